Source: an optimization exercise on an open RTL-to-GDS flow (aim: small area and a short achievable clock period). Production flows keep margins and buffers that such runs may drop.
Where RTL was checked, it was by simulation tests only, not by an equivalence proof against the original.
Order is by start time. A run may have started before the one above it ended, and the first run may already hold edits.
The series may have gaps, and a smaller design here may also do less where the tests do not look.
For runs 2 to 4, 7, 9, 10, 27 to 29, 34 and 35, only the layout was checked, not whether the RTL still works.
Power figures rest on the tool's default switching activity, not on a simulated workload.

==> design/flow/run.sh <==
#!/bin/bash
# synth_recipe.tcl (not shown) runs the flow's synth.tcl, then flattens the netlist and writes it again
# the make line also repeats each setting of config.mk as NAME=value (left out here)
make -C /OpenROAD-flow-scripts/flow DESIGN_CONFIG=/design/flow/config.mk WORK_HOME=/design/flow/orfs CLKGATE_MAP_FILE= SYNTH_SCRIPT=/design/flow/synth_recipe.tcl finish
==> design/flow/constraint.sdc <==
create_clock -name core_clock -period 6.0 [get_ports {clk}]
set_input_delay 1.2000 -clock core_clock [delete_from_list [all_inputs] [get_ports {clk}]]
set_output_delay 1.2000 -clock core_clock [all_outputs]
set_load 0.01 [all_outputs]
==> design/flow/design.v <==
module top(clk,reset,a1,a2,a3,b1,b2,b3,c1,c2,c3,c4,c5,c6,c7,c8,c9);
 parameter data_size=8;
 input wire clk,reset;
 input wire [data_size-1:0] a1,a2,a3,b1,b2,b3;
 output wire [2*data_size:0] c1,c2,c3,c4,c5,c6,c7,c8,c9;
 wire [data_size-1:0] a12,a23,a45,a56,a78,a89,b14,b25,b36,b47,b58,b69;
 pe pe1 (.clk(clk), .reset(reset), .in_a(a1), .in_b(b1), .out_a(a12), .out_b(b14), .out_c(c1));
 pe pe2 (.clk(clk), .reset(reset), .in_a(a12), .in_b(b2), .out_a(a23), .out_b(b25), .out_c(c2));
 pe pe3 (.clk(clk), .reset(reset), .in_a(a23), .in_b(b3), .out_a(), .out_b(b36), .out_c(c3));
 pe pe4 (.clk(clk), .reset(reset), .in_a(a2), .in_b(b14), .out_a(a45), .out_b(b47), .out_c(c4));
 pe pe5 (.clk(clk), .reset(reset), .in_a(a45), .in_b(b25), .out_a(a56), .out_b(b58), .out_c(c5));
 pe pe6 (.clk(clk), .reset(reset), .in_a(a56), .in_b(b36), .out_a(), .out_b(b69), .out_c(c6));
 pe pe7 (.clk(clk), .reset(reset), .in_a(a3), .in_b(b47), .out_a(a78), .out_b(), .out_c(c7));
 pe pe8 (.clk(clk), .reset(reset), .in_a(a78), .in_b(b58), .out_a(a89), .out_b(), .out_c(c8));
 pe pe9 (.clk(clk), .reset(reset), .in_a(a89), .in_b(b69), .out_a(), .out_b(), .out_c(c9));
endmodule
module pe(clk,reset,in_a,in_b,out_a,out_b,out_c);
 parameter data_size=8;
 input wire reset,clk;
 input wire [data_size-1:0] in_a,in_b;
 output reg [2*data_size:0] out_c;
 output reg [data_size-1:0] out_a,out_b;
 always @(posedge clk)begin
    if(reset) begin
      out_a<=0;
      out_b<=0;
      out_c<=0;
    end
    else begin  
      out_c<=out_c+in_a*in_b;
      out_a<=in_a;
      out_b<=in_b;
    end
 end
endmodule
==> design/flow/config.mk <==
export PLATFORM = sky130hd
export DESIGN_NAME = top
export DESIGN_NICKNAME = top
export VERILOG_FILES = /design/flow/design.v
export SDC_FILE = /design/flow/constraint.sdc
export NUM_CORES = 4
export LEC_CHECK = 0
export CAP_MARGIN = 20
export CORE_MARGIN = 2
export CORE_UTILIZATION = 40
export SLEW_MARGIN = 20
==> run_results.csv, run 1 <==
group,metric,value,unit
worst_setup_path,cpMaxStageDelayCell,"fa_1",
placement,port_buffers,202,
logic_synthesis,async_flop_share,0,%
outcome,status,"timing/DRC/antenna clean",
detailed_routing,drc,0,
logic_synthesis,ys_seq_elements,249,
timing,fmax,171.8,MHz
detailed_routing,drt_pass1_iterations,5,
cts,clkTransAtPathRegs,0.05,ns
logic_synthesis,seq_area_frac_synth,15.54,%
placement,post-place-cells,5172,
global_routing,antenna_found_initial,3,
cts,clock-sinks,249,
global_routing,grt_usage,19.72,%
timing,period_share,96.99,%
pwr,p_per_area,280.1,nW/um^2
pwr,ir_worst_vdd,0.0003538,V
detailed_routing,drt.antenna.violating_nets,0,
worst_setup_path,cp_num_buf_inv,4,
finish,drive_above_1_share,12.62,%
min_path,hold_path_class,"flip-flop to flip-flop",
flow_run,cap_violations,0,
timing,final_critical_path_setup_slack,0.1808,ns
finish,fin_cells,5244,
placement,hpwl,66.18,mm
logic_synthesis,synth_edf_count,0,
pwr,p_leak,19.92,nW
global_routing,grt.overflow.total,0,
global_routing,grt_pass1_vias,26888,
worst_setup_path,crit_family,"adder cells",
floorplan,core.rowCount,103,
floorplan,core,79260,sq um
global_routing,grt_max_degree,119,
pwr,power,11.00,mW
worst_setup_path,critPathCaptureType,"flip-flop",
logic_synthesis,ys_types,72,
logic_synthesis,syn_nets,4498,
timing,setup_viol,0,
timing,min_period,5.819,ns
placement,dpl_cell_area,37770,sq um
floorplan,boundaryPins,203,
cts,cts_tree,"built",
worst_setup_path,cp_cell_sequence,"clkdlybuf4s15_1 -> buf_4 -> and2_1 -> fa_1 -> fa_1 -> fa_1 -> inv_1 -> fa_1 -> inv_1 -> ha_2 -> or2_2 -> o311ai_0 -> o21bai_1 -> a21oi_1 -> xnor2_1 -> ha_1 -> a21oi_2 -> o21ai_1 -> a21o_1 -> a221oi_2 -> mux2_1",
logic_synthesis,synth_ff_type,"dfxtp_1",
timing,fin_worst_skew,0.03172,ns
detailed_routing,avgRoutedWirePerCell,15.36,um
worst_setup_path,required,6.45,ns
timing,hold_viol,0,
cts,cts_htree_levels,2,
worst_setup_path,critPathKind,"input port to flip-flop",
worst_setup_path,max_stage_delay,0.49,ns
finish,nFillCells,7661,
cts,cts_buffers,35,
timing,setup_tns,0,ns
timing,hold_ws,0.5139,ns
detailed_routing,drt_first_iter_violations,1070,
worst_setup_path,cp-start-kind,"input port",
finish,syn2layout_area_growth,22.39,%
logic_synthesis,syn_area_per_cell,8.819,sq um
worst_setup_path,critical_path_arrival,6.27,ns
logic_synthesis,synth_area,32080,sq um
global_routing,grt_pass1_wl,133.5,mm
floorplan,initial_utilization,40.48,%
detailed_routing,via_per_inst,5.019,
cts,clock-root-buffer,"clkbuf_16",
logic_synthesis,ys_warn_count,1,
worst_setup_path,path_common_cell,"fa_1",
timing,worstMarginPinSlew,0.9148,ns
logic_synthesis,syn_inst,3638,
finish,design_area,39270,sq um
timing,rsz0062_at_grt,"true",
floorplan,die_area,82490,sq um
cts,clock_path_buffers,3,
finish,nets,5028,
placement,pre_cts_slack,-0.9629,ns
floorplan,die_h,287.2,um
cts,clk_latency,0.57,ns
worst_setup_path,cp_max_fo,4,
timing,finalMaxSlewViolations,0,
finish,fin_util,49.54,%
placement,place.gp.congestion,0.8980,
timing,slew_headroom,39.01,%
detailed_routing,vias,26319,
detailed_routing,wirelength,80.54,mm
floorplan,fp.dieW,287.2,um
## Yosys cell counts (all sizes together), types with 13 or more instances
library cell    n  area (sq um)
o31ai          23         187.7
nor2b         137         857.1
a21o           62         465.5
o21a           37         277.8
nand4          23         143.9
buf            22         97.60
nand2         176         660.6
a31o           15         131.4
o211ai         15         112.6
mux2           13         146.4
xnor2         141          1235
xor2           55         481.7
dfxtp         249          4985
a221oi         15         156.4
a31oi          14         93.84
and2          490          3065
nand2b         27         168.9
clkbuf         30         113.9
nor2          244         915.9
nand3          32         170.2
nor3           49         245.2
a211oi         58         455.4
o21ai         129         649.4
a21oi         145         737.0
o21bai         29         217.7
inv           498          1869
fa            333          6666
ha            477          5968
## per-layer routing
| metal | part of all wire [%] | track usage, % | vias up |
|---|---|---|---|
| li1 | - | - | 13088 |
| met1 | 44 | 24.63 | 12798 |
| met2 | 51 | 36.34 | 347 |
| met3 | 3.0 | 2.230 | 82 |
| met4 | 1.7 | 4.089 | 4 |
| met5 | 0.037 | 0 | - |
## final cells by class
type / instances / area [sq um] / area share (%)
Antenna cell: 1 / 2.502 / 0.006373
Tap cell: 1050 / 1314 / 3.346
Timing Repair Buffer: 545 / 4559 / 11.61
Sequential cell: 249 / 5002 / 12.74
Clock inverter: 13 / 165.2 / 0.4206
Clock buffer: 49 / 998.5 / 2.543
Multi-Input combinational cell: 2839 / 25360 / 64.57
Inverter: 498 / 1869 / 4.760
## final timing paths
| path | slack [ns] | endpoint | cells past startpoint | startpoint |
|---|---|---|---|---|
| worst max-delay path | 0.18 | pe4.out_c[15]$_SDFF_PP0_ | 21 | a2[5] |
| worst min-delay path | 0.51 | pe1.out_c[16]$_SDFF_PP0_ | 2 | pe1.out_c[16]$_SDFF_PP0_ |
| worst max register to register | 0.30 | pe6.out_c[14]$_SDFF_PP0_ | 20 | pe5.out_a[4]$_SDFF_PP0_ |
| worst min register to register | 0.51 | pe1.out_c[16]$_SDFF_PP0_ | 2 | pe1.out_c[16]$_SDFF_PP0_ |
## where the power goes
part           internal (mW)  switching (mW)
sequential              1.94           0.296
clock                   1.29           0.863
combinational           3.34            3.27
total                   6.57            4.43
## what timing repair did
item | CTS | global route
endpoints found under the hold margin | 0 | 0
setup buffers | 2 | 7
pin swaps | 12 | 60
endpoints found under the setup margin | 18 | 29
hold buffers | 0 | 0
resized for setup | 46 | 129
## kinds of logic after synthesis
| family | after synthesis | share of synthesized area, % |
|---|---|---|
| and+or+nand+nor | 1216 | 20.22 |
| adders and majority gates | 810 | 39.38 |
| AOI/OAI and AO/OA | 604 | 12.57 |
| buffers and inverters | 550 | 6.485 |
| DFF | 249 | 15.54 |
| xor gates and xnor gates | 196 | 5.351 |
| muxes | 13 | 0.4563 |
## registers in the layout, indices dropped and copies added (netlist names)
name,count
pe5.out_a,8
pe7.out_c,17
pe8.out_a,8
pe5.out_b,8
pe7.out_a,8
pe2.out_b,8
pe3.out_c,17
pe1.out_a,8
pe9.out_c,17
pe1.out_b,8
pe4.out_b,8
pe2.out_c,17
pe5.out_c,17
pe2.out_a,8
pe6.out_b,8
pe1.out_c,17
pe4.out_c,17
pe4.out_a,8
pe6.out_c,17
pe8.out_c,17
pe3.out_b,8
## tightest hold or removal path, stage by stage, from the launching register on
cell and delay, ns:
dfxtp_1 0.34, xnor2_1 0.07, nor2_1 0.07
## cell usage in the layout, fill, tap and decap left out, drive strengths merged, types with 141 or more instances in the layout
cell type	Yosys	layout
inv	498	501
and2	490	490
ha	477	477
buf	22	345
fa	333	333
dfxtp	249	249
nor2	244	244
nand2	176	176
clkdlybuf4s50	0	158
a21oi	145	145
xnor2	141	141
==> run 2, diff against run 1 <==
==> design/flow/design.v (replaced) <==
module top(clk,reset,a1,a2,a3,b1,b2,b3,c1,c2,c3,c4,c5,c6,c7,c8,c9);
 input wire clk,reset;
 input wire [7:0] a1,a2,a3,b1,b2,b3;
 output wire [16:0] c1,c2,c3,c4,c5,c6,c7,c8,c9;
 reg [7:0] a01,a02,a11,a12,a21,a22,b10,b11,b12,b20,b21,b22;
 reg [16:0] acc1,acc2,acc3,acc4,acc5,acc6,acc7,acc8,acc9;
 wire [16:0] s1,s2,s3,s4,s5,s6,s7,s8,s9;
 mac m1 (.a(a1),  .b(b1),  .acc(acc1), .s(s1));
 mac m2 (.a(a01), .b(b2),  .acc(acc2), .s(s2));
 mac m3 (.a(a02), .b(b3),  .acc(acc3), .s(s3));
 mac m4 (.a(a2),  .b(b10), .acc(acc4), .s(s4));
 mac m5 (.a(a11), .b(b11), .acc(acc5), .s(s5));
 mac m6 (.a(a12), .b(b12), .acc(acc6), .s(s6));
 mac m7 (.a(a3),  .b(b20), .acc(acc7), .s(s7));
 mac m8 (.a(a21), .b(b21), .acc(acc8), .s(s8));
 mac m9 (.a(a22), .b(b22), .acc(acc9), .s(s9));
 always @(posedge clk) begin
    if (reset) begin
      a01 <= 0; a02 <= 0; a11 <= 0; a12 <= 0; a21 <= 0; a22 <= 0;
      b10 <= 0; b11 <= 0; b12 <= 0; b20 <= 0; b21 <= 0; b22 <= 0;
      acc1 <= 0; acc2 <= 0; acc3 <= 0; acc4 <= 0; acc5 <= 0;
      acc6 <= 0; acc7 <= 0; acc8 <= 0; acc9 <= 0;
    end
    else begin
      a01 <= a1; a02 <= a01; a11 <= a2; a12 <= a11; a21 <= a3; a22 <= a21;
      b10 <= b1; b20 <= b10; b11 <= b2; b21 <= b11; b12 <= b3; b22 <= b12;
      acc1 <= s1; acc2 <= s2; acc3 <= s3; acc4 <= s4; acc5 <= s5;
      acc6 <= s6; acc7 <= s7; acc8 <= s8; acc9 <= s9;
    end
 end
 assign c1 = acc1; assign c2 = acc2; assign c3 = acc3;
 assign c4 = acc4; assign c5 = acc5; assign c6 = acc6;
 assign c7 = acc7; assign c8 = acc8; assign c9 = acc9;
endmodule
module mac(input wire [7:0] a, input wire [7:0] b, input wire [16:0] acc, output wire [16:0] s);
  wire pp0_0 = a[0] & b[0];
  wire pp0_1 = a[0] & b[1];
  wire pp0_2 = a[0] & b[2];
  wire pp0_3 = a[0] & b[3];
  wire pp0_4 = a[0] & b[4];
  wire pp0_5 = a[0] & b[5];
  wire pp0_6 = a[0] & b[6];
  wire pp0_7 = a[0] & b[7];
  wire pp1_0 = a[1] & b[0];
  wire pp1_1 = a[1] & b[1];
  wire pp1_2 = a[1] & b[2];
  wire pp1_3 = a[1] & b[3];
  wire pp1_4 = a[1] & b[4];
  wire pp1_5 = a[1] & b[5];
  wire pp1_6 = a[1] & b[6];
  wire pp1_7 = a[1] & b[7];
  wire pp2_0 = a[2] & b[0];
  wire pp2_1 = a[2] & b[1];
  wire pp2_2 = a[2] & b[2];
  wire pp2_3 = a[2] & b[3];
  wire pp2_4 = a[2] & b[4];
  wire pp2_5 = a[2] & b[5];
  wire pp2_6 = a[2] & b[6];
  wire pp2_7 = a[2] & b[7];
  wire pp3_0 = a[3] & b[0];
  wire pp3_1 = a[3] & b[1];
  wire pp3_2 = a[3] & b[2];
  wire pp3_3 = a[3] & b[3];
  wire pp3_4 = a[3] & b[4];
  wire pp3_5 = a[3] & b[5];
  wire pp3_6 = a[3] & b[6];
  wire pp3_7 = a[3] & b[7];
  wire pp4_0 = a[4] & b[0];
  wire pp4_1 = a[4] & b[1];
  wire pp4_2 = a[4] & b[2];
  wire pp4_3 = a[4] & b[3];
  wire pp4_4 = a[4] & b[4];
  wire pp4_5 = a[4] & b[5];
  wire pp4_6 = a[4] & b[6];
  wire pp4_7 = a[4] & b[7];
  wire pp5_0 = a[5] & b[0];
  wire pp5_1 = a[5] & b[1];
  wire pp5_2 = a[5] & b[2];
  wire pp5_3 = a[5] & b[3];
  wire pp5_4 = a[5] & b[4];
  wire pp5_5 = a[5] & b[5];
  wire pp5_6 = a[5] & b[6];
  wire pp5_7 = a[5] & b[7];
  wire pp6_0 = a[6] & b[0];
  wire pp6_1 = a[6] & b[1];
  wire pp6_2 = a[6] & b[2];
  wire pp6_3 = a[6] & b[3];
  wire pp6_4 = a[6] & b[4];
  wire pp6_5 = a[6] & b[5];
  wire pp6_6 = a[6] & b[6];
  wire pp6_7 = a[6] & b[7];
  wire pp7_0 = a[7] & b[0];
  wire pp7_1 = a[7] & b[1];
  wire pp7_2 = a[7] & b[2];
  wire pp7_3 = a[7] & b[3];
  wire pp7_4 = a[7] & b[4];
  wire pp7_5 = a[7] & b[5];
  wire pp7_6 = a[7] & b[6];
  wire pp7_7 = a[7] & b[7];
  wire s1, c2;
  ha us1 (acc[5], pp0_5, s1, c2);
  wire s3, c4;
  fa us3 (acc[6], pp0_6, pp1_5, s3, c4);
  wire s5, c6;
  ha us5 (pp2_4, pp3_3, s5, c6);
  wire s7, c8;
  fa us7 (acc[7], pp0_7, pp1_6, s7, c8);
  wire s9, c10;
  fa us9 (pp2_5, pp3_4, pp4_3, s9, c10);
  wire s11, c12;
  ha us11 (pp5_2, pp6_1, s11, c12);
  wire s13, c14;
  fa us13 (acc[8], pp1_7, pp2_6, s13, c14);
  wire s15, c16;
  fa us15 (pp3_5, pp4_4, pp5_3, s15, c16);
  wire s17, c18;
  ha us17 (pp6_2, pp7_1, s17, c18);
  wire s19, c20;
  fa us19 (acc[9], pp2_7, pp3_6, s19, c20);
  wire s21, c22;
  fa us21 (pp4_5, pp5_4, pp6_3, s21, c22);
  wire s23, c24;
  fa us23 (acc[10], pp3_7, pp4_6, s23, c24);
  wire s25, c26;
  ha us25 (acc[3], pp0_3, s25, c26);
  wire s27, c28;
  fa us27 (acc[4], pp0_4, pp1_3, s27, c28);
  wire s29, c30;
  ha us29 (pp2_2, pp3_1, s29, c30);
  wire s31, c32;
  fa us31 (pp1_4, pp2_3, pp3_2, s31, c32);
  wire s33, c34;
  fa us33 (pp4_1, pp5_0, s1, s33, c34);
  wire s35, c36;
  fa us35 (pp4_2, pp5_1, pp6_0, s35, c36);
  wire s37, c38;
  fa us37 (s3, s5, c2, s37, c38);
  wire s39, c40;
  fa us39 (pp7_0, s7, s9, s39, c40);
  wire s41, c42;
  fa us41 (s11, c4, c6, s41, c42);
  wire s43, c44;
  fa us43 (s13, s15, s17, s43, c44);
  wire s45, c46;
  fa us45 (c8, c10, c12, s45, c46);
  wire s47, c48;
  fa us47 (pp7_2, s19, s21, s47, c48);
  wire s49, c50;
  fa us49 (c14, c16, c18, s49, c50);
  wire s51, c52;
  fa us51 (pp5_5, pp6_4, pp7_3, s51, c52);
  wire s53, c54;
  fa us53 (s23, c20, c22, s53, c54);
  wire s55, c56;
  fa us55 (acc[11], pp4_7, pp5_6, s55, c56);
  wire s57, c58;
  fa us57 (pp6_5, pp7_4, c24, s57, c58);
  wire s59, c60;
  fa us59 (acc[12], pp5_7, pp6_6, s59, c60);
  wire s61, c62;
  ha us61 (acc[2], pp0_2, s61, c62);
  wire s63, c64;
  fa us63 (pp1_2, pp2_1, pp3_0, s63, c64);
  wire s65, c66;
  fa us65 (pp4_0, s27, s29, s65, c66);
  wire s67, c68;
  fa us67 (s31, s33, c28, s67, c68);
  wire s69, c70;
  fa us69 (s35, s37, c32, s69, c70);
  wire s71, c72;
  fa us71 (s39, s41, c36, s71, c72);
  wire s73, c74;
  fa us73 (s43, s45, c40, s73, c74);
  wire s75, c76;
  fa us75 (s47, s49, c44, s75, c76);
  wire s77, c78;
  fa us77 (s51, s53, c48, s77, c78);
  wire s79, c80;
  fa us79 (s55, s57, c52, s79, c80);
  wire s81, c82;
  fa us81 (pp7_5, s59, c56, s81, c82);
  wire s83, c84;
  fa us83 (acc[13], pp6_7, pp7_6, s83, c84);
  wire s85, c86;
  ha us85 (acc[1], pp0_1, s85, c86);
  wire s87, c88;
  fa us87 (pp1_1, pp2_0, s61, s87, c88);
  wire s89, c90;
  fa us89 (s25, s63, c62, s89, c90);
  wire s91, c92;
  fa us91 (c26, s65, c64, s91, c92);
  wire s93, c94;
  fa us93 (c30, s67, c66, s93, c94);
  wire s95, c96;
  fa us95 (c34, s69, c68, s95, c96);
  wire s97, c98;
  fa us97 (c38, s71, c70, s97, c98);
  wire s99, c100;
  fa us99 (c42, s73, c72, s99, c100);
  wire s101, c102;
  fa us101 (c46, s75, c74, s101, c102);
  wire s103, c104;
  fa us103 (c50, s77, c76, s103, c104);
  wire s105, c106;
  fa us105 (c54, s79, c78, s105, c106);
  wire s107, c108;
  fa us107 (c58, s81, c80, s107, c108);
  wire s109, c110;
  fa us109 (c60, s83, c82, s109, c110);
  wire s111, c112;
  fa us111 (acc[14], pp7_7, c84, s111, c112);
  wire [16:0] x = {acc[16], acc[15], s111, s109, s107, s105, s103, s101, s99, s97, s95, s93, s91, s89, s87, pp1_0, acc[0]};
  wire [16:0] y = {1'b0, c112, c110, c108, c106, c104, c102, c100, c98, c96, c94, c92, c90, c88, c86, s85, pp0_0};
  assign s = x + y;
endmodule
module fa(input wire x, input wire y, input wire z, output wire s, output wire c);
  assign s = x ^ y ^ z;
  assign c = (x & y) | (z & (x ^ y));
endmodule
module ha(input wire x, input wire y, output wire s, output wire c);
  assign s = x ^ y;
  assign c = x & y;
endmodule
--- a/design/flow/config.mk
+++ b/design/flow/config.mk
@@ -10,2 +10,3 @@
 export CORE_UTILIZATION = 40
 export SLEW_MARGIN = 20
+export SYNTH_HIERARCHICAL = 1
==> run 2 against run 1 <==
Power down 6.9%; register-to-register slack gained 1.1 ns; global-route usage rose by 0.084 points; sequential power barely moved; worst hold slack gained 0.061 ns; clock power is essentially flat; cell area fell by 22%; largest cell class unchanged; count of clock-buffer cells in the layout shrank 1; routed wire length shrank 20%; critical path depth shrank 7; synthesized cell count fell by 34%; final cell count decreased by 33%.
==> run_results.csv, run 2 <==
group,metric,value,unit
outcome,status,"timing/DRC/antenna clean",
floorplan,core,65750,sq um
cts,cts_tree,"built",
logic_synthesis,synth.top_cell.area_share,33.28,%
logic_synthesis,synth_edf_count,0,
worst_setup_path,critPathKind,"input port to flip-flop",
finish,diodes,0,
detailed_routing,drc,0,
timing,setup_viol,0,
timing,period_share,87.28,%
detailed_routing,wirelength,64.48,mm
logic_synthesis,ys_seq_elements,249,
cts,clk_latency,0.56,ns
placement,port_buffers,202,
placement,hpwl,51.38,mm
finish,fin_util,46.86,%
cts,postCtsSetupBuffers,0,
logic_synthesis,async_flop_share,0,%
worst_setup_path,required,6.41,ns
timing,hold_viol,0,
finish,syn2layout_area_growth,16.13,%
floorplan,core.rowCount,94,
detailed_routing,drt_first_iter_violations,748,
detailed_routing,vias,17926,
global_routing,antenna_found_initial,0,
cts,cts_buffers,36,
detailed_routing,via_per_inst,5.098,
pwr,p_per_area,332.5,nW/um^2
timing,rsz0062_at_grt,"false",
logic_synthesis,yosys.cell_count.top_type,"and2_1",
global_routing,grt_max_degree,106,
worst_setup_path,cp-startpoint,"b3[5]",
floorplan,fp.dieW,261.5,um
logic_synthesis,synth_area,26530,sq um
detailed_routing,drt_pass1_iterations,5,
finish,nFillCells,6110,
placement,dpl_cell_area,29620,sq um
timing,worstMarginPinSlew,0.7773,ns
worst_setup_path,cp-start-kind,"input port",
pwr,p_leak,14.67,nW
min_path,hold_path_class,"flip-flop to flip-flop",
floorplan,boundaryPins,203,
logic_synthesis,ys_warn_count,7,
worst_setup_path,reg2regPathDepth,13,
detailed_routing,drt.antenna.violating_nets,0,
timing,setup_tns,0,ns
flow_run,cap_violations,0,
timing,hold_ws,0.5750,ns
global_routing,grt_pass1_wl,108.3,mm
finish,design_area,30810,sq um
cts,cts_resized,0,
logic_synthesis,syn_area_per_cell,11.07,sq um
cts,clock-sinks,249,
floorplan,die_h,261.5,um
worst_setup_path,critical_path_arrival,5.65,ns
timing,fin_worst_skew,0.01817,ns
logic_synthesis,seq_area_frac_synth,18.79,%
worst_setup_path,cp_max_fo,9,
finish,nets,3333,
cts,clkTransAtPathRegs,0.05,ns
timing,min_period,5.237,ns
floorplan,initial_utilization,40.35,%
global_routing,grt.overflow.total,0,
cts,clock_path_buffers,3,
timing,finalMaxSlewViolations,0,
cts,holdBufCountCts,0,
finish,drive_above_1_share,6.863,%
global_routing,grt_usage,19.81,%
worst_setup_path,worstSetupEndpoint,"acc3[13]$_SDFF_PP0_",
global_routing,grt_pass1_vias,20432,
finish,final_cell_mix,"585 x and2_1, 441 x fa_1, 267 x nor2b_1",
finish,final_common_cell,"and2_1",
timing,fmax,191.0,MHz
logic_synthesis,syn_nets,3104,
logic_synthesis,syn_inst,2397,
cts,cts_htree_levels,2,
logic_synthesis,ys_top_cells_by_area,"fa_1 33%, dfxtp_1 19%, and2_1 14%, ha_1 10%, nor2b_1 6.3%",
worst_setup_path,reg2reg_from,"b22[6]$_SDFF_PP0_",
floorplan,die_area,68390,sq um
logic_synthesis,ys_types,33,
pwr,ir_worst_vdd,0.0003585,V
worst_setup_path,critPathCaptureType,"flip-flop",
placement,place.gp.congestion,0.8612,
cts,clock-root-buffer,"clkbuf_16",
detailed_routing,avgRoutedWirePerCell,18.34,um
timing,slew_headroom,48.18,%
logic_synthesis,yosys.area.top_type,"fa_1",
logic_synthesis,synthTopCellsByCount,"585 x and2_1, 441 x fa_1, 267 x nor2b_1",
worst_setup_path,r2r_slack,1.40,ns
worst_setup_path,r2r-end,"acc9[13]$_SDFF_PP0_",
logic_synthesis,synth_ff_type,"dfxtp_1",
run 2: modules after synthesis, one instance, submodules excluded:
module	times used	cells	flops+latches	cell area [sq um]
mac	9	152	0	1145
fa	432	1	0	20.02
ha	72	1	0	12.51
top	1	525	249	6674
run 2: worst min-delay path by stage:
| stage | end | slack, ns | cells after the start | from |
|---|---|---|---|---|
| after floorplan | a02[0]$_SDFF_PP0_ | 0.50 | 1 | a01[0]$_SDFF_PP0_ |
| after global placement | acc4[16]$_SDFF_PP0_ | 0.56 | 2 | acc4[16]$_SDFF_PP0_ |
| after detailed placement | acc5[16]$_SDFF_PP0_ | 0.56 | 2 | acc5[16]$_SDFF_PP0_ |
| after CTS | acc9[16]$_SDFF_PP0_ | 0.58 | 2 | acc9[16]$_SDFF_PP0_ |
| after global routing | acc9[16]$_SDFF_PP0_ | 0.60 | 2 | acc9[16]$_SDFF_PP0_ |
| final | acc6[16]$_SDFF_PP0_ | 0.58 | 2 | acc6[16]$_SDFF_PP0_ |
run 2: where the power goes:
part           internal (mW)  total [mW]  switching (mW)
registers               1.95        2.27           0.315
clock network           1.31        2.15           0.843
logic                   2.86        5.82            2.96
total                   6.12        10.2            4.12
run 2: kinds of logic after synthesis:
logic type | share of synthesized area (%)
flip-flops | 18.79
XOR/XNOR | 4.457
buffers and inverters | 0.6226
AND/OR/NAND/NOR | 22.26
adder cells (fa/ha/maj) | 43.47
AO/OA/AOI/OAI | 10.40
run 2: metrics by stage:
stage / total power [mW] / std cells / setup WS (ns)
after floorplan: 6.462 / 2397 / 1.220
after global placement: 8.032 / 3452 / 0.3589
after detailed placement: 8.123 / 3452 / 0.2388
after CTS: 10.40 / 3516 / 0.8296
after global routing: 11.18 / 3516 / 0.6268
final: 10.24 / 3516 / 0.7632
run 2: per-layer routing:
| layer | part of all wire [%] | GRT usage (%) | vias to the layer above | wire [um] |
|---|---|---|---|---|
| li1 | - | - | 8404 | - |
| met1 | 43 | 25.37 | 9055 | 27850 |
| met2 | 49 | 33.64 | 349 | 31560 |
| met3 | 5.0 | 3.968 | 118 | 3246 |
| met4 | 2.8 | 6.234 | 0 | 1827 |
| met5 | 0 | 0 | - | 0 |
run 2: layout make-up:
type,count,area [sq um],area share [%]
inverters,9,33.78,0.1097
well taps,864,1081,3.509
clock inverters,16,176.4,0.5727
clock buffers,48,1007,3.270
flip-flops and latches,249,4985,16.18
multi-input cells,2112,21380,69.39
repair buffers,218,2146,6.966
run 2: worst max-delay path: stages:
cell and delay [ns]:
clkdlybuf4s50_1 0.59, and2_1 0.27, fa_1 0.54, fa_1 0.44, fa_1 0.53, fa_1 0.49, ha_1 0.36, a21o_1 0.24
o21ai_0 0.31, nor4_2 0.09, o21ai_2 0.22, a21oi_2 0.09, xor2_1 0.14, nor2b_1 0.13
==> run 3, diff against run 2 <==
==> design/flow/flow/run.sh (new file) <==
#!/bin/bash
# Standard ORFS layout with small port buffers and no CTS dummy loads.
set -euo pipefail
export BUFFER_PORTS_ARGS="-buffer_cell sky130_fd_sc_hd__buf_2"
export CTS_ARGS="-sink_clustering_enable -repair_clock_nets -dont_use_dummy_load -buf_list sky130_fd_sc_hd__clkbuf_8"
bash standard.sh > standard_flow.log 2>&1
==> design/flow/standard.sh (new file) <==
#!/bin/bash
# synth_recipe.tcl (not shown) runs the flow's synth.tcl, then flattens the netlist and writes it again
# the make line also repeats each setting of config.mk as NAME=value (left out here)
make -C /OpenROAD-flow-scripts/flow DESIGN_CONFIG=/design/flow/config.mk WORK_HOME=/design/flow/orfs CLKGATE_MAP_FILE= SYNTH_SCRIPT=/design/flow/synth_recipe.tcl "${@:-finish}"
removed: design/flow/run.sh
==> run 3 against run 2 <==
Highest routed layer unchanged; count of clock-buffer cells in the layout grew 4; still clean on timing, DRC and antenna; utilization shrank 2.4 points; routed wire length shrank 2.2%; worst hold slack lost 0.010 ns; critical endpoint is now acc4[15]$_SDFF_PP0_; cell area shrank 5.1%; via count shrank 1.3%; critical path type unchanged.
==> run_results.csv, run 3 <==
group,metric,value,unit
outcome,status,"timing/DRC/antenna clean",
timing,fin_worst_skew,0.06841,ns
floorplan,die_h,261.5,um
worst_setup_path,critPathKind,"input port to flip-flop",
cts,cts_tree,"built",
timing,slew_headroom,40.21,%
worst_setup_path,required,6.47,ns
pwr,power,9.297,mW
worst_setup_path,cp_max_fo,9,
timing,fmax,219.4,MHz
pwr,ir_worst_vdd,0.0004623,V
logic_synthesis,async_flop_share,0,%
timing,hold_viol,0,
cts,postCtsSetupBuffers,0,
cts,cts_htree_levels,2,
logic_synthesis,ys_top_cells_by_area,"fa_1 33%, dfxtp_1 19%, and2_1 14%, ha_1 10%, nor2b_1 6.3%",
worst_setup_path,cp-start-kind,"input port",
placement,place.gp.congestion,0.8918,
timing,setup_tns,0,ns
detailed_routing,drt_first_iter_violations,592,
detailed_routing,via_per_inst,5.071,
floorplan,die_area,68390,sq um
global_routing,grt_pass1_vias,19769,
logic_synthesis,synth_edf_count,0,
worst_setup_path,crit_family,"adder cells",
global_routing,grt.overflow.total,0,
logic_synthesis,syn_nets,3104,
global_routing,grt_usage,19.01,%
pwr,p_leak,14.65,nW
floorplan,core.rowCount,94,
placement,port_buffers,202,
pwr,p_per_area,318.0,nW/um^2
placement,pre_cts_slack,0.7667,ns
cts,clkTransAtPathRegs,0.05,ns
logic_synthesis,syn_area_per_cell,11.07,sq um
logic_synthesis,ys_types,33,
detailed_routing,vias,17699,
logic_synthesis,synthTopCellsByCount,"585 x and2_1, 441 x fa_1, 267 x nor2b_1",
worst_setup_path,cpMaxStageDelayCell,"fa_1",
logic_synthesis,synth_ff_type,"dfxtp_1",
flow_run,cap_violations,0,
min_path,hold_path_class,"flip-flop to flip-flop",
global_routing,grt_pass1_wl,104.3,mm
finish,final_common_cell,"and2_1",
logic_synthesis,seq_area_frac_synth,18.79,%
logic_synthesis,ys_warn_count,7,
worst_setup_path,path_common_cell,"fa_1",
timing,setup_viol,0,
detailed_routing,drt.antenna.violating_nets,0,
cts,clk_latency,0.67,ns
timing,rsz0062_at_grt,"false",
cts,clock-sinks,249,
timing,min_period,4.558,ns
worst_setup_path,critPathCaptureType,"flip-flop",
cts,cts_resized,0,
detailed_routing,drc,0,
logic_synthesis,yosys.area.top_type,"fa_1",
finish,syn2layout_area_growth,10.21,%
finish,drive_above_1_share,13.83,%
timing,final_critical_path_setup_slack,1.442,ns
logic_synthesis,synth_area,26530,sq um
global_routing,antenna_found_initial,1,
detailed_routing,wirelength,63.04,mm
timing,finalMaxSlewViolations,0,
floorplan,fp.dieW,261.5,um
logic_synthesis,yosys.cell_count.top_type,"and2_1",
logic_synthesis,synth.top_cell.area_share,33.28,%
cts,cts_buffers,52,
timing,period_share,75.97,%
placement,hpwl,49.87,mm
worst_setup_path,cp_num_buf_inv,1,
worst_setup_path,max_stage_delay,0.55,ns
logic_synthesis,ys_seq_elements,249,
floorplan,boundaryPins,203,
detailed_routing,avgRoutedWirePerCell,18.06,um
worst_setup_path,critical_path_arrival,5.03,ns
worst_setup_path,cp_cell_sequence,"buf_2 -> and2_1 -> fa_1 -> fa_1 -> fa_1 -> fa_1 -> ha_1 -> a21o_1 -> o21ai_0 -> nor4_2 -> o21ai_2 -> o21ai_2 -> xor2_1 -> nor2b_1",
finish,nFillCells,6181,
finish,nets,3334,
floorplan,core,65750,sq um
global_routing,grt_max_degree,133,
cts,clock_path_buffers,3,
logic_synthesis,syn_inst,2397,
detailed_routing,drt_pass1_iterations,4,
floorplan,initial_utilization,40.35,%
cts,holdBufCountCts,0,
cts,clock-root-buffer,"clkbuf_8",
finish,final_cell_mix,"585 x and2_1, 441 x fa_1, 267 x nor2b_1",
timing,worstMarginPinSlew,0.8968,ns
[run 3: area by class of cell]
cell class              instances  area [sq um]  share of cell area [%]
multi-input cells            2112         21380                   73.12
inverters                       9         33.78                  0.1156
well taps                     864          1081                   3.698
flip-flops and latches        249          4985                   17.05
diodes                          1         2.502                0.008560
clock buffers                  52         715.7                   2.448
repair buffers                203          1040                   3.557
[run 3: final timing paths]
path         slack, ns  depth (start not counted)                   to           startpoint
max               1.44                         14  acc4[15]$_SDFF_PP0_                a2[0]
min reg2reg       0.56                          2  acc7[16]$_SDFF_PP0_  acc7[16]$_SDFF_PP0_
max reg2reg       1.52                         13  acc5[15]$_SDFF_PP0_    b11[5]$_SDFF_PP0_
min               0.56                          2  acc7[16]$_SDFF_PP0_  acc7[16]$_SDFF_PP0_
[run 3: power by group]
group	switching (mW)	internal (mW)	leakage (nW)
clock network	0.732	0.753	0.374
logic	2.94	2.61	12.2
registers	0.305	1.96	2.05
[run 3: Yosys stat by module, one instance, submodules excluded]
module  cells  flops+latches
top       525            249
mac       152              0
fa          1              0
ha          1              0
[run 3: per-stage QoR]
stage               hold WS [ns]  cells  utilization [%]  cell area (sq um)
floorplan                 0.5000   2397                -              26530
global placement          0.5526   3437            43.37              28520
detailed placement        0.5498   3437            43.37              28520
CTS                       0.5658   3489            44.46              29230
global route              0.5924   3490            44.47              29230
finish                    0.5650   3490            44.47              29230
[run 3: kinds of logic (layout without fill, tap and decap cells)]
logic type                 count (synthesis)  in the layout  share of synthesized area, %
other                                      0              1                             0
adders and majority gates                657            657                         43.47
DFF                                      249            249                         18.79
buffers and inverters                     36            264                        0.6226
xor gates and xnor gates                 135            135                         4.457
and+or+nand+nor                          969            969                         22.26
AOI/OAI and AO/OA                        351            351                         10.40
[run 3: routing by layer]
metal	track usage (%)	routed length, um	vias up	share of wire, %
met5	0	0	-	0
met2	32.22	30820	285	49
met1	24.96	28150	8958	45
met4	4.893	1443	0	2.3
met3	3.630	2633	89	4.2
li1	-	-	8367	-
[run 3: worst min-delay path: stages (launching register included)]
cell,delay (ns)
dfxtp_1,0.33
xnor2_1,0.07
nor2b_1,0.12
==> run 4, diff against run 3 <==
--- a/design/flow/design.v
+++ b/design/flow/design.v
@@ -3,28 +3,28 @@
  input wire [7:0] a1,a2,a3,b1,b2,b3;
  output wire [16:0] c1,c2,c3,c4,c5,c6,c7,c8,c9;
- reg [7:0] a01,a02,a11,a12,a21,a22,b10,b11,b12,b20,b21,b22;
+ reg [7:0] a01n,a02n,a11n,a12n,a21n,a22n,b10n,b11n,b12n,b20n,b21n,b22n;
  reg [16:0] acc1,acc2,acc3,acc4,acc5,acc6,acc7,acc8,acc9;
- wire [16:0] s1,s2,s3,s4,s5,s6,s7,s8,s9;
- mac m1 (.a(a1),  .b(b1),  .acc(acc1), .s(s1));
- mac m2 (.a(a01), .b(b2),  .acc(acc2), .s(s2));
- mac m3 (.a(a02), .b(b3),  .acc(acc3), .s(s3));
- mac m4 (.a(a2),  .b(b10), .acc(acc4), .s(s4));
- mac m5 (.a(a11), .b(b11), .acc(acc5), .s(s5));
- mac m6 (.a(a12), .b(b12), .acc(acc6), .s(s6));
- mac m7 (.a(a3),  .b(b20), .acc(acc7), .s(s7));
- mac m8 (.a(a21), .b(b21), .acc(acc8), .s(s8));
- mac m9 (.a(a22), .b(b22), .acc(acc9), .s(s9));
+ wire [16:0] s1n,s2n,s3n,s4n,s5n,s6n,s7n,s8n,s9n;
+ mac m1 (.an(~a1),  .bn(~b1),  .acc(acc1), .sn(s1n));
+ mac m2 (.an(a01n), .bn(~b2),  .acc(acc2), .sn(s2n));
+ mac m3 (.an(a02n), .bn(~b3),  .acc(acc3), .sn(s3n));
+ mac m4 (.an(~a2),  .bn(b10n), .acc(acc4), .sn(s4n));
+ mac m5 (.an(a11n), .bn(b11n), .acc(acc5), .sn(s5n));
+ mac m6 (.an(a12n), .bn(b12n), .acc(acc6), .sn(s6n));
+ mac m7 (.an(~a3),  .bn(b20n), .acc(acc7), .sn(s7n));
+ mac m8 (.an(a21n), .bn(b21n), .acc(acc8), .sn(s8n));
+ mac m9 (.an(a22n), .bn(b22n), .acc(acc9), .sn(s9n));
  always @(posedge clk) begin
     if (reset) begin
-      a01 <= 0; a02 <= 0; a11 <= 0; a12 <= 0; a21 <= 0; a22 <= 0;
-      b10 <= 0; b11 <= 0; b12 <= 0; b20 <= 0; b21 <= 0; b22 <= 0;
+      a01n <= 8'hff; a02n <= 8'hff; a11n <= 8'hff; a12n <= 8'hff; a21n <= 8'hff; a22n <= 8'hff;
+      b10n <= 8'hff; b11n <= 8'hff; b12n <= 8'hff; b20n <= 8'hff; b21n <= 8'hff; b22n <= 8'hff;
       acc1 <= 0; acc2 <= 0; acc3 <= 0; acc4 <= 0; acc5 <= 0;
       acc6 <= 0; acc7 <= 0; acc8 <= 0; acc9 <= 0;
     end
     else begin
-      a01 <= a1; a02 <= a01; a11 <= a2; a12 <= a11; a21 <= a3; a22 <= a21;
-      b10 <= b1; b20 <= b10; b11 <= b2; b21 <= b11; b12 <= b3; b22 <= b12;
-      acc1 <= s1; acc2 <= s2; acc3 <= s3; acc4 <= s4; acc5 <= s5;
-      acc6 <= s6; acc7 <= s7; acc8 <= s8; acc9 <= s9;
+      a01n <= ~a1; a02n <= a01n; a11n <= ~a2; a12n <= a11n; a21n <= ~a3; a22n <= a21n;
+      b10n <= ~b1; b20n <= b10n; b11n <= ~b2; b21n <= b11n; b12n <= ~b3; b22n <= b12n;
+      acc1 <= ~s1n; acc2 <= ~s2n; acc3 <= ~s3n; acc4 <= ~s4n; acc5 <= ~s5n;
+      acc6 <= ~s6n; acc7 <= ~s7n; acc8 <= ~s8n; acc9 <= ~s9n;
     end
  end
@@ -33,69 +33,69 @@
  assign c7 = acc7; assign c8 = acc8; assign c9 = acc9;
 endmodule
-module mac(input wire [7:0] a, input wire [7:0] b, input wire [16:0] acc, output wire [16:0] s);
-  wire pp0_0 = a[0] & b[0];
-  wire pp0_1 = a[0] & b[1];
-  wire pp0_2 = a[0] & b[2];
-  wire pp0_3 = a[0] & b[3];
-  wire pp0_4 = a[0] & b[4];
-  wire pp0_5 = a[0] & b[5];
-  wire pp0_6 = a[0] & b[6];
-  wire pp0_7 = a[0] & b[7];
-  wire pp1_0 = a[1] & b[0];
-  wire pp1_1 = a[1] & b[1];
-  wire pp1_2 = a[1] & b[2];
-  wire pp1_3 = a[1] & b[3];
-  wire pp1_4 = a[1] & b[4];
-  wire pp1_5 = a[1] & b[5];
-  wire pp1_6 = a[1] & b[6];
-  wire pp1_7 = a[1] & b[7];
-  wire pp2_0 = a[2] & b[0];
-  wire pp2_1 = a[2] & b[1];
-  wire pp2_2 = a[2] & b[2];
-  wire pp2_3 = a[2] & b[3];
-  wire pp2_4 = a[2] & b[4];
-  wire pp2_5 = a[2] & b[5];
-  wire pp2_6 = a[2] & b[6];
-  wire pp2_7 = a[2] & b[7];
-  wire pp3_0 = a[3] & b[0];
-  wire pp3_1 = a[3] & b[1];
-  wire pp3_2 = a[3] & b[2];
-  wire pp3_3 = a[3] & b[3];
-  wire pp3_4 = a[3] & b[4];
-  wire pp3_5 = a[3] & b[5];
-  wire pp3_6 = a[3] & b[6];
-  wire pp3_7 = a[3] & b[7];
-  wire pp4_0 = a[4] & b[0];
-  wire pp4_1 = a[4] & b[1];
-  wire pp4_2 = a[4] & b[2];
-  wire pp4_3 = a[4] & b[3];
-  wire pp4_4 = a[4] & b[4];
-  wire pp4_5 = a[4] & b[5];
-  wire pp4_6 = a[4] & b[6];
-  wire pp4_7 = a[4] & b[7];
-  wire pp5_0 = a[5] & b[0];
-  wire pp5_1 = a[5] & b[1];
-  wire pp5_2 = a[5] & b[2];
-  wire pp5_3 = a[5] & b[3];
-  wire pp5_4 = a[5] & b[4];
-  wire pp5_5 = a[5] & b[5];
-  wire pp5_6 = a[5] & b[6];
-  wire pp5_7 = a[5] & b[7];
-  wire pp6_0 = a[6] & b[0];
-  wire pp6_1 = a[6] & b[1];
-  wire pp6_2 = a[6] & b[2];
-  wire pp6_3 = a[6] & b[3];
-  wire pp6_4 = a[6] & b[4];
-  wire pp6_5 = a[6] & b[5];
-  wire pp6_6 = a[6] & b[6];
-  wire pp6_7 = a[6] & b[7];
-  wire pp7_0 = a[7] & b[0];
-  wire pp7_1 = a[7] & b[1];
-  wire pp7_2 = a[7] & b[2];
-  wire pp7_3 = a[7] & b[3];
-  wire pp7_4 = a[7] & b[4];
-  wire pp7_5 = a[7] & b[5];
-  wire pp7_6 = a[7] & b[6];
-  wire pp7_7 = a[7] & b[7];
+module mac(input wire [7:0] an, input wire [7:0] bn, input wire [16:0] acc, output wire [16:0] sn);
+  wire pp0_0 = ~(an[0] | bn[0]);
+  wire pp0_1 = ~(an[0] | bn[1]);
+  wire pp0_2 = ~(an[0] | bn[2]);
+  wire pp0_3 = ~(an[0] | bn[3]);
+  wire pp0_4 = ~(an[0] | bn[4]);
+  wire pp0_5 = ~(an[0] | bn[5]);
+  wire pp0_6 = ~(an[0] | bn[6]);
+  wire pp0_7 = ~(an[0] | bn[7]);
+  wire pp1_0 = ~(an[1] | bn[0]);
+  wire pp1_1 = ~(an[1] | bn[1]);
+  wire pp1_2 = ~(an[1] | bn[2]);
+  wire pp1_3 = ~(an[1] | bn[3]);
+  wire pp1_4 = ~(an[1] | bn[4]);
+  wire pp1_5 = ~(an[1] | bn[5]);
+  wire pp1_6 = ~(an[1] | bn[6]);
+  wire pp1_7 = ~(an[1] | bn[7]);
+  wire pp2_0 = ~(an[2] | bn[0]);
+  wire pp2_1 = ~(an[2] | bn[1]);
+  wire pp2_2 = ~(an[2] | bn[2]);
+  wire pp2_3 = ~(an[2] | bn[3]);
+  wire pp2_4 = ~(an[2] | bn[4]);
+  wire pp2_5 = ~(an[2] | bn[5]);
+  wire pp2_6 = ~(an[2] | bn[6]);
+  wire pp2_7 = ~(an[2] | bn[7]);
+  wire pp3_0 = ~(an[3] | bn[0]);
+  wire pp3_1 = ~(an[3] | bn[1]);
+  wire pp3_2 = ~(an[3] | bn[2]);
+  wire pp3_3 = ~(an[3] | bn[3]);
+  wire pp3_4 = ~(an[3] | bn[4]);
+  wire pp3_5 = ~(an[3] | bn[5]);
+  wire pp3_6 = ~(an[3] | bn[6]);
+  wire pp3_7 = ~(an[3] | bn[7]);
+  wire pp4_0 = ~(an[4] | bn[0]);
+  wire pp4_1 = ~(an[4] | bn[1]);
+  wire pp4_2 = ~(an[4] | bn[2]);
+  wire pp4_3 = ~(an[4] | bn[3]);
+  wire pp4_4 = ~(an[4] | bn[4]);
+  wire pp4_5 = ~(an[4] | bn[5]);
+  wire pp4_6 = ~(an[4] | bn[6]);
+  wire pp4_7 = ~(an[4] | bn[7]);
+  wire pp5_0 = ~(an[5] | bn[0]);
+  wire pp5_1 = ~(an[5] | bn[1]);
+  wire pp5_2 = ~(an[5] | bn[2]);
+  wire pp5_3 = ~(an[5] | bn[3]);
+  wire pp5_4 = ~(an[5] | bn[4]);
+  wire pp5_5 = ~(an[5] | bn[5]);
+  wire pp5_6 = ~(an[5] | bn[6]);
+  wire pp5_7 = ~(an[5] | bn[7]);
+  wire pp6_0 = ~(an[6] | bn[0]);
+  wire pp6_1 = ~(an[6] | bn[1]);
+  wire pp6_2 = ~(an[6] | bn[2]);
+  wire pp6_3 = ~(an[6] | bn[3]);
+  wire pp6_4 = ~(an[6] | bn[4]);
+  wire pp6_5 = ~(an[6] | bn[5]);
+  wire pp6_6 = ~(an[6] | bn[6]);
+  wire pp6_7 = ~(an[6] | bn[7]);
+  wire pp7_0 = ~(an[7] | bn[0]);
+  wire pp7_1 = ~(an[7] | bn[1]);
+  wire pp7_2 = ~(an[7] | bn[2]);
+  wire pp7_3 = ~(an[7] | bn[3]);
+  wire pp7_4 = ~(an[7] | bn[4]);
+  wire pp7_5 = ~(an[7] | bn[5]);
+  wire pp7_6 = ~(an[7] | bn[6]);
+  wire pp7_7 = ~(an[7] | bn[7]);
   wire s1, c2;
   ha us1 (acc[5], pp0_5, s1, c2);
@@ -212,5 +212,5 @@
   wire [16:0] x = {acc[16], acc[15], s111, s109, s107, s105, s103, s101, s99, s97, s95, s93, s91, s89, s87, pp1_0, acc[0]};
   wire [16:0] y = {1'b0, c112, c110, c108, c106, c104, c102, c100, c98, c96, c94, c92, c90, c88, c86, s85, pp0_0};
-  assign s = x + y;
+  assign sn = ~(x + y);
 endmodule
 module fa(input wire x, input wire y, input wire z, output wire s, output wire c);
==> run 4 against run 3 <==
Highest routed layer is now met5; register-to-register slack got worse by 0.18 ns; clock power about the same; critical endpoint is now acc3[15]$_SDFF_PP0_; area after synthesis decreased by 3.2%; still clean.
==> run_results.csv, run 4 <==
group,metric,value,unit
logic_synthesis,synthTopCellsByCount,"756 x nor2_1, 441 x fa_1, 249 x dfxtp_1",
cts,clk_latency,0.63,ns
logic_synthesis,synth_area,25680,sq um
min_path,hold_path_class,"flip-flop to flip-flop",
logic_synthesis,synth.top_cell.area_share,34.38,%
cts,postCtsSetupBuffers,0,
global_routing,antenna_found_initial,4,
timing,slew_headroom,38.75,%
placement,post-place-cells,3568,
pwr,p_per_area,349.3,nW/um^2
logic_synthesis,seq_area_frac_synth,19.41,%
logic_synthesis,yosys.area.top_type,"fa_1",
cts,cts_tree,"built",
placement,port_buffers,202,
detailed_routing,via_per_inst,5.209,
finish,nets,3482,
detailed_routing,dr_wl_met2,32.87,mm
worst_setup_path,reg2regPathDepth,13,
worst_setup_path,reg2reg_from,"b10n[7]$_SDFF_PP1_",
global_routing,grt_max_degree,102,
cts,holdBufCountCts,0,
timing,finalMaxSlewViolations,0,
min_path,worstHoldStart,"acc3[16]$_SDFF_PP0_",
cts,cts_resized,0,
logic_synthesis,yosys.cell_count.top_type,"nor2_1",
timing,period_share,82.76,%
detailed_routing,drc,0,
global_routing,grt.overflow.total,0,
floorplan,die_h,257.4,um
logic_synthesis,synth_edf_count,0,
floorplan,die_area,66230,sq um
floorplan,boundaryPins,203,
floorplan,core,63310,sq um
logic_synthesis,synth_ff_type,"dfxtp_1",
placement,hpwl,54.33,mm
detailed_routing,dr_wl_met3,4.477,mm
logic_synthesis,syn_area_per_cell,9.520,sq um
logic_synthesis,syn_nets,3404,
min_path,hold_end,"acc3[16]$_SDFF_PP0_",
logic_synthesis,ys_seq_elements,249,
timing,min_period,4.966,ns
timing,setup_tns,0,ns
finish,drive_above_1_share,14.21,%
worst_setup_path,cp_max_fo,8,
finish,final_cell_mix,"756 x nor2_1, 441 x fa_1, 249 x dfxtp_1",
flow_run,cap_violations,0,
timing,hold_viol,0,
floorplan,fp.dieW,257.4,um
detailed_routing,drt.antenna.violating_nets,0,
detailed_routing,avgRoutedWirePerCell,18.50,um
timing,rsz0062_at_grt,"false",
cts,clock-sinks,249,
detailed_routing,met1_length,27.80,mm
logic_synthesis,ys_types,40,
detailed_routing,top_layer,"met5",
global_routing,grt_pass1_wl,109.4,mm
finish,final_common_cell,"nor2_1",
floorplan,core.rowCount,92,
cts,clock_path_buffers,3,
worst_setup_path,required,6.49,ns
cts,clkTransAtPathRegs,0.05,ns
detailed_routing,wirelength,66.96,mm
pwr,ir_worst_vdd,0.0005064,V
finish,syn2layout_area_growth,8.026,%
placement,place.gp.congestion,0.9301,
timing,setup_viol,0,
floorplan,initial_utilization,40.56,%
min_path,hold_depth,2,
timing,fin_worst_skew,0.04647,ns
logic_synthesis,ys_warn_count,7,
worst_setup_path,cp-start-kind,"input port",
logic_synthesis,syn_inst,2697,
timing,fmax,201.4,MHz
global_routing,grt_usage,20.63,%
timing,worstMarginPinSlew,0.9187,ns
worst_setup_path,critPathCaptureType,"flip-flop",
detailed_routing,drt_pass1_iterations,5,
logic_synthesis,ys_top_cells_by_area,"fa_1 34%, dfxtp_1 19%, nor2_1 11%, ha_1 11%, xor2_1 2.5%",
worst_setup_path,critPathKind,"input port to flip-flop",
detailed_routing,vias,18856,
pwr,p_leak,13.95,nW
cts,cts_htree_levels,2,
detailed_routing,drt_first_iter_violations,1117,
worst_setup_path,critical_path_arrival,5.46,ns
logic_synthesis,async_flop_share,0,%
global_routing,grt_pass1_vias,20533,
worst_setup_path,r2r_slack,1.34,ns
cts,clock-root-buffer,"clkbuf_8",
cts,cts_buffers,51,
outcome,status,"timing/DRC/antenna clean",
pwr,power,9.687,mW
worst_setup_path,r2r-end,"acc4[14]$_SDFF_PP0_",
finish,fin_cells,3620,
run 4: routing by layer:
layer | up-vias | track usage [%]
li1 | 8760 | -
met1 | 9432 | 25.81
met2 | 541 | 35.50
met3 | 117 | 4.502
met4 | 6 | 6.471
met5 | - | 0
run 4: stage by stage:
step | hold slack (ns) | area (sq um) | utilization (%) | setup slack (ns)
final | 0.5231 | 27740 | 43.81 | 1.034
after global routing | 0.5521 | 27740 | 43.81 | 0.8310
after CTS | 0.5314 | 27730 | 43.81 | 1.104
after detailed placement | 0.5149 | 27030 | 42.70 | 0.4039
after global placement | 0.5068 | 27030 | 42.70 | 0.5073
after floorplan | 0.4122 | 25680 | - | 0.9210
run 4: report_power, final:
part / switching, mW / internal [mW] / leakage (nW)
clock: 0.724 / 0.740 / 0.367
sequential: 0.368 / 1.97 / 2.06
combinational: 3.35 / 2.54 / 11.5
total: 4.44 / 5.25 / 13.9
run 4: cell families (layout without fill, tap and decap cells):
group | after synthesis | count (layout) | share of synthesized area (%)
fa+ha+maj | 657 | 657 | 44.91
flops | 249 | 249 | 19.41
simple gates | 1113 | 1113 | 18.96
xor+xnor | 117 | 117 | 3.991
other cells | 0 | 1 | 0
buf+inv | 291 | 367 | 4.522
compound gates | 270 | 270 | 8.201
run 4: worst max-delay path, cell delays in order:
cell and delay, ns:
buf_2 0.16, inv_1 0.27, nor2_1 0.12, fa_1 0.51, fa_1 0.59, fa_1 0.46, fa_1 0.49, ha_1 0.36
a21oi_1 0.28, nand2_1 0.12, a21oi_1 0.20, o21bai_1 0.12, a221oi_2 0.33, xor2_1 0.18, nor2_1 0.06
run 4: layout make-up:
| type | instances | area [sq um] |
|---|---|---|
| Antenna cell | 1 | 2.502 |
| Clock buffer | 51 | 701.9 |
| Fill cell | 6187 | 35570 |
| Inverter | 111 | 416.7 |
| Multi-Input combinational cell | 2157 | 19530 |
| Sequential cell | 249 | 4985 |
| Tap cell | 846 | 1059 |
| Timing Repair Buffer | 205 | 1042 |
run 4: how the worst max path moves through the flow:
stage           from                   to  cells past startpoint
2_1_floorplan  a2[0]  acc4[11]$_SDFF_PP0_                     14
3_3_place_gp   b3[7]  acc3[15]$_SDFF_PP0_                     15
3_5_place_dp   b3[7]  acc3[15]$_SDFF_PP0_                     15
4_1_cts        b3[7]  acc3[15]$_SDFF_PP0_                     15
5_1_grt        b3[7]  acc3[15]$_SDFF_PP0_                     15
6_report       b3[7]  acc3[15]$_SDFF_PP0_                     15
run 4: per-module statistics from Yosys, one instance, submodules excluded:
module  copies in the design  flops+latches
mac                        9              0
ha                        72              0
top                        1            249
fa                       432              0
==> run 5, diff against run 4 <==
==> design/flow/design.v (replaced) <==
module top(clk,reset,a1,a2,a3,b1,b2,b3,c1,c2,c3,c4,c5,c6,c7,c8,c9);
 input wire clk,reset;
 input wire [7:0] a1,a2,a3,b1,b2,b3;
 output wire [16:0] c1,c2,c3,c4,c5,c6,c7,c8,c9;
 reg [7:0] a01n,a02n,a11n,a12n,a21n,a22n,b10n,b11n,b12n,b20n,b21n,b22n;
 reg [16:0] acc1,acc2,acc3,acc4,acc5,acc6,acc7,acc8,acc9;
 wire [16:0] s1n,s2n,s3n,s4n,s5n,s6n,s7n,s8n,s9n;
 mac_pp m1 (.a(a1),    .b(b1),    .acc(acc1), .sn(s1n));
 mac_np m2 (.an(a01n), .b(b2),    .acc(acc2), .sn(s2n));
 mac_np m3 (.an(a02n), .b(b3),    .acc(acc3), .sn(s3n));
 mac_pn m4 (.a(a2),    .bn(b10n), .acc(acc4), .sn(s4n));
 mac_nn m5 (.an(a11n), .bn(b11n), .acc(acc5), .sn(s5n));
 mac_nn m6 (.an(a12n), .bn(b12n), .acc(acc6), .sn(s6n));
 mac_pn m7 (.a(a3),    .bn(b20n), .acc(acc7), .sn(s7n));
 mac_nn m8 (.an(a21n), .bn(b21n), .acc(acc8), .sn(s8n));
 mac_nn m9 (.an(a22n), .bn(b22n), .acc(acc9), .sn(s9n));
 always @(posedge clk) begin
    if (reset) begin
      a01n <= 8'hff; a02n <= 8'hff; a11n <= 8'hff; a12n <= 8'hff; a21n <= 8'hff; a22n <= 8'hff;
      b10n <= 8'hff; b11n <= 8'hff; b12n <= 8'hff; b20n <= 8'hff; b21n <= 8'hff; b22n <= 8'hff;
      acc1 <= 0; acc2 <= 0; acc3 <= 0; acc4 <= 0; acc5 <= 0;
      acc6 <= 0; acc7 <= 0; acc8 <= 0; acc9 <= 0;
    end
    else begin
      a01n <= ~a1; a02n <= a01n; a11n <= ~a2; a12n <= a11n; a21n <= ~a3; a22n <= a21n;
      b10n <= ~b1; b20n <= b10n; b11n <= ~b2; b21n <= b11n; b12n <= ~b3; b22n <= b12n;
      acc1 <= ~s1n; acc2 <= ~s2n; acc3 <= ~s3n; acc4 <= ~s4n; acc5 <= ~s5n;
      acc6 <= ~s6n; acc7 <= ~s7n; acc8 <= ~s8n; acc9 <= ~s9n;
    end
 end
 assign c1 = acc1; assign c2 = acc2; assign c3 = acc3;
 assign c4 = acc4; assign c5 = acc5; assign c6 = acc6;
 assign c7 = acc7; assign c8 = acc8; assign c9 = acc9;
endmodule
module mac_pp(input wire [7:0] a, input wire [7:0] b, input wire [16:0] acc, output wire [16:0] sn);
  wire pp0_0 = a[0] & b[0];
  wire pp0_1 = a[0] & b[1];
  wire pp0_2 = a[0] & b[2];
  wire pp0_3 = a[0] & b[3];
  wire pp0_4 = a[0] & b[4];
  wire pp0_5 = a[0] & b[5];
  wire pp0_6 = a[0] & b[6];
  wire pp0_7 = a[0] & b[7];
  wire pp1_0 = a[1] & b[0];
  wire pp1_1 = a[1] & b[1];
  wire pp1_2 = a[1] & b[2];
  wire pp1_3 = a[1] & b[3];
  wire pp1_4 = a[1] & b[4];
  wire pp1_5 = a[1] & b[5];
  wire pp1_6 = a[1] & b[6];
  wire pp1_7 = a[1] & b[7];
  wire pp2_0 = a[2] & b[0];
  wire pp2_1 = a[2] & b[1];
  wire pp2_2 = a[2] & b[2];
  wire pp2_3 = a[2] & b[3];
  wire pp2_4 = a[2] & b[4];
  wire pp2_5 = a[2] & b[5];
  wire pp2_6 = a[2] & b[6];
  wire pp2_7 = a[2] & b[7];
  wire pp3_0 = a[3] & b[0];
  wire pp3_1 = a[3] & b[1];
  wire pp3_2 = a[3] & b[2];
  wire pp3_3 = a[3] & b[3];
  wire pp3_4 = a[3] & b[4];
  wire pp3_5 = a[3] & b[5];
  wire pp3_6 = a[3] & b[6];
  wire pp3_7 = a[3] & b[7];
  wire pp4_0 = a[4] & b[0];
  wire pp4_1 = a[4] & b[1];
  wire pp4_2 = a[4] & b[2];
  wire pp4_3 = a[4] & b[3];
  wire pp4_4 = a[4] & b[4];
  wire pp4_5 = a[4] & b[5];
  wire pp4_6 = a[4] & b[6];
  wire pp4_7 = a[4] & b[7];
  wire pp5_0 = a[5] & b[0];
  wire pp5_1 = a[5] & b[1];
  wire pp5_2 = a[5] & b[2];
  wire pp5_3 = a[5] & b[3];
  wire pp5_4 = a[5] & b[4];
  wire pp5_5 = a[5] & b[5];
  wire pp5_6 = a[5] & b[6];
  wire pp5_7 = a[5] & b[7];
  wire pp6_0 = a[6] & b[0];
  wire pp6_1 = a[6] & b[1];
  wire pp6_2 = a[6] & b[2];
  wire pp6_3 = a[6] & b[3];
  wire pp6_4 = a[6] & b[4];
  wire pp6_5 = a[6] & b[5];
  wire pp6_6 = a[6] & b[6];
  wire pp6_7 = a[6] & b[7];
  wire pp7_0 = a[7] & b[0];
  wire pp7_1 = a[7] & b[1];
  wire pp7_2 = a[7] & b[2];
  wire pp7_3 = a[7] & b[3];
  wire pp7_4 = a[7] & b[4];
  wire pp7_5 = a[7] & b[5];
  wire pp7_6 = a[7] & b[6];
  wire pp7_7 = a[7] & b[7];
  wire s1, c1;
  ha us1 (acc[5], pp0_5, s1, c1);
  wire s2, c2;
  fax us2 (acc[6], pp0_6, pp1_5, s2, c2);
  wire s3, c3;
  hax us3 (pp2_4, pp3_3, s3, c3);
  wire s4, c4;
  fax us4 (acc[7], pp0_7, pp1_6, s4, c4);
  wire s5, c5;
  fax us5 (pp2_5, pp3_4, pp4_3, s5, c5);
  wire s6, c6;
  ha us6 (pp5_2, pp6_1, s6, c6);
  wire s7, c7;
  fax us7 (acc[8], pp1_7, pp2_6, s7, c7);
  wire s8, c8;
  fa us8 (pp3_5, pp4_4, pp5_3, s8, c8);
  wire s9, c9;
  hax us9 (pp6_2, pp7_1, s9, c9);
  wire s10, c10;
  fax us10 (acc[9], pp2_7, pp3_6, s10, c10);
  wire s11, c11;
  fax us11 (pp4_5, pp5_4, pp6_3, s11, c11);
  wire s12, c12;
  fax us12 (acc[10], pp3_7, pp4_6, s12, c12);
  wire s13, c13;
  ha us13 (acc[3], pp0_3, s13, c13);
  wire s14, c14;
  fa us14 (acc[4], pp0_4, pp1_3, s14, c14);
  wire s15, c15;
  ha us15 (pp2_2, pp3_1, s15, c15);
  wire s16, c16;
  fax us16 (pp1_4, pp2_3, pp3_2, s16, c16);
  wire s17, c17;
  fax us17 (pp4_1, pp5_0, s1, s17, c17);
  wire s18, c18;
  fa us18 (pp4_2, pp5_1, pp6_0, s18, c18);
  wire s19, c19;
  fax us19 (c1, s3, s2, s19, c19);
  wire s20, c20;
  fax us20 (pp7_0, c3, s6, s20, c20);
  wire s21, c21;
  fa us21 (c2, s4, s5, s21, c21);
  wire s22, c22;
  fax us22 (c6, s9, c4, s22, c22);
  wire s23, c23;
  fax us23 (c5, s7, s8, s23, c23);
  wire s24, c24;
  fax us24 (pp7_2, c9, c7, s24, c24);
  wire s25, c25;
  fa us25 (c8, s10, s11, s25, c25);
  wire s26, c26;
  fa us26 (pp5_5, pp6_4, pp7_3, s26, c26);
  wire s27, c27;
  fa us27 (c10, c11, s12, s27, c27);
  wire s28, c28;
  fa us28 (acc[11], pp4_7, pp5_6, s28, c28);
  wire s29, c29;
  fax us29 (pp6_5, pp7_4, c12, s29, c29);
  wire s30, c30;
  fa us30 (acc[12], pp5_7, pp6_6, s30, c30);
  wire s31, c31;
  ha us31 (acc[2], pp0_2, s31, c31);
  wire s32, c32;
  fa us32 (pp1_2, pp2_1, pp3_0, s32, c32);
  wire s33, c33;
  fa us33 (pp4_0, c13, s15, s33, c33);
  wire s34, c34;
  fa us34 (c15, c14, s16, s34, c34);
  wire s35, c35;
  fax us35 (c16, c17, s18, s35, c35);
  wire s36, c36;
  fa us36 (c18, s20, c19, s36, c36);
  wire s37, c37;
  fax us37 (c20, s22, c21, s37, c37);
  wire s38, c38;
  fax us38 (s24, c22, c23, s38, c38);
  wire s39, c39;
  fax us39 (s26, c24, s27, s39, c39);
  wire s40, c40;
  fax us40 (c26, s28, s29, s40, c40);
  wire s41, c41;
  fax us41 (pp7_5, c28, s30, s41, c41);
  wire s42, c42;
  fa us42 (acc[13], pp6_7, pp7_6, s42, c42);
  wire s43, c43;
  ha us43 (acc[1], pp0_1, s43, c43);
  wire s44, c44;
  fa us44 (pp1_1, pp2_0, s31, s44, c44);
  wire s45, c45;
  fa us45 (c31, s13, s32, s45, c45);
  wire s46, c46;
  fa us46 (c32, s14, s33, s46, c46);
  wire s47, c47;
  fa us47 (s17, c33, s34, s47, c47);
  wire s48, c48;
  fa us48 (s19, c34, s35, s48, c48);
  wire s49, c49;
  fax us49 (c35, s21, s36, s49, c49);
  wire s50, c50;
  fax us50 (s23, c36, s37, s50, c50);
  wire s51, c51;
  fax us51 (s25, s38, c37, s51, c51);
  wire s52, c52;
  fax us52 (c25, c38, s39, s52, c52);
  wire s53, c53;
  fax us53 (c27, s40, c39, s53, c53);
  wire s54, c54;
  fa us54 (c29, s41, c40, s54, c54);
  wire s55, c55;
  fa us55 (c30, s42, c41, s55, c55);
  wire s56, c56;
  fa us56 (acc[14], pp7_7, c42, s56, c56);
  wire p0_0, g0_0;
  x2 px0 (acc[0], pp0_0, p0_0);
  assign g0_0 = acc[0] & pp0_0;
  wire p1_1, g1_1;
  x2 px1 (pp1_0, s43, p1_1);
  assign g1_1 = pp1_0 & s43;
  wire p2_2, g2_2;
  x2 px2 (s44, c43, p2_2);
  assign g2_2 = s44 & c43;
  wire p3_3, g3_3;
  x2 px3 (s45, c44, p3_3);
  assign g3_3 = s45 & c44;
  wire p4_4, g4_4;
  x2 px4 (s46, c45, p4_4);
  assign g4_4 = s46 & c45;
  wire p5_5, g5_5;
  x2 px5 (s47, c46, p5_5);
  assign g5_5 = s47 & c46;
  wire p6_6, g6_6;
  x2 px6 (s48, c47, p6_6);
  assign g6_6 = s48 & c47;
  wire p7_7, g7_7;
  x2 px7 (s49, c48, p7_7);
  assign g7_7 = s49 & c48;
  wire p8_8, g8_8;
  x2 px8 (s50, c49, p8_8);
  assign g8_8 = s50 & c49;
  wire p9_9, g9_9;
  x2 px9 (s51, c50, p9_9);
  assign g9_9 = s51 & c50;
  wire p10_10, g10_10;
  x2 px10 (s52, c51, p10_10);
  assign g10_10 = s52 & c51;
  wire p11_11, g11_11;
  x2 px11 (s53, c52, p11_11);
  assign g11_11 = s53 & c52;
  wire p12_12, g12_12;
  x2 px12 (s54, c53, p12_12);
  assign g12_12 = s54 & c53;
  wire p13_13, g13_13;
  x2 px13 (s55, c54, p13_13);
  assign g13_13 = s55 & c54;
  wire p14_14, g14_14;
  x2 px14 (s56, c55, p14_14);
  assign g14_14 = s56 & c55;
  wire p15_15, g15_15;
  x2 px15 (acc[15], c56, p15_15);
  assign g15_15 = acc[15] & c56;
  wire g1_0 = g1_1 | (p1_1 & g0_0);
  wire g2_1 = g2_2 | (p2_2 & g1_1);
  wire p2_1 = p2_2 & p1_1;
  wire g3_2 = g3_3 | (p3_3 & g2_2);
  wire p3_2 = p3_3 & p2_2;
  wire g4_3 = g4_4 | (p4_4 & g3_3);
  wire p4_3 = p4_4 & p3_3;
  wire g5_4 = g5_5 | (p5_5 & g4_4);
  wire p5_4 = p5_5 & p4_4;
  wire g6_5 = g6_6 | (p6_6 & g5_5);
  wire p6_5 = p6_6 & p5_5;
  wire g7_6 = g7_7 | (p7_7 & g6_6);
  wire p7_6 = p7_7 & p6_6;
  wire g8_7 = g8_8 | (p8_8 & g7_7);
  wire p8_7 = p8_8 & p7_7;
  wire g9_8 = g9_9 | (p9_9 & g8_8);
  wire p9_8 = p9_9 & p8_8;
  wire g10_9 = g10_10 | (p10_10 & g9_9);
  wire p10_9 = p10_10 & p9_9;
  wire g11_10 = g11_11 | (p11_11 & g10_10);
  wire p11_10 = p11_11 & p10_10;
  wire g12_11 = g12_12 | (p12_12 & g11_11);
  wire p12_11 = p12_12 & p11_11;
  wire g13_12 = g13_13 | (p13_13 & g12_12);
  wire p13_12 = p13_13 & p12_12;
  wire g14_13 = g14_14 | (p14_14 & g13_13);
  wire p14_13 = p14_14 & p13_13;
  wire g15_14 = g15_15 | (p15_15 & g14_14);
  wire p15_14 = p15_15 & p14_14;
  wire g2_0 = g2_1 | (p2_1 & g0_0);
  wire g3_0 = g3_2 | (p3_2 & g1_0);
  wire g4_1 = g4_3 | (p4_3 & g2_1);
  wire p4_1 = p4_3 & p2_1;
  wire g5_2 = g5_4 | (p5_4 & g3_2);
  wire p5_2 = p5_4 & p3_2;
  wire g6_3 = g6_5 | (p6_5 & g4_3);
  wire p6_3 = p6_5 & p4_3;
  wire g7_4 = g7_6 | (p7_6 & g5_4);
  wire p7_4 = p7_6 & p5_4;
  wire g8_5 = g8_7 | (p8_7 & g6_5);
  wire p8_5 = p8_7 & p6_5;
  wire g9_6 = g9_8 | (p9_8 & g7_6);
  wire p9_6 = p9_8 & p7_6;
  wire g10_7 = g10_9 | (p10_9 & g8_7);
  wire p10_7 = p10_9 & p8_7;
  wire g11_8 = g11_10 | (p11_10 & g9_8);
  wire p11_8 = p11_10 & p9_8;
  wire g12_9 = g12_11 | (p12_11 & g10_9);
  wire p12_9 = p12_11 & p10_9;
  wire g13_10 = g13_12 | (p13_12 & g11_10);
  wire p13_10 = p13_12 & p11_10;
  wire g14_11 = g14_13 | (p14_13 & g12_11);
  wire p14_11 = p14_13 & p12_11;
  wire g15_12 = g15_14 | (p15_14 & g13_12);
  wire p15_12 = p15_14 & p13_12;
  wire g4_0 = g4_1 | (p4_1 & g0_0);
  wire g5_0 = g5_2 | (p5_2 & g1_0);
  wire g6_0 = g6_3 | (p6_3 & g2_0);
  wire g7_0 = g7_4 | (p7_4 & g3_0);
  wire g8_1 = g8_5 | (p8_5 & g4_1);
  wire p8_1 = p8_5 & p4_1;
  wire g9_2 = g9_6 | (p9_6 & g5_2);
  wire p9_2 = p9_6 & p5_2;
  wire g10_3 = g10_7 | (p10_7 & g6_3);
  wire p10_3 = p10_7 & p6_3;
  wire g11_4 = g11_8 | (p11_8 & g7_4);
  wire p11_4 = p11_8 & p7_4;
  wire g12_5 = g12_9 | (p12_9 & g8_5);
  wire p12_5 = p12_9 & p8_5;
  wire g13_6 = g13_10 | (p13_10 & g9_6);
  wire p13_6 = p13_10 & p9_6;
  wire g14_7 = g14_11 | (p14_11 & g10_7);
  wire p14_7 = p14_11 & p10_7;
  wire g15_8 = g15_12 | (p15_12 & g11_8);
  wire p15_8 = p15_12 & p11_8;
  wire g8_0 = g8_1 | (p8_1 & g0_0);
  wire g9_0 = g9_2 | (p9_2 & g1_0);
  wire g10_0 = g10_3 | (p10_3 & g2_0);
  wire g11_0 = g11_4 | (p11_4 & g3_0);
  wire g12_0 = g12_5 | (p12_5 & g4_0);
  wire g13_0 = g13_6 | (p13_6 & g5_0);
  wire g14_0 = g14_7 | (p14_7 & g6_0);
  wire g15_0 = g15_8 | (p15_8 & g7_0);
  assign sn[0] = ~p0_0;
  xn2 sx1 (p1_1, g0_0, sn[1]);
  xn2 sx2 (p2_2, g1_0, sn[2]);
  xn2 sx3 (p3_3, g2_0, sn[3]);
  xn2 sx4 (p4_4, g3_0, sn[4]);
  xn2 sx5 (p5_5, g4_0, sn[5]);
  xn2 sx6 (p6_6, g5_0, sn[6]);
  xn2 sx7 (p7_7, g6_0, sn[7]);
  xn2 sx8 (p8_8, g7_0, sn[8]);
  xn2 sx9 (p9_9, g8_0, sn[9]);
  xn2 sx10 (p10_10, g9_0, sn[10]);
  xn2 sx11 (p11_11, g10_0, sn[11]);
  xn2 sx12 (p12_12, g11_0, sn[12]);
  xn2 sx13 (p13_13, g12_0, sn[13]);
  xn2 sx14 (p14_14, g13_0, sn[14]);
  xn2 sx15 (p15_15, g14_0, sn[15]);
  xn2 sx16 (acc[16], g15_0, sn[16]);
endmodule
module mac_np(input wire [7:0] an, input wire [7:0] b, input wire [16:0] acc, output wire [16:0] sn);
  wire pp0_0 = ~an[0] & b[0];
  wire pp0_1 = ~an[0] & b[1];
  wire pp0_2 = ~an[0] & b[2];
  wire pp0_3 = ~an[0] & b[3];
  wire pp0_4 = ~an[0] & b[4];
  wire pp0_5 = ~an[0] & b[5];
  wire pp0_6 = ~an[0] & b[6];
  wire pp0_7 = ~an[0] & b[7];
  wire pp1_0 = ~an[1] & b[0];
  wire pp1_1 = ~an[1] & b[1];
  wire pp1_2 = ~an[1] & b[2];
  wire pp1_3 = ~an[1] & b[3];
  wire pp1_4 = ~an[1] & b[4];
  wire pp1_5 = ~an[1] & b[5];
  wire pp1_6 = ~an[1] & b[6];
  wire pp1_7 = ~an[1] & b[7];
  wire pp2_0 = ~an[2] & b[0];
  wire pp2_1 = ~an[2] & b[1];
  wire pp2_2 = ~an[2] & b[2];
  wire pp2_3 = ~an[2] & b[3];
  wire pp2_4 = ~an[2] & b[4];
  wire pp2_5 = ~an[2] & b[5];
  wire pp2_6 = ~an[2] & b[6];
  wire pp2_7 = ~an[2] & b[7];
  wire pp3_0 = ~an[3] & b[0];
  wire pp3_1 = ~an[3] & b[1];
  wire pp3_2 = ~an[3] & b[2];
  wire pp3_3 = ~an[3] & b[3];
  wire pp3_4 = ~an[3] & b[4];
  wire pp3_5 = ~an[3] & b[5];
  wire pp3_6 = ~an[3] & b[6];
  wire pp3_7 = ~an[3] & b[7];
  wire pp4_0 = ~an[4] & b[0];
  wire pp4_1 = ~an[4] & b[1];
  wire pp4_2 = ~an[4] & b[2];
  wire pp4_3 = ~an[4] & b[3];
  wire pp4_4 = ~an[4] & b[4];
  wire pp4_5 = ~an[4] & b[5];
  wire pp4_6 = ~an[4] & b[6];
  wire pp4_7 = ~an[4] & b[7];
  wire pp5_0 = ~an[5] & b[0];
  wire pp5_1 = ~an[5] & b[1];
  wire pp5_2 = ~an[5] & b[2];
  wire pp5_3 = ~an[5] & b[3];
  wire pp5_4 = ~an[5] & b[4];
  wire pp5_5 = ~an[5] & b[5];
  wire pp5_6 = ~an[5] & b[6];
  wire pp5_7 = ~an[5] & b[7];
  wire pp6_0 = ~an[6] & b[0];
  wire pp6_1 = ~an[6] & b[1];
  wire pp6_2 = ~an[6] & b[2];
  wire pp6_3 = ~an[6] & b[3];
  wire pp6_4 = ~an[6] & b[4];
  wire pp6_5 = ~an[6] & b[5];
  wire pp6_6 = ~an[6] & b[6];
  wire pp6_7 = ~an[6] & b[7];
  wire pp7_0 = ~an[7] & b[0];
  wire pp7_1 = ~an[7] & b[1];
  wire pp7_2 = ~an[7] & b[2];
  wire pp7_3 = ~an[7] & b[3];
  wire pp7_4 = ~an[7] & b[4];
  wire pp7_5 = ~an[7] & b[5];
  wire pp7_6 = ~an[7] & b[6];
  wire pp7_7 = ~an[7] & b[7];
  wire s1, c1;
  ha us1 (acc[5], pp0_5, s1, c1);
  wire s2, c2;
  fax us2 (acc[6], pp0_6, pp1_5, s2, c2);
  wire s3, c3;
  hax us3 (pp2_4, pp3_3, s3, c3);
  wire s4, c4;
  fax us4 (acc[7], pp0_7, pp1_6, s4, c4);
  wire s5, c5;
  fax us5 (pp2_5, pp3_4, pp4_3, s5, c5);
  wire s6, c6;
  ha us6 (pp5_2, pp6_1, s6, c6);
  wire s7, c7;
  fax us7 (acc[8], pp1_7, pp2_6, s7, c7);
  wire s8, c8;
  fa us8 (pp3_5, pp4_4, pp5_3, s8, c8);
  wire s9, c9;
  hax us9 (pp6_2, pp7_1, s9, c9);
  wire s10, c10;
  fax us10 (acc[9], pp2_7, pp3_6, s10, c10);
  wire s11, c11;
  fax us11 (pp4_5, pp5_4, pp6_3, s11, c11);
  wire s12, c12;
  fax us12 (acc[10], pp3_7, pp4_6, s12, c12);
  wire s13, c13;
  ha us13 (acc[3], pp0_3, s13, c13);
  wire s14, c14;
  fa us14 (acc[4], pp0_4, pp1_3, s14, c14);
  wire s15, c15;
  ha us15 (pp2_2, pp3_1, s15, c15);
  wire s16, c16;
  fax us16 (pp1_4, pp2_3, pp3_2, s16, c16);
  wire s17, c17;
  fax us17 (pp4_1, pp5_0, s1, s17, c17);
  wire s18, c18;
  fa us18 (pp4_2, pp5_1, pp6_0, s18, c18);
  wire s19, c19;
  fax us19 (c1, s3, s2, s19, c19);
  wire s20, c20;
  fax us20 (pp7_0, c3, s6, s20, c20);
  wire s21, c21;
  fa us21 (c2, s4, s5, s21, c21);
  wire s22, c22;
  fax us22 (c6, s9, c4, s22, c22);
  wire s23, c23;
  fax us23 (c5, s7, s8, s23, c23);
  wire s24, c24;
  fax us24 (pp7_2, c9, c7, s24, c24);
  wire s25, c25;
  fa us25 (c8, s10, s11, s25, c25);
  wire s26, c26;
  fa us26 (pp5_5, pp6_4, pp7_3, s26, c26);
  wire s27, c27;
  fa us27 (c10, c11, s12, s27, c27);
  wire s28, c28;
  fa us28 (acc[11], pp4_7, pp5_6, s28, c28);
  wire s29, c29;
  fax us29 (pp6_5, pp7_4, c12, s29, c29);
  wire s30, c30;
  fa us30 (acc[12], pp5_7, pp6_6, s30, c30);
  wire s31, c31;
  ha us31 (acc[2], pp0_2, s31, c31);
  wire s32, c32;
  fa us32 (pp1_2, pp2_1, pp3_0, s32, c32);
  wire s33, c33;
  fa us33 (pp4_0, c13, s15, s33, c33);
  wire s34, c34;
  fa us34 (c15, c14, s16, s34, c34);
  wire s35, c35;
  fax us35 (c16, c17, s18, s35, c35);
  wire s36, c36;
  fa us36 (c18, s20, c19, s36, c36);
  wire s37, c37;
  fax us37 (c20, s22, c21, s37, c37);
  wire s38, c38;
  fax us38 (s24, c22, c23, s38, c38);
  wire s39, c39;
  fax us39 (s26, c24, s27, s39, c39);
  wire s40, c40;
  fax us40 (c26, s28, s29, s40, c40);
  wire s41, c41;
  fax us41 (pp7_5, c28, s30, s41, c41);
  wire s42, c42;
  fa us42 (acc[13], pp6_7, pp7_6, s42, c42);
  wire s43, c43;
  ha us43 (acc[1], pp0_1, s43, c43);
  wire s44, c44;
  fa us44 (pp1_1, pp2_0, s31, s44, c44);
  wire s45, c45;
  fa us45 (c31, s13, s32, s45, c45);
  wire s46, c46;
  fa us46 (c32, s14, s33, s46, c46);
  wire s47, c47;
  fa us47 (s17, c33, s34, s47, c47);
  wire s48, c48;
  fa us48 (s19, c34, s35, s48, c48);
  wire s49, c49;
  fax us49 (c35, s21, s36, s49, c49);
  wire s50, c50;
  fax us50 (s23, c36, s37, s50, c50);
  wire s51, c51;
  fax us51 (s25, s38, c37, s51, c51);
  wire s52, c52;
  fax us52 (c25, c38, s39, s52, c52);
  wire s53, c53;
  fax us53 (c27, s40, c39, s53, c53);
  wire s54, c54;
  fa us54 (c29, s41, c40, s54, c54);
  wire s55, c55;
  fa us55 (c30, s42, c41, s55, c55);
  wire s56, c56;
  fa us56 (acc[14], pp7_7, c42, s56, c56);
  wire p0_0, g0_0;
  x2 px0 (acc[0], pp0_0, p0_0);
  assign g0_0 = acc[0] & pp0_0;
  wire p1_1, g1_1;
  x2 px1 (pp1_0, s43, p1_1);
  assign g1_1 = pp1_0 & s43;
  wire p2_2, g2_2;
  x2 px2 (s44, c43, p2_2);
  assign g2_2 = s44 & c43;
  wire p3_3, g3_3;
  x2 px3 (s45, c44, p3_3);
  assign g3_3 = s45 & c44;
  wire p4_4, g4_4;
  x2 px4 (s46, c45, p4_4);
  assign g4_4 = s46 & c45;
  wire p5_5, g5_5;
  x2 px5 (s47, c46, p5_5);
  assign g5_5 = s47 & c46;
  wire p6_6, g6_6;
  x2 px6 (s48, c47, p6_6);
  assign g6_6 = s48 & c47;
  wire p7_7, g7_7;
  x2 px7 (s49, c48, p7_7);
  assign g7_7 = s49 & c48;
  wire p8_8, g8_8;
  x2 px8 (s50, c49, p8_8);
  assign g8_8 = s50 & c49;
  wire p9_9, g9_9;
  x2 px9 (s51, c50, p9_9);
  assign g9_9 = s51 & c50;
  wire p10_10, g10_10;
  x2 px10 (s52, c51, p10_10);
  assign g10_10 = s52 & c51;
  wire p11_11, g11_11;
  x2 px11 (s53, c52, p11_11);
  assign g11_11 = s53 & c52;
  wire p12_12, g12_12;
  x2 px12 (s54, c53, p12_12);
  assign g12_12 = s54 & c53;
  wire p13_13, g13_13;
  x2 px13 (s55, c54, p13_13);
  assign g13_13 = s55 & c54;
  wire p14_14, g14_14;
  x2 px14 (s56, c55, p14_14);
  assign g14_14 = s56 & c55;
  wire p15_15, g15_15;
  x2 px15 (acc[15], c56, p15_15);
  assign g15_15 = acc[15] & c56;
  wire g1_0 = g1_1 | (p1_1 & g0_0);
  wire g2_1 = g2_2 | (p2_2 & g1_1);
  wire p2_1 = p2_2 & p1_1;
  wire g3_2 = g3_3 | (p3_3 & g2_2);
  wire p3_2 = p3_3 & p2_2;
  wire g4_3 = g4_4 | (p4_4 & g3_3);
  wire p4_3 = p4_4 & p3_3;
  wire g5_4 = g5_5 | (p5_5 & g4_4);
  wire p5_4 = p5_5 & p4_4;
  wire g6_5 = g6_6 | (p6_6 & g5_5);
  wire p6_5 = p6_6 & p5_5;
  wire g7_6 = g7_7 | (p7_7 & g6_6);
  wire p7_6 = p7_7 & p6_6;
  wire g8_7 = g8_8 | (p8_8 & g7_7);
  wire p8_7 = p8_8 & p7_7;
  wire g9_8 = g9_9 | (p9_9 & g8_8);
  wire p9_8 = p9_9 & p8_8;
  wire g10_9 = g10_10 | (p10_10 & g9_9);
  wire p10_9 = p10_10 & p9_9;
  wire g11_10 = g11_11 | (p11_11 & g10_10);
  wire p11_10 = p11_11 & p10_10;
  wire g12_11 = g12_12 | (p12_12 & g11_11);
  wire p12_11 = p12_12 & p11_11;
  wire g13_12 = g13_13 | (p13_13 & g12_12);
  wire p13_12 = p13_13 & p12_12;
  wire g14_13 = g14_14 | (p14_14 & g13_13);
  wire p14_13 = p14_14 & p13_13;
  wire g15_14 = g15_15 | (p15_15 & g14_14);
  wire p15_14 = p15_15 & p14_14;
  wire g2_0 = g2_1 | (p2_1 & g0_0);
  wire g3_0 = g3_2 | (p3_2 & g1_0);
  wire g4_1 = g4_3 | (p4_3 & g2_1);
  wire p4_1 = p4_3 & p2_1;
  wire g5_2 = g5_4 | (p5_4 & g3_2);
  wire p5_2 = p5_4 & p3_2;
  wire g6_3 = g6_5 | (p6_5 & g4_3);
  wire p6_3 = p6_5 & p4_3;
  wire g7_4 = g7_6 | (p7_6 & g5_4);
  wire p7_4 = p7_6 & p5_4;
  wire g8_5 = g8_7 | (p8_7 & g6_5);
  wire p8_5 = p8_7 & p6_5;
  wire g9_6 = g9_8 | (p9_8 & g7_6);
  wire p9_6 = p9_8 & p7_6;
  wire g10_7 = g10_9 | (p10_9 & g8_7);
  wire p10_7 = p10_9 & p8_7;
  wire g11_8 = g11_10 | (p11_10 & g9_8);
  wire p11_8 = p11_10 & p9_8;
  wire g12_9 = g12_11 | (p12_11 & g10_9);
  wire p12_9 = p12_11 & p10_9;
  wire g13_10 = g13_12 | (p13_12 & g11_10);
  wire p13_10 = p13_12 & p11_10;
  wire g14_11 = g14_13 | (p14_13 & g12_11);
  wire p14_11 = p14_13 & p12_11;
  wire g15_12 = g15_14 | (p15_14 & g13_12);
  wire p15_12 = p15_14 & p13_12;
  wire g4_0 = g4_1 | (p4_1 & g0_0);
  wire g5_0 = g5_2 | (p5_2 & g1_0);
  wire g6_0 = g6_3 | (p6_3 & g2_0);
  wire g7_0 = g7_4 | (p7_4 & g3_0);
  wire g8_1 = g8_5 | (p8_5 & g4_1);
  wire p8_1 = p8_5 & p4_1;
  wire g9_2 = g9_6 | (p9_6 & g5_2);
  wire p9_2 = p9_6 & p5_2;
  wire g10_3 = g10_7 | (p10_7 & g6_3);
  wire p10_3 = p10_7 & p6_3;
  wire g11_4 = g11_8 | (p11_8 & g7_4);
  wire p11_4 = p11_8 & p7_4;
  wire g12_5 = g12_9 | (p12_9 & g8_5);
  wire p12_5 = p12_9 & p8_5;
  wire g13_6 = g13_10 | (p13_10 & g9_6);
  wire p13_6 = p13_10 & p9_6;
  wire g14_7 = g14_11 | (p14_11 & g10_7);
  wire p14_7 = p14_11 & p10_7;
  wire g15_8 = g15_12 | (p15_12 & g11_8);
  wire p15_8 = p15_12 & p11_8;
  wire g8_0 = g8_1 | (p8_1 & g0_0);
  wire g9_0 = g9_2 | (p9_2 & g1_0);
  wire g10_0 = g10_3 | (p10_3 & g2_0);
  wire g11_0 = g11_4 | (p11_4 & g3_0);
  wire g12_0 = g12_5 | (p12_5 & g4_0);
  wire g13_0 = g13_6 | (p13_6 & g5_0);
  wire g14_0 = g14_7 | (p14_7 & g6_0);
  wire g15_0 = g15_8 | (p15_8 & g7_0);
  assign sn[0] = ~p0_0;
  xn2 sx1 (p1_1, g0_0, sn[1]);
  xn2 sx2 (p2_2, g1_0, sn[2]);
  xn2 sx3 (p3_3, g2_0, sn[3]);
  xn2 sx4 (p4_4, g3_0, sn[4]);
  xn2 sx5 (p5_5, g4_0, sn[5]);
  xn2 sx6 (p6_6, g5_0, sn[6]);
  xn2 sx7 (p7_7, g6_0, sn[7]);
  xn2 sx8 (p8_8, g7_0, sn[8]);
  xn2 sx9 (p9_9, g8_0, sn[9]);
  xn2 sx10 (p10_10, g9_0, sn[10]);
  xn2 sx11 (p11_11, g10_0, sn[11]);
  xn2 sx12 (p12_12, g11_0, sn[12]);
  xn2 sx13 (p13_13, g12_0, sn[13]);
  xn2 sx14 (p14_14, g13_0, sn[14]);
  xn2 sx15 (p15_15, g14_0, sn[15]);
  xn2 sx16 (acc[16], g15_0, sn[16]);
endmodule
module mac_pn(input wire [7:0] a, input wire [7:0] bn, input wire [16:0] acc, output wire [16:0] sn);
  wire pp0_0 = a[0] & ~bn[0];
  wire pp0_1 = a[0] & ~bn[1];
  wire pp0_2 = a[0] & ~bn[2];
  wire pp0_3 = a[0] & ~bn[3];
  wire pp0_4 = a[0] & ~bn[4];
  wire pp0_5 = a[0] & ~bn[5];
  wire pp0_6 = a[0] & ~bn[6];
  wire pp0_7 = a[0] & ~bn[7];
  wire pp1_0 = a[1] & ~bn[0];
  wire pp1_1 = a[1] & ~bn[1];
  wire pp1_2 = a[1] & ~bn[2];
  wire pp1_3 = a[1] & ~bn[3];
  wire pp1_4 = a[1] & ~bn[4];
  wire pp1_5 = a[1] & ~bn[5];
  wire pp1_6 = a[1] & ~bn[6];
  wire pp1_7 = a[1] & ~bn[7];
  wire pp2_0 = a[2] & ~bn[0];
  wire pp2_1 = a[2] & ~bn[1];
  wire pp2_2 = a[2] & ~bn[2];
  wire pp2_3 = a[2] & ~bn[3];
  wire pp2_4 = a[2] & ~bn[4];
  wire pp2_5 = a[2] & ~bn[5];
  wire pp2_6 = a[2] & ~bn[6];
  wire pp2_7 = a[2] & ~bn[7];
  wire pp3_0 = a[3] & ~bn[0];
  wire pp3_1 = a[3] & ~bn[1];
  wire pp3_2 = a[3] & ~bn[2];
  wire pp3_3 = a[3] & ~bn[3];
  wire pp3_4 = a[3] & ~bn[4];
  wire pp3_5 = a[3] & ~bn[5];
  wire pp3_6 = a[3] & ~bn[6];
  wire pp3_7 = a[3] & ~bn[7];
  wire pp4_0 = a[4] & ~bn[0];
  wire pp4_1 = a[4] & ~bn[1];
  wire pp4_2 = a[4] & ~bn[2];
  wire pp4_3 = a[4] & ~bn[3];
  wire pp4_4 = a[4] & ~bn[4];
  wire pp4_5 = a[4] & ~bn[5];
  wire pp4_6 = a[4] & ~bn[6];
  wire pp4_7 = a[4] & ~bn[7];
  wire pp5_0 = a[5] & ~bn[0];
  wire pp5_1 = a[5] & ~bn[1];
  wire pp5_2 = a[5] & ~bn[2];
  wire pp5_3 = a[5] & ~bn[3];
  wire pp5_4 = a[5] & ~bn[4];
  wire pp5_5 = a[5] & ~bn[5];
  wire pp5_6 = a[5] & ~bn[6];
  wire pp5_7 = a[5] & ~bn[7];
  wire pp6_0 = a[6] & ~bn[0];
  wire pp6_1 = a[6] & ~bn[1];
  wire pp6_2 = a[6] & ~bn[2];
  wire pp6_3 = a[6] & ~bn[3];
  wire pp6_4 = a[6] & ~bn[4];
  wire pp6_5 = a[6] & ~bn[5];
  wire pp6_6 = a[6] & ~bn[6];
  wire pp6_7 = a[6] & ~bn[7];
  wire pp7_0 = a[7] & ~bn[0];
  wire pp7_1 = a[7] & ~bn[1];
  wire pp7_2 = a[7] & ~bn[2];
  wire pp7_3 = a[7] & ~bn[3];
  wire pp7_4 = a[7] & ~bn[4];
  wire pp7_5 = a[7] & ~bn[5];
  wire pp7_6 = a[7] & ~bn[6];
  wire pp7_7 = a[7] & ~bn[7];
  wire s1, c1;
  ha us1 (acc[5], pp0_5, s1, c1);
  wire s2, c2;
  fax us2 (acc[6], pp0_6, pp1_5, s2, c2);
  wire s3, c3;
  hax us3 (pp2_4, pp3_3, s3, c3);
  wire s4, c4;
  fax us4 (acc[7], pp0_7, pp1_6, s4, c4);
  wire s5, c5;
  fax us5 (pp2_5, pp3_4, pp4_3, s5, c5);
  wire s6, c6;
  ha us6 (pp5_2, pp6_1, s6, c6);
  wire s7, c7;
  fax us7 (acc[8], pp1_7, pp2_6, s7, c7);
  wire s8, c8;
  fa us8 (pp3_5, pp4_4, pp5_3, s8, c8);
  wire s9, c9;
  hax us9 (pp6_2, pp7_1, s9, c9);
  wire s10, c10;
  fax us10 (acc[9], pp2_7, pp3_6, s10, c10);
  wire s11, c11;
  fax us11 (pp4_5, pp5_4, pp6_3, s11, c11);
  wire s12, c12;
  fax us12 (acc[10], pp3_7, pp4_6, s12, c12);
  wire s13, c13;
  ha us13 (acc[3], pp0_3, s13, c13);
  wire s14, c14;
  fa us14 (acc[4], pp0_4, pp1_3, s14, c14);
  wire s15, c15;
  ha us15 (pp2_2, pp3_1, s15, c15);
  wire s16, c16;
  fax us16 (pp1_4, pp2_3, pp3_2, s16, c16);
  wire s17, c17;
  fax us17 (pp4_1, pp5_0, s1, s17, c17);
  wire s18, c18;
  fa us18 (pp4_2, pp5_1, pp6_0, s18, c18);
  wire s19, c19;
  fax us19 (c1, s3, s2, s19, c19);
  wire s20, c20;
  fax us20 (pp7_0, c3, s6, s20, c20);
  wire s21, c21;
  fa us21 (c2, s4, s5, s21, c21);
  wire s22, c22;
  fax us22 (c6, s9, c4, s22, c22);
  wire s23, c23;
  fax us23 (c5, s7, s8, s23, c23);
  wire s24, c24;
  fax us24 (pp7_2, c9, c7, s24, c24);
  wire s25, c25;
  fa us25 (c8, s10, s11, s25, c25);
  wire s26, c26;
  fa us26 (pp5_5, pp6_4, pp7_3, s26, c26);
  wire s27, c27;
  fa us27 (c10, c11, s12, s27, c27);
  wire s28, c28;
  fa us28 (acc[11], pp4_7, pp5_6, s28, c28);
  wire s29, c29;
  fax us29 (pp6_5, pp7_4, c12, s29, c29);
  wire s30, c30;
  fa us30 (acc[12], pp5_7, pp6_6, s30, c30);
  wire s31, c31;
  ha us31 (acc[2], pp0_2, s31, c31);
  wire s32, c32;
  fa us32 (pp1_2, pp2_1, pp3_0, s32, c32);
  wire s33, c33;
  fa us33 (pp4_0, c13, s15, s33, c33);
  wire s34, c34;
  fa us34 (c15, c14, s16, s34, c34);
  wire s35, c35;
  fax us35 (c16, c17, s18, s35, c35);
  wire s36, c36;
  fa us36 (c18, s20, c19, s36, c36);
  wire s37, c37;
  fax us37 (c20, s22, c21, s37, c37);
  wire s38, c38;
  fax us38 (s24, c22, c23, s38, c38);
  wire s39, c39;
  fax us39 (s26, c24, s27, s39, c39);
  wire s40, c40;
  fax us40 (c26, s28, s29, s40, c40);
  wire s41, c41;
  fax us41 (pp7_5, c28, s30, s41, c41);
  wire s42, c42;
  fa us42 (acc[13], pp6_7, pp7_6, s42, c42);
  wire s43, c43;
  ha us43 (acc[1], pp0_1, s43, c43);
  wire s44, c44;
  fa us44 (pp1_1, pp2_0, s31, s44, c44);
  wire s45, c45;
  fa us45 (c31, s13, s32, s45, c45);
  wire s46, c46;
  fa us46 (c32, s14, s33, s46, c46);
  wire s47, c47;
  fa us47 (s17, c33, s34, s47, c47);
  wire s48, c48;
  fa us48 (s19, c34, s35, s48, c48);
  wire s49, c49;
  fax us49 (c35, s21, s36, s49, c49);
  wire s50, c50;
  fax us50 (s23, c36, s37, s50, c50);
  wire s51, c51;
  fax us51 (s25, s38, c37, s51, c51);
  wire s52, c52;
  fax us52 (c25, c38, s39, s52, c52);
  wire s53, c53;
  fax us53 (c27, s40, c39, s53, c53);
  wire s54, c54;
  fa us54 (c29, s41, c40, s54, c54);
  wire s55, c55;
  fa us55 (c30, s42, c41, s55, c55);
  wire s56, c56;
  fa us56 (acc[14], pp7_7, c42, s56, c56);
  wire p0_0, g0_0;
  x2 px0 (acc[0], pp0_0, p0_0);
  assign g0_0 = acc[0] & pp0_0;
  wire p1_1, g1_1;
  x2 px1 (pp1_0, s43, p1_1);
  assign g1_1 = pp1_0 & s43;
  wire p2_2, g2_2;
  x2 px2 (s44, c43, p2_2);
  assign g2_2 = s44 & c43;
  wire p3_3, g3_3;
  x2 px3 (s45, c44, p3_3);
  assign g3_3 = s45 & c44;
  wire p4_4, g4_4;
  x2 px4 (s46, c45, p4_4);
  assign g4_4 = s46 & c45;
  wire p5_5, g5_5;
  x2 px5 (s47, c46, p5_5);
  assign g5_5 = s47 & c46;
  wire p6_6, g6_6;
  x2 px6 (s48, c47, p6_6);
  assign g6_6 = s48 & c47;
  wire p7_7, g7_7;
  x2 px7 (s49, c48, p7_7);
  assign g7_7 = s49 & c48;
  wire p8_8, g8_8;
  x2 px8 (s50, c49, p8_8);
  assign g8_8 = s50 & c49;
  wire p9_9, g9_9;
  x2 px9 (s51, c50, p9_9);
  assign g9_9 = s51 & c50;
  wire p10_10, g10_10;
  x2 px10 (s52, c51, p10_10);
  assign g10_10 = s52 & c51;
  wire p11_11, g11_11;
  x2 px11 (s53, c52, p11_11);
  assign g11_11 = s53 & c52;
  wire p12_12, g12_12;
  x2 px12 (s54, c53, p12_12);
  assign g12_12 = s54 & c53;
  wire p13_13, g13_13;
  x2 px13 (s55, c54, p13_13);
  assign g13_13 = s55 & c54;
  wire p14_14, g14_14;
  x2 px14 (s56, c55, p14_14);
  assign g14_14 = s56 & c55;
  wire p15_15, g15_15;
  x2 px15 (acc[15], c56, p15_15);
  assign g15_15 = acc[15] & c56;
  wire g1_0 = g1_1 | (p1_1 & g0_0);
  wire g2_1 = g2_2 | (p2_2 & g1_1);
  wire p2_1 = p2_2 & p1_1;
  wire g3_2 = g3_3 | (p3_3 & g2_2);
  wire p3_2 = p3_3 & p2_2;
  wire g4_3 = g4_4 | (p4_4 & g3_3);
  wire p4_3 = p4_4 & p3_3;
  wire g5_4 = g5_5 | (p5_5 & g4_4);
  wire p5_4 = p5_5 & p4_4;
  wire g6_5 = g6_6 | (p6_6 & g5_5);
  wire p6_5 = p6_6 & p5_5;
  wire g7_6 = g7_7 | (p7_7 & g6_6);
  wire p7_6 = p7_7 & p6_6;
  wire g8_7 = g8_8 | (p8_8 & g7_7);
  wire p8_7 = p8_8 & p7_7;
  wire g9_8 = g9_9 | (p9_9 & g8_8);
  wire p9_8 = p9_9 & p8_8;
  wire g10_9 = g10_10 | (p10_10 & g9_9);
  wire p10_9 = p10_10 & p9_9;
  wire g11_10 = g11_11 | (p11_11 & g10_10);
  wire p11_10 = p11_11 & p10_10;
  wire g12_11 = g12_12 | (p12_12 & g11_11);
  wire p12_11 = p12_12 & p11_11;
  wire g13_12 = g13_13 | (p13_13 & g12_12);
  wire p13_12 = p13_13 & p12_12;
  wire g14_13 = g14_14 | (p14_14 & g13_13);
  wire p14_13 = p14_14 & p13_13;
  wire g15_14 = g15_15 | (p15_15 & g14_14);
  wire p15_14 = p15_15 & p14_14;
  wire g2_0 = g2_1 | (p2_1 & g0_0);
  wire g3_0 = g3_2 | (p3_2 & g1_0);
  wire g4_1 = g4_3 | (p4_3 & g2_1);
  wire p4_1 = p4_3 & p2_1;
  wire g5_2 = g5_4 | (p5_4 & g3_2);
  wire p5_2 = p5_4 & p3_2;
  wire g6_3 = g6_5 | (p6_5 & g4_3);
  wire p6_3 = p6_5 & p4_3;
  wire g7_4 = g7_6 | (p7_6 & g5_4);
  wire p7_4 = p7_6 & p5_4;
  wire g8_5 = g8_7 | (p8_7 & g6_5);
  wire p8_5 = p8_7 & p6_5;
  wire g9_6 = g9_8 | (p9_8 & g7_6);
  wire p9_6 = p9_8 & p7_6;
  wire g10_7 = g10_9 | (p10_9 & g8_7);
  wire p10_7 = p10_9 & p8_7;
  wire g11_8 = g11_10 | (p11_10 & g9_8);
  wire p11_8 = p11_10 & p9_8;
  wire g12_9 = g12_11 | (p12_11 & g10_9);
  wire p12_9 = p12_11 & p10_9;
  wire g13_10 = g13_12 | (p13_12 & g11_10);
  wire p13_10 = p13_12 & p11_10;
  wire g14_11 = g14_13 | (p14_13 & g12_11);
  wire p14_11 = p14_13 & p12_11;
  wire g15_12 = g15_14 | (p15_14 & g13_12);
  wire p15_12 = p15_14 & p13_12;
  wire g4_0 = g4_1 | (p4_1 & g0_0);
  wire g5_0 = g5_2 | (p5_2 & g1_0);
  wire g6_0 = g6_3 | (p6_3 & g2_0);
  wire g7_0 = g7_4 | (p7_4 & g3_0);
  wire g8_1 = g8_5 | (p8_5 & g4_1);
  wire p8_1 = p8_5 & p4_1;
  wire g9_2 = g9_6 | (p9_6 & g5_2);
  wire p9_2 = p9_6 & p5_2;
  wire g10_3 = g10_7 | (p10_7 & g6_3);
  wire p10_3 = p10_7 & p6_3;
  wire g11_4 = g11_8 | (p11_8 & g7_4);
  wire p11_4 = p11_8 & p7_4;
  wire g12_5 = g12_9 | (p12_9 & g8_5);
  wire p12_5 = p12_9 & p8_5;
  wire g13_6 = g13_10 | (p13_10 & g9_6);
  wire p13_6 = p13_10 & p9_6;
  wire g14_7 = g14_11 | (p14_11 & g10_7);
  wire p14_7 = p14_11 & p10_7;
  wire g15_8 = g15_12 | (p15_12 & g11_8);
  wire p15_8 = p15_12 & p11_8;
  wire g8_0 = g8_1 | (p8_1 & g0_0);
  wire g9_0 = g9_2 | (p9_2 & g1_0);
  wire g10_0 = g10_3 | (p10_3 & g2_0);
  wire g11_0 = g11_4 | (p11_4 & g3_0);
  wire g12_0 = g12_5 | (p12_5 & g4_0);
  wire g13_0 = g13_6 | (p13_6 & g5_0);
  wire g14_0 = g14_7 | (p14_7 & g6_0);
  wire g15_0 = g15_8 | (p15_8 & g7_0);
  assign sn[0] = ~p0_0;
  xn2 sx1 (p1_1, g0_0, sn[1]);
  xn2 sx2 (p2_2, g1_0, sn[2]);
  xn2 sx3 (p3_3, g2_0, sn[3]);
  xn2 sx4 (p4_4, g3_0, sn[4]);
  xn2 sx5 (p5_5, g4_0, sn[5]);
  xn2 sx6 (p6_6, g5_0, sn[6]);
  xn2 sx7 (p7_7, g6_0, sn[7]);
  xn2 sx8 (p8_8, g7_0, sn[8]);
  xn2 sx9 (p9_9, g8_0, sn[9]);
  xn2 sx10 (p10_10, g9_0, sn[10]);
  xn2 sx11 (p11_11, g10_0, sn[11]);
  xn2 sx12 (p12_12, g11_0, sn[12]);
  xn2 sx13 (p13_13, g12_0, sn[13]);
  xn2 sx14 (p14_14, g13_0, sn[14]);
  xn2 sx15 (p15_15, g14_0, sn[15]);
  xn2 sx16 (acc[16], g15_0, sn[16]);
endmodule
module mac_nn(input wire [7:0] an, input wire [7:0] bn, input wire [16:0] acc, output wire [16:0] sn);
  wire pp0_0 = ~an[0] & ~bn[0];
  wire pp0_1 = ~an[0] & ~bn[1];
  wire pp0_2 = ~an[0] & ~bn[2];
  wire pp0_3 = ~an[0] & ~bn[3];
  wire pp0_4 = ~an[0] & ~bn[4];
  wire pp0_5 = ~an[0] & ~bn[5];
  wire pp0_6 = ~an[0] & ~bn[6];
  wire pp0_7 = ~an[0] & ~bn[7];
  wire pp1_0 = ~an[1] & ~bn[0];
  wire pp1_1 = ~an[1] & ~bn[1];
  wire pp1_2 = ~an[1] & ~bn[2];
  wire pp1_3 = ~an[1] & ~bn[3];
  wire pp1_4 = ~an[1] & ~bn[4];
  wire pp1_5 = ~an[1] & ~bn[5];
  wire pp1_6 = ~an[1] & ~bn[6];
  wire pp1_7 = ~an[1] & ~bn[7];
  wire pp2_0 = ~an[2] & ~bn[0];
  wire pp2_1 = ~an[2] & ~bn[1];
  wire pp2_2 = ~an[2] & ~bn[2];
  wire pp2_3 = ~an[2] & ~bn[3];
  wire pp2_4 = ~an[2] & ~bn[4];
  wire pp2_5 = ~an[2] & ~bn[5];
  wire pp2_6 = ~an[2] & ~bn[6];
  wire pp2_7 = ~an[2] & ~bn[7];
  wire pp3_0 = ~an[3] & ~bn[0];
  wire pp3_1 = ~an[3] & ~bn[1];
  wire pp3_2 = ~an[3] & ~bn[2];
  wire pp3_3 = ~an[3] & ~bn[3];
  wire pp3_4 = ~an[3] & ~bn[4];
  wire pp3_5 = ~an[3] & ~bn[5];
  wire pp3_6 = ~an[3] & ~bn[6];
  wire pp3_7 = ~an[3] & ~bn[7];
  wire pp4_0 = ~an[4] & ~bn[0];
  wire pp4_1 = ~an[4] & ~bn[1];
  wire pp4_2 = ~an[4] & ~bn[2];
  wire pp4_3 = ~an[4] & ~bn[3];
  wire pp4_4 = ~an[4] & ~bn[4];
  wire pp4_5 = ~an[4] & ~bn[5];
  wire pp4_6 = ~an[4] & ~bn[6];
  wire pp4_7 = ~an[4] & ~bn[7];
  wire pp5_0 = ~an[5] & ~bn[0];
  wire pp5_1 = ~an[5] & ~bn[1];
  wire pp5_2 = ~an[5] & ~bn[2];
  wire pp5_3 = ~an[5] & ~bn[3];
  wire pp5_4 = ~an[5] & ~bn[4];
  wire pp5_5 = ~an[5] & ~bn[5];
  wire pp5_6 = ~an[5] & ~bn[6];
  wire pp5_7 = ~an[5] & ~bn[7];
  wire pp6_0 = ~an[6] & ~bn[0];
  wire pp6_1 = ~an[6] & ~bn[1];
  wire pp6_2 = ~an[6] & ~bn[2];
  wire pp6_3 = ~an[6] & ~bn[3];
  wire pp6_4 = ~an[6] & ~bn[4];
  wire pp6_5 = ~an[6] & ~bn[5];
  wire pp6_6 = ~an[6] & ~bn[6];
  wire pp6_7 = ~an[6] & ~bn[7];
  wire pp7_0 = ~an[7] & ~bn[0];
  wire pp7_1 = ~an[7] & ~bn[1];
  wire pp7_2 = ~an[7] & ~bn[2];
  wire pp7_3 = ~an[7] & ~bn[3];
  wire pp7_4 = ~an[7] & ~bn[4];
  wire pp7_5 = ~an[7] & ~bn[5];
  wire pp7_6 = ~an[7] & ~bn[6];
  wire pp7_7 = ~an[7] & ~bn[7];
  wire s1, c1;
  ha us1 (acc[5], pp0_5, s1, c1);
  wire s2, c2;
  fax us2 (acc[6], pp0_6, pp1_5, s2, c2);
  wire s3, c3;
  ha us3 (pp2_4, pp3_3, s3, c3);
  wire s4, c4;
  fax us4 (acc[7], pp0_7, pp1_6, s4, c4);
  wire s5, c5;
  fax us5 (pp2_5, pp3_4, pp4_3, s5, c5);
  wire s6, c6;
  ha us6 (pp5_2, pp6_1, s6, c6);
  wire s7, c7;
  fax us7 (acc[8], pp1_7, pp2_6, s7, c7);
  wire s8, c8;
  fa us8 (pp3_5, pp4_4, pp5_3, s8, c8);
  wire s9, c9;
  ha us9 (pp6_2, pp7_1, s9, c9);
  wire s10, c10;
  fa us10 (acc[9], pp2_7, pp3_6, s10, c10);
  wire s11, c11;
  fax us11 (pp4_5, pp5_4, pp6_3, s11, c11);
  wire s12, c12;
  fa us12 (acc[10], pp3_7, pp4_6, s12, c12);
  wire s13, c13;
  ha us13 (acc[3], pp0_3, s13, c13);
  wire s14, c14;
  fa us14 (acc[4], pp0_4, pp1_3, s14, c14);
  wire s15, c15;
  ha us15 (pp2_2, pp3_1, s15, c15);
  wire s16, c16;
  fa us16 (pp1_4, pp2_3, pp3_2, s16, c16);
  wire s17, c17;
  fa us17 (pp4_1, pp5_0, s1, s17, c17);
  wire s18, c18;
  fa us18 (pp4_2, pp5_1, pp6_0, s18, c18);
  wire s19, c19;
  fa us19 (c1, s3, s2, s19, c19);
  wire s20, c20;
  fa us20 (pp7_0, c3, s6, s20, c20);
  wire s21, c21;
  fa us21 (c2, s4, s5, s21, c21);
  wire s22, c22;
  fax us22 (c6, s9, c4, s22, c22);
  wire s23, c23;
  fax us23 (c5, s7, s8, s23, c23);
  wire s24, c24;
  fax us24 (pp7_2, c9, c7, s24, c24);
  wire s25, c25;
  fa us25 (c8, s10, s11, s25, c25);
  wire s26, c26;
  fa us26 (pp5_5, pp6_4, pp7_3, s26, c26);
  wire s27, c27;
  fax us27 (c11, c10, s12, s27, c27);
  wire s28, c28;
  fa us28 (acc[11], pp4_7, pp5_6, s28, c28);
  wire s29, c29;
  fax us29 (pp6_5, pp7_4, c12, s29, c29);
  wire s30, c30;
  fa us30 (acc[12], pp5_7, pp6_6, s30, c30);
  wire s31, c31;
  ha us31 (acc[2], pp0_2, s31, c31);
  wire s32, c32;
  fa us32 (pp1_2, pp2_1, pp3_0, s32, c32);
  wire s33, c33;
  fa us33 (pp4_0, c13, s15, s33, c33);
  wire s34, c34;
  fa us34 (c15, c14, s16, s34, c34);
  wire s35, c35;
  fa us35 (c16, c17, s18, s35, c35);
  wire s36, c36;
  fa us36 (c18, s20, c19, s36, c36);
  wire s37, c37;
  fa us37 (c20, s22, c21, s37, c37);
  wire s38, c38;
  fa us38 (s24, c22, c23, s38, c38);
  wire s39, c39;
  fa us39 (s26, c24, s27, s39, c39);
  wire s40, c40;
  fa us40 (c26, s28, s29, s40, c40);
  wire s41, c41;
  fa us41 (pp7_5, c28, s30, s41, c41);
  wire s42, c42;
  fa us42 (acc[13], pp6_7, pp7_6, s42, c42);
  wire s43, c43;
  ha us43 (acc[1], pp0_1, s43, c43);
  wire s44, c44;
  fa us44 (pp1_1, pp2_0, s31, s44, c44);
  wire s45, c45;
  fa us45 (c31, s13, s32, s45, c45);
  wire s46, c46;
  fa us46 (c32, s14, s33, s46, c46);
  wire s47, c47;
  fa us47 (s17, c33, s34, s47, c47);
  wire s48, c48;
  fa us48 (s19, c34, s35, s48, c48);
  wire s49, c49;
  fa us49 (c35, s21, s36, s49, c49);
  wire s50, c50;
  fa us50 (s23, c36, s37, s50, c50);
  wire s51, c51;
  fa us51 (s25, s38, c37, s51, c51);
  wire s52, c52;
  fa us52 (c25, c38, s39, s52, c52);
  wire s53, c53;
  fa us53 (c27, s40, c39, s53, c53);
  wire s54, c54;
  fa us54 (c29, s41, c40, s54, c54);
  wire s55, c55;
  fa us55 (c30, s42, c41, s55, c55);
  wire s56, c56;
  fa us56 (acc[14], pp7_7, c42, s56, c56);
  wire p0_0, g0_0;
  x2 px0 (acc[0], pp0_0, p0_0);
  assign g0_0 = acc[0] & pp0_0;
  wire p1_1, g1_1;
  x2 px1 (pp1_0, s43, p1_1);
  assign g1_1 = pp1_0 & s43;
  wire p2_2, g2_2;
  x2 px2 (s44, c43, p2_2);
  assign g2_2 = s44 & c43;
  wire p3_3, g3_3;
  x2 px3 (s45, c44, p3_3);
  assign g3_3 = s45 & c44;
  wire p4_4, g4_4;
  x2 px4 (s46, c45, p4_4);
  assign g4_4 = s46 & c45;
  wire p5_5, g5_5;
  x2 px5 (s47, c46, p5_5);
  assign g5_5 = s47 & c46;
  wire p6_6, g6_6;
  x2 px6 (s48, c47, p6_6);
  assign g6_6 = s48 & c47;
  wire p7_7, g7_7;
  x2 px7 (s49, c48, p7_7);
  assign g7_7 = s49 & c48;
  wire p8_8, g8_8;
  x2 px8 (s50, c49, p8_8);
  assign g8_8 = s50 & c49;
  wire p9_9, g9_9;
  x2 px9 (s51, c50, p9_9);
  assign g9_9 = s51 & c50;
  wire p10_10, g10_10;
  x2 px10 (s52, c51, p10_10);
  assign g10_10 = s52 & c51;
  wire p11_11, g11_11;
  x2 px11 (s53, c52, p11_11);
  assign g11_11 = s53 & c52;
  wire p12_12, g12_12;
  x2 px12 (s54, c53, p12_12);
  assign g12_12 = s54 & c53;
  wire p13_13, g13_13;
  x2 px13 (s55, c54, p13_13);
  assign g13_13 = s55 & c54;
  wire p14_14, g14_14;
  x2 px14 (s56, c55, p14_14);
  assign g14_14 = s56 & c55;
  wire p15_15, g15_15;
  x2 px15 (acc[15], c56, p15_15);
  assign g15_15 = acc[15] & c56;
  wire g1_0 = g1_1 | (p1_1 & g0_0);
  wire g2_1 = g2_2 | (p2_2 & g1_1);
  wire p2_1 = p2_2 & p1_1;
  wire g3_2 = g3_3 | (p3_3 & g2_2);
  wire p3_2 = p3_3 & p2_2;
  wire g4_3 = g4_4 | (p4_4 & g3_3);
  wire p4_3 = p4_4 & p3_3;
  wire g5_4 = g5_5 | (p5_5 & g4_4);
  wire p5_4 = p5_5 & p4_4;
  wire g6_5 = g6_6 | (p6_6 & g5_5);
  wire p6_5 = p6_6 & p5_5;
  wire g7_6 = g7_7 | (p7_7 & g6_6);
  wire p7_6 = p7_7 & p6_6;
  wire g8_7 = g8_8 | (p8_8 & g7_7);
  wire p8_7 = p8_8 & p7_7;
  wire g9_8 = g9_9 | (p9_9 & g8_8);
  wire p9_8 = p9_9 & p8_8;
  wire g10_9 = g10_10 | (p10_10 & g9_9);
  wire p10_9 = p10_10 & p9_9;
  wire g11_10 = g11_11 | (p11_11 & g10_10);
  wire p11_10 = p11_11 & p10_10;
  wire g12_11 = g12_12 | (p12_12 & g11_11);
  wire p12_11 = p12_12 & p11_11;
  wire g13_12 = g13_13 | (p13_13 & g12_12);
  wire p13_12 = p13_13 & p12_12;
  wire g14_13 = g14_14 | (p14_14 & g13_13);
  wire p14_13 = p14_14 & p13_13;
  wire g15_14 = g15_15 | (p15_15 & g14_14);
  wire p15_14 = p15_15 & p14_14;
  wire g2_0 = g2_1 | (p2_1 & g0_0);
  wire g3_0 = g3_2 | (p3_2 & g1_0);
  wire g4_1 = g4_3 | (p4_3 & g2_1);
  wire p4_1 = p4_3 & p2_1;
  wire g5_2 = g5_4 | (p5_4 & g3_2);
  wire p5_2 = p5_4 & p3_2;
  wire g6_3 = g6_5 | (p6_5 & g4_3);
  wire p6_3 = p6_5 & p4_3;
  wire g7_4 = g7_6 | (p7_6 & g5_4);
  wire p7_4 = p7_6 & p5_4;
  wire g8_5 = g8_7 | (p8_7 & g6_5);
  wire p8_5 = p8_7 & p6_5;
  wire g9_6 = g9_8 | (p9_8 & g7_6);
  wire p9_6 = p9_8 & p7_6;
  wire g10_7 = g10_9 | (p10_9 & g8_7);
  wire p10_7 = p10_9 & p8_7;
  wire g11_8 = g11_10 | (p11_10 & g9_8);
  wire p11_8 = p11_10 & p9_8;
  wire g12_9 = g12_11 | (p12_11 & g10_9);
  wire p12_9 = p12_11 & p10_9;
  wire g13_10 = g13_12 | (p13_12 & g11_10);
  wire p13_10 = p13_12 & p11_10;
  wire g14_11 = g14_13 | (p14_13 & g12_11);
  wire p14_11 = p14_13 & p12_11;
  wire g15_12 = g15_14 | (p15_14 & g13_12);
  wire p15_12 = p15_14 & p13_12;
  wire g4_0 = g4_1 | (p4_1 & g0_0);
  wire g5_0 = g5_2 | (p5_2 & g1_0);
  wire g6_0 = g6_3 | (p6_3 & g2_0);
  wire g7_0 = g7_4 | (p7_4 & g3_0);
  wire g8_1 = g8_5 | (p8_5 & g4_1);
  wire p8_1 = p8_5 & p4_1;
  wire g9_2 = g9_6 | (p9_6 & g5_2);
  wire p9_2 = p9_6 & p5_2;
  wire g10_3 = g10_7 | (p10_7 & g6_3);
  wire p10_3 = p10_7 & p6_3;
  wire g11_4 = g11_8 | (p11_8 & g7_4);
  wire p11_4 = p11_8 & p7_4;
  wire g12_5 = g12_9 | (p12_9 & g8_5);
  wire p12_5 = p12_9 & p8_5;
  wire g13_6 = g13_10 | (p13_10 & g9_6);
  wire p13_6 = p13_10 & p9_6;
  wire g14_7 = g14_11 | (p14_11 & g10_7);
  wire p14_7 = p14_11 & p10_7;
  wire g15_8 = g15_12 | (p15_12 & g11_8);
  wire p15_8 = p15_12 & p11_8;
  wire g8_0 = g8_1 | (p8_1 & g0_0);
  wire g9_0 = g9_2 | (p9_2 & g1_0);
  wire g10_0 = g10_3 | (p10_3 & g2_0);
  wire g11_0 = g11_4 | (p11_4 & g3_0);
  wire g12_0 = g12_5 | (p12_5 & g4_0);
  wire g13_0 = g13_6 | (p13_6 & g5_0);
  wire g14_0 = g14_7 | (p14_7 & g6_0);
  wire g15_0 = g15_8 | (p15_8 & g7_0);
  assign sn[0] = ~p0_0;
  xn2 sx1 (p1_1, g0_0, sn[1]);
  xn2 sx2 (p2_2, g1_0, sn[2]);
  xn2 sx3 (p3_3, g2_0, sn[3]);
  xn2 sx4 (p4_4, g3_0, sn[4]);
  xn2 sx5 (p5_5, g4_0, sn[5]);
  xn2 sx6 (p6_6, g5_0, sn[6]);
  xn2 sx7 (p7_7, g6_0, sn[7]);
  xn2 sx8 (p8_8, g7_0, sn[8]);
  xn2 sx9 (p9_9, g8_0, sn[9]);
  xn2 sx10 (p10_10, g9_0, sn[10]);
  xn2 sx11 (p11_11, g10_0, sn[11]);
  xn2 sx12 (p12_12, g11_0, sn[12]);
  xn2 sx13 (p13_13, g12_0, sn[13]);
  xn2 sx14 (p14_14, g13_0, sn[14]);
  xn2 sx15 (p15_15, g14_0, sn[15]);
  xn2 sx16 (acc[16], g15_0, sn[16]);
endmodule
module fa(input wire x, input wire y, input wire z, output wire s, output wire c);
  assign s = x ^ y ^ z;
  assign c = (x & y) | (z & (x ^ y));
endmodule
module fax(input wire x, input wire y, input wire z, output wire s, output wire c);
  wire t;
  x2 u0 (x, y, t);
  x2 u1 (t, z, s);
  assign c = (x & y) | (z & t);
endmodule
module ha(input wire x, input wire y, output wire s, output wire c);
  assign s = x ^ y;
  assign c = x & y;
endmodule
module hax(input wire x, input wire y, output wire s, output wire c);
  x2 u0 (x, y, s);
  assign c = x & y;
endmodule
module x2(input wire x, input wire y, output wire s);
  assign s = x ^ y;
endmodule
module xn2(input wire x, input wire y, output wire s);
  assign s = ~(x ^ y);
endmodule
--- a/design/flow/config.mk
+++ b/design/flow/config.mk
@@ -9,4 +9,5 @@
 export CORE_MARGIN = 2
 export CORE_UTILIZATION = 40
+export SETUP_SLACK_MARGIN = 1.0
 export SLEW_MARGIN = 20
 export SYNTH_HIERARCHICAL = 1
==> run 5 against run 4 <==
Still clean on timing, DRC and antenna; count of clock-buffer cells in the layout is 1 higher; critical path depth is 2 lower; cell area is 0.56% higher; non-clock buffer count is 2 lower; utilization is 0.41 points higher; global-route usage is 0.12 points lower; area after synthesis is 0.57% lower; register-to-register slack better by 0.12 ns; clock power hardly changed; largest power group unchanged.
==> run_results.csv, run 5 <==
group,metric,value,unit
outcome,status,"timing/DRC/antenna clean",
pwr,p_per_area,331.6,nW/um^2
cts,clkTransAtPathRegs,0.05,ns
logic_synthesis,syn_nets,3098,
worst_setup_path,critPathKind,"flip-flop to flip-flop",
floorplan,initial_utilization,40.47,%
detailed_routing,drt.antenna.violating_nets,0,
floorplan,boundaryPins,203,
timing,min_period,4.542,ns
worst_setup_path,cp_max_fo,9,
global_routing,grt_pass1_wl,110.0,mm
logic_synthesis,ys_types,52,
min_path,hold_depth,2,
flow_run,cap_violations,0,
placement,pre_cts_slack,1.091,ns
logic_synthesis,ys_warn_count,7,
placement,dpl_cell_area,27170,sq um
placement,place.gp.congestion,0.8715,
logic_synthesis,syn_area_per_cell,9.373,sq um
min_path,hold_path_class,"flip-flop to flip-flop",
logic_synthesis,synth.top_cell.area_share,20.54,%
cts,holdBufCountCts,0,
logic_synthesis,synth_area,25530,sq um
floorplan,fp.dieW,256.6,um
floorplan,core.rowCount,92,
detailed_routing,drc,0,
finish,nFillCells,6266,
logic_synthesis,ys_seq_elements,249,
worst_setup_path,critical_path_arrival,5.00,ns
floorplan,core,63080,sq um
timing,final_critical_path_setup_slack,1.458,ns
worst_setup_path,required,6.46,ns
placement,port_buffers,202,
worst_setup_path,reg2regPathDepth,13,
global_routing,grt_max_degree,142,
global_routing,grt.overflow.total,0,
detailed_routing,drt_pass1_iterations,5,
logic_synthesis,ys_top_cells_by_area,"fa_1 21%, dfxtp_1 20%, xor2_1 17%, a22o_1 7.0%, nor2b_1 6.2%",
logic_synthesis,seq_area_frac_synth,19.52,%
timing,fin_worst_skew,0.05241,ns
floorplan,die_h,256.6,um
cts,cts_tree,"built",
detailed_routing,drt_first_iter_violations,869,
global_routing,grt_pass1_vias,20982,
logic_synthesis,yosys.area.top_type,"fa_1",
timing,setup_tns,0,ns
cts,clock-root-buffer,"clkbuf_8",
logic_synthesis,synth_edf_count,0,
global_routing,grt_usage,20.51,%
finish,final_common_cell,"xor2_1",
detailed_routing,via_per_inst,5.293,
logic_synthesis,yosys.cell_count.top_type,"xor2_1",
timing,hold_viol,0,
placement,hpwl,52.16,mm
finish,syn2layout_area_growth,9.248,%
cts,cts_htree_levels,2,
worst_setup_path,critPathCaptureType,"flip-flop",
logic_synthesis,synth_ff_type,"dfxtp_1",
timing,slew_headroom,41.63,%
worst_setup_path,cp-start-kind,"flip-flop",
pwr,ir_worst_vdd,0.0003176,V
cts,clock-sinks,249,
cts,clk_latency,0.65,ns
timing,rsz0062_at_grt,"false",
timing,worstMarginPinSlew,0.8756,ns
timing,period_share,75.70,%
logic_synthesis,async_flop_share,0,%
cts,cts_buffers,52,
detailed_routing,vias,19764,
global_routing,antenna_found_initial,8,
timing,setup_viol,0,
cts,clock_path_buffers,3,
detailed_routing,avgRoutedWirePerCell,18.20,um
detailed_routing,wirelength,67.94,mm
cts,postCtsSetupBuffers,0,
floorplan,die_area,65860,sq um
logic_synthesis,synthTopCellsByCount,"494 x xor2_1, 416 x nor2_1, 262 x fa_1",
cts,cts_resized,0,
timing,finalMaxSlewViolations,0,
finish,final_cell_mix,"494 x xor2_1, 416 x nor2_1, 262 x fa_1",
finish,design_area,27890,sq um
timing,fmax,220.2,MHz
finish,drive_above_1_share,12.02,%
finish,nets,3263,
logic_synthesis,syn_inst,2724,
pwr,p_leak,14.03,nW
-- run 5: logic make-up after synthesis --
family	Yosys count	synth area share (%)
xor+xnor	638	21.89
compound gates	393	13.01
fa+ha+maj	324	23.58
simple gates	989	19.65
flops	249	19.52
buf+inv	131	2.347
-- run 5: path summary, 6_finish.rpt --
kind                            slack, ns                start                  end
worst max-delay path                 1.46   a11n[5]$_SDFF_PP1_  acc5[16]$_SDFF_PP0_
worst min-delay path                 0.52  acc5[16]$_SDFF_PP0_  acc5[16]$_SDFF_PP0_
worst max register to register       1.46   a11n[5]$_SDFF_PP1_  acc5[16]$_SDFF_PP0_
worst min register to register       0.52  acc5[16]$_SDFF_PP0_  acc5[16]$_SDFF_PP0_
-- run 5: layout make-up --
cell class	count	area (sq um)	share of cell area, %
inverters	39	146.4	0.5248
diodes	1	2.502	0.008972
repair buffers	203	1037	3.719
flip-flops and latches	249	4985	17.87
well taps	846	1059	3.795
multi-input cells	2344	19950	71.51
clock buffers	52	715.7	2.566
-- run 5: modules after synthesis (local to each module, per instance) --
module	cells	flip-flops and latches	times used
x2	1	0	494
fax	1	0	170
top	525	249	1
mac_pp	111	0	1
fa	1	0	262
mac_pn	111	0	2
xn2	1	0	144
mac_nn	126	0	4
mac_np	110	0	2
hax	1	0	10
ha	1	0	62
-- run 5: layer usage --
layer	wire [um]	GRT usage, %
met5	74	0
met4	2286	7.590
met3	3241	3.440
met2	32630	35.03
met1	29700	25.96
-- run 5: worst max-delay path: stages (launching register included) --
cell and delay (ns):
dfxtp_1 0.74, nor2_1 0.10, ha_1 0.32, fa_1 0.49, fa_1 0.58, fa_1 0.45
xor2_1 0.19, and3_1 0.23, a32oi_1 0.31, nand3_1 0.16, o21ai_1 0.37, o221ai_1 0.19
xnor2_1 0.19, nor2_1 0.06
-- run 5: power by group --
part	leakage [nW]	switching, mW	total [mW]	internal, mW
logic	11.6	3.13	5.45	2.33
clock network	0.374	0.735	1.49	0.753
registers	2.06	0.343	2.31	1.96
total	14.0	4.21	9.25	5.04
-- run 5: through the flow --
stage	std cells	util (%)	hold slack [ns]	total power, mW
6_report	3734	44.22	0.5170	9.249
5_1_grt	3734	44.22	0.5606	10.04
4_1_cts	3733	44.21	0.5269	9.338
3_5_place_dp	3681	43.08	0.5097	7.733
3_3_place_gp	3681	43.08	0.4995	7.631
2_1_floorplan	2724	-	0.4084	6.518
==> run 6, diff against run 5 <==
--- a/design/flow/config.mk
+++ b/design/flow/config.mk
@@ -9,5 +9,5 @@
 export CORE_MARGIN = 2
 export CORE_UTILIZATION = 40
-export SETUP_SLACK_MARGIN = 1.0
+export SETUP_SLACK_MARGIN = 2.0
 export SLEW_MARGIN = 20
 export SYNTH_HIERARCHICAL = 1
==> run 6 against run 5 <==
Routed wire length grew 8.9%; final cell count grew 4.6%; register-to-register slack gained 0.58 ns; cell area grew 16%; worst setup slack gained 0.55 ns; worst hold slack lost 0.0031 ns; flip-flop and latch count is the same; highest routed layer is now met4.
==> run_results.csv, run 6 <==
group,metric,value,unit
logic_synthesis,syn_area_per_cell,9.373,sq um
logic_synthesis,synth-compound-area-share,13.01,%
worst_setup_path,critPathKind,"input port to flip-flop",
finish,drive_above_1_share,32.81,%
global_routing,grt_max_degree,125,
logic_synthesis,synth_mux_area_share,0,%
logic_synthesis,synth_area,25530,sq um
logic_synthesis,synth-xor-area-share,21.89,%
logic_synthesis,ys_top_cells_by_area,"fa_1 21%, dfxtp_1 20%, xor2_1 17%, a22o_1 7.0%, nor2b_1 6.2%",
floorplan,boundaryPins,203,
floorplan,core,63080,sq um
outcome,status,"timing/DRC/antenna clean",
pwr,seqPwrFrac,21.1,%
logic_synthesis,synthAdderAreaFrac,23.58,%
timing,finalMaxSlewViolations,0,
worst_setup_path,cpMaxStageDelayCell,"fa_2",
worst_setup_path,cp_cell_sequence,"buf_4 -> and2b_1 -> fa_2 -> fa_2 -> fa_2 -> xor2_4 -> and3_4 -> and4_4 -> a21o_4 -> or2_4 -> a22o_1 -> xnor2_1 -> nor2_1",
worst_setup_path,required,6.49,ns
floorplan,fp.dieW,256.6,um
timing,min_period,3.991,ns
min_path,hold_depth,1,
detailed_routing,avgRoutedWirePerCell,18.94,um
worst_setup_path,cp-startpoint,"b3[4]",
logic_synthesis,syn_nets,3098,
floorplan,die_h,256.6,um
floorplan,core.rowCount,92,
logic_synthesis,synthTopCellsByCount,"494 x xor2_1, 416 x nor2_1, 262 x fa_1",
finish,nets,3436,
placement,place.gp.congestion,0.8739,
timing,fin_worst_skew,0.05877,ns
logic_synthesis,async_flop_share,0,%
detailed_routing,drt_first_iter_violations,1111,
floorplan,die_area,65860,sq um
placement,hpwl,53.50,mm
pwr,p_clk_share,13.7,%
cts,clock_path_buffers,3,
finish,fin_util,51.10,%
logic_synthesis,syn_inst,2724,
logic_synthesis,synth.top_cell.area_share,20.54,%
finish,final_common_cell,"nor2_1",
floorplan,initial_utilization,40.47,%
placement,port_buffers,202,
global_routing,grt_pass1_wl,112.2,mm
cts,cts_htree_levels,2,
timing,hold_viol,0,
logic_synthesis,ys_warn_count,7,
finish,syn2layout_area_growth,26.26,%
timing,hold_ws,0.5138,ns
timing,slew_headroom,38.89,%
detailed_routing,drt_pass1_iterations,5,
worst_setup_path,cp_max_fo,9,
cts,clkTransAtPathRegs,0.05,ns
timing,period_share,66.52,%
min_path,hold_end,"b21n[5]$_SDFF_PP1_",
global_routing,antenna_found_initial,0,
cts,cts_tree,"built",
min_path,worstHoldStart,"b11n[5]$_SDFF_PP1_",
placement,post-place-cells,3682,
pwr,ir_worst_vdd,0.0002971,V
global_routing,grt_pass1_vias,20921,
pwr,switching_share,45.43,%
cts,clock-root-buffer,"clkbuf_8",
detailed_routing,drc,0,
worst_setup_path,r2r-end,"acc9[11]$_SDFF_PP0_",
min_path,hold_path_class,"flip-flop to flip-flop",
cts,cts_buffers,54,
timing,fmax,250.6,MHz
flow_run,cap_violations,0,
logic_synthesis,synthSimpleGateAreaFrac,19.65,%
global_routing,grt_usage,20.99,%
detailed_routing,drt.antenna.violating_nets,0,
worst_setup_path,cp-start-kind,"input port",
pwr,power.share.combinational,65.2,%
pwr,power,11.10,mW
global_routing,grt.overflow.total,0,
timing,worstMarginPinSlew,0.9167,ns
detailed_routing,via_per_inst,5.302,
logic_synthesis,ys_types,52,
worst_setup_path,max_stage_delay,0.57,ns
pwr,p_per_area,344.5,nW/um^2
cts,holdBufCountCts,0,
timing,setup_tns,0,ns
logic_synthesis,yosys.area.top_type,"fa_1",
pwr,switchingPower,5.044,mW
timing,rsz0062_at_grt,"true",
logic_synthesis,ys_seq_elements,249,
finish,fin_cells,3906,
worst_setup_path,critical_path_arrival,4.48,ns
detailed_routing,wirelength,73.98,mm
logic_synthesis,yosys.cell_count.top_type,"xor2_1",
cts,clk_latency,0.66,ns
logic_synthesis,synth_edf_count,0,
cts,clock-sinks,249,
logic_synthesis,synth_top_family_by_area,"adder cells",
pwr,internal_power,6.060,mW
detailed_routing,vias,20708,
finish,final_cell_mix,"390 x nor2_1, 322 x xor2_1, 222 x fa_1",
worst_setup_path,reg2regPathDepth,13,
logic_synthesis,seq_area_frac_synth,19.52,%
logic_synthesis,synth_ff_type,"dfxtp_1",
worst_setup_path,path_common_cell,"fa_2",
finish,diodes,0,
pwr,p_leak,15.40,nW
worst_setup_path,reg2reg_from,"a22n[6]$_SDFF_PP1_",
worst_setup_path,critPathCaptureType,"flip-flop",
timing,setup_viol,0,
worst_setup_path,r2r_slack,2.04,ns
==> run 6: cell counts after synthesis <==
Identical to the previous run, type by type.
==> run 6: power groups by stage <==
| stage | combinational (mW) | sequential [mW] | clock [mW] |
|---|---|---|---|
| 2_1_floorplan | 4.38 | 2.31 | 0 |
| 3_3_place_gp | 5.51 | 2.37 | 0 |
| 3_5_place_dp | 5.62 | 2.36 | 0 |
| 4_1_cts | 5.95 | 2.32 | 1.60 |
| 5_1_grt | 7.84 | 2.38 | 1.66 |
| 6_report | 7.24 | 2.34 | 1.52 |
==> run 6: final cells by class <==
class,count,area [sq um]
inverter,39,146.4
fill,5855,30840
sequential,249,5187
multi-input combinational,2344,22660
tap,846,1059
timing repair buffer,374,2445
clock buffer,54,743.2
==> run 6: worst max-delay path: cells and delay by family <==
kind,cells,cell delay (ns)
xor+xnor,2,0.36
simple gates,5,0.89
compound gates,2,0.43
buf+inv,1,0.15
fa+ha+maj,3,1.44
==> run 6: timing repair <==
item,in CTS,in global routing
pin swaps,46,355
endpoints found under the setup margin,53,73
resized for setup,138,465
setup buffers,34,136
hold endpoints to repair,0,0
gates cloned,0,0
==> run 6: cell families after synthesis <==
family / Yosys count
xor gates and xnor gates: 638
and+or+nand+nor: 989
buffers and inverters: 131
adders and majority gates: 324
AOI/OAI and AO/OA: 393
DFF: 249
==> run 6: Yosys stat by module (local to each module, per instance), excerpt <==
module,cell area [sq um],flip-flops and latches,times used
ha,12.51,0,62
hax,6.256,0,10
mac_nn,615.6,0,4
mac_pn,705.7,0,2
top,6319,249,1
xn2,8.758,0,144
==> run 6: worst max path at each step <==
stage | end | slack [ns] | cells past startpoint
final | acc3[9]$_SDFF_PP0_ | 2.01 | 13
after global routing | acc9[11]$_SDFF_PP0_ | 1.85 | 14
after CTS | acc9[16]$_SDFF_PP0_ | 1.97 | 15
after detailed placement | acc3[16]$_SDFF_PP0_ | 1.19 | 15
after global placement | acc1[13]$_SDFF_PP0_ | 1.28 | 14
after floorplan | acc3[9]$_SDFF_PP0_ | 1.81 | 14
==> run 6: metrics by stage <==
| step | area [sq um] | worst slack, ns |
|---|---|---|
| after floorplan | 25870 | 1.807 |
| after global placement | 27500 | 1.281 |
| after detailed placement | 27500 | 1.186 |
| after CTS | 28940 | 1.967 |
| after global routing | 32240 | 1.851 |
| final | 32240 | 2.009 |
==> run 6: per-layer routing <==
| layer | routed length (um) | track usage (%) |
|---|---|---|
| met5 | 0 | 0 |
| met2 | 36750 | 35.60 |
| met3 | 3747 | 3.667 |
| met1 | 31310 | 27.33 |
| met4 | 2170 | 6.137 |
--- run 7: outline of the changes from run 6 ---
design/flow/design.v: 1362 -> 1364 lines; modules unchanged: 6
  top: edited, 34 -> 32 lines
  mac_pp: edited, 326 -> 327 lines
  mac_np: edited, 326 -> 327 lines
  mac_pn: edited, 326 -> 327 lines, not shown
  mac_nn: edited, 326 -> 327 lines, shown in part
==> module top as of run 7 <==
module top(clk,reset,a1,a2,a3,b1,b2,b3,c1,c2,c3,c4,c5,c6,c7,c8,c9);
 input wire clk,reset;
 input wire [7:0] a1,a2,a3,b1,b2,b3;
 output wire [16:0] c1,c2,c3,c4,c5,c6,c7,c8,c9;
 reg [7:0] a01n,a02n,a11n,a12n,a21n,a22n,b10n,b11n,b12n,b20n,b21n,b22n;
 reg [16:0] acc1,acc2,acc3,acc4,acc5,acc6,acc7,acc8,acc9;
 wire [16:0] n1,n2,n3,n4,n5,n6,n7,n8,n9;
 mac_pp m1 (.a(a1),    .b(b1),    .acc(acc1), .reset(reset), .nxt(n1));
 mac_np m2 (.an(a01n), .b(b2),    .acc(acc2), .reset(reset), .nxt(n2));
 mac_np m3 (.an(a02n), .b(b3),    .acc(acc3), .reset(reset), .nxt(n3));
 mac_pn m4 (.a(a2),    .bn(b10n), .acc(acc4), .reset(reset), .nxt(n4));
 mac_nn m5 (.an(a11n), .bn(b11n), .acc(acc5), .reset(reset), .nxt(n5));
 mac_nn m6 (.an(a12n), .bn(b12n), .acc(acc6), .reset(reset), .nxt(n6));
 mac_pn m7 (.a(a3),    .bn(b20n), .acc(acc7), .reset(reset), .nxt(n7));
 mac_nn m8 (.an(a21n), .bn(b21n), .acc(acc8), .reset(reset), .nxt(n8));
 mac_nn m9 (.an(a22n), .bn(b22n), .acc(acc9), .reset(reset), .nxt(n9));
 always @(posedge clk) begin
    if (reset) begin
      a01n <= 8'hff; a02n <= 8'hff; a11n <= 8'hff; a12n <= 8'hff; a21n <= 8'hff; a22n <= 8'hff;
      b10n <= 8'hff; b11n <= 8'hff; b12n <= 8'hff; b20n <= 8'hff; b21n <= 8'hff; b22n <= 8'hff;
    end
    else begin
      a01n <= ~a1; a02n <= a01n; a11n <= ~a2; a12n <= a11n; a21n <= ~a3; a22n <= a21n;
      b10n <= ~b1; b20n <= b10n; b11n <= ~b2; b21n <= b11n; b12n <= ~b3; b22n <= b12n;
    end
    acc1 <= n1; acc2 <= n2; acc3 <= n3; acc4 <= n4; acc5 <= n5;
    acc6 <= n6; acc7 <= n7; acc8 <= n8; acc9 <= n9;
 end
 assign c1 = acc1; assign c2 = acc2; assign c3 = acc3;
 assign c4 = acc4; assign c5 = acc5; assign c6 = acc6;
 assign c7 = acc7; assign c8 = acc8; assign c9 = acc9;
endmodule
==> module mac_pp, changes in run 7 <==
@@ -1,3 +1,3 @@
-module mac_pp(input wire [7:0] a, input wire [7:0] b, input wire [16:0] acc, output wire [16:0] sn);
+module mac_pp(input wire [7:0] a, input wire [7:0] b, input wire [16:0] acc, input wire reset, output wire [16:0] nxt);
   wire pp0_0 = a[0] & b[0];
   wire pp0_1 = a[0] & b[1];
@@ -176,16 +176,16 @@
   wire s56, c56;
   fa us56 (acc[14], pp7_7, c42, s56, c56);
-  wire p0_0, g0_0;
-  x2 px0 (acc[0], pp0_0, p0_0);
-  assign g0_0 = acc[0] & pp0_0;
-  wire p1_1, g1_1;
-  x2 px1 (pp1_0, s43, p1_1);
-  assign g1_1 = pp1_0 & s43;
-  wire p2_2, g2_2;
-  x2 px2 (s44, c43, p2_2);
-  assign g2_2 = s44 & c43;
-  wire p3_3, g3_3;
-  x2 px3 (s45, c44, p3_3);
-  assign g3_3 = s45 & c44;
+  wire rs0, rc1;
+  ha r0 (acc[0], pp0_0, rs0, rc1);
+  assign nxt[0] = rs0 & ~reset;
+  wire rs1, rc2;
+  fa r1 (pp1_0, s43, rc1, rs1, rc2);
+  assign nxt[1] = rs1 & ~reset;
+  wire rs2, rc3;
+  fa r2 (s44, c43, rc2, rs2, rc3);
+  assign nxt[2] = rs2 & ~reset;
+  wire rs3, rc4;
+  fa r3 (s45, c44, rc3, rs3, rc4);
+  assign nxt[3] = rs3 & ~reset;
   wire p4_4, g4_4;
   x2 px4 (s46, c45, p4_4);
@@ -224,11 +224,5 @@
   x2 px15 (acc[15], c56, p15_15);
   assign g15_15 = acc[15] & c56;
-  wire g1_0 = g1_1 | (p1_1 & g0_0);
-  wire g2_1 = g2_2 | (p2_2 & g1_1);
-  wire p2_1 = p2_2 & p1_1;
-  wire g3_2 = g3_3 | (p3_3 & g2_2);
-  wire p3_2 = p3_3 & p2_2;
-  wire g4_3 = g4_4 | (p4_4 & g3_3);
-  wire p4_3 = p4_4 & p3_3;
+  wire g4_3 = g4_4 | (p4_4 & rc4);
   wire g5_4 = g5_5 | (p5_5 & g4_4);
   wire p5_4 = p5_5 & p4_4;
@@ -253,12 +247,6 @@
   wire g15_14 = g15_15 | (p15_15 & g14_14);
   wire p15_14 = p15_15 & p14_14;
-  wire g2_0 = g2_1 | (p2_1 & g0_0);
-  wire g3_0 = g3_2 | (p3_2 & g1_0);
-  wire g4_1 = g4_3 | (p4_3 & g2_1);
-  wire p4_1 = p4_3 & p2_1;
-  wire g5_2 = g5_4 | (p5_4 & g3_2);
-  wire p5_2 = p5_4 & p3_2;
+  wire g5_3 = g5_4 | (p5_4 & rc4);
   wire g6_3 = g6_5 | (p6_5 & g4_3);
-  wire p6_3 = p6_5 & p4_3;
   wire g7_4 = g7_6 | (p7_6 & g5_4);
   wire p7_4 = p7_6 & p5_4;
@@ -279,14 +267,8 @@
   wire g15_12 = g15_14 | (p15_14 & g13_12);
   wire p15_12 = p15_14 & p13_12;
-  wire g4_0 = g4_1 | (p4_1 & g0_0);
-  wire g5_0 = g5_2 | (p5_2 & g1_0);
-  wire g6_0 = g6_3 | (p6_3 & g2_0);
-  wire g7_0 = g7_4 | (p7_4 & g3_0);
-  wire g8_1 = g8_5 | (p8_5 & g4_1);
-  wire p8_1 = p8_5 & p4_1;
-  wire g9_2 = g9_6 | (p9_6 & g5_2);
-  wire p9_2 = p9_6 & p5_2;
+  wire g7_3 = g7_4 | (p7_4 & rc4);
+  wire g8_3 = g8_5 | (p8_5 & g4_3);
+  wire g9_3 = g9_6 | (p9_6 & g5_3);
   wire g10_3 = g10_7 | (p10_7 & g6_3);
-  wire p10_3 = p10_7 & p6_3;
   wire g11_4 = g11_8 | (p11_8 & g7_4);
   wire p11_4 = p11_8 & p7_4;
@@ -299,28 +281,47 @@
   wire g15_8 = g15_12 | (p15_12 & g11_8);
   wire p15_8 = p15_12 & p11_8;
-  wire g8_0 = g8_1 | (p8_1 & g0_0);
-  wire g9_0 = g9_2 | (p9_2 & g1_0);
-  wire g10_0 = g10_3 | (p10_3 & g2_0);
-  wire g11_0 = g11_4 | (p11_4 & g3_0);
-  wire g12_0 = g12_5 | (p12_5 & g4_0);
-  wire g13_0 = g13_6 | (p13_6 & g5_0);
-  wire g14_0 = g14_7 | (p14_7 & g6_0);
-  wire g15_0 = g15_8 | (p15_8 & g7_0);
-  assign sn[0] = ~p0_0;
-  xn2 sx1 (p1_1, g0_0, sn[1]);
-  xn2 sx2 (p2_2, g1_0, sn[2]);
-  xn2 sx3 (p3_3, g2_0, sn[3]);
-  xn2 sx4 (p4_4, g3_0, sn[4]);
-  xn2 sx5 (p5_5, g4_0, sn[5]);
-  xn2 sx6 (p6_6, g5_0, sn[6]);
-  xn2 sx7 (p7_7, g6_0, sn[7]);
-  xn2 sx8 (p8_8, g7_0, sn[8]);
-  xn2 sx9 (p9_9, g8_0, sn[9]);
-  xn2 sx10 (p10_10, g9_0, sn[10]);
-  xn2 sx11 (p11_11, g10_0, sn[11]);
-  xn2 sx12 (p12_12, g11_0, sn[12]);
-  xn2 sx13 (p13_13, g12_0, sn[13]);
-  xn2 sx14 (p14_14, g13_0, sn[14]);
-  xn2 sx15 (p15_15, g14_0, sn[15]);
-  xn2 sx16 (acc[16], g15_0, sn[16]);
+  wire g11_3 = g11_4 | (p11_4 & rc4);
+  wire g12_3 = g12_5 | (p12_5 & g4_3);
+  wire g13_3 = g13_6 | (p13_6 & g5_3);
+  wire g14_3 = g14_7 | (p14_7 & g6_3);
+  wire g15_3 = g15_8 | (p15_8 & g7_3);
+  wire sn4;
+  xn2 sx4 (p4_4, rc4, sn4);
+  assign nxt[4] = ~(sn4 | reset);
+  wire sn5;
+  xn2 sx5 (p5_5, g4_3, sn5);
+  assign nxt[5] = ~(sn5 | reset);
+  wire sn6;
+  xn2 sx6 (p6_6, g5_3, sn6);
+  assign nxt[6] = ~(sn6 | reset);
+  wire sn7;
+  xn2 sx7 (p7_7, g6_3, sn7);
+  assign nxt[7] = ~(sn7 | reset);
+  wire sn8;
+  xn2 sx8 (p8_8, g7_3, sn8);
+  assign nxt[8] = ~(sn8 | reset);
+  wire sn9;
+  xn2 sx9 (p9_9, g8_3, sn9);
+  assign nxt[9] = ~(sn9 | reset);
+  wire sn10;
+  xn2 sx10 (p10_10, g9_3, sn10);
+  assign nxt[10] = ~(sn10 | reset);
+  wire sn11;
+  xn2 sx11 (p11_11, g10_3, sn11);
+  assign nxt[11] = ~(sn11 | reset);
+  wire sn12;
+  xn2 sx12 (p12_12, g11_3, sn12);
+  assign nxt[12] = ~(sn12 | reset);
+  wire sn13;
+  xn2 sx13 (p13_13, g12_3, sn13);
+  assign nxt[13] = ~(sn13 | reset);
+  wire sn14;
+  xn2 sx14 (p14_14, g13_3, sn14);
+  assign nxt[14] = ~(sn14 | reset);
+  wire sn15;
+  xn2 sx15 (p15_15, g14_3, sn15);
+  assign nxt[15] = ~(sn15 | reset);
+  wire sn16;
+  xn2 sx16 (acc[16], g15_3, sn16);
+  assign nxt[16] = ~(sn16 | reset);
 endmodule
==> module mac_np, changes in run 7 <==
@@ -1,3 +1,3 @@
-module mac_np(input wire [7:0] an, input wire [7:0] b, input wire [16:0] acc, output wire [16:0] sn);
+module mac_np(input wire [7:0] an, input wire [7:0] b, input wire [16:0] acc, input wire reset, output wire [16:0] nxt);
   wire pp0_0 = ~an[0] & b[0];
   wire pp0_1 = ~an[0] & b[1];
@@ -176,16 +176,16 @@
   wire s56, c56;
   fa us56 (acc[14], pp7_7, c42, s56, c56);
-  wire p0_0, g0_0;
-  x2 px0 (acc[0], pp0_0, p0_0);
-  assign g0_0 = acc[0] & pp0_0;
-  wire p1_1, g1_1;
-  x2 px1 (pp1_0, s43, p1_1);
-  assign g1_1 = pp1_0 & s43;
-  wire p2_2, g2_2;
-  x2 px2 (s44, c43, p2_2);
-  assign g2_2 = s44 & c43;
-  wire p3_3, g3_3;
-  x2 px3 (s45, c44, p3_3);
-  assign g3_3 = s45 & c44;
+  wire rs0, rc1;
+  ha r0 (acc[0], pp0_0, rs0, rc1);
+  assign nxt[0] = rs0 & ~reset;
+  wire rs1, rc2;
+  fa r1 (pp1_0, s43, rc1, rs1, rc2);
+  assign nxt[1] = rs1 & ~reset;
+  wire rs2, rc3;
+  fa r2 (s44, c43, rc2, rs2, rc3);
+  assign nxt[2] = rs2 & ~reset;
+  wire rs3, rc4;
+  fa r3 (s45, c44, rc3, rs3, rc4);
+  assign nxt[3] = rs3 & ~reset;
   wire p4_4, g4_4;
   x2 px4 (s46, c45, p4_4);
@@ -224,11 +224,5 @@
   x2 px15 (acc[15], c56, p15_15);
   assign g15_15 = acc[15] & c56;
-  wire g1_0 = g1_1 | (p1_1 & g0_0);
-  wire g2_1 = g2_2 | (p2_2 & g1_1);
-  wire p2_1 = p2_2 & p1_1;
-  wire g3_2 = g3_3 | (p3_3 & g2_2);
-  wire p3_2 = p3_3 & p2_2;
-  wire g4_3 = g4_4 | (p4_4 & g3_3);
-  wire p4_3 = p4_4 & p3_3;
+  wire g4_3 = g4_4 | (p4_4 & rc4);
   wire g5_4 = g5_5 | (p5_5 & g4_4);
   wire p5_4 = p5_5 & p4_4;
@@ -253,12 +247,6 @@
   wire g15_14 = g15_15 | (p15_15 & g14_14);
   wire p15_14 = p15_15 & p14_14;
-  wire g2_0 = g2_1 | (p2_1 & g0_0);
-  wire g3_0 = g3_2 | (p3_2 & g1_0);
-  wire g4_1 = g4_3 | (p4_3 & g2_1);
-  wire p4_1 = p4_3 & p2_1;
-  wire g5_2 = g5_4 | (p5_4 & g3_2);
-  wire p5_2 = p5_4 & p3_2;
+  wire g5_3 = g5_4 | (p5_4 & rc4);
   wire g6_3 = g6_5 | (p6_5 & g4_3);
-  wire p6_3 = p6_5 & p4_3;
   wire g7_4 = g7_6 | (p7_6 & g5_4);
   wire p7_4 = p7_6 & p5_4;
@@ -279,14 +267,8 @@
   wire g15_12 = g15_14 | (p15_14 & g13_12);
   wire p15_12 = p15_14 & p13_12;
-  wire g4_0 = g4_1 | (p4_1 & g0_0);
-  wire g5_0 = g5_2 | (p5_2 & g1_0);
-  wire g6_0 = g6_3 | (p6_3 & g2_0);
-  wire g7_0 = g7_4 | (p7_4 & g3_0);
-  wire g8_1 = g8_5 | (p8_5 & g4_1);
-  wire p8_1 = p8_5 & p4_1;
-  wire g9_2 = g9_6 | (p9_6 & g5_2);
-  wire p9_2 = p9_6 & p5_2;
+  wire g7_3 = g7_4 | (p7_4 & rc4);
+  wire g8_3 = g8_5 | (p8_5 & g4_3);
+  wire g9_3 = g9_6 | (p9_6 & g5_3);
   wire g10_3 = g10_7 | (p10_7 & g6_3);
-  wire p10_3 = p10_7 & p6_3;
   wire g11_4 = g11_8 | (p11_8 & g7_4);
   wire p11_4 = p11_8 & p7_4;
@@ -299,28 +281,47 @@
   wire g15_8 = g15_12 | (p15_12 & g11_8);
   wire p15_8 = p15_12 & p11_8;
-  wire g8_0 = g8_1 | (p8_1 & g0_0);
-  wire g9_0 = g9_2 | (p9_2 & g1_0);
-  wire g10_0 = g10_3 | (p10_3 & g2_0);
-  wire g11_0 = g11_4 | (p11_4 & g3_0);
-  wire g12_0 = g12_5 | (p12_5 & g4_0);
-  wire g13_0 = g13_6 | (p13_6 & g5_0);
-  wire g14_0 = g14_7 | (p14_7 & g6_0);
-  wire g15_0 = g15_8 | (p15_8 & g7_0);
-  assign sn[0] = ~p0_0;
-  xn2 sx1 (p1_1, g0_0, sn[1]);
-  xn2 sx2 (p2_2, g1_0, sn[2]);
-  xn2 sx3 (p3_3, g2_0, sn[3]);
-  xn2 sx4 (p4_4, g3_0, sn[4]);
-  xn2 sx5 (p5_5, g4_0, sn[5]);
-  xn2 sx6 (p6_6, g5_0, sn[6]);
-  xn2 sx7 (p7_7, g6_0, sn[7]);
-  xn2 sx8 (p8_8, g7_0, sn[8]);
-  xn2 sx9 (p9_9, g8_0, sn[9]);
-  xn2 sx10 (p10_10, g9_0, sn[10]);
-  xn2 sx11 (p11_11, g10_0, sn[11]);
-  xn2 sx12 (p12_12, g11_0, sn[12]);
-  xn2 sx13 (p13_13, g12_0, sn[13]);
-  xn2 sx14 (p14_14, g13_0, sn[14]);
-  xn2 sx15 (p15_15, g14_0, sn[15]);
-  xn2 sx16 (acc[16], g15_0, sn[16]);
+  wire g11_3 = g11_4 | (p11_4 & rc4);
+  wire g12_3 = g12_5 | (p12_5 & g4_3);
+  wire g13_3 = g13_6 | (p13_6 & g5_3);
+  wire g14_3 = g14_7 | (p14_7 & g6_3);
+  wire g15_3 = g15_8 | (p15_8 & g7_3);
+  wire sn4;
+  xn2 sx4 (p4_4, rc4, sn4);
+  assign nxt[4] = ~(sn4 | reset);
+  wire sn5;
+  xn2 sx5 (p5_5, g4_3, sn5);
+  assign nxt[5] = ~(sn5 | reset);
+  wire sn6;
+  xn2 sx6 (p6_6, g5_3, sn6);
+  assign nxt[6] = ~(sn6 | reset);
+  wire sn7;
+  xn2 sx7 (p7_7, g6_3, sn7);
+  assign nxt[7] = ~(sn7 | reset);
+  wire sn8;
+  xn2 sx8 (p8_8, g7_3, sn8);
+  assign nxt[8] = ~(sn8 | reset);
+  wire sn9;
+  xn2 sx9 (p9_9, g8_3, sn9);
+  assign nxt[9] = ~(sn9 | reset);
+  wire sn10;
+  xn2 sx10 (p10_10, g9_3, sn10);
+  assign nxt[10] = ~(sn10 | reset);
+  wire sn11;
+  xn2 sx11 (p11_11, g10_3, sn11);
+  assign nxt[11] = ~(sn11 | reset);
+  wire sn12;
+  xn2 sx12 (p12_12, g11_3, sn12);
+  assign nxt[12] = ~(sn12 | reset);
+  wire sn13;
+  xn2 sx13 (p13_13, g12_3, sn13);
+  assign nxt[13] = ~(sn13 | reset);
+  wire sn14;
+  xn2 sx14 (p14_14, g13_3, sn14);
+  assign nxt[14] = ~(sn14 | reset);
+  wire sn15;
+  xn2 sx15 (p15_15, g14_3, sn15);
+  assign nxt[15] = ~(sn15 | reset);
+  wire sn16;
+  xn2 sx16 (acc[16], g15_3, sn16);
+  assign nxt[16] = ~(sn16 | reset);
 endmodule
==> module mac_nn, changes in run 7, first 53 of 250 lines <==
@@ -1,3 +1,3 @@
-module mac_nn(input wire [7:0] an, input wire [7:0] bn, input wire [16:0] acc, output wire [16:0] sn);
+module mac_nn(input wire [7:0] an, input wire [7:0] bn, input wire [16:0] acc, input wire reset, output wire [16:0] nxt);
   wire pp0_0 = ~an[0] & ~bn[0];
   wire pp0_1 = ~an[0] & ~bn[1];
@@ -65,9 +65,9 @@
   wire pp7_7 = ~an[7] & ~bn[7];
   wire s1, c1;
-  ha us1 (acc[5], pp0_5, s1, c1);
+  hax us1 (acc[5], pp0_5, s1, c1);
   wire s2, c2;
-  fax us2 (acc[6], pp0_6, pp1_5, s2, c2);
+  fa us2 (acc[6], pp0_6, pp1_5, s2, c2);
   wire s3, c3;
-  ha us3 (pp2_4, pp3_3, s3, c3);
+  hax us3 (pp2_4, pp3_3, s3, c3);
   wire s4, c4;
   fax us4 (acc[7], pp0_7, pp1_6, s4, c4);
@@ -79,9 +79,9 @@
   fax us7 (acc[8], pp1_7, pp2_6, s7, c7);
   wire s8, c8;
-  fa us8 (pp3_5, pp4_4, pp5_3, s8, c8);
+  fax us8 (pp3_5, pp4_4, pp5_3, s8, c8);
   wire s9, c9;
-  ha us9 (pp6_2, pp7_1, s9, c9);
+  hax us9 (pp6_2, pp7_1, s9, c9);
   wire s10, c10;
-  fa us10 (acc[9], pp2_7, pp3_6, s10, c10);
+  fax us10 (acc[9], pp2_7, pp3_6, s10, c10);
   wire s11, c11;
   fax us11 (pp4_5, pp5_4, pp6_3, s11, c11);
@@ -95,13 +95,13 @@
   ha us15 (pp2_2, pp3_1, s15, c15);
   wire s16, c16;
-  fa us16 (pp1_4, pp2_3, pp3_2, s16, c16);
+  fax us16 (pp1_4, pp2_3, pp3_2, s16, c16);
   wire s17, c17;
-  fa us17 (pp4_1, pp5_0, s1, s17, c17);
+  fax us17 (pp4_1, pp5_0, s1, s17, c17);
   wire s18, c18;
-  fa us18 (pp4_2, pp5_1, pp6_0, s18, c18);
+  fax us18 (pp4_2, pp5_1, pp6_0, s18, c18);
   wire s19, c19;
-  fa us19 (c1, s3, s2, s19, c19);
+  fax us19 (c1, s3, s2, s19, c19);
   wire s20, c20;
-  fa us20 (pp7_0, c3, s6, s20, c20);
+  fax us20 (pp7_0, c3, s6, s20, c20);
   wire s21, c21;
   fa us21 (c2, s4, s5, s21, c21);
@@ -109,5 +109,5 @@
   fax us22 (c6, s9, c4, s22, c22);
   wire s23, c23;
--- a/design/flow/config.mk
+++ b/design/flow/config.mk
@@ -9,5 +9,4 @@
 export CORE_MARGIN = 2
 export CORE_UTILIZATION = 40
-export SETUP_SLACK_MARGIN = 2.0
 export SLEW_MARGIN = 20
 export SYNTH_HIERARCHICAL = 1
==> run 7 against run 6 <==
Non-clock buffer count is 170 lower; sequential share of layout area is 1.7 points higher; sequential power fell by 2%; flip-flop and latch count unchanged; combinational power decreased by 25%; utilization decreased by 6.7 points.
==> run_results.csv, run 7 <==
group,metric,value,unit
logic_synthesis,ys_warn_count,7,
worst_setup_path,cp_num_buf_inv,1,
cts,clock_path_buffers,3,
worst_setup_path,cp-start-kind,"input port",
timing,final_critical_path_setup_slack,1.713,ns
logic_synthesis,syn_nets,3116,
cts,cts_buffers,53,
logic_synthesis,synth_mux_area_share,0,%
finish,nFillCells,6213,
worst_setup_path,max_stage_delay,0.48,ns
timing,finalMaxSlewViolations,0,
logic_synthesis,synthAdderAreaFrac,21.15,%
floorplan,core,63080,sq um
timing,fin_worst_skew,0.03839,ns
worst_setup_path,crit_family,"XOR/XNOR gates",
timing,setup_viol,0,
timing,fmax,233.2,MHz
detailed_routing,vias,20115,
global_routing,grt_pass1_vias,21126,
logic_synthesis,ys_types,31,
logic_synthesis,synth_ff_type,"dfxtp_1",
cts,cts_resized,0,
pwr,switchingPower,4.256,mW
worst_setup_path,critPathKind,"input port to flip-flop",
placement,hpwl,51.51,mm
floorplan,core.rowCount,92,
cts,postCtsSetupBuffers,0,
detailed_routing,drt_first_iter_violations,916,
pwr,internal_power,4.943,mW
worst_setup_path,critPathCaptureType,"flip-flop",
worst_setup_path,required,6.48,ns
detailed_routing,wirelength,66.46,mm
cts,clock-sinks,249,
timing,rsz0062_at_grt,"false",
pwr,ir_worst_vdd,0.0003763,V
logic_synthesis,syn_area_per_cell,9.209,sq um
worst_setup_path,cp_max_fo,9,
worst_setup_path,path_common_cell,"xor2_1",
global_routing,grt_max_degree,116,
logic_synthesis,synthTopCellsByCount,"582 x xor2_1, 391 x nor2_1, 310 x nor2b_1",
finish,multiInputGateArea,20140,sq um
logic_synthesis,synth_top_family_by_area,"XOR/XNOR gates",
pwr,p_leak,14.28,nW
pwr,switching_share,46.27,%
logic_synthesis,ys_seq_elements,249,
logic_synthesis,synth-xor-area-share,23.97,%
finish,nets,3292,
cts,cts_tree,"built",
logic_synthesis,syn_inst,2774,
logic_synthesis,ys_top_cells_by_area,"xor2_1 20%, dfxtp_1 20%, fa_1 18%, a22o_1 8.7%, nor2b_1 7.6%",
floorplan,die_h,256.7,um
finish,syn2layout_area_growth,9.693,%
pwr,p_per_area,328.3,nW/um^2
finish,drive_above_1_share,9.600,%
pwr,p_clk_share,16.1,%
cts,clk_latency,0.64,ns
worst_setup_path,cpMaxStageDelayCell,"fa_1",
pwr,seqPwrFrac,25.0,%
placement,place.gp.congestion,0.8727,
worst_setup_path,critical_path_arrival,4.77,ns
cts,cts_htree_levels,2,
finish,seq_area,4985,sq um
timing,setup_tns,0,ns
cts,holdBufCountCts,0,
global_routing,antenna_found_initial,1,
detailed_routing,via_per_inst,5.300,
detailed_routing,drt.antenna.violating_nets,0,
logic_synthesis,yosys.area.top_type,"xor2_1",
timing,min_period,4.287,ns
logic_synthesis,synth_area,25550,sq um
floorplan,die_area,65900,sq um
detailed_routing,drc,0,
pwr,power.share.combinational,58.9,%
timing,slew_headroom,46.56,%
placement,port_buffers,202,
worst_setup_path,cp_cell_sequence,"buf_2 -> nor2b_1 -> xor2_1 -> xor2_1 -> fa_1 -> xor2_1 -> xor2_1 -> xor2_1 -> and4_1 -> a41o_1 -> o21ai_2 -> o31ai_1 -> xnor2_1 -> nor2_1",
finish,final_common_cell,"xor2_1",
outcome,status,"timing/DRC/antenna clean",
placement,pre_cts_slack,1.219,ns
min_path,hold_path_class,"flip-flop to flip-flop",
logic_synthesis,async_flop_share,0,%
global_routing,grt.overflow.total,0,
timing,worstMarginPinSlew,0.8016,ns
floorplan,initial_utilization,40.50,%
cts,clock-root-buffer,"clkbuf_8",
logic_synthesis,synthSimpleGateAreaFrac,20.09,%
detailed_routing,drt_pass1_iterations,5,
floorplan,boundaryPins,203,
logic_synthesis,seq_area_frac_synth,19.51,%
logic_synthesis,synth-compound-area-share,13.66,%
detailed_routing,avgRoutedWirePerCell,17.51,um
flow_run,cap_violations,0,
cts,clkTransAtPathRegs,0.04,ns
timing,hold_viol,0,
logic_synthesis,synth.top_cell.area_share,19.95,%
timing,period_share,71.46,%
global_routing,grt_pass1_wl,108.6,mm
finish,final_cell_mix,"582 x xor2_1, 391 x nor2_1, 310 x nor2b_1",
floorplan,fp.dieW,256.7,um
logic_synthesis,synth_edf_count,0,
logic_synthesis,yosys.cell_count.top_type,"xor2_1",
global_routing,grt_usage,20.08,%
## run 7: changes by cell type after synthesis, moves of 29 or more
cell and delta:
fa_1 -29, inv_1 -30, or2_1 +34, or2_2 -40, xor2_1 +88, a22o_1 +49, nor2b_1 +57
## run 7: layer usage
metal	share of wire (%)	up-vias	track usage, %	wire [um]
met3	4.5	113	3.183	2978
met2	48	428	34.97	32230
met5	0	-	0	0
met1	44	9975	25.40	29430
met4	2.7	0	6.234	1823
li1	-	9599	-	-
## run 7: metrics by stage
| stage | utilization (%) | power (mW) | instance area (sq um) | cells | hold WS (ns) |
|---|---|---|---|---|---|
| 3_5_place_dp | 43.26 | 7.680 | 27290 | 3741 | 0.4925 |
| 6_report | 44.42 | 9.199 | 28020 | 3795 | 0.4981 |
| 4_1_cts | 44.42 | 9.292 | 28020 | 3794 | 0.5050 |
| 2_1_floorplan | - | 6.452 | 25550 | 2774 | 0.4059 |
| 3_3_place_gp | 43.26 | 7.593 | 27290 | 3741 | 0.4874 |
| 5_1_grt | 44.42 | 9.989 | 28020 | 3795 | 0.5447 |
## run 7: Yosys stat by module (local to each module, per instance)
module  flip-flops and latches  times used  cells  area (sq um)
fa                           0         233      1         20.02
fax                          0         226      1         8.758
ha                           0          59      1         12.51
hax                          0          22      1         6.256
mac_nn                       0           4    140         638.1
mac_np                       0           2    124         738.2
mac_pn                       0           2    124         738.2
mac_pp                       0           1    124         738.2
top                        249           1    355          5660
x2                           0         582      1         8.758
xn2                          0         117      1         8.758
## run 7: power by group through the flow
stage / clock [mW] / sequential, mW / combinational (mW)
after floorplan: 0 / 2.30 / 4.16
after global placement: 0 / 2.33 / 5.26
after detailed placement: 0 / 2.33 / 5.35
after CTS: 1.58 / 2.31 / 5.41
after global routing: 1.64 / 2.34 / 6.01
final: 1.48 / 2.30 / 5.41
## run 7: tightest hold or removal path, delay by kind of cell (launching register included)
family	cells	cell delay (ns)
flops	1	0.33
simple gates	1	0.07
xor+xnor	1	0.06
## run 7: area by class of cell
| type | instances | area share (%) |
|---|---|---|
| Antenna cell | 1 | 0.008930 |
| Sequential cell | 249 | 17.79 |
| Tap cell | 846 | 3.777 |
| Inverter | 18 | 0.2411 |
| Multi-Input combinational cell | 2424 | 71.89 |
| Clock buffer | 53 | 2.603 |
| Timing Repair Buffer | 204 | 3.693 |
## run 7: cell families after synthesis
logic type	Yosys count
adder cells (fa/ha/maj)	292
buffers and inverters	101
AO/OA/AOI/OAI	424
XOR/XNOR	699
flip-flops	249
AND/OR/NAND/NOR	1009
## run 7: worst paths after layout
path,from,endpoint,slack [ns],cells after the start
setup / recovery,b2[4],acc2[14]$_DFF_P_,1.71,14
setup reg to reg,b11n[3]$_SDFF_PP1_,acc5[12]$_DFF_P_,2.00,14
hold reg to reg,acc8[16]$_DFF_P_,acc8[16]$_DFF_P_,0.50,2
hold / removal,acc8[16]$_DFF_P_,acc8[16]$_DFF_P_,0.50,2
==> run 8, diff against run 7 <==
==> design/flow/design.v: back to that of run 5 <==
==> run 8 against run 7 <==
Still clean; utilization down 0.21 points; count of clock-buffer cells in the layout down 1; cell area down 0.46%; critical path type is now flip-flop to flip-flop; largest power group unchanged.
==> run_results.csv, run 8 <==
group,metric,value,unit
floorplan,core.rowCount,92,
timing,worstMarginPinSlew,0.8756,ns
global_routing,antenna_found_initial,8,
worst_setup_path,critical_path_arrival,5.00,ns
timing,fin_worst_skew,0.05241,ns
finish,fin_cells,3734,
logic_synthesis,ys_top_cells_by_area,"fa_1 21%, dfxtp_1 20%, xor2_1 17%, a22o_1 7.0%, nor2b_1 6.2%",
outcome,status,"timing/DRC/antenna clean",
detailed_routing,drt_first_iter_violations,869,
logic_synthesis,synthTopCellsByCount,"494 x xor2_1, 416 x nor2_1, 262 x fa_1",
placement,hpwl,52.16,mm
logic_synthesis,syn_nets,3098,
cts,cts_tree,"built",
pwr,p_per_area,331.6,nW/um^2
detailed_routing,drt.antenna.violating_nets,0,
logic_synthesis,syn_area_per_cell,9.373,sq um
timing,period_share,75.70,%
timing,final_critical_path_setup_slack,1.458,ns
detailed_routing,avgRoutedWirePerCell,18.20,um
logic_synthesis,synth_edf_count,0,
cts,clock-sinks,249,
placement,place.gp.congestion,0.8715,
finish,final_common_cell,"xor2_1",
worst_setup_path,cp_max_fo,9,
cts,holdBufCountCts,0,
worst_setup_path,required,6.46,ns
finish,drive_above_1_share,12.02,%
global_routing,grt_pass1_vias,20982,
floorplan,die_area,65860,sq um
logic_synthesis,synth_ff_type,"dfxtp_1",
cts,clk_latency,0.65,ns
logic_synthesis,ys_seq_elements,249,
cts,clock_path_buffers,3,
finish,final_cell_mix,"494 x xor2_1, 416 x nor2_1, 262 x fa_1",
finish,fin_util,44.22,%
logic_synthesis,yosys.area.top_type,"fa_1",
timing,rsz0062_at_grt,"false",
floorplan,initial_utilization,40.47,%
global_routing,grt_usage,20.51,%
timing,setup_tns,0,ns
timing,min_period,4.542,ns
cts,clkTransAtPathRegs,0.05,ns
flow_run,cap_violations,0,
floorplan,fp.dieW,256.6,um
logic_synthesis,synth_area,25530,sq um
min_path,hold_path_class,"flip-flop to flip-flop",
floorplan,core,63080,sq um
cts,clock-root-buffer,"clkbuf_8",
logic_synthesis,async_flop_share,0,%
timing,hold_viol,0,
worst_setup_path,critPathCaptureType,"flip-flop",
finish,multiInputGateArea,19950,sq um
floorplan,boundaryPins,203,
logic_synthesis,yosys.cell_count.top_type,"xor2_1",
min_path,hold_depth,2,
placement,port_buffers,202,
timing,slew_headroom,41.63,%
logic_synthesis,ys_warn_count,7,
logic_synthesis,seq_area_frac_synth,19.52,%
finish,seq_area,4985,sq um
cts,cts_resized,0,
finish,syn2layout_area_growth,9.248,%
pwr,p_leak,14.03,nW
detailed_routing,drt_pass1_iterations,5,
detailed_routing,wirelength,67.94,mm
timing,fmax,220.2,MHz
placement,post-place-cells,3681,
pwr,ir_worst_vdd,0.0003176,V
global_routing,grt_max_degree,142,
worst_setup_path,reg2regPathDepth,13,
cts,cts_buffers,52,
cts,postCtsSetupBuffers,0,
logic_synthesis,synth.top_cell.area_share,20.54,%
detailed_routing,via_per_inst,5.293,
detailed_routing,drc,0,
logic_synthesis,ys_types,52,
global_routing,grt_pass1_wl,110.0,mm
timing,finalMaxSlewViolations,0,
logic_synthesis,syn_inst,2724,
worst_setup_path,cp-start-kind,"flip-flop",
finish,nets,3263,
finish,nFillCells,6266,
global_routing,grt.overflow.total,0,
detailed_routing,vias,19764,
floorplan,die_h,256.6,um
cts,cts_htree_levels,2,
worst_setup_path,critPathKind,"flip-flop to flip-flop",
placement,pre_cts_slack,1.091,ns
timing,setup_viol,0,
-- run 8: per-stage QoR --
| stage | hold WS (ns) | power (mW) | cell area, sq um |
|---|---|---|---|
| 6_report | 0.5170 | 9.249 | 27890 |
| 2_1_floorplan | 0.4084 | 6.518 | 25530 |
| 3_3_place_gp | 0.4995 | 7.631 | 27170 |
| 3_5_place_dp | 0.5097 | 7.733 | 27170 |
| 5_1_grt | 0.5606 | 10.04 | 27890 |
| 4_1_cts | 0.5269 | 9.338 | 27890 |
-- run 8: final timing paths --
check / start / endpoint / slack, ns
hold / removal: acc5[16]$_SDFF_PP0_ / acc5[16]$_SDFF_PP0_ / 0.52
setup / recovery: a11n[5]$_SDFF_PP1_ / acc5[16]$_SDFF_PP0_ / 1.46
hold reg to reg: acc5[16]$_SDFF_PP0_ / acc5[16]$_SDFF_PP0_ / 0.52
setup reg to reg: a11n[5]$_SDFF_PP1_ / acc5[16]$_SDFF_PP0_ / 1.46
-- run 8: critical path, stage by stage, from the launching register on --
cell,delay (ns)
dfxtp_1,0.74
nor2_1,0.10
ha_1,0.32
fa_1,0.49
fa_1,0.58
fa_1,0.45
xor2_1,0.19
and3_1,0.23
a32oi_1,0.31
nand3_1,0.16
o21ai_1,0.37
o221ai_1,0.19
xnor2_1,0.19
nor2_1,0.06
-- run 8: report_power, final --
| part | switching (mW) | internal (mW) | total (mW) |
|---|---|---|---|
| registers | 0.343 | 1.96 | 2.31 |
| clock network | 0.735 | 0.753 | 1.49 |
| logic | 3.13 | 2.33 | 5.45 |
| total | 4.21 | 5.04 | 9.25 |
-- run 8: area by class of cell --
| cell class | instances | area share [%] |
|---|---|---|
| inverters | 39 | 0.5248 |
| well taps | 846 | 3.795 |
| clock buffers | 52 | 2.566 |
| repair buffers | 203 | 3.719 |
| diodes | 1 | 0.008972 |
| multi-input cells | 2344 | 71.51 |
| flip-flops and latches | 249 | 17.87 |
-- run 8: metal layers --
| metal | GRT usage, % | vias up | part of all wire (%) |
|---|---|---|---|
| met1 | 25.96 | 9831 | 44 |
| met5 | 0 | - | 0.11 |
| li1 | - | 9366 | - |
| met3 | 3.440 | 132 | 4.8 |
| met4 | 7.590 | 12 | 3.4 |
| met2 | 35.03 | 423 | 48 |
-- run 8: Yosys stat by module, one instance, submodules excluded --
module	area, sq um	flip-flops and latches	times used
top	6319	249	1
fa	20.02	0	262
ha	12.51	0	62
fax	8.758	0	170
x2	8.758	0	494
mac_nn	615.6	0	4
mac_pn	705.7	0	2
mac_np	726.9	0	2
hax	6.256	0	10
mac_pp	724.4	0	1
xn2	8.758	0	144
-- run 8: cell families after synthesis --
group                      after synthesis  synth area share (%)
DFF                                    249                 19.52
AOI/OAI and AO/OA                      393                 13.01
adders and majority gates              324                 23.58
buffers and inverters                  131                 2.347
xor gates and xnor gates               638                 21.89
and+or+nand+nor                        989                 19.65
==> run 9, diff against run 8 <==
==> design/flow/design.v: back to that of run 7 <==
--- a/design/flow/config.mk
+++ b/design/flow/config.mk
@@ -9,4 +9,5 @@
 export CORE_MARGIN = 2
 export CORE_UTILIZATION = 40
+export SETUP_SLACK_MARGIN = 1.9
 export SLEW_MARGIN = 20
 export SYNTH_HIERARCHICAL = 1
==> run 9 against run 8 <==
Critical endpoint is now acc1[16]$_DFF_P_; first-iteration DRC count up 9.2%; count of clock-buffer cells in the layout unchanged; non-clock buffer count up 54; flip-flop and latch count unchanged; highest routed layer is now met4; worst hold slack worse by 0.018 ns; utilization up 2.3 points; die area about the same; still clean on timing, DRC and antenna; cell area up 5.3%; critical path depth up 3; sequential power about the same; largest cell class unchanged; global-route usage down 0.18 points.
==> run_results.csv, run 9 <==
group,metric,value,unit
floorplan,core,63080,sq um
placement,dpl_cell_area,27340,sq um
cts,clock_path_buffers,3,
global_routing,grt.overflow.total,0,
timing,slew_headroom,42.91,%
flow_run,cap_violations,0,
logic_synthesis,synth_edf_count,0,
floorplan,die_area,65900,sq um
detailed_routing,vias,20292,
worst_setup_path,cp_max_fo,9,
floorplan,core.rowCount,92,
finish,nFillCells,6106,
timing,fmax,249.1,MHz
cts,clkTransAtPathRegs,0.05,ns
worst_setup_path,cp-start-kind,"input port",
logic_synthesis,synthTopCellsByCount,"582 x xor2_1, 391 x nor2_1, 310 x nor2b_1",
finish,multiInputGateArea,21060,sq um
finish,seq_area,5025,sq um
detailed_routing,drc,0,
global_routing,grt_pass1_vias,21606,
detailed_routing,drt_first_iter_violations,949,
floorplan,boundaryPins,203,
worst_setup_path,cp_num_buf_inv,2,
logic_synthesis,ys_top_cells_by_area,"xor2_1 20%, dfxtp_1 20%, fa_1 18%, a22o_1 8.7%, nor2b_1 7.6%",
floorplan,fp.dieW,256.7,um
cts,cts_buffers,52,
finish,syn2layout_area_growth,14.95,%
floorplan,die_h,256.7,um
logic_synthesis,async_flop_share,0,%
global_routing,grt_max_degree,88,
cts,clock-root-buffer,"clkbuf_8",
cts,clk_latency,0.63,ns
detailed_routing,drt.antenna.violating_nets,0,
worst_setup_path,crit_family,"compound AO/OA/AOI/OAI gates",
timing,fin_worst_skew,0.03888,ns
logic_synthesis,syn_inst,2774,
logic_synthesis,yosys.area.top_type,"xor2_1",
logic_synthesis,synth.top_cell.area_share,19.95,%
cts,holdBufCountCts,0,
timing,period_share,66.92,%
worst_setup_path,critPathKind,"input port to flip-flop",
pwr,p_per_area,344.7,nW/um^2
detailed_routing,via_per_inst,5.275,
pwr,ir_worst_vdd,0.0004307,V
logic_synthesis,synth_ff_type,"dfxtp_1",
cts,cts_tree,"built",
pwr,p_leak,14.62,nW
logic_synthesis,syn_nets,3116,
finish,nets,3344,
worst_setup_path,cp_cell_sequence,"buf_2 -> and2_1 -> xor2_2 -> a22o_1 -> buf_4 -> a22o_1 -> xor2_1 -> xor2_1 -> a22o_1 -> xor2_2 -> a32oi_2 -> a21oi_2 -> nor3_1 -> a211oi_2 -> xnor2_1 -> nor2_1",
placement,place.gp.congestion,0.8695,
finish,final_common_cell,"xor2_1",
floorplan,initial_utilization,40.50,%
placement,hpwl,52.03,mm
detailed_routing,avgRoutedWirePerCell,17.75,um
logic_synthesis,syn_area_per_cell,9.209,sq um
cts,cts_htree_levels,2,
timing,setup_tns,0,ns
finish,drive_above_1_share,16.83,%
placement,port_buffers,202,
logic_synthesis,ys_warn_count,7,
logic_synthesis,ys_seq_elements,249,
timing,min_period,4.015,ns
worst_setup_path,max_stage_delay,0.38,ns
timing,setup_viol,0,
global_routing,antenna_found_initial,1,
logic_synthesis,synth_area,25550,sq um
finish,final_cell_mix,"492 x xor2_1, 391 x nor2_1, 283 x nor2b_1",
worst_setup_path,cpMaxStageDelayCell,"xor2_1",
detailed_routing,wirelength,68.28,mm
timing,hold_viol,0,
finish,design_area,29370,sq um
outcome,status,"timing/DRC/antenna clean",
min_path,hold_path_class,"flip-flop to flip-flop",
timing,rsz0062_at_grt,"true",
timing,finalMaxSlewViolations,0,
timing,worstMarginPinSlew,0.8564,ns
logic_synthesis,yosys.cell_count.top_type,"xor2_1",
worst_setup_path,critPathCaptureType,"flip-flop",
global_routing,grt_usage,20.33,%
detailed_routing,drt_pass1_iterations,5,
worst_setup_path,critical_path_arrival,4.50,ns
worst_setup_path,required,6.48,ns
logic_synthesis,ys_types,31,
global_routing,grt_pass1_wl,110.4,mm
logic_synthesis,seq_area_frac_synth,19.51,%
worst_setup_path,path_common_cell,"a22o_1",
cts,clock-sinks,249,
## run 9: Yosys stat by module, one instance, submodules excluded
module,flip-flops and latches,cells
mac_pp,0,124
mac_nn,0,140
xn2,0,1
mac_np,0,124
ha,0,1
hax,0,1
fa,0,1
x2,0,1
top,249,355
mac_pn,0,124
fax,0,1
## run 9: metal layers
| layer | up-vias | part of all wire (%) | routed length (um) | track usage, % |
|---|---|---|---|---|
| met2 | 419 | 49 | 33670 | 35.93 |
| li1 | 9619 | - | - | - |
| met3 | 127 | 4.3 | 2949 | 3.351 |
| met4 | 0 | 2.9 | 1968 | 6.379 |
| met5 | - | 0 | 0 | 0 |
| met1 | 10127 | 43 | 29690 | 25.18 |
## run 9: cell families after synthesis
logic type / count (synthesis) / share of synthesized area, %
xor gates and xnor gates: 699 / 23.97
buffers and inverters: 101 / 1.631
DFF: 249 / 19.51
AOI/OAI and AO/OA: 424 / 13.66
and+or+nand+nor: 1009 / 20.09
adders and majority gates: 292 / 21.15
## run 9: final timing paths
path                            from          endpoint  slack, ns  depth (start not counted)
setup reg to reg  a22n[4]$_SDFF_PP1_  acc9[15]$_DFF_P_       2.12                         14
hold reg to reg     acc8[16]$_DFF_P_  acc8[16]$_DFF_P_       0.50                          2
hold / removal      acc8[16]$_DFF_P_  acc8[16]$_DFF_P_       0.50                          2
setup / recovery               a1[1]  acc1[16]$_DFF_P_       1.99                         16
## run 9: tightest hold or removal path, stage by stage (launching register included)
cell	delay (ns)
dfxtp_1	0.33
xnor2_1	0.06
nor2_1	0.07
## run 9: what timing repair did
item                       4_1_cts  5_1_grt
resized for setup                7      169
pin swaps                        0       85
setup endpoints to repair        4       52
setup buffers                    0       53
## run 9: cell type report
type	count	share of cell area, %
well taps	846	3.605
clock buffers	52	2.437
flip-flops and latches	249	17.11
multi-input cells	2424	71.70
diodes	1	0.008522
repair buffers	257	4.904
inverters	18	0.2301
## run 9: stage by stage
stage / total power [mW] / hold WS [ns] / cells / worst slack (ns) / util, %
2_1_floorplan: 6.481 / 0.4059 / 2774 / 1.907 / -
3_3_place_gp: 7.593 / 0.4898 / 3741 / 1.246 / 43.33
4_1_cts: 9.310 / 0.5064 / 3793 / 1.896 / 44.55
6_report: 10.12 / 0.4992 / 3847 / 1.985 / 46.55
5_1_grt: 10.94 / 0.5472 / 3847 / 1.782 / 46.55
3_5_place_dp: 7.698 / 0.4951 / 3741 / 1.110 / 43.33
## run 9: report_power, final
| group | internal (mW) | switching [mW] |
|---|---|---|
| combinational | 2.76 | 3.58 |
| sequential | 1.96 | 0.349 |
| clock | 0.752 | 0.716 |
==> run 10, diff against run 9 <==
--- a/design/flow/config.mk
+++ b/design/flow/config.mk
@@ -9,5 +9,5 @@
 export CORE_MARGIN = 2
 export CORE_UTILIZATION = 40
-export SETUP_SLACK_MARGIN = 1.9
+export SETUP_SLACK_MARGIN = 2.15
 export SLEW_MARGIN = 20
 export SYNTH_HIERARCHICAL = 1
==> run 10 against run 9 <==
Critical path depth grew 1; largest cell class unchanged; still clean; register-to-register slack gained 0.10 ns; global-route usage grew 0.41 points; critical path type unchanged; highest routed layer unchanged; die area is the same; area after synthesis is the same.
==> run_results.csv, run 10 <==
group,metric,value,unit
outcome,status,"timing/DRC/antenna clean",
global_routing,grt_pass1_wl,111.2,mm
global_routing,top_usage_layer,"met2",
logic_synthesis,ys_types,31,
global_routing,grt_usage,20.74,%
cts,holdBufCountCts,0,
floorplan,initial_utilization,40.50,%
global_routing,grt_use_met2,35.81,%
timing,setup_viol,0,
detailed_routing,via_per_inst,5.343,
detailed_routing,wirelength,72.43,mm
placement,hpwl,52.20,mm
finish,drive_above_1_share,29.12,%
worst_setup_path,critPathCaptureType,"flip-flop",
global_routing,gr-usage-met3,3.302,%
pwr,p_leak,15.47,nW
pwr,ir_worst_vdd,0.0004857,V
timing,rsz0062_at_grt,"true",
logic_synthesis,ys_top_cells_by_area,"xor2_1 20%, dfxtp_1 20%, fa_1 18%, a22o_1 8.7%, nor2b_1 7.6%",
timing,finalMaxSlewViolations,0,
logic_synthesis,seq_area_frac_synth,19.51,%
worst_setup_path,reg2regPathDepth,15,
detailed_routing,drc,0,
min_path,hold_end,"acc6[16]$_DFF_P_",
worst_setup_path,reg2reg_from,"b10n[7]$_SDFF_PP1_",
floorplan,fp.dieW,256.7,um
global_routing,grt.overflow.total,0,
worst_setup_path,cp-start-kind,"input port",
global_routing,grt_max_degree,115,
logic_synthesis,async_flop_share,0,%
cts,clkTransAtPathRegs,0.06,ns
cts,clock_path_buffers,3,
logic_synthesis,synth_ff_type,"dfxtp_1",
timing,fin_worst_skew,0.05287,ns
cts,cts_buffers,52,
min_path,worstHoldStart,"acc6[16]$_DFF_P_",
worst_setup_path,r2r_slack,2.22,ns
placement,place.gp.congestion,0.8601,
detailed_routing,drt_pass1_iterations,6,
pwr,p_per_area,354.8,nW/um^2
logic_synthesis,yosys.cell_count.top_type,"xor2_1",
global_routing,grt_pass1_vias,21395,
flow_run,cap_violations,0,
logic_synthesis,yosys.area.top_type,"xor2_1",
logic_synthesis,synthTopCellsByCount,"582 x xor2_1, 391 x nor2_1, 310 x nor2b_1",
floorplan,die_h,256.7,um
cts,clk_latency,0.65,ns
timing,hold_viol,0,
floorplan,boundaryPins,203,
finish,nets,3428,
logic_synthesis,synth.top_cell.area_share,19.95,%
min_path,hold_path_class,"flip-flop to flip-flop",
detailed_routing,drt.antenna.violating_nets,0,
worst_setup_path,critPathKind,"input port to flip-flop",
floorplan,core,63080,sq um
placement,post-place-cells,3741,
worst_setup_path,r2r-end,"acc4[16]$_DFF_P_",
detailed_routing,avgRoutedWirePerCell,18.42,um
timing,setup_tns,0,ns
global_routing,antenna_found_initial,1,
floorplan,die_area,65900,sq um
logic_synthesis,ys_seq_elements,249,
logic_synthesis,synth_area,25550,sq um
finish,final_cell_mix,"390 x xor2_1, 385 x nor2_1, 246 x a22o_1",
logic_synthesis,syn_nets,3116,
cts,clock-root-buffer,"clkbuf_8",
cts,cts_htree_levels,2,
finish,fin_cells,3932,
placement,port_buffers,202,
worst_setup_path,critical_path_arrival,4.38,ns
timing,slew_headroom,46.20,%
global_routing,use_met1,26.12,%
cts,clock-sinks,249,
timing,worstMarginPinSlew,0.8071,ns
worst_setup_path,cp_max_fo,9,
logic_synthesis,ys_warn_count,7,
detailed_routing,vias,21009,
timing,min_period,3.874,ns
min_path,hold_depth,2,
logic_synthesis,syn_area_per_cell,9.209,sq um
worst_setup_path,required,6.51,ns
timing,fmax,258.1,MHz
finish,syn2layout_area_growth,25.86,%
timing,period_share,64.57,%
detailed_routing,drt_first_iter_violations,974,
logic_synthesis,syn_inst,2774,
cts,cts_tree,"built",
logic_synthesis,synth_edf_count,0,
finish,final_common_cell,"xor2_1",
floorplan,core.rowCount,92,
run 10: cell counts after synthesis:
No cell type changed its count.
run 10: power breakdown:
part	internal, mW	switching [mW]
registers	1.97	0.377
clock network	0.752	0.723
logic	3.49	4.11
total	6.20	5.21
run 10: repair_timing:
action / CTS / global route
endpoints found under the setup margin: 41 / 72
cloned: 0 / 2
setup buffers: 23 / 112
pin swaps: 41 / 279
resized for setup: 63 / 535
run 10: cell type report:
cell class | instances | area [sq um]
timing repair buffer | 341 | 2377
multi-input combinational | 2424 | 22850
clock buffer | 52 | 715.7
fill | 5784 | 30930
inverter | 18 | 67.56
tap | 846 | 1059
antenna | 2 | 5.005
sequential | 249 | 5081
run 10: per-module statistics from Yosys (local to each module, per instance):
module | cell area (sq um) | times used | flops+latches
mac_pp | 738.2 | 1 | 0
mac_pn | 738.2 | 2 | 0
fax | 8.758 | 226 | 0
xn2 | 8.758 | 117 | 0
fa | 20.02 | 233 | 0
mac_np | 738.2 | 2 | 0
top | 5660 | 1 | 249
mac_nn | 638.1 | 4 | 0
ha | 12.51 | 59 | 0
x2 | 8.758 | 582 | 0
hax | 6.256 | 22 | 0
run 10: logic make-up (layout without fill, tap and decap cells):
logic type | after synthesis | in the layout | share of synthesized area (%)
compound gates | 424 | 424 | 13.66
xor+xnor | 699 | 699 | 23.97
fa+ha+maj | 292 | 292 | 21.15
buf+inv | 101 | 411 | 1.631
flops | 249 | 249 | 19.51
other cells | 0 | 2 | 0
simple gates | 1009 | 1009 | 20.09
run 10: per-layer routing:
metal,up-vias,wire length (um),part of all wire [%]
li1,9696,-,-
met1,10590,30670,42
met2,563,35520,49
met3,160,3815,5.3
met4,0,2435,3.4
met5,-,0,0
run 10: worst max-delay path by stage:
stage,end,start,slack [ns],cells after the start
finish,acc1[14]$_DFF_P_,a1[7],2.13,17
global route,acc3[13]$_DFF_P_,b3[7],1.96,17
floorplan,acc1[16]$_DFF_P_,a1[5],2.00,13
global placement,acc2[14]$_DFF_P_,b2[5],1.34,14
CTS,acc2[14]$_DFF_P_,b2[2],2.14,16
detailed placement,acc2[14]$_DFF_P_,b2[5],1.28,14
run 10: per-stage QoR:
stage	hold WS, ns	setup slack (ns)	instance area [sq um]	power, mW	utilization [%]
floorplan	0.4059	2.002	25910	6.689	-
global placement	0.4855	1.340	27650	7.832	43.84
detailed placement	0.4983	1.279	27650	7.932	43.84
CTS	0.5142	2.142	28770	9.788	45.61
global route	0.5299	1.958	32150	12.24	50.97
finish	0.5048	2.126	32150	11.41	50.97
run 10: critical path, cell delays in order:
cell      delay [ns]
clkbuf_4        0.17
and2_4          0.18
xor2_2          0.22
xor2_2          0.20
a22o_1          0.23
xor2_2          0.24
xor2_2          0.20
xor2_1          0.24
xor2_1          0.33
xor2_2          0.15
a32oi_2         0.24
nand2_2         0.11
o21ai_4         0.20
buf_4           0.16
o31ai_4         0.06
xnor2_1         0.17
nor2_1          0.06
==> run 11, diff against run 10 <==
--- a/design/flow/design.v
+++ b/design/flow/design.v
@@ -1078,5 +1078,5 @@
   wire pp7_7 = ~an[7] & ~bn[7];
   wire s1, c1;
-  hax us1 (acc[5], pp0_5, s1, c1);
+  ha us1 (acc[5], pp0_5, s1, c1);
   wire s2, c2;
   fa us2 (acc[6], pp0_6, pp1_5, s2, c2);
@@ -1084,19 +1084,19 @@
   hax us3 (pp2_4, pp3_3, s3, c3);
   wire s4, c4;
-  fax us4 (acc[7], pp0_7, pp1_6, s4, c4);
+  fa us4 (acc[7], pp0_7, pp1_6, s4, c4);
   wire s5, c5;
-  fax us5 (pp2_5, pp3_4, pp4_3, s5, c5);
+  fa us5 (pp2_5, pp3_4, pp4_3, s5, c5);
   wire s6, c6;
-  ha us6 (pp5_2, pp6_1, s6, c6);
+  hax us6 (pp5_2, pp6_1, s6, c6);
   wire s7, c7;
-  fax us7 (acc[8], pp1_7, pp2_6, s7, c7);
+  fa us7 (acc[8], pp1_7, pp2_6, s7, c7);
   wire s8, c8;
-  fax us8 (pp3_5, pp4_4, pp5_3, s8, c8);
+  fa us8 (pp3_5, pp4_4, pp5_3, s8, c8);
   wire s9, c9;
-  hax us9 (pp6_2, pp7_1, s9, c9);
+  ha us9 (pp6_2, pp7_1, s9, c9);
   wire s10, c10;
-  fax us10 (acc[9], pp2_7, pp3_6, s10, c10);
+  fa us10 (acc[9], pp2_7, pp3_6, s10, c10);
   wire s11, c11;
-  fax us11 (pp4_5, pp5_4, pp6_3, s11, c11);
+  fa us11 (pp4_5, pp5_4, pp6_3, s11, c11);
   wire s12, c12;
   fa us12 (acc[10], pp3_7, pp4_6, s12, c12);
@@ -1108,13 +1108,13 @@
   ha us15 (pp2_2, pp3_1, s15, c15);
   wire s16, c16;
-  fax us16 (pp1_4, pp2_3, pp3_2, s16, c16);
+  fa us16 (pp1_4, pp2_3, pp3_2, s16, c16);
   wire s17, c17;
-  fax us17 (pp4_1, pp5_0, s1, s17, c17);
+  fa us17 (pp4_1, pp5_0, s1, s17, c17);
   wire s18, c18;
-  fax us18 (pp4_2, pp5_1, pp6_0, s18, c18);
+  fa us18 (pp4_2, pp5_1, pp6_0, s18, c18);
   wire s19, c19;
   fax us19 (c1, s3, s2, s19, c19);
   wire s20, c20;
-  fax us20 (pp7_0, c3, s6, s20, c20);
+  fa us20 (pp7_0, c3, s6, s20, c20);
   wire s21, c21;
   fa us21 (c2, s4, s5, s21, c21);
@@ -1130,5 +1130,5 @@
   fa us26 (pp5_5, pp6_4, pp7_3, s26, c26);
   wire s27, c27;
-  fax us27 (c10, c11, s12, s27, c27);
+  fa us27 (c10, c11, s12, s27, c27);
   wire s28, c28;
   fa us28 (acc[11], pp4_7, pp5_6, s28, c28);
@@ -1136,5 +1136,5 @@
   fax us29 (pp6_5, pp7_4, c12, s29, c29);
   wire s30, c30;
-  fax us30 (acc[12], pp5_7, pp6_6, s30, c30);
+  fa us30 (acc[12], pp5_7, pp6_6, s30, c30);
   wire s31, c31;
   ha us31 (acc[2], pp0_2, s31, c31);
@@ -1148,5 +1148,5 @@
   fa us35 (c16, c17, s18, s35, c35);
   wire s36, c36;
-  fax us36 (c18, s20, c19, s36, c36);
+  fa us36 (c18, s20, c19, s36, c36);
   wire s37, c37;
   fax us37 (c20, s22, c21, s37, c37);
@@ -1156,5 +1156,5 @@
   fax us39 (s26, c24, s27, s39, c39);
   wire s40, c40;
-  fax us40 (c26, s28, s29, s40, c40);
+  fa us40 (c26, s28, s29, s40, c40);
   wire s41, c41;
   fa us41 (pp7_5, c28, s30, s41, c41);
@@ -1176,9 +1176,9 @@
   fa us49 (c35, s21, s36, s49, c49);
   wire s50, c50;
-  fax us50 (s23, c36, s37, s50, c50);
+  fa us50 (s23, c36, s37, s50, c50);
   wire s51, c51;
-  fax us51 (s25, c37, s38, s51, c51);
+  fa us51 (s25, s38, c37, s51, c51);
   wire s52, c52;
-  fax us52 (c25, c38, s39, s52, c52);
+  fa us52 (c25, c38, s39, s52, c52);
   wire s53, c53;
   fa us53 (c27, s40, c39, s53, c53);
@@ -1201,7 +1201,7 @@
   fa r3 (s45, c44, rc3, rs3, rc4);
   assign nxt[3] = rs3 & ~reset;
-  wire p4_4, g4_4;
-  x2 px4 (s46, c45, p4_4);
-  assign g4_4 = s46 & c45;
+  wire rs4, rc5;
+  fa r4 (s46, c45, rc4, rs4, rc5);
+  assign nxt[4] = rs4 & ~reset;
   wire p5_5, g5_5;
   x2 px5 (s47, c46, p5_5);
@@ -1237,7 +1237,5 @@
   x2 px15 (acc[15], c56, p15_15);
   assign g15_15 = acc[15] & c56;
-  wire g4_3 = g4_4 | (p4_4 & rc4);
-  wire g5_4 = g5_5 | (p5_5 & g4_4);
-  wire p5_4 = p5_5 & p4_4;
+  wire g5_4 = g5_5 | (p5_5 & rc5);
   wire g6_5 = g6_6 | (p6_6 & g5_5);
   wire p6_5 = p6_6 & p5_5;
@@ -1260,8 +1258,6 @@
   wire g15_14 = g15_15 | (p15_15 & g14_14);
   wire p15_14 = p15_15 & p14_14;
-  wire g5_3 = g5_4 | (p5_4 & rc4);
-  wire g6_3 = g6_5 | (p6_5 & g4_3);
+  wire g6_4 = g6_5 | (p6_5 & rc5);
   wire g7_4 = g7_6 | (p7_6 & g5_4);
-  wire p7_4 = p7_6 & p5_4;
   wire g8_5 = g8_7 | (p8_7 & g6_5);
   wire p8_5 = p8_7 & p6_5;
@@ -1280,10 +1276,8 @@
   wire g15_12 = g15_14 | (p15_14 & g13_12);
   wire p15_12 = p15_14 & p13_12;
-  wire g7_3 = g7_4 | (p7_4 & rc4);
-  wire g8_3 = g8_5 | (p8_5 & g4_3);
-  wire g9_3 = g9_6 | (p9_6 & g5_3);
-  wire g10_3 = g10_7 | (p10_7 & g6_3);
+  wire g8_4 = g8_5 | (p8_5 & rc5);
+  wire g9_4 = g9_6 | (p9_6 & g5_4);
+  wire g10_4 = g10_7 | (p10_7 & g6_4);
   wire g11_4 = g11_8 | (p11_8 & g7_4);
-  wire p11_4 = p11_8 & p7_4;
   wire g12_5 = g12_9 | (p12_9 & g8_5);
   wire p12_5 = p12_9 & p8_5;
@@ -1294,47 +1288,43 @@
   wire g15_8 = g15_12 | (p15_12 & g11_8);
   wire p15_8 = p15_12 & p11_8;
-  wire g11_3 = g11_4 | (p11_4 & rc4);
-  wire g12_3 = g12_5 | (p12_5 & g4_3);
-  wire g13_3 = g13_6 | (p13_6 & g5_3);
-  wire g14_3 = g14_7 | (p14_7 & g6_3);
-  wire g15_3 = g15_8 | (p15_8 & g7_3);
-  wire sn4;
-  xn2 sx4 (p4_4, rc4, sn4);
-  assign nxt[4] = ~(sn4 | reset);
+  wire g12_4 = g12_5 | (p12_5 & rc5);
+  wire g13_4 = g13_6 | (p13_6 & g5_4);
+  wire g14_4 = g14_7 | (p14_7 & g6_4);
+  wire g15_4 = g15_8 | (p15_8 & g7_4);
   wire sn5;
-  xn2 sx5 (p5_5, g4_3, sn5);
+  xn2 sx5 (p5_5, rc5, sn5);
   assign nxt[5] = ~(sn5 | reset);
   wire sn6;
-  xn2 sx6 (p6_6, g5_3, sn6);
+  xn2 sx6 (p6_6, g5_4, sn6);
   assign nxt[6] = ~(sn6 | reset);
   wire sn7;
-  xn2 sx7 (p7_7, g6_3, sn7);
+  xn2 sx7 (p7_7, g6_4, sn7);
   assign nxt[7] = ~(sn7 | reset);
   wire sn8;
-  xn2 sx8 (p8_8, g7_3, sn8);
+  xn2 sx8 (p8_8, g7_4, sn8);
   assign nxt[8] = ~(sn8 | reset);
   wire sn9;
-  xn2 sx9 (p9_9, g8_3, sn9);
+  xn2 sx9 (p9_9, g8_4, sn9);
   assign nxt[9] = ~(sn9 | reset);
   wire sn10;
-  xn2 sx10 (p10_10, g9_3, sn10);
+  xn2 sx10 (p10_10, g9_4, sn10);
   assign nxt[10] = ~(sn10 | reset);
   wire sn11;
-  xn2 sx11 (p11_11, g10_3, sn11);
+  xn2 sx11 (p11_11, g10_4, sn11);
   assign nxt[11] = ~(sn11 | reset);
   wire sn12;
-  xn2 sx12 (p12_12, g11_3, sn12);
+  xn2 sx12 (p12_12, g11_4, sn12);
   assign nxt[12] = ~(sn12 | reset);
   wire sn13;
-  xn2 sx13 (p13_13, g12_3, sn13);
+  xn2 sx13 (p13_13, g12_4, sn13);
   assign nxt[13] = ~(sn13 | reset);
   wire sn14;
-  xn2 sx14 (p14_14, g13_3, sn14);
+  xn2 sx14 (p14_14, g13_4, sn14);
   assign nxt[14] = ~(sn14 | reset);
   wire sn15;
-  xn2 sx15 (p15_15, g14_3, sn15);
+  xn2 sx15 (p15_15, g14_4, sn15);
   assign nxt[15] = ~(sn15 | reset);
   wire sn16;
-  xn2 sx16 (acc[16], g15_3, sn16);
+  xn2 sx16 (acc[16], g15_4, sn16);
   assign nxt[16] = ~(sn16 | reset);
 endmodule
--- a/design/flow/config.mk
+++ b/design/flow/config.mk
@@ -9,5 +9,5 @@
 export CORE_MARGIN = 2
 export CORE_UTILIZATION = 40
-export SETUP_SLACK_MARGIN = 2.15
+export SETUP_SLACK_MARGIN = 1.9
 export SLEW_MARGIN = 20
 export SYNTH_HIERARCHICAL = 1
==> run 11 against run 10 <==
Area after synthesis fell by 1.3%; synthesized cell count decreased by 5.0%; clock skew shrank 0.0088 ns; final cell count decreased by 6.1%; critical path type unchanged; flip-flop and latch count did not move; still clean; routed wire length is 9.1% lower; critical path depth rose by 1; largest power group unchanged; maximum frequency is 4.4% lower; non-clock buffer count shrank 98.
==> run_results.csv, run 11 <==
group,metric,value,unit
pwr,ir_worst_vdd,0.0003398,V
timing,slew_headroom,40.33,%
finish,final_common_cell,"nor2_1",
logic_synthesis,ys_top_cells_by_area,"fa_1 24%, dfxtp_1 20%, xor2_1 15%, nor2b_1 7.6%, a22o_1 6.1%",
logic_synthesis,synth_mux_area_share,0,%
timing,final_critical_path_setup_slack,1.948,ns
logic_synthesis,synth_edf_count,0,
cts,clock_path_buffers,3,
logic_synthesis,syn_inst,2634,
worst_setup_path,critPathCaptureType,"flip-flop",
pwr,p_leak,13.97,nW
cts,cts_buffers,52,
logic_synthesis,ys_seq_elements,249,
global_routing,grt_pass1_wl,105.4,mm
detailed_routing,vias,19338,
global_routing,grt_pass1_vias,20324,
detailed_routing,avgRoutedWirePerCell,17.83,um
detailed_routing,drt_first_iter_violations,867,
finish,nets,3266,
logic_synthesis,synthTopCellsByCount,"438 x xor2_1, 383 x nor2_1, 306 x nor2b_1",
detailed_routing,wirelength,65.84,mm
floorplan,die_h,255.1,um
placement,place.gp.congestion,0.8792,
timing,hold_ws,0.5004,ns
logic_synthesis,synthAdderAreaFrac,27.34,%
logic_synthesis,async_flop_share,0,%
detailed_routing,drt.antenna.violating_nets,0,
logic_synthesis,ys_warn_count,7,
finish,nFillCells,5978,
min_path,hold_path_class,"flip-flop to flip-flop",
floorplan,fp.dieW,255.1,um
logic_synthesis,synth-xor-area-share,19.14,%
finish,syn2layout_area_growth,15.35,%
worst_setup_path,critical_path_arrival,4.55,ns
timing,fin_worst_skew,0.04411,ns
logic_synthesis,synth_ff_type,"dfxtp_1",
logic_synthesis,synth_top_family_by_area,"adder cells",
floorplan,core,62740,sq um
logic_synthesis,synth-compound-area-share,12.03,%
timing,rsz0062_at_grt,"true",
logic_synthesis,synth.top_cell.area_share,24.21,%
detailed_routing,drt_pass1_iterations,5,
finish,final_cell_mix,"383 x nor2_1, 340 x xor2_1, 296 x fa_1",
placement,pre_cts_slack,1.153,ns
logic_synthesis,synth_area,25220,sq um
logic_synthesis,synthSimpleGateAreaFrac,20.01,%
cts,clock-root-buffer,"clkbuf_8",
timing,finalMaxSlewViolations,0,
logic_synthesis,seq_area_frac_synth,19.77,%
global_routing,antenna_found_initial,2,
timing,period_share,67.54,%
timing,worstMarginPinSlew,0.8950,ns
timing,setup_tns,0,ns
floorplan,core.rowCount,92,
worst_setup_path,critPathKind,"input port to flip-flop",
global_routing,grt.overflow.total,0,
cts,cts_htree_levels,2,
placement,hpwl,50.17,mm
floorplan,boundaryPins,203,
worst_setup_path,cp-start-kind,"input port",
global_routing,grt_usage,20.13,%
logic_synthesis,ys_types,39,
logic_synthesis,yosys.cell_count.top_type,"xor2_1",
pwr,power,10.03,mW
cts,clkTransAtPathRegs,0.06,ns
cts,clock-sinks,249,
timing,fmax,246.8,MHz
flow_run,cap_violations,0,
timing,setup_viol,0,
timing,hold_viol,0,
detailed_routing,drc,0,
worst_setup_path,required,6.50,ns
logic_synthesis,yosys.area.top_type,"fa_1",
cts,cts_tree,"built",
global_routing,grt_max_degree,92,
cts,holdBufCountCts,0,
outcome,status,"timing/DRC/antenna clean",
pwr,p_per_area,345.0,nW/um^2
detailed_routing,via_per_inst,5.236,
cts,clk_latency,0.64,ns
floorplan,initial_utilization,40.19,%
logic_synthesis,syn_nets,3052,
placement,port_buffers,202,
logic_synthesis,syn_area_per_cell,9.573,sq um
timing,min_period,4.052,ns
floorplan,die_area,65060,sq um
placement,dpl_cell_area,27000,sq um
finish,design_area,29090,sq um
finish,drive_above_1_share,18.87,%
worst_setup_path,cp_max_fo,9,
run 11: worst paths after layout:
check | cells past startpoint | start | to | slack, ns
max | 18 | b3[2] | acc3[14]$_DFF_P_ | 1.95
min | 2 | acc6[16]$_DFF_P_ | acc6[16]$_DFF_P_ | 0.50
min reg2reg | 2 | acc6[16]$_DFF_P_ | acc6[16]$_DFF_P_ | 0.50
max reg2reg | 12 | b22n[6]$_SDFF_PP1_ | acc9[13]$_DFF_P_ | 2.08
run 11: final cells by class:
| class | count | area [sq um] | share of cell area, % |
|---|---|---|---|
| sequential | 249 | 5044 | 17.34 |
| tap | 846 | 1059 | 3.639 |
| timing repair buffer | 243 | 1335 | 4.590 |
| inverter | 22 | 82.58 | 0.2839 |
| clock buffer | 52 | 715.7 | 2.461 |
| antenna | 1 | 2.502 | 0.008604 |
| multi-input combinational | 2280 | 20850 | 71.68 |
run 11: kinds of logic (layout without fill, tap and decap cells):
logic type,after synthesis,in the layout
AO/OA/AOI/OAI,368,368
XOR/XNOR,551,551
adder cells (fa/ha/maj),368,368
buffers and inverters,105,317
flip-flops,249,249
other,0,1
AND/OR/NAND/NOR,993,993
run 11: timing repair:
action,CTS,global route
buffers inserted,1,38
endpoints found under the setup margin,8,60
gates resized for setup,9,202
pin swaps,1,83
run 11: critical path, stage by stage:
cell     delay, ns
buf_2         0.18
nor2b_2       0.20
xor2_1        0.24
xor2_1        0.26
a22o_1        0.23
xor2_1        0.22
buf_4         0.16
xor2_2        0.21
xor2_2        0.22
xor2_2        0.21
xor2_1        0.24
buf_4         0.16
nand2_1       0.05
nand2_1       0.16
o21ai_4       0.12
o31ai_2       0.30
xnor2_1       0.15
nor2_1        0.05
run 11: routing by layer:
layer	GRT usage, %	wire length, um	part of all wire [%]
met1	25.55	28650	44
met3	3.997	3501	5.3
met4	6.099	1637	2.5
met2	34.50	32040	49
met5	0	7	0.011
run 11: power by group:
group | total, mW | leakage (nW) | switching (mW) | internal (mW)
clock | 1.47 | 0.374 | 0.716 | 0.753
sequential | 2.30 | 2.04 | 0.335 | 1.96
combinational | 6.27 | 11.6 | 3.55 | 2.72
total | 10.0 | 14.0 | 4.60 | 5.44
run 11: modules after synthesis (local to each module, per instance), excerpt:
| module | cell area, sq um | cells inside | flip-flops and latches |
|---|---|---|---|
| fa | 20.02 | 1 | 0 |
| top | 5660 | 355 | 249 |
| mac_pp | 738.2 | 124 | 0 |
| mac_np | 738.2 | 124 | 0 |
| mac_pn | 738.2 | 124 | 0 |
| xn2 | 8.758 | 1 | 0 |
| fax | 8.758 | 1 | 0 |
| x2 | 8.758 | 1 | 0 |
run 11: per-stage QoR:
step / util [%] / instances
2_1_floorplan: - / 2634
3_3_place_gp: 43.05 / 3601
3_5_place_dp: 43.05 / 3601
4_1_cts: 44.25 / 3654
5_1_grt: 46.36 / 3693
6_report: 46.36 / 3693
==> run 12, diff against run 11 <==
--- a/design/flow/config.mk
+++ b/design/flow/config.mk
@@ -9,5 +9,4 @@
 export CORE_MARGIN = 2
 export CORE_UTILIZATION = 40
-export SETUP_SLACK_MARGIN = 1.9
 export SLEW_MARGIN = 20
 export SYNTH_HIERARCHICAL = 1
==> run 12 against run 11 <==
Worst setup slack worse by 0.20 ns; clock power about the same; critical path depth decreased by 4; global-route usage about the same; critical endpoint is now acc7[14]$_DFF_P_.
==> run_results.csv, run 12 <==
group,metric,value,unit
outcome,status,"timing/DRC/antenna clean",
pwr,switching_share,46.15,%
global_routing,grt_usage,20.14,%
pwr,p_leak,13.67,nW
cts,cts_buffers,51,
finish,syn2layout_area_growth,9.720,%
finish,drive_above_1_share,10.58,%
floorplan,die_h,255.1,um
timing,fin_worst_skew,0.02542,ns
timing,rsz0062_at_grt,"false",
logic_synthesis,syn_nets,3052,
worst_setup_path,critical_path_arrival,4.72,ns
pwr,internal_power,4.901,mW
min_path,worstHoldStart,"acc8[16]$_DFF_P_",
logic_synthesis,syn_area_per_cell,9.573,sq um
logic_synthesis,yosys.cell_count.top_type,"xor2_1",
detailed_routing,drt.antenna.violating_nets,0,
logic_synthesis,yosys.area.top_type,"fa_1",
finish,fin_cells,3654,
floorplan,core.rowCount,92,
placement,post-place-cells,3601,
detailed_routing,wirelength,64.43,mm
logic_synthesis,ys_warn_count,7,
cts,clkTransAtPathRegs,0.05,ns
timing,period_share,70.95,%
global_routing,grt_pass1_vias,20434,
detailed_routing,drt_first_iter_violations,875,
pwr,p_clk_share,16.0,%
worst_setup_path,required,6.46,ns
worst_setup_path,cp-start-kind,"input port",
global_routing,grt.overflow.total,0,
global_routing,antenna_found_initial,3,
timing,final_critical_path_setup_slack,1.743,ns
placement,place.gp.congestion,0.8785,
cts,cts_tree,"built",
flow_run,cap_violations,0,
placement,pre_cts_slack,1.207,ns
floorplan,die_area,65060,sq um
finish,final_common_cell,"xor2_1",
floorplan,boundaryPins,203,
logic_synthesis,ys_seq_elements,249,
detailed_routing,vias,19172,
worst_setup_path,cp_max_fo,9,
timing,worstMarginPinSlew,0.8931,ns
pwr,power.share.combinational,58.9,%
timing,min_period,4.257,ns
logic_synthesis,seq_area_frac_synth,19.77,%
logic_synthesis,synth_edf_count,0,
logic_synthesis,synthTopCellsByCount,"438 x xor2_1, 383 x nor2_1, 306 x nor2b_1",
worst_setup_path,critPathCaptureType,"flip-flop",
cts,cts_resized,0,
logic_synthesis,ys_top_cells_by_area,"fa_1 24%, dfxtp_1 20%, xor2_1 15%, nor2b_1 7.6%, a22o_1 6.1%",
cts,cts_htree_levels,2,
detailed_routing,via_per_inst,5.247,
pwr,p_per_area,328.9,nW/um^2
cts,clk_latency,0.62,ns
detailed_routing,drt_pass1_iterations,5,
floorplan,core,62740,sq um
worst_setup_path,cp-startpoint,"a3[0]",
logic_synthesis,ys_types,39,
worst_setup_path,reg2reg_from,"b11n[6]$_SDFF_PP1_",
global_routing,grt_max_degree,123,
logic_synthesis,synth.top_cell.area_share,24.21,%
worst_setup_path,critPathKind,"input port to flip-flop",
timing,slew_headroom,40.46,%
logic_synthesis,synth_area,25220,sq um
placement,port_buffers,202,
timing,finalMaxSlewViolations,0,
cts,holdBufCountCts,0,
pwr,seqPwrFrac,25.1,%
cts,postCtsSetupBuffers,0,
floorplan,fp.dieW,255.1,um
logic_synthesis,async_flop_share,0,%
detailed_routing,drc,0,
cts,clock_path_buffers,3,
floorplan,initial_utilization,40.19,%
cts,clock-root-buffer,"clkbuf_8",
finish,final_cell_mix,"438 x xor2_1, 383 x nor2_1, 306 x nor2b_1",
cts,clock-sinks,249,
timing,fmax,234.9,MHz
min_path,hold_path_class,"flip-flop to flip-flop",
timing,hold_viol,0,
placement,hpwl,50.03,mm
logic_synthesis,syn_inst,2634,
pwr,switchingPower,4.199,mW
finish,nets,3226,
timing,setup_viol,0,
logic_synthesis,synth_ff_type,"dfxtp_1",
timing,hold_ws,0.5081,ns
pwr,ir_worst_vdd,0.0003470,V
detailed_routing,avgRoutedWirePerCell,17.63,um
global_routing,grt_pass1_wl,105.7,mm
timing,setup_tns,0,ns
==> run 12: final cells by class <==
| cell class | instances | area, sq um |
|---|---|---|
| timing repair buffer | 204 | 1035 |
| fill | 6100 | 35070 |
| tap | 846 | 1059 |
| clock buffer | 51 | 701.9 |
| inverter | 22 | 82.58 |
| sequential | 249 | 4985 |
| antenna | 2 | 5.005 |
| multi-input combinational | 2280 | 19800 |
==> run 12: critical path, cell delays in order <==
cell and delay [ns]:
buf_2 0.18, nor2b_1 0.26, xor2_1 0.30, xor2_1 0.15, fa_1 0.61, xor2_1 0.28, xor2_1 0.31, xor2_1 0.37
and4_1 0.25, a41o_1 0.16, o21ai_2 0.13, o31ai_1 0.30, xnor2_1 0.15, nor2_1 0.05
==> run 12: power groups by stage <==
| stage | Sequential [mW] | Clock, mW | Combinational (mW) |
|---|---|---|---|
| 4_1_cts | 2.29 | 1.55 | 5.36 |
| 3_3_place_gp | 2.31 | 0 | 5.22 |
| 3_5_place_dp | 2.32 | 0 | 5.30 |
| 5_1_grt | 2.32 | 1.60 | 6.01 |
| 6_report | 2.28 | 1.46 | 5.36 |
| 2_1_floorplan | 2.29 | 0 | 4.11 |
==> run 12: cell families (layout without fill, tap and decap cells) <==
| logic type | count (synthesis) | count (layout) | share of synthesized area [%] |
|---|---|---|---|
| AO/OA/AOI/OAI | 368 | 368 | 12.03 |
| adder cells (fa/ha/maj) | 368 | 368 | 27.34 |
| other | 0 | 2 | 0 |
| AND/OR/NAND/NOR | 993 | 993 | 20.01 |
| buffers and inverters | 105 | 277 | 1.712 |
| XOR/XNOR | 551 | 551 | 19.14 |
| flip-flops | 249 | 249 | 19.77 |
==> run 12: routing by layer <==
metal | vias to the layer above | share of wire (%) | GRT usage [%]
met4 | 2 | 2.3 | 6.015
met2 | 432 | 48 | 34.22
met3 | 93 | 6.1 | 4.505
met5 | - | 0.011 | 0
li1 | 9075 | - | -
met1 | 9570 | 44 | 25.54
==> run 12: worst paths after layout <==
path	to	slack (ns)	cells after the start
max reg2reg	acc5[13]$_DFF_P_	1.78	12
min reg2reg	acc8[16]$_DFF_P_	0.51	2
min	acc8[16]$_DFF_P_	0.51	2
max	acc7[14]$_DFF_P_	1.74	14
==> run 12: modules after synthesis (local to each module, per instance), a selection <==
| module | cells inside | cell area, sq um | times used |
|---|---|---|---|
| ha | 1 | 12.51 | 63 |
| xn2 | 1 | 8.758 | 113 |
| fax | 1 | 8.758 | 158 |
| mac_pp | 124 | 738.2 | 1 |
| mac_pn | 124 | 738.2 | 2 |
| fa | 1 | 20.02 | 305 |
| top | 355 | 5660 | 1 |
| mac_nn | 141 | 661.9 | 4 |
| hax | 1 | 6.256 | 18 |
| mac_np | 124 | 738.2 | 2 |
==> run 12: per-stage QoR <==
| step | power, mW | util (%) | instance area [sq um] |
|---|---|---|---|
| after floorplan | 6.398 | - | 25220 |
| after global placement | 7.531 | 42.97 | 26960 |
| after detailed placement | 7.619 | 42.97 | 26960 |
| after CTS | 9.195 | 44.09 | 27660 |
| after global routing | 9.931 | 44.10 | 27670 |
| final | 9.100 | 44.10 | 27670 |
==> run 13, diff against run 12 <==
==> design/flow/flow/run.sh (replaced) <==
#!/bin/bash
# Standard ORFS layout, with buf_2 input buffers, buf_1 output buffers and no
# CTS dummy loads.
set -euo pipefail
export BUFFER_PORTS_ARGS="-inputs -buffer_cell sky130_fd_sc_hd__buf_2"
export PRE_GLOBAL_PLACE_TCL="$(pwd)/flow/pre_gpl.tcl"
export CTS_ARGS="-sink_clustering_enable -repair_clock_nets -dont_use_dummy_load -buf_list sky130_fd_sc_hd__clkbuf_8"
bash standard.sh > standard_flow.log 2>&1
==> design/flow/flow/pre_gpl.tcl (new file) <==
# Output ports get the smallest buffer: they drive only the fixed output load
# and have most of the cycle to spare.
buffer_ports -outputs -buffer_cell sky130_fd_sc_hd__buf_1
==> run 13 against run 12 <==
Highest routed layer unchanged; still clean; sequential share of layout area up 0.50 points; area after synthesis stayed put; combinational power is 6.9% lower; critical endpoint is now acc5[13]$_DFF_P_; first-iteration DRC count decreased by 7.8%; largest power group unchanged; sequential power is 8.8% higher; synthesized cell count unchanged.
==> run_results.csv, run 13 <==
group,metric,value,unit
logic_synthesis,seq_area_frac_synth,19.77,%
pwr,switching_share,46.77,%
global_routing,grt.overflow.total,0,
pwr,p_clk_share,16.4,%
timing,rsz0062_at_grt,"false",
logic_synthesis,synth.top_cell.area_share,24.21,%
logic_synthesis,ys_top_cells_by_area,"fa_1 24%, dfxtp_1 20%, xor2_1 15%, nor2b_1 7.6%, a22o_1 6.1%",
cts,clkTransAtPathRegs,0.05,ns
logic_synthesis,yosys.area.top_type,"fa_1",
logic_synthesis,ys_warn_count,7,
global_routing,antenna_found_initial,2,
detailed_routing,drt.antenna.violating_nets,0,
cts,postCtsSetupBuffers,0,
finish,nets,3073,
timing,slew_headroom,52.38,%
cts,cts_htree_levels,2,
placement,dpl_cell_area,26200,sq um
detailed_routing,vias,18639,
timing,hold_viol,0,
timing,setup_tns,0,ns
cts,cts_buffers,52,
finish,final_cell_mix,"438 x xor2_1, 383 x nor2_1, 306 x nor2b_1",
timing,hold_ws,0.5664,ns
logic_synthesis,synth_top_family_by_area,"adder cells",
flow_run,cap_violations,0,
cts,clock-root-buffer,"clkbuf_8",
global_routing,grt_pass1_vias,19729,
cts,clock-sinks,249,
logic_synthesis,synth_mux_area_share,0,%
placement,hpwl,49.72,mm
floorplan,die_h,255.1,um
timing,finalMaxSlewViolations,0,
pwr,power,8.939,mW
logic_synthesis,syn_nets,3052,
finish,drive_above_1_share,5.428,%
detailed_routing,wirelength,64.27,mm
finish,final_common_cell,"xor2_1",
logic_synthesis,synthTopCellsByCount,"438 x xor2_1, 383 x nor2_1, 306 x nor2b_1",
logic_synthesis,synth_edf_count,0,
detailed_routing,avgRoutedWirePerCell,18.36,um
logic_synthesis,yosys.cell_count.top_type,"xor2_1",
finish,syn2layout_area_growth,6.749,%
worst_setup_path,cpMaxStageDelayCell,"dfxtp_1",
floorplan,core.rowCount,92,
placement,port_buffers,202,
cts,cts_tree,"built",
logic_synthesis,synthAdderAreaFrac,27.34,%
floorplan,die_area,65060,sq um
logic_synthesis,ys_seq_elements,249,
cts,holdBufCountCts,0,
finish,fin_util,42.91,%
min_path,hold_path_class,"flip-flop to flip-flop",
logic_synthesis,synth-compound-area-share,12.03,%
logic_synthesis,synthSimpleGateAreaFrac,20.01,%
timing,fin_worst_skew,0.04545,ns
timing,fmax,230.8,MHz
floorplan,boundaryPins,203,
floorplan,core,62740,sq um
logic_synthesis,synth_ff_type,"dfxtp_1",
worst_setup_path,cp-start-kind,"flip-flop",
detailed_routing,drc,0,
global_routing,grt_usage,19.95,%
outcome,status,"timing/DRC/antenna clean",
pwr,power.share.combinational,55.8,%
timing,worstMarginPinSlew,0.7143,ns
detailed_routing,drt_pass1_iterations,5,
cts,clock_path_buffers,3,
logic_synthesis,ys_types,39,
logic_synthesis,syn_area_per_cell,9.573,sq um
pwr,p_leak,12.89,nW
cts,clk_latency,0.63,ns
worst_setup_path,critPathKind,"flip-flop to flip-flop",
logic_synthesis,synth_area,25220,sq um
logic_synthesis,syn_inst,2634,
logic_synthesis,synth-xor-area-share,19.14,%
pwr,p_per_area,332.1,nW/um^2
detailed_routing,via_per_inst,5.325,
timing,min_period,4.333,ns
cts,cts_resized,0,
pwr,switchingPower,4.181,mW
global_routing,grt_max_degree,151,
placement,place.gp.congestion,0.8701,
worst_setup_path,required,6.44,ns
pwr,ir_worst_vdd,0.0003363,V
floorplan,initial_utilization,40.19,%
floorplan,fp.dieW,255.1,um
finish,nFillCells,6063,
worst_setup_path,cp_cell_sequence,"nor2_1 -> fa_1 -> a22o_1 -> fa_1 -> fa_1 -> xor2_1 -> nand3_1 -> o22ai_1 -> o211ai_1 -> a31oi_1 -> xnor2_1 -> nor2_1",
pwr,internal_power,4.758,mW
worst_setup_path,critPathCaptureType,"flip-flop",
worst_setup_path,critical_path_arrival,4.77,ns
worst_setup_path,max_stage_delay,0.65,ns
worst_setup_path,cp_max_fo,9,
detailed_routing,drt_first_iter_violations,807,
timing,setup_viol,0,
worst_setup_path,path_common_cell,"fa_1",
global_routing,grt_pass1_wl,103.7,mm
logic_synthesis,async_flop_share,0,%
pwr,seqPwrFrac,27.8,%
timing,period_share,72.22,%
finish,design_area,26920,sq um
-- run 13: cell counts after synthesis --
No cell type changed its count.
-- run 13: stage by stage --
stage	setup WS (ns)	instances
floorplan	1.857	2634
global placement	1.237	3447
detailed placement	1.191	3447
CTS	1.729	3499
global route	1.410	3500
finish	1.667	3500
-- run 13: layer usage --
metal  GRT usage (%)  routed length [um]  vias to the layer above
met5               0                  14                        -
met4           6.282                1668                        2
met3           5.899                4558                      109
met2           33.94               30890                      408
met1           24.23               27140                     9360
li1                -                   -                     8760
-- run 13: worst paths after layout --
| check | from | endpoint | slack [ns] | depth (start not counted) |
|---|---|---|---|---|
| worst max-delay path | b11n[5]$_SDFF_PP1_ | acc5[13]$_DFF_P_ | 1.67 | 12 |
| worst min register to register | acc4[16]$_DFF_P_ | acc4[16]$_DFF_P_ | 0.57 | 2 |
| worst max register to register | b11n[5]$_SDFF_PP1_ | acc5[13]$_DFF_P_ | 1.67 | 12 |
| worst min-delay path | acc4[16]$_DFF_P_ | acc4[16]$_DFF_P_ | 0.57 | 2 |
-- run 13: power groups by stage --
stage	clock [mW]	sequential [mW]	combinational (mW)
5_1_grt	1.62	2.54	5.56
3_3_place_gp	0	2.53	4.82
4_1_cts	1.57	2.50	4.96
2_1_floorplan	0	2.29	4.11
6_report	1.46	2.48	4.99
3_5_place_dp	0	2.53	4.90
-- run 13: cell type report --
class | instances | area, sq um | area share, %
Multi-Input combinational cell | 2280 | 19800 | 73.56
Antenna cell | 1 | 2.502 | 0.009297
Timing Repair Buffer | 50 | 274.0 | 1.018
Inverter | 22 | 82.58 | 0.3068
Sequential cell | 249 | 4985 | 18.52
Tap cell | 846 | 1059 | 3.933
Clock buffer | 52 | 715.7 | 2.659
-- run 13: cells by family after synthesis --
group	after synthesis
XOR/XNOR	551
AO/OA/AOI/OAI	368
AND/OR/NAND/NOR	993
flip-flops	249
buffers and inverters	105
adder cells (fa/ha/maj)	368
-- run 13: worst max-delay path, delay by kind of cell, from the launching register on --
kind	cells	cell delay, ns
AO/OA/AOI/OAI	4	0.96
XOR/XNOR	2	0.63
adder cells (fa/ha/maj)	3	1.56
flip-flops	1	0.65
AND/OR/NAND/NOR	3	0.36
-- run 13: modules after synthesis (local to each module, per instance), excerpt --
module	cell area [sq um]	cells	flip-flops and latches
mac_np	738.2	124	0
mac_pp	738.2	124	0
x2	8.758	1	0
ha	12.51	1	0
mac_pn	738.2	124	0
fax	8.758	1	0
xn2	8.758	1	0
hax	6.256	1	0
top	5660	355	249
fa	20.02	1	0
==> run 14, diff against run 13 <==
==> design/flow/flow/run.sh (replaced) <==
#!/bin/bash
# Standard ORFS layout with buf_1 port buffers (input ones then upsized) and
# no CTS dummy loads.
set -euo pipefail
export BUFFER_PORTS_ARGS="-buffer_cell sky130_fd_sc_hd__buf_1"
export POST_GLOBAL_PLACE_TCL="$(pwd)/flow/post_gpl.tcl"
export CTS_ARGS="-sink_clustering_enable -repair_clock_nets -dont_use_dummy_load -buf_list sky130_fd_sc_hd__clkbuf_8"
bash standard.sh > standard_flow.log 2>&1
==> design/flow/flow/post_gpl.tcl (new file) <==
# Port buffers are inserted as buf_1; the input ones each drive a PE's partial
# products, so they get a stronger buffer.
foreach inst [get_cells input*] {
  replace_cell $inst sky130_fd_sc_hd__buf_2
}
removed: design/flow/flow/pre_gpl.tcl
==> run 14 against run 13 <==
Flip-flop and latch count is the same; maximum frequency is 0.33% higher; die area unchanged; sequential share of layout area fell by 0.39 points; critical path type is now input port to flip-flop; global-route usage increased by 0.091 points; first-iteration DRC count grew 4.1%; critical path depth up 2; cell area increased by 2.2%; combinational power increased by 6.2%; area after synthesis stayed put; still clean; sequential power fell by 8%.
==> run_results.csv, run 14 <==
group,metric,value,unit
cts,clock-root-buffer,"clkbuf_8",
logic_synthesis,async_flop_share,0,%
timing,min_period,4.319,ns
floorplan,initial_utilization,40.19,%
global_routing,grt_use_met2,34.37,%
timing,hold_viol,0,
logic_synthesis,syn_nets,3052,
min_path,worstHoldStart,"acc6[16]$_DFF_P_",
global_routing,grt_pass1_vias,20173,
logic_synthesis,ys_types,39,
min_path,hold_depth,2,
cts,cts_resized,0,
detailed_routing,vias,19167,
worst_setup_path,cp_num_buf_inv,1,
detailed_routing,drt_pass1_iterations,5,
finish,nets,3229,
finish,nFillCells,6095,
cts,clock_path_buffers,3,
logic_synthesis,synth_edf_count,0,
min_path,hold_path_class,"flip-flop to flip-flop",
global_routing,grt_max_degree,82,
cts,clk_latency,0.63,ns
logic_synthesis,synth_ff_type,"dfxtp_1",
timing,slew_headroom,39.19,%
worst_setup_path,cpMaxStageDelayCell,"fa_1",
logic_synthesis,synthTopCellsByCount,"438 x xor2_1, 383 x nor2_1, 306 x nor2b_1",
finish,final_common_cell,"xor2_1",
worst_setup_path,crit_family,"XOR/XNOR gates",
global_routing,grt.overflow.total,0,
detailed_routing,drt_first_iter_violations,840,
floorplan,core.rowCount,92,
worst_setup_path,max_stage_delay,0.49,ns
timing,setup_viol,0,
global_routing,grt_pass1_wl,104.7,mm
cts,postCtsSetupBuffers,0,
timing,worstMarginPinSlew,0.9122,ns
timing,hold_ws,0.5066,ns
global_routing,top_usage_layer,"met2",
cts,clock-sinks,249,
placement,port_buffers,202,
logic_synthesis,ys_seq_elements,249,
worst_setup_path,cp_cell_sequence,"buf_2 -> nor2b_1 -> xor2_1 -> xor2_1 -> fa_1 -> xor2_1 -> xor2_1 -> xor2_1 -> and4_1 -> a41o_1 -> o21ai_2 -> a211oi_1 -> xnor2_1 -> nor2_1",
timing,setup_tns,0,ns
worst_setup_path,reg2regPathDepth,12,
timing,finalMaxSlewViolations,0,
pwr,p_leak,13.08,nW
timing,period_share,71.98,%
worst_setup_path,critPathCaptureType,"flip-flop",
cts,holdBufCountCts,0,
detailed_routing,avgRoutedWirePerCell,17.60,um
cts,cts_tree,"built",
finish,fin_cells,3656,
worst_setup_path,reg2reg_from,"b11n[5]$_SDFF_PP1_",
logic_synthesis,yosys.cell_count.top_type,"xor2_1",
placement,post-place-cells,3602,
worst_setup_path,r2r-end,"acc5[16]$_DFF_P_",
timing,rsz0062_at_grt,"false",
logic_synthesis,synth_area,25220,sq um
pwr,power,9.070,mW
outcome,status,"timing/DRC/antenna clean",
logic_synthesis,synth.top_cell.area_share,24.21,%
pwr,p_per_area,329.8,nW/um^2
floorplan,die_area,65060,sq um
floorplan,die_h,255.1,um
finish,fin_util,43.84,%
floorplan,core,62740,sq um
worst_setup_path,required,6.47,ns
worst_setup_path,cp-start-kind,"input port",
global_routing,antenna_found_initial,2,
finish,syn2layout_area_growth,9.066,%
logic_synthesis,yosys.area.top_type,"fa_1",
flow_run,cap_violations,0,
logic_synthesis,syn_inst,2634,
logic_synthesis,seq_area_frac_synth,19.77,%
global_routing,grt_usage,20.04,%
detailed_routing,drc,0,
timing,fin_worst_skew,0.03069,ns
floorplan,fp.dieW,255.1,um
worst_setup_path,cp_max_fo,9,
worst_setup_path,r2r_slack,1.81,ns
worst_setup_path,path_common_cell,"xor2_1",
finish,drive_above_1_share,5.233,%
detailed_routing,via_per_inst,5.243,
logic_synthesis,ys_top_cells_by_area,"fa_1 24%, dfxtp_1 20%, xor2_1 15%, nor2b_1 7.6%, a22o_1 6.1%",
finish,final_cell_mix,"438 x xor2_1, 383 x nor2_1, 306 x nor2b_1",
logic_synthesis,syn_area_per_cell,9.573,sq um
global_routing,gr-usage-met3,4.800,%
detailed_routing,drt.antenna.violating_nets,0,
detailed_routing,wirelength,64.35,mm
cts,cts_htree_levels,2,
worst_setup_path,critical_path_arrival,4.79,ns
timing,fmax,231.5,MHz
cts,cts_buffers,53,
global_routing,use_met1,24.98,%
logic_synthesis,ys_warn_count,7,
pwr,ir_worst_vdd,0.0002488,V
cts,clkTransAtPathRegs,0.05,ns
worst_setup_path,critPathKind,"input port to flip-flop",
min_path,hold_end,"acc6[16]$_DFF_P_",
floorplan,boundaryPins,203,
placement,hpwl,50.41,mm
==> run 14: cell counts after synthesis <==
No cell type changed its count.
==> run 14: worst max path at each step <==
stage	start	slack [ns]	endpoint	cells after the start
finish	b2[5]	1.68	acc2[16]$_DFF_P_	14
global route	b2[1]	1.43	acc2[16]$_DFF_P_	16
CTS	b2[5]	1.77	acc2[16]$_DFF_P_	14
detailed placement	b2[5]	1.11	acc2[16]$_DFF_P_	14
global placement	b2[5]	0.90	acc2[16]$_DFF_P_	14
floorplan	b1[4]	1.86	acc1[14]$_DFF_P_	11
==> run 14: power breakdown <==
| group | total, mW | switching, mW | internal [mW] |
|---|---|---|---|
| registers | 2.29 | 0.328 | 1.96 |
| clock network | 1.48 | 0.717 | 0.766 |
| logic | 5.30 | 3.16 | 2.14 |
| total | 9.07 | 4.20 | 4.87 |
==> run 14: cells by family after synthesis <==
group / count (synthesis) / share of synthesized area, %
simple gates: 993 / 20.01
flops: 249 / 19.77
compound gates: 368 / 12.03
buf+inv: 105 / 1.712
fa+ha+maj: 368 / 27.34
xor+xnor: 551 / 19.14
==> run 14: per-stage QoR <==
stage | area [sq um] | setup slack [ns]
2_1_floorplan | 25220 | 1.857
3_3_place_gp | 26710 | 0.9009
3_5_place_dp | 26770 | 1.110
4_1_cts | 27500 | 1.773
5_1_grt | 27500 | 1.430
6_report | 27500 | 1.681
==> run 14: worst reg2reg max path: stages (launching register included) <==
cell and delay, ns:
dfxtp_1 0.64, nor2_1 0.14, fa_1 0.52, a22o_1 0.25, fa_1 0.49, fa_1 0.59, xor2_1 0.36, nand2_1 0.12
o21ai_2 0.19, a31oi_2 0.20, o31ai_1 0.38, xnor2_1 0.16, nor2_1 0.05
==> run 14: layout make-up <==
cell class                 count  area [sq um]  area share (%)
timing repair buffer         205         844.6           3.071
multi-input combinational   2280         19800           71.99
antenna                        1         2.502        0.009099
tap                          846          1059           3.849
inverter                      22         82.58          0.3003
clock buffer                  53         729.5           2.652
sequential                   249          4985           18.13
==> run 14: routing by layer <==
layer | up-vias | share of wire (%)
li1 | 9077 | -
met1 | 9563 | 43
met2 | 420 | 48
met3 | 105 | 6.3
met4 | 2 | 2.4
met5 | - | 0.020
==> run 14: per-module statistics from Yosys, one instance, submodules excluded <==
module	area [sq um]	flip-flops and latches
fax	8.758	0
xn2	8.758	0
hax	6.256	0
mac_np	738.2	0
mac_nn	661.9	0
mac_pn	738.2	0
mac_pp	738.2	0
fa	20.02	0
ha	12.51	0
x2	8.758	0
top	5660	249
==> run 15, diff against run 14 <==
--- a/design/flow/config.mk
+++ b/design/flow/config.mk
@@ -8,5 +8,6 @@
 export CAP_MARGIN = 20
 export CORE_MARGIN = 2
-export CORE_UTILIZATION = 40
+export CORE_UTILIZATION = 60
+export PLACE_DENSITY = 0.8
 export SLEW_MARGIN = 20
 export SYNTH_HIERARCHICAL = 1
==> run 15 against run 14 <==
Synthesized cell count is the same; utilization rose by 21 points; power is 0.29% lower; clock skew shrank 0.013 ns; die area fell by 33%; flip-flop and latch count is the same; worst setup slack worse by 0.16 ns; combinational power increased by 2%; register-to-register slack about the same; sequential power is essentially flat; non-clock buffer count stayed put; critical path type unchanged; critical endpoint is now acc4[14]$_DFF_P_; highest routed layer is now met4.
==> run_results.csv, run 15 <==
group,metric,value,unit
outcome,status,"timing/DRC/antenna clean",
logic_synthesis,seq_area_frac_synth,19.77,%
finish,nets,3221,
placement,hpwl,48.71,mm
worst_setup_path,critical_path_arrival,4.94,ns
cts,cts_tree,"built",
logic_synthesis,ys_types,39,
worst_setup_path,crit_family,"XOR/XNOR gates",
cts,clk_latency,0.61,ns
floorplan,initial_utilization,60.38,%
worst_setup_path,reg2reg_from,"a22n[6]$_SDFF_PP1_",
floorplan,die_area,43680,sq um
logic_synthesis,ys_seq_elements,249,
floorplan,core.rowCount,75,
global_routing,antenna_found_initial,0,
flow_run,cap_violations,0,
cts,cts_htree_levels,2,
worst_setup_path,cpMaxStageDelayCell,"fa_1",
timing,fin_worst_skew,0.01744,ns
detailed_routing,drt_first_iter_violations,1164,
detailed_routing,avgRoutedWirePerCell,18.87,um
cts,holdBufCountCts,0,
finish,diodes,0,
finish,final_cell_mix,"438 x xor2_1, 383 x nor2_1, 306 x nor2b_1",
global_routing,grt_pass1_vias,21151,
placement,pre_cts_slack,1.140,ns
logic_synthesis,synth.top_cell.area_share,24.21,%
timing,finalMaxSlewViolations,0,
logic_synthesis,ys_top_cells_by_area,"fa_1 24%, dfxtp_1 20%, xor2_1 15%, nor2b_1 7.6%, a22o_1 6.1%",
logic_synthesis,ys_warn_count,7,
pwr,p_per_area,334.8,nW/um^2
finish,syn2layout_area_growth,7.145,%
detailed_routing,via_per_inst,5.913,
finish,drive_above_1_share,4.963,%
timing,period_share,74.68,%
placement,port_buffers,202,
global_routing,grt_pass1_wl,103.8,mm
timing,rsz0062_at_grt,"false",
cts,cts_resized,0,
finish,final_common_cell,"xor2_1",
worst_setup_path,required,6.46,ns
global_routing,grt_usage,29.13,%
timing,min_period,4.481,ns
floorplan,core,41760,sq um
worst_setup_path,reg2regPathDepth,12,
worst_setup_path,cp_max_fo,9,
global_routing,grt_max_degree,115,
timing,slew_headroom,50.86,%
worst_setup_path,r2r-end,"acc9[16]$_DFF_P_",
floorplan,fp.dieW,209,um
detailed_routing,drt.antenna.violating_nets,0,
logic_synthesis,syn_area_per_cell,9.573,sq um
timing,setup_viol,0,
worst_setup_path,critPathKind,"input port to flip-flop",
logic_synthesis,yosys.area.top_type,"fa_1",
cts,clock_path_buffers,3,
worst_setup_path,cp_num_buf_inv,1,
global_routing,grt.overflow.total,0,
timing,hold_viol,0,
detailed_routing,drt_pass1_iterations,6,
logic_synthesis,async_flop_share,0,%
floorplan,boundaryPins,203,
logic_synthesis,synth_ff_type,"dfxtp_1",
worst_setup_path,cp_cell_sequence,"buf_2 -> nor2b_1 -> xor2_1 -> xor2_1 -> fa_1 -> xor2_1 -> xor2_1 -> xor2_1 -> and4_1 -> a41o_1 -> o21ai_2 -> o31ai_1 -> xnor2_1 -> nor2_1",
min_path,hold_depth,2,
detailed_routing,vias,19749,
cts,clock-root-buffer,"clkbuf_8",
detailed_routing,drc,0,
cts,clock-sinks,249,
logic_synthesis,syn_inst,2634,
cts,cts_buffers,45,
cts,postCtsSetupBuffers,0,
timing,final_critical_path_setup_slack,1.519,ns
pwr,ir_worst_vdd,0.0003520,V
worst_setup_path,cp-start-kind,"input port",
cts,clkTransAtPathRegs,0.05,ns
min_path,hold_end,"acc4[16]$_DFF_P_",
logic_synthesis,synth_edf_count,0,
min_path,worstHoldStart,"acc4[16]$_DFF_P_",
timing,fmax,223.2,MHz
timing,setup_tns,0,ns
detailed_routing,wirelength,63.01,mm
timing,hold_ws,0.5178,ns
worst_setup_path,critPathCaptureType,"flip-flop",
worst_setup_path,max_stage_delay,0.50,ns
worst_setup_path,path_common_cell,"xor2_1",
timing,worstMarginPinSlew,0.7371,ns
floorplan,die_h,209,um
worst_setup_path,r2r_slack,1.80,ns
logic_synthesis,synth_area,25220,sq um
pwr,p_leak,13.03,nW
logic_synthesis,yosys.cell_count.top_type,"xor2_1",
logic_synthesis,synthTopCellsByCount,"438 x xor2_1, 383 x nor2_1, 306 x nor2b_1",
min_path,hold_path_class,"flip-flop to flip-flop",
logic_synthesis,syn_nets,3052,
[run 15: cell counts after synthesis]
Identical to the previous run, type by type.
[run 15: how the worst max path moves through the flow]
| stage | from | end | cells past startpoint |
|---|---|---|---|
| 5_1_grt | a2[1] | acc4[14]$_DFF_P_ | 16 |
| 2_1_floorplan | b1[4] | acc1[14]$_DFF_P_ | 11 |
| 3_5_place_dp | a2[3] | acc4[14]$_DFF_P_ | 14 |
| 4_1_cts | a2[3] | acc4[14]$_DFF_P_ | 14 |
| 3_3_place_gp | b2[1] | acc2[16]$_DFF_P_ | 16 |
| 6_report | a2[3] | acc4[14]$_DFF_P_ | 14 |
[run 15: final cells by class]
type / count / area, sq um
clock buffers: 45 / 619.3
well taps: 539 / 674.4
inverters: 22 / 82.58
multi-input cells: 2280 / 19800
flip-flops and latches: 249 / 4985
repair buffers: 205 / 857.1
fillers: 3372 / 14740
[run 15: worst register-to-register path: stages (launching register included)]
cell,delay [ns]
dfxtp_1,0.55
nor2_1,0.12
xor2_1,0.29
fa_1,0.49
fa_1,0.51
fa_1,0.60
xor2_1,0.37
nand2_1,0.12
o21ai_2,0.19
a31oi_2,0.17
o31ai_1,0.43
xnor2_1,0.16
nor2_1,0.06
[run 15: kinds of logic after synthesis]
kind of cell,after synthesis,synth area share (%)
compound gates,368,12.03
xor+xnor,551,19.14
fa+ha+maj,368,27.34
buf+inv,105,1.712
flops,249,19.77
simple gates,993,20.01
[run 15: routing by layer]
| metal | routed length, um | up-vias | global-route usage, % | part of all wire (%) |
|---|---|---|---|---|
| met2 | 31070 | 643 | 49.66 | 49 |
| li1 | - | 9046 | - | - |
| met4 | 1782 | 0 | 10.62 | 2.8 |
| met3 | 4191 | 152 | 6.237 | 6.7 |
| met5 | 0 | - | 0 | 0 |
| met1 | 25960 | 9908 | 36.53 | 41 |
[run 15: modules after synthesis, one instance, submodules excluded]
module | area (sq um) | flip-flops and latches
mac_pn | 738.2 | 0
mac_pp | 738.2 | 0
fa | 20.02 | 0
xn2 | 8.758 | 0
mac_nn | 661.9 | 0
x2 | 8.758 | 0
top | 5660 | 249
ha | 12.51 | 0
mac_np | 738.2 | 0
hax | 6.256 | 0
fax | 8.758 | 0
[run 15: per-stage QoR]
| step | instance area, sq um | cells | total power [mW] | utilization, % |
|---|---|---|---|---|
| after global routing | 27020 | 3340 | 9.739 | 64.70 |
| after CTS | 27020 | 3340 | 9.029 | 64.70 |
| after floorplan | 25220 | 2634 | 6.398 | - |
| final | 27020 | 3340 | 9.044 | 64.70 |
| after detailed placement | 26400 | 3295 | 7.609 | 63.21 |
| after global placement | 26340 | 3295 | 7.401 | 63.07 |
[run 15: report_power, final]
part	total (mW)	switching (mW)	internal (mW)	leakage (nW)
combinational	5.42	3.28	2.14	10.6
sequential	2.29	0.330	1.96	2.06
clock	1.33	0.675	0.658	0.324
total	9.04	4.28	4.76	13.0
==> run 16, diff against run 15 <==
==> design/flow/flow/post_gpl.tcl (replaced) <==
# Port buffers are inserted as buf_1; the input ones each drive a PE's partial
# products, so they get a stronger buffer.
foreach inst [get_cells input*] {
  replace_cell $inst sky130_fd_sc_hd__buf_4
}
--- a/design/flow/config.mk
+++ b/design/flow/config.mk
@@ -8,6 +8,5 @@
 export CAP_MARGIN = 20
 export CORE_MARGIN = 2
-export CORE_UTILIZATION = 60
-export PLACE_DENSITY = 0.8
+export CORE_UTILIZATION = 40
 export SLEW_MARGIN = 20
 export SYNTH_HIERARCHICAL = 1
==> run 16 against run 15 <==
Clock skew increased by 0.017 ns; via count decreased by 3.5%; clock power increased by 9.8%; routed wire length increased by 2.4%; power increased by 0.18%; final cell count increased by 9.4%; largest power group unchanged.
==> run_results.csv, run 16 <==
group,metric,value,unit
global_routing,antenna_found_initial,1,
placement,hpwl,50.43,mm
timing,fmax,237.9,MHz
worst_setup_path,critPathCaptureType,"flip-flop",
worst_setup_path,cp_max_fo,9,
logic_synthesis,ys_types,39,
detailed_routing,vias,19066,
timing,rsz0062_at_grt,"false",
worst_setup_path,critical_path_arrival,4.68,ns
logic_synthesis,synthTopCellsByCount,"438 x xor2_1, 383 x nor2_1, 306 x nor2b_1",
cts,cts_resized,0,
global_routing,grt.overflow.total,0,
global_routing,grt_max_degree,82,
cts,cts_buffers,51,
timing,period_share,70.05,%
cts,clock_path_buffers,3,
finish,syn2layout_area_growth,9.433,%
floorplan,core.rowCount,92,
global_routing,grt_pass1_vias,20026,
detailed_routing,avgRoutedWirePerCell,17.65,um
timing,finalMaxSlewViolations,0,
floorplan,die_h,255.1,um
detailed_routing,wirelength,64.51,mm
logic_synthesis,async_flop_share,0,%
flow_run,cap_violations,0,
cts,cts_tree,"built",
logic_synthesis,syn_nets,3052,
finish,nFillCells,6200,
logic_synthesis,synth_area,25220,sq um
cts,clock-root-buffer,"clkbuf_8",
cts,clkTransAtPathRegs,0.06,ns
timing,min_period,4.203,ns
outcome,status,"timing/DRC/antenna clean",
finish,final_common_cell,"xor2_1",
detailed_routing,drt.antenna.violating_nets,0,
finish,design_area,27590,sq um
logic_synthesis,yosys.cell_count.top_type,"xor2_1",
worst_setup_path,critPathKind,"input port to flip-flop",
logic_synthesis,ys_warn_count,7,
logic_synthesis,ys_seq_elements,249,
detailed_routing,drt_first_iter_violations,827,
placement,dpl_cell_area,26890,sq um
logic_synthesis,yosys.area.top_type,"fa_1",
min_path,hold_path_class,"flip-flop to flip-flop",
logic_synthesis,synth_ff_type,"dfxtp_1",
logic_synthesis,syn_inst,2634,
cts,holdBufCountCts,0,
cts,clk_latency,0.63,ns
pwr,p_per_area,328.3,nW/um^2
detailed_routing,via_per_inst,5.218,
cts,clock-sinks,249,
placement,post-place-cells,3602,
detailed_routing,drc,0,
finish,drive_above_1_share,5.166,%
timing,fin_worst_skew,0.03444,ns
finish,fin_cells,3654,
logic_synthesis,synth.top_cell.area_share,24.21,%
logic_synthesis,ys_top_cells_by_area,"fa_1 24%, dfxtp_1 20%, xor2_1 15%, nor2b_1 7.6%, a22o_1 6.1%",
logic_synthesis,synth_edf_count,0,
detailed_routing,drt_pass1_iterations,5,
timing,slew_headroom,39.57,%
logic_synthesis,seq_area_frac_synth,19.77,%
pwr,ir_worst_vdd,0.0002497,V
floorplan,initial_utilization,40.19,%
pwr,p_leak,13.11,nW
timing,setup_tns,0,ns
finish,nets,3227,
global_routing,grt_usage,20.04,%
worst_setup_path,cp-start-kind,"input port",
floorplan,die_area,65060,sq um
placement,port_buffers,202,
timing,worstMarginPinSlew,0.9064,ns
global_routing,grt_pass1_wl,104.6,mm
worst_setup_path,required,6.48,ns
floorplan,fp.dieW,255.1,um
cts,postCtsSetupBuffers,0,
floorplan,boundaryPins,203,
timing,hold_viol,0,
cts,cts_htree_levels,2,
finish,final_cell_mix,"438 x xor2_1, 383 x nor2_1, 306 x nor2b_1",
floorplan,core,62740,sq um
logic_synthesis,syn_area_per_cell,9.573,sq um
timing,setup_viol,0,
## run 16: worst max-delay path, cell delays in order
cell and delay (ns):
buf_4 0.17, nor2b_1 0.22, xor2_1 0.25, xor2_1 0.26, fa_1 0.49, xor2_1 0.24, xor2_1 0.31, xor2_1 0.40
and4_1 0.24, a41o_1 0.16, o21ai_2 0.13, a211oi_1 0.37, xnor2_1 0.17, nor2_1 0.05
## run 16: metrics by stage
stage / power, mW / utilization, % / hold slack, ns / setup slack [ns]
finish: 9.060 / 43.98 / 0.5105 / 1.797
global route: 9.854 / 43.98 / 0.5342 / 1.520
CTS: 9.144 / 43.98 / 0.5155 / 1.850
detailed placement: 7.580 / 42.86 / 0.5018 / 1.204
global placement: 7.462 / 42.57 / 0.4910 / 0.9009
floorplan: 6.398 / - / 0.4059 / 1.857
## run 16: final cells by class
type | count | area (sq um) | area share, %
timing repair buffer | 205 | 964.7 | 3.496
inverter | 22 | 82.58 | 0.2993
antenna | 1 | 2.502 | 0.009069
clock buffer | 51 | 701.9 | 2.544
tap | 846 | 1059 | 3.836
sequential | 249 | 4985 | 18.06
multi-input combinational | 2280 | 19800 | 71.75
## run 16: routing by layer
metal / vias up / GRT usage, % / part of all wire, %
met5: - / 0 / 0
met4: 0 / 5.380 / 2.2
met3: 98 / 4.475 / 5.3
met2: 391 / 34.36 / 48
met1: 9508 / 25.37 / 44
li1: 9069 / - / -
## run 16: per-module statistics from Yosys (local to each module, per instance)
module / copies in the design / cell area, sq um
fa: 305 / 20.02
fax: 158 / 8.758
ha: 63 / 12.51
hax: 18 / 6.256
mac_nn: 4 / 661.9
mac_np: 2 / 738.2
mac_pn: 2 / 738.2
mac_pp: 1 / 738.2
top: 1 / 5660
x2: 438 / 8.758
xn2: 113 / 8.758
## run 16: cell families after synthesis
group | count (synthesis) | synth area share, %
and+or+nand+nor | 993 | 20.01
xor gates and xnor gates | 551 | 19.14
AOI/OAI and AO/OA | 368 | 12.03
adders and majority gates | 368 | 27.34
DFF | 249 | 19.77
buffers and inverters | 105 | 1.712
## run 16: path summary, 6_finish.rpt
check	from	to	slack (ns)	cells past startpoint
worst max-delay path	b2[5]	acc2[16]$_DFF_P_	1.80	14
worst min-delay path	acc6[16]$_DFF_P_	acc6[16]$_DFF_P_	0.51	2
worst max register to register	b11n[5]$_SDFF_PP1_	acc5[13]$_DFF_P_	1.85	12
worst min register to register	acc6[16]$_DFF_P_	acc6[16]$_DFF_P_	0.51	2
## run 16: where the power goes
| part | total [mW] | leakage (nW) | internal, mW | switching, mW |
|---|---|---|---|---|
| Sequential | 2.29 | 2.06 | 1.96 | 0.328 |
| Combinational | 5.31 | 10.7 | 2.15 | 3.16 |
| Clock | 1.46 | 0.367 | 0.740 | 0.719 |
| Total | 9.06 | 13.1 | 4.85 | 4.21 |
==> run 17, diff against run 16 <==
==> design/flow/design.v (replaced) <==
module top(clk,reset,a1,a2,a3,b1,b2,b3,c1,c2,c3,c4,c5,c6,c7,c8,c9);
 input wire clk,reset;
 input wire [7:0] a1,a2,a3,b1,b2,b3;
 output wire [16:0] c1,c2,c3,c4,c5,c6,c7,c8,c9;
 reg [7:0] a01n,a02n,a11n,a12n,a21n,a22n,b10n,b11n,b12n,b20n,b21n,b22n;
 reg [16:0] acc1,acc2,acc3,acc4,acc5,acc6,acc7,acc8,acc9;
 wire [16:0] n1,n2,n3,n4,n5,n6,n7,n8,n9;
 wire [7:0] a1n = ~a1, a2n = ~a2, a3n = ~a3, b1n = ~b1, b2n = ~b2, b3n = ~b3;
 mac_in  m1 (.an(a1n),  .bn(b1n),  .acc(acc1), .reset(reset), .nxt(n1));
 mac_in  m2 (.an(a01n), .bn(b2n),  .acc(acc2), .reset(reset), .nxt(n2));
 mac_in  m3 (.an(a02n), .bn(b3n),  .acc(acc3), .reset(reset), .nxt(n3));
 mac_in  m4 (.an(a2n),  .bn(b10n), .acc(acc4), .reset(reset), .nxt(n4));
 mac_reg m5 (.an(a11n), .bn(b11n), .acc(acc5), .reset(reset), .nxt(n5));
 mac_reg m6 (.an(a12n), .bn(b12n), .acc(acc6), .reset(reset), .nxt(n6));
 mac_in  m7 (.an(a3n),  .bn(b20n), .acc(acc7), .reset(reset), .nxt(n7));
 mac_reg m8 (.an(a21n), .bn(b21n), .acc(acc8), .reset(reset), .nxt(n8));
 mac_reg m9 (.an(a22n), .bn(b22n), .acc(acc9), .reset(reset), .nxt(n9));
 always @(posedge clk) begin
    if (reset) begin
      a01n <= 8'hff; a02n <= 8'hff; a11n <= 8'hff; a12n <= 8'hff; a21n <= 8'hff; a22n <= 8'hff;
      b10n <= 8'hff; b11n <= 8'hff; b12n <= 8'hff; b20n <= 8'hff; b21n <= 8'hff; b22n <= 8'hff;
    end
    else begin
      a01n <= ~a1; a02n <= a01n; a11n <= ~a2; a12n <= a11n; a21n <= ~a3; a22n <= a21n;
      b10n <= ~b1; b20n <= b10n; b11n <= ~b2; b21n <= b11n; b12n <= ~b3; b22n <= b12n;
    end
    acc1 <= n1; acc2 <= n2; acc3 <= n3; acc4 <= n4; acc5 <= n5;
    acc6 <= n6; acc7 <= n7; acc8 <= n8; acc9 <= n9;
 end
 assign c1 = acc1; assign c2 = acc2; assign c3 = acc3;
 assign c4 = acc4; assign c5 = acc5; assign c6 = acc6;
 assign c7 = acc7; assign c8 = acc8; assign c9 = acc9;
endmodule
module mac_in(input wire [7:0] an, input wire [7:0] bn, input wire [16:0] acc, input wire reset, output wire [16:0] nxt);
  wire pp0_0 = ~an[0] & ~bn[0];
  wire pp0_1 = ~an[0] & ~bn[1];
  wire pp0_2 = ~an[0] & ~bn[2];
  wire pp0_3 = ~an[0] & ~bn[3];
  wire pp0_4 = ~an[0] & ~bn[4];
  wire pp0_5 = ~an[0] & ~bn[5];
  wire pp0_6 = ~an[0] & ~bn[6];
  wire pp0_7 = ~an[0] & ~bn[7];
  wire pp1_0 = ~an[1] & ~bn[0];
  wire pp1_1 = ~an[1] & ~bn[1];
  wire pp1_2 = ~an[1] & ~bn[2];
  wire pp1_3 = ~an[1] & ~bn[3];
  wire pp1_4 = ~an[1] & ~bn[4];
  wire pp1_5 = ~an[1] & ~bn[5];
  wire pp1_6 = ~an[1] & ~bn[6];
  wire pp1_7 = ~an[1] & ~bn[7];
  wire pp2_0 = ~an[2] & ~bn[0];
  wire pp2_1 = ~an[2] & ~bn[1];
  wire pp2_2 = ~an[2] & ~bn[2];
  wire pp2_3 = ~an[2] & ~bn[3];
  wire pp2_4 = ~an[2] & ~bn[4];
  wire pp2_5 = ~an[2] & ~bn[5];
  wire pp2_6 = ~an[2] & ~bn[6];
  wire pp2_7 = ~an[2] & ~bn[7];
  wire pp3_0 = ~an[3] & ~bn[0];
  wire pp3_1 = ~an[3] & ~bn[1];
  wire pp3_2 = ~an[3] & ~bn[2];
  wire pp3_3 = ~an[3] & ~bn[3];
  wire pp3_4 = ~an[3] & ~bn[4];
  wire pp3_5 = ~an[3] & ~bn[5];
  wire pp3_6 = ~an[3] & ~bn[6];
  wire pp3_7 = ~an[3] & ~bn[7];
  wire pp4_0 = ~an[4] & ~bn[0];
  wire pp4_1 = ~an[4] & ~bn[1];
  wire pp4_2 = ~an[4] & ~bn[2];
  wire pp4_3 = ~an[4] & ~bn[3];
  wire pp4_4 = ~an[4] & ~bn[4];
  wire pp4_5 = ~an[4] & ~bn[5];
  wire pp4_6 = ~an[4] & ~bn[6];
  wire pp4_7 = ~an[4] & ~bn[7];
  wire pp5_0 = ~an[5] & ~bn[0];
  wire pp5_1 = ~an[5] & ~bn[1];
  wire pp5_2 = ~an[5] & ~bn[2];
  wire pp5_3 = ~an[5] & ~bn[3];
  wire pp5_4 = ~an[5] & ~bn[4];
  wire pp5_5 = ~an[5] & ~bn[5];
  wire pp5_6 = ~an[5] & ~bn[6];
  wire pp5_7 = ~an[5] & ~bn[7];
  wire pp6_0 = ~an[6] & ~bn[0];
  wire pp6_1 = ~an[6] & ~bn[1];
  wire pp6_2 = ~an[6] & ~bn[2];
  wire pp6_3 = ~an[6] & ~bn[3];
  wire pp6_4 = ~an[6] & ~bn[4];
  wire pp6_5 = ~an[6] & ~bn[5];
  wire pp6_6 = ~an[6] & ~bn[6];
  wire pp6_7 = ~an[6] & ~bn[7];
  wire pp7_0 = ~an[7] & ~bn[0];
  wire pp7_1 = ~an[7] & ~bn[1];
  wire pp7_2 = ~an[7] & ~bn[2];
  wire pp7_3 = ~an[7] & ~bn[3];
  wire pp7_4 = ~an[7] & ~bn[4];
  wire pp7_5 = ~an[7] & ~bn[5];
  wire pp7_6 = ~an[7] & ~bn[6];
  wire pp7_7 = ~an[7] & ~bn[7];
  wire s1, c1;
  ha us1 (acc[5], pp0_5, s1, c1);
  wire s2, c2;
  fax us2 (acc[6], pp0_6, pp1_5, s2, c2);
  wire s3, c3;
  hax us3 (pp2_4, pp3_3, s3, c3);
  wire s4, c4;
  fax us4 (acc[7], pp0_7, pp1_6, s4, c4);
  wire s5, c5;
  fax us5 (pp2_5, pp3_4, pp4_3, s5, c5);
  wire s6, c6;
  ha us6 (pp5_2, pp6_1, s6, c6);
  wire s7, c7;
  fax us7 (acc[8], pp1_7, pp2_6, s7, c7);
  wire s8, c8;
  fa us8 (pp3_5, pp4_4, pp5_3, s8, c8);
  wire s9, c9;
  hax us9 (pp6_2, pp7_1, s9, c9);
  wire s10, c10;
  fax us10 (acc[9], pp2_7, pp3_6, s10, c10);
  wire s11, c11;
  fax us11 (pp4_5, pp5_4, pp6_3, s11, c11);
  wire s12, c12;
  fax us12 (acc[10], pp3_7, pp4_6, s12, c12);
  wire s13, c13;
  ha us13 (acc[3], pp0_3, s13, c13);
  wire s14, c14;
  fa us14 (acc[4], pp0_4, pp1_3, s14, c14);
  wire s15, c15;
  ha us15 (pp2_2, pp3_1, s15, c15);
  wire s16, c16;
  fax us16 (pp1_4, pp2_3, pp3_2, s16, c16);
  wire s17, c17;
  fax us17 (pp4_1, pp5_0, s1, s17, c17);
  wire s18, c18;
  fa us18 (pp4_2, pp5_1, pp6_0, s18, c18);
  wire s19, c19;
  fax us19 (c1, s3, s2, s19, c19);
  wire s20, c20;
  fax us20 (pp7_0, c3, s6, s20, c20);
  wire s21, c21;
  fa us21 (c2, s4, s5, s21, c21);
  wire s22, c22;
  fax us22 (c6, s9, c4, s22, c22);
  wire s23, c23;
  fax us23 (c5, s7, s8, s23, c23);
  wire s24, c24;
  fax us24 (pp7_2, c9, c7, s24, c24);
  wire s25, c25;
  fa us25 (c8, s10, s11, s25, c25);
  wire s26, c26;
  fa us26 (pp5_5, pp6_4, pp7_3, s26, c26);
  wire s27, c27;
  fa us27 (c10, c11, s12, s27, c27);
  wire s28, c28;
  fa us28 (acc[11], pp4_7, pp5_6, s28, c28);
  wire s29, c29;
  fax us29 (pp6_5, pp7_4, c12, s29, c29);
  wire s30, c30;
  fa us30 (acc[12], pp5_7, pp6_6, s30, c30);
  wire s31, c31;
  ha us31 (acc[2], pp0_2, s31, c31);
  wire s32, c32;
  fa us32 (pp1_2, pp2_1, pp3_0, s32, c32);
  wire s33, c33;
  fa us33 (pp4_0, c13, s15, s33, c33);
  wire s34, c34;
  fa us34 (c15, c14, s16, s34, c34);
  wire s35, c35;
  fax us35 (c16, c17, s18, s35, c35);
  wire s36, c36;
  fa us36 (c18, s20, c19, s36, c36);
  wire s37, c37;
  fax us37 (c20, s22, c21, s37, c37);
  wire s38, c38;
  fax us38 (s24, c22, c23, s38, c38);
  wire s39, c39;
  fax us39 (s26, c24, s27, s39, c39);
  wire s40, c40;
  fax us40 (c26, s28, s29, s40, c40);
  wire s41, c41;
  fax us41 (pp7_5, c28, s30, s41, c41);
  wire s42, c42;
  fa us42 (acc[13], pp6_7, pp7_6, s42, c42);
  wire s43, c43;
  ha us43 (acc[1], pp0_1, s43, c43);
  wire s44, c44;
  fa us44 (pp1_1, pp2_0, s31, s44, c44);
  wire s45, c45;
  fa us45 (c31, s13, s32, s45, c45);
  wire s46, c46;
  fa us46 (c32, s14, s33, s46, c46);
  wire s47, c47;
  fa us47 (s17, c33, s34, s47, c47);
  wire s48, c48;
  fa us48 (s19, c34, s35, s48, c48);
  wire s49, c49;
  fax us49 (c35, s21, s36, s49, c49);
  wire s50, c50;
  fax us50 (s23, c36, s37, s50, c50);
  wire s51, c51;
  fax us51 (s25, s38, c37, s51, c51);
  wire s52, c52;
  fax us52 (c25, c38, s39, s52, c52);
  wire s53, c53;
  fax us53 (c27, s40, c39, s53, c53);
  wire s54, c54;
  fa us54 (c29, s41, c40, s54, c54);
  wire s55, c55;
  fa us55 (c30, s42, c41, s55, c55);
  wire s56, c56;
  fa us56 (acc[14], pp7_7, c42, s56, c56);
  wire rs0, rc1;
  ha r0 (acc[0], pp0_0, rs0, rc1);
  assign nxt[0] = rs0 & ~reset;
  wire rs1, rc2;
  fa r1 (pp1_0, s43, rc1, rs1, rc2);
  assign nxt[1] = rs1 & ~reset;
  wire rs2, rc3;
  fa r2 (s44, c43, rc2, rs2, rc3);
  assign nxt[2] = rs2 & ~reset;
  wire rs3, rc4;
  fa r3 (s45, c44, rc3, rs3, rc4);
  assign nxt[3] = rs3 & ~reset;
  wire p4_4, g4_4;
  x2 px4 (s46, c45, p4_4);
  assign g4_4 = s46 & c45;
  wire p5_5, g5_5;
  x2 px5 (s47, c46, p5_5);
  assign g5_5 = s47 & c46;
  wire p6_6, g6_6;
  x2 px6 (s48, c47, p6_6);
  assign g6_6 = s48 & c47;
  wire p7_7, g7_7;
  x2 px7 (s49, c48, p7_7);
  assign g7_7 = s49 & c48;
  wire p8_8, g8_8;
  x2 px8 (s50, c49, p8_8);
  assign g8_8 = s50 & c49;
  wire p9_9, g9_9;
  x2 px9 (s51, c50, p9_9);
  assign g9_9 = s51 & c50;
  wire p10_10, g10_10;
  x2 px10 (s52, c51, p10_10);
  assign g10_10 = s52 & c51;
  wire p11_11, g11_11;
  x2 px11 (s53, c52, p11_11);
  assign g11_11 = s53 & c52;
  wire p12_12, g12_12;
  x2 px12 (s54, c53, p12_12);
  assign g12_12 = s54 & c53;
  wire p13_13, g13_13;
  x2 px13 (s55, c54, p13_13);
  assign g13_13 = s55 & c54;
  wire p14_14, g14_14;
  x2 px14 (s56, c55, p14_14);
  assign g14_14 = s56 & c55;
  wire p15_15, g15_15;
  x2 px15 (acc[15], c56, p15_15);
  assign g15_15 = acc[15] & c56;
  wire g4_3 = g4_4 | (p4_4 & rc4);
  wire g5_4 = g5_5 | (p5_5 & g4_4);
  wire p5_4 = p5_5 & p4_4;
  wire g6_5 = g6_6 | (p6_6 & g5_5);
  wire p6_5 = p6_6 & p5_5;
  wire g7_6 = g7_7 | (p7_7 & g6_6);
  wire p7_6 = p7_7 & p6_6;
  wire g8_7 = g8_8 | (p8_8 & g7_7);
  wire p8_7 = p8_8 & p7_7;
  wire g9_8 = g9_9 | (p9_9 & g8_8);
  wire p9_8 = p9_9 & p8_8;
  wire g10_9 = g10_10 | (p10_10 & g9_9);
  wire p10_9 = p10_10 & p9_9;
  wire g11_10 = g11_11 | (p11_11 & g10_10);
  wire p11_10 = p11_11 & p10_10;
  wire g12_11 = g12_12 | (p12_12 & g11_11);
  wire p12_11 = p12_12 & p11_11;
  wire g13_12 = g13_13 | (p13_13 & g12_12);
  wire p13_12 = p13_13 & p12_12;
  wire g14_13 = g14_14 | (p14_14 & g13_13);
  wire p14_13 = p14_14 & p13_13;
  wire g15_14 = g15_15 | (p15_15 & g14_14);
  wire p15_14 = p15_15 & p14_14;
  wire g5_3 = g5_4 | (p5_4 & rc4);
  wire g6_3 = g6_5 | (p6_5 & g4_3);
  wire g7_4 = g7_6 | (p7_6 & g5_4);
  wire p7_4 = p7_6 & p5_4;
  wire g8_5 = g8_7 | (p8_7 & g6_5);
  wire p8_5 = p8_7 & p6_5;
  wire g9_6 = g9_8 | (p9_8 & g7_6);
  wire p9_6 = p9_8 & p7_6;
  wire g10_7 = g10_9 | (p10_9 & g8_7);
  wire p10_7 = p10_9 & p8_7;
  wire g11_8 = g11_10 | (p11_10 & g9_8);
  wire p11_8 = p11_10 & p9_8;
  wire g12_9 = g12_11 | (p12_11 & g10_9);
  wire p12_9 = p12_11 & p10_9;
  wire g13_10 = g13_12 | (p13_12 & g11_10);
  wire p13_10 = p13_12 & p11_10;
  wire g14_11 = g14_13 | (p14_13 & g12_11);
  wire p14_11 = p14_13 & p12_11;
  wire g15_12 = g15_14 | (p15_14 & g13_12);
  wire p15_12 = p15_14 & p13_12;
  wire g7_3 = g7_4 | (p7_4 & rc4);
  wire g8_3 = g8_5 | (p8_5 & g4_3);
  wire g9_3 = g9_6 | (p9_6 & g5_3);
  wire g10_3 = g10_7 | (p10_7 & g6_3);
  wire g11_4 = g11_8 | (p11_8 & g7_4);
  wire p11_4 = p11_8 & p7_4;
  wire g12_5 = g12_9 | (p12_9 & g8_5);
  wire p12_5 = p12_9 & p8_5;
  wire g13_6 = g13_10 | (p13_10 & g9_6);
  wire p13_6 = p13_10 & p9_6;
  wire g14_7 = g14_11 | (p14_11 & g10_7);
  wire p14_7 = p14_11 & p10_7;
  wire g15_8 = g15_12 | (p15_12 & g11_8);
  wire p15_8 = p15_12 & p11_8;
  wire g11_3 = g11_4 | (p11_4 & rc4);
  wire g12_3 = g12_5 | (p12_5 & g4_3);
  wire g13_3 = g13_6 | (p13_6 & g5_3);
  wire g14_3 = g14_7 | (p14_7 & g6_3);
  wire g15_3 = g15_8 | (p15_8 & g7_3);
  wire sn4;
  xn2 sx4 (p4_4, rc4, sn4);
  assign nxt[4] = ~(sn4 | reset);
  wire sn5;
  xn2 sx5 (p5_5, g4_3, sn5);
  assign nxt[5] = ~(sn5 | reset);
  wire sn6;
  xn2 sx6 (p6_6, g5_3, sn6);
  assign nxt[6] = ~(sn6 | reset);
  wire sn7;
  xn2 sx7 (p7_7, g6_3, sn7);
  assign nxt[7] = ~(sn7 | reset);
  wire sn8;
  xn2 sx8 (p8_8, g7_3, sn8);
  assign nxt[8] = ~(sn8 | reset);
  wire sn9;
  xn2 sx9 (p9_9, g8_3, sn9);
  assign nxt[9] = ~(sn9 | reset);
  wire sn10;
  xn2 sx10 (p10_10, g9_3, sn10);
  assign nxt[10] = ~(sn10 | reset);
  wire sn11;
  xn2 sx11 (p11_11, g10_3, sn11);
  assign nxt[11] = ~(sn11 | reset);
  wire sn12;
  xn2 sx12 (p12_12, g11_3, sn12);
  assign nxt[12] = ~(sn12 | reset);
  wire sn13;
  xn2 sx13 (p13_13, g12_3, sn13);
  assign nxt[13] = ~(sn13 | reset);
  wire sn14;
  xn2 sx14 (p14_14, g13_3, sn14);
  assign nxt[14] = ~(sn14 | reset);
  wire sn15;
  xn2 sx15 (p15_15, g14_3, sn15);
  assign nxt[15] = ~(sn15 | reset);
  wire sn16;
  xn2 sx16 (acc[16], g15_3, sn16);
  assign nxt[16] = ~(sn16 | reset);
endmodule
module mac_reg(input wire [7:0] an, input wire [7:0] bn, input wire [16:0] acc, input wire reset, output wire [16:0] nxt);
  wire pp0_0 = ~an[0] & ~bn[0];
  wire pp0_1 = ~an[0] & ~bn[1];
  wire pp0_2 = ~an[0] & ~bn[2];
  wire pp0_3 = ~an[0] & ~bn[3];
  wire pp0_4 = ~an[0] & ~bn[4];
  wire pp0_5 = ~an[0] & ~bn[5];
  wire pp0_6 = ~an[0] & ~bn[6];
  wire pp0_7 = ~an[0] & ~bn[7];
  wire pp1_0 = ~an[1] & ~bn[0];
  wire pp1_1 = ~an[1] & ~bn[1];
  wire pp1_2 = ~an[1] & ~bn[2];
  wire pp1_3 = ~an[1] & ~bn[3];
  wire pp1_4 = ~an[1] & ~bn[4];
  wire pp1_5 = ~an[1] & ~bn[5];
  wire pp1_6 = ~an[1] & ~bn[6];
  wire pp1_7 = ~an[1] & ~bn[7];
  wire pp2_0 = ~an[2] & ~bn[0];
  wire pp2_1 = ~an[2] & ~bn[1];
  wire pp2_2 = ~an[2] & ~bn[2];
  wire pp2_3 = ~an[2] & ~bn[3];
  wire pp2_4 = ~an[2] & ~bn[4];
  wire pp2_5 = ~an[2] & ~bn[5];
  wire pp2_6 = ~an[2] & ~bn[6];
  wire pp2_7 = ~an[2] & ~bn[7];
  wire pp3_0 = ~an[3] & ~bn[0];
  wire pp3_1 = ~an[3] & ~bn[1];
  wire pp3_2 = ~an[3] & ~bn[2];
  wire pp3_3 = ~an[3] & ~bn[3];
  wire pp3_4 = ~an[3] & ~bn[4];
  wire pp3_5 = ~an[3] & ~bn[5];
  wire pp3_6 = ~an[3] & ~bn[6];
  wire pp3_7 = ~an[3] & ~bn[7];
  wire pp4_0 = ~an[4] & ~bn[0];
  wire pp4_1 = ~an[4] & ~bn[1];
  wire pp4_2 = ~an[4] & ~bn[2];
  wire pp4_3 = ~an[4] & ~bn[3];
  wire pp4_4 = ~an[4] & ~bn[4];
  wire pp4_5 = ~an[4] & ~bn[5];
  wire pp4_6 = ~an[4] & ~bn[6];
  wire pp4_7 = ~an[4] & ~bn[7];
  wire pp5_0 = ~an[5] & ~bn[0];
  wire pp5_1 = ~an[5] & ~bn[1];
  wire pp5_2 = ~an[5] & ~bn[2];
  wire pp5_3 = ~an[5] & ~bn[3];
  wire pp5_4 = ~an[5] & ~bn[4];
  wire pp5_5 = ~an[5] & ~bn[5];
  wire pp5_6 = ~an[5] & ~bn[6];
  wire pp5_7 = ~an[5] & ~bn[7];
  wire pp6_0 = ~an[6] & ~bn[0];
  wire pp6_1 = ~an[6] & ~bn[1];
  wire pp6_2 = ~an[6] & ~bn[2];
  wire pp6_3 = ~an[6] & ~bn[3];
  wire pp6_4 = ~an[6] & ~bn[4];
  wire pp6_5 = ~an[6] & ~bn[5];
  wire pp6_6 = ~an[6] & ~bn[6];
  wire pp6_7 = ~an[6] & ~bn[7];
  wire pp7_0 = ~an[7] & ~bn[0];
  wire pp7_1 = ~an[7] & ~bn[1];
  wire pp7_2 = ~an[7] & ~bn[2];
  wire pp7_3 = ~an[7] & ~bn[3];
  wire pp7_4 = ~an[7] & ~bn[4];
  wire pp7_5 = ~an[7] & ~bn[5];
  wire pp7_6 = ~an[7] & ~bn[6];
  wire pp7_7 = ~an[7] & ~bn[7];
  wire s1, c1;
  ha us1 (acc[5], pp0_5, s1, c1);
  wire s2, c2;
  fa us2 (acc[6], pp0_6, pp1_5, s2, c2);
  wire s3, c3;
  hax us3 (pp2_4, pp3_3, s3, c3);
  wire s4, c4;
  fa us4 (acc[7], pp0_7, pp1_6, s4, c4);
  wire s5, c5;
  fa us5 (pp2_5, pp3_4, pp4_3, s5, c5);
  wire s6, c6;
  hax us6 (pp5_2, pp6_1, s6, c6);
  wire s7, c7;
  fa us7 (acc[8], pp1_7, pp2_6, s7, c7);
  wire s8, c8;
  fa us8 (pp3_5, pp4_4, pp5_3, s8, c8);
  wire s9, c9;
  ha us9 (pp6_2, pp7_1, s9, c9);
  wire s10, c10;
  fa us10 (acc[9], pp2_7, pp3_6, s10, c10);
  wire s11, c11;
  fa us11 (pp4_5, pp5_4, pp6_3, s11, c11);
  wire s12, c12;
  fa us12 (acc[10], pp3_7, pp4_6, s12, c12);
  wire s13, c13;
  ha us13 (acc[3], pp0_3, s13, c13);
  wire s14, c14;
  fa us14 (acc[4], pp0_4, pp1_3, s14, c14);
  wire s15, c15;
  ha us15 (pp2_2, pp3_1, s15, c15);
  wire s16, c16;
  fa us16 (pp1_4, pp2_3, pp3_2, s16, c16);
  wire s17, c17;
  fa us17 (pp4_1, pp5_0, s1, s17, c17);
  wire s18, c18;
  fa us18 (pp4_2, pp5_1, pp6_0, s18, c18);
  wire s19, c19;
  fax us19 (c1, s3, s2, s19, c19);
  wire s20, c20;
  fa us20 (pp7_0, c3, s6, s20, c20);
  wire s21, c21;
  fa us21 (c2, s4, s5, s21, c21);
  wire s22, c22;
  fax us22 (c6, s9, c4, s22, c22);
  wire s23, c23;
  fa us23 (c5, s7, s8, s23, c23);
  wire s24, c24;
  fax us24 (pp7_2, c9, c7, s24, c24);
  wire s25, c25;
  fa us25 (c8, s10, s11, s25, c25);
  wire s26, c26;
  fa us26 (pp5_5, pp6_4, pp7_3, s26, c26);
  wire s27, c27;
  fa us27 (c10, c11, s12, s27, c27);
  wire s28, c28;
  fa us28 (acc[11], pp4_7, pp5_6, s28, c28);
  wire s29, c29;
  fax us29 (pp6_5, pp7_4, c12, s29, c29);
  wire s30, c30;
  fa us30 (acc[12], pp5_7, pp6_6, s30, c30);
  wire s31, c31;
  ha us31 (acc[2], pp0_2, s31, c31);
  wire s32, c32;
  fa us32 (pp1_2, pp2_1, pp3_0, s32, c32);
  wire s33, c33;
  fa us33 (pp4_0, c13, s15, s33, c33);
  wire s34, c34;
  fa us34 (c15, c14, s16, s34, c34);
  wire s35, c35;
  fa us35 (c16, c17, s18, s35, c35);
  wire s36, c36;
  fa us36 (c18, s20, c19, s36, c36);
  wire s37, c37;
  fax us37 (c20, s22, c21, s37, c37);
  wire s38, c38;
  fax us38 (s24, c22, c23, s38, c38);
  wire s39, c39;
  fax us39 (s26, c24, s27, s39, c39);
  wire s40, c40;
  fa us40 (c26, s28, s29, s40, c40);
  wire s41, c41;
  fa us41 (pp7_5, c28, s30, s41, c41);
  wire s42, c42;
  fa us42 (acc[13], pp6_7, pp7_6, s42, c42);
  wire s43, c43;
  ha us43 (acc[1], pp0_1, s43, c43);
  wire s44, c44;
  fa us44 (pp1_1, pp2_0, s31, s44, c44);
  wire s45, c45;
  fa us45 (c31, s13, s32, s45, c45);
  wire s46, c46;
  fa us46 (c32, s14, s33, s46, c46);
  wire s47, c47;
  fa us47 (s17, c33, s34, s47, c47);
  wire s48, c48;
  fa us48 (s19, c34, s35, s48, c48);
  wire s49, c49;
  fa us49 (c35, s21, s36, s49, c49);
  wire s50, c50;
  fa us50 (s23, c36, s37, s50, c50);
  wire s51, c51;
  fa us51 (s25, s38, c37, s51, c51);
  wire s52, c52;
  fa us52 (c25, c38, s39, s52, c52);
  wire s53, c53;
  fa us53 (c27, s40, c39, s53, c53);
  wire s54, c54;
  fa us54 (c29, s41, c40, s54, c54);
  wire s55, c55;
  fa us55 (c30, s42, c41, s55, c55);
  wire s56, c56;
  fa us56 (acc[14], pp7_7, c42, s56, c56);
  wire rs0, rc1;
  ha r0 (acc[0], pp0_0, rs0, rc1);
  assign nxt[0] = rs0 & ~reset;
  wire rs1, rc2;
  fa r1 (pp1_0, s43, rc1, rs1, rc2);
  assign nxt[1] = rs1 & ~reset;
  wire rs2, rc3;
  fa r2 (s44, c43, rc2, rs2, rc3);
  assign nxt[2] = rs2 & ~reset;
  wire rs3, rc4;
  fa r3 (s45, c44, rc3, rs3, rc4);
  assign nxt[3] = rs3 & ~reset;
  wire rs4, rc5;
  fa r4 (s46, c45, rc4, rs4, rc5);
  assign nxt[4] = rs4 & ~reset;
  wire p5_5, g5_5;
  x2 px5 (s47, c46, p5_5);
  assign g5_5 = s47 & c46;
  wire p6_6, g6_6;
  x2 px6 (s48, c47, p6_6);
  assign g6_6 = s48 & c47;
  wire p7_7, g7_7;
  x2 px7 (s49, c48, p7_7);
  assign g7_7 = s49 & c48;
  wire p8_8, g8_8;
  x2 px8 (s50, c49, p8_8);
  assign g8_8 = s50 & c49;
  wire p9_9, g9_9;
  x2 px9 (s51, c50, p9_9);
  assign g9_9 = s51 & c50;
  wire p10_10, g10_10;
  x2 px10 (s52, c51, p10_10);
  assign g10_10 = s52 & c51;
  wire p11_11, g11_11;
  x2 px11 (s53, c52, p11_11);
  assign g11_11 = s53 & c52;
  wire p12_12, g12_12;
  x2 px12 (s54, c53, p12_12);
  assign g12_12 = s54 & c53;
  wire p13_13, g13_13;
  x2 px13 (s55, c54, p13_13);
  assign g13_13 = s55 & c54;
  wire p14_14, g14_14;
  x2 px14 (s56, c55, p14_14);
  assign g14_14 = s56 & c55;
  wire p15_15, g15_15;
  x2 px15 (acc[15], c56, p15_15);
  assign g15_15 = acc[15] & c56;
  wire g5_4 = g5_5 | (p5_5 & rc5);
  wire g6_5 = g6_6 | (p6_6 & g5_5);
  wire p6_5 = p6_6 & p5_5;
  wire g7_6 = g7_7 | (p7_7 & g6_6);
  wire p7_6 = p7_7 & p6_6;
  wire g8_7 = g8_8 | (p8_8 & g7_7);
  wire p8_7 = p8_8 & p7_7;
  wire g9_8 = g9_9 | (p9_9 & g8_8);
  wire p9_8 = p9_9 & p8_8;
  wire g10_9 = g10_10 | (p10_10 & g9_9);
  wire p10_9 = p10_10 & p9_9;
  wire g11_10 = g11_11 | (p11_11 & g10_10);
  wire p11_10 = p11_11 & p10_10;
  wire g12_11 = g12_12 | (p12_12 & g11_11);
  wire p12_11 = p12_12 & p11_11;
  wire g13_12 = g13_13 | (p13_13 & g12_12);
  wire p13_12 = p13_13 & p12_12;
  wire g14_13 = g14_14 | (p14_14 & g13_13);
  wire p14_13 = p14_14 & p13_13;
  wire g15_14 = g15_15 | (p15_15 & g14_14);
  wire p15_14 = p15_15 & p14_14;
  wire g6_4 = g6_5 | (p6_5 & rc5);
  wire g7_4 = g7_6 | (p7_6 & g5_4);
  wire g8_5 = g8_7 | (p8_7 & g6_5);
  wire p8_5 = p8_7 & p6_5;
  wire g9_6 = g9_8 | (p9_8 & g7_6);
  wire p9_6 = p9_8 & p7_6;
  wire g10_7 = g10_9 | (p10_9 & g8_7);
  wire p10_7 = p10_9 & p8_7;
  wire g11_8 = g11_10 | (p11_10 & g9_8);
  wire p11_8 = p11_10 & p9_8;
  wire g12_9 = g12_11 | (p12_11 & g10_9);
  wire p12_9 = p12_11 & p10_9;
  wire g13_10 = g13_12 | (p13_12 & g11_10);
  wire p13_10 = p13_12 & p11_10;
  wire g14_11 = g14_13 | (p14_13 & g12_11);
  wire p14_11 = p14_13 & p12_11;
  wire g15_12 = g15_14 | (p15_14 & g13_12);
  wire p15_12 = p15_14 & p13_12;
  wire g8_4 = g8_5 | (p8_5 & rc5);
  wire g9_4 = g9_6 | (p9_6 & g5_4);
  wire g10_4 = g10_7 | (p10_7 & g6_4);
  wire g11_4 = g11_8 | (p11_8 & g7_4);
  wire g12_5 = g12_9 | (p12_9 & g8_5);
  wire p12_5 = p12_9 & p8_5;
  wire g13_6 = g13_10 | (p13_10 & g9_6);
  wire p13_6 = p13_10 & p9_6;
  wire g14_7 = g14_11 | (p14_11 & g10_7);
  wire p14_7 = p14_11 & p10_7;
  wire g15_8 = g15_12 | (p15_12 & g11_8);
  wire p15_8 = p15_12 & p11_8;
  wire g12_4 = g12_5 | (p12_5 & rc5);
  wire g13_4 = g13_6 | (p13_6 & g5_4);
  wire g14_4 = g14_7 | (p14_7 & g6_4);
  wire g15_4 = g15_8 | (p15_8 & g7_4);
  wire sn5;
  xn2 sx5 (p5_5, rc5, sn5);
  assign nxt[5] = ~(sn5 | reset);
  wire sn6;
  xn2 sx6 (p6_6, g5_4, sn6);
  assign nxt[6] = ~(sn6 | reset);
  wire sn7;
  xn2 sx7 (p7_7, g6_4, sn7);
  assign nxt[7] = ~(sn7 | reset);
  wire sn8;
  xn2 sx8 (p8_8, g7_4, sn8);
  assign nxt[8] = ~(sn8 | reset);
  wire sn9;
  xn2 sx9 (p9_9, g8_4, sn9);
  assign nxt[9] = ~(sn9 | reset);
  wire sn10;
  xn2 sx10 (p10_10, g9_4, sn10);
  assign nxt[10] = ~(sn10 | reset);
  wire sn11;
  xn2 sx11 (p11_11, g10_4, sn11);
  assign nxt[11] = ~(sn11 | reset);
  wire sn12;
  xn2 sx12 (p12_12, g11_4, sn12);
  assign nxt[12] = ~(sn12 | reset);
  wire sn13;
  xn2 sx13 (p13_13, g12_4, sn13);
  assign nxt[13] = ~(sn13 | reset);
  wire sn14;
  xn2 sx14 (p14_14, g13_4, sn14);
  assign nxt[14] = ~(sn14 | reset);
  wire sn15;
  xn2 sx15 (p15_15, g14_4, sn15);
  assign nxt[15] = ~(sn15 | reset);
  wire sn16;
  xn2 sx16 (acc[16], g15_4, sn16);
  assign nxt[16] = ~(sn16 | reset);
endmodule
module fa(input wire x, input wire y, input wire z, output wire s, output wire c);
  assign s = x ^ y ^ z;
  assign c = (x & y) | (z & (x ^ y));
endmodule
module fax(input wire x, input wire y, input wire z, output wire s, output wire c);
  wire t;
  x2 u0 (x, y, t);
  x2 u1 (t, z, s);
  assign c = (x & y) | (z & t);
endmodule
module ha(input wire x, input wire y, output wire s, output wire c);
  assign s = x ^ y;
  assign c = x & y;
endmodule
module hax(input wire x, input wire y, output wire s, output wire c);
  x2 u0 (x, y, s);
  assign c = x & y;
endmodule
module x2(input wire x, input wire y, output wire s);
  assign s = x ^ y;
endmodule
module xn2(input wire x, input wire y, output wire s);
  assign s = ~(x ^ y);
endmodule
==> run 17 against run 16 <==
Routed wire length increased by 2.4%; largest power group unchanged; register-to-register slack lost 0.06 ns; sequential power about the same.
==> run_results.csv, run 17 <==
group,metric,value,unit
worst_setup_path,cp_max_fo,8,
logic_synthesis,syn_area_per_cell,9.013,sq um
placement,post-place-cells,3640,
timing,worstMarginPinSlew,0.7942,ns
placement,pre_cts_slack,1.097,ns
global_routing,use_met1,25.45,%
worst_setup_path,cp_num_buf_inv,2,
timing,period_share,71.86,%
timing,rsz0062_at_grt,"false",
finish,nFillCells,5977,
cts,postCtsSetupBuffers,0,
detailed_routing,drt_first_iter_violations,1007,
flow_run,cap_violations,0,
detailed_routing,drt_pass1_iterations,5,
placement,hpwl,52.55,mm
timing,hold_viol,0,
finish,fin_cells,3698,
detailed_routing,avgRoutedWirePerCell,17.86,um
cts,clock-sinks,249,
global_routing,antenna_found_initial,3,
floorplan,initial_utilization,40.42,%
finish,nets,3277,
cts,holdBufCountCts,0,
cts,clk_latency,0.65,ns
timing,setup_tns,0,ns
worst_setup_path,max_stage_delay,0.60,ns
logic_synthesis,synth_edf_count,0,
logic_synthesis,seq_area_frac_synth,20.02,%
finish,final_common_cell,"nor2_1",
global_routing,grt_usage,20.76,%
pwr,power,9.143,mW
cts,cts_htree_levels,2,
global_routing,grt_pass1_wl,106.7,mm
floorplan,core,61600,sq um
cts,cts_buffers,54,
min_path,hold_path_class,"flip-flop to flip-flop",
logic_synthesis,synth.top_cell.area_share,24.53,%
logic_synthesis,synthTopCellsByCount,"703 x nor2_1, 438 x xor2_1, 305 x fa_1",
cts,cts_tree,"built",
cts,cts_resized,0,
logic_synthesis,syn_nets,3180,
timing,min_period,4.312,ns
detailed_routing,wirelength,66.04,mm
global_routing,grt_use_met2,35.30,%
global_routing,grt_pass1_vias,20701,
timing,fmax,231.9,MHz
worst_setup_path,required,6.48,ns
worst_setup_path,path_common_cell,"xor2_1",
logic_synthesis,async_flop_share,0,%
floorplan,die_area,64250,sq um
floorplan,die_h,253.5,um
floorplan,boundaryPins,203,
logic_synthesis,ys_seq_elements,249,
timing,setup_viol,0,
finish,syn2layout_area_growth,8.519,%
worst_setup_path,crit_family,"XOR/XNOR gates",
timing,final_critical_path_setup_slack,1.688,ns
pwr,p_per_area,338.4,nW/um^2
global_routing,grt.overflow.total,0,
logic_synthesis,yosys.cell_count.top_type,"nor2_1",
detailed_routing,via_per_inst,5.307,
logic_synthesis,synth_area,24900,sq um
timing,slew_headroom,47.05,%
global_routing,grt_max_degree,150,
worst_setup_path,cpMaxStageDelayCell,"fa_1",
detailed_routing,drt.antenna.violating_nets,0,
global_routing,gr-usage-met3,5.162,%
logic_synthesis,syn_inst,2762,
worst_setup_path,critPathCaptureType,"flip-flop",
floorplan,core.rowCount,91,
cts,clock-root-buffer,"clkbuf_8",
worst_setup_path,cp-start-kind,"input port",
placement,port_buffers,202,
worst_setup_path,critPathKind,"input port to flip-flop",
logic_synthesis,ys_top_cells_by_area,"fa_1 25%, dfxtp_1 20%, xor2_1 15%, nor2_1 11%, a22o_1 6.2%",
detailed_routing,vias,19626,
finish,final_cell_mix,"703 x nor2_1, 438 x xor2_1, 305 x fa_1",
worst_setup_path,critical_path_arrival,4.80,ns
global_routing,top_usage_layer,"met2",
worst_setup_path,cp_cell_sequence,"buf_4 -> inv_1 -> nor2_1 -> fa_1 -> xor2_1 -> xor2_1 -> xor2_1 -> xor2_1 -> xor2_1 -> a32oi_1 -> a21oi_1 -> nor3_1 -> a211oi_1 -> xnor2_1 -> nor2_1",
pwr,ir_worst_vdd,0.0002224,V
logic_synthesis,yosys.area.top_type,"fa_1",
timing,fin_worst_skew,0.04102,ns
finish,drive_above_1_share,5.145,%
detailed_routing,drc,0,
cts,clock_path_buffers,3,
outcome,status,"timing/DRC/antenna clean",
logic_synthesis,ys_types,40,
logic_synthesis,ys_warn_count,7,
timing,finalMaxSlewViolations,0,
logic_synthesis,synth_ff_type,"dfxtp_1",
floorplan,fp.dieW,253.5,um
pwr,p_leak,13.37,nW
cts,clkTransAtPathRegs,0.05,ns
run 17: cell types whose count changed in the layout (fill, tap and decap cells not counted):
| cell | previous run | this run |
|---|---|---|
| and2_1 | 82 | 18 |
| buf_12 | 0 | 1 |
| buf_4 | 52 | 50 |
| clkbuf_8 | 51 | 54 |
| diode_2 | 1 | 4 |
| inv_1 | 17 | 65 |
| nor2_1 | 383 | 703 |
| nor2b_1 | 306 | 50 |
run 17: area by class of cell:
cell class / count / area (sq um) / area share (%)
diodes: 4 / 10.01 / 0.03705
clock buffers: 54 / 743.2 / 2.751
inverters: 70 / 262.8 / 0.9726
repair buffers: 204 / 969.7 / 3.589
multi-input cells: 2280 / 19000 / 70.32
well taps: 837 / 1047 / 3.876
flip-flops and latches: 249 / 4985 / 18.45
run 17: path summary, 6_finish.rpt:
check / from / cells after the start / to / slack, ns
worst max-delay path: a3[4] / 15 / acc7[16]$_DFF_P_ / 1.69
worst min-delay path: acc8[16]$_DFF_P_ / 2 / acc8[16]$_DFF_P_ / 0.50
worst max register to register: b12n[6]$_SDFF_PP1_ / 12 / acc6[13]$_DFF_P_ / 1.79
worst min register to register: acc8[16]$_DFF_P_ / 2 / acc8[16]$_DFF_P_ / 0.50
run 17: metal layers:
layer | part of all wire (%) | routed length, um
met4 | 3.3 | 2148
met1 | 42 | 27840
met3 | 6.5 | 4296
met5 | 0.21 | 139
met2 | 48 | 31610
run 17: through the flow:
| step | util (%) | hold slack (ns) | cell area (sq um) |
|---|---|---|---|
| global route | 43.85 | 0.5517 | 27010 |
| global placement | 42.34 | 0.4886 | 26080 |
| CTS | 43.84 | 0.5152 | 27010 |
| detailed placement | 42.64 | 0.5025 | 26260 |
| floorplan | - | 0.4059 | 24900 |
| finish | 43.86 | 0.5019 | 27020 |
run 17: cell families (layout without fill, tap and decap cells):
kind of cell | Yosys count | in the layout | share of synthesized area (%)
and+or+nand+nor | 993 | 993 | 17.05
xor gates and xnor gates | 551 | 551 | 19.38
adders and majority gates | 368 | 368 | 27.69
AOI/OAI and AO/OA | 368 | 368 | 12.18
DFF | 249 | 249 | 20.02
buffers and inverters | 233 | 328 | 3.664
other | 0 | 4 | 0
run 17: Yosys stat by module (local to each module, per instance):
module / cells / area [sq um]
mac_in: 140 / 638.1
mac_reg: 141 / 661.9
fax: 1 / 8.758
ha: 1 / 12.51
xn2: 1 / 8.758
fa: 1 / 20.02
hax: 1 / 6.256
x2: 1 / 8.758
top: 403 / 5841
run 17: tightest hold or removal path, delay by kind of cell, from the launching register on:
kind	cells	cell delay, ns
xor gates and xnor gates	1	0.06
DFF	1	0.34
and+or+nand+nor	1	0.07
run 17: where the power goes:
| group | switching (mW) | internal [mW] | leakage [nW] |
|---|---|---|---|
| clock | 0.737 | 0.779 | 0.388 |
| sequential | 0.339 | 1.96 | 2.06 |
| combinational | 3.20 | 2.13 | 10.9 |
| total | 4.28 | 4.87 | 13.4 |
==> run 18, diff against run 17 <==
==> design/flow/flow/post_gpl.tcl (replaced) <==
# Port buffers are inserted as buf_1; the input ones each drive a PE's partial
# products, so they get a stronger buffer, and so do the inverters they drive.
foreach inst [get_cells input*] {
  replace_cell $inst sky130_fd_sc_hd__buf_4
  foreach pin [get_pins -of_objects [get_nets -of_objects [get_pins $inst/X]] -filter "direction == input"] {
    set c [get_cells -of_objects $pin]
    if {[get_property $c ref_name] == "sky130_fd_sc_hd__inv_1"} {
      replace_cell $c sky130_fd_sc_hd__inv_4
    }
  }
}
==> run 18 against run 17 <==
Area after synthesis unchanged; global-route usage unchanged; utilization stayed put; power stayed put; routed wire length did not move; highest routed layer unchanged.
==> run_results.csv, run 18 <==
group,metric,value,unit
finish,design_area,27020,sq um
timing,worstMarginPinSlew,0.7942,ns
logic_synthesis,ys_top_cells_by_area,"fa_1 25%, dfxtp_1 20%, xor2_1 15%, nor2_1 11%, a22o_1 6.2%",
logic_synthesis,syn_nets,3180,
cts,cts_htree_levels,2,
timing,fin_worst_skew,0.04102,ns
floorplan,core,61600,sq um
cts,clock-sinks,249,
placement,dpl_cell_area,26260,sq um
worst_setup_path,path_common_cell,"xor2_1",
timing,final_critical_path_setup_slack,1.688,ns
cts,cts_buffers,54,
pwr,p_leak,13.37,nW
detailed_routing,drt_pass1_iterations,5,
flow_run,cap_violations,0,
finish,multiInputGateArea,19000,sq um
timing,setup_tns,0,ns
floorplan,boundaryPins,203,
logic_synthesis,yosys.area.top_type,"fa_1",
timing,setup_viol,0,
placement,port_buffers,202,
cts,clk_latency,0.65,ns
logic_synthesis,ys_types,40,
logic_synthesis,synthTopCellsByCount,"703 x nor2_1, 438 x xor2_1, 305 x fa_1",
finish,final_cell_mix,"703 x nor2_1, 438 x xor2_1, 305 x fa_1",
worst_setup_path,critical_path_arrival,4.80,ns
detailed_routing,avgRoutedWirePerCell,17.86,um
floorplan,die_h,253.5,um
timing,hold_ws,0.5019,ns
logic_synthesis,synth_area,24900,sq um
placement,post-place-cells,3640,
cts,clock_path_buffers,3,
detailed_routing,wirelength,66.04,mm
worst_setup_path,r2r_slack,1.79,ns
cts,holdBufCountCts,0,
logic_synthesis,synth_ff_type,"dfxtp_1",
detailed_routing,drt_first_iter_violations,1007,
logic_synthesis,syn_area_per_cell,9.013,sq um
timing,finalMaxSlewViolations,0,
floorplan,core.rowCount,91,
worst_setup_path,critPathKind,"input port to flip-flop",
global_routing,grt_pass1_vias,20701,
global_routing,grt_pass1_wl,106.7,mm
finish,nFillCells,5977,
cts,clock-root-buffer,"clkbuf_8",
cts,cts_resized,0,
placement,hpwl,52.55,mm
timing,slew_headroom,47.05,%
logic_synthesis,seq_area_frac_synth,20.02,%
worst_setup_path,cp_max_fo,8,
finish,final_common_cell,"nor2_1",
worst_setup_path,reg2reg_from,"b12n[6]$_SDFF_PP1_",
finish,nets,3277,
detailed_routing,via_per_inst,5.307,
logic_synthesis,ys_warn_count,7,
pwr,p_per_area,338.4,nW/um^2
logic_synthesis,synth_edf_count,0,
min_path,worstHoldStart,"acc8[16]$_DFF_P_",
outcome,status,"timing/DRC/antenna clean",
global_routing,grt_usage,20.76,%
worst_setup_path,cp-startpoint,"a3[4]",
global_routing,grt_max_degree,150,
detailed_routing,vias,19626,
detailed_routing,drt.antenna.violating_nets,0,
logic_synthesis,syn_inst,2762,
timing,period_share,71.86,%
finish,fin_cells,3698,
logic_synthesis,synth.top_cell.area_share,24.53,%
timing,fmax,231.9,MHz
logic_synthesis,yosys.cell_count.top_type,"nor2_1",
worst_setup_path,cpMaxStageDelayCell,"fa_1",
timing,min_period,4.312,ns
cts,postCtsSetupBuffers,0,
placement,pre_cts_slack,1.097,ns
finish,syn2layout_area_growth,8.519,%
worst_setup_path,required,6.48,ns
cts,clkTransAtPathRegs,0.05,ns
min_path,hold_path_class,"flip-flop to flip-flop",
worst_setup_path,cp-start-kind,"input port",
timing,rsz0062_at_grt,"false",
worst_setup_path,critPathCaptureType,"flip-flop",
worst_setup_path,cp_cell_sequence,"buf_4 -> inv_1 -> nor2_1 -> fa_1 -> xor2_1 -> xor2_1 -> xor2_1 -> xor2_1 -> xor2_1 -> a32oi_1 -> a21oi_1 -> nor3_1 -> a211oi_1 -> xnor2_1 -> nor2_1",
floorplan,fp.dieW,253.5,um
pwr,ir_worst_vdd,0.0002224,V
global_routing,grt.overflow.total,0,
worst_setup_path,max_stage_delay,0.60,ns
global_routing,antenna_found_initial,3,
floorplan,die_area,64250,sq um
detailed_routing,drc,0,
logic_synthesis,ys_seq_elements,249,
finish,drive_above_1_share,5.145,%
finish,seq_area,4985,sq um
timing,hold_viol,0,
logic_synthesis,async_flop_share,0,%
cts,cts_tree,"built",
floorplan,initial_utilization,40.42,%
run 18: cell counts after synthesis:
No cell type changed its count.
run 18: logic make-up (layout without fill, tap and decap cells):
family | count (synthesis) | after routing | synth area share, %
fa+ha+maj | 368 | 368 | 27.69
flops | 249 | 249 | 20.02
buf+inv | 233 | 328 | 3.664
xor+xnor | 551 | 551 | 19.38
other cells | 0 | 4 | 0
compound gates | 368 | 368 | 12.18
simple gates | 993 | 993 | 17.05
run 18: per-module statistics from Yosys (local to each module, per instance):
module / flops+latches / cells inside
top: 249 / 403
fax: 0 / 1
xn2: 0 / 1
mac_reg: 0 / 141
hax: 0 / 1
mac_in: 0 / 140
x2: 0 / 1
fa: 0 / 1
ha: 0 / 1
run 18: area by class of cell:
class | count | area share [%]
Tap cell | 837 | 3.876
Timing Repair Buffer | 204 | 3.589
Multi-Input combinational cell | 2280 | 70.32
Inverter | 70 | 0.9726
Antenna cell | 4 | 0.03705
Clock buffer | 54 | 2.751
Sequential cell | 249 | 18.45
run 18: power by group:
part	switching, mW	leakage [nW]	internal, mW	total [mW]
clock network	0.737	0.388	0.779	1.52
logic	3.20	10.9	2.13	5.33
registers	0.339	2.06	1.96	2.30
run 18: through the flow:
step / power (mW) / util [%]
5_1_grt: 9.939 / 43.85
3_5_place_dp: 7.606 / 42.64
2_1_floorplan: 6.411 / -
4_1_cts: 9.229 / 43.84
6_report: 9.143 / 43.86
3_3_place_gp: 7.488 / 42.34
run 18: layer usage:
metal / up-vias / GRT usage [%] / part of all wire (%)
li1: 9186 / - / -
met1: 9778 / 25.45 / 42
met2: 536 / 35.30 / 48
met3: 122 / 5.162 / 6.5
met4: 4 / 7.456 / 3.3
met5: - / 0 / 0.21
run 18: worst paths after layout:
kind | depth (start not counted) | end
min reg2reg | 2 | acc8[16]$_DFF_P_
min | 2 | acc8[16]$_DFF_P_
max | 15 | acc7[16]$_DFF_P_
max reg2reg | 12 | acc6[13]$_DFF_P_
run 18: critical path: cells and delay by family:
kind,cells,cell delay (ns)
compound gates,3,0.83
xor+xnor,6,1.52
fa+ha+maj,1,0.60
buf+inv,2,0.40
simple gates,3,0.25
==> run 19, diff against run 18 <==
==> design/flow/design.v: back to that of run 11 <==
==> design/flow/flow/run.sh (replaced) <==
#!/bin/bash
# Standard ORFS layout with buf_1 port buffers (input ones then upsized) and
# no CTS dummy loads.
set -euo pipefail
export BUFFER_PORTS_ARGS="-buffer_cell sky130_fd_sc_hd__buf_1"
export POST_GLOBAL_PLACE_TCL="$(pwd)/flow/post_gpl.tcl"
export CTS_ARGS="-sink_clustering_enable -repair_clock_nets -dont_use_dummy_load -buf_list {sky130_fd_sc_hd__clkbuf_4 sky130_fd_sc_hd__clkbuf_8}"
bash standard.sh > standard_flow.log 2>&1
==> design/flow/flow/post_gpl.tcl (replaced) <==
# Port buffers are inserted as buf_1; the input ones each drive a PE's partial
# products, so they get a stronger buffer.
foreach inst [get_cells input*] {
  replace_cell $inst sky130_fd_sc_hd__buf_4
}
==> run 19 against run 18 <==
Flip-flop and latch count is the same; non-clock buffer count increased by 1; utilization up 0.13 points; worst setup slack improved by 0.11 ns; critical endpoint is now acc2[16]$_DFF_P_.
==> run_results.csv, run 19 <==
group,metric,value,unit
worst_setup_path,r2r_slack,1.85,ns
worst_setup_path,reg2reg_from,"b11n[5]$_SDFF_PP1_",
global_routing,grt.overflow.total,0,
floorplan,die_h,255.1,um
global_routing,grt_pass1_vias,20026,
logic_synthesis,synthAdderAreaFrac,27.34,%
outcome,status,"timing/DRC/antenna clean",
logic_synthesis,synth_area,25220,sq um
cts,cts_htree_levels,2,
detailed_routing,drt_pass1_iterations,5,
logic_synthesis,ys_seq_elements,249,
detailed_routing,avgRoutedWirePerCell,17.65,um
detailed_routing,drc,0,
global_routing,grt_usage,20.04,%
cts,clk_latency,0.63,ns
worst_setup_path,required,6.48,ns
finish,fin_util,43.98,%
worst_setup_path,max_stage_delay,0.49,ns
timing,finalMaxSlewViolations,0,
timing,period_share,70.05,%
logic_synthesis,yosys.cell_count.top_type,"xor2_1",
timing,setup_tns,0,ns
logic_synthesis,synth-xor-area-share,19.14,%
floorplan,boundaryPins,203,
global_routing,antenna_found_initial,1,
worst_setup_path,r2r-end,"acc5[13]$_DFF_P_",
cts,cts_tree,"built",
placement,dpl_cell_area,26890,sq um
detailed_routing,wirelength,64.51,mm
timing,fmax,237.9,MHz
worst_setup_path,cp-start-kind,"input port",
detailed_routing,drt_first_iter_violations,827,
placement,hpwl,50.43,mm
logic_synthesis,ys_top_cells_by_area,"fa_1 24%, dfxtp_1 20%, xor2_1 15%, nor2b_1 7.6%, a22o_1 6.1%",
logic_synthesis,synthSimpleGateAreaFrac,20.01,%
worst_setup_path,critPathCaptureType,"flip-flop",
finish,final_common_cell,"xor2_1",
logic_synthesis,ys_warn_count,7,
detailed_routing,drt.antenna.violating_nets,0,
cts,clock_path_buffers,3,
logic_synthesis,syn_inst,2634,
min_path,hold_path_class,"flip-flop to flip-flop",
logic_synthesis,synth_ff_type,"dfxtp_1",
logic_synthesis,syn_nets,3052,
logic_synthesis,synth_edf_count,0,
logic_synthesis,yosys.area.top_type,"fa_1",
timing,setup_viol,0,
logic_synthesis,seq_area_frac_synth,19.77,%
global_routing,grt_max_degree,82,
worst_setup_path,cp-startpoint,"b2[5]",
floorplan,core,62740,sq um
logic_synthesis,synth_top_family_by_area,"adder cells",
pwr,ir_worst_vdd,0.0002497,V
floorplan,die_area,65060,sq um
logic_synthesis,synthTopCellsByCount,"438 x xor2_1, 383 x nor2_1, 306 x nor2b_1",
worst_setup_path,cp_max_fo,9,
logic_synthesis,async_flop_share,0,%
finish,final_cell_mix,"438 x xor2_1, 383 x nor2_1, 306 x nor2b_1",
finish,nets,3227,
logic_synthesis,syn_area_per_cell,9.573,sq um
finish,design_area,27590,sq um
floorplan,fp.dieW,255.1,um
detailed_routing,via_per_inst,5.218,
worst_setup_path,reg2regPathDepth,12,
logic_synthesis,synth_mux_area_share,0,%
pwr,p_leak,13.11,nW
pwr,p_per_area,328.3,nW/um^2
logic_synthesis,synth.top_cell.area_share,24.21,%
cts,clkTransAtPathRegs,0.06,ns
timing,hold_viol,0,
cts,clock-sinks,249,
floorplan,initial_utilization,40.19,%
timing,worstMarginPinSlew,0.9064,ns
finish,drive_above_1_share,5.166,%
flow_run,cap_violations,0,
logic_synthesis,ys_types,39,
worst_setup_path,path_common_cell,"xor2_1",
timing,min_period,4.203,ns
cts,clock-root-buffer,"clkbuf_8",
detailed_routing,vias,19066,
worst_setup_path,critPathKind,"input port to flip-flop",
timing,rsz0062_at_grt,"false",
timing,fin_worst_skew,0.03444,ns
logic_synthesis,synth-compound-area-share,12.03,%
cts,cts_buffers,51,
cts,postCtsSetupBuffers,0,
timing,slew_headroom,39.57,%
worst_setup_path,cp_cell_sequence,"buf_4 -> nor2b_1 -> xor2_1 -> xor2_1 -> fa_1 -> xor2_1 -> xor2_1 -> xor2_1 -> and4_1 -> a41o_1 -> o21ai_2 -> a211oi_1 -> xnor2_1 -> nor2_1",
cts,cts_resized,0,
cts,holdBufCountCts,0,
finish,syn2layout_area_growth,9.433,%
global_routing,grt_pass1_wl,104.6,mm
placement,port_buffers,202,
worst_setup_path,critical_path_arrival,4.68,ns
worst_setup_path,cpMaxStageDelayCell,"fa_1",
pwr,power,9.060,mW
floorplan,core.rowCount,92,
worst_setup_path,worstSetupEndpoint,"acc2[16]$_DFF_P_",
[run 19: cell count changes after synthesis, sizes merged]
cell | previous run | this run
nor2 | 703 | 383
inv | 70 | 22
buf | 40 | 5
clkbuf | 123 | 78
and2 | 18 | 82
nor2b | 50 | 306
[run 19: logic make-up (layout without fill, tap and decap cells)]
group,after synthesis,after routing
and+or+nand+nor,993,993
adders and majority gates,368,368
xor gates and xnor gates,551,551
other,0,1
AOI/OAI and AO/OA,368,368
DFF,249,249
buffers and inverters,105,278
[run 19: per-module statistics from Yosys, one instance, submodules excluded, a selection]
module / cells / times used / cell area [sq um]
fa: 1 / 305 / 20.02
top: 355 / 1 / 5660
mac_pn: 124 / 2 / 738.2
xn2: 1 / 113 / 8.758
mac_np: 124 / 2 / 738.2
ha: 1 / 63 / 12.51
x2: 1 / 438 / 8.758
mac_nn: 141 / 4 / 661.9
[run 19: cell type report]
class	instances	area [sq um]
sequential	249	4985
fill	6200	35140
clock buffer	51	701.9
tap	846	1059
inverter	22	82.58
antenna	1	2.502
multi-input combinational	2280	19800
timing repair buffer	205	964.7
[run 19: worst min path at each step]
stage | startpoint | end | slack [ns] | cells after the start
3_3_place_gp | acc4[16]$_DFF_P_ | acc4[16]$_DFF_P_ | 0.49 | 2
4_1_cts | acc6[16]$_DFF_P_ | acc6[16]$_DFF_P_ | 0.52 | 2
3_5_place_dp | acc6[16]$_DFF_P_ | acc6[16]$_DFF_P_ | 0.50 | 2
6_report | acc6[16]$_DFF_P_ | acc6[16]$_DFF_P_ | 0.51 | 2
2_1_floorplan | a11n[0]$_SDFF_PP1_ | a12n[0]$_SDFF_PP1_ | 0.41 | 1
5_1_grt | acc3[16]$_DFF_P_ | acc3[16]$_DFF_P_ | 0.53 | 2
[run 19: worst max-delay path, delay by kind of cell]
kind | cells | cell delay, ns
xor gates and xnor gates | 6 | 1.63
adders and majority gates | 1 | 0.49
buffers and inverters | 1 | 0.17
and+or+nand+nor | 3 | 0.51
AOI/OAI and AO/OA | 3 | 0.66
[run 19: routing by layer]
layer / track usage [%] / routed length (um) / vias up
li1: - / - / 9069
met1: 25.37 / 28440 / 9508
met2: 34.36 / 31250 / 391
met3: 4.475 / 3394 / 98
met4: 5.380 / 1423 / 0
met5: 0 / 0 / -
[run 19: metrics by stage]
step | hold slack (ns) | cells | worst slack, ns
after detailed placement | 0.5018 | 3602 | 1.204
after floorplan | 0.4059 | 2634 | 1.857
after global placement | 0.4910 | 3602 | 0.9009
after global routing | 0.5342 | 3654 | 1.520
after CTS | 0.5155 | 3653 | 1.850
final | 0.5105 | 3654 | 1.797
[run 19: power breakdown]
group	switching (mW)	internal [mW]	leakage, nW	total, mW
sequential	0.328	1.96	2.06	2.29
combinational	3.16	2.15	10.7	5.31
clock	0.719	0.740	0.367	1.46
==> run 20, diff against run 19 <==
==> design/flow/design.v: back to that of run 17 <==
==> design/flow/flow/run.sh (replaced) <==
#!/bin/bash
# Standard ORFS layout with buf_1 port buffers (input ones then upsized) and
# no CTS dummy loads.
set -euo pipefail
export BUFFER_PORTS_ARGS="-buffer_cell sky130_fd_sc_hd__buf_1"
export POST_GLOBAL_PLACE_TCL="$(pwd)/flow/post_gpl.tcl"
export CTS_ARGS="-sink_clustering_enable -repair_clock_nets -dont_use_dummy_load -buf_list sky130_fd_sc_hd__clkbuf_8"
bash standard.sh > standard_flow.log 2>&1
==> design/flow/flow/post_gpl.tcl (replaced) <==
# Port buffers are inserted as buf_1; the input ones each drive a PE's partial
# products, so they get a stronger buffer, and so do the inverters they drive.
foreach inst [get_cells input*] {
  replace_cell $inst sky130_fd_sc_hd__buf_4
  foreach pin [get_pins -of_objects [get_nets -of_objects [get_pins [get_full_name $inst]/X]] -filter "direction == input"] {
    set c [get_cells -of_objects $pin]
    if {[get_property $c ref_name] == "sky130_fd_sc_hd__inv_1"} {
      replace_cell $c sky130_fd_sc_hd__inv_4
    }
  }
}
==> run 20 against run 19 <==
Largest power group unchanged; sequential share of layout area up 0.32 points; maximum frequency down 0.43%; worst setup slack worse by 0.018 ns.
==> run_results.csv, run 20 <==
group,metric,value,unit
outcome,status,"timing/DRC/antenna clean",
worst_setup_path,reg2regPathDepth,12,
global_routing,grt_usage,20.78,%
timing,slew_headroom,44.76,%
cts,holdBufCountCts,0,
logic_synthesis,synth_mux_area_share,0,%
cts,clock-root-buffer,"clkbuf_8",
detailed_routing,drt_pass1_iterations,5,
cts,cts_tree,"built",
logic_synthesis,synth-compound-area-share,12.18,%
worst_setup_path,critPathCaptureType,"flip-flop",
cts,cts_buffers,52,
timing,worstMarginPinSlew,0.8286,ns
timing,fin_worst_skew,0.04015,ns
detailed_routing,avgRoutedWirePerCell,17.80,um
min_path,worstHoldStart,"acc8[16]$_DFF_P_",
cts,cts_htree_levels,2,
finish,seq_area,4985,sq um
min_path,hold_end,"acc8[16]$_DFF_P_",
global_routing,grt.overflow.total,0,
logic_synthesis,synth_edf_count,0,
logic_synthesis,syn_area_per_cell,9.013,sq um
cts,clock_path_buffers,3,
detailed_routing,wirelength,65.81,mm
logic_synthesis,synth_area,24900,sq um
detailed_routing,drt.antenna.violating_nets,0,
logic_synthesis,syn_inst,2762,
global_routing,grt_pass1_wl,107.2,mm
logic_synthesis,async_flop_share,0,%
logic_synthesis,synth.top_cell.area_share,24.53,%
cts,cts_resized,0,
logic_synthesis,yosys.cell_count.top_type,"nor2_1",
worst_setup_path,required,6.49,ns
detailed_routing,drc,0,
cts,clock-sinks,249,
floorplan,fp.dieW,253.5,um
cts,postCtsSetupBuffers,0,
timing,setup_viol,0,
worst_setup_path,cp-start-kind,"flip-flop",
detailed_routing,via_per_inst,5.291,
pwr,p_leak,13.31,nW
worst_setup_path,critPathKind,"flip-flop to flip-flop",
worst_setup_path,cp_cell_sequence,"nor2_1 -> fa_1 -> a22o_1 -> fa_1 -> fa_1 -> xor2_1 -> nand3_1 -> o22ai_1 -> o211ai_1 -> a31oi_1 -> xnor2_1 -> nor2_1",
finish,final_cell_mix,"703 x nor2_1, 438 x xor2_1, 305 x fa_1",
worst_setup_path,cpMaxStageDelayCell,"dfxtp_1",
logic_synthesis,yosys.area.top_type,"fa_1",
timing,min_period,4.221,ns
pwr,p_per_area,336.2,nW/um^2
min_path,hold_path_class,"flip-flop to flip-flop",
global_routing,grt_max_degree,150,
detailed_routing,drt_first_iter_violations,967,
logic_synthesis,seq_area_frac_synth,20.02,%
global_routing,grt_pass1_vias,20859,
worst_setup_path,cp_max_fo,9,
floorplan,die_area,64250,sq um
cts,clk_latency,0.65,ns
logic_synthesis,ys_top_cells_by_area,"fa_1 25%, dfxtp_1 20%, xor2_1 15%, nor2_1 11%, a22o_1 6.2%",
finish,final_common_cell,"nor2_1",
timing,fmax,236.9,MHz
floorplan,core,61600,sq um
worst_setup_path,reg2reg_from,"b12n[6]$_SDFF_PP1_",
floorplan,initial_utilization,40.42,%
flow_run,cap_violations,0,
worst_setup_path,max_stage_delay,0.66,ns
min_path,hold_depth,2,
timing,period_share,70.35,%
finish,multiInputGateArea,19000,sq um
timing,finalMaxSlewViolations,0,
placement,port_buffers,202,
floorplan,core.rowCount,91,
timing,setup_tns,0,ns
timing,hold_viol,0,
finish,fin_cells,3697,
logic_synthesis,synth_ff_type,"dfxtp_1",
floorplan,boundaryPins,203,
worst_setup_path,r2r-end,"acc6[13]$_DFF_P_",
logic_synthesis,synth_top_family_by_area,"adder cells",
logic_synthesis,ys_types,40,
logic_synthesis,synthSimpleGateAreaFrac,17.05,%
pwr,ir_worst_vdd,0.0002016,V
worst_setup_path,path_common_cell,"fa_1",
logic_synthesis,synth-xor-area-share,19.38,%
floorplan,die_h,253.5,um
placement,post-place-cells,3640,
worst_setup_path,r2r_slack,1.78,ns
logic_synthesis,ys_warn_count,7,
finish,syn2layout_area_growth,8.901,%
logic_synthesis,syn_nets,3180,
logic_synthesis,synthTopCellsByCount,"703 x nor2_1, 438 x xor2_1, 305 x fa_1",
placement,hpwl,52.64,mm
logic_synthesis,synthAdderAreaFrac,27.69,%
global_routing,antenna_found_initial,5,
cts,clkTransAtPathRegs,0.05,ns
worst_setup_path,critical_path_arrival,4.71,ns
finish,nFillCells,6003,
timing,rsz0062_at_grt,"false",
finish,nets,3275,
logic_synthesis,ys_seq_elements,249,
detailed_routing,vias,19562,
finish,drive_above_1_share,6.760,%
-- run 20: cell count changes after synthesis, sizes merged --
cell	previous run	this run
nor2	383	703
nor2b	306	50
and2	82	18
inv	22	70
clkbuf	78	123
buf	5	40
-- run 20: power by group --
part,switching (mW),internal (mW)
logic,3.21,2.13
registers,0.341,1.96
clock network,0.722,0.752
-- run 20: routing by layer --
metal	routed length, um	vias to the layer above	global-route usage [%]
met1	27970	9725	25.55
met2	31290	523	35.18
li1	-	9179	-
met4	2519	4	8.740
met5	23	-	0
met3	4007	131	4.497
-- run 20: logic make-up (layout without fill, tap and decap cells) --
group,after synthesis,in the layout
flops,249,249
compound gates,368,368
xor+xnor,551,551
fa+ha+maj,368,368
simple gates,993,993
other cells,0,5
buf+inv,233,326
-- run 20: cell type report --
| cell class | count | area share, % |
|---|---|---|
| diodes | 5 | 0.04615 |
| clock buffers | 52 | 2.640 |
| inverters | 70 | 1.412 |
| multi-input cells | 2280 | 70.08 |
| flip-flops and latches | 249 | 18.39 |
| well taps | 837 | 3.863 |
| repair buffers | 204 | 3.577 |
-- run 20: metrics by stage --
step	setup WS (ns)	cell area [sq um]	power [mW]	hold WS, ns	util (%)
floorplan	1.659	24900	6.411	0.4059	-
global placement	1.043	26080	7.488	0.4886	42.34
detailed placement	1.232	26380	7.627	0.4967	42.83
CTS	1.804	27100	9.203	0.5145	43.99
global route	1.511	27100	9.917	0.5331	44.00
finish	1.779	27110	9.114	0.5020	44.01
-- run 20: worst max-delay path, delay by kind of cell, from the launching register on --
family / cells / cell delay [ns]
adders and majority gates: 3 / 1.61
AOI/OAI and AO/OA: 4 / 0.97
DFF: 1 / 0.66
xor gates and xnor gates: 2 / 0.53
and+or+nand+nor: 3 / 0.33
-- run 20: worst max path at each step --
| stage | to | startpoint | depth (start not counted) |
|---|---|---|---|
| 5_1_grt | acc6[13]$_DFF_P_ | b12n[6]$_SDFF_PP1_ | 12 |
| 2_1_floorplan | acc1[14]$_DFF_P_ | a1[0] | 13 |
| 6_report | acc6[13]$_DFF_P_ | b12n[6]$_SDFF_PP1_ | 12 |
| 3_3_place_gp | acc2[14]$_DFF_P_ | b2[7] | 15 |
| 3_5_place_dp | acc7[16]$_DFF_P_ | a3[2] | 15 |
| 4_1_cts | acc6[13]$_DFF_P_ | b12n[6]$_SDFF_PP1_ | 12 |
-- run 20: per-module statistics from Yosys, one instance, submodules excluded --
module | cells inside | times used
mac_in | 140 | 5
ha | 1 | 63
x2 | 1 | 438
fax | 1 | 158
hax | 1 | 18
xn2 | 1 | 113
mac_reg | 141 | 4
top | 403 | 1
fa | 1 | 305
==> run 21, diff against run 20 <==
==> design/flow/design.v: back to that of run 11 <==
--- a/design/flow/flow/run.sh
+++ b/design/flow/flow/run.sh
@@ -6,3 +6,4 @@
 export POST_GLOBAL_PLACE_TCL="$(pwd)/flow/post_gpl.tcl"
 export CTS_ARGS="-sink_clustering_enable -repair_clock_nets -dont_use_dummy_load -buf_list sky130_fd_sc_hd__clkbuf_8"
+export SETUP_MOVE_SEQUENCE="sizeup,swap"
 bash standard.sh > standard_flow.log 2>&1
==> design/flow/flow/post_gpl.tcl (replaced) <==
# Port buffers are inserted as buf_1; the input ones each drive a PE's partial
# products, so they get a stronger buffer.
foreach inst [get_cells input*] {
  replace_cell $inst sky130_fd_sc_hd__buf_4
}
--- a/design/flow/config.mk
+++ b/design/flow/config.mk
@@ -9,4 +9,5 @@
 export CORE_MARGIN = 2
 export CORE_UTILIZATION = 40
+export SETUP_SLACK_MARGIN = 1.95
 export SLEW_MARGIN = 20
 export SYNTH_HIERARCHICAL = 1
==> run 21 against run 20 <==
Highest routed layer is now met4; worst setup slack better by 0.27 ns; cell area increased by 6.9%; area after synthesis rose by 1.3%; synthesized cell count fell by 4.6%; first-iteration DRC count decreased by 19%; register-to-register slack better by 0.33 ns; worst hold slack improved by 0.0070 ns; via count decreased by 1.4%; global-route usage down 0.45 points.
==> run_results.csv, run 21 <==
group,metric,value,unit
global_routing,grt_max_degree,201,
logic_synthesis,seq_area_frac_synth,19.77,%
timing,min_period,3.950,ns
logic_synthesis,synthAdderAreaFrac,27.34,%
logic_synthesis,ys_top_cells_by_area,"fa_1 24%, dfxtp_1 20%, xor2_1 15%, nor2b_1 7.6%, a22o_1 6.1%",
placement,hpwl,50.51,mm
finish,syn2layout_area_growth,14.91,%
pwr,ir_worst_vdd,0.0002892,V
logic_synthesis,syn_area_per_cell,9.573,sq um
logic_synthesis,syn_inst,2634,
flow_run,cap_violations,0,
cts,clock-sinks,249,
logic_synthesis,yosys.cell_count.top_type,"xor2_1",
timing,fin_worst_skew,0.02838,ns
timing,worstMarginPinSlew,0.8828,ns
cts,postCtsSetupBuffers,0,
finish,nFillCells,6020,
timing,slew_headroom,41.15,%
worst_setup_path,critical_path_arrival,4.44,ns
cts,cts_buffers,52,
floorplan,core,62740,sq um
worst_setup_path,crit_family,"XOR/XNOR gates",
logic_synthesis,async_flop_share,0,%
worst_setup_path,required,6.49,ns
placement,pre_cts_slack,1.238,ns
cts,clkTransAtPathRegs,0.05,ns
timing,fmax,253.2,MHz
pwr,internal_power,5.122,mW
finish,nets,3227,
logic_synthesis,synth-compound-area-share,12.03,%
worst_setup_path,cp-startpoint,"a2[2]",
cts,clk_latency,0.65,ns
pwr,p_clk_share,15.3,%
logic_synthesis,synth_ff_type,"dfxtp_1",
worst_setup_path,reg2reg_from,"b11n[7]$_SDFF_PP1_",
worst_setup_path,path_depth,14,
logic_synthesis,synth_edf_count,0,
global_routing,antenna_found_initial,1,
cts,holdBufCountCts,0,
finish,design_area,28970,sq um
min_path,hold_path_class,"flip-flop to flip-flop",
worst_setup_path,cp_max_fo,9,
timing,final_critical_path_setup_slack,2.050,ns
finish,multiInputGateArea,21030,sq um
placement,port_buffers,202,
global_routing,grt_usage,20.33,%
logic_synthesis,synth.top_cell.area_share,24.21,%
pwr,p_per_area,334.6,nW/um^2
detailed_routing,avgRoutedWirePerCell,18.19,um
placement,dpl_cell_area,27000,sq um
pwr,power.share.combinational,60.9,%
min_path,hold_depth,2,
finish,drive_above_1_share,13.86,%
worst_setup_path,reg2regPathDepth,11,
detailed_routing,drt_first_iter_violations,779,
pwr,switching_share,47.17,%
cts,clock_path_buffers,3,
worst_setup_path,path_common_cell,"xor2_1",
worst_setup_path,critPathCaptureType,"flip-flop",
cts,cts_tree,"built",
global_routing,grt.overflow.total,0,
timing,setup_viol,0,
outcome,status,"timing/DRC/antenna clean",
logic_synthesis,synth-xor-area-share,19.14,%
logic_synthesis,synth_top_family_by_area,"adder cells",
logic_synthesis,synth_area,25220,sq um
pwr,power,9.696,mW
finish,final_cell_mix,"383 x nor2_1, 322 x xor2_1, 293 x fa_1",
detailed_routing,drt.antenna.violating_nets,0,
detailed_routing,via_per_inst,5.276,
floorplan,boundaryPins,203,
worst_setup_path,cp_cell_sequence,"buf_4 -> nor2b_1 -> xor2_1 -> xor2_1 -> fa_1 -> xor2_1 -> xor2_1 -> xor2_2 -> and4_1 -> a41o_1 -> o21ai_4 -> o21ai_1 -> xnor2_1 -> nor2_1",
finish,fin_util,46.18,%
timing,setup_tns,0,ns
worst_setup_path,cp_num_buf_inv,1,
worst_setup_path,critPathKind,"input port to flip-flop",
worst_setup_path,r2r_slack,2.11,ns
finish,fin_cells,3654,
cts,cts_htree_levels,2,
cts,clock-root-buffer,"clkbuf_8",
timing,period_share,65.84,%
logic_synthesis,yosys.area.top_type,"fa_1",
floorplan,core.rowCount,92,
logic_synthesis,ys_warn_count,7,
worst_setup_path,worstSetupEndpoint,"acc4[11]$_DFF_P_",
worst_setup_path,cpMaxStageDelayCell,"fa_1",
worst_setup_path,cp-start-kind,"input port",
logic_synthesis,synthSimpleGateAreaFrac,20.01,%
timing,finalMaxSlewViolations,0,
floorplan,die_h,255.1,um
logic_synthesis,synth_mux_area_share,0,%
timing,hold_viol,0,
pwr,seqPwrFrac,23.8,%
logic_synthesis,ys_seq_elements,249,
finish,final_common_cell,"nor2_1",
placement,post-place-cells,3601,
logic_synthesis,ys_types,39,
detailed_routing,wirelength,66.45,mm
pwr,switchingPower,4.574,mW
worst_setup_path,max_stage_delay,0.48,ns
floorplan,initial_utilization,40.19,%
pwr,p_leak,13.22,nW
detailed_routing,vias,19280,
global_routing,grt_pass1_wl,106.3,mm
logic_synthesis,syn_nets,3052,
finish,seq_area,5095,sq um
worst_setup_path,r2r-end,"acc5[16]$_DFF_P_",
floorplan,die_area,65060,sq um
timing,rsz0062_at_grt,"true",
floorplan,fp.dieW,255.1,um
global_routing,grt_pass1_vias,20708,
detailed_routing,drt_pass1_iterations,5,
logic_synthesis,synthTopCellsByCount,"438 x xor2_1, 383 x nor2_1, 306 x nor2b_1",
timing,hold_ws,0.5091,ns
detailed_routing,drc,0,
==> run 21: cells by family (layout without fill, tap and decap cells) <==
group	after synthesis	in the layout
and+or+nand+nor	993	993
DFF	249	249
xor gates and xnor gates	551	551
AOI/OAI and AO/OA	368	368
adders and majority gates	368	368
buffers and inverters	105	278
other	0	1
==> run 21: worst min path at each step <==
| stage | slack, ns | start | end |
|---|---|---|---|
| 6_report | 0.51 | acc8[16]$_DFF_P_ | acc8[16]$_DFF_P_ |
| 4_1_cts | 0.52 | acc8[16]$_DFF_P_ | acc8[16]$_DFF_P_ |
| 3_3_place_gp | 0.49 | acc6[16]$_DFF_P_ | acc6[16]$_DFF_P_ |
| 2_1_floorplan | 0.41 | a11n[0]$_SDFF_PP1_ | a12n[0]$_SDFF_PP1_ |
| 5_1_grt | 0.53 | acc9[16]$_DFF_P_ | acc9[16]$_DFF_P_ |
| 3_5_place_dp | 0.50 | acc1[16]$_DFF_P_ | acc1[16]$_DFF_P_ |
==> run 21: power groups by stage <==
stage / combinational, mW / sequential [mW] / clock [mW]
after floorplan: 4.22 / 2.29 / 0
after global placement: 5.24 / 2.33 / 0
after detailed placement: 5.34 / 2.33 / 0
after CTS: 5.41 / 2.30 / 1.58
after global routing: 6.57 / 2.34 / 1.63
final: 5.90 / 2.31 / 1.48
==> run 21: repair_timing <==
action / 4_1_cts / 5_1_grt
endpoints found under the setup margin: 10 / 60
pin swaps: 3 / 128
gates resized for setup: 18 / 244
==> run 21: area by class of cell <==
class | instances | area share, %
multi-input combinational | 2280 | 72.57
sequential | 249 | 17.58
tap | 846 | 3.653
timing repair buffer | 204 | 3.424
clock buffer | 52 | 2.470
inverter | 22 | 0.2850
antenna | 1 | 0.008637
==> run 21: worst reg2reg max path: stages (launching register included) <==
cell and delay (ns):
dfxtp_2 0.46, nor2_1 0.10, fa_1 0.52, fa_1 0.48, a22o_1 0.26, fa_1 0.59
xor2_1 0.41, a32o_1 0.30, a31oi_4 0.07, o31ai_1 0.34, xnor2_1 0.16, nor2_1 0.05
==> run 21: metal layers <==
metal	share of wire, %	up-vias	track usage (%)	wire length [um]
li1	-	8957	-	-
met1	43	9772	25.43	28480
met2	49	415	35.04	32740
met3	5.0	136	4.149	3329
met4	2.9	0	6.533	1903
met5	0	-	0	0
==> run 21: Yosys stat by module, one instance, submodules excluded <==
| module | copies in the design | cells | cell area (sq um) | flops+latches |
|---|---|---|---|---|
| top | 1 | 355 | 5660 | 249 |
| mac_pp | 1 | 124 | 738.2 | 0 |
| fax | 158 | 1 | 8.758 | 0 |
| mac_nn | 4 | 141 | 661.9 | 0 |
| mac_np | 2 | 124 | 738.2 | 0 |
| fa | 305 | 1 | 20.02 | 0 |
| xn2 | 113 | 1 | 8.758 | 0 |
| hax | 18 | 1 | 6.256 | 0 |
| x2 | 438 | 1 | 8.758 | 0 |
| ha | 63 | 1 | 12.51 | 0 |
| mac_pn | 2 | 124 | 738.2 | 0 |
==> run 22, diff against run 21 <==
==> design/flow/design.v: back to that of run 17 <==
==> design/flow/flow/post_gpl.tcl (replaced) <==
# Port buffers are inserted as buf_1; the input ones each drive a PE's partial
# products, so they get a stronger buffer, and so do the inverters they drive.
foreach inst [get_cells input*] {
  replace_cell $inst sky130_fd_sc_hd__buf_4
  foreach pin [get_pins -of_objects [get_nets -of_objects [get_pins [get_full_name $inst]/X]] -filter "direction == input"] {
    set c [get_cells -of_objects $pin]
    if {[get_property $c ref_name] == "sky130_fd_sc_hd__inv_1"} {
      replace_cell $c sky130_fd_sc_hd__inv_4
    }
  }
}
--- a/design/flow/config.mk
+++ b/design/flow/config.mk
@@ -9,5 +9,5 @@
 export CORE_MARGIN = 2
 export CORE_UTILIZATION = 40
-export SETUP_SLACK_MARGIN = 1.95
+export SETUP_SLACK_MARGIN = 2.1
 export SLEW_MARGIN = 20
 export SYNTH_HIERARCHICAL = 1
==> run 22 against run 21 <==
Still clean on timing, DRC and antenna; die area is 1.3% lower; flip-flop and latch count is the same; area after synthesis shrank 1.3%; routed wire length up 2.2%; cell area increased by 4.6%; combinational power rose by about 10%; first-iteration DRC count is 24% higher; critical path depth up 3; non-clock buffer count unchanged; clock skew grew 0.046 ns.
==> run_results.csv, run 22 <==
group,metric,value,unit
outcome,status,"timing/DRC/antenna clean",
detailed_routing,avgRoutedWirePerCell,18.39,um
floorplan,boundaryPins,203,
logic_synthesis,ys_seq_elements,249,
flow_run,cap_violations,0,
floorplan,core.rowCount,91,
cts,clock-sinks,249,
worst_setup_path,cpMaxStageDelayCell,"a22o_1",
finish,nets,3275,
finish,syn2layout_area_growth,21.74,%
timing,fmax,250.7,MHz
timing,slew_headroom,55.85,%
cts,clkTransAtPathRegs,0.05,ns
cts,cts_tree,"built",
global_routing,antenna_found_initial,2,
worst_setup_path,cp_max_fo,8,
worst_setup_path,path_common_cell,"xor2_2",
cts,clk_latency,0.64,ns
logic_synthesis,yosys.area.top_type,"fa_1",
pwr,ir_worst_vdd,0.0006155,V
finish,nFillCells,5648,
logic_synthesis,synthTopCellsByCount,"703 x nor2_1, 438 x xor2_1, 305 x fa_1",
cts,postCtsSetupBuffers,0,
logic_synthesis,seq_area_frac_synth,20.02,%
detailed_routing,drt_pass1_iterations,5,
cts,cts_buffers,52,
worst_setup_path,cp-start-kind,"input port",
cts,cts_htree_levels,2,
worst_setup_path,critPathKind,"input port to flip-flop",
cts,holdBufCountCts,0,
cts,clock-root-buffer,"clkbuf_8",
global_routing,grt.overflow.total,0,
placement,port_buffers,202,
logic_synthesis,synth.top_cell.area_share,24.53,%
timing,setup_viol,0,
global_routing,grt_usage,21.09,%
worst_setup_path,cp_cell_sequence,"buf_4 -> inv_8 -> nor2_4 -> xor2_4 -> xor2_2 -> a22o_1 -> xor2_2 -> xor2_2 -> xor2_2 -> xor2_2 -> xor2_2 -> a32oi_2 -> nand2_1 -> o21ai_4 -> o31ai_2 -> xnor2_1 -> nor2_1",
timing,hold_viol,0,
logic_synthesis,ys_top_cells_by_area,"fa_1 25%, dfxtp_1 20%, xor2_1 15%, nor2_1 11%, a22o_1 6.2%",
timing,rsz0062_at_grt,"true",
floorplan,core,61600,sq um
detailed_routing,wirelength,67.90,mm
worst_setup_path,crit_family,"XOR/XNOR gates",
finish,fin_cells,3693,
logic_synthesis,synth_ff_type,"dfxtp_1",
worst_setup_path,critical_path_arrival,4.46,ns
worst_setup_path,cp_num_buf_inv,2,
logic_synthesis,ys_types,40,
worst_setup_path,critPathCaptureType,"flip-flop",
placement,hpwl,52.72,mm
finish,drive_above_1_share,24.24,%
placement,post-place-cells,3640,
worst_setup_path,required,6.48,ns
floorplan,die_area,64250,sq um
logic_synthesis,synth_area,24900,sq um
logic_synthesis,syn_nets,3180,
global_routing,grt_pass1_vias,20585,
min_path,hold_path_class,"flip-flop to flip-flop",
timing,finalMaxSlewViolations,0,
timing,fin_worst_skew,0.07413,ns
logic_synthesis,syn_area_per_cell,9.013,sq um
logic_synthesis,syn_inst,2762,
detailed_routing,via_per_inst,5.236,
floorplan,initial_utilization,40.42,%
floorplan,fp.dieW,253.5,um
detailed_routing,vias,19336,
worst_setup_path,max_stage_delay,0.29,ns
finish,final_common_cell,"nor2_1",
global_routing,grt_max_degree,144,
logic_synthesis,async_flop_share,0,%
detailed_routing,drt.antenna.violating_nets,0,
pwr,p_leak,13.47,nW
floorplan,die_h,253.5,um
cts,clock_path_buffers,3,
detailed_routing,drt_first_iter_violations,964,
finish,final_cell_mix,"613 x nor2_1, 256 x xor2_1, 247 x fa_1",
timing,worstMarginPinSlew,0.6623,ns
global_routing,grt_pass1_wl,108.3,mm
logic_synthesis,yosys.cell_count.top_type,"nor2_1",
pwr,p_per_area,339.9,nW/um^2
logic_synthesis,synth_edf_count,0,
detailed_routing,drc,0,
timing,setup_tns,0,ns
timing,period_share,66.47,%
logic_synthesis,ys_warn_count,7,
timing,min_period,3.988,ns
## run 22: changes by cell type in the layout (fill, tap and decap cells not counted), sizes merged
cell,previous run,this run
and2,82,18
nor2b,306,50
clkinv,0,1
inv,22,69
nor2,383,703
## run 22: routing by layer
metal | GRT usage, % | vias to the layer above | part of all wire [%]
met2 | 35.73 | 433 | 49
met3 | 4.118 | 125 | 5.1
met4 | 8.318 | 2 | 3.7
met5 | 0 | - | 0.024
met1 | 26.41 | 9753 | 42
li1 | - | 9023 | -
## run 22: metrics by stage
step / setup slack [ns] / util, % / instance area [sq um] / power, mW / hold slack (ns)
CTS: 2.077 / 46.14 / 28420 / 9.679 / 0.5109
floorplan: 1.943 / - / 26460 / 6.879 / 0.4059
finish: 2.012 / 49.20 / 30310 / 10.30 / 0.5141
global route: 1.807 / 49.20 / 30310 / 11.16 / 0.5388
global placement: 1.352 / 44.24 / 27250 / 7.886 / 0.4934
detailed placement: 1.422 / 44.64 / 27500 / 8.044 / 0.4920
## run 22: timing repair
item | CTS | global route
pin swaps | 20 | 254
gates resized for setup | 75 | 359
endpoints found under the setup margin | 35 | 61
## run 22: final timing paths
path	startpoint	end	slack, ns	cells past startpoint
max	a2[7]	acc4[14]$_DFF_P_	2.01	17
min	a11n[6]$_SDFF_PP1_	a12n[6]$_SDFF_PP1_	0.51	1
max reg2reg	b10n[1]$_SDFF_PP1_	acc4[14]$_DFF_P_	2.11	15
min reg2reg	a11n[6]$_SDFF_PP1_	a12n[6]$_SDFF_PP1_	0.51	1
## run 22: kinds of logic (layout without fill, tap and decap cells)
kind of cell,count (synthesis),count (layout),share of synthesized area (%)
other,0,1,0
buffers and inverters,233,326,3.664
xor gates and xnor gates,551,551,19.38
and+or+nand+nor,993,993,17.05
DFF,249,249,20.02
adders and majority gates,368,368,27.69
AOI/OAI and AO/OA,368,368,12.18
## run 22: Yosys stat by module (local to each module, per instance), a selection
module   flip-flops and latches  cell area (sq um)
x2                            0              8.758
mac_reg                       0              661.9
fa                            0              20.02
ha                            0              12.51
hax                           0              6.256
xn2                           0              8.758
mac_in                        0              638.1
top                         249               5841
## run 22: power breakdown
| part | total (mW) | leakage [nW] | switching, mW | internal, mW |
|---|---|---|---|---|
| clock | 1.47 | 0.374 | 0.717 | 0.754 |
| combinational | 6.51 | 11.1 | 3.85 | 2.66 |
| sequential | 2.32 | 2.05 | 0.363 | 1.96 |
## run 22: layout make-up
type	count	area [sq um]	share of cell area, %
Tap cell	837	1047	3.456
Sequential cell	249	5139	16.96
Clock buffer	52	715.7	2.361
Inverter	70	545.5	1.800
Multi-Input combinational cell	2280	21830	72.03
Antenna cell	1	2.502	0.008257
Timing Repair Buffer	204	1027	3.389
==> run 23, diff against run 22 <==
--- a/design/flow/config.mk
+++ b/design/flow/config.mk
@@ -9,5 +9,5 @@
 export CORE_MARGIN = 2
 export CORE_UTILIZATION = 40
-export SETUP_SLACK_MARGIN = 2.1
+export SETUP_SLACK_MARGIN = 1.95
 export SLEW_MARGIN = 20
 export SYNTH_HIERARCHICAL = 1
==> run 23 against run 22 <==
Area after synthesis did not move; flip-flop and latch count did not move; clock skew fell by 0.016 ns.
==> run_results.csv, run 23 <==
group,metric,value,unit
pwr,power,9.793,mW
finish,syn2layout_area_growth,15.27,%
logic_synthesis,synthTopCellsByCount,"703 x nor2_1, 438 x xor2_1, 305 x fa_1",
timing,worstMarginPinSlew,0.7086,ns
worst_setup_path,critical_path_arrival,4.43,ns
placement,hpwl,51.93,mm
detailed_routing,avgRoutedWirePerCell,17.96,um
global_routing,gr-usage-met3,3.595,%
timing,slew_headroom,52.76,%
worst_setup_path,required,6.48,ns
logic_synthesis,synth_mux_area_share,0,%
logic_synthesis,ys_top_cells_by_area,"fa_1 25%, dfxtp_1 20%, xor2_1 15%, nor2_1 11%, a22o_1 6.2%",
pwr,switching_share,47.61,%
timing,finalMaxSlewViolations,0,
worst_setup_path,critPathCaptureType,"flip-flop",
cts,clk_latency,0.64,ns
pwr,internal_power,5.131,mW
timing,setup_viol,0,
timing,fmax,253.0,MHz
floorplan,initial_utilization,40.42,%
floorplan,fp.dieW,253.5,um
logic_synthesis,syn_nets,3180,
logic_synthesis,synthAdderAreaFrac,27.69,%
global_routing,grt.overflow.total,0,
min_path,hold_depth,2,
worst_setup_path,cp_cell_sequence,"buf_4 -> inv_4 -> nor2_1 -> ha_1 -> xor2_2 -> a22o_1 -> xor2_2 -> a22o_1 -> xor2_1 -> a22o_2 -> xor2_2 -> a32oi_4 -> nand2_1 -> nor2_1 -> a211oi_2 -> xnor2_1 -> nor2_1",
timing,min_period,3.953,ns
cts,cts_tree,"built",
finish,nets,3277,
logic_synthesis,synth-xor-area-share,19.38,%
min_path,hold_path_class,"flip-flop to flip-flop",
global_routing,antenna_found_initial,1,
detailed_routing,drt_first_iter_violations,926,
cts,clock-root-buffer,"clkbuf_8",
cts,clock_path_buffers,3,
timing,period_share,65.88,%
outcome,status,"timing/DRC/antenna clean",
pwr,p_leak,13.37,nW
worst_setup_path,cp_max_fo,8,
finish,final_common_cell,"nor2_1",
logic_synthesis,synth_edf_count,0,
pwr,p_per_area,341.3,nW/um^2
finish,final_cell_mix,"644 x nor2_1, 340 x xor2_1, 275 x fa_1",
logic_synthesis,synth_ff_type,"dfxtp_1",
logic_synthesis,yosys.cell_count.top_type,"nor2_1",
placement,post-place-cells,3640,
cts,cts_buffers,54,
cts,clock-sinks,249,
pwr,seqPwrFrac,23.6,%
logic_synthesis,yosys.area.top_type,"fa_1",
finish,fin_util,46.59,%
worst_setup_path,cp-start-kind,"input port",
worst_setup_path,path_depth,17,
finish,design_area,28700,sq um
detailed_routing,via_per_inst,5.248,
global_routing,grt_pass1_vias,20378,
worst_setup_path,reg2regPathDepth,12,
global_routing,grt_max_degree,122,
detailed_routing,wirelength,66.36,mm
floorplan,die_h,253.5,um
cts,clkTransAtPathRegs,0.06,ns
cts,postCtsSetupBuffers,0,
placement,port_buffers,202,
timing,rsz0062_at_grt,"true",
finish,fin_cells,3695,
logic_synthesis,synth-compound-area-share,12.18,%
timing,setup_tns,0,ns
logic_synthesis,synth_area,24900,sq um
timing,fin_worst_skew,0.05796,ns
floorplan,core,61600,sq um
floorplan,boundaryPins,203,
logic_synthesis,synthSimpleGateAreaFrac,17.05,%
cts,cts_htree_levels,2,
global_routing,use_met1,25.17,%
worst_setup_path,critPathKind,"input port to flip-flop",
finish,drive_above_1_share,17.36,%
global_routing,grt_pass1_wl,106.3,mm
worst_setup_path,cpMaxStageDelayCell,"xor2_1",
logic_synthesis,synth_top_family_by_area,"adder cells",
global_routing,grt_usage,20.58,%
global_routing,top_usage_layer,"met2",
finish,nFillCells,5904,
detailed_routing,drc,0,
worst_setup_path,crit_family,"compound AO/OA/AOI/OAI gates",
logic_synthesis,syn_inst,2762,
logic_synthesis,ys_types,40,
floorplan,die_area,64250,sq um
logic_synthesis,async_flop_share,0,%
timing,hold_viol,0,
pwr,power.share.combinational,60.7,%
logic_synthesis,seq_area_frac_synth,20.02,%
logic_synthesis,synth.top_cell.area_share,24.53,%
global_routing,grt_use_met2,35.72,%
logic_synthesis,syn_area_per_cell,9.013,sq um
flow_run,cap_violations,0,
pwr,switchingPower,4.662,mW
floorplan,core.rowCount,91,
logic_synthesis,ys_seq_elements,249,
pwr,ir_worst_vdd,0.0004451,V
pwr,p_clk_share,15.6,%
logic_synthesis,ys_warn_count,7,
detailed_routing,drt.antenna.violating_nets,0,
worst_setup_path,max_stage_delay,0.31,ns
detailed_routing,drt_pass1_iterations,5,
worst_setup_path,cp_num_buf_inv,2,
detailed_routing,vias,19393,
placement,dpl_cell_area,27220,sq um
[run 23: cell count changes in the layout (fill, tap and decap cells not counted), sizes merged]
cell,previous run,this run
clkbuf,52,54
[run 23: per-layer routing]
layer	up-vias	part of all wire, %
met5	-	0
met4	0	3.7
met3	138	4.9
met2	446	50
met1	9727	41
li1	9082	-
[run 23: what timing repair did]
item                                    4_1_cts  5_1_grt
hold buffers                                  0        0
resized for setup                            10      164
endpoints found under the setup margin        7       58
pin swaps                                     0       84
endpoints found under the hold margin         0        0
[run 23: path summary, 6_finish.rpt]
kind / startpoint / to / slack (ns)
worst min-delay path: acc9[16]$_DFF_P_ / acc9[16]$_DFF_P_ / 0.51
worst min register to register: acc9[16]$_DFF_P_ / acc9[16]$_DFF_P_ / 0.51
worst max-delay path: a1[6] / acc1[16]$_DFF_P_ / 2.05
worst max register to register: a11n[1]$_SDFF_PP1_ / acc5[16]$_DFF_P_ / 2.13
[run 23: final cells by class]
class,instances,area (sq um),share of cell area [%]
Clock buffer,54,743.2,2.590
Multi-Input combinational cell,2280,20440,71.24
Antenna cell,1,2.502,0.008720
Sequential cell,249,5077,17.69
Inverter,70,401.6,1.400
Tap cell,837,1047,3.649
Timing Repair Buffer,204,980.9,3.418
[run 23: tightest hold or removal path, delay by kind of cell, from the launching register on]
kind          cells  cell delay [ns]
flops             1             0.34
xor+xnor          1             0.06
simple gates      1             0.07
[run 23: cell families (layout without fill, tap and decap cells)]
family | Yosys count | after routing
and+or+nand+nor | 993 | 993
xor gates and xnor gates | 551 | 551
adders and majority gates | 368 | 368
AOI/OAI and AO/OA | 368 | 368
DFF | 249 | 249
buffers and inverters | 233 | 328
other | 0 | 1
[run 23: power groups by stage]
stage	Combinational, mW	Clock, mW	Sequential [mW]
floorplan	4.56	0	2.28
global placement	5.50	0	2.34
detailed placement	5.64	0	2.34
CTS	5.70	1.62	2.31
global route	6.59	1.67	2.35
finish	5.95	1.53	2.31
[run 23: stage by stage]
stage / hold slack, ns / setup WS, ns
after detailed placement: 0.5058 / 1.392
after global routing: 0.5469 / 1.909
after CTS: 0.5247 / 1.899
final: 0.5144 / 2.047
after global placement: 0.4935 / 1.205
after floorplan: 0.4059 / 1.940
[run 23: Yosys stat by module, one instance, submodules excluded, a selection]
module / cell area, sq um / cells inside
hax: 6.256 / 1
ha: 12.51 / 1
mac_reg: 661.9 / 141
xn2: 8.758 / 1
fa: 20.02 / 1
fax: 8.758 / 1
top: 5841 / 403
==> run 24, diff against run 23 <==
--- a/design/flow/config.mk
+++ b/design/flow/config.mk
@@ -9,5 +9,5 @@
 export CORE_MARGIN = 2
 export CORE_UTILIZATION = 40
-export SETUP_SLACK_MARGIN = 1.95
+export SETUP_SLACK_MARGIN = 1.8
 export SLEW_MARGIN = 20
 export SYNTH_HIERARCHICAL = 1
==> run 24 against run 23 <==
Still clean on timing, DRC and antenna; count of clock-buffer cells in the layout decreased by 2; flip-flop and latch count unchanged; register-to-register slack got worse by 0.12 ns; sequential power about the same; combinational power decreased by 6.1%; global-route usage decreased by 0.12 points; synthesized cell count unchanged; utilization decreased by 1.7 points; area after synthesis unchanged; worst setup slack got worse by 0.071 ns; die area unchanged; largest cell class unchanged; largest power group unchanged.
==> run_results.csv, run 24 <==
group,metric,value,unit
finish,nets,3274,
floorplan,die_area,64250,sq um
finish,nFillCells,5939,
cts,postCtsSetupBuffers,0,
logic_synthesis,synth_edf_count,0,
detailed_routing,drt_pass1_iterations,5,
logic_synthesis,ys_types,40,
floorplan,fp.dieW,253.5,um
finish,syn2layout_area_growth,11.05,%
min_path,hold_path_class,"flip-flop to flip-flop",
worst_setup_path,critPathKind,"input port to flip-flop",
worst_setup_path,critical_path_arrival,4.47,ns
logic_synthesis,ys_warn_count,7,
logic_synthesis,syn_inst,2762,
placement,post-place-cells,3639,
timing,period_share,67.06,%
timing,setup_tns,0,ns
cts,cts_buffers,52,
finish,drive_above_1_share,9.986,%
worst_setup_path,required,6.45,ns
placement,pre_cts_slack,1.357,ns
cts,clk_latency,0.64,ns
floorplan,die_h,253.5,um
floorplan,core,61600,sq um
floorplan,boundaryPins,203,
logic_synthesis,yosys.area.top_type,"fa_1",
detailed_routing,vias,19419,
timing,fmax,248.5,MHz
global_routing,grt_max_degree,201,
timing,setup_viol,0,
detailed_routing,drc,0,
logic_synthesis,yosys.cell_count.top_type,"nor2_1",
logic_synthesis,syn_nets,3180,
cts,cts_htree_levels,2,
logic_synthesis,syn_area_per_cell,9.013,sq um
timing,rsz0062_at_grt,"true",
pwr,p_per_area,339.4,nW/um^2
timing,fin_worst_skew,0.05184,ns
detailed_routing,via_per_inst,5.257,
placement,port_buffers,202,
timing,hold_viol,0,
timing,min_period,4.024,ns
cts,clock-sinks,249,
logic_synthesis,synthTopCellsByCount,"703 x nor2_1, 438 x xor2_1, 305 x fa_1",
cts,clock_path_buffers,3,
global_routing,grt_pass1_wl,105.3,mm
logic_synthesis,ys_seq_elements,249,
timing,finalMaxSlewViolations,0,
outcome,status,"timing/DRC/antenna clean",
logic_synthesis,synth_ff_type,"dfxtp_1",
worst_setup_path,cp_max_fo,8,
worst_setup_path,critPathCaptureType,"flip-flop",
finish,final_cell_mix,"703 x nor2_1, 383 x xor2_1, 300 x fa_1",
detailed_routing,drt.antenna.violating_nets,0,
flow_run,cap_violations,0,
detailed_routing,avgRoutedWirePerCell,17.85,um
logic_synthesis,seq_area_frac_synth,20.02,%
floorplan,core.rowCount,91,
logic_synthesis,synth.top_cell.area_share,24.53,%
cts,clock-root-buffer,"clkbuf_8",
placement,hpwl,51.62,mm
global_routing,grt.overflow.total,0,
timing,worstMarginPinSlew,0.8996,ns
global_routing,grt_pass1_vias,20251,
timing,slew_headroom,40.03,%
finish,fin_util,44.88,%
cts,holdBufCountCts,0,
logic_synthesis,synth_area,24900,sq um
logic_synthesis,async_flop_share,0,%
finish,final_common_cell,"nor2_1",
cts,clkTransAtPathRegs,0.05,ns
pwr,ir_worst_vdd,0.0004276,V
detailed_routing,wirelength,65.95,mm
timing,final_critical_path_setup_slack,1.976,ns
detailed_routing,drt_first_iter_violations,875,
global_routing,antenna_found_initial,2,
cts,cts_tree,"built",
floorplan,initial_utilization,40.42,%
logic_synthesis,ys_top_cells_by_area,"fa_1 25%, dfxtp_1 20%, xor2_1 15%, nor2_1 11%, a22o_1 6.2%",
global_routing,grt_usage,20.46,%
finish,fin_cells,3694,
worst_setup_path,cp-start-kind,"input port",
pwr,p_leak,13.33,nW
==> run 24: changes by cell type in the layout (fill, tap and decap cells not counted), moves of 28 or more <==
cell,before,now
nor2_2,28,0
nor2_4,31,0
xor2_1,340,383
dfxtp_1,189,226
nor2_1,644,703
dfxtp_2,53,23
xor2_2,96,55
==> run 24: kinds of logic after synthesis <==
group                      Yosys count  share of synthesized area (%)
and+or+nand+nor                    993                          17.05
AOI/OAI and AO/OA                  368                          12.18
adders and majority gates          368                          27.69
xor gates and xnor gates           551                          19.38
DFF                                249                          20.02
buffers and inverters              233                          3.664
==> run 24: report_power, final <==
group / internal (mW) / switching, mW / total [mW] / leakage, nW
logic: 2.26 / 3.33 / 5.59 / 10.9
registers: 1.96 / 0.351 / 2.31 / 2.05
clock network: 0.754 / 0.724 / 1.48 / 0.374
total: 4.98 / 4.40 / 9.38 / 13.3
==> run 24: timing repair <==
item,CTS,global route
gates resized for setup,1,87
gates cloned,0,0
endpoints found under the hold margin,0,0
setup endpoints to repair,1,42
pin swaps,0,30
==> run 24: metrics by stage <==
stage / area [sq um] / power, mW / hold WS, ns
floorplan: 24990 / 6.446 / 0.4059
global placement: 26130 / 7.471 / 0.4868
detailed placement: 26430 / 7.588 / 0.5002
CTS: 27140 / 9.192 / 0.5138
global route: 27650 / 10.21 / 0.5366
finish: 27650 / 9.384 / 0.5065
==> run 24: modules after synthesis, one instance, submodules excluded <==
| module | flip-flops and latches | times used | area [sq um] | cells |
|---|---|---|---|---|
| fa | 0 | 305 | 20.02 | 1 |
| fax | 0 | 158 | 8.758 | 1 |
| ha | 0 | 63 | 12.51 | 1 |
| hax | 0 | 18 | 6.256 | 1 |
| mac_in | 0 | 5 | 638.1 | 140 |
| mac_reg | 0 | 4 | 661.9 | 141 |
| top | 249 | 1 | 5841 | 403 |
| x2 | 0 | 438 | 8.758 | 1 |
| xn2 | 0 | 113 | 8.758 | 1 |
==> run 24: layer usage <==
metal / wire length, um / track usage (%) / up-vias
met5: 14 / 0 / -
met4: 1562 / 5.900 / 2
met3: 3640 / 3.503 / 99
met2: 32230 / 35.33 / 484
met1: 28500 / 26.20 / 9701
li1: - / - / 9133
==> run 24: worst max-delay path: stages <==
cell and delay, ns:
buf_4 0.11, inv_4 0.06, nor2_1 0.17, xor2_1 0.25, xor2_1 0.27, a22o_1 0.23, xor2_1 0.28, a22o_1 0.24
xor2_2 0.22, a22o_1 0.24, xor2_2 0.25, a32oi_2 0.19, a21oi_1 0.20, nor3_1 0.08, a211oi_1 0.26, xnor2_1 0.15
nor2_1 0.05
==> run 24: worst paths after layout <==
kind / startpoint / endpoint / slack (ns) / cells past startpoint
max: b1[1] / acc1[16]$_DFF_P_ / 1.98 / 17
max reg2reg: b22n[3]$_SDFF_PP1_ / acc9[13]$_DFF_P_ / 2.01 / 12
min reg2reg: acc6[16]$_DFF_P_ / acc6[16]$_DFF_P_ / 0.51 / 2
min: acc6[16]$_DFF_P_ / acc6[16]$_DFF_P_ / 0.51 / 2
==> run 24: cell type report <==
type,count,area (sq um),area share [%]
Sequential cell,249,5014,18.14
Inverter,70,382.9,1.385
Clock buffer,52,715.7,2.589
Multi-Input combinational cell,2280,19520,70.60
Antenna cell,3,7.507,0.02716
Timing Repair Buffer,203,962.2,3.480
Tap cell,837,1047,3.788
==> run 25, diff against run 24 <==
--- a/design/flow/config.mk
+++ b/design/flow/config.mk
@@ -9,5 +9,5 @@
 export CORE_MARGIN = 2
 export CORE_UTILIZATION = 40
-export SETUP_SLACK_MARGIN = 1.8
+export SETUP_SLACK_MARGIN = 1.85
 export SLEW_MARGIN = 20
 export SYNTH_HIERARCHICAL = 1
==> run 25 against run 24 <==
Routed wire length up 1.8%; sequential share of layout area about the same; sequential power about the same; critical endpoint is now acc1[14]$_DFF_P_; highest routed layer is now met4.
==> run_results.csv, run 25 <==
group,metric,value,unit
global_routing,antenna_found_initial,0,
timing,slew_headroom,52.23,%
timing,period_share,66.60,%
logic_synthesis,synth.top_cell.area_share,24.53,%
global_routing,grt.overflow.total,0,
finish,diodes,0,
worst_setup_path,critical_path_arrival,4.46,ns
pwr,seqPwrFrac,24.5,%
pwr,internal_power,4.986,mW
logic_synthesis,seq_area_frac_synth,20.02,%
cts,clock-sinks,249,
pwr,switching_share,47.29,%
detailed_routing,wirelength,67.12,mm
cts,cts_htree_levels,2,
floorplan,core.rowCount,91,
timing,worstMarginPinSlew,0.7165,ns
logic_synthesis,ys_warn_count,7,
finish,drive_above_1_share,11.25,%
logic_synthesis,synthTopCellsByCount,"703 x nor2_1, 438 x xor2_1, 305 x fa_1",
floorplan,initial_utilization,40.42,%
logic_synthesis,syn_inst,2762,
cts,cts_buffers,51,
finish,design_area,27730,sq um
cts,postCtsSetupBuffers,0,
flow_run,cap_violations,0,
cts,clock-root-buffer,"clkbuf_8",
worst_setup_path,cp-start-kind,"input port",
detailed_routing,drt_pass1_iterations,5,
worst_setup_path,cp_max_fo,8,
finish,final_common_cell,"nor2_1",
finish,final_cell_mix,"700 x nor2_1, 380 x xor2_1, 293 x fa_1",
global_routing,grt_usage,20.84,%
logic_synthesis,ys_top_cells_by_area,"fa_1 25%, dfxtp_1 20%, xor2_1 15%, nor2_1 11%, a22o_1 6.2%",
timing,hold_ws,0.5190,ns
pwr,ir_worst_vdd,0.0004541,V
pwr,power.share.combinational,60.0,%
pwr,p_per_area,341.1,nW/um^2
timing,min_period,3.996,ns
timing,finalMaxSlewViolations,0,
cts,cts_tree,"built",
timing,fmax,250.3,MHz
placement,pre_cts_slack,1.388,ns
floorplan,die_h,253.5,um
timing,fin_worst_skew,0.03552,ns
pwr,power,9.459,mW
timing,hold_viol,0,
outcome,status,"timing/DRC/antenna clean",
finish,nets,3274,
floorplan,fp.dieW,253.5,um
global_routing,grt_pass1_wl,107.2,mm
placement,port_buffers,202,
cts,holdBufCountCts,0,
timing,rsz0062_at_grt,"true",
floorplan,boundaryPins,203,
worst_setup_path,critPathCaptureType,"flip-flop",
logic_synthesis,ys_seq_elements,249,
logic_synthesis,async_flop_share,0,%
logic_synthesis,ys_types,40,
logic_synthesis,syn_nets,3180,
global_routing,grt_max_degree,139,
detailed_routing,drt_first_iter_violations,956,
finish,syn2layout_area_growth,11.40,%
detailed_routing,avgRoutedWirePerCell,18.18,um
logic_synthesis,yosys.area.top_type,"fa_1",
cts,clk_latency,0.65,ns
logic_synthesis,synth_area,24900,sq um
pwr,p_leak,13.32,nW
worst_setup_path,required,6.47,ns
detailed_routing,via_per_inst,5.280,
pwr,switchingPower,4.473,mW
timing,setup_viol,0,
floorplan,die_area,64250,sq um
logic_synthesis,synth_ff_type,"dfxtp_1",
global_routing,grt_pass1_vias,20311,
cts,clock_path_buffers,3,
timing,setup_tns,0,ns
detailed_routing,vias,19487,
logic_synthesis,yosys.cell_count.top_type,"nor2_1",
floorplan,core,61600,sq um
pwr,p_clk_share,15.5,%
cts,clkTransAtPathRegs,0.05,ns
placement,hpwl,52.29,mm
logic_synthesis,syn_area_per_cell,9.013,sq um
logic_synthesis,synth_edf_count,0,
detailed_routing,drt.antenna.violating_nets,0,
placement,dpl_cell_area,26540,sq um
detailed_routing,drc,0,
worst_setup_path,critPathKind,"input port to flip-flop",
timing,final_critical_path_setup_slack,2.004,ns
min_path,hold_path_class,"flip-flop to flip-flop",
==> run 25: cell counts after synthesis <==
No cell type changed its count.
==> run 25: timing repair <==
action | in CTS | in global routing
setup endpoints to repair | 0 | 50
endpoints found under the hold margin | 0 | 0
gates resized for setup | 0 | 103
==> run 25: final timing paths <==
| path | from | end | slack (ns) | cells after the start |
|---|---|---|---|---|
| worst max-delay path | a1[0] | acc1[14]$_DFF_P_ | 2.00 | 15 |
| worst min-delay path | acc7[16]$_DFF_P_ | acc7[16]$_DFF_P_ | 0.52 | 2 |
| worst max register to register | a11n[7]$_SDFF_PP1_ | acc5[13]$_DFF_P_ | 2.05 | 14 |
| worst min register to register | acc7[16]$_DFF_P_ | acc7[16]$_DFF_P_ | 0.52 | 2 |
==> run 25: stage by stage <==
stage	utilization, %	std cells
2_1_floorplan	-	2762
3_3_place_gp	42.59	3640
3_5_place_dp	43.08	3640
4_1_cts	44.22	3691
5_1_grt	45.02	3691
6_report	45.02	3691
==> run 25: final cells by class <==
| type | instances | area (sq um) |
|---|---|---|
| clock buffers | 51 | 701.9 |
| fillers | 6003 | 33860 |
| inverters | 70 | 382.9 |
| multi-input cells | 2280 | 19600 |
| flip-flops and latches | 249 | 5034 |
| well taps | 837 | 1047 |
| repair buffers | 204 | 969.7 |
==> run 25: critical path, cell delays in order <==
cell and delay, ns:
buf_4 0.12, inv_4 0.06, nor2_1 0.18, xor2_1 0.27, xor2_1 0.14, fa_1 0.60
xor2_1 0.32, xor2_2 0.27, xor2_2 0.28, and4_1 0.24, a41o_1 0.20, o21ai_4 0.12
o31ai_1 0.26, xnor2_1 0.15, nor2_1 0.06
==> run 25: cell families after synthesis <==
group                    share of synthesized area [%]
AND/OR/NAND/NOR                                  17.05
XOR/XNOR                                         19.38
AO/OA/AOI/OAI                                    12.18
adder cells (fa/ha/maj)                          27.69
flip-flops                                       20.02
buffers and inverters                            3.664
==> run 25: per-layer routing <==
metal	routed length, um	vias to the layer above	global-route usage [%]	share of wire, %
li1	-	9122	-	-
met1	28800	9772	26.57	43
met2	32770	485	35.72	49
met3	3570	108	3.585	5.3
met4	1971	0	6.830	2.9
met5	0	-	0	0
==> run 25: power by group through the flow <==
stage | clock (mW) | sequential (mW) | combinational [mW]
floorplan | 0 | 2.27 | 4.27
global placement | 0 | 2.34 | 5.24
detailed placement | 0 | 2.35 | 5.35
CTS | 1.54 | 2.31 | 5.41
global route | 1.60 | 2.35 | 6.30
finish | 1.47 | 2.32 | 5.67
==> run 25: modules after synthesis, one instance, submodules excluded <==
module   cells  flops+latches  area, sq um  times used
fa           1              0        20.02         305
fax          1              0        8.758         158
ha           1              0        12.51          63
hax          1              0        6.256          18
mac_in     140              0        638.1           5
mac_reg    141              0        661.9           4
top        403            249         5841           1
x2           1              0        8.758         438
xn2          1              0        8.758         113
==> run 26, diff against run 25 <==
==> design/flow/flow/run.sh (replaced) <==
#!/bin/bash
# Standard ORFS layout with buf_1 port buffers (input ones then upsized) and
# no CTS dummy loads.
set -euo pipefail
export BUFFER_PORTS_ARGS="-buffer_cell sky130_fd_sc_hd__buf_1"
export POST_GLOBAL_PLACE_TCL="$(pwd)/flow/post_gpl.tcl"
export CTS_ARGS="-sink_clustering_enable -repair_clock_nets -dont_use_dummy_load -buf_list sky130_fd_sc_hd__clkbuf_4"
export SETUP_MOVE_SEQUENCE="sizeup,swap"
bash standard.sh > standard_flow.log 2>&1
==> run 26 against run 25 <==
Area after synthesis unchanged; worst hold slack lost 0.0025 ns; highest routed layer unchanged; synthesized cell count did not move; clock power fell by 12%; still clean on timing, DRC and antenna; routed wire length fell by 0.87%; count of clock-buffer cells in the layout up 27; critical path type is now flip-flop to flip-flop; combinational power is 4% lower.
==> run_results.csv, run 26 <==
group,metric,value,unit
global_routing,antenna_found_initial,2,
detailed_routing,drt_pass1_iterations,5,
timing,hold_ws,0.5165,ns
worst_setup_path,required,6.60,ns
detailed_routing,vias,19574,
timing,slew_headroom,52.10,%
cts,cts_tree,"built",
logic_synthesis,synth.top_cell.area_share,24.53,%
pwr,ir_worst_vdd,0.0004362,V
finish,syn2layout_area_growth,9.645,%
floorplan,initial_utilization,40.42,%
logic_synthesis,synth_ff_type,"dfxtp_1",
logic_synthesis,async_flop_share,0,%
logic_synthesis,synth_edf_count,0,
global_routing,grt_pass1_vias,20544,
placement,port_buffers,202,
timing,setup_tns,0,ns
timing,fmax,253.8,MHz
logic_synthesis,synth_area,24900,sq um
pwr,p_leak,13.28,nW
floorplan,core.rowCount,91,
timing,fin_worst_skew,0.07772,ns
cts,clock-root-buffer,"clkbuf_4",
finish,final_cell_mix,"703 x nor2_1, 420 x xor2_1, 293 x fa_1",
timing,min_period,3.940,ns
timing,finalMaxSlewViolations,0,
logic_synthesis,yosys.area.top_type,"fa_1",
cts,clkTransAtPathRegs,0.05,ns
cts,cts_buffers,78,
logic_synthesis,ys_top_cells_by_area,"fa_1 25%, dfxtp_1 20%, xor2_1 15%, nor2_1 11%, a22o_1 6.2%",
worst_setup_path,critical_path_arrival,4.54,ns
finish,fin_cells,3720,
timing,worstMarginPinSlew,0.7186,ns
global_routing,grt_pass1_wl,107.2,mm
worst_setup_path,critPathCaptureType,"flip-flop",
logic_synthesis,ys_seq_elements,249,
timing,setup_viol,0,
detailed_routing,wirelength,66.53,mm
finish,fin_util,44.31,%
worst_setup_path,critPathKind,"flip-flop to flip-flop",
logic_synthesis,seq_area_frac_synth,20.02,%
cts,holdBufCountCts,0,
cts,clock-sinks,249,
floorplan,boundaryPins,203,
logic_synthesis,ys_warn_count,7,
floorplan,die_h,253.5,um
detailed_routing,drc,0,
detailed_routing,avgRoutedWirePerCell,17.88,um
floorplan,core,61600,sq um
timing,period_share,65.66,%
logic_synthesis,syn_inst,2762,
finish,drive_above_1_share,10.76,%
min_path,hold_path_class,"flip-flop to flip-flop",
finish,final_common_cell,"nor2_1",
worst_setup_path,cp-start-kind,"flip-flop",
worst_setup_path,cp_max_fo,9,
timing,hold_viol,0,
global_routing,grt_usage,20.90,%
worst_setup_path,r2r_slack,2.06,ns
cts,clk_latency,0.80,ns
global_routing,grt_max_degree,139,
outcome,status,"timing/DRC/antenna clean",
detailed_routing,drt.antenna.violating_nets,0,
placement,hpwl,52.29,mm
logic_synthesis,ys_types,40,
cts,cts_htree_levels,3,
detailed_routing,drt_first_iter_violations,901,
finish,nets,3301,
logic_synthesis,synthTopCellsByCount,"703 x nor2_1, 438 x xor2_1, 305 x fa_1",
placement,post-place-cells,3640,
cts,clock_path_buffers,3,
flow_run,cap_violations,0,
logic_synthesis,syn_nets,3180,
pwr,p_per_area,332.4,nW/um^2
logic_synthesis,yosys.cell_count.top_type,"nor2_1",
global_routing,grt.overflow.total,0,
floorplan,fp.dieW,253.5,um
detailed_routing,via_per_inst,5.262,
floorplan,die_area,64250,sq um
timing,rsz0062_at_grt,"true",
logic_synthesis,syn_area_per_cell,9.013,sq um
[run 26: cell counts after synthesis]
Identical to the previous run, type by type.
[run 26: what timing repair did]
item                       4_1_cts  5_1_grt
resized for setup                0       65
buffers inserted                 0        0
setup endpoints to repair        0       33
[run 26: per-layer routing]
metal | up-vias | routed length (um) | global-route usage (%)
met1 | 9734 | 28640 | 26.33
met2 | 498 | 32260 | 35.57
met4 | 0 | 1993 | 7.777
met3 | 108 | 3635 | 3.872
met5 | - | 0 | 0
li1 | 9234 | - | -
[run 26: kinds of logic (layout without fill, tap and decap cells)]
logic type	count (synthesis)	after routing	synth area share, %
compound gates	368	368	12.18
simple gates	993	993	17.05
buf+inv	233	352	3.664
other cells	0	2	0
fa+ha+maj	368	368	27.69
flops	249	249	20.02
xor+xnor	551	551	19.38
[run 26: worst max-delay path: stages, from the launching register on]
cell and delay [ns]:
dfxtp_2 0.47, nor2_1 0.09, ha_1 0.32, fa_1 0.42, fa_1 0.53, fa_1 0.59
xor2_1 0.33, nand2_1 0.11, o21ai_2 0.19, a31oi_2 0.16, o31ai_1 0.34, xnor2_1 0.15
nor2_1 0.05
[run 26: path summary, 6_finish.rpt]
path	endpoint	depth (start not counted)	start
worst max-delay path	acc8[16]$_DFF_P_	12	a21n[0]$_SDFF_PP1_
worst min-delay path	acc9[16]$_DFF_P_	2	acc9[16]$_DFF_P_
worst max register to register	acc8[16]$_DFF_P_	12	a21n[0]$_SDFF_PP1_
worst min register to register	acc9[16]$_DFF_P_	2	acc9[16]$_DFF_P_
[run 26: Yosys stat by module (local to each module, per instance), excerpt]
| module | cells inside | cell area (sq um) | flip-flops and latches | times used |
|---|---|---|---|---|
| top | 403 | 5841 | 249 | 1 |
| ha | 1 | 12.51 | 0 | 63 |
| fax | 1 | 8.758 | 0 | 158 |
| hax | 1 | 6.256 | 0 | 18 |
| xn2 | 1 | 8.758 | 0 | 113 |
| mac_reg | 141 | 661.9 | 0 | 4 |
[run 26: cell type report]
| cell class | instances | area (sq um) |
|---|---|---|
| Fill cell | 6023 | 34300 |
| Multi-Input combinational cell | 2280 | 19260 |
| Sequential cell | 249 | 5047 |
| Tap cell | 837 | 1047 |
| Timing Repair Buffer | 204 | 969.7 |
| Clock buffer | 78 | 585.6 |
| Inverter | 70 | 382.9 |
| Antenna cell | 2 | 5.005 |
[run 26: stage by stage]
stage / total power [mW] / instance area [sq um] / setup WS, ns
floorplan: 6.540 / 25100 / 1.821
global placement: 7.579 / 26240 / 1.232
detailed placement: 7.700 / 26540 / 1.388
CTS: 9.112 / 27120 / 1.862
global route: 9.873 / 27300 / 1.801
finish: 9.073 / 27300 / 2.060
[run 26: power breakdown]
| group | switching, mW | internal [mW] | leakage, nW |
|---|---|---|---|
| Clock | 0.706 | 0.584 | 0.359 |
| Combinational | 3.27 | 2.20 | 10.9 |
| Sequential | 0.351 | 1.96 | 2.04 |
==> run 27, diff against run 26 <==
--- a/design/flow/design.v
+++ b/design/flow/design.v
@@ -102,5 +102,5 @@
   fax us2 (acc[6], pp0_6, pp1_5, s2, c2);
   wire s3, c3;
-  hax us3 (pp2_4, pp3_3, s3, c3);
+  ha us3 (pp2_4, pp3_3, s3, c3);
   wire s4, c4;
   fax us4 (acc[7], pp0_7, pp1_6, s4, c4);
@@ -112,5 +112,5 @@
   fax us7 (acc[8], pp1_7, pp2_6, s7, c7);
   wire s8, c8;
-  fa us8 (pp3_5, pp4_4, pp5_3, s8, c8);
+  fax us8 (pp3_5, pp4_4, pp5_3, s8, c8);
   wire s9, c9;
   hax us9 (pp6_2, pp7_1, s9, c9);
@@ -120,5 +120,5 @@
   fax us11 (pp4_5, pp5_4, pp6_3, s11, c11);
   wire s12, c12;
-  fax us12 (acc[10], pp3_7, pp4_6, s12, c12);
+  fa us12 (acc[10], pp3_7, pp4_6, s12, c12);
   wire s13, c13;
   ha us13 (acc[3], pp0_3, s13, c13);
@@ -128,5 +128,5 @@
   ha us15 (pp2_2, pp3_1, s15, c15);
   wire s16, c16;
-  fax us16 (pp1_4, pp2_3, pp3_2, s16, c16);
+  fa us16 (pp1_4, pp2_3, pp3_2, s16, c16);
   wire s17, c17;
   fax us17 (pp4_1, pp5_0, s1, s17, c17);
@@ -134,5 +134,5 @@
   fa us18 (pp4_2, pp5_1, pp6_0, s18, c18);
   wire s19, c19;
-  fax us19 (c1, s3, s2, s19, c19);
+  fa us19 (c1, s3, s2, s19, c19);
   wire s20, c20;
   fax us20 (pp7_0, c3, s6, s20, c20);
@@ -142,5 +142,5 @@
   fax us22 (c6, s9, c4, s22, c22);
   wire s23, c23;
-  fax us23 (c5, s7, s8, s23, c23);
+  fa us23 (c5, s7, s8, s23, c23);
   wire s24, c24;
   fax us24 (pp7_2, c9, c7, s24, c24);
@@ -150,5 +150,5 @@
   fa us26 (pp5_5, pp6_4, pp7_3, s26, c26);
   wire s27, c27;
-  fa us27 (c10, c11, s12, s27, c27);
+  fax us27 (c10, c11, s12, s27, c27);
   wire s28, c28;
   fa us28 (acc[11], pp4_7, pp5_6, s28, c28);
@@ -166,7 +166,7 @@
   fa us34 (c15, c14, s16, s34, c34);
   wire s35, c35;
-  fax us35 (c16, c17, s18, s35, c35);
+  fa us35 (c16, c17, s18, s35, c35);
   wire s36, c36;
-  fa us36 (c18, s20, c19, s36, c36);
+  fax us36 (c18, s20, c19, s36, c36);
   wire s37, c37;
   fax us37 (c20, s22, c21, s37, c37);
@@ -178,5 +178,5 @@
   fax us40 (c26, s28, s29, s40, c40);
   wire s41, c41;
-  fax us41 (pp7_5, c28, s30, s41, c41);
+  fa us41 (pp7_5, c28, s30, s41, c41);
   wire s42, c42;
   fa us42 (acc[13], pp6_7, pp7_6, s42, c42);
@@ -194,13 +194,13 @@
   fa us48 (s19, c34, s35, s48, c48);
   wire s49, c49;
-  fax us49 (c35, s21, s36, s49, c49);
+  fa us49 (c35, s21, s36, s49, c49);
   wire s50, c50;
-  fax us50 (s23, c36, s37, s50, c50);
+  fa us50 (s23, c36, s37, s50, c50);
   wire s51, c51;
-  fax us51 (s25, s38, c37, s51, c51);
+  fa us51 (s25, s38, c37, s51, c51);
   wire s52, c52;
-  fax us52 (c25, c38, s39, s52, c52);
+  fa us52 (c25, c38, s39, s52, c52);
   wire s53, c53;
-  fax us53 (c27, s40, c39, s53, c53);
+  fa us53 (c27, s40, c39, s53, c53);
   wire s54, c54;
   fa us54 (c29, s41, c40, s54, c54);
@@ -221,7 +221,7 @@
   fa r3 (s45, c44, rc3, rs3, rc4);
   assign nxt[3] = rs3 & ~reset;
-  wire p4_4, g4_4;
-  x2 px4 (s46, c45, p4_4);
-  assign g4_4 = s46 & c45;
+  wire rs4, rc5;
+  fa r4 (s46, c45, rc4, rs4, rc5);
+  assign nxt[4] = rs4 & ~reset;
   wire p5_5, g5_5;
   x2 px5 (s47, c46, p5_5);
@@ -257,7 +257,5 @@
   x2 px15 (acc[15], c56, p15_15);
   assign g15_15 = acc[15] & c56;
-  wire g4_3 = g4_4 | (p4_4 & rc4);
-  wire g5_4 = g5_5 | (p5_5 & g4_4);
-  wire p5_4 = p5_5 & p4_4;
+  wire g5_4 = g5_5 | (p5_5 & rc5);
   wire g6_5 = g6_6 | (p6_6 & g5_5);
   wire p6_5 = p6_6 & p5_5;
@@ -280,8 +278,6 @@
   wire g15_14 = g15_15 | (p15_15 & g14_14);
   wire p15_14 = p15_15 & p14_14;
-  wire g5_3 = g5_4 | (p5_4 & rc4);
-  wire g6_3 = g6_5 | (p6_5 & g4_3);
+  wire g6_4 = g6_5 | (p6_5 & rc5);
   wire g7_4 = g7_6 | (p7_6 & g5_4);
-  wire p7_4 = p7_6 & p5_4;
   wire g8_5 = g8_7 | (p8_7 & g6_5);
   wire p8_5 = p8_7 & p6_5;
@@ -300,10 +296,8 @@
   wire g15_12 = g15_14 | (p15_14 & g13_12);
   wire p15_12 = p15_14 & p13_12;
-  wire g7_3 = g7_4 | (p7_4 & rc4);
-  wire g8_3 = g8_5 | (p8_5 & g4_3);
-  wire g9_3 = g9_6 | (p9_6 & g5_3);
-  wire g10_3 = g10_7 | (p10_7 & g6_3);
+  wire g8_4 = g8_5 | (p8_5 & rc5);
+  wire g9_4 = g9_6 | (p9_6 & g5_4);
+  wire g10_4 = g10_7 | (p10_7 & g6_4);
   wire g11_4 = g11_8 | (p11_8 & g7_4);
-  wire p11_4 = p11_8 & p7_4;
   wire g12_5 = g12_9 | (p12_9 & g8_5);
   wire p12_5 = p12_9 & p8_5;
@@ -314,47 +308,43 @@
   wire g15_8 = g15_12 | (p15_12 & g11_8);
   wire p15_8 = p15_12 & p11_8;
-  wire g11_3 = g11_4 | (p11_4 & rc4);
-  wire g12_3 = g12_5 | (p12_5 & g4_3);
-  wire g13_3 = g13_6 | (p13_6 & g5_3);
-  wire g14_3 = g14_7 | (p14_7 & g6_3);
-  wire g15_3 = g15_8 | (p15_8 & g7_3);
-  wire sn4;
-  xn2 sx4 (p4_4, rc4, sn4);
-  assign nxt[4] = ~(sn4 | reset);
+  wire g12_4 = g12_5 | (p12_5 & rc5);
+  wire g13_4 = g13_6 | (p13_6 & g5_4);
+  wire g14_4 = g14_7 | (p14_7 & g6_4);
+  wire g15_4 = g15_8 | (p15_8 & g7_4);
   wire sn5;
-  xn2 sx5 (p5_5, g4_3, sn5);
+  xn2 sx5 (p5_5, rc5, sn5);
   assign nxt[5] = ~(sn5 | reset);
   wire sn6;
-  xn2 sx6 (p6_6, g5_3, sn6);
+  xn2 sx6 (p6_6, g5_4, sn6);
   assign nxt[6] = ~(sn6 | reset);
   wire sn7;
-  xn2 sx7 (p7_7, g6_3, sn7);
+  xn2 sx7 (p7_7, g6_4, sn7);
   assign nxt[7] = ~(sn7 | reset);
   wire sn8;
-  xn2 sx8 (p8_8, g7_3, sn8);
+  xn2 sx8 (p8_8, g7_4, sn8);
   assign nxt[8] = ~(sn8 | reset);
   wire sn9;
-  xn2 sx9 (p9_9, g8_3, sn9);
+  xn2 sx9 (p9_9, g8_4, sn9);
   assign nxt[9] = ~(sn9 | reset);
   wire sn10;
-  xn2 sx10 (p10_10, g9_3, sn10);
+  xn2 sx10 (p10_10, g9_4, sn10);
   assign nxt[10] = ~(sn10 | reset);
   wire sn11;
-  xn2 sx11 (p11_11, g10_3, sn11);
+  xn2 sx11 (p11_11, g10_4, sn11);
   assign nxt[11] = ~(sn11 | reset);
   wire sn12;
-  xn2 sx12 (p12_12, g11_3, sn12);
+  xn2 sx12 (p12_12, g11_4, sn12);
   assign nxt[12] = ~(sn12 | reset);
   wire sn13;
-  xn2 sx13 (p13_13, g12_3, sn13);
+  xn2 sx13 (p13_13, g12_4, sn13);
   assign nxt[13] = ~(sn13 | reset);
   wire sn14;
-  xn2 sx14 (p14_14, g13_3, sn14);
+  xn2 sx14 (p14_14, g13_4, sn14);
   assign nxt[14] = ~(sn14 | reset);
   wire sn15;
-  xn2 sx15 (p15_15, g14_3, sn15);
+  xn2 sx15 (p15_15, g14_4, sn15);
   assign nxt[15] = ~(sn15 | reset);
   wire sn16;
-  xn2 sx16 (acc[16], g15_3, sn16);
+  xn2 sx16 (acc[16], g15_4, sn16);
   assign nxt[16] = ~(sn16 | reset);
 endmodule
@@ -427,17 +417,17 @@
   ha us1 (acc[5], pp0_5, s1, c1);
   wire s2, c2;
-  fa us2 (acc[6], pp0_6, pp1_5, s2, c2);
+  fax us2 (acc[6], pp0_6, pp1_5, s2, c2);
   wire s3, c3;
-  hax us3 (pp2_4, pp3_3, s3, c3);
+  ha us3 (pp2_4, pp3_3, s3, c3);
   wire s4, c4;
-  fa us4 (acc[7], pp0_7, pp1_6, s4, c4);
+  fax us4 (acc[7], pp0_7, pp1_6, s4, c4);
   wire s5, c5;
-  fa us5 (pp2_5, pp3_4, pp4_3, s5, c5);
+  fax us5 (pp2_5, pp3_4, pp4_3, s5, c5);
   wire s6, c6;
-  hax us6 (pp5_2, pp6_1, s6, c6);
+  ha us6 (pp5_2, pp6_1, s6, c6);
   wire s7, c7;
-  fa us7 (acc[8], pp1_7, pp2_6, s7, c7);
+  fax us7 (acc[8], pp1_7, pp2_6, s7, c7);
   wire s8, c8;
-  fa us8 (pp3_5, pp4_4, pp5_3, s8, c8);
+  fax us8 (pp3_5, pp4_4, pp5_3, s8, c8);
   wire s9, c9;
   ha us9 (pp6_2, pp7_1, s9, c9);
@@ -461,5 +451,5 @@
   fa us18 (pp4_2, pp5_1, pp6_0, s18, c18);
   wire s19, c19;
-  fax us19 (c1, s3, s2, s19, c19);
+  fa us19 (c1, s3, s2, s19, c19);
   wire s20, c20;
   fa us20 (pp7_0, c3, s6, s20, c20);
@@ -477,5 +467,5 @@
   fa us26 (pp5_5, pp6_4, pp7_3, s26, c26);
   wire s27, c27;
-  fa us27 (c10, c11, s12, s27, c27);
+  fax us27 (c10, c11, s12, s27, c27);
   wire s28, c28;
   fa us28 (acc[11], pp4_7, pp5_6, s28, c28);
@@ -497,9 +487,9 @@
   fa us36 (c18, s20, c19, s36, c36);
   wire s37, c37;
-  fax us37 (c20, s22, c21, s37, c37);
+  fa us37 (c20, s22, c21, s37, c37);
   wire s38, c38;
-  fax us38 (s24, c22, c23, s38, c38);
+  fa us38 (s24, c22, c23, s38, c38);
   wire s39, c39;
-  fax us39 (s26, c24, s27, s39, c39);
+  fa us39 (s26, c24, s27, s39, c39);
   wire s40, c40;
   fa us40 (c26, s28, s29, s40, c40);
==> design/flow/flow/run.sh (replaced) <==
#!/bin/bash
# Standard ORFS layout with buf_1 port buffers (input ones then upsized) and
# no CTS dummy loads.
set -euo pipefail
export BUFFER_PORTS_ARGS="-buffer_cell sky130_fd_sc_hd__buf_1"
export POST_GLOBAL_PLACE_TCL="$(pwd)/flow/post_gpl.tcl"
export CTS_ARGS="-sink_clustering_enable -repair_clock_nets -dont_use_dummy_load -buf_list sky130_fd_sc_hd__clkbuf_8"
export SETUP_MOVE_SEQUENCE="sizeup,swap"
bash standard.sh > standard_flow.log 2>&1
==> run 27 against run 26 <==
Clock skew fell by 0.025 ns; global-route usage fell by 0.35 points; cell area rose by 2.3%; first-iteration DRC count fell by 5.5%; sequential power barely moved; power rose by 4.3%; synthesized cell count fell by 2.8%; combinational power rose by 4.0%; flip-flop and latch count did not move; worst hold slack got worse by 0.0084 ns.
==> run_results.csv, run 27 <==
group,metric,value,unit
timing,hold_viol,0,
min_path,worstHoldStart,"acc9[16]$_DFF_P_",
timing,worstMarginPinSlew,0.9156,ns
global_routing,antenna_found_initial,1,
cts,holdBufCountCts,0,
detailed_routing,drc,0,
floorplan,initial_utilization,40.33,%
global_routing,grt_max_degree,139,
pwr,p_leak,13.07,nW
logic_synthesis,synthTopCellsByCount,"693 x nor2_1, 356 x xor2_1, 342 x fa_1",
flow_run,cap_violations,0,
logic_synthesis,ys_seq_elements,249,
timing,period_share,66.66,%
placement,hpwl,51.82,mm
timing,rsz0062_at_grt,"true",
logic_synthesis,ys_warn_count,7,
min_path,hold_end,"acc9[16]$_DFF_P_",
logic_synthesis,syn_area_per_cell,9.234,sq um
finish,nets,3248,
floorplan,die_h,253.0,um
worst_setup_path,cp-start-kind,"input port",
floorplan,fp.dieW,253.0,um
logic_synthesis,synth_ff_type,"dfxtp_1",
finish,drive_above_1_share,15.37,%
cts,clock_path_buffers,3,
logic_synthesis,syn_inst,2685,
finish,diodes,0,
cts,clock-root-buffer,"clkbuf_8",
detailed_routing,via_per_inst,5.340,
finish,final_common_cell,"nor2_1",
finish,nFillCells,5999,
detailed_routing,wirelength,65.43,mm
detailed_routing,avgRoutedWirePerCell,18.34,um
cts,cts_tree,"built",
cts,clkTransAtPathRegs,0.05,ns
detailed_routing,drt_first_iter_violations,851,
worst_setup_path,reg2reg_from,"a12n[1]$_SDFF_PP1_",
pwr,p_per_area,339.2,nW/um^2
logic_synthesis,syn_nets,3153,
min_path,hold_depth,2,
logic_synthesis,seq_area_frac_synth,20.10,%
floorplan,core,61480,sq um
timing,slew_headroom,38.96,%
worst_setup_path,reg2regPathDepth,12,
worst_setup_path,critPathCaptureType,"flip-flop",
worst_setup_path,r2r_slack,2.01,ns
global_routing,grt.overflow.total,0,
logic_synthesis,synth_area,24790,sq um
worst_setup_path,critPathKind,"input port to flip-flop",
timing,hold_ws,0.5080,ns
timing,setup_tns,0,ns
logic_synthesis,yosys.cell_count.top_type,"nor2_1",
pwr,power,9.467,mW
floorplan,die_area,63990,sq um
logic_synthesis,synth.top_cell.area_share,27.61,%
timing,min_period,4.000,ns
logic_synthesis,ys_types,33,
logic_synthesis,yosys.area.top_type,"fa_1",
detailed_routing,vias,19054,
logic_synthesis,synth_edf_count,0,
worst_setup_path,required,6.48,ns
cts,cts_htree_levels,2,
cts,postCtsSetupBuffers,0,
placement,port_buffers,202,
global_routing,grt_pass1_vias,20009,
cts,clock-sinks,249,
cts,clk_latency,0.64,ns
timing,finalMaxSlewViolations,0,
timing,setup_viol,0,
logic_synthesis,async_flop_share,0,%
cts,cts_buffers,52,
timing,fin_worst_skew,0.05278,ns
floorplan,core.rowCount,91,
worst_setup_path,cp_max_fo,8,
detailed_routing,drt_pass1_iterations,7,
worst_setup_path,r2r-end,"acc6[16]$_DFF_P_",
global_routing,grt_pass1_wl,105.4,mm
min_path,hold_path_class,"flip-flop to flip-flop",
finish,final_cell_mix,"656 x nor2_1, 299 x fa_1, 293 x xor2_1",
timing,fmax,250.0,MHz
global_routing,grt_usage,20.55,%
finish,syn2layout_area_growth,12.58,%
outcome,status,"timing/DRC/antenna clean",
pwr,ir_worst_vdd,0.0004728,V
logic_synthesis,ys_top_cells_by_area,"fa_1 28%, dfxtp_1 20%, xor2_1 13%, nor2_1 10%, a22o_1 4.8%",
worst_setup_path,critical_path_arrival,4.48,ns
detailed_routing,drt.antenna.violating_nets,0,
floorplan,boundaryPins,203,
[run 27: cell types whose count changed after synthesis, moves of 15 or more]
cell / delta
fa_1: +37
o21ai_0: +15
clkbuf_1: +35
nand4_1: +15
xor2_1: -82
buf_1: -35
a22o_1: -42
[run 27: logic make-up after synthesis]
| logic type | after synthesis | synth area share, % |
|---|---|---|
| XOR/XNOR | 464 | 16.39 |
| AND/OR/NAND/NOR | 965 | 16.49 |
| adder cells (fa/ha/maj) | 418 | 31.45 |
| flip-flops | 249 | 20.10 |
| buffers and inverters | 238 | 3.755 |
| AO/OA/AOI/OAI | 351 | 11.81 |
[run 27: how the worst max path moves through the flow]
stage | endpoint | slack, ns | depth (start not counted) | start
2_1_floorplan | acc4[13]$_DFF_P_ | 1.80 | 14 | a2[0]
3_3_place_gp | acc3[16]$_DFF_P_ | 1.16 | 16 | b3[5]
3_5_place_dp | acc3[16]$_DFF_P_ | 1.35 | 16 | b3[7]
4_1_cts | acc5[16]$_DFF_P_ | 1.80 | 13 | a11n[0]$_SDFF_PP1_
5_1_grt | acc6[13]$_DFF_P_ | 1.82 | 12 | a12n[6]$_SDFF_PP1_
6_report | acc3[16]$_DFF_P_ | 2.00 | 16 | b3[3]
[run 27: final cells by class]
class / instances / area (sq um) / share of cell area (%)
Multi-Input combinational cell: 2198 / 19760 / 70.81
Sequential cell: 249 / 5050 / 18.09
Tap cell: 790 / 988.4 / 3.541
Timing Repair Buffer: 204 / 969.7 / 3.474
Clock buffer: 52 / 715.7 / 2.564
Inverter: 75 / 424.2 / 1.520
[run 27: report_power, final]
group | total, mW | internal [mW] | switching, mW
Sequential | 2.32 | 1.97 | 0.349
Clock | 1.46 | 0.752 | 0.706
Combinational | 5.69 | 2.36 | 3.34
Total | 9.47 | 5.07 | 4.39
[run 27: routing by layer]
| layer | up-vias | part of all wire [%] | global-route usage [%] |
|---|---|---|---|
| met3 | 120 | 4.5 | 3.310 |
| met5 | - | 0.024 | 0 |
| li1 | 8861 | - | - |
| met4 | 2 | 3.6 | 8.166 |
| met1 | 9623 | 44 | 26.82 |
| met2 | 448 | 48 | 34.07 |
[run 27: timing repair]
item,4_1_cts,5_1_grt
endpoints found under the setup margin,7,42
resized for setup,6,105
pin swaps,0,35
[run 27: per-stage QoR]
| step | utilization (%) | setup WS (ns) | area, sq um | std cells |
|---|---|---|---|---|
| after global routing | 45.40 | 1.817 | 27910 | 3568 |
| after detailed placement | 43.52 | 1.354 | 26760 | 3516 |
| after floorplan | - | 1.800 | 25660 | 2685 |
| after global placement | 43.06 | 1.157 | 26470 | 3516 |
| final | 45.40 | 2.000 | 27910 | 3568 |
| after CTS | 44.72 | 1.803 | 27490 | 3568 |
[run 27: critical path: stages]
cell     delay [ns]
buf_4          0.14
inv_4          0.11
nor2_1         0.07
ha_2           0.23
xor2_2         0.18
xor2_1         0.24
xor2_1         0.24
xor2_1         0.21
fa_1           0.52
xor2_2         0.31
nand2_1        0.11
o21ai_2        0.20
a31oi_2        0.16
o31ai_1        0.34
xnor2_1        0.16
nor2_1         0.05
[run 27: Yosys stat by module (local to each module, per instance)]
module,flops+latches,cells,copies in the design
ha,0,1,76
mac_reg,0,141,4
top,249,403,1
fax,0,1,126
hax,0,1,5
xn2,0,1,108
mac_in,0,141,5
x2,0,1,356
fa,0,1,342
==> run 28, diff against run 27 <==
--- a/design/flow/design.v
+++ b/design/flow/design.v
@@ -102,5 +102,5 @@
   fax us2 (acc[6], pp0_6, pp1_5, s2, c2);
   wire s3, c3;
-  ha us3 (pp2_4, pp3_3, s3, c3);
+  hax us3 (pp2_4, pp3_3, s3, c3);
   wire s4, c4;
   fax us4 (acc[7], pp0_7, pp1_6, s4, c4);
@@ -112,5 +112,5 @@
   fax us7 (acc[8], pp1_7, pp2_6, s7, c7);
   wire s8, c8;
-  fax us8 (pp3_5, pp4_4, pp5_3, s8, c8);
+  fa us8 (pp3_5, pp4_4, pp5_3, s8, c8);
   wire s9, c9;
   hax us9 (pp6_2, pp7_1, s9, c9);
@@ -120,5 +120,5 @@
   fax us11 (pp4_5, pp5_4, pp6_3, s11, c11);
   wire s12, c12;
-  fa us12 (acc[10], pp3_7, pp4_6, s12, c12);
+  fax us12 (acc[10], pp3_7, pp4_6, s12, c12);
   wire s13, c13;
   ha us13 (acc[3], pp0_3, s13, c13);
@@ -128,5 +128,5 @@
   ha us15 (pp2_2, pp3_1, s15, c15);
   wire s16, c16;
-  fa us16 (pp1_4, pp2_3, pp3_2, s16, c16);
+  fax us16 (pp1_4, pp2_3, pp3_2, s16, c16);
   wire s17, c17;
   fax us17 (pp4_1, pp5_0, s1, s17, c17);
@@ -134,5 +134,5 @@
   fa us18 (pp4_2, pp5_1, pp6_0, s18, c18);
   wire s19, c19;
-  fa us19 (c1, s3, s2, s19, c19);
+  fax us19 (c1, s3, s2, s19, c19);
   wire s20, c20;
   fax us20 (pp7_0, c3, s6, s20, c20);
@@ -142,5 +142,5 @@
   fax us22 (c6, s9, c4, s22, c22);
   wire s23, c23;
-  fa us23 (c5, s7, s8, s23, c23);
+  fax us23 (c5, s7, s8, s23, c23);
   wire s24, c24;
   fax us24 (pp7_2, c9, c7, s24, c24);
@@ -150,5 +150,5 @@
   fa us26 (pp5_5, pp6_4, pp7_3, s26, c26);
   wire s27, c27;
-  fax us27 (c10, c11, s12, s27, c27);
+  fa us27 (c10, c11, s12, s27, c27);
   wire s28, c28;
   fa us28 (acc[11], pp4_7, pp5_6, s28, c28);
@@ -166,7 +166,7 @@
   fa us34 (c15, c14, s16, s34, c34);
   wire s35, c35;
-  fa us35 (c16, c17, s18, s35, c35);
+  fax us35 (c16, c17, s18, s35, c35);
   wire s36, c36;
-  fax us36 (c18, s20, c19, s36, c36);
+  fa us36 (c18, s20, c19, s36, c36);
   wire s37, c37;
   fax us37 (c20, s22, c21, s37, c37);
@@ -178,5 +178,5 @@
   fax us40 (c26, s28, s29, s40, c40);
   wire s41, c41;
-  fa us41 (pp7_5, c28, s30, s41, c41);
+  fax us41 (pp7_5, c28, s30, s41, c41);
   wire s42, c42;
   fa us42 (acc[13], pp6_7, pp7_6, s42, c42);
@@ -194,13 +194,13 @@
   fa us48 (s19, c34, s35, s48, c48);
   wire s49, c49;
-  fa us49 (c35, s21, s36, s49, c49);
+  fax us49 (c35, s21, s36, s49, c49);
   wire s50, c50;
-  fa us50 (s23, c36, s37, s50, c50);
+  fax us50 (s23, c36, s37, s50, c50);
   wire s51, c51;
-  fa us51 (s25, s38, c37, s51, c51);
+  fax us51 (s25, s38, c37, s51, c51);
   wire s52, c52;
-  fa us52 (c25, c38, s39, s52, c52);
+  fax us52 (c25, c38, s39, s52, c52);
   wire s53, c53;
-  fa us53 (c27, s40, c39, s53, c53);
+  fax us53 (c27, s40, c39, s53, c53);
   wire s54, c54;
   fa us54 (c29, s41, c40, s54, c54);
@@ -221,7 +221,7 @@
   fa r3 (s45, c44, rc3, rs3, rc4);
   assign nxt[3] = rs3 & ~reset;
-  wire rs4, rc5;
-  fa r4 (s46, c45, rc4, rs4, rc5);
-  assign nxt[4] = rs4 & ~reset;
+  wire p4_4, g4_4;
+  x2 px4 (s46, c45, p4_4);
+  assign g4_4 = s46 & c45;
   wire p5_5, g5_5;
   x2 px5 (s47, c46, p5_5);
@@ -257,5 +257,7 @@
   x2 px15 (acc[15], c56, p15_15);
   assign g15_15 = acc[15] & c56;
-  wire g5_4 = g5_5 | (p5_5 & rc5);
+  wire g4_3 = g4_4 | (p4_4 & rc4);
+  wire g5_4 = g5_5 | (p5_5 & g4_4);
+  wire p5_4 = p5_5 & p4_4;
   wire g6_5 = g6_6 | (p6_6 & g5_5);
   wire p6_5 = p6_6 & p5_5;
@@ -278,6 +280,8 @@
   wire g15_14 = g15_15 | (p15_15 & g14_14);
   wire p15_14 = p15_15 & p14_14;
-  wire g6_4 = g6_5 | (p6_5 & rc5);
+  wire g5_3 = g5_4 | (p5_4 & rc4);
+  wire g6_3 = g6_5 | (p6_5 & g4_3);
   wire g7_4 = g7_6 | (p7_6 & g5_4);
+  wire p7_4 = p7_6 & p5_4;
   wire g8_5 = g8_7 | (p8_7 & g6_5);
   wire p8_5 = p8_7 & p6_5;
@@ -296,8 +300,10 @@
   wire g15_12 = g15_14 | (p15_14 & g13_12);
   wire p15_12 = p15_14 & p13_12;
-  wire g8_4 = g8_5 | (p8_5 & rc5);
-  wire g9_4 = g9_6 | (p9_6 & g5_4);
-  wire g10_4 = g10_7 | (p10_7 & g6_4);
+  wire g7_3 = g7_4 | (p7_4 & rc4);
+  wire g8_3 = g8_5 | (p8_5 & g4_3);
+  wire g9_3 = g9_6 | (p9_6 & g5_3);
+  wire g10_3 = g10_7 | (p10_7 & g6_3);
   wire g11_4 = g11_8 | (p11_8 & g7_4);
+  wire p11_4 = p11_8 & p7_4;
   wire g12_5 = g12_9 | (p12_9 & g8_5);
   wire p12_5 = p12_9 & p8_5;
@@ -308,43 +314,47 @@
   wire g15_8 = g15_12 | (p15_12 & g11_8);
   wire p15_8 = p15_12 & p11_8;
-  wire g12_4 = g12_5 | (p12_5 & rc5);
-  wire g13_4 = g13_6 | (p13_6 & g5_4);
-  wire g14_4 = g14_7 | (p14_7 & g6_4);
-  wire g15_4 = g15_8 | (p15_8 & g7_4);
+  wire g11_3 = g11_4 | (p11_4 & rc4);
+  wire g12_3 = g12_5 | (p12_5 & g4_3);
+  wire g13_3 = g13_6 | (p13_6 & g5_3);
+  wire g14_3 = g14_7 | (p14_7 & g6_3);
+  wire g15_3 = g15_8 | (p15_8 & g7_3);
+  wire sn4;
+  xn2 sx4 (p4_4, rc4, sn4);
+  assign nxt[4] = ~(sn4 | reset);
   wire sn5;
-  xn2 sx5 (p5_5, rc5, sn5);
+  xn2 sx5 (p5_5, g4_3, sn5);
   assign nxt[5] = ~(sn5 | reset);
   wire sn6;
-  xn2 sx6 (p6_6, g5_4, sn6);
+  xn2 sx6 (p6_6, g5_3, sn6);
   assign nxt[6] = ~(sn6 | reset);
   wire sn7;
-  xn2 sx7 (p7_7, g6_4, sn7);
+  xn2 sx7 (p7_7, g6_3, sn7);
   assign nxt[7] = ~(sn7 | reset);
   wire sn8;
-  xn2 sx8 (p8_8, g7_4, sn8);
+  xn2 sx8 (p8_8, g7_3, sn8);
   assign nxt[8] = ~(sn8 | reset);
   wire sn9;
-  xn2 sx9 (p9_9, g8_4, sn9);
+  xn2 sx9 (p9_9, g8_3, sn9);
   assign nxt[9] = ~(sn9 | reset);
   wire sn10;
-  xn2 sx10 (p10_10, g9_4, sn10);
+  xn2 sx10 (p10_10, g9_3, sn10);
   assign nxt[10] = ~(sn10 | reset);
   wire sn11;
-  xn2 sx11 (p11_11, g10_4, sn11);
+  xn2 sx11 (p11_11, g10_3, sn11);
   assign nxt[11] = ~(sn11 | reset);
   wire sn12;
-  xn2 sx12 (p12_12, g11_4, sn12);
+  xn2 sx12 (p12_12, g11_3, sn12);
   assign nxt[12] = ~(sn12 | reset);
   wire sn13;
-  xn2 sx13 (p13_13, g12_4, sn13);
+  xn2 sx13 (p13_13, g12_3, sn13);
   assign nxt[13] = ~(sn13 | reset);
   wire sn14;
-  xn2 sx14 (p14_14, g13_4, sn14);
+  xn2 sx14 (p14_14, g13_3, sn14);
   assign nxt[14] = ~(sn14 | reset);
   wire sn15;
-  xn2 sx15 (p15_15, g14_4, sn15);
+  xn2 sx15 (p15_15, g14_3, sn15);
   assign nxt[15] = ~(sn15 | reset);
   wire sn16;
-  xn2 sx16 (acc[16], g15_4, sn16);
+  xn2 sx16 (acc[16], g15_3, sn16);
   assign nxt[16] = ~(sn16 | reset);
 endmodule
@@ -419,5 +429,5 @@
   fax us2 (acc[6], pp0_6, pp1_5, s2, c2);
   wire s3, c3;
-  ha us3 (pp2_4, pp3_3, s3, c3);
+  hax us3 (pp2_4, pp3_3, s3, c3);
   wire s4, c4;
   fax us4 (acc[7], pp0_7, pp1_6, s4, c4);
@@ -431,9 +441,9 @@
   fax us8 (pp3_5, pp4_4, pp5_3, s8, c8);
   wire s9, c9;
-  ha us9 (pp6_2, pp7_1, s9, c9);
+  hax us9 (pp6_2, pp7_1, s9, c9);
   wire s10, c10;
-  fa us10 (acc[9], pp2_7, pp3_6, s10, c10);
+  fax us10 (acc[9], pp2_7, pp3_6, s10, c10);
   wire s11, c11;
-  fa us11 (pp4_5, pp5_4, pp6_3, s11, c11);
+  fax us11 (pp4_5, pp5_4, pp6_3, s11, c11);
   wire s12, c12;
   fa us12 (acc[10], pp3_7, pp4_6, s12, c12);
@@ -447,11 +457,11 @@
   fa us16 (pp1_4, pp2_3, pp3_2, s16, c16);
   wire s17, c17;
-  fa us17 (pp4_1, pp5_0, s1, s17, c17);
+  fax us17 (pp4_1, pp5_0, s1, s17, c17);
   wire s18, c18;
   fa us18 (pp4_2, pp5_1, pp6_0, s18, c18);
   wire s19, c19;
-  fa us19 (c1, s3, s2, s19, c19);
+  fax us19 (c1, s3, s2, s19, c19);
   wire s20, c20;
-  fa us20 (pp7_0, c3, s6, s20, c20);
+  fax us20 (pp7_0, c3, s6, s20, c20);
   wire s21, c21;
   fa us21 (c2, s4, s5, s21, c21);
@@ -487,11 +497,11 @@
   fa us36 (c18, s20, c19, s36, c36);
   wire s37, c37;
-  fa us37 (c20, s22, c21, s37, c37);
+  fax us37 (c20, s22, c21, s37, c37);
   wire s38, c38;
-  fa us38 (s24, c22, c23, s38, c38);
+  fax us38 (s24, c22, c23, s38, c38);
   wire s39, c39;
-  fa us39 (s26, c24, s27, s39, c39);
+  fax us39 (s26, c24, s27, s39, c39);
   wire s40, c40;
-  fa us40 (c26, s28, s29, s40, c40);
+  fax us40 (c26, s28, s29, s40, c40);
   wire s41, c41;
   fa us41 (pp7_5, c28, s30, s41, c41);
==> run 28 against run 27 <==
Utilization down 0.22 points; critical path depth down 1; count of clock-buffer cells in the layout down 1; first-iteration DRC count up 31%.
==> run_results.csv, run 28 <==
group,metric,value,unit
finish,syn2layout_area_growth,11.16,%
timing,setup_tns,0,ns
timing,slew_headroom,44.99,%
cts,clock-sinks,249,
detailed_routing,drt_pass1_iterations,7,
timing,final_critical_path_setup_slack,1.891,ns
cts,clock_path_buffers,3,
detailed_routing,drc,0,
cts,clock-root-buffer,"clkbuf_8",
timing,fmax,243.4,MHz
logic_synthesis,ys_types,40,
flow_run,cap_violations,0,
finish,drive_above_1_share,10.47,%
worst_setup_path,cp_cell_sequence,"buf_4 -> inv_4 -> nor2_1 -> xor2_1 -> xor2_1 -> fa_1 -> xor2_1 -> xor2_1 -> xor2_2 -> and4_1 -> a41o_1 -> o21ai_4 -> o31ai_1 -> xnor2_1 -> nor2_1",
floorplan,core.rowCount,91,
cts,cts_htree_levels,2,
worst_setup_path,cp-start-kind,"input port",
worst_setup_path,crit_family,"XOR/XNOR gates",
timing,fin_worst_skew,0.05127,ns
floorplan,fp.dieW,254.9,um
logic_synthesis,yosys.area.top_type,"fa_1",
pwr,power,9.446,mW
floorplan,core,61940,sq um
cts,clkTransAtPathRegs,0.06,ns
pwr,internal_power,4.974,mW
global_routing,antenna_found_initial,4,
global_routing,grt_usage,20.59,%
cts,cts_tree,"built",
cts,cts_buffers,51,
placement,dpl_cell_area,26810,sq um
worst_setup_path,critPathCaptureType,"flip-flop",
worst_setup_path,reg2regPathDepth,12,
logic_synthesis,ys_seq_elements,249,
finish,design_area,27980,sq um
timing,setup_viol,0,
placement,pre_cts_slack,1.353,ns
logic_synthesis,ys_top_cells_by_area,"fa_1 21%, dfxtp_1 20%, xor2_1 18%, nor2_1 10%, a22o_1 7.7%",
placement,port_buffers,202,
worst_setup_path,path_common_cell,"xor2_1",
pwr,p_per_area,337.6,nW/um^2
placement,hpwl,53.08,mm
placement,post-place-cells,3728,
detailed_routing,top_layer,"met5",
logic_synthesis,ys_warn_count,7,
timing,min_period,4.109,ns
finish,nets,3318,
detailed_routing,dr_wl_met3,4.032,mm
detailed_routing,vias,20140,
timing,period_share,68.48,%
worst_setup_path,cp_max_fo,8,
pwr,p_clk_share,15.3,%
detailed_routing,drt_first_iter_violations,1112,
detailed_routing,wirelength,67.34,mm
worst_setup_path,worstSetupEndpoint,"acc3[14]$_DFF_P_",
detailed_routing,met1_length,28.60,mm
floorplan,die_area,64950,sq um
worst_setup_path,required,6.48,ns
global_routing,grt_max_degree,128,
timing,finalMaxSlewViolations,0,
timing,worstMarginPinSlew,0.8252,ns
floorplan,initial_utilization,40.64,%
worst_setup_path,max_stage_delay,0.49,ns
pwr,power.share.combinational,60.2,%
floorplan,boundaryPins,203,
logic_synthesis,syn_area_per_cell,8.832,sq um
finish,fin_cells,3781,
worst_setup_path,r2r_slack,2.05,ns
outcome,status,"timing/DRC/antenna clean",
global_routing,grt.overflow.total,0,
logic_synthesis,synth_ff_type,"dfxtp_1",
logic_synthesis,synth_area,25170,sq um
worst_setup_path,critical_path_arrival,4.59,ns
timing,rsz0062_at_grt,"true",
detailed_routing,drt.antenna.violating_nets,0,
worst_setup_path,cp-startpoint,"b3[4]",
floorplan,die_h,254.9,um
global_routing,grt_pass1_wl,107.5,mm
logic_synthesis,synth_edf_count,0,
logic_synthesis,async_flop_share,0,%
pwr,switching_share,47.34,%
global_routing,grt_pass1_vias,21160,
pwr,seqPwrFrac,24.5,%
finish,final_cell_mix,"698 x nor2_1, 473 x xor2_1, 249 x fa_1",
cts,clk_latency,0.64,ns
detailed_routing,avgRoutedWirePerCell,17.81,um
pwr,ir_worst_vdd,0.0005197,V
finish,fin_util,45.17,%
worst_setup_path,path_depth,15,
worst_setup_path,cpMaxStageDelayCell,"fa_1",
logic_synthesis,synthTopCellsByCount,"703 x nor2_1, 526 x xor2_1, 261 x fa_1",
detailed_routing,dr_wl_met2,32.54,mm
pwr,switchingPower,4.472,mW
timing,hold_ws,0.5074,ns
logic_synthesis,yosys.cell_count.top_type,"nor2_1",
min_path,hold_path_class,"flip-flop to flip-flop",
detailed_routing,via_per_inst,5.327,
logic_synthesis,syn_nets,3224,
pwr,p_leak,13.70,nW
logic_synthesis,syn_inst,2850,
worst_setup_path,critPathKind,"input port to flip-flop",
finish,final_common_cell,"nor2_1",
worst_setup_path,cp_num_buf_inv,2,
timing,hold_viol,0,
worst_setup_path,r2r-end,"acc6[13]$_DFF_P_",
logic_synthesis,seq_area_frac_synth,19.80,%
logic_synthesis,synth.top_cell.area_share,20.76,%
worst_setup_path,reg2reg_from,"b12n[2]$_SDFF_PP1_",
## run 28: cell count changes after synthesis, sizes merged, moves of 13 or more
cell	previous run	this run
and2	5	18
nand4	27	12
a22o	135	221
ha	76	63
xor2	356	526
clkbuf	158	123
buf	5	40
fa	342	261
## run 28: repair_timing
action | in CTS | in global routing
resized for setup | 0 | 92
endpoints found under the setup margin | 0 | 56
hold buffers | 0 | 0
buffers inserted | 0 | 0
endpoints found under the hold margin | 0 | 0
## run 28: worst min-delay path by stage
stage / startpoint / end / slack, ns / cells after the start
3_3_place_gp: acc8[16]$_DFF_P_ / acc8[16]$_DFF_P_ / 0.49 / 2
2_1_floorplan: a01n[0]$_SDFF_PP1_ / a02n[0]$_SDFF_PP1_ / 0.41 / 1
6_report: b12n[1]$_SDFF_PP1_ / b22n[1]$_SDFF_PP1_ / 0.51 / 1
4_1_cts: acc8[16]$_DFF_P_ / acc8[16]$_DFF_P_ / 0.51 / 2
5_1_grt: b12n[1]$_SDFF_PP1_ / b22n[1]$_SDFF_PP1_ / 0.52 / 1
3_5_place_dp: acc4[16]$_DFF_P_ / acc4[16]$_DFF_P_ / 0.50 / 2
## run 28: area by class of cell
| cell class | count | area, sq um |
|---|---|---|
| fillers | 6070 | 33960 |
| multi-input cells | 2368 | 19850 |
| flip-flops and latches | 249 | 5025 |
| well taps | 837 | 1047 |
| repair buffers | 204 | 969.7 |
| clock buffers | 51 | 701.9 |
| inverters | 70 | 382.9 |
| diodes | 2 | 5.005 |
## run 28: worst register-to-register path: stages (launching register included)
cell      delay [ns]
dfxtp_2         0.43
nor2_1          0.07
ha_1            0.31
fa_1            0.48
fa_1            0.40
fa_1            0.44
fa_1            0.46
a22oi_2         0.24
o22ai_1         0.16
o211ai_1        0.38
a31oi_1         0.16
xnor2_1         0.24
nor2_1          0.06
## run 28: routing by layer
| metal | vias to the layer above | track usage, % |
|---|---|---|
| li1 | 9476 | - |
| met1 | 10036 | 25.48 |
| met2 | 488 | 35.40 |
| met3 | 136 | 4.200 |
| met4 | 4 | 7.485 |
| met5 | - | 0 |
## run 28: modules after synthesis, one instance, submodules excluded
module	area [sq um]	cells	copies in the design
hax	6.256	1	18
ha	12.51	1	63
mac_reg	661.9	141	4
x2	8.758	1	526
fa	20.02	1	261
mac_in	638.1	140	5
fax	8.758	1	202
top	5841	403	1
xn2	8.758	1	113
## run 28: cells by family after synthesis
| logic type | after synthesis | synth area share (%) |
|---|---|---|
| fa+ha+maj | 324 | 23.89 |
| simple gates | 993 | 16.87 |
| compound gates | 412 | 13.58 |
| flops | 249 | 19.80 |
| buf+inv | 233 | 3.624 |
| xor+xnor | 639 | 22.23 |
## run 28: power groups by stage
stage                     Clock [mW]  Sequential [mW]  Combinational, mW
after floorplan                    0             2.28               4.30
final                           1.44             2.31               5.69
after detailed placement           0             2.34               5.40
after global placement             0             2.34               5.28
after CTS                       1.53             2.31               5.47
after global routing            1.58             2.35               6.33
==> run 29, diff against run 28 <==
--- a/design/flow/design.v
+++ b/design/flow/design.v
@@ -6,4 +6,12 @@
  reg [16:0] acc1,acc2,acc3,acc4,acc5,acc6,acc7,acc8,acc9;
  wire [16:0] n1,n2,n3,n4,n5,n6,n7,n8,n9;
+ wire rst_n = ~reset;
+ wire [7:0] a1g, a2g, a3g, b1g, b2g, b3g;
+ nand8 g1 (a1, rst_n, a1g);
+ nand8 g2 (a2, rst_n, a2g);
+ nand8 g3 (a3, rst_n, a3g);
+ nand8 g4 (b1, rst_n, b1g);
+ nand8 g5 (b2, rst_n, b2g);
+ nand8 g6 (b3, rst_n, b3g);
  wire [7:0] a1n = ~a1, a2n = ~a2, a3n = ~a3, b1n = ~b1, b2n = ~b2, b3n = ~b3;
  mac_in  m1 (.an(a1n),  .bn(b1n),  .acc(acc1), .reset(reset), .nxt(n1));
@@ -18,11 +26,12 @@
  always @(posedge clk) begin
     if (reset) begin
-      a01n <= 8'hff; a02n <= 8'hff; a11n <= 8'hff; a12n <= 8'hff; a21n <= 8'hff; a22n <= 8'hff;
-      b10n <= 8'hff; b11n <= 8'hff; b12n <= 8'hff; b20n <= 8'hff; b21n <= 8'hff; b22n <= 8'hff;
+      a02n <= 8'hff; a12n <= 8'hff; a22n <= 8'hff;
+      b20n <= 8'hff; b21n <= 8'hff; b22n <= 8'hff;
     end
     else begin
-      a01n <= ~a1; a02n <= a01n; a11n <= ~a2; a12n <= a11n; a21n <= ~a3; a22n <= a21n;
-      b10n <= ~b1; b20n <= b10n; b11n <= ~b2; b21n <= b11n; b12n <= ~b3; b22n <= b12n;
+      a02n <= a01n; a12n <= a11n; a22n <= a21n;
+      b20n <= b10n; b21n <= b11n; b22n <= b12n;
     end
+    a01n <= a1g; a11n <= a2g; a21n <= a3g; b10n <= b1g; b11n <= b2g; b12n <= b3g;
     acc1 <= n1; acc2 <= n2; acc3 <= n3; acc4 <= n4; acc5 <= n5;
     acc6 <= n6; acc7 <= n7; acc8 <= n8; acc9 <= n9;
@@ -427,23 +436,23 @@
   ha us1 (acc[5], pp0_5, s1, c1);
   wire s2, c2;
-  fax us2 (acc[6], pp0_6, pp1_5, s2, c2);
+  fa us2 (acc[6], pp0_6, pp1_5, s2, c2);
   wire s3, c3;
   hax us3 (pp2_4, pp3_3, s3, c3);
   wire s4, c4;
-  fax us4 (acc[7], pp0_7, pp1_6, s4, c4);
+  fa us4 (acc[7], pp0_7, pp1_6, s4, c4);
   wire s5, c5;
-  fax us5 (pp2_5, pp3_4, pp4_3, s5, c5);
+  fa us5 (pp2_5, pp3_4, pp4_3, s5, c5);
   wire s6, c6;
-  ha us6 (pp5_2, pp6_1, s6, c6);
+  hax us6 (pp5_2, pp6_1, s6, c6);
   wire s7, c7;
-  fax us7 (acc[8], pp1_7, pp2_6, s7, c7);
+  fa us7 (acc[8], pp1_7, pp2_6, s7, c7);
   wire s8, c8;
-  fax us8 (pp3_5, pp4_4, pp5_3, s8, c8);
+  fa us8 (pp3_5, pp4_4, pp5_3, s8, c8);
   wire s9, c9;
-  hax us9 (pp6_2, pp7_1, s9, c9);
+  ha us9 (pp6_2, pp7_1, s9, c9);
   wire s10, c10;
-  fax us10 (acc[9], pp2_7, pp3_6, s10, c10);
+  fa us10 (acc[9], pp2_7, pp3_6, s10, c10);
   wire s11, c11;
-  fax us11 (pp4_5, pp5_4, pp6_3, s11, c11);
+  fa us11 (pp4_5, pp5_4, pp6_3, s11, c11);
   wire s12, c12;
   fa us12 (acc[10], pp3_7, pp4_6, s12, c12);
@@ -457,5 +466,5 @@
   fa us16 (pp1_4, pp2_3, pp3_2, s16, c16);
   wire s17, c17;
-  fax us17 (pp4_1, pp5_0, s1, s17, c17);
+  fa us17 (pp4_1, pp5_0, s1, s17, c17);
   wire s18, c18;
   fa us18 (pp4_2, pp5_1, pp6_0, s18, c18);
@@ -463,5 +472,5 @@
   fax us19 (c1, s3, s2, s19, c19);
   wire s20, c20;
-  fax us20 (pp7_0, c3, s6, s20, c20);
+  fa us20 (pp7_0, c3, s6, s20, c20);
   wire s21, c21;
   fa us21 (c2, s4, s5, s21, c21);
@@ -477,5 +486,5 @@
   fa us26 (pp5_5, pp6_4, pp7_3, s26, c26);
   wire s27, c27;
-  fax us27 (c10, c11, s12, s27, c27);
+  fa us27 (c10, c11, s12, s27, c27);
   wire s28, c28;
   fa us28 (acc[11], pp4_7, pp5_6, s28, c28);
@@ -503,5 +512,5 @@
   fax us39 (s26, c24, s27, s39, c39);
   wire s40, c40;
-  fax us40 (c26, s28, s29, s40, c40);
+  fa us40 (c26, s28, s29, s40, c40);
   wire s41, c41;
   fa us41 (pp7_5, c28, s30, s41, c41);
@@ -676,4 +685,7 @@
   assign nxt[16] = ~(sn16 | reset);
 endmodule
+module nand8(input wire [7:0] x, input wire e, output wire [7:0] y);
+  assign y = ~(x & {8{e}});
+endmodule
 module fa(input wire x, input wire y, input wire z, output wire s, output wire c);
   assign s = x ^ y ^ z;
==> run 29 against run 28 <==
Sequential share of layout area grew 0.24 points; clock power is essentially flat; first-iteration DRC count shrank 5.6%; global-route usage grew 0.56 points; power grew 0.24%; worst setup slack gained 0.030 ns; still clean; die area shrank 1.6%; combinational power is essentially flat; via count shrank 2.8%.
==> run_results.csv, run 29 <==
group,metric,value,unit
worst_setup_path,reg2reg_from,"b22n[3]$_SDFF_PP1_",
timing,setup_tns,0,ns
cts,postCtsSetupBuffers,0,
pwr,switching_share,47.09,%
cts,clk_latency,0.65,ns
detailed_routing,top_layer,"met4",
logic_synthesis,ys_types,40,
logic_synthesis,synth-compound-area-share,12.24,%
timing,hold_ws,0.5038,ns
timing,slew_headroom,30.06,%
logic_synthesis,synth.top_cell.area_share,24.65,%
timing,finalMaxSlewViolations,0,
pwr,p_per_area,342.3,nW/um^2
worst_setup_path,critPathCaptureType,"flip-flop",
floorplan,boundaryPins,203,
min_path,hold_path_class,"flip-flop to flip-flop",
global_routing,grt_pass1_wl,107.7,mm
pwr,p_leak,13.33,nW
detailed_routing,wirelength,67.97,mm
floorplan,die_area,63930,sq um
cts,clkTransAtPathRegs,0.05,ns
detailed_routing,drt_pass1_iterations,7,
timing,fin_worst_skew,0.04896,ns
floorplan,die_h,252.8,um
logic_synthesis,syn_inst,2764,
timing,hold_viol,0,
logic_synthesis,synth-xor-area-share,19.48,%
floorplan,fp.dieW,252.8,um
floorplan,core.rowCount,91,
timing,worstMarginPinSlew,1.049,ns
worst_setup_path,r2r_slack,2.06,ns
cts,clock-root-buffer,"clkbuf_8",
finish,nets,3274,
placement,post-place-cells,3593,
worst_setup_path,critical_path_arrival,4.54,ns
worst_setup_path,required,6.46,ns
logic_synthesis,ys_top_cells_by_area,"fa_1 25%, dfxtp_1 20%, xor2_1 15%, nor2_1 11%, a22o_1 6.3%",
logic_synthesis,synthSimpleGateAreaFrac,16.65,%
logic_synthesis,synthAdderAreaFrac,27.83,%
worst_setup_path,r2r-end,"acc9[16]$_DFF_P_",
pwr,ir_worst_vdd,0.0006616,V
min_path,hold_depth,2,
detailed_routing,drc,0,
finish,final_common_cell,"nor2_1",
worst_setup_path,worstSetupEndpoint,"acc1[15]$_DFF_P_",
floorplan,core,61480,sq um
flow_run,cap_violations,0,
finish,drive_above_1_share,12.96,%
detailed_routing,drt_first_iter_violations,1050,
pwr,internal_power,5.010,mW
worst_setup_path,critPathKind,"input port to flip-flop",
pwr,p_clk_share,15.4,%
logic_synthesis,synth_area,24770,sq um
cts,cts_tree,"built",
logic_synthesis,synth_mux_area_share,0,%
finish,syn2layout_area_growth,11.68,%
detailed_routing,dr_wl_met3,3.698,mm
logic_synthesis,yosys.area.top_type,"fa_1",
detailed_routing,met1_length,28.39,mm
pwr,power.share.combinational,60.3,%
cts,cts_buffers,51,
detailed_routing,via_per_inst,5.367,
cts,clock-sinks,249,
logic_synthesis,syn_area_per_cell,8.961,sq um
pwr,switchingPower,4.458,mW
global_routing,grt_max_degree,202,
detailed_routing,dr_wl_met2,33.58,mm
finish,fin_cells,3647,
global_routing,grt_usage,21.15,%
timing,period_share,67.99,%
timing,min_period,4.079,ns
detailed_routing,drt.antenna.violating_nets,0,
global_routing,antenna_found_initial,3,
logic_synthesis,async_flop_share,0,%
cts,cts_htree_levels,2,
detailed_routing,avgRoutedWirePerCell,18.64,um
pwr,power,9.468,mW
worst_setup_path,cp-startpoint,"b1[7]",
logic_synthesis,yosys.cell_count.top_type,"nor2_1",
logic_synthesis,synthTopCellsByCount,"703 x nor2_1, 438 x xor2_1, 305 x fa_1",
logic_synthesis,synth_ff_type,"dfxtp_1",
finish,final_cell_mix,"698 x nor2_1, 372 x xor2_1, 290 x fa_1",
logic_synthesis,syn_nets,3182,
worst_setup_path,cp_max_fo,8,
detailed_routing,vias,19573,
floorplan,initial_utilization,40.28,%
worst_setup_path,cp-start-kind,"input port",
placement,port_buffers,202,
timing,fmax,245.2,MHz
timing,setup_viol,0,
outcome,status,"timing/DRC/antenna clean",
worst_setup_path,reg2regPathDepth,12,
logic_synthesis,synth_edf_count,0,
logic_synthesis,ys_warn_count,7,
placement,hpwl,52.86,mm
logic_synthesis,seq_area_frac_synth,20.13,%
timing,rsz0062_at_grt,"true",
pwr,seqPwrFrac,24.4,%
global_routing,grt.overflow.total,0,
cts,clock_path_buffers,3,
logic_synthesis,synth_top_family_by_area,"adder cells",
logic_synthesis,ys_seq_elements,249,
global_routing,grt_pass1_vias,20344,
-- run 29: cell count changes in the layout (fill, tap and decap cells not counted), sizes merged, moves of 44 or more --
| cell | change |
|---|---|
| fa | +44 |
| a22o | -44 |
| xor2 | -88 |
| nand2 | +48 |
| nand2b | -48 |
-- run 29: kinds of logic (layout without fill, tap and decap cells) --
kind of cell / Yosys count / after routing
simple gates: 993 / 993
flops: 249 / 249
xor+xnor: 551 / 551
buf+inv: 235 / 325
fa+ha+maj: 368 / 368
other cells: 0 / 3
compound gates: 368 / 368
-- run 29: layout make-up --
class	count	area, sq um
Antenna cell	3	7.507
Clock buffer	51	701.9
Multi-Input combinational cell	2280	19580
Tap cell	790	988.4
Sequential cell	249	5034
Timing Repair Buffer	203	962.2
Fill cell	6045	33820
Inverter	71	389.1
-- run 29: what timing repair did --
action	CTS	global route
gates cloned	0	0
pin swaps	0	53
gates resized for setup	2	120
hold buffers	0	0
setup endpoints to repair	2	54
-- run 29: how the worst min path moves through the flow --
stage | startpoint | end | slack, ns
CTS | acc9[16]$_DFF_P_ | acc9[16]$_DFF_P_ | 0.51
global placement | acc9[16]$_DFF_P_ | acc9[16]$_DFF_P_ | 0.49
floorplan | a11n[0]$_DFF_P_ | a12n[0]$_SDFF_PP1_ | 0.41
finish | acc9[16]$_DFF_P_ | acc9[16]$_DFF_P_ | 0.50
detailed placement | acc7[16]$_DFF_P_ | acc7[16]$_DFF_P_ | 0.50
global route | acc9[16]$_DFF_P_ | acc9[16]$_DFF_P_ | 0.53
-- run 29: power groups by stage --
stage / Combinational, mW / Sequential [mW] / Clock [mW]
after detailed placement: 5.33 / 2.34 / 0
final: 5.71 / 2.31 / 1.45
after CTS: 5.39 / 2.31 / 1.54
after global routing: 6.34 / 2.34 / 1.59
after floorplan: 4.23 / 2.27 / 0
after global placement: 5.20 / 2.33 / 0
-- run 29: modules after synthesis (local to each module, per instance), a selection --
module	cells	flops+latches	cell area, sq um
hax	1	0	6.256
mac_in	140	0	638.1
fax	1	0	8.758
top	351	249	5504
x2	1	0	8.758
ha	1	0	12.51
xn2	1	0	8.758
-- run 29: metrics by stage --
| step | area [sq um] | util, % | setup WS (ns) |
|---|---|---|---|
| floorplan | 24970 | - | 1.830 |
| global route | 27660 | 44.99 | 1.795 |
| detailed placement | 26350 | 42.85 | 1.356 |
| finish | 27660 | 44.99 | 1.921 |
| CTS | 27050 | 44.00 | 1.844 |
| global placement | 26050 | 42.36 | 1.053 |
-- run 29: critical path: stages --
cell and delay, ns:
buf_4 0.10, inv_4 0.06, nor2_1 0.21, xor2_1 0.32, xor2_1 0.27, xor2_1 0.24
a22o_1 0.23, a22o_1 0.23, xor2_2 0.22, a22o_1 0.25, xor2_2 0.14, a32oi_2 0.37
nand2_1 0.15, nor3_1 0.19, o21ai_1 0.12, xnor2_1 0.17, nor2_1 0.06
-- run 29: layer usage --
layer | global-route usage (%) | up-vias
li1 | - | 9116
met1 | 26.14 | 9826
met2 | 36.52 | 514
met3 | 3.824 | 117
met4 | 8.250 | 0
met5 | 0 | -
==> run 30, diff against run 29 <==
--- a/design/flow/design.v
+++ b/design/flow/design.v
@@ -434,43 +434,43 @@
   wire pp7_7 = ~an[7] & ~bn[7];
   wire s1, c1;
-  ha us1 (acc[5], pp0_5, s1, c1);
+  ha us1 (pp0_5, pp1_4, s1, c1);
   wire s2, c2;
-  fa us2 (acc[6], pp0_6, pp1_5, s2, c2);
+  fax us2 (pp0_6, pp1_5, pp2_4, s2, c2);
   wire s3, c3;
-  hax us3 (pp2_4, pp3_3, s3, c3);
+  ha us3 (pp3_3, pp4_2, s3, c3);
   wire s4, c4;
-  fa us4 (acc[7], pp0_7, pp1_6, s4, c4);
+  fax us4 (pp0_7, pp1_6, pp2_5, s4, c4);
   wire s5, c5;
-  fa us5 (pp2_5, pp3_4, pp4_3, s5, c5);
+  fax us5 (pp3_4, pp4_3, pp5_2, s5, c5);
   wire s6, c6;
-  hax us6 (pp5_2, pp6_1, s6, c6);
+  ha us6 (pp6_1, pp7_0, s6, c6);
   wire s7, c7;
-  fa us7 (acc[8], pp1_7, pp2_6, s7, c7);
+  fax us7 (pp1_7, pp2_6, pp3_5, s7, c7);
   wire s8, c8;
-  fa us8 (pp3_5, pp4_4, pp5_3, s8, c8);
+  fax us8 (pp4_4, pp5_3, pp6_2, s8, c8);
   wire s9, c9;
-  ha us9 (pp6_2, pp7_1, s9, c9);
+  ha us9 (pp7_1, acc[8], s9, c9);
   wire s10, c10;
-  fa us10 (acc[9], pp2_7, pp3_6, s10, c10);
+  fa us10 (pp2_7, pp3_6, pp4_5, s10, c10);
   wire s11, c11;
-  fa us11 (pp4_5, pp5_4, pp6_3, s11, c11);
+  fa us11 (pp5_4, pp6_3, pp7_2, s11, c11);
   wire s12, c12;
-  fa us12 (acc[10], pp3_7, pp4_6, s12, c12);
+  fa us12 (pp3_7, pp4_6, pp5_5, s12, c12);
   wire s13, c13;
-  ha us13 (acc[3], pp0_3, s13, c13);
+  ha us13 (pp0_3, pp1_2, s13, c13);
   wire s14, c14;
-  fa us14 (acc[4], pp0_4, pp1_3, s14, c14);
+  fa us14 (pp0_4, pp1_3, pp2_2, s14, c14);
   wire s15, c15;
-  ha us15 (pp2_2, pp3_1, s15, c15);
+  ha us15 (pp3_1, pp4_0, s15, c15);
   wire s16, c16;
-  fa us16 (pp1_4, pp2_3, pp3_2, s16, c16);
+  fa us16 (pp2_3, pp3_2, pp4_1, s16, c16);
   wire s17, c17;
-  fa us17 (pp4_1, pp5_0, s1, s17, c17);
+  fa us17 (pp5_0, acc[5], s1, s17, c17);
   wire s18, c18;
-  fa us18 (pp4_2, pp5_1, pp6_0, s18, c18);
+  fa us18 (pp5_1, pp6_0, acc[6], s18, c18);
   wire s19, c19;
-  fax us19 (c1, s3, s2, s19, c19);
+  fa us19 (c1, s3, s2, s19, c19);
   wire s20, c20;
-  fa us20 (pp7_0, c3, s6, s20, c20);
+  fa us20 (acc[7], c3, s6, s20, c20);
   wire s21, c21;
   fa us21 (c2, s4, s5, s21, c21);
@@ -480,23 +480,23 @@
   fa us23 (c5, s7, s8, s23, c23);
   wire s24, c24;
-  fax us24 (pp7_2, c9, c7, s24, c24);
+  fax us24 (acc[9], c9, c7, s24, c24);
   wire s25, c25;
   fa us25 (c8, s10, s11, s25, c25);
   wire s26, c26;
-  fa us26 (pp5_5, pp6_4, pp7_3, s26, c26);
+  fa us26 (pp6_4, pp7_3, acc[10], s26, c26);
   wire s27, c27;
-  fa us27 (c10, c11, s12, s27, c27);
+  fax us27 (c10, c11, s12, s27, c27);
   wire s28, c28;
-  fa us28 (acc[11], pp4_7, pp5_6, s28, c28);
+  fa us28 (pp4_7, pp5_6, pp6_5, s28, c28);
   wire s29, c29;
-  fax us29 (pp6_5, pp7_4, c12, s29, c29);
+  fax us29 (pp7_4, acc[11], c12, s29, c29);
   wire s30, c30;
-  fa us30 (acc[12], pp5_7, pp6_6, s30, c30);
+  fa us30 (pp5_7, pp6_6, pp7_5, s30, c30);
   wire s31, c31;
-  ha us31 (acc[2], pp0_2, s31, c31);
+  ha us31 (pp0_2, pp1_1, s31, c31);
   wire s32, c32;
-  fa us32 (pp1_2, pp2_1, pp3_0, s32, c32);
+  fa us32 (pp2_1, pp3_0, acc[3], s32, c32);
   wire s33, c33;
-  fa us33 (pp4_0, c13, s15, s33, c33);
+  fa us33 (acc[4], c13, s15, s33, c33);
   wire s34, c34;
   fa us34 (c15, c14, s16, s34, c34);
@@ -506,19 +506,19 @@
   fa us36 (c18, s20, c19, s36, c36);
   wire s37, c37;
-  fax us37 (c20, s22, c21, s37, c37);
+  fa us37 (c20, s22, c21, s37, c37);
   wire s38, c38;
-  fax us38 (s24, c22, c23, s38, c38);
+  fa us38 (s24, c22, c23, s38, c38);
   wire s39, c39;
-  fax us39 (s26, c24, s27, s39, c39);
+  fa us39 (s26, c24, s27, s39, c39);
   wire s40, c40;
   fa us40 (c26, s28, s29, s40, c40);
   wire s41, c41;
-  fa us41 (pp7_5, c28, s30, s41, c41);
+  fa us41 (acc[12], c28, s30, s41, c41);
   wire s42, c42;
-  fa us42 (acc[13], pp6_7, pp7_6, s42, c42);
+  fa us42 (pp6_7, pp7_6, acc[13], s42, c42);
   wire s43, c43;
-  ha us43 (acc[1], pp0_1, s43, c43);
+  ha us43 (pp0_1, pp1_0, s43, c43);
   wire s44, c44;
-  fa us44 (pp1_1, pp2_0, s31, s44, c44);
+  fa us44 (pp2_0, acc[2], s31, s44, c44);
   wire s45, c45;
   fa us45 (c31, s13, s32, s45, c45);
@@ -544,10 +544,10 @@
   fa us55 (c30, s42, c41, s55, c55);
   wire s56, c56;
-  fa us56 (acc[14], pp7_7, c42, s56, c56);
+  fa us56 (pp7_7, acc[14], c42, s56, c56);
   wire rs0, rc1;
-  ha r0 (acc[0], pp0_0, rs0, rc1);
+  ha r0 (pp0_0, acc[0], rs0, rc1);
   assign nxt[0] = rs0 & ~reset;
   wire rs1, rc2;
-  fa r1 (pp1_0, s43, rc1, rs1, rc2);
+  fa r1 (acc[1], s43, rc1, rs1, rc2);
   assign nxt[1] = rs1 & ~reset;
   wire rs2, rc3;
--- a/design/flow/config.mk
+++ b/design/flow/config.mk
@@ -9,5 +9,5 @@
 export CORE_MARGIN = 2
 export CORE_UTILIZATION = 40
-export SETUP_SLACK_MARGIN = 1.85
+export SETUP_SLACK_MARGIN = 1.8
 export SLEW_MARGIN = 20
 export SYNTH_HIERARCHICAL = 1
==> run 30 against run 29 <==
Area after synthesis up 0.12%; sequential power about the same; critical path type unchanged; still clean on timing, DRC and antenna; critical path depth fell by 1; largest power group unchanged; critical endpoint is now acc1[14]$_DFF_P_.
==> run_results.csv, run 30 <==
group,metric,value,unit
worst_setup_path,cp_cell_sequence,"buf_4 -> inv_4 -> nor2_1 -> xor2_2 -> xor2_2 -> xor2_1 -> xor2_1 -> xor2_1 -> xor2_1 -> xor2_2 -> nand2_1 -> nand2_1 -> o21ai_4 -> o31ai_1 -> xnor2_1 -> nor2_1",
timing,period_share,67.94,%
worst_setup_path,critPathCaptureType,"flip-flop",
logic_synthesis,seq_area_frac_synth,20.10,%
logic_synthesis,ys_top_cells_by_area,"fa_1 24%, dfxtp_1 20%, xor2_1 16%, nor2_1 11%, a22o_1 6.5%",
logic_synthesis,async_flop_share,0,%
logic_synthesis,synthTopCellsByCount,"703 x nor2_1, 446 x xor2_1, 297 x fa_1",
placement,post-place-cells,3604,
global_routing,grt.overflow.total,0,
logic_synthesis,yosys.cell_count.top_type,"nor2_1",
pwr,p_clk_share,15.6,%
floorplan,initial_utilization,40.33,%
logic_synthesis,synth_area,24800,sq um
cts,cts_htree_levels,2,
timing,setup_tns,0,ns
pwr,p_per_area,341.0,nW/um^2
floorplan,core,61480,sq um
timing,slew_headroom,52.92,%
detailed_routing,drt_first_iter_violations,975,
timing,hold_ws,0.5039,ns
logic_synthesis,synth_mux_area_share,0,%
logic_synthesis,synth-compound-area-share,12.51,%
worst_setup_path,max_stage_delay,0.48,ns
worst_setup_path,cp-start-kind,"input port",
worst_setup_path,path_common_cell,"xor2_1",
worst_setup_path,critPathKind,"input port to flip-flop",
logic_synthesis,ys_warn_count,7,
worst_setup_path,cp-startpoint,"a1[7]",
timing,fmax,245.3,MHz
cts,clock-sinks,249,
logic_synthesis,syn_area_per_cell,8.946,sq um
floorplan,die_area,64000,sq um
logic_synthesis,synthAdderAreaFrac,27.56,%
pwr,p_leak,13.39,nW
floorplan,fp.dieW,253.0,um
detailed_routing,avgRoutedWirePerCell,18.53,um
timing,rsz0062_at_grt,"true",
finish,syn2layout_area_growth,10.53,%
global_routing,grt_pass1_wl,107.4,mm
logic_synthesis,ys_types,40,
cts,clk_latency,0.65,ns
finish,final_common_cell,"nor2_1",
worst_setup_path,required,6.48,ns
finish,drive_above_1_share,11.20,%
global_routing,grt_pass1_vias,20341,
pwr,internal_power,4.930,mW
cts,cts_buffers,51,
worst_setup_path,critical_path_arrival,4.56,ns
finish,final_cell_mix,"703 x nor2_1, 398 x xor2_1, 292 x fa_1",
detailed_routing,drc,0,
floorplan,boundaryPins,203,
outcome,status,"timing/DRC/antenna clean",
global_routing,grt_max_degree,64,
logic_synthesis,synthSimpleGateAreaFrac,16.43,%
worst_setup_path,cp_num_buf_inv,2,
timing,setup_viol,0,
min_path,hold_path_class,"flip-flop to flip-flop",
cts,clock_path_buffers,3,
worst_setup_path,cp_max_fo,8,
logic_synthesis,synth_edf_count,0,
placement,hpwl,53.49,mm
pwr,seqPwrFrac,24.8,%
logic_synthesis,synth-xor-area-share,19.74,%
logic_synthesis,synth.top_cell.area_share,23.98,%
min_path,worstHoldStart,"acc9[16]$_DFF_P_",
worst_setup_path,cpMaxStageDelayCell,"xor2_1",
cts,clkTransAtPathRegs,0.06,ns
timing,worstMarginPinSlew,0.7063,ns
flow_run,cap_violations,0,
cts,holdBufCountCts,0,
detailed_routing,vias,19674,
logic_synthesis,syn_nets,3190,
logic_synthesis,synth_ff_type,"dfxtp_1",
global_routing,grt_usage,21.10,%
finish,nets,3285,
floorplan,die_h,253.0,um
worst_setup_path,reg2reg_from,"a22n[4]$_SDFF_PP1_",
timing,finalMaxSlewViolations,0,
detailed_routing,wirelength,67.71,mm
global_routing,antenna_found_initial,0,
logic_synthesis,ys_seq_elements,249,
logic_synthesis,syn_inst,2772,
worst_setup_path,crit_family,"XOR/XNOR gates",
pwr,switchingPower,4.418,mW
finish,diodes,0,
timing,min_period,4.077,ns
detailed_routing,drt.antenna.violating_nets,0,
cts,cts_tree,"built",
detailed_routing,via_per_inst,5.383,
pwr,ir_worst_vdd,0.0004455,V
cts,clock-root-buffer,"clkbuf_8",
pwr,switching_share,47.26,%
finish,fin_cells,3655,
pwr,power.share.combinational,59.6,%
detailed_routing,drt_pass1_iterations,5,
timing,fin_worst_skew,0.05542,ns
timing,hold_viol,0,
logic_synthesis,yosys.area.top_type,"fa_1",
floorplan,core.rowCount,91,
placement,port_buffers,202,
logic_synthesis,synth_top_family_by_area,"adder cells",
## run 30: changes by cell type after synthesis
| cell | previous run | this run |
|---|---|---|
| a22o_1 | 177 | 185 |
| and2_1 | 18 | 10 |
| fa_1 | 305 | 297 |
| ha_1 | 63 | 71 |
| xor2_1 | 438 | 446 |
## run 30: power by group through the flow
stage / combinational (mW) / sequential [mW] / clock [mW]
after floorplan: 4.14 / 2.28 / 0
after global placement: 5.15 / 2.34 / 0
after detailed placement: 5.24 / 2.35 / 0
after CTS: 5.30 / 2.32 / 1.54
after global routing: 6.14 / 2.36 / 1.60
final: 5.57 / 2.32 / 1.46
## run 30: logic make-up (layout without fill, tap and decap cells)
logic type,count (synthesis),count (layout)
adder cells (fa/ha/maj),368,368
flip-flops,249,249
AND/OR/NAND/NOR,985,985
XOR/XNOR,559,559
buffers and inverters,235,328
AO/OA/AOI/OAI,376,376
## run 30: cell type report
type,instances,area (sq um)
tap,790,988.4
multi-input combinational,2288,19320
timing repair buffer,206,972.2
inverter,71,386.6
fill,5894,34070
clock buffer,51,701.9
sequential,249,5037
## run 30: final timing paths
| check | slack (ns) | cells after the start | end |
|---|---|---|---|
| worst max-delay path | 1.92 | 16 | acc1[14]$_DFF_P_ |
| worst min-delay path | 0.50 | 2 | acc9[16]$_DFF_P_ |
| worst max register to register | 2.01 | 13 | acc9[13]$_DFF_P_ |
| worst min register to register | 0.50 | 2 | acc9[16]$_DFF_P_ |
## run 30: worst register-to-register path, delay by kind of cell, from the launching register on
kind | cells | cell delay, ns
AND/OR/NAND/NOR | 3 | 0.31
adder cells (fa/ha/maj) | 3 | 1.54
AO/OA/AOI/OAI | 3 | 0.66
XOR/XNOR | 4 | 0.82
flip-flops | 1 | 0.54
## run 30: Yosys stat by module, one instance, submodules excluded
module / flops+latches / area (sq um) / cells / copies in the design
x2: 0 / 8.758 / 1 / 446
hax: 0 / 6.256 / 1 / 10
top: 249 / 5504 / 351 / 1
fa: 0 / 20.02 / 1 / 297
mac_reg: 0 / 661.9 / 141 / 4
mac_in: 0 / 638.1 / 140 / 5
nand8: 0 / 35.03 / 9 / 6
fax: 0 / 8.758 / 1 / 166
xn2: 0 / 8.758 / 1 / 113
ha: 0 / 12.51 / 1 / 71
## run 30: routing by layer
layer  up-vias  wire (um)  GRT usage (%)
met5         -          0              0
met1      9800      28660          26.22
met4         0       2224          7.658
met2       548      33280          36.33
li1       9192          -              -
met3       134       3541          4.081
## run 30: through the flow
step                      utilization, %  power [mW]  worst slack, ns  area (sq um)
after floorplan                        -       6.418            1.773         24900
after global placement             42.27       7.494            1.181         25990
after detailed placement           42.76       7.592            1.306         26290
after CTS                          43.91       9.154            1.783         27000
after global routing               44.58       10.10            1.746         27410
final                              44.58       9.348            1.923         27410
## run 30: timing repair
item	CTS	global route
buffers inserted	0	0
hold endpoints to repair	0	0
pin swaps	0	10
setup endpoints to repair	3	44
gates resized for setup	4	87
==> run 31, diff against run 30 <==
--- a/design/flow/config.mk
+++ b/design/flow/config.mk
@@ -9,5 +9,5 @@
 export CORE_MARGIN = 2
 export CORE_UTILIZATION = 40
-export SETUP_SLACK_MARGIN = 1.8
+export SETUP_SLACK_MARGIN = 1.9
 export SLEW_MARGIN = 20
 export SYNTH_HIERARCHICAL = 1
==> run 31 against run 30 <==
Still clean; sequential share of layout area down 0.31 points; combinational power up 3%; area after synthesis unchanged; utilization up 1.1 points; global-route usage down 0.51 points; routed wire length down 1.9%; register-to-register slack about the same; synthesized cell count unchanged; count of clock-buffer cells in the layout up 1; critical path depth down 3; largest power group unchanged.
==> run_results.csv, run 31 <==
group,metric,value,unit
outcome,status,"timing/DRC/antenna clean",
logic_synthesis,ys_types,40,
detailed_routing,wirelength,66.43,mm
worst_setup_path,critical_path_arrival,4.47,ns
flow_run,cap_violations,0,
worst_setup_path,r2r-end,"acc5[16]$_DFF_P_",
worst_setup_path,crit_family,"adder cells",
logic_synthesis,syn_area_per_cell,8.946,sq um
logic_synthesis,ys_top_cells_by_area,"fa_1 24%, dfxtp_1 20%, xor2_1 16%, nor2_1 11%, a22o_1 6.5%",
timing,fin_worst_skew,0.03208,ns
finish,design_area,28080,sq um
worst_setup_path,max_stage_delay,0.52,ns
logic_synthesis,seq_area_frac_synth,20.10,%
timing,setup_tns,0,ns
pwr,p_leak,13.42,nW
timing,min_period,3.989,ns
detailed_routing,via_per_inst,5.334,
cts,clock_path_buffers,3,
logic_synthesis,synth_edf_count,0,
logic_synthesis,synth.top_cell.area_share,23.98,%
logic_synthesis,synth_area,24800,sq um
worst_setup_path,required,6.49,ns
global_routing,grt.overflow.total,0,
timing,rsz0062_at_grt,"true",
cts,cts_tree,"built",
placement,port_buffers,202,
timing,setup_viol,0,
cts,cts_htree_levels,2,
timing,hold_ws,0.5025,ns
detailed_routing,drc,0,
timing,slew_headroom,29.77,%
timing,finalMaxSlewViolations,0,
timing,hold_viol,0,
logic_synthesis,syn_inst,2772,
worst_setup_path,critPathCaptureType,"flip-flop",
detailed_routing,vias,19496,
global_routing,grt_usage,20.59,%
finish,multiInputGateArea,19950,sq um
worst_setup_path,cp-startpoint,"a11n[6]$_DFF_P_",
timing,period_share,66.48,%
worst_setup_path,r2r_slack,2.01,ns
worst_setup_path,worstSetupEndpoint,"acc5[16]$_DFF_P_",
placement,post-place-cells,3602,
logic_synthesis,ys_seq_elements,249,
finish,nFillCells,5932,
floorplan,die_area,64000,sq um
detailed_routing,drt_first_iter_violations,948,
finish,fin_cells,3655,
detailed_routing,drt.antenna.violating_nets,0,
worst_setup_path,reg2regPathDepth,13,
cts,clkTransAtPathRegs,0.06,ns
floorplan,die_h,253.0,um
worst_setup_path,cp_max_fo,9,
pwr,ir_worst_vdd,0.0004242,V
logic_synthesis,synthTopCellsByCount,"703 x nor2_1, 446 x xor2_1, 297 x fa_1",
placement,dpl_cell_area,26520,sq um
cts,clock-root-buffer,"clkbuf_8",
floorplan,initial_utilization,40.33,%
placement,hpwl,52.34,mm
logic_synthesis,synth_ff_type,"dfxtp_1",
logic_synthesis,syn_nets,3190,
logic_synthesis,async_flop_share,0,%
finish,final_cell_mix,"667 x nor2_1, 374 x xor2_1, 271 x fa_1",
worst_setup_path,cp_cell_sequence,"nor2_1 -> fa_1 -> xor2_1 -> xor2_1 -> fa_1 -> fa_1 -> xor2_2 -> a32oi_2 -> nor2_1 -> a221oi_2 -> o31ai_2 -> xnor2_1 -> nor2_1",
detailed_routing,avgRoutedWirePerCell,18.17,um
worst_setup_path,cp_num_buf_inv,0,
floorplan,core.rowCount,91,
global_routing,antenna_found_initial,0,
cts,cts_buffers,52,
logic_synthesis,yosys.area.top_type,"fa_1",
timing,fmax,250.7,MHz
global_routing,grt_pass1_vias,20577,
worst_setup_path,path_depth,13,
global_routing,grt_pass1_wl,105.9,mm
finish,final_common_cell,"nor2_1",
pwr,p_per_area,338.4,nW/um^2
cts,clk_latency,0.63,ns
worst_setup_path,cp-start-kind,"flip-flop",
worst_setup_path,cpMaxStageDelayCell,"fa_1",
worst_setup_path,critPathKind,"flip-flop to flip-flop",
cts,holdBufCountCts,0,
floorplan,core,61480,sq um
min_path,hold_path_class,"flip-flop to flip-flop",
worst_setup_path,reg2reg_from,"a11n[6]$_DFF_P_",
global_routing,grt_max_degree,81,
finish,syn2layout_area_growth,13.21,%
timing,worstMarginPinSlew,1.052,ns
finish,drive_above_1_share,15.96,%
logic_synthesis,ys_warn_count,7,
floorplan,fp.dieW,253.0,um
finish,seq_area,5072,sq um
logic_synthesis,yosys.cell_count.top_type,"nor2_1",
cts,clock-sinks,249,
finish,nets,3284,
floorplan,boundaryPins,203,
detailed_routing,drt_pass1_iterations,6,
## run 31: logic make-up after synthesis
| kind of cell | after synthesis | share of synthesized area [%] |
|---|---|---|
| adders and majority gates | 368 | 27.56 |
| xor gates and xnor gates | 559 | 19.74 |
| and+or+nand+nor | 985 | 16.43 |
| DFF | 249 | 20.10 |
| buffers and inverters | 235 | 3.653 |
| AOI/OAI and AO/OA | 376 | 12.51 |
## run 31: how the worst min path moves through the flow
stage	start	to	slack [ns]	cells past startpoint
detailed placement	acc1[16]$_DFF_P_	acc1[16]$_DFF_P_	0.50	2
CTS	acc1[16]$_DFF_P_	acc1[16]$_DFF_P_	0.51	2
global route	acc7[16]$_DFF_P_	acc7[16]$_DFF_P_	0.54	2
global placement	acc9[16]$_DFF_P_	acc9[16]$_DFF_P_	0.49	2
finish	acc9[16]$_DFF_P_	acc9[16]$_DFF_P_	0.50	2
floorplan	a11n[0]$_DFF_P_	a12n[0]$_SDFF_PP1_	0.41	1
## run 31: layer usage
layer  GRT usage, %  vias to the layer above  wire, um  share of wire [%]
met4          7.828                        2      2324                3.5
met2          35.86                      470     32940                 50
met1          25.15                     9741     27940                 42
met3          3.762                      127      3118                4.7
met5          1.158                        -       102               0.15
li1               -                     9156         -                  -
## run 31: what timing repair did
item                                   in CTS  in global routing
gates cloned                                0                  0
endpoints found under the hold margin       0                  0
pin swaps                                   0                 93
setup endpoints to repair                  10                 59
resized for setup                          20                166
setup buffers                               0                  0
## run 31: power breakdown
part	internal (mW)	switching, mW
clock network	0.752	0.711
registers	1.96	0.353
logic	2.31	3.41
## run 31: layout make-up
type,count,share of cell area [%]
Multi-Input combinational cell,2288,71.04
Inverter,71,1.404
Timing Repair Buffer,204,3.409
Antenna cell,1,0.008913
Sequential cell,249,18.07
Tap cell,790,3.521
Clock buffer,52,2.549
## run 31: per-module statistics from Yosys (local to each module, per instance), a selection
module | cells inside | times used
fa | 1 | 297
mac_in | 140 | 5
ha | 1 | 71
x2 | 1 | 446
mac_reg | 141 | 4
nand8 | 9 | 6
top | 351 | 1
fax | 1 | 166
## run 31: tightest hold or removal path, stage by stage (launching register included)
cell and delay [ns]:
dfxtp_1 0.33, xnor2_1 0.07, nor2_1 0.07
## run 31: stage by stage
stage / utilization, % / total power, mW / setup WS, ns
after detailed placement: 43.14 / 7.696 / 1.390
final: 45.66 / 9.501 / 2.011
after global routing: 45.66 / 10.33 / 1.806
after global placement: 42.65 / 7.576 / 1.173
after floorplan: - / 6.595 / 1.886
after CTS: 44.38 / 9.293 / 1.888
==> run 32, diff against run 31 <==
--- a/design/flow/config.mk
+++ b/design/flow/config.mk
@@ -9,5 +9,5 @@
 export CORE_MARGIN = 2
 export CORE_UTILIZATION = 40
-export SETUP_SLACK_MARGIN = 1.9
+export SETUP_SLACK_MARGIN = 1.85
 export SLEW_MARGIN = 20
 export SYNTH_HIERARCHICAL = 1
==> run 32 against run 31 <==
Critical path type is now input port to flip-flop; still clean on timing, DRC and antenna; area after synthesis is the same; sequential power is essentially flat; combinational power is essentially flat; critical endpoint is now acc3[16]$_DFF_P_.
==> run_results.csv, run 32 <==
group,metric,value,unit
pwr,seqPwrFrac,24.5,%
logic_synthesis,yosys.cell_count.top_type,"nor2_1",
min_path,worstHoldStart,"acc5[16]$_DFF_P_",
timing,fmax,250.1,MHz
placement,hpwl,53.43,mm
placement,post-place-cells,3604,
worst_setup_path,path_common_cell,"xor2_1",
worst_setup_path,cp-startpoint,"b3[7]",
timing,hold_viol,0,
finish,drive_above_1_share,12.92,%
cts,clock_path_buffers,3,
timing,fin_worst_skew,0.05805,ns
floorplan,boundaryPins,203,
detailed_routing,drt.antenna.violating_nets,0,
timing,period_share,66.64,%
pwr,internal_power,4.957,mW
global_routing,grt_pass1_wl,108.2,mm
pwr,p_leak,13.39,nW
logic_synthesis,synth_edf_count,0,
logic_synthesis,synth_area,24800,sq um
detailed_routing,wirelength,68.06,mm
worst_setup_path,cp-start-kind,"input port",
timing,finalMaxSlewViolations,0,
logic_synthesis,seq_area_frac_synth,20.10,%
pwr,power.share.combinational,60.2,%
cts,cts_htree_levels,2,
worst_setup_path,required,6.44,ns
worst_setup_path,critical_path_arrival,4.44,ns
global_routing,grt_usage,21.19,%
worst_setup_path,path_depth,15,
timing,setup_tns,0,ns
worst_setup_path,reg2reg_from,"b12n[6]$_DFF_P_",
worst_setup_path,critPathCaptureType,"flip-flop",
worst_setup_path,r2r_slack,2.03,ns
global_routing,antenna_found_initial,4,
detailed_routing,drt_first_iter_violations,1042,
logic_synthesis,synth_ff_type,"dfxtp_1",
floorplan,die_area,64000,sq um
logic_synthesis,syn_area_per_cell,8.946,sq um
detailed_routing,drt_pass1_iterations,5,
finish,nFillCells,5928,
floorplan,core.rowCount,91,
floorplan,die_h,253.0,um
worst_setup_path,crit_family,"XOR/XNOR gates",
logic_synthesis,yosys.area.top_type,"fa_1",
cts,cts_tree,"built",
cts,clkTransAtPathRegs,0.05,ns
timing,slew_headroom,38.20,%
logic_synthesis,ys_seq_elements,249,
pwr,switchingPower,4.518,mW
global_routing,grt_pass1_vias,20631,
pwr,p_clk_share,15.2,%
min_path,hold_depth,2,
finish,fin_cells,3657,
timing,worstMarginPinSlew,0.9270,ns
worst_setup_path,cp_cell_sequence,"buf_4 -> inv_4 -> nor2_1 -> fa_1 -> xor2_1 -> xor2_1 -> xor2_1 -> xor2_1 -> xor2_2 -> a32oi_2 -> nand2_1 -> nor2_1 -> a211oi_2 -> xnor2_1 -> nor2_1",
floorplan,fp.dieW,253.0,um
placement,port_buffers,202,
finish,final_common_cell,"nor2_1",
outcome,status,"timing/DRC/antenna clean",
pwr,p_per_area,343.4,nW/um^2
floorplan,core,61480,sq um
worst_setup_path,reg2regPathDepth,13,
logic_synthesis,synth.top_cell.area_share,23.98,%
cts,cts_buffers,50,
finish,syn2layout_area_growth,11.26,%
min_path,hold_end,"acc5[16]$_DFF_P_",
timing,min_period,3.999,ns
worst_setup_path,r2r-end,"acc6[13]$_DFF_P_",
worst_setup_path,cp_num_buf_inv,2,
logic_synthesis,ys_warn_count,7,
min_path,hold_path_class,"flip-flop to flip-flop",
logic_synthesis,synthTopCellsByCount,"703 x nor2_1, 446 x xor2_1, 297 x fa_1",
pwr,switching_share,47.68,%
global_routing,grt_max_degree,98,
worst_setup_path,cpMaxStageDelayCell,"fa_1",
detailed_routing,drc,0,
floorplan,initial_utilization,40.33,%
timing,rsz0062_at_grt,"true",
worst_setup_path,critPathKind,"input port to flip-flop",
logic_synthesis,async_flop_share,0,%
flow_run,cap_violations,0,
cts,postCtsSetupBuffers,0,
pwr,power,9.475,mW
detailed_routing,vias,19702,
cts,clk_latency,0.64,ns
detailed_routing,via_per_inst,5.387,
pwr,ir_worst_vdd,0.0004052,V
finish,final_cell_mix,"699 x nor2_1, 395 x xor2_1, 282 x fa_1",
logic_synthesis,syn_nets,3190,
logic_synthesis,ys_types,40,
worst_setup_path,cp_max_fo,8,
timing,setup_viol,0,
cts,clock-root-buffer,"clkbuf_8",
logic_synthesis,ys_top_cells_by_area,"fa_1 24%, dfxtp_1 20%, xor2_1 16%, nor2_1 11%, a22o_1 6.5%",
detailed_routing,avgRoutedWirePerCell,18.61,um
worst_setup_path,max_stage_delay,0.59,ns
cts,clock-sinks,249,
logic_synthesis,syn_inst,2772,
global_routing,grt.overflow.total,0,
finish,nets,3284,
run 32: power by group through the flow:
stage                     Combinational (mW)  Clock, mW  Sequential (mW)
final                                   5.71       1.44             2.32
after global routing                    6.28       1.59             2.36
after CTS                               5.39       1.52             2.32
after detailed placement                5.33          0             2.35
after global placement                  5.21          0             2.35
after floorplan                         4.20          0             2.28
run 32: metal layers:
metal	share of wire, %	up-vias	routed length, um	track usage (%)
met2	48	536	32970	36.41
met5	0.026	-	18	0
met4	3.7	4	2496	7.929
met1	42	9841	28660	26.20
li1	-	9172	-	-
met3	5.7	149	3904	4.225
run 32: per-module statistics from Yosys, one instance, submodules excluded:
module   cells inside  area (sq um)
hax                 1         6.256
fax                 1         8.758
xn2                 1         8.758
mac_reg           141         661.9
fa                  1         20.02
x2                  1         8.758
ha                  1         12.51
top               351          5504
nand8               9         35.03
mac_in            140         638.1
run 32: timing repair:
action	CTS	global route
hold buffers	0	0
gates resized for setup	9	111
setup endpoints to repair	5	53
gates cloned	0	0
pin swaps	0	39
run 32: stage by stage:
stage | utilization [%] | hold slack (ns) | instance area, sq um | setup WS (ns)
2_1_floorplan | - | 0.4059 | 25000 | 1.830
3_3_place_gp | 42.43 | 0.4865 | 26090 | 1.178
3_5_place_dp | 42.91 | 0.5035 | 26390 | 1.337
4_1_cts | 44.06 | 0.5168 | 27090 | 1.834
5_1_grt | 44.87 | 0.5304 | 27590 | 1.824
6_report | 44.87 | 0.5062 | 27590 | 2.001
run 32: logic make-up (layout without fill, tap and decap cells):
| logic type | count (synthesis) | count (layout) | synth area share, % |
|---|---|---|---|
| fa+ha+maj | 368 | 368 | 27.56 |
| other cells | 0 | 3 | 0 |
| compound gates | 376 | 376 | 12.51 |
| buf+inv | 235 | 327 | 3.653 |
| xor+xnor | 559 | 559 | 19.74 |
| simple gates | 985 | 985 | 16.43 |
| flops | 249 | 249 | 20.10 |
run 32: layout make-up:
type                       count  area [sq um]  area share [%]
sequential                   249          5055           18.32
timing repair buffer         206         972.2           3.524
clock buffer                  50         688.2           2.494
multi-input combinational   2288         19490           70.65
tap                          790         988.4           3.583
antenna                        3         7.507         0.02721
inverter                      71         386.6           1.401
run 32: how the worst max path moves through the flow:
stage               slack, ns          endpoint
finish                   2.00  acc3[16]$_DFF_P_
global route             1.82  acc5[13]$_DFF_P_
global placement         1.18  acc3[13]$_DFF_P_
detailed placement       1.34  acc3[14]$_DFF_P_
CTS                      1.83  acc6[13]$_DFF_P_
floorplan                1.83  acc2[16]$_DFF_P_
run 32: worst reg2reg max path, delay by kind of cell (launching register included):
| family | cells | cell delay [ns] |
|---|---|---|
| fa+ha+maj | 3 | 1.57 |
| xor+xnor | 4 | 0.83 |
| compound gates | 3 | 0.63 |
| flops | 1 | 0.51 |
| simple gates | 3 | 0.32 |
==> run 33, diff against run 32 <==
--- a/design/flow/config.mk
+++ b/design/flow/config.mk
@@ -9,4 +9,5 @@
 export CORE_MARGIN = 2
 export CORE_UTILIZATION = 40
+export GPL_TIMING_DRIVEN = 0
 export SETUP_SLACK_MARGIN = 1.85
 export SLEW_MARGIN = 20
==> run 33 against run 32 <==
Synthesized cell count unchanged; critical path type unchanged; still clean; sequential share of layout area decreased by 1.6 points; global-route usage decreased by 0.32 points; flip-flop and latch count unchanged; critical path depth increased by 3; combinational power increased by 9.3%; largest cell class unchanged.
==> run_results.csv, run 33 <==
group,metric,value,unit
finish,nets,3445,
finish,fin_cells,3818,
logic_synthesis,yosys.cell_count.top_type,"nor2_1",
finish,syn2layout_area_growth,20.61,%
placement,hpwl,53.21,mm
floorplan,die_h,253.0,um
global_routing,grt_pass1_vias,20926,
logic_synthesis,ys_top_cells_by_area,"fa_1 24%, dfxtp_1 20%, xor2_1 16%, nor2_1 11%, a22o_1 6.5%",
detailed_routing,vias,20060,
pwr,p_per_area,331.4,nW/um^2
pwr,p_leak,14.04,nW
worst_setup_path,cp_cell_sequence,"buf_4 -> inv_4 -> buf_4 -> nor2_4 -> xor2_2 -> a22o_1 -> xor2_2 -> xor2_2 -> xor2_2 -> xor2_1 -> xor2_1 -> xor2_2 -> a32oi_2 -> nand2_2 -> nor3_1 -> o21ai_1 -> xnor2_1 -> nor2_1",
cts,clock_path_buffers,3,
detailed_routing,drt_pass1_iterations,5,
cts,clk_latency,0.64,ns
global_routing,grt_pass1_wl,107.1,mm
logic_synthesis,ys_seq_elements,249,
detailed_routing,drt.antenna.violating_nets,0,
logic_synthesis,syn_inst,2772,
global_routing,grt_max_degree,77,
cts,cts_tree,"built",
detailed_routing,drt_first_iter_violations,1170,
logic_synthesis,ys_types,40,
finish,nFillCells,5840,
logic_synthesis,synth.top_cell.area_share,23.98,%
timing,worstMarginPinSlew,0.8169,ns
worst_setup_path,critPathKind,"input port to flip-flop",
cts,clock-sinks,249,
timing,fmax,244.2,MHz
logic_synthesis,synthTopCellsByCount,"703 x nor2_1, 446 x xor2_1, 297 x fa_1",
logic_synthesis,seq_area_frac_synth,20.10,%
detailed_routing,drc,0,
timing,setup_tns,0,ns
global_routing,antenna_found_initial,3,
detailed_routing,via_per_inst,5.254,
worst_setup_path,critical_path_arrival,4.57,ns
finish,drive_above_1_share,21.65,%
timing,slew_headroom,45.54,%
finish,final_common_cell,"nor2_1",
worst_setup_path,cpMaxStageDelayCell,"xor2_1",
timing,rsz0062_at_grt,"true",
global_routing,grt.overflow.total,0,
worst_setup_path,required,6.48,ns
placement,post-place-cells,3764,
detailed_routing,wirelength,68.14,mm
worst_setup_path,max_stage_delay,0.36,ns
floorplan,initial_utilization,40.33,%
flow_run,cap_violations,0,
worst_setup_path,path_common_cell,"xor2_2",
outcome,status,"timing/DRC/antenna clean",
cts,clock-root-buffer,"clkbuf_8",
finish,seq_area,4991,sq um
cts,cts_htree_levels,2,
cts,postCtsSetupBuffers,0,
worst_setup_path,cp_max_fo,8,
cts,cts_buffers,51,
logic_synthesis,syn_area_per_cell,8.946,sq um
floorplan,core,61480,sq um
floorplan,boundaryPins,203,
timing,fin_worst_skew,0.03385,ns
worst_setup_path,critPathCaptureType,"flip-flop",
detailed_routing,avgRoutedWirePerCell,17.85,um
logic_synthesis,synth_edf_count,0,
pwr,ir_worst_vdd,0.0005611,V
logic_synthesis,yosys.area.top_type,"fa_1",
logic_synthesis,syn_nets,3190,
finish,final_cell_mix,"643 x nor2_1, 289 x xor2_1, 262 x fa_1",
global_routing,grt_usage,20.86,%
floorplan,fp.dieW,253.0,um
logic_synthesis,ys_warn_count,7,
timing,setup_viol,0,
floorplan,die_area,64000,sq um
min_path,hold_path_class,"flip-flop to flip-flop",
logic_synthesis,synth_area,24800,sq um
logic_synthesis,synth_ff_type,"dfxtp_1",
logic_synthesis,async_flop_share,0,%
cts,clkTransAtPathRegs,0.05,ns
timing,finalMaxSlewViolations,0,
timing,period_share,68.24,%
floorplan,core.rowCount,91,
cts,holdBufCountCts,0,
timing,min_period,4.094,ns
worst_setup_path,cp-start-kind,"input port",
timing,hold_viol,0,
finish,multiInputGateArea,20990,sq um
placement,port_buffers,202,
[run 33: cell types whose count changed in the layout (fill, tap and decap cells not counted), sizes merged]
| cell | change |
|---|---|
| buf | +35 |
| clkbuf | +126 |
| clkinv | -1 |
| inv | +1 |
[run 33: cells by family after synthesis]
family                   count (synthesis)  share of synthesized area, %
AO/OA/AOI/OAI                          376                         12.51
flip-flops                             249                         20.10
AND/OR/NAND/NOR                        985                         16.43
buffers and inverters                  235                         3.653
XOR/XNOR                               559                         19.74
adder cells (fa/ha/maj)                368                         27.56
[run 33: Yosys stat by module (local to each module, per instance)]
module | flops+latches | cells
mac_reg | 0 | 141
top | 249 | 351
hax | 0 | 1
mac_in | 0 | 140
xn2 | 0 | 1
fax | 0 | 1
x2 | 0 | 1
ha | 0 | 1
nand8 | 0 | 9
fa | 0 | 1
[run 33: timing repair]
action | in CTS | in global routing
setup endpoints to repair | 28 | 65
resized for setup | 55 | 494
endpoints found under the hold margin | 0 | 0
pin swaps | 12 | 207
[run 33: through the flow]
step	utilization (%)	instance area (sq um)	hold WS [ns]	worst slack (ns)	power, mW
global route	48.65	29910	0.4523	1.740	10.74
detailed placement	44.00	27050	0.4165	1.071	7.636
finish	48.65	29910	0.4251	1.906	9.911
floorplan	-	25000	0.4059	1.830	6.480
global placement	43.50	26750	0.4207	0.01762	7.513
CTS	45.44	27940	0.4279	1.830	9.307
[run 33: layer usage]
metal / up-vias / GRT usage [%] / routed length, um / part of all wire (%)
li1: 9410 / - / - / -
met1: 10069 / 26.78 / 29240 / 43
met2: 459 / 35.53 / 33380 / 49
met3: 122 / 3.516 / 3363 / 4.9
met4: 0 / 7.050 / 2146 / 3.1
met5: - / 0 / 0 / 0
[run 33: cell type report]
cell class / count / share of cell area [%]
Antenna cell: 3 / 0.02510
Buffer: 164 / 2.995
Clock buffer: 51 / 2.347
Inverter: 71 / 1.293
Multi-Input combinational cell: 2288 / 70.17
Sequential cell: 249 / 16.69
Tap cell: 790 / 3.305
Timing Repair Buffer: 202 / 3.175
[run 33: worst max-delay path, delay by kind of cell]
kind	cells	cell delay (ns)
xor+xnor	8	1.87
compound gates	3	0.62
simple gates	4	0.56
buf+inv	3	0.30
[run 33: worst paths after layout]
path	startpoint	to	slack (ns)	depth (start not counted)
worst max-delay path	a1[1]	acc1[15]$_DFF_P_	1.91	18
worst min-delay path	a21n[0]$_DFF_P_	a22n[0]$_SDFF_PP1_	0.43	1
worst max register to register	b12n[7]$_DFF_P_	acc6[13]$_DFF_P_	1.97	14
worst min register to register	a21n[0]$_DFF_P_	a22n[0]$_SDFF_PP1_	0.43	1
[run 33: where the power goes]
| part | internal [mW] | switching, mW |
|---|---|---|
| combinational | 2.52 | 3.72 |
| sequential | 1.96 | 0.267 |
| clock | 0.737 | 0.711 |
| total | 5.22 | 4.70 |
==> run 34, diff against run 33 <==
--- a/design/flow/design.v
+++ b/design/flow/design.v
@@ -129,5 +129,5 @@
   fax us11 (pp4_5, pp5_4, pp6_3, s11, c11);
   wire s12, c12;
-  fax us12 (acc[10], pp3_7, pp4_6, s12, c12);
+  fa us12 (acc[10], pp3_7, pp4_6, s12, c12);
   wire s13, c13;
   ha us13 (acc[3], pp0_3, s13, c13);
@@ -141,11 +141,11 @@
   fax us17 (pp4_1, pp5_0, s1, s17, c17);
   wire s18, c18;
-  fa us18 (pp4_2, pp5_1, pp6_0, s18, c18);
+  fax us18 (pp4_2, pp5_1, pp6_0, s18, c18);
   wire s19, c19;
-  fax us19 (c1, s3, s2, s19, c19);
+  fa us19 (c1, s3, s2, s19, c19);
   wire s20, c20;
   fax us20 (pp7_0, c3, s6, s20, c20);
   wire s21, c21;
-  fa us21 (c2, s4, s5, s21, c21);
+  fax us21 (c2, s4, s5, s21, c21);
   wire s22, c22;
   fax us22 (c6, s9, c4, s22, c22);
@@ -159,5 +159,5 @@
   fa us26 (pp5_5, pp6_4, pp7_3, s26, c26);
   wire s27, c27;
-  fa us27 (c10, c11, s12, s27, c27);
+  fax us27 (c10, c11, s12, s27, c27);
   wire s28, c28;
   fa us28 (acc[11], pp4_7, pp5_6, s28, c28);
@@ -165,5 +165,5 @@
   fax us29 (pp6_5, pp7_4, c12, s29, c29);
   wire s30, c30;
-  fa us30 (acc[12], pp5_7, pp6_6, s30, c30);
+  fax us30 (acc[12], pp5_7, pp6_6, s30, c30);
   wire s31, c31;
   ha us31 (acc[2], pp0_2, s31, c31);
@@ -175,9 +175,9 @@
   fa us34 (c15, c14, s16, s34, c34);
   wire s35, c35;
-  fax us35 (c16, c17, s18, s35, c35);
+  fa us35 (c16, c17, s18, s35, c35);
   wire s36, c36;
-  fa us36 (c18, s20, c19, s36, c36);
+  fax us36 (c18, s20, c19, s36, c36);
   wire s37, c37;
-  fax us37 (c20, s22, c21, s37, c37);
+  fa us37 (c20, s22, c21, s37, c37);
   wire s38, c38;
   fax us38 (s24, c22, c23, s38, c38);
@@ -187,5 +187,5 @@
   fax us40 (c26, s28, s29, s40, c40);
   wire s41, c41;
-  fax us41 (pp7_5, c28, s30, s41, c41);
+  fa us41 (pp7_5, c28, s30, s41, c41);
   wire s42, c42;
   fa us42 (acc[13], pp6_7, pp7_6, s42, c42);
@@ -203,5 +203,5 @@
   fa us48 (s19, c34, s35, s48, c48);
   wire s49, c49;
-  fax us49 (c35, s21, s36, s49, c49);
+  fa us49 (c35, s21, s36, s49, c49);
   wire s50, c50;
   fax us50 (s23, c36, s37, s50, c50);
@@ -209,7 +209,7 @@
   fax us51 (s25, s38, c37, s51, c51);
   wire s52, c52;
-  fax us52 (c25, c38, s39, s52, c52);
+  fa us52 (c25, c38, s39, s52, c52);
   wire s53, c53;
-  fax us53 (c27, s40, c39, s53, c53);
+  fa us53 (c27, s40, c39, s53, c53);
   wire s54, c54;
   fa us54 (c29, s41, c40, s54, c54);
@@ -436,11 +436,11 @@
   ha us1 (pp0_5, pp1_4, s1, c1);
   wire s2, c2;
-  fax us2 (pp0_6, pp1_5, pp2_4, s2, c2);
+  fa us2 (pp0_6, pp1_5, pp2_4, s2, c2);
   wire s3, c3;
   ha us3 (pp3_3, pp4_2, s3, c3);
   wire s4, c4;
-  fax us4 (pp0_7, pp1_6, pp2_5, s4, c4);
+  fa us4 (pp0_7, pp1_6, pp2_5, s4, c4);
   wire s5, c5;
-  fax us5 (pp3_4, pp4_3, pp5_2, s5, c5);
+  fa us5 (pp3_4, pp4_3, pp5_2, s5, c5);
   wire s6, c6;
   ha us6 (pp6_1, pp7_0, s6, c6);
@@ -448,13 +448,13 @@
   fax us7 (pp1_7, pp2_6, pp3_5, s7, c7);
   wire s8, c8;
-  fax us8 (pp4_4, pp5_3, pp6_2, s8, c8);
+  fa us8 (pp4_4, pp5_3, pp6_2, s8, c8);
   wire s9, c9;
   ha us9 (pp7_1, acc[8], s9, c9);
   wire s10, c10;
-  fa us10 (pp2_7, pp3_6, pp4_5, s10, c10);
+  fax us10 (pp2_7, pp3_6, pp4_5, s10, c10);
   wire s11, c11;
   fa us11 (pp5_4, pp6_3, pp7_2, s11, c11);
   wire s12, c12;
-  fa us12 (pp3_7, pp4_6, pp5_5, s12, c12);
+  fax us12 (pp3_7, pp4_6, pp5_5, s12, c12);
   wire s13, c13;
   ha us13 (pp0_3, pp1_2, s13, c13);
@@ -476,9 +476,9 @@
   fa us21 (c2, s4, s5, s21, c21);
   wire s22, c22;
-  fax us22 (c6, s9, c4, s22, c22);
+  fa us22 (c6, s9, c4, s22, c22);
   wire s23, c23;
   fa us23 (c5, s7, s8, s23, c23);
   wire s24, c24;
-  fax us24 (acc[9], c9, c7, s24, c24);
+  fa us24 (acc[9], c9, c7, s24, c24);
   wire s25, c25;
   fa us25 (c8, s10, s11, s25, c25);
@@ -486,9 +486,9 @@
   fa us26 (pp6_4, pp7_3, acc[10], s26, c26);
   wire s27, c27;
-  fax us27 (c10, c11, s12, s27, c27);
+  fa us27 (c10, c11, s12, s27, c27);
   wire s28, c28;
   fa us28 (pp4_7, pp5_6, pp6_5, s28, c28);
   wire s29, c29;
-  fax us29 (pp7_4, acc[11], c12, s29, c29);
+  fa us29 (pp7_4, acc[11], c12, s29, c29);
   wire s30, c30;
   fa us30 (pp5_7, pp6_6, pp7_5, s30, c30);
@@ -560,7 +560,7 @@
   fa r4 (s46, c45, rc4, rs4, rc5);
   assign nxt[4] = rs4 & ~reset;
-  wire p5_5, g5_5;
-  x2 px5 (s47, c46, p5_5);
-  assign g5_5 = s47 & c46;
+  wire rs5, rc6;
+  fa r5 (s47, c46, rc5, rs5, rc6);
+  assign nxt[5] = rs5 & ~reset;
   wire p6_6, g6_6;
   x2 px6 (s48, c47, p6_6);
@@ -593,7 +593,5 @@
   x2 px15 (acc[15], c56, p15_15);
   assign g15_15 = acc[15] & c56;
-  wire g5_4 = g5_5 | (p5_5 & rc5);
-  wire g6_5 = g6_6 | (p6_6 & g5_5);
-  wire p6_5 = p6_6 & p5_5;
+  wire g6_5 = g6_6 | (p6_6 & rc6);
   wire g7_6 = g7_7 | (p7_7 & g6_6);
   wire p7_6 = p7_7 & p6_6;
@@ -614,8 +612,6 @@
   wire g15_14 = g15_15 | (p15_15 & g14_14);
   wire p15_14 = p15_15 & p14_14;
-  wire g6_4 = g6_5 | (p6_5 & rc5);
-  wire g7_4 = g7_6 | (p7_6 & g5_4);
+  wire g7_5 = g7_6 | (p7_6 & rc6);
   wire g8_5 = g8_7 | (p8_7 & g6_5);
-  wire p8_5 = p8_7 & p6_5;
   wire g9_6 = g9_8 | (p9_8 & g7_6);
   wire p9_6 = p9_8 & p7_6;
@@ -632,10 +628,8 @@
   wire g15_12 = g15_14 | (p15_14 & g13_12);
   wire p15_12 = p15_14 & p13_12;
-  wire g8_4 = g8_5 | (p8_5 & rc5);
-  wire g9_4 = g9_6 | (p9_6 & g5_4);
-  wire g10_4 = g10_7 | (p10_7 & g6_4);
-  wire g11_4 = g11_8 | (p11_8 & g7_4);
+  wire g9_5 = g9_6 | (p9_6 & rc6);
+  wire g10_5 = g10_7 | (p10_7 & g6_5);
+  wire g11_5 = g11_8 | (p11_8 & g7_5);
   wire g12_5 = g12_9 | (p12_9 & g8_5);
-  wire p12_5 = p12_9 & p8_5;
   wire g13_6 = g13_10 | (p13_10 & g9_6);
   wire p13_6 = p13_10 & p9_6;
@@ -644,43 +638,39 @@
   wire g15_8 = g15_12 | (p15_12 & g11_8);
   wire p15_8 = p15_12 & p11_8;
-  wire g12_4 = g12_5 | (p12_5 & rc5);
-  wire g13_4 = g13_6 | (p13_6 & g5_4);
-  wire g14_4 = g14_7 | (p14_7 & g6_4);
-  wire g15_4 = g15_8 | (p15_8 & g7_4);
-  wire sn5;
-  xn2 sx5 (p5_5, rc5, sn5);
-  assign nxt[5] = ~(sn5 | reset);
+  wire g13_5 = g13_6 | (p13_6 & rc6);
+  wire g14_5 = g14_7 | (p14_7 & g6_5);
+  wire g15_5 = g15_8 | (p15_8 & g7_5);
   wire sn6;
-  xn2 sx6 (p6_6, g5_4, sn6);
+  xn2 sx6 (p6_6, rc6, sn6);
   assign nxt[6] = ~(sn6 | reset);
   wire sn7;
-  xn2 sx7 (p7_7, g6_4, sn7);
+  xn2 sx7 (p7_7, g6_5, sn7);
   assign nxt[7] = ~(sn7 | reset);
   wire sn8;
-  xn2 sx8 (p8_8, g7_4, sn8);
+  xn2 sx8 (p8_8, g7_5, sn8);
   assign nxt[8] = ~(sn8 | reset);
   wire sn9;
-  xn2 sx9 (p9_9, g8_4, sn9);
+  xn2 sx9 (p9_9, g8_5, sn9);
   assign nxt[9] = ~(sn9 | reset);
   wire sn10;
-  xn2 sx10 (p10_10, g9_4, sn10);
+  xn2 sx10 (p10_10, g9_5, sn10);
   assign nxt[10] = ~(sn10 | reset);
   wire sn11;
-  xn2 sx11 (p11_11, g10_4, sn11);
+  xn2 sx11 (p11_11, g10_5, sn11);
   assign nxt[11] = ~(sn11 | reset);
   wire sn12;
-  xn2 sx12 (p12_12, g11_4, sn12);
+  xn2 sx12 (p12_12, g11_5, sn12);
   assign nxt[12] = ~(sn12 | reset);
   wire sn13;
-  xn2 sx13 (p13_13, g12_4, sn13);
+  xn2 sx13 (p13_13, g12_5, sn13);
   assign nxt[13] = ~(sn13 | reset);
   wire sn14;
-  xn2 sx14 (p14_14, g13_4, sn14);
+  xn2 sx14 (p14_14, g13_5, sn14);
   assign nxt[14] = ~(sn14 | reset);
   wire sn15;
-  xn2 sx15 (p15_15, g14_4, sn15);
+  xn2 sx15 (p15_15, g14_5, sn15);
   assign nxt[15] = ~(sn15 | reset);
   wire sn16;
-  xn2 sx16 (acc[16], g15_4, sn16);
+  xn2 sx16 (acc[16], g15_5, sn16);
   assign nxt[16] = ~(sn16 | reset);
 endmodule
--- a/design/flow/config.mk
+++ b/design/flow/config.mk
@@ -9,5 +9,4 @@
 export CORE_MARGIN = 2
 export CORE_UTILIZATION = 40
-export GPL_TIMING_DRIVEN = 0
 export SETUP_SLACK_MARGIN = 1.85
 export SLEW_MARGIN = 20
==> run 34 against run 33 <==
Via count decreased by 7.2%; clock power decreased by 3%; power decreased by 3.8%; worst setup slack got worse by 0.017 ns; global-route usage increased by 0.15 points; sequential share of layout area increased by 1.7 points; clock skew increased by 0.027 ns; first-iteration DRC count decreased by 20%.
==> run_results.csv, run 34 <==
group,metric,value,unit
worst_setup_path,critical_path_arrival,4.56,ns
worst_setup_path,critPathKind,"flip-flop to flip-flop",
cts,clock-root-buffer,"clkbuf_8",
logic_synthesis,synthTopCellsByCount,"695 x nor2_1, 364 x xor2_1, 340 x fa_1",
finish,final_cell_mix,"642 x nor2_1, 296 x xor2_1, 272 x fa_1",
cts,clock_path_buffers,3,
finish,design_area,28060,sq um
cts,postCtsSetupBuffers,0,
global_routing,grt_max_degree,76,
logic_synthesis,synth.top_cell.area_share,28.10,%
global_routing,grt.overflow.total,0,
pwr,ir_worst_vdd,0.0005255,V
detailed_routing,via_per_inst,5.321,
cts,clk_latency,0.66,ns
finish,drive_above_1_share,19.88,%
global_routing,grt_pass1_vias,19697,
timing,hold_ws,0.5147,ns
timing,finalMaxSlewViolations,0,
timing,worstMarginPinSlew,0.8147,ns
floorplan,die_area,62550,sq um
flow_run,cap_violations,0,
placement,dpl_cell_area,26270,sq um
floorplan,die_h,250.1,um
cts,clkTransAtPathRegs,0.06,ns
pwr,p_per_area,339.8,nW/um^2
min_path,hold_path_class,"flip-flop to flip-flop",
pwr,p_leak,12.92,nW
floorplan,fp.dieW,250.1,um
worst_setup_path,cp-start-kind,"flip-flop",
floorplan,core,60130,sq um
cts,cts_tree,"built",
cts,holdBufCountCts,0,
finish,diodes,0,
detailed_routing,drt.antenna.violating_nets,0,
timing,setup_tns,0,ns
detailed_routing,drc,0,
logic_synthesis,async_flop_share,0,%
logic_synthesis,syn_inst,2626,
timing,fin_worst_skew,0.06130,ns
logic_synthesis,syn_nets,3087,
placement,hpwl,51.74,mm
logic_synthesis,ys_top_cells_by_area,"fa_1 28%, dfxtp_1 21%, xor2_1 13%, nor2_1 11%, a22o_1 5.7%",
logic_synthesis,yosys.area.top_type,"fa_1",
worst_setup_path,required,6.45,ns
finish,multiInputGateArea,19920,sq um
finish,syn2layout_area_growth,15.84,%
logic_synthesis,seq_area_frac_synth,20.58,%
cts,cts_buffers,48,
detailed_routing,wirelength,65.85,mm
placement,port_buffers,202,
global_routing,antenna_found_initial,2,
timing,slew_headroom,45.69,%
pwr,power,9.537,mW
timing,rsz0062_at_grt,"true",
worst_setup_path,critPathCaptureType,"flip-flop",
outcome,status,"timing/DRC/antenna clean",
logic_synthesis,synth_ff_type,"dfxtp_1",
global_routing,grt_pass1_wl,105.1,mm
cts,clock-sinks,249,
timing,hold_viol,0,
logic_synthesis,syn_area_per_cell,9.225,sq um
logic_synthesis,ys_seq_elements,249,
timing,period_share,68.53,%
detailed_routing,drt_first_iter_violations,939,
detailed_routing,vias,18613,
worst_setup_path,r2r_slack,1.89,ns
timing,fmax,243.2,MHz
timing,min_period,4.112,ns
logic_synthesis,ys_warn_count,7,
finish,seq_area,5166,sq um
cts,cts_htree_levels,2,
logic_synthesis,synth_area,24220,sq um
timing,setup_viol,0,
worst_setup_path,cp_max_fo,9,
global_routing,grt_usage,21.02,%
floorplan,boundaryPins,203,
floorplan,core.rowCount,90,
detailed_routing,avgRoutedWirePerCell,18.82,um
finish,nFillCells,5683,
logic_synthesis,ys_types,38,
finish,nets,3179,
finish,final_common_cell,"nor2_1",
floorplan,initial_utilization,40.29,%
logic_synthesis,synth_edf_count,0,
logic_synthesis,yosys.cell_count.top_type,"nor2_1",
detailed_routing,drt_pass1_iterations,5,
[run 34: cell types whose count changed in the layout (fill, tap and decap cells not counted), sizes merged, moves of 8 or more]
cell	before	now
clkbuf	176	48
buf	241	206
nor2	703	695
xor2	446	364
nand4	12	0
o21ai	49	29
fa	297	340
a22o	185	162
nand2	124	108
a32o	22	14
a31oi	8	16
a32oi	40	28
inv	71	62
[run 34: report_power, final]
part | switching (mW) | internal [mW]
combinational | 3.41 | 2.42
sequential | 0.360 | 1.95
clock | 0.706 | 0.697
[run 34: cells by family (layout without fill, tap and decap cells)]
logic type / after synthesis / count (layout) / synth area share, %
xor+xnor: 473 / 473 / 17.10
flops: 249 / 249 / 20.58
compound gates: 309 / 309 / 10.45
buf+inv: 227 / 317 / 3.616
fa+ha+maj: 411 / 411 / 31.76
simple gates: 957 / 957 / 16.49
[run 34: layout make-up]
type	count	share of cell area, %
inverters	63	1.289
flip-flops and latches	249	18.41
clock buffers	48	2.354
multi-input cells	2150	71.00
well taps	782	3.487
repair buffers	206	3.464
[run 34: worst paths after layout]
kind                         start          endpoint  cells past startpoint
setup reg to reg   a21n[4]$_DFF_P_  acc8[15]$_DFF_P_                     12
setup / recovery   a21n[4]$_DFF_P_  acc8[15]$_DFF_P_                     12
hold reg to reg   acc6[16]$_DFF_P_  acc6[16]$_DFF_P_                      2
hold / removal    acc6[16]$_DFF_P_  acc6[16]$_DFF_P_                      2
[run 34: worst max-delay path, cell delays in order, from the launching register on]
cell     delay, ns
dfxtp_4       0.41
nor2_1        0.08
fa_1          0.53
fa_1          0.42
fa_1          0.47
fa_2          0.66
xor2_4        0.24
and4_4        0.27
a41oi_4       0.05
or3_4         0.40
a31oi_4       0.17
xnor2_1       0.14
nor2_1        0.05
[run 34: routing by layer]
metal  track usage (%)  up-vias  part of all wire, %
li1                  -     8570                    -
met3             3.585      103                  5.3
met4             5.492        4                  2.4
met2             36.12      541                   49
met1             27.39     9395                   43
met5                 0        -                0.029
[run 34: timing repair]
item | CTS | global route
pin swaps | 18 | 106
resized for setup | 144 | 134
endpoints found under the setup margin | 33 | 46
endpoints found under the hold margin | 0 | 0
[run 34: Yosys stat by module, one instance, submodules excluded, excerpt]
module,flops+latches,copies in the design,cells
fa,0,340,1
fax,0,127,1
mac_in,0,5,140
top,249,1,351
x2,0,364,1
xn2,0,109,1
[run 34: metrics by stage]
stage	setup slack (ns)	utilization, %	cells
2_1_floorplan	1.835	-	2626
3_3_place_gp	1.201	43.20	3450
3_5_place_dp	1.371	43.69	3450
4_1_cts	1.852	45.57	3498
5_1_grt	1.758	46.67	3498
6_report	1.888	46.67	3498
==> run 35, diff against run 34 <==
--- a/design/flow/design.v
+++ b/design/flow/design.v
@@ -129,5 +129,5 @@
   fax us11 (pp4_5, pp5_4, pp6_3, s11, c11);
   wire s12, c12;
-  fa us12 (acc[10], pp3_7, pp4_6, s12, c12);
+  fax us12 (acc[10], pp3_7, pp4_6, s12, c12);
   wire s13, c13;
   ha us13 (acc[3], pp0_3, s13, c13);
@@ -141,11 +141,11 @@
   fax us17 (pp4_1, pp5_0, s1, s17, c17);
   wire s18, c18;
-  fax us18 (pp4_2, pp5_1, pp6_0, s18, c18);
+  fa us18 (pp4_2, pp5_1, pp6_0, s18, c18);
   wire s19, c19;
-  fa us19 (c1, s3, s2, s19, c19);
+  fax us19 (c1, s3, s2, s19, c19);
   wire s20, c20;
   fax us20 (pp7_0, c3, s6, s20, c20);
   wire s21, c21;
-  fax us21 (c2, s4, s5, s21, c21);
+  fa us21 (c2, s4, s5, s21, c21);
   wire s22, c22;
   fax us22 (c6, s9, c4, s22, c22);
@@ -159,5 +159,5 @@
   fa us26 (pp5_5, pp6_4, pp7_3, s26, c26);
   wire s27, c27;
-  fax us27 (c10, c11, s12, s27, c27);
+  fa us27 (c10, c11, s12, s27, c27);
   wire s28, c28;
   fa us28 (acc[11], pp4_7, pp5_6, s28, c28);
@@ -165,5 +165,5 @@
   fax us29 (pp6_5, pp7_4, c12, s29, c29);
   wire s30, c30;
-  fax us30 (acc[12], pp5_7, pp6_6, s30, c30);
+  fa us30 (acc[12], pp5_7, pp6_6, s30, c30);
   wire s31, c31;
   ha us31 (acc[2], pp0_2, s31, c31);
@@ -175,9 +175,9 @@
   fa us34 (c15, c14, s16, s34, c34);
   wire s35, c35;
-  fa us35 (c16, c17, s18, s35, c35);
+  fax us35 (c16, c17, s18, s35, c35);
   wire s36, c36;
-  fax us36 (c18, s20, c19, s36, c36);
+  fa us36 (c18, s20, c19, s36, c36);
   wire s37, c37;
-  fa us37 (c20, s22, c21, s37, c37);
+  fax us37 (c20, s22, c21, s37, c37);
   wire s38, c38;
   fax us38 (s24, c22, c23, s38, c38);
@@ -187,5 +187,5 @@
   fax us40 (c26, s28, s29, s40, c40);
   wire s41, c41;
-  fa us41 (pp7_5, c28, s30, s41, c41);
+  fax us41 (pp7_5, c28, s30, s41, c41);
   wire s42, c42;
   fa us42 (acc[13], pp6_7, pp7_6, s42, c42);
@@ -203,5 +203,5 @@
   fa us48 (s19, c34, s35, s48, c48);
   wire s49, c49;
-  fa us49 (c35, s21, s36, s49, c49);
+  fax us49 (c35, s21, s36, s49, c49);
   wire s50, c50;
   fax us50 (s23, c36, s37, s50, c50);
@@ -209,7 +209,7 @@
   fax us51 (s25, s38, c37, s51, c51);
   wire s52, c52;
-  fa us52 (c25, c38, s39, s52, c52);
+  fax us52 (c25, c38, s39, s52, c52);
   wire s53, c53;
-  fa us53 (c27, s40, c39, s53, c53);
+  fax us53 (c27, s40, c39, s53, c53);
   wire s54, c54;
   fa us54 (c29, s41, c40, s54, c54);
@@ -446,5 +446,5 @@
   ha us6 (pp6_1, pp7_0, s6, c6);
   wire s7, c7;
-  fax us7 (pp1_7, pp2_6, pp3_5, s7, c7);
+  fa us7 (pp1_7, pp2_6, pp3_5, s7, c7);
   wire s8, c8;
   fa us8 (pp4_4, pp5_3, pp6_2, s8, c8);
@@ -452,9 +452,9 @@
   ha us9 (pp7_1, acc[8], s9, c9);
   wire s10, c10;
-  fax us10 (pp2_7, pp3_6, pp4_5, s10, c10);
+  fa us10 (pp2_7, pp3_6, pp4_5, s10, c10);
   wire s11, c11;
   fa us11 (pp5_4, pp6_3, pp7_2, s11, c11);
   wire s12, c12;
-  fax us12 (pp3_7, pp4_6, pp5_5, s12, c12);
+  fa us12 (pp3_7, pp4_6, pp5_5, s12, c12);
   wire s13, c13;
   ha us13 (pp0_3, pp1_2, s13, c13);
@@ -468,15 +468,15 @@
   fa us17 (pp5_0, acc[5], s1, s17, c17);
   wire s18, c18;
-  fa us18 (pp5_1, pp6_0, acc[6], s18, c18);
+  fa us18 (pp5_1, pp6_0, c1, s18, c18);
   wire s19, c19;
-  fa us19 (c1, s3, s2, s19, c19);
+  fa us19 (acc[6], s3, s2, s19, c19);
   wire s20, c20;
-  fa us20 (acc[7], c3, s6, s20, c20);
+  fa us20 (c3, acc[7], s6, s20, c20);
   wire s21, c21;
   fa us21 (c2, s4, s5, s21, c21);
   wire s22, c22;
-  fa us22 (c6, s9, c4, s22, c22);
+  fa us22 (c6, c4, c5, s22, c22);
   wire s23, c23;
-  fa us23 (c5, s7, s8, s23, c23);
+  fa us23 (s9, s7, s8, s23, c23);
   wire s24, c24;
   fa us24 (acc[9], c9, c7, s24, c24);
@@ -498,11 +498,11 @@
   fa us32 (pp2_1, pp3_0, acc[3], s32, c32);
   wire s33, c33;
-  fa us33 (acc[4], c13, s15, s33, c33);
+  fa us33 (c13, acc[4], s15, s33, c33);
   wire s34, c34;
   fa us34 (c15, c14, s16, s34, c34);
   wire s35, c35;
-  fa us35 (c16, c17, s18, s35, c35);
+  fa us35 (c16, s18, c17, s35, c35);
   wire s36, c36;
-  fa us36 (c18, s20, c19, s36, c36);
+  fa us36 (c18, c19, s20, s36, c36);
   wire s37, c37;
   fa us37 (c20, s22, c21, s37, c37);
@@ -526,5 +526,5 @@
   fa us46 (c32, s14, s33, s46, c46);
   wire s47, c47;
-  fa us47 (s17, c33, s34, s47, c47);
+  fa us47 (c33, s17, s34, s47, c47);
   wire s48, c48;
   fa us48 (s19, c34, s35, s48, c48);
@@ -536,5 +536,5 @@
   fa us51 (s25, s38, c37, s51, c51);
   wire s52, c52;
-  fa us52 (c25, c38, s39, s52, c52);
+  fa us52 (c25, s39, c38, s52, c52);
   wire s53, c53;
   fa us53 (c27, s40, c39, s53, c53);
==> run 35 against run 34 <==
Sequential share of layout area increased by 0.23 points; power fell by 1.1%; sequential power hardly changed; worst setup slack got worse by 0.042 ns; global-route usage fell by 0.055 points; critical endpoint is now acc8[16]$_DFF_P_; largest power group unchanged; highest routed layer is now met4.
==> run_results.csv, run 35 <==
group,metric,value,unit
worst_setup_path,cp-start-kind,"flip-flop",
cts,clock-sinks,249,
finish,syn2layout_area_growth,14.97,%
logic_synthesis,async_flop_share,0,%
floorplan,core,60130,sq um
logic_synthesis,ys_seq_elements,249,
logic_synthesis,syn_inst,2632,
logic_synthesis,syn_area_per_cell,9.211,sq um
timing,fin_worst_skew,0.04914,ns
logic_synthesis,synth_area,24240,sq um
logic_synthesis,synth.top_cell.area_share,27.83,%
timing,setup_viol,0,
placement,post-place-cells,3455,
worst_setup_path,critPathCaptureType,"flip-flop",
detailed_routing,wirelength,66.28,mm
global_routing,grt_usage,20.96,%
outcome,status,"timing/DRC/antenna clean",
finish,seq_area,5195,sq um
detailed_routing,vias,18736,
cts,cts_tree,"built",
worst_setup_path,critical_path_arrival,4.64,ns
detailed_routing,via_per_inst,5.346,
cts,clock-root-buffer,"clkbuf_8",
finish,final_cell_mix,"662 x nor2_1, 315 x xor2_1, 268 x fa_1",
logic_synthesis,ys_top_cells_by_area,"fa_1 28%, dfxtp_1 21%, xor2_1 13%, nor2_1 11%, a22o_1 5.8%",
cts,postCtsSetupBuffers,0,
timing,rsz0062_at_grt,"true",
detailed_routing,drc,0,
cts,cts_buffers,50,
floorplan,fp.dieW,250.2,um
placement,hpwl,51.02,mm
timing,fmax,240.7,MHz
cts,holdBufCountCts,0,
finish,final_common_cell,"nor2_1",
worst_setup_path,cp_max_fo,8,
finish,multiInputGateArea,19690,sq um
timing,min_period,4.154,ns
cts,cts_htree_levels,2,
global_routing,grt_pass1_vias,19836,
detailed_routing,drt_first_iter_violations,909,
floorplan,die_area,62590,sq um
finish,drive_above_1_share,17.92,%
finish,nFillCells,5693,
detailed_routing,drt_pass1_iterations,5,
cts,clock_path_buffers,3,
logic_synthesis,synthTopCellsByCount,"695 x nor2_1, 370 x xor2_1, 337 x fa_1",
floorplan,core.rowCount,90,
timing,worstMarginPinSlew,0.8527,ns
cts,clkTransAtPathRegs,0.06,ns
flow_run,cap_violations,0,
logic_synthesis,seq_area_frac_synth,20.56,%
timing,hold_viol,0,
finish,nets,3183,
logic_synthesis,synth_ff_type,"dfxtp_1",
worst_setup_path,critPathKind,"flip-flop to flip-flop",
timing,setup_tns,0,ns
finish,fin_cells,3505,
timing,period_share,69.23,%
floorplan,initial_utilization,40.32,%
logic_synthesis,synth_edf_count,0,
logic_synthesis,syn_nets,3090,
timing,final_critical_path_setup_slack,1.846,ns
logic_synthesis,yosys.area.top_type,"fa_1",
global_routing,grt_pass1_wl,104.9,mm
pwr,p_leak,12.92,nW
min_path,hold_path_class,"flip-flop to flip-flop",
global_routing,antenna_found_initial,0,
pwr,p_per_area,338.4,nW/um^2
logic_synthesis,yosys.cell_count.top_type,"nor2_1",
timing,finalMaxSlewViolations,0,
floorplan,boundaryPins,203,
placement,port_buffers,202,
global_routing,grt_max_degree,81,
detailed_routing,drt.antenna.violating_nets,0,
logic_synthesis,ys_warn_count,7,
pwr,ir_worst_vdd,0.0004605,V
timing,slew_headroom,43.15,%
finish,fin_util,46.35,%
cts,clk_latency,0.64,ns
floorplan,die_h,250.2,um
global_routing,grt.overflow.total,0,
pwr,power,9.432,mW
finish,diodes,0,
logic_synthesis,ys_types,38,
worst_setup_path,required,6.48,ns
detailed_routing,avgRoutedWirePerCell,18.91,um
placement,pre_cts_slack,1.328,ns
==> run 35: kinds of logic after synthesis <==
logic type	synth area share, %
compound gates	10.55
xor+xnor	17.30
fa+ha+maj	31.49
buf+inv	3.613
flops	20.56
simple gates	16.48
==> run 35: through the flow <==
step                hold WS, ns  area [sq um]
global route             0.5476         27870
detailed placement       0.5012         25810
global placement         0.4894         25510
floorplan                0.4059         24460
finish                   0.5106         27870
CTS                      0.5213         26930
==> run 35: per-layer routing <==
metal  GRT usage (%)  wire (um)  up-vias
li1                -          -     8594
met5               0          0        -
met3           4.053       3635      138
met2           36.41      33210      494
met4           7.322       2204        0
met1           25.96      27230     9510
==> run 35: area by class of cell <==
type	instances	share of cell area (%)
Clock buffer	50	2.469
Inverter	63	1.288
Multi-Input combinational cell	2156	70.63
Sequential cell	249	18.64
Tap cell	782	3.510
Timing Repair Buffer	205	3.461
==> run 35: repair_timing <==
item	in CTS	in global routing
setup endpoints to repair	33	54
resized for setup	144	186
pin swaps	29	93
hold endpoints to repair	0	0
==> run 35: per-module statistics from Yosys (local to each module, per instance) <==
module / cells / area [sq um] / times used
nand8: 9 / 35.03 / 6
mac_in: 140 / 638.1 / 5
mac_reg: 125 / 576.8 / 4
hax: 1 / 6.256 / 10
top: 351 / 5504 / 1
fa: 1 / 20.02 / 337
fax: 1 / 8.758 / 130
ha: 1 / 12.51 / 71
xn2: 1 / 8.758 / 109
x2: 1 / 8.758 / 370
==> run 35: where the power goes <==
part	switching (mW)	internal, mW	leakage [nW]
clock	0.725	0.725	0.359
combinational	3.39	2.29	10.5
sequential	0.355	1.95	2.05
total	4.47	4.96	12.9
==> run 35: path summary, 6_finish.rpt <==
kind	startpoint	to	cells past startpoint	slack, ns
worst max register to register	b21n[6]$_SDFF_PP1_	acc8[16]$_DFF_P_	12	1.85
worst max-delay path	b21n[6]$_SDFF_PP1_	acc8[16]$_DFF_P_	12	1.85
worst min register to register	acc9[16]$_DFF_P_	acc9[16]$_DFF_P_	2	0.51
worst min-delay path	acc9[16]$_DFF_P_	acc9[16]$_DFF_P_	2	0.51
==> run 35: worst max-delay path, stage by stage (launching register included) <==
cell,delay [ns]
dfxtp_4,0.41
nor2_1,0.08
fa_1,0.43
fa_1,0.57
fa_2,0.46
fa_2,0.67
xor2_4,0.24
and4_4,0.27
a41oi_4,0.05
or3_4,0.40
a31oi_4,0.24
xnor2_2,0.14
nor2_1,0.05

[afterwards: timing with drivers on the ports]
Ports are ideal in the flow. The routed layouts listed here were re-timed in OpenROAD.
Step 1, drivers: a clkbuf_16 drives clk and a buf_2 each remaining input, both assumed.
Step 2, shift: input delay + t, output delay - t, t = (earliest + latest rising clock arrival at the registers) / 2. This alone moves slack from input paths to output paths.
Three values: ideal, step 1, step 2; two values: the first two.
| run | t (ns) | setup slack, ns | hold slack, ns |
|---|---|---|---|
| run 1 | 0.617 | 0.181 / 0.184 / -0.433 | 0.514 / 0.514 / 0.514 |
| run 2 | 0.609 | 0.763 / 0.806 / 0.198 | 0.575 / 0.575 / 0.575 |
| run 3 | 0.688 | 1.442 / 1.479 / 0.791 | 0.565 / 0.565 / 0.565 |
| run 4 | 0.665 | 1.034 / 1.070 / 0.405 | 0.523 / 0.523 / 0.523 |
| run 5 | 0.684 | 1.458 / 1.458 / 1.000 | 0.517 / 0.517 / 0.517 |
| run 6 | 0.694 | 2.009 / 2.040 / 1.347 | 0.514 / 0.514 / 0.514 |
| run 7 | 0.673 | 1.713 / 1.748 / 1.075 | 0.498 / 0.498 / 0.498 |
| run 8 | 0.684 | 1.458 / 1.458 / 1.000 | 0.517 / 0.517 / 0.517 |
| run 9 | 0.665 | 1.985 / 2.023 / 1.358 | 0.499 / 0.499 / 0.499 |
| run 10 | 0.684 | 2.126 / 2.096 / 1.412 | 0.505 / 0.505 / 0.505 |
| run 11 | 0.674 | 1.948 / 1.980 / 1.306 | 0.500 / 0.500 / 0.500 |
| run 12 | 0.677 | 1.743 / 1.778 / 1.101 | 0.508 / 0.508 / 0.508 |
| run 13 | 0.664 | 1.667 / 1.667 / 1.096 | 0.566 / 0.566 / 0.566 |
| run 14 | 0.679 | 1.681 / 1.720 / 1.041 | 0.507 / 0.507 / 0.507 |
| run 15 | 0.655 | 1.519 / 1.544 / 0.889 | 0.518 / 0.518 / 0.518 |
| run 16 | 0.672 | 1.797 / 1.831 / 1.159 | 0.510 / 0.510 / 0.510 |
| run 17 | 0.689 | 1.688 / 1.716 / 1.027 | 0.502 / 0.502 / 0.502 |
| run 18 | 0.689 | 1.688 / 1.716 / 1.027 | 0.502 / 0.502 / 0.502 |
| run 19 | 0.672 | 1.797 / 1.831 / 1.159 | 0.510 / 0.510 / 0.510 |
| run 20 | 0.686 | 1.779 / 1.779 / 1.139 | 0.502 / 0.502 / 0.502 |
| run 21 | 0.689 | 2.050 / 2.075 / 1.386 | 0.509 / 0.509 / 0.509 |
| run 22 | 0.660 | 2.012 / 2.016 / 1.356 | 0.514 / 0.514 / 0.514 |
| run 23 | 0.671 | 2.047 / 2.077 / 1.406 | 0.514 / 0.514 / 0.514 |
| run 24 | 0.664 | 1.976 / 1.963 / 1.299 | 0.506 / 0.506 / 0.506 |
| run 25 | 0.682 | 2.004 / 2.034 / 1.352 | 0.519 / 0.519 / 0.519 |
| run 26 | 0.806 | 2.060 / 2.060 / 1.297 | 0.516 / 0.516 / 0.516 |
| run 27 | 0.672 | 2.000 / 2.014 / 1.360 | 0.508 / 0.508 / 0.508 |
| run 28 | 0.673 | 1.891 / 1.910 / 1.236 | 0.507 / 0.507 / 0.507 |
| run 29 | 0.681 | 1.921 / 1.951 / 1.270 | 0.504 / 0.504 / 0.504 |
| run 30 | 0.674 | 1.923 / 1.943 / 1.269 | 0.504 / 0.504 / 0.504 |
| run 31 | 0.676 | 2.011 / 2.011 / 1.410 | 0.502 / 0.502 / 0.502 |
| run 32 | 0.660 | 2.001 / 2.026 / 1.366 | 0.506 / 0.506 / 0.506 |
| run 33 | 0.681 | 1.906 / 1.919 / 1.237 | 0.425 / 0.425 / 0.425 |
| run 34 | 0.674 | 1.888 / 1.888 / 1.333 | 0.515 / 0.515 / 0.515 |
| run 35 | 0.669 | 1.846 / 1.846 / 1.314 | 0.511 / 0.511 / 0.511 |
Met with ideal ports but missed after step 2: setup timing in run 1. The setup slack of run 26, which loses most, moves by 0.000 ns with the drivers and by -0.763 ns with both steps.
